Source: an optimization exercise on an open RTL-to-GDS flow (aim: small area, a short achievable clock period and few clock cycles per item). Production flows keep margins and buffers that such runs may drop.
At most, simulation tests tie the RTL to the original design; equivalence was not proved.
Runs are listed by start time; runs that overlapped did not see each other's results, and the first one shown may already differ from the original design.
Some runs may be left out. An edit can pass the tests and still lose a function that they never use.
Function not checked in runs 1 to 7, 12 to 15, 21, 23, 26 and 27: the RTL went through the layout flow alone.

[design/flow/run.sh]
#!/bin/bash
# synth_recipe.tcl (not shown) runs the flow's synth.tcl, then flattens the netlist and writes it again
# the make line also repeats each setting of config.mk as NAME=value (left out here)
make -C /OpenROAD-flow-scripts/flow DESIGN_CONFIG=/design/flow/config.mk WORK_HOME=/design/flow/orfs CLKGATE_MAP_FILE= SYNTH_SCRIPT=/design/flow/synth_recipe.tcl finish
[design/flow/constraint.sdc]
create_clock -name core_clock -period 6.0 [get_ports {clk}]
set_input_delay 1.2000 -clock core_clock [delete_from_list [all_inputs] [get_ports {clk}]]
set_output_delay 1.2000 -clock core_clock [all_outputs]
set_load 0.01 [all_outputs]
[design/flow/config.mk]
export PLATFORM = sky130hd
export DESIGN_NAME = lzss_enc_top
export DESIGN_NICKNAME = lzss_enc_top
export VERILOG_FILES = /design/flow/design.v
export SDC_FILE = /design/flow/constraint.sdc
export NUM_CORES = 4
export LEC_CHECK = 0
export CAP_MARGIN = 20
export CORE_MARGIN = 2
export CORE_UTILIZATION = 40
export SLEW_MARGIN = 20
[design/flow/design.v]
module lzss_buffer #(
    parameter   pWidth                  = 8,                             
    parameter   pDepth                  = 64,                            
    parameter   pTotalWidth             = pWidth * pDepth                
)(
    input                               clk,                             
    input                               rst_x,                           
    input                               i_clear,                         
    input                               i_shift,                         
    input       [pWidth-1:0]            i_d,                             
    output      [pTotalWidth-1:0]       o_d                              
);
    reg         [pWidth-1:0]            r_d[0:pDepth-2];
    wire        [pWidth-1:0]            w_d[0:pDepth-1];
    genvar                              i;
    generate
        for (i = 0;i < pDepth;i = i + 1) begin : buffer_loop
            assign  o_d[i*pWidth+:pWidth]   = w_d[i];
            if (i == (pDepth - 1)) begin : last
                assign  w_d[i]  = i_d;
            end
            else begin : other
                assign  w_d[i]  = r_d[i];
                always @(posedge clk or negedge rst_x) begin
                    if (!rst_x) begin
                        r_d[i]  <= {pWidth{1'b0}};
                    end
                    else if (i_clear) begin
                        r_d[i]  <= {pWidth{1'b0}};
                    end
                    else if (i_shift) begin
                        r_d[i]  <= w_d[i+1];
                    end
                end
            end
        end
    endgenerate
endmodule
module lzss_enc_match #(
    parameter   pOffset                 = 0,                             
    parameter   pDataWidth              = 8,                             
    parameter   pCodingSize             = 5,                             
    parameter   pOffsetWidth            = 6,                             
    parameter   pLengthWidth            = 3,                             
    parameter   pTotalData              = pDataWidth * pCodingSize       
)(
    input                               clk,                             
    input                               rst_x,                           
    input                               i_update,                        
    input                               i_clear,                         
    input       [pCodingSize-1:0]       i_valid,                         
    input       [pTotalData-1:0]        i_data,                          
    input       [pCodingSize-1:0]       i_last,                          
    input       [pCodingSize-1:0]       i_ref_valid,                     
    input       [pTotalData-1:0]        i_ref_data,                      
    output      [pOffsetWidth-1:0]      o_offset,                        
    output      [pLengthWidth-1:0]      o_length,                        
    output                              o_last                           
);
    wire        [pCodingSize-1:0]       w_each_match;
    wire        [pCodingSize-1:0]       w_match;
    reg         [pCodingSize-1:0]       r_match;
    wire        [pCodingSize-1:0]       w_sel;
    wire        [pLengthWidth-1:0]      w_length;
    wire                                w_last;
    reg         [pLengthWidth-1:0]      r_length;
    reg         [1:0]                   r_last;
    genvar                              i;
    genvar                              j;
    generate
        for (i = 0;i < pCodingSize;i = i + 1) begin : each_matching_loop
            assign  w_each_match[i] = (
                i_valid[i] &&
                i_ref_valid[i] &&
                (i_data[i*pDataWidth+:pDataWidth] == i_ref_data[i*pDataWidth+:pDataWidth])
            ) ? 1'b1 : 1'b0;
        end
        for (i = 0;i < pCodingSize;i = i + 1) begin : matching_loop
            if (i == 0) begin : first
                assign  w_match[i]  = w_each_match[i];
            end
            else begin : other
                assign  w_match[i]  = &w_each_match[i:0];
            end
        end
    endgenerate
    always @(posedge clk or negedge rst_x) begin
        if (!rst_x) begin
            r_match <= {pCodingSize{1'b0}};
        end
        else if (i_clear) begin
            r_match <= {pCodingSize{1'b0}};
        end
        else if (i_update) begin
            r_match <= w_match;
        end
    end
    assign  o_offset    = pOffset[pOffsetWidth-1:0];
    assign  o_length    = r_length;
    assign  o_last      = r_last[1];
    generate
        for (i = 0;i < pCodingSize;i = i + 1) begin : sel_loop
            if (i == (pCodingSize - 1)) begin : last
                assign  w_sel[i]    = r_match[i];
            end
            else begin : other
                assign  w_sel[i]    = r_match[i] & (~r_match[i+1]);
            end
        end
        for (i = 0;i < pLengthWidth;i = i + 1) begin : length_loop1
            wire    [pCodingSize-1:0]   w_length_temp;
            assign  w_length[i] = |(w_sel & w_length_temp);
            for (j = 0;j < pCodingSize;j = j + 1) begin : length_loop2
                assign  w_length_temp[j]    = j[i];
            end
        end
    endgenerate
    assign  w_last  = (|(i_last & w_match)) | i_last[0];
    always @(posedge clk or negedge rst_x) begin
        if (!rst_x) begin
            r_length    <= {pLengthWidth{1'b0}};
            r_last      <= 2'b00;
        end
        else if (i_clear) begin
            r_length    <= {pLengthWidth{1'b0}};
            r_last      <= 2'b00;
        end
        else if (i_update) begin
            r_length    <= w_length;
            r_last      <= {r_last[0], w_last};
        end
    end
endmodule
module lzss_enc_search #(
    parameter   pReferenceSize          = 64,                            
    parameter   pOffsetWidth            = 6,                             
    parameter   pLengthWidth            = 3,                             
    parameter   pTotalOffset            = pOffsetWidth                   
                                        * pReferenceSize,
    parameter   pTotalLength            = pLengthWidth                   
                                        * pReferenceSize
)(
    input                               clk,                             
    input                               rst_x,                           
    input                               i_update,                        
    input                               i_clear,                         
    input       [pTotalOffset-1:0]      i_offset,                        
    input       [pTotalLength-1:0]      i_length,                        
    input       [pReferenceSize-1:0]    i_last,                          
    output      [pOffsetWidth-1:0]      o_offset,                        
    output      [pLengthWidth-1:0]      o_length,                        
    output                              o_last                           
);
    localparam  lpSelNum1               = (1 << (pOffsetWidth + 1)) - 1;
    localparam  lpSelNum2               = (1 << (pOffsetWidth + 0)) - 1;
    wire        [pOffsetWidth-1:0]      w_offset[0:lpSelNum1-1];
    wire        [pLengthWidth-1:0]      w_length[0:lpSelNum1-1];
    wire                                w_last[0:lpSelNum1-1];
    reg         [pOffsetWidth-1:0]      r_offset[0:lpSelNum2-1];
    reg         [pLengthWidth-1:0]      r_length[0:lpSelNum2-1];
    reg                                 r_last[0:lpSelNum2-1];
    genvar                              i;
    genvar                              j;
    assign  o_offset    = w_offset[0];
    assign  o_length    = w_length[0];
    assign  o_last      = w_last[0];
    generate
        for (i = 0;i < pReferenceSize;i = i + 1) begin : input_loop
            assign  w_offset[lpSelNum2+i]  = i_offset[i*pOffsetWidth+:pOffsetWidth];
            assign  w_length[lpSelNum2+i]  = i_length[i*pLengthWidth+:pLengthWidth];
            assign    w_last[lpSelNum2+i]  = i_last[i];
        end
        for (i = 0;i < pOffsetWidth;i = i + 1) begin : search_loop1
            for (j = 0;j < (1 << i);j = j + 1) begin : search_loop2
                assign  w_offset[((1<<i)-1)+j]  = r_offset[((1<<i)-1)+j];
                assign  w_length[((1<<i)-1)+j]  = r_length[((1<<i)-1)+j];
                assign    w_last[((1<<i)-1)+j]  =   r_last[((1<<i)-1)+j];
                always @(posedge clk or negedge rst_x) begin
                    if (!rst_x) begin
                        r_offset[((1<<i)-1)+j]  <= {pOffsetWidth{1'b0}};
                        r_length[((1<<i)-1)+j]  <= {pLengthWidth{1'b0}};
                          r_last[((1<<i)-1)+j]  <= 1'b0;
                    end
                    else if (i_clear) begin
                        r_offset[((1<<i)-1)+j]  <= {pOffsetWidth{1'b0}};
                        r_length[((1<<i)-1)+j]  <= {pLengthWidth{1'b0}};
                          r_last[((1<<i)-1)+j]  <= 1'b0;
                    end
                    else if (i_update) begin
                        if (w_length[((1<<(i+1))-1)+(2*j+1)] >= w_length[((1<<(i+1))-1)+(2*j+0)]) begin
                            r_offset[((1<<i)-1)+j]  <= w_offset[((1<<(i+1))-1)+(2*j+1)];
                            r_length[((1<<i)-1)+j]  <= w_length[((1<<(i+1))-1)+(2*j+1)];
                              r_last[((1<<i)-1)+j]  <=   w_last[((1<<(i+1))-1)+(2*j+1)];
                        end
                        else begin
                            r_offset[((1<<i)-1)+j]  <= w_offset[((1<<(i+1))-1)+(2*j+0)];
                            r_length[((1<<i)-1)+j]  <= w_length[((1<<(i+1))-1)+(2*j+0)];
                              r_last[((1<<i)-1)+j]  <=   w_last[((1<<(i+1))-1)+(2*j+0)];
                        end
                    end
                end
            end
        end
    endgenerate
endmodule
module lzss_enc_top #(
    parameter   pDataWidth              = 8,                             
    parameter   pReferenceSize          = 64,                            
    parameter   pCodingSize             = 5,                             
    parameter   pCodeWidth              = get_code_width(                
                                            pDataWidth,
                                            pReferenceSize,
                                            pCodingSize
                                          )
)(
    input                               clk,                             
    input                               rst_x,                           
    input                               i_valid,                         
    output                              ow_ready,                        
    input       [pDataWidth-1:0]        i_data,                          
    input                               i_last,                          
    output                              o_valid,                         
    input                               i_ready,                         
    output      [pCodeWidth-1:0]        o_code,                          
    output                              o_last                           
);
function integer log2 (
    input   integer n
);
    integer val;
    for (val = 0;n > 0;val = val + 1) begin
        n       = n / 2;
        log2    = val;
    end
endfunction
function integer get_code_width (
    input   integer data_width,
    input   integer reference_size,
    input   integer coding_size
);
    if (data_width <= (log2(reference_size) + log2(coding_size - 1))) begin
        get_code_width  = 1
                        + log2(reference_size )
                        + log2(coding_size - 1);
    end
    else begin
        get_code_width  = 0;
    end
endfunction
    localparam  lpWindowSize            = pReferenceSize + pCodingSize;
    localparam  lpOffsetWidth           = log2(pReferenceSize);
    localparam  lpLengthWidth           = log2(pCodingSize) + 1;
    localparam  lpMatchingData          = pCodingSize    * pDataWidth;
    localparam  lpTotalData             = lpWindowSize   * pDataWidth;
    localparam  lpTotalOffset           = pReferenceSize * lpOffsetWidth;
    localparam  lpTotalLength           = pReferenceSize * lpLengthWidth;
    localparam  lpOutputIndex           = pReferenceSize
                                        - lpOffsetWidth
                                        - 2;
    wire                                w_ready;
    reg                                 r_valid;
    wire                                w_in_ack;
    wire                                w_out_ack;
    wire                                w_new_code;
    wire                                w_shift_enable;
    wire                                w_shift;
    reg         [lpLengthWidth-1:0]     r_shift_count;
    wire                                w_shift_count_ne_0;
    wire                                w_shift_count_eq_0;
    reg                                 r_last_data_done;
    wire                                w_last_code_done;
    wire                                w_in_valid;
    wire        [lpWindowSize-1:0]      w_valid_buffer;
    wire        [lpTotalData-1:0]       w_data_buffer;
    wire        [pCodingSize-1:0]       w_last_buffer;
    wire        [lpTotalOffset-1:0]     w_each_offset;
    wire        [lpTotalLength-1:0]     w_each_length;
    wire        [pReferenceSize-1:0]    w_each_last;
    wire        [lpOffsetWidth-1:0]     w_offset;
    wire        [lpLengthWidth-1:0]     w_length;
    wire                                w_last;
    wire                                w_match;
    wire        [lpLengthWidth-2:0]     w_out_length;
    wire        [pDataWidth-1:0]        w_out_data;
    wire        [pCodeWidth-1:0]        w_match_code;
    wire        [pCodeWidth-1:0]        w_unmatch_code;
    wire        [pCodeWidth-1:0]        w_code;
    reg         [pCodeWidth-1:0]        r_code;
    reg                                 r_last;
    genvar                              i;
    assign  ow_ready    = w_ready;
    assign  o_valid     = r_valid;
    assign  w_ready     = w_shift_enable & (~r_last_data_done);
    assign  w_in_ack    = i_valid & w_ready;
    assign  w_out_ack   = r_valid & i_ready;
    always @(posedge clk or negedge rst_x) begin
        if (!rst_x) begin
            r_valid <= 1'b0;
        end
        else if (w_new_code) begin
            r_valid <= 1'b1;
        end
        else if (w_out_ack) begin
            r_valid <= 1'b0;
        end
    end
    assign  w_shift_enable      = w_shift_count_ne_0 | (w_shift_count_eq_0 & (w_out_ack | (~r_valid)));
    assign  w_shift             = w_shift_enable & (w_in_ack | r_last_data_done);
    assign  w_new_code          = w_shift_count_eq_0 & w_shift & w_valid_buffer[lpOutputIndex];
    assign  w_last_code_done    = w_out_ack & r_last;
    assign  w_shift_count_ne_0  = |r_shift_count;
    assign  w_shift_count_eq_0  = ~w_shift_count_ne_0;
    always @(posedge clk or negedge rst_x) begin
        if (!rst_x) begin
            r_shift_count   <= {lpLengthWidth{1'b0}};
        end
        else if (w_last_code_done) begin
            r_shift_count   <= {lpLengthWidth{1'b0}};
        end
        else if (w_new_code) begin
            r_shift_count   <= w_length;
        end
        else if (w_shift && w_shift_count_ne_0) begin
            r_shift_count   <= r_shift_count + {lpLengthWidth{1'b1}};
        end
    end
    always @(posedge clk or negedge rst_x) begin
        if (!rst_x) begin
            r_last_data_done    <= 1'b0;
        end
        else if (w_last_code_done) begin
            r_last_data_done    <= 1'b0;
        end
        else if (w_in_ack && i_last) begin
            r_last_data_done    <= 1'b1;
        end
    end
    assign  w_in_valid  = i_valid & (~r_last_data_done);
    lzss_buffer #(
        .pWidth (1              ),
        .pDepth (lpWindowSize   )
    ) u_valid_buffer (
        .clk        (clk                ),
        .rst_x      (rst_x              ),
        .i_clear    (w_last_code_done   ),
        .i_shift    (w_shift            ),
        .i_d        (w_in_valid         ),
        .o_d        (w_valid_buffer     )
    );
    lzss_buffer #(
        .pWidth (pDataWidth     ),
        .pDepth (lpWindowSize   )
    ) u_data_buffer (
        .clk        (clk                ),
        .rst_x      (rst_x              ),
        .i_clear    (w_last_code_done   ),
        .i_shift    (w_shift            ),
        .i_d        (i_data             ),
        .o_d        (w_data_buffer      )
    );
    lzss_buffer #(
        .pWidth (1              ),
        .pDepth (pCodingSize    )
    ) u_last_buffer (
        .clk        (clk                ),
        .rst_x      (rst_x              ),
        .i_clear    (w_last_code_done   ),
        .i_shift    (w_shift            ),
        .i_d        (i_last             ),
        .o_d        (w_last_buffer      )
    );
    generate
        for (i = 0;i < pReferenceSize;i = i + 1) begin : matching_loop
            lzss_enc_match #(
                .pOffset        (i              ),
                .pDataWidth     (pDataWidth     ),
                .pCodingSize    (pCodingSize    ),
                .pOffsetWidth   (lpOffsetWidth  ),
                .pLengthWidth   (lpLengthWidth  )
            ) u_match (
                .clk            (clk                                            ),
                .rst_x          (rst_x                                          ),
                .i_update       (w_shift                                        ),
                .i_clear        (w_last_code_done                               ),
                .i_valid        (w_valid_buffer[lpWindowSize-1-:pCodingSize]    ),
                .i_data         (w_data_buffer[lpTotalData-1-:lpMatchingData]   ),
                .i_last         (w_last_buffer[pCodingSize-1:0]                 ),
                .i_ref_valid    (w_valid_buffer[i+:pCodingSize]                 ),
                .i_ref_data     (w_data_buffer[i*pDataWidth+:lpMatchingData]    ),
                .o_offset       (w_each_offset[i*lpOffsetWidth+:lpOffsetWidth]  ),
                .o_length       (w_each_length[i*lpLengthWidth+:lpLengthWidth]  ),
                .o_last         (w_each_last[i]                                 )
            );
        end
    endgenerate
    lzss_enc_search #(
        .pReferenceSize (pReferenceSize ),
        .pOffsetWidth   (lpOffsetWidth  ),
        .pLengthWidth   (lpLengthWidth  )
    ) u_search (
        .clk        (clk                ),
        .rst_x      (rst_x              ),
        .i_update   (w_shift            ),
        .i_clear    (w_last_code_done   ),
        .i_offset   (w_each_offset      ),
        .i_length   (w_each_length      ),
        .i_last     (w_each_last        ),
        .o_offset   (w_offset           ),
        .o_length   (w_length           ),
        .o_last     (w_last             )
    );
    assign  o_code  = r_code;
    assign  o_last  = r_last;
    assign  w_match         = |w_length;
    assign  w_out_length    = w_length[lpLengthWidth-2:0] + {(lpLengthWidth-1){1'b1}};
    assign  w_out_data      = w_data_buffer[lpOutputIndex*pDataWidth+:pDataWidth];
    assign  w_match_code    = {1'b1, w_offset, w_out_length};
    assign  w_unmatch_code  = {{(pCodeWidth-pDataWidth){1'b0}}, w_out_data};
    assign  w_code          = (w_match) ? w_match_code : w_unmatch_code;
    always @(posedge clk or negedge rst_x) begin
        if (!rst_x) begin
            r_code  <= {pCodeWidth{1'b0}};
            r_last  <= 1'b0;
        end
        else if (w_last_code_done) begin
            r_code  <= {pCodeWidth{1'b0}};
            r_last  <= 1'b0;
        end
        else if (w_new_code) begin
            r_code  <= w_code;
            r_last  <= w_last;
        end
    end
endmodule
==> metrics.cfg, run 1 <==
[global_routing]
grt_pass1_wl_um=536000
grt_pass1_vias=78317
antenna_found_initial=15
grt_max_degree=169
overflow=0
grt_usage=0.282

[route]
vias=80129
viasPerCell=6.12
routed_wl_um=360000
drtIter0Drc=9825
drc=0
dr.pass1.iters=9
detail_route.wl_per_cell_um=27.5
detail-route-antenna-nets=0

[layout]
drive_gt1_frac=0.0569
area_delta_synth_final_pct=8.28
fin_nets=9922
seq_area_um2=39800
utilization=0.435
multiInputGateArea_um2=53200
fillers=23216

[cts]
clockRootBuffer=clkbuf_16
postCtsHoldBufs=0
clk_pin_slew_ns=0.07
numClockSinks=1584
cts_max_path_buffers=3
numCtsBuffers=175
htree_levels=4
post-cts-setup-buffers=0
tritoncts=built
cts_resized=0
clkLatencyLatePin_ns=0.85

[floorplan]
rows=182
die_area_um2=251000
die_y_um=501
initial_utilization=0.402
ioPinCount=25
die_x_um=501
design.core.area_um2=245000

[timing]
grt_setup_unrepaired=no
max_freq_mhz=210
finalSetupViolCount=0
final_hold_viol_count=0
tightestPinTransition_ns=1.24
report.final.slew_viol_count=0
finalSetupTns_ns=0
period_needed_ns=4.77
finalCritPeriodShare=0.795
fin_worst_skew_ns=0.0377
maxSlewHeadroom=0.168

[yosys]
ys_async_sr_fraction=1.00
synth.area.top_cells=dfrtp_1 40%, xnor2_1 12%, xor2_1 11%
synthCells=10521
yosysSeqAreaShare=0.402
synthDistinctLibCells=57
ys_ff_latch=1584
syn_avg_cell_area_um2=9.37
synth_edf_count=0
post-synth-top-area-cell=dfrtp_1
ys.flop_type=dfrtp_1
synth_area_um2=98600
syn_nets=10726
synth_top_area_frac=0.402
synth.yosys.warnings=75

[critical_path]
arrival_ns=3.57
worstSetupPathType=input port to output port
required_ns=4.80
worstPathMaxFanout=7
end_kind=output port
cp-start-kind=input port

[status]
status=finished clean

[hold_path]
hp-class=input port to async pin

[placed_design]
place_hpwl_um=222000
port_buffers=24
place_congestion=0.942

[flow_run]
max_cap_viol_count=0

[registers in the layout, summed over array words and instances (netlist names)]
signal	cells
matching_loop.u_match.r_length	192
u_search.r_last	63
r_shift_count	3
r_valid	1
matching_loop.u_match.r_last	128
r_code	9
u_data_buffer.r_d	544
u_search.r_length	189
matching_loop.u_match.r_match	256
u_valid_buffer.r_d	68
r_last	1
u_search.r_offset	125
r_last_data_done	1
u_last_buffer.r_d	4
[metal layers]
metal | vias to the layer above | wire length (um) | GRT usage
met5 | - | 47 | 0
met4 | 8 | 22800 | 0.156
met3 | 1277 | 39400 | 0.0690
met2 | 4788 | 154000 | 0.417
met1 | 39773 | 143000 | 0.377
li1 | 34283 | - | -
[final timing paths]
check	cells after the start	slack (ns)	end	startpoint
worst max-delay path	4	1.23	ow_ready	i_ready
worst min-delay path	1	0.38	u_data_buffer.r_d[35][5]$_DFFE_PN0P_	rst_x
worst max register to register	9	1.98	matching_loop[24].u_match.r_match[4]$_DFFE_PN0P_	r_shift_count[0]$_DFFE_PN0P_
worst min register to register	2	0.47	u_search.r_offset[12][1]$_DFFE_PN0P_	u_search.r_offset[12][1]$_DFFE_PN0P_
max in group asynchronous	2	4.10	u_search.r_offset[59][0]$_DFFE_PN0P_	rst_x
min in group core_clock	2	0.47	u_search.r_offset[12][1]$_DFFE_PN0P_	u_search.r_offset[12][1]$_DFFE_PN0P_
[layout make-up]
cell class              instances  share of cell area
well taps                    3220              0.0377
repair buffers                212              0.0224
clock inverters                81             0.00984
multi-input cells            7410               0.498
diodes                          5            0.000117
clock buffers                 241              0.0475
inverters                     334              0.0118
flip-flops and latches       1584               0.372
[cells in the mapped netlist (25+ instances only)]
master and instances:
and3_1 64, nand2b_1 80, o21a_1 86, nor3_1 159, a22o_1 819, nor2_1 106
nand3_1 278, ha_1 192, nand2_1 1014, buf_1 369, o22ai_1 67, nand4_1 327
mux2i_1 253, clkbuf_1 673, xnor2_1 1337, nor4_1 308, o211ai_1 66, buf_2 150
inv_1 332, a21oi_1 302, a21o_1 91, o31ai_1 25, dfrtp_1 1584, xor2_1 1201
o21ai_0 519
[cells in the final DEF, fill, tap and decap left out, types with 36 or more instances in the layout]
master,count
clkbuf_8,36
and3_1,63
inv_1,330
nand2_1,1013
o211ai_1,66
o22ai_1,67
buf_4,137
nand3_1,278
dfrtp_1,1548
buf_12,58
clkbuf_16,179
o21ai_0,518
nor2_1,104
nor3_1,157
a22o_1,819
xor2_1,1201
mux2i_1,253
xnor2_1,1337
nand2b_1,80
nand4_1,327
o21a_1,86
a21o_1,91
nor4_1,307
a21oi_1,294
ha_1,192
[worst max-delay path, stage by stage]
cell and delay, ns:
clkdlybuf4s50_1 0.81, and3b_1 0.28, nor2_1 0.59, clkdlybuf4s50_1 0.67
[metrics by stage]
stage / setup WS [ns] / hold WS, ns / cells / cell area (um2)
finish: 1.23 / 0.381 / 13087 / 107000
global route: 1.27 / 0.410 / 13083 / 107000
CTS: 1.30 / 0.367 / 13081 / 107000
detailed placement: 1.04 / 0.463 / 12759 / 101000
global placement: 1.16 / 0.458 / 12758 / 101000
floorplan: 2.85 / 0.446 / 10521 / 98600
[kinds of logic (layout without fill, tap and decap cells)]
logic type	Yosys count	count (layout)	share of synthesized area
and+or+nand+nor	2398	2398	0.119
AOI/OAI and AO/OA	2028	2028	0.143
adders and majority gates	192	192	0.0244
buffers and inverters	1527	868	0.0601
muxes	254	254	0.0258
other	0	5	0
DFF	1584	1584	0.402
xor gates and xnor gates	2538	2538	0.225
Power of run 1 is not shown: the default activity estimate is doubtful for this run.
==> inputs of run 2 (changes only) <==
==> design/flow/design.v (replaced) <==
module lzss_enc_top (
    input               clk,
    input               rst_x,
    input               i_valid,
    output              ow_ready,
    input       [7:0]   i_data,
    input               i_last,
    output              o_valid,
    input               i_ready,
    output      [8:0]   o_code,
    output              o_last
);
    integer             k;
    reg                 r_iv;
    reg     [7:0]       r_ib;
    reg                 r_il;
    reg     [7:0]       r_win [1:64];    
    reg     [63:0]      r_row [0:4];     
    reg     [4:0]       r_rv;            
    reg     [4:0]       r_lb;            
    reg     [6:0]       r_cnt;           
    reg     [2:0]       r_skip;          
    reg                 r_hv;
    reg     [9:0]       r_hd;
    reg                 r_sv;
    reg     [9:0]       r_sd;
    wire                w_room  = ~r_sv;
    wire                w_ended = ~r_rv[0] | r_lb[0];
    wire                w_adv   = w_room & (r_iv | (w_ended & (|r_rv)));
    wire                w_take  = w_room;                
    assign  ow_ready    = w_take;
    assign  o_valid     = r_hv;
    assign  o_code      = r_hd[8:0];
    assign  o_last      = r_hd[9];
    always @(posedge clk or negedge rst_x) begin
        if (!rst_x) begin
            r_iv    <= 1'b0;
        end
        else if (w_take) begin
            r_iv    <= i_valid;
        end
    end
    always @(posedge clk) begin
        if (w_take) begin
            r_ib    <= i_data;
            r_il    <= i_last;
        end
    end
    reg     [63:0]      w_eq;
    always @(*) begin
        for (k = 0; k < 64; k = k + 1)
            w_eq[k] = (r_ib == r_win[k+1]) && (r_cnt > k);
    end
    always @(posedge clk) begin
        if (w_adv) begin
            r_win[1]    <= r_ib;
            for (k = 2; k <= 64; k = k + 1)
                r_win[k]    <= r_win[k-1];
            r_row[0]    <= w_eq;
            for (k = 1; k <= 4; k = k + 1)
                r_row[k]    <= r_row[k-1];
            r_lb        <= {r_lb[3:0], r_iv & r_il};
        end
    end
    always @(posedge clk or negedge rst_x) begin
        if (!rst_x) begin
            r_rv    <= 5'd0;
            r_cnt   <= 7'd0;
        end
        else if (w_adv) begin
            r_rv    <= {r_rv[3:0], r_iv};
            if (r_iv) begin
                if (r_il)
                    r_cnt   <= 7'd0;
                else if (!r_cnt[6])
                    r_cnt   <= r_cnt + 7'd1;
            end
        end
    end
    wire    [63:0]      e0 = r_row[4];
    wire    [63:0]      e1 = r_row[3];
    wire    [63:0]      e2 = r_row[2];
    wire    [63:0]      e3 = r_row[1];
    wire    [63:0]      e4 = r_row[0];
    wire    [63:0]      m2 = e0 & e1;
    wire    [63:0]      m3 = m2 & e2;
    wire    [63:0]      m4 = m3 & e3;
    wire    [63:0]      m5 = m4 & e4;
    wire                a2 = |m2;
    wire                a3 = |m3;
    wire                a4 = |m4;
    wire                a5 = |m5;
    wire    [63:0]      sel = m2 & (e2 | {64{~a3}}) & (e3 | {64{~a4}}) & (e4 | {64{~a5}});
    wire    [5:0]       w_idx;
    lzss_lowest #(.W(64), .N(6)) u_lowest (.i_v(sel), .o_idx(w_idx));
    wire    [1:0]       w_len = a5 ? 2'd3 : a4 ? 2'd2 : a3 ? 2'd1 : 2'd0;    
    wire                w_lst = r_lb[4] | (a2 & r_lb[3]) | (a3 & r_lb[2]) | (a4 & r_lb[1]) | (a5 & r_lb[0]);
    wire    [9:0]       w_code = a2 ? {w_lst, 1'b1, ~w_idx, w_len} : {w_lst, 1'b0, r_win[5]};
    wire                w_push = w_adv & r_rv[4] & (r_skip == 3'd0);
    wire                w_pop  = r_hv & i_ready;
    always @(posedge clk or negedge rst_x) begin
        if (!rst_x) begin
            r_skip  <= 3'd0;
        end
        else if (w_adv && r_rv[4]) begin
            if (r_skip != 3'd0)
                r_skip  <= r_skip - 3'd1;
            else
                r_skip  <= a5 ? 3'd4 : a4 ? 3'd3 : a3 ? 3'd2 : a2 ? 3'd1 : 3'd0;
        end
    end
    always @(posedge clk or negedge rst_x) begin
        if (!rst_x) begin
            r_hv    <= 1'b0;
            r_sv    <= 1'b0;
        end
        else begin
            if (r_sv) begin
                if (w_pop)
                    r_sv    <= 1'b0;
            end
            else if (w_push) begin
                r_hv    <= 1'b1;
                if (r_hv && !w_pop)
                    r_sv    <= 1'b1;
            end
            else if (w_pop) begin
                r_hv    <= 1'b0;
            end
        end
    end
    always @(posedge clk) begin
        if (r_sv) begin
            if (w_pop)
                r_hd    <= r_sd;
        end
        else if (w_push) begin
            if (!r_hv || w_pop)
                r_hd    <= w_code;
            else
                r_sd    <= w_code;
        end
    end
endmodule
module lzss_lowest #(
    parameter   W   = 64,
    parameter   N   = 6
)(
    input       [W-1:0]     i_v,
    output      [N-1:0]     o_idx
);
    generate
        if (W == 2) begin : leaf
            assign  o_idx   = ~i_v[0];
        end
        else begin : node
            wire    [N-2:0]     w_lo;
            wire    [N-2:0]     w_hi;
            lzss_lowest #(.W(W/2), .N(N-1)) u_lo (.i_v(i_v[W/2-1:0]), .o_idx(w_lo));
            lzss_lowest #(.W(W/2), .N(N-1)) u_hi (.i_v(i_v[W-1:W/2]), .o_idx(w_hi));
            wire                w_any_lo = |i_v[W/2-1:0];
            assign  o_idx   = w_any_lo ? {1'b0, w_lo} : {1'b1, w_hi};
        end
    endgenerate
endmodule
==> run 2 against run 1 <==
Effect of this change:
- register-to-register slack got worse by 0.97 ns
- critical path depth increased by 9
- flip-flop and latch count decreased by 700
- critical endpoint is now r_hd[2]$_DFFE_PP_
- still clean on timing, DRC and antenna
- first-iteration DRC count decreased by 68%
- count of clock-buffer cells in the layout decreased by 127
- sequential share of layout area increased by 24 points
- setup slack got worse by 0.21 ns
- synthesized cell count decreased by 75%
- critical path type is now register to register
- maximum frequency decreased by 4.3%
- non-clock buffer count decreased by 156
- design area decreased by 60%
==> metrics.cfg, run 2 <==
[cts]
clkLatencyLatePin_ns=0.66  ; -0.19 ns
numCtsBuffers=94  ; -46%
postCtsHoldBufs=0  ; unchanged
htree_levels=3  ; -1
cts_max_path_buffers=3  ; unchanged
clk_pin_slew_ns=0.06  ; about the same
clockRootBuffer=clkbuf_16
tritoncts=built
numClockSinks=884  ; -44%
post-cts-setup-buffers=0  ; unchanged
cts_resized=0  ; unchanged

[timing]
finalSetupViolCount=0  ; unchanged
max_freq_mhz=201  ; -4.3%
finalCritPeriodShare=0.831  ; +0.0356
final_hold_viol_count=0  ; unchanged
fin_worst_skew_ns=0.0371  ; -0.000628 ns
grt_setup_unrepaired=no
tightestPinTransition_ns=1.03  ; -0.205 ns
report.final.slew_viol_count=0  ; unchanged
setup_slack_ns=1.01  ; -0.214 ns
period_needed_ns=4.99  ; +0.214 ns
maxSlewHeadroom=0.309  ; +0.141

[global_routing]
grt_pass1_vias=22275  ; -72%
antenna_found_initial=4  ; -11
grt_pass1_wl_um=156000  ; -71%
grt_usage=0.216  ; -0.0664
overflow=0  ; unchanged
grt_max_degree=183  ; +8.3%

[yosys]
synth_top_area_frac=0.683  ; +0.281
syn_avg_cell_area_um2=14.4  ; +53%
synthCells=2648  ; -75%
yosysSeqAreaShare=0.695  ; +0.293
synthDistinctLibCells=85  ; +49%
synth.area.top_cells=edfxtp_1 68%, xnor2_1 8.9%, nand4_1 3.2%
post-synth-top-area-cell=edfxtp_1
syn_nets=2667  ; -75%
yosysMostFrequentCell=edfxtp_1
ys_ff_latch=884  ; -44%
synth.yosys.warnings=3  ; -96%
synthTopCellsByCount=866 x edfxtp_1, 389 x xnor2_1, 192 x nand4_1
synth_area_um2=38100  ; -61%
ys_async_sr_fraction=0.0204  ; -0.980
ys.flop_type=edfxtp_1
synth_edf_count=866  ; +866

[floorplan]
ioPinCount=25  ; unchanged
die_y_um=313  ; -38%
die_x_um=313  ; -38%
initial_utilization=0.402  ; about the same
rows=113  ; -38%
design.core.area_um2=94700  ; -61%
die_area_um2=97700  ; -61%

[layout]
drive_gt1_frac=0.0853  ; +0.0285
final_cell_mix=866 x edfxtp_1, 389 x xnor2_1, 192 x nand4_1, 133 x inv_1, 123 x xor2_1
utilization=0.454  ; +0.0195
regMostFlops=r_win
fin_nets=2715  ; -73%
stdcell_area_um2=43100  ; -60%
area_delta_synth_final_pct=13.0
top_regs=r_win: 512 flops, r_row: 320 flops
largest_reg_flops=512  ; -5.9%
final_common_cell=edfxtp_1

[critical_path]
path_buf_inv=1  ; -1
cp-start-kind=register
slowest_stage=nor4_1
required_ns=6.38  ; +1.58 ns
worstPathMaxFanout=31  ; +24
crit_family=simple AND/OR/NAND/NOR gates
worstSetupPathType=register to register
end_kind=register
max_stage_delay_ns=0.73  ; -0.08 ns
cp_cell_sequence=nand4_1 > nand4_1 > nor4_1 > nand3_1 > buf_4 > nor2_4 > o21ai_0 > a41oi_1 > nor3_1 > a21o_1 > a221o_1 > a311oi_2 > o31ai_1
crit_top_cell=nand4_1
arrival_ns=5.36  ; +1.79 ns

[placed_design]
place_area_um2=39900  ; -60%
place_congestion=0.998  ; +5.9%
pre_cts_slack_ns=1.06  ; +0.0214 ns
port_buffers=24  ; unchanged
place_hpwl_um=74100  ; -67%

[route]
routed_wl_um=107000  ; -70%
drc=0  ; unchanged
vias=23062  ; -71%
viasPerCell=5.70  ; -6.8%
dr.pass1.iters=6  ; -3
drtIter0Drc=3100  ; -68%
detail-route-antenna-nets=0  ; unchanged
detail_route.wl_per_cell_um=26.4  ; -4.1%

[status]
status=finished clean

[hold_path]
hp-class=register to register

[flow_run]
max_cap_viol_count=0  ; unchanged

-- run 2: routing by layer --
layer,global-route usage,vias up,part of all wire,wire length (um)
met5,0,-,0,0
met4,0.0582,0,0.027,2930
met3,0.0317,164,0.064,6790
met2,0.333,913,0.45,48400
met1,0.319,11817,0.45,48500
li1,-,10168,-,-
-- run 2: layout make-up --
class | instances | area (um2)
Fill cell | 8332 | 51700
Sequential cell | 884 | 26500
Multi-Input combinational cell | 1526 | 10700
Clock buffer | 114 | 2490
Tap cell | 1265 | 1580
Clock inverter | 63 | 703
Timing Repair Buffer | 56 | 631
Inverter | 134 | 503
Antenna cell | 1 | 2.50
-- run 2: worst register-to-register path, cell delays in order, from the launching register on --
cell and delay (ns):
edfxtp_1 0.52, nand4_1 0.24, nand4_1 0.13, nor4_1 0.73, nand3_1 0.14, buf_4 0.24, nor2_4 0.69, o21ai_0 0.39
a41oi_1 0.35, nor3_1 0.16, a21o_1 0.19, a221o_1 0.42, a311oi_2 0.39, o31ai_1 0.13
-- run 2: cell families after synthesis --
group,synth area share
flip-flops,0.695
multiplexers,0.00355
AO/OA/AOI/OAI,0.0681
adder cells (fa/ha/maj),0.00197
buffers and inverters,0.0261
XOR/XNOR,0.118
AND/OR/NAND/NOR,0.0879
-- run 2: stage by stage --
stage	hold WS, ns	TNS (ns)	std cells
after floorplan	0.424	-6497.65	2648
after detailed placement	0.434	0	3865
after global placement	0.433	0	3865
after global routing	0.472	0	4042
after CTS	0.448	0	4042
final	0.457	0	4043
-- run 2: final timing paths --
path | startpoint | to | slack [ns] | depth (start not counted)
setup / recovery | r_row[1][43]$_DFFE_PP_ | r_hd[2]$_DFFE_PP_ | 1.01 | 13
hold / removal | r_row[1][63]$_DFFE_PP_ | r_row[2][63]$_DFFE_PP_ | 0.46 | 0
setup reg to reg | r_row[1][43]$_DFFE_PP_ | r_hd[2]$_DFFE_PP_ | 1.01 | 13
hold reg to reg | r_row[1][63]$_DFFE_PP_ | r_row[2][63]$_DFFE_PP_ | 0.46 | 0
max in group asynchronous | rst_x | r_rv[0]$_DFFE_PN0P_ | 4.26 | 1
min in group asynchronous | rst_x | r_cnt[6]$_DFFE_PN0P_ | 1.11 | 1
Power of run 2 is not shown: the default activity estimate is doubtful for this run.
==> inputs of run 3 (changes only) <==
==> design/flow/design.v (replaced) <==
module lzss_enc_top (
    input               clk,
    input               rst_x,
    input               i_valid,
    output              ow_ready,
    input       [7:0]   i_data,
    input               i_last,
    output              o_valid,
    input               i_ready,
    output      [8:0]   o_code,
    output              o_last
);
    integer             k;
    reg     [7:0]       r_win [1:64];    
    reg     [63:0]      r_row [0:4];     
    reg     [5:0]       r_rv;            
    reg     [5:0]       r_lb;            
    reg     [6:0]       r_cnt;           
    reg     [2:0]       r_skip;          
    reg     [3:0]       r_any;
    reg     [5:0]       r_idx [2:5];
    reg                 r_hv;
    reg     [9:0]       r_hd;
    reg                 r_sv;
    reg     [9:0]       r_sd;
    wire                w_room  = ~r_sv;
    wire                w_ended = ~r_rv[0] | r_lb[0];
    wire                w_adv   = w_room & (i_valid | (w_ended & (|r_rv)));
    assign  ow_ready    = w_room;
    assign  o_valid     = r_hv;
    assign  o_code      = r_hd[8:0];
    assign  o_last      = r_hd[9];
    reg     [63:0]      w_eq;
    always @(*) begin
        for (k = 0; k < 64; k = k + 1)
            w_eq[k] = (i_data == r_win[k+1]) && (r_cnt > k);
    end
    wire    [63:0]      m2 = r_row[4] & r_row[3];
    wire    [63:0]      m3 = m2 & r_row[2];
    wire    [63:0]      m4 = m3 & r_row[1];
    wire    [63:0]      m5 = m4 & r_row[0];
    wire    [5:0]       w_idx2, w_idx3, w_idx4, w_idx5;
    wire    [3:0]       w_any;
    lzss_lowest #(.W(64), .N(6)) u_low2 (.i_v(m2), .o_any(w_any[0]), .o_idx(w_idx2));
    lzss_lowest #(.W(64), .N(6)) u_low3 (.i_v(m3), .o_any(w_any[1]), .o_idx(w_idx3));
    lzss_lowest #(.W(64), .N(6)) u_low4 (.i_v(m4), .o_any(w_any[2]), .o_idx(w_idx4));
    lzss_lowest #(.W(64), .N(6)) u_low5 (.i_v(m5), .o_any(w_any[3]), .o_idx(w_idx5));
    always @(posedge clk) begin
        if (w_adv) begin
            r_win[1]    <= i_data;
            for (k = 2; k <= 64; k = k + 1)
                r_win[k]    <= r_win[k-1];
            r_row[0]    <= w_eq;
            for (k = 1; k <= 4; k = k + 1)
                r_row[k]    <= r_row[k-1];
            r_lb        <= {r_lb[4:0], i_valid & i_last};
            r_any       <= w_any;
            r_idx[2]    <= w_idx2;
            r_idx[3]    <= w_idx3;
            r_idx[4]    <= w_idx4;
            r_idx[5]    <= w_idx5;
        end
    end
    always @(posedge clk or negedge rst_x) begin
        if (!rst_x) begin
            r_rv    <= 6'd0;
            r_cnt   <= 7'd0;
        end
        else if (w_adv) begin
            r_rv    <= {r_rv[4:0], i_valid};
            if (i_valid) begin
                if (i_last)
                    r_cnt   <= 7'd0;
                else if (!r_cnt[6])
                    r_cnt   <= r_cnt + 7'd1;
            end
        end
    end
    wire                a2 = r_any[0];
    wire                a3 = r_any[1];
    wire                a4 = r_any[2];
    wire                a5 = r_any[3];
    wire    [5:0]       w_idx = a5 ? r_idx[5] : a4 ? r_idx[4] : a3 ? r_idx[3] : r_idx[2];
    wire    [1:0]       w_len = a5 ? 2'd3 : a4 ? 2'd2 : a3 ? 2'd1 : 2'd0;    
    wire                w_lst = r_lb[5] | (a2 & r_lb[4]) | (a3 & r_lb[3]) | (a4 & r_lb[2]) | (a5 & r_lb[1]);
    wire    [9:0]       w_code = a2 ? {w_lst, 1'b1, ~w_idx, w_len} : {w_lst, 1'b0, r_win[6]};
    wire                w_push = w_adv & r_rv[5] & (r_skip == 3'd0);
    wire                w_pop  = r_hv & i_ready;
    always @(posedge clk or negedge rst_x) begin
        if (!rst_x) begin
            r_skip  <= 3'd0;
        end
        else if (w_adv && r_rv[5]) begin
            if (r_skip != 3'd0)
                r_skip  <= r_skip - 3'd1;
            else
                r_skip  <= a5 ? 3'd4 : a4 ? 3'd3 : a3 ? 3'd2 : a2 ? 3'd1 : 3'd0;
        end
    end
    always @(posedge clk or negedge rst_x) begin
        if (!rst_x) begin
            r_hv    <= 1'b0;
            r_sv    <= 1'b0;
        end
        else begin
            if (r_sv) begin
                if (w_pop)
                    r_sv    <= 1'b0;
            end
            else if (w_push) begin
                r_hv    <= 1'b1;
                if (r_hv && !w_pop)
                    r_sv    <= 1'b1;
            end
            else if (w_pop) begin
                r_hv    <= 1'b0;
            end
        end
    end
    always @(posedge clk) begin
        if (r_sv) begin
            if (w_pop)
                r_hd    <= r_sd;
        end
        else if (w_push) begin
            if (!r_hv || w_pop)
                r_hd    <= w_code;
            else
                r_sd    <= w_code;
        end
    end
endmodule
module lzss_lowest #(
    parameter   W   = 64,
    parameter   N   = 6
)(
    input       [W-1:0]     i_v,
    output                  o_any,
    output      [N-1:0]     o_idx
);
    generate
        if (W == 2) begin : leaf
            assign  o_any   = i_v[0] | i_v[1];
            assign  o_idx   = ~i_v[0];
        end
        else begin : node
            wire                w_any_lo;
            wire                w_any_hi;
            wire    [N-2:0]     w_lo;
            wire    [N-2:0]     w_hi;
            lzss_lowest #(.W(W/2), .N(N-1)) u_lo (.i_v(i_v[W/2-1:0]), .o_any(w_any_lo), .o_idx(w_lo));
            lzss_lowest #(.W(W/2), .N(N-1)) u_hi (.i_v(i_v[W-1:W/2]), .o_any(w_any_hi), .o_idx(w_hi));
            assign  o_any   = w_any_lo | w_any_hi;
            assign  o_idx   = w_any_lo ? {1'b0, w_lo} : {1'b1, w_hi};
        end
    endgenerate
endmodule
==> run 3 against run 2 <==
Effect of this change:
- global-route usage down 3.2 points
- flip-flop and latch count increased by 20
- area after synthesis grew 1.3%
- non-clock buffer count is 5 lower
- worst hold slack got worse by 0.030 ns
- count of clock-buffer cells in the layout fell by 1
- critical path depth down 9
- maximum frequency is 41% higher
- register-to-register slack improved by 1.6 ns
- die area rose by 1.3%
- critical path type is now input port to register
- critical endpoint is now r_win[37][5]$_DFFE_PN_
==> metrics.cfg, run 3 <==
[status]
status=finished clean

[floorplan]
design.core.area_um2=95300  ; +0.60%
ioPinCount=25  ; unchanged
initial_utilization=0.405  ; +0.00300
die_x_um=315  ; +0.66%
die_y_um=315  ; +0.66%
rows=113  ; unchanged
die_area_um2=99000  ; +1.3%

[cts]
numCtsBuffers=93  ; -1.1%
clkLatencyLatePin_ns=0.66  ; about the same
htree_levels=3  ; unchanged
tritoncts=built
cts_max_path_buffers=3  ; unchanged
clk_pin_slew_ns=0.06  ; about the same
post-cts-setup-buffers=0  ; unchanged
postCtsHoldBufs=0  ; unchanged
cts_resized=0  ; unchanged
clockRootBuffer=clkbuf_16
numClockSinks=904  ; +2.3%

[layout]
final_cell_mix=886 x edfxtp_1, 431 x xnor2_1, 161 x nand2_1, 149 x nand4_1, 95 x clkbuf_16
layout.cells.non_filler=4035  ; -0.20%
final_common_cell=edfxtp_1
area_delta_synth_final_pct=12.5
largest_reg_flops=512  ; unchanged
top_regs=r_win: 512 flops, r_row: 320 flops, r_idx: 24 flops
utilization=0.456  ; +0.00131
drive_gt1_frac=0.0813  ; -0.00409
fin_nets=2713  ; -0.074%
regMostFlops=r_win

[timing]
max_freq_mhz=283  ; +41%
finalSetupViolCount=0  ; unchanged
maxSlewHeadroom=0.244  ; -0.0647
final_hold_viol_count=0  ; unchanged
period_needed_ns=3.54  ; -1.45 ns
fin_worst_skew_ns=0.0264  ; -0.0107 ns
grt_setup_unrepaired=no
tightestPinTransition_ns=1.13  ; +0.0960 ns
finalSetupTns_ns=0  ; unchanged
report.final.slew_viol_count=0  ; unchanged
finalCritPeriodShare=0.589  ; -0.242
hold_ws_ns=0.427  ; -0.0302 ns

[placed_design]
place_hpwl_um=63100  ; -15%
place_congestion=0.908  ; -9.0%
port_buffers=24  ; unchanged
dp_cells=3864  ; -0.026%

[critical_path]
required_ns=6.26  ; -0.12 ns
arrival_ns=3.80  ; -1.56 ns
startpoint=i_valid
end_kind=register
cp-start-kind=input port
worstSetupPathType=input port to register
reg2reg_from=r_sv$_DFF_PN0_
worstPathMaxFanout=116  ; +270%

[yosys]
synth_area_um2=38600  ; +1.3%
synth_edf_count=886  ; +2.3%
ys.flop_type=edfxtp_1
yosysSeqAreaShare=0.701  ; +0.00633
synth_top_area_frac=0.689  ; +0.00648
syn_nets=2655  ; -0.45%
synthCells=2636  ; -0.45%
yosysMostFrequentCell=edfxtp_1
synth.area.top_cells=edfxtp_1 69%, xnor2_1 9.8%, nand4_1 2.4%
synth.yosys.warnings=4  ; +1
post-synth-top-area-cell=edfxtp_1
syn_avg_cell_area_um2=14.6  ; +1.8%
synthTopCellsByCount=886 x edfxtp_1, 431 x xnor2_1, 161 x nand2_1
ys_ff_latch=904  ; +2.3%
ys_async_sr_fraction=0.0199  ; -0.000450
synthDistinctLibCells=78  ; -8.2%

[route]
dr.pass1.iters=5  ; -1
drtIter0Drc=2601  ; -16%
drc=0  ; unchanged
detail_route.wl_per_cell_um=22.9  ; -13%
detail-route-antenna-nets=0  ; unchanged
routed_wl_um=92300  ; -13%
vias=22673  ; -1.7%
viasPerCell=5.62  ; -1.5%

[global_routing]
overflow=0  ; unchanged
grt_pass1_wl_um=139000  ; -11%
grt_usage=0.184  ; -0.0317
antenna_found_initial=2  ; -2
grt_pass1_vias=22180  ; -0.43%
grt_max_degree=192  ; +4.9%

[flow_run]
max_cap_viol_count=0  ; unchanged

[hold_path]
hp-class=register to register
min_from=r_row[1][9]$_DFFE_PN_

[run 3: logic make-up (layout without fill, tap and decap cells)]
logic type / after synthesis / after routing / synth area share
DFF: 904 / 904 / 0.701
other: 0 / 1 / 0
buffers and inverters: 121 / 254 / 0.0120
AOI/OAI and AO/OA: 352 / 352 / 0.0625
muxes: 22 / 22 / 0.00622
and+or+nand+nor: 719 / 719 / 0.100
adders and majority gates: 6 / 6 / 0.00194
xor gates and xnor gates: 512 / 512 / 0.116
[run 3: layout make-up]
class	instances	area, um2
Clock buffer	113	2480
Timing Repair Buffer	51	455
Clock inverter	57	628
Sequential cell	904	27100
Antenna cell	1	2.50
Fill cell	8417	51900
Tap cell	1265	1580
Inverter	33	124
Multi-Input combinational cell	1611	11100
[run 3: final timing paths]
check / slack (ns) / to / cells past startpoint
worst min-delay path: 0.43 / r_row[2][9]$_DFFE_PN_ / 0
worst min register to register: 0.43 / r_row[2][9]$_DFFE_PN_ / 0
min in group asynchronous: 0.52 / r_rv[0]$_DFFE_PN0N_ / 1
max in group asynchronous: 5.10 / r_cnt[6]$_DFFE_PN0P_ / 1
worst max-delay path: 2.46 / r_win[37][5]$_DFFE_PN_ / 4
worst max register to register: 2.58 / r_win[37][5]$_DFFE_PN_ / 4
[run 3: through the flow]
step                      setup WS, ns  instance area, um2
after floorplan                  0.707               38600
after global placement            1.83               40300
after detailed placement          1.75               40300
after CTS                         2.44               43400
after global routing              2.29               43400
final                             2.46               43400
[run 3: metal layers]
metal / wire, um / up-vias / GRT usage
met4: 2190 / 0 / 0.0545
met5: 0 / - / 0
li1: - / 10245 / -
met2: 43000 / 842 / 0.290
met3: 5420 / 135 / 0.0242
met1: 41800 / 11451 / 0.266
[run 3: worst max-delay path: stages]
cell and delay (ns):
clkdlybuf4s50_1 0.53, o21a_4 0.52, buf_12 0.53, buf_4 0.92
Power of run 3 is not shown: the default activity estimate is doubtful for this run.
==> inputs of run 4 (changes only) <==
--- a/design/flow/config.mk
+++ b/design/flow/config.mk
@@ -8,4 +8,5 @@
 export CAP_MARGIN = 20
 export CORE_MARGIN = 2
 export CORE_UTILIZATION = 40
+export SETUP_SLACK_MARGIN = 3.5
 export SLEW_MARGIN = 20
==> run 4 against run 3 <==
Effect of this change:
- still clean on timing, DRC and antenna
- count of clock-buffer cells in the layout decreased by 2
- final cell count increased by 1.5%
- setup slack improved by 0.95 ns
- sequential share of layout area decreased by 1.5 points
- critical endpoint is now r_idx[5][1]$_DFFE_PN_
==> metrics.cfg, run 4 <==
[status]
status=finished clean

[yosys]
ys.flop_type=edfxtp_1
synthDistinctLibCells=78  ; unchanged
synth_area_um2=38600  ; unchanged
syn_nets=2655  ; unchanged
ys_async_sr_fraction=0.0199  ; unchanged
syn_avg_cell_area_um2=14.6  ; unchanged
synth_edf_count=886  ; unchanged
yosysSeqAreaShare=0.701  ; unchanged
synthTopCellsByCount=886 x edfxtp_1, 431 x xnor2_1, 161 x nand2_1
post-synth-top-area-cell=edfxtp_1
synth_top_area_frac=0.689  ; unchanged
ys_ff_latch=904  ; unchanged
synth.area.top_cells=edfxtp_1 69%, xnor2_1 9.8%, nand4_1 2.4%
synthCells=2636  ; unchanged
synth.yosys.warnings=4  ; unchanged
yosysMostFrequentCell=edfxtp_1

[timing]
maxSlewHeadroom=0.359  ; +0.115
grt_setup_unrepaired=yes
finalCritPeriodShare=0.432  ; -0.158
final_hold_viol_count=0  ; unchanged
finalSetupTns_ns=0  ; unchanged
fin_worst_skew_ns=0.0363  ; +0.00986 ns
finalSetupViolCount=0  ; unchanged
tightestPinTransition_ns=0.958  ; -0.171 ns
report.final.slew_viol_count=0  ; unchanged
max_freq_mhz=386  ; +36%
period_needed_ns=2.59  ; -0.946 ns

[global_routing]
grt_pass1_vias=22754  ; +2.6%
antenna_found_initial=1  ; -1
grt_pass1_wl_um=143000  ; +3.1%
overflow=0  ; unchanged
grt_usage=0.190  ; +0.00579
grt_max_degree=164  ; -15%

[placed_design]
port_buffers=24  ; unchanged
place_congestion=0.903  ; -0.64%
place_area_um2=40300  ; about the same
place_hpwl_um=62800  ; -0.51%
dp_cells=3857  ; -0.18%

[flow_run]
max_cap_viol_count=0  ; unchanged

[layout]
largest_reg_flops=512  ; unchanged
insertedDiodeCount=0  ; -1
fillers=8289  ; -1.5%
drive_gt1_frac=0.119  ; +0.0382
utilization=0.467  ; +0.0114
regMostFlops=r_win
top_regs=r_win: 512 flops, r_row: 320 flops, r_idx: 24 flops
final_cell_mix=886 x edfxtp_1, 431 x xnor2_1, 160 x nand2_1, 149 x nand4_1, 99 x clkbuf_16
stdcell_area_um2=44500  ; +2.5%
seq_area_um2=27100  ; about the same
final_common_cell=edfxtp_1
multiInputGateArea_um2=11400  ; +2.7%
fin_nets=2774  ; +2.2%
area_delta_synth_final_pct=15.3
layout.cells.non_filler=4094  ; +1.5%

[critical_path]
worstSetupPathType=register to register
startpoint=r_row[3][4]$_DFFE_PN_
reg2reg_from=r_row[3][4]$_DFFE_PN_
required_ns=6.39  ; +0.13 ns
cp-start-kind=register
r2r_slack_ns=3.41  ; +0.83 ns
end_kind=register
arrival_ns=2.98  ; -0.82 ns
worstPathMaxFanout=6  ; -95%

[route]
drc=0  ; unchanged
routed_wl_um=95100  ; +3.0%
vias=23076  ; +1.8%
detail-route-antenna-nets=0  ; unchanged
drtIter0Drc=2751  ; +5.8%
dr.pass1.iters=7  ; +2
viasPerCell=5.64  ; +0.31%
detail_route.wl_per_cell_um=23.2  ; +1.5%

[floorplan]
die_area_um2=99000  ; unchanged
initial_utilization=0.405  ; unchanged
die_y_um=315  ; unchanged
die_x_um=315  ; unchanged
ioPinCount=25  ; unchanged
rows=113  ; unchanged
design.core.area_um2=95300  ; unchanged

[cts]
htree_levels=3  ; unchanged
cts_max_path_buffers=3  ; unchanged
postCtsHoldBufs=0  ; unchanged
clk_pin_slew_ns=0.06  ; about the same
clockRootBuffer=clkbuf_16
tritoncts=built
clkLatencyLatePin_ns=0.67  ; about the same
numClockSinks=904  ; unchanged
numCtsBuffers=95  ; +2.2%

[hold_path]
hp-class=register to register
min_from=r_row[1][29]$_DFFE_PN_

run 4: path summary, 6_finish.rpt:
path                                     endpoint  cells after the start
setup / recovery            r_idx[5][1]$_DFFE_PN_                      7
hold / removal             r_row[2][29]$_DFFE_PN_                      0
setup reg to reg            r_idx[5][1]$_DFFE_PN_                      7
hold reg to reg            r_row[2][29]$_DFFE_PN_                      0
max in group asynchronous    r_cnt[4]$_DFFE_PN0P_                      1
min in group asynchronous     r_rv[2]$_DFFE_PN0N_                      1
run 4: logic make-up after synthesis:
| group | share of synthesized area |
|---|---|
| and+or+nand+nor | 0.100 |
| DFF | 0.701 |
| xor gates and xnor gates | 0.116 |
| buffers and inverters | 0.0120 |
| muxes | 0.00622 |
| adders and majority gates | 0.00194 |
| AOI/OAI and AO/OA | 0.0625 |
run 4: cell type report:
class / instances / share of cell area
sequential: 904 / 0.608
multi-input combinational: 1613 / 0.256
clock buffer: 111 / 0.0552
tap: 1265 / 0.0356
timing repair buffer: 108 / 0.0260
clock inverter: 60 / 0.0163
inverter: 33 / 0.00287
run 4: timing repair:
action | CTS | global route
setup buffers | 41 | 18
pin swaps | 13 | 15
endpoints found under the setup margin | 917 | 403
gates cloned | 4 | 3
gates resized for setup | 96 | 40
run 4: critical path, stage by stage (launching register included):
cell,delay [ns]
edfxtp_1,0.46
and3_1,0.22
a32oi_1,0.34
nand4_1,0.30
nor2_1,0.39
o21ai_0,0.27
nand3b_1,0.20
o31ai_1,0.13
run 4: routing by layer:
layer  track usage  routed length (um)  vias to the layer above
met1         0.273               42000                    11700
met2         0.294               44100                      845
met4        0.0640                2900                        0
met3        0.0296                6120                      168
met5             0                   0                        -
li1              -                   -                    10363
run 4: metrics by stage:
| step | hold WS (ns) | worst slack (ns) |
|---|---|---|
| after CTS | 0.442 | 3.45 |
| final | 0.442 | 3.41 |
| after floorplan | 0.417 | 1.23 |
| after global routing | 0.449 | 3.37 |
| after detailed placement | 0.426 | 2.05 |
| after global placement | 0.425 | 2.16 |
Power of run 4 is not shown: the default activity estimate is doubtful for this run.
==> inputs of run 5 (changes only) <==
--- a/design/flow/config.mk
+++ b/design/flow/config.mk
@@ -5,8 +5,9 @@
 export SDC_FILE = /design/flow/constraint.sdc
 export NUM_CORES = 4
 export LEC_CHECK = 0
+export ABC_CLOCK_PERIOD_IN_PS = 2500
 export CAP_MARGIN = 20
 export CORE_MARGIN = 2
-export CORE_UTILIZATION = 40
+export CORE_UTILIZATION = 55
 export SETUP_SLACK_MARGIN = 3.5
 export SLEW_MARGIN = 20
==> run 5 against run 4 <==
Effect of this change:
- die area is 27% lower
- first-iteration DRC count fell by 8.0%
- flip-flop and latch count stayed put
- maximum frequency fell by 2.2%
- critical endpoint is now r_any[1]$_DFFE_PN_
- final cell count shrank 7.5%
- sequential share of layout area grew 0.31 points
- critical path depth fell by 1
- setup slack got worse by 0.058 ns
==> metrics.cfg, run 5 <==
[status]
status=finished clean

[yosys]
synth_area_um2=38600  ; unchanged
synth.area.top_cells=edfxtp_1 69%, xnor2_1 9.8%, nand4_1 2.4%
syn_avg_cell_area_um2=14.6  ; unchanged
synthTopCellsByCount=886 x edfxtp_1, 431 x xnor2_1, 161 x nand2_1
syn_nets=2655  ; unchanged
yosysMostFrequentCell=edfxtp_1
ys_ff_latch=904  ; unchanged
synthDistinctLibCells=78  ; unchanged
yosysSeqAreaShare=0.701  ; unchanged
ys_async_sr_fraction=0.0199  ; unchanged
ys.flop_type=edfxtp_1
synthCells=2636  ; unchanged
post-synth-top-area-cell=edfxtp_1
synth.yosys.warnings=4  ; unchanged
synth_edf_count=886  ; unchanged
synth_top_area_frac=0.689  ; unchanged

[floorplan]
die_x_um=269  ; -15%
rows=97  ; -14%
design.core.area_um2=69800  ; -27%
ioPinCount=25  ; unchanged
initial_utilization=0.553  ; +0.148
die_area_um2=72300  ; -27%
die_y_um=269  ; -15%

[timing]
maxSlewHeadroom=0.379  ; +0.0202
finalSetupViolCount=0  ; unchanged
finalSetupTns_ns=0  ; unchanged
tightestPinTransition_ns=0.928  ; -0.0296 ns
report.final.slew_viol_count=0  ; unchanged
fin_worst_skew_ns=0.0276  ; -0.00868 ns
max_freq_mhz=377  ; -2.2%
final_hold_viol_count=0  ; unchanged
grt_setup_unrepaired=yes
period_needed_ns=2.65  ; +0.0582 ns
finalCritPeriodShare=0.442  ; +0.00971

[layout]
fin_nets=2786  ; +0.43%
regMostFlops=r_win
insertedDiodeCount=0  ; unchanged
final_common_cell=edfxtp_1
area_delta_synth_final_pct=14.7
largest_reg_flops=512  ; unchanged
drive_gt1_frac=0.129  ; +0.00948
final_cell_mix=886 x edfxtp_1, 431 x xnor2_1, 161 x nand2_1, 149 x nand4_1, 98 x clkbuf_16
top_regs=r_win: 512 flops, r_row: 320 flops, r_idx: 24 flops

[flow_run]
max_cap_viol_count=0  ; unchanged

[global_routing]
grt_usage=0.272  ; +0.0826
overflow=0  ; unchanged
antenna_found_initial=0  ; -1
grt_max_degree=114  ; -30%
grt_pass1_wl_um=144000  ; +0.79%
grt_pass1_vias=22411  ; -1.5%

[route]
dr.pass1.iters=5  ; -2
detail-route-antenna-nets=0  ; unchanged
met1_length_um=43900  ; +4.5%
viasPerCell=6.18  ; +9.6%
drc=0  ; unchanged
dr_wl_met3_um=6530  ; +6.7%
vias=23399  ; +1.4%
drtIter0Drc=2532  ; -8.0%
dr_wl_met2_um=45300  ; +2.7%
routed_wl_um=98600  ; +3.6%
detail_route.wl_per_cell_um=26.0  ; +12%
top_layer_used=met4

[cts]
clockRootBuffer=clkbuf_16
clkLatencyLatePin_ns=0.65  ; -0.02 ns
tritoncts=built
numClockSinks=904  ; unchanged
numCtsBuffers=94  ; -1.1%
clk_pin_slew_ns=0.06  ; about the same
htree_levels=3  ; unchanged
cts_max_path_buffers=3  ; unchanged
postCtsHoldBufs=0  ; unchanged

[hold_path]
hp-class=register to register

[placed_design]
place_hpwl_um=65800  ; +4.8%
place_congestion=0.984  ; +9.0%
port_buffers=24  ; unchanged

[critical_path]
arrival_ns=2.96  ; -0.02 ns
cp_cell_sequence=nand3_2 > nand4_1 > or4_4 > or4_4 > nor2_4 > nand4_1
worstSetupPathType=register to register
r2r_slack_ns=3.35  ; -0.06 ns
worstPathMaxFanout=5  ; -1
required_ns=6.32  ; -0.07 ns
cp-start-kind=register
max_stage_delay_ns=0.59  ; +0.13 ns
slowest_stage=or4_4
end_kind=register

## run 5: cell types whose count changed in the layout (fill, tap and decap cells not counted), moves of 3 or more
cell / before / now
buf_8: 5 / 0
clkbuf_8: 0 / 4
buf_6: 13 / 16
buf_2: 3 / 0
a22oi_1: 26 / 22
buf_4: 61 / 74
a22oi_2: 1 / 5
## run 5: path summary, 6_finish.rpt
| kind | from | to | cells after the start |
|---|---|---|---|
| max | r_row[2][17]$_DFFE_PN_ | r_any[1]$_DFFE_PN_ | 6 |
| min | r_row[1][29]$_DFFE_PN_ | r_row[2][29]$_DFFE_PN_ | 0 |
| max reg2reg | r_row[2][17]$_DFFE_PN_ | r_any[1]$_DFFE_PN_ | 6 |
| min reg2reg | r_row[1][29]$_DFFE_PN_ | r_row[2][29]$_DFFE_PN_ | 0 |
| max in group asynchronous | rst_x | r_cnt[1]$_DFFE_PN0P_ | 1 |
| min in group asynchronous | rst_x | r_sv$_DFF_PN0_ | 1 |
## run 5: metal layers
layer | track usage | vias up
li1 | - | 10408
met1 | 0.402 | 11886
met2 | 0.420 | 931
met3 | 0.0442 | 174
met4 | 0.0805 | 0
met5 | 0 | -
## run 5: final cells by class
type	count	area (um2)
clock inverters	59	671
clock buffers	116	2510
flip-flops and latches	904	27100
multi-input cells	1613	11500
repair buffers	121	1260
well taps	940	1180
fillers	5221	25500
inverters	33	128
## run 5: stage by stage
step,util,instances,worst slack (ns),area (um2),hold slack (ns)
floorplan,-,2636,1.23,38700,0.417
global placement,0.572,3536,2.29,39900,0.421
detailed placement,0.572,3537,2.21,39900,0.427
CTS,0.630,3769,3.30,44000,0.435
global route,0.635,3786,3.33,44300,0.456
finish,0.635,3786,3.35,44300,0.444
## run 5: worst max-delay path, delay by kind of cell, from the launching register on
kind,cells,cell delay [ns]
simple gates,6,1.90
flops,1,0.42
## run 5: repair_timing
action,4_1_cts,5_1_grt
endpoints found under the setup margin,932,430
pin swaps,21,12
buffers inserted,52,15
gates resized for setup,96,44
gates cloned,5,2
hold endpoints to repair,0,0
## run 5: kinds of logic after synthesis
group / after synthesis / share of synthesized area
adder cells (fa/ha/maj): 6 / 0.00194
AND/OR/NAND/NOR: 719 / 0.100
XOR/XNOR: 512 / 0.116
AO/OA/AOI/OAI: 352 / 0.0625
flip-flops: 904 / 0.701
multiplexers: 22 / 0.00622
buffers and inverters: 121 / 0.0120
Power of run 5 is not shown: the default activity estimate is doubtful for this run.
==> inputs of run 6 (changes only) <==
==> design/flow/config.mk (replaced) <==
export PLATFORM = sky130hd
export DESIGN_NAME = lzss_enc_top
export DESIGN_NICKNAME = lzss_enc_top
export VERILOG_FILES = /design/flow/design.v
export SDC_FILE = /design/flow/constraint.sdc
export NUM_CORES = 4
export LEC_CHECK = 0
export CAP_MARGIN = 20
export CORE_MARGIN = 2
export CORE_UTILIZATION = 40
export CTS_BUF_LIST = sky130_fd_sc_hd__clkbuf_8
export CTS_CLUSTER_SIZE = 30
export SETUP_SLACK_MARGIN = 3.5
export SLEW_MARGIN = 20
==> run 6 against run 5 <==
Effect of this change:
- wire length fell by 3.5%
- synthesized cell count did not move
- still clean
- critical path depth fell by 4
- worst hold slack got worse by 0.069 ns
- final cell count rose by 10%
- critical endpoint is now ow_ready
- setup slack got worse by 0.028 ns
- die area rose by 37%
- flip-flop and latch count did not move
- maximum frequency fell by 1.0%
==> metrics.cfg, run 6 <==
[critical_path]
worstSetupPathType=register to output port
cp_cell_sequence=clkinvlp_4 > buf_6
worstPathMaxFanout=2  ; -3
cp-start-kind=register
r2r_slack_ns=3.37  ; +0.02 ns
max_stage_delay_ns=0.39  ; -0.20 ns
reg2reg_from=r_cnt[3]$_DFFE_PN0P_
r2r_cells=6  ; unchanged
slowest_stage=dfrtp_2
r2r-end=r_row[0][2]$_DFFE_PN_
end_kind=output port
required_ns=4.80  ; -1.52 ns
arrival_ns=1.48  ; -1.48 ns

[yosys]
ys.flop_type=edfxtp_1
yosysMostFrequentCell=edfxtp_1
synth_edf_count=886  ; unchanged
synthDistinctLibCells=78  ; unchanged
synth.area.top_cells=edfxtp_1 69%, xnor2_1 9.8%, nand4_1 2.4%
syn_avg_cell_area_um2=14.6  ; unchanged
synth_area_um2=38600  ; unchanged
post-synth-top-area-cell=edfxtp_1
ys_async_sr_fraction=0.0199  ; unchanged
yosysSeqAreaShare=0.701  ; unchanged
synth.yosys.warnings=4  ; unchanged
ys_ff_latch=904  ; unchanged
synthTopCellsByCount=886 x edfxtp_1, 431 x xnor2_1, 161 x nand2_1
syn_nets=2655  ; unchanged
synthCells=2636  ; unchanged
synth_top_area_frac=0.689  ; unchanged

[layout]
area_delta_synth_final_pct=13.7
fin_nets=2825  ; +1.4%
top_regs=r_win: 512 flops, r_row: 320 flops, r_idx: 24 flops
largest_reg_flops=512  ; unchanged
drive_gt1_frac=0.131  ; +0.00248
regMostFlops=r_win
final_common_cell=edfxtp_1
final_cell_mix=886 x edfxtp_1, 431 x xnor2_1, 161 x clkbuf_8, 160 x nand2_1, 149 x nand4_1

[hold_path]
hp-class=input port to async pin

[route]
drc=0  ; unchanged
viasPerCell=5.56  ; -10%
detail_route.wl_per_cell_um=22.8  ; -13%
vias=23220  ; -0.76%
routed_wl_um=95100  ; -3.5%
detail-route-antenna-nets=0  ; unchanged
dr.pass1.iters=6  ; +1
drtIter0Drc=2421  ; -4.4%

[timing]
final_hold_viol_count=0  ; unchanged
finalCritPeriodShare=0.446  ; +0.00465
grt_setup_unrepaired=yes
report.final.slew_viol_count=0  ; unchanged
fin_worst_skew_ns=0.0389  ; +0.0113 ns
finalSetupTns_ns=0  ; unchanged
max_freq_mhz=374  ; -1.0%
maxSlewHeadroom=0.360  ; -0.0190
finalSetupViolCount=0  ; unchanged
tightestPinTransition_ns=0.956  ; +0.0278 ns
period_needed_ns=2.68  ; +0.0279 ns

[floorplan]
initial_utilization=0.405  ; -0.148
die_x_um=315  ; +17%
die_area_um2=99000  ; +37%
die_y_um=315  ; +17%
ioPinCount=25  ; unchanged
rows=113  ; +16%
design.core.area_um2=95300  ; +37%

[placed_design]
place_congestion=0.903  ; -8.3%
place_hpwl_um=62800  ; -4.6%
port_buffers=24  ; unchanged

[cts]
clockRootBuffer=clkbuf_8
clkLatencyLatePin_ns=0.83  ; +0.18 ns
htree_levels=4  ; +1
numCtsBuffers=152  ; +62%
cts_max_path_buffers=3  ; unchanged
tritoncts=built
clk_pin_slew_ns=0.06  ; about the same
numClockSinks=904  ; unchanged

[global_routing]
grt_pass1_wl_um=144000  ; -0.47%
overflow=0  ; unchanged
grt_usage=0.191  ; -0.0810
antenna_found_initial=3  ; +3
grt_pass1_vias=23173  ; +3.4%
grt_max_degree=164  ; +44%

[status]
status=finished clean

[flow_run]
max_cap_viol_count=0  ; unchanged

## run 6: cell families after synthesis
family / after synthesis / synth area share
xor gates and xnor gates: 512 / 0.116
muxes: 22 / 0.00622
and+or+nand+nor: 719 / 0.100
AOI/OAI and AO/OA: 352 / 0.0625
buffers and inverters: 121 / 0.0120
DFF: 904 / 0.701
adders and majority gates: 6 / 0.00194
## run 6: worst max path at each step
stage / start / end / cells past startpoint
CTS: r_sv$_DFF_PN0_ / ow_ready / 2
global route: r_sv$_DFF_PN0_ / ow_ready / 2
finish: r_sv$_DFF_PN0_ / ow_ready / 2
detailed placement: i_valid / r_sd[2]$_DFFE_PP_ / 5
global placement: i_valid / r_sd[2]$_DFFE_PP_ / 5
floorplan: i_valid / r_sd[0]$_DFFE_PP_ / 6
## run 6: layer usage
layer | GRT usage | wire (um) | share of wire
met1 | 0.267 | 42000 | 0.44
met2 | 0.300 | 44600 | 0.47
met3 | 0.0373 | 6020 | 0.063
met4 | 0.0665 | 2470 | 0.026
met5 | 0 | 0 | 0
## run 6: timing repair
action | CTS | global route
endpoints found under the hold margin | 0 | 0
buffers inserted | 37 | 19
setup endpoints to repair | 892 | 428
hold buffers | 0 | 0
gates cloned | 2 | 2
pin swaps | 13 | 14
resized for setup | 96 | 32
## run 6: worst max-delay path, delay by kind of cell (launching register included)
kind | cells | cell delay [ns]
buffers and inverters | 2 | 0.27
flip-flops | 1 | 0.39
## run 6: layout make-up
class,instances,area [um2]
Clock buffer,159,2190
Antenna cell,1,2.50
Sequential cell,904,27100
Tap cell,1265,1580
Timing Repair Buffer,102,957
Clock inverter,103,582
Multi-Input combinational cell,1613,11400
Fill cell,8417,51400
Inverter,33,128
## run 6: metrics by stage
stage               worst slack, ns  hold WS (ns)  instances   util  instance area, um2
finish                         3.32         0.375       4180  0.460               43900
global route                   3.27         0.362       4180  0.460               43900
CTS                            3.25         0.425       4158  0.457               43500
detailed placement             2.05         0.426       3857  0.423               40300
global placement               2.16         0.425       3857  0.423               40300
floorplan                      1.23         0.417       2636      -               38700
Power of run 6 is not shown: the default activity estimate is doubtful for this run.
==> inputs of run 7 (changes only) <==
==> design/flow/design.v (replaced) <==
module lzss_enc_top (
    input               clk,
    input               rst_x,
    input               i_valid,
    output              ow_ready,
    input       [7:0]   i_data,
    input               i_last,
    output              o_valid,
    input               i_ready,
    output      [8:0]   o_code,
    output              o_last
);
    integer             k;
    reg                 r_room;          
    reg                 r_iv;
    reg     [7:0]       r_ib;
    reg                 r_il;
    reg     [7:0]       r_win [1:64];    
    reg     [63:0]      r_s0, r_s1, r_s2;    
    reg     [5:0]       r_rv;            
    reg     [5:0]       r_lb;            
    reg     [6:0]       r_cnt;           
    reg     [2:0]       r_skip;          
    reg                 r_m1, r_m2, r_m3, r_m4;
    reg                 r_l2;
    reg     [1:0]       r_l3, r_l4;      
    reg     [5:0]       r_x1, r_x2, r_x3, r_x4;  
    reg                 r_hv;
    reg     [9:0]       r_hd;
    reg     [9:0]       r_sd;
    wire                w_ended = ~r_rv[0] | r_lb[0];
    wire                w_adv   = r_room & (r_iv | (w_ended & (|r_rv)));
    assign  ow_ready    = r_room;
    assign  o_valid     = r_hv;
    assign  o_code      = r_hd[8:0];
    assign  o_last      = r_hd[9];
    always @(posedge clk or negedge rst_x) begin
        if (!rst_x) begin
            r_iv    <= 1'b0;
        end
        else if (r_room) begin
            r_iv    <= i_valid;
        end
    end
    always @(posedge clk) begin
        if (r_room) begin
            r_ib    <= i_data;
            r_il    <= i_last;
        end
    end
    reg     [63:0]      w_eq;
    always @(*) begin
        for (k = 0; k < 64; k = k + 1)
            w_eq[k] = (r_ib == r_win[k+1]) && (r_cnt > k);
    end
    wire    [63:0]      t2 = r_s1 | r_s2;
    wire    [63:0]      t3 = r_s2;
    wire    [63:0]      t4 = r_s2 & ~r_s0;
    wire    [63:0]      t5 = r_s2 & ~r_s1;
    wire    [5:0]       w_x2, w_x3, w_x4, w_x5;
    wire                a2, a3, a4, a5;
    lzss_lowest #(.W(64), .N(6)) u_low2 (.i_v(t2), .o_any(a2), .o_idx(w_x2));
    lzss_lowest #(.W(64), .N(6)) u_low3 (.i_v(t3), .o_any(a3), .o_idx(w_x3));
    lzss_lowest #(.W(64), .N(6)) u_low4 (.i_v(t4), .o_any(a4), .o_idx(w_x4));
    lzss_lowest #(.W(64), .N(6)) u_low5 (.i_v(t5), .o_any(a5), .o_idx(w_x5));
    always @(posedge clk) begin
        if (w_adv) begin
            r_win[1]    <= r_ib;
            for (k = 2; k <= 64; k = k + 1)
                r_win[k]    <= r_win[k-1];
            r_s0        <= w_eq & ~r_s2;
            r_s1        <= w_eq & r_s0;
            r_s2        <= w_eq & (r_s1 | (r_s2 & ~r_s0));
            r_lb        <= {r_lb[4:0], r_iv & r_il};
            r_m1        <= a2;
            r_x1        <= w_x2;
            r_m2        <= a3 | r_m1;
            r_l2        <= a3;
            r_x2        <= a3 ? w_x3 : r_x1;
            r_m3        <= a4 | r_m2;
            r_l3        <= a4 ? 2'd2 : {1'b0, r_l2};
            r_x3        <= a4 ? w_x4 : r_x2;
            r_m4        <= a5 | r_m3;
            r_l4        <= a5 ? 2'd3 : r_l3;
            r_x4        <= a5 ? w_x5 : r_x3;
        end
    end
    always @(posedge clk or negedge rst_x) begin
        if (!rst_x) begin
            r_rv    <= 6'd0;
            r_cnt   <= 7'd0;
        end
        else if (w_adv) begin
            r_rv    <= {r_rv[4:0], r_iv};
            if (r_iv) begin
                if (r_il)
                    r_cnt   <= 7'd0;
                else if (!r_cnt[6])
                    r_cnt   <= r_cnt + 7'd1;
            end
        end
    end
    wire                w_lst = r_lb[5] | (r_m4 & (r_lb[4] | ((r_l4 != 2'd0) & r_lb[3]) |
                                ((r_l4[1]) & r_lb[2]) | ((r_l4 == 2'd3) & r_lb[1])));
    wire    [9:0]       w_code = r_m4 ? {w_lst, 1'b1, ~r_x4, r_l4} : {w_lst, 1'b0, r_win[6]};
    wire                w_push = w_adv & r_rv[5] & (r_skip == 3'd0);
    wire                w_pop  = r_hv & i_ready;
    always @(posedge clk or negedge rst_x) begin
        if (!rst_x) begin
            r_skip  <= 3'd0;
        end
        else if (w_adv && r_rv[5]) begin
            if (r_skip != 3'd0)
                r_skip  <= r_skip - 3'd1;
            else if (r_m4)
                r_skip  <= {1'b0, r_l4} + 3'd1;
        end
    end
    always @(posedge clk or negedge rst_x) begin
        if (!rst_x) begin
            r_hv    <= 1'b0;
            r_room  <= 1'b1;
        end
        else begin
            if (!r_room) begin
                if (w_pop)
                    r_room  <= 1'b1;
            end
            else if (w_push) begin
                r_hv    <= 1'b1;
                if (r_hv && !w_pop)
                    r_room  <= 1'b0;
            end
            else if (w_pop) begin
                r_hv    <= 1'b0;
            end
        end
    end
    always @(posedge clk) begin
        if (!r_room) begin
            if (w_pop)
                r_hd    <= r_sd;
        end
        else if (w_push) begin
            if (!r_hv || w_pop)
                r_hd    <= w_code;
            else
                r_sd    <= w_code;
        end
    end
endmodule
module lzss_lowest #(
    parameter   W   = 64,
    parameter   N   = 6
)(
    input       [W-1:0]     i_v,
    output                  o_any,
    output      [N-1:0]     o_idx
);
    generate
        if (W == 2) begin : leaf
            assign  o_any   = i_v[0] | i_v[1];
            assign  o_idx   = ~i_v[0];
        end
        else begin : node
            wire                w_any_lo;
            wire                w_any_hi;
            wire    [N-2:0]     w_lo;
            wire    [N-2:0]     w_hi;
            lzss_lowest #(.W(W/2), .N(N-1)) u_lo (.i_v(i_v[W/2-1:0]), .o_any(w_any_lo), .o_idx(w_lo));
            lzss_lowest #(.W(W/2), .N(N-1)) u_hi (.i_v(i_v[W-1:W/2]), .o_any(w_any_hi), .o_idx(w_hi));
            assign  o_any   = w_any_lo | w_any_hi;
            assign  o_idx   = w_any_lo ? {1'b0, w_lo} : {1'b1, w_hi};
        end
    endgenerate
endmodule
--- a/design/flow/config.mk
+++ b/design/flow/config.mk
@@ -8,7 +8,8 @@
 export CAP_MARGIN = 20
 export CORE_MARGIN = 2
 export CORE_UTILIZATION = 40
-export CTS_BUF_LIST = sky130_fd_sc_hd__clkbuf_8
-export CTS_CLUSTER_SIZE = 30
+export CTS_BUF_LIST = sky130_fd_sc_hd__clkbuf_4 sky130_fd_sc_hd__clkbuf_8
+export CTS_CLUSTER_DIAMETER = 60
+export CTS_CLUSTER_SIZE = 12
 export SETUP_SLACK_MARGIN = 3.5
 export SLEW_MARGIN = 20
==> run 7 against run 6 <==
Effect of this change:
- setup slack got worse by 0.073 ns
- area after synthesis fell by 6.5%
- synthesized cell count rose by 3.8%
- critical path depth rose by 5
- register-to-register slack got worse by 0.12 ns
- sequential share of layout area fell by 4.3 points
- wire length fell by 3.1%
- design area fell by 5.9%
- via count fell by 1.4%
- worst hold slack improved by 0.048 ns
- critical path type is now register to register
- critical endpoint is now r_x4[0]$_DFFE_PP_
- highest routed layer unchanged
==> metrics.cfg, run 7 <==
[cts]
numCtsBuffers=80  ; -47%
htree_levels=3  ; -1
postCtsHoldBufs=0  ; unchanged
clkLatencyLatePin_ns=0.74  ; -0.09 ns
tritoncts=built
clk_pin_slew_ns=0.09  ; +0.03 ns
numClockSinks=791  ; -13%
cts_max_path_buffers=3  ; unchanged
clockRootBuffer=clkbuf_8

[layout]
final_common_cell=edfxtp_1
fin_nets=2923  ; +3.5%
utilization=0.460  ; about the same
fillers=7976  ; -5.2%
largest_reg_flops=512  ; unchanged
final_cell_mix=772 x edfxtp_1, 322 x xnor2_1, 233 x nor2_1, 190 x xor2_1, 111 x buf_4
regMostFlops=r_win
area_delta_synth_final_pct=14.3
drive_gt1_frac=0.145  ; +0.0134

[floorplan]
rows=110  ; -2.7%
design.core.area_um2=89700  ; -5.8%
die_y_um=304  ; -3.2%
die_area_um2=92700  ; -6.4%
die_x_um=304  ; -3.2%
ioPinCount=25  ; unchanged
initial_utilization=0.402  ; -0.00273

[yosys]
synthTopCellsByCount=772 x edfxtp_1, 322 x xnor2_1, 250 x nor2_1
yosysSeqAreaShare=0.655  ; -0.0456
ys_ff_latch=791  ; -13%
synth_area_um2=36100  ; -6.5%
syn_nets=2757  ; +3.8%
post-synth-top-area-cell=edfxtp_1
ys_async_sr_fraction=0.0240  ; +0.00411
ys.flop_type=edfxtp_1
synth.yosys.warnings=2  ; -2
synthDistinctLibCells=74  ; -5.1%
synthCells=2736  ; +3.8%
yosysMostFrequentCell=edfxtp_1
synth.area.top_cells=edfxtp_1 64%, xnor2_1 7.8%, xor2_1 4.6%
syn_avg_cell_area_um2=13.2  ; -9.9%
synth_top_area_frac=0.642  ; -0.0472
synth_edf_count=772  ; -13%

[global_routing]
grt_usage=0.192  ; +0.00111
antenna_found_initial=2  ; -1
grt_pass1_vias=22548  ; -2.7%
grt_max_degree=106  ; -35%
overflow=0  ; unchanged
grt_pass1_wl_um=138000  ; -4.1%

[critical_path]
cp-start-kind=register
worstSetupPathType=register to register
slowest_stage=a2111oi_2
arrival_ns=3.23  ; +1.75 ns
worstPathMaxFanout=5  ; +3
end_kind=register
required_ns=6.47  ; +1.67 ns
crit_family=compound AO/OA/AOI/OAI gates
path_buf_inv=0  ; -2
max_stage_delay_ns=0.61  ; +0.22 ns
cp_cell_sequence=nor2b_1 > a2111oi_2 > and4b_1 > o21ai_0 > a21oi_1 > nor4_2 > o22a_1

[flow_run]
max_cap_viol_count=0  ; unchanged

[timing]
final_hold_viol_count=0  ; unchanged
report.final.slew_viol_count=0  ; unchanged
finalSetupTns_ns=0  ; unchanged
finalSetupViolCount=0  ; unchanged
max_freq_mhz=364  ; -2.7%
tightestPinTransition_ns=0.945  ; -0.0116 ns
period_needed_ns=2.75  ; +0.0732 ns
fin_worst_skew_ns=0.0527  ; +0.0138 ns
finalCritPeriodShare=0.458  ; +0.0122
grt_setup_unrepaired=yes
maxSlewHeadroom=0.368  ; +0.00809

[route]
detail_route.wl_per_cell_um=22.4  ; -1.4%
drc=0  ; unchanged
routed_wl_um=92100  ; -3.1%
dr_wl_met3_um=4770  ; -21%
met1_length_um=41800  ; -0.35%
vias=22889  ; -1.4%
dr_wl_met2_um=42100  ; -5.6%
dr.pass1.iters=6  ; unchanged
detail-route-antenna-nets=0  ; unchanged
top_layer_used=met4
drtIter0Drc=2179  ; -10%
viasPerCell=5.58  ; +0.38%

[status]
status=finished clean

[hold_path]
hp-class=register to register

[placed_design]
place_hpwl_um=58500  ; -6.8%
place_congestion=0.979  ; +8.5%
port_buffers=24  ; unchanged

run 7: changes by cell type after synthesis, moves of 26 or more:
cell,before,now
inv_1,32,68
nor2b_1,8,124
nor2_1,84,250
and2_1,12,47
nand4_1,149,89
a22oi_1,27,1
o21a_1,5,40
edfxtp_1,886,772
and4_1,40,2
xor2_1,81,190
nand3_1,88,31
nand2_1,161,71
xnor2_1,431,322
nor4_1,32,128
run 7: per-layer routing:
layer	vias up	GRT usage
met5	-	0
met2	738	0.300
met3	200	0.0280
li1	10413	-
met4	0	0.0722
met1	11538	0.273
run 7: path summary, 6_finish.rpt:
path	endpoint	slack, ns	cells after the start	start
worst max-delay path	r_x4[0]$_DFFE_PP_	3.25	7	r_s2[45]$_DFFE_PP_
worst max register to register	r_x4[0]$_DFFE_PP_	3.25	7	r_s2[45]$_DFFE_PP_
max in group asynchronous	r_cnt[3]$_DFFE_PN0P_	4.32	1	rst_x
worst min register to register	r_win[29][5]$_DFFE_PP_	0.42	0	r_win[28][5]$_DFFE_PP_
worst min-delay path	r_win[29][5]$_DFFE_PP_	0.42	0	r_win[28][5]$_DFFE_PP_
min in group asynchronous	r_rv[1]$_DFFE_PN0P_	0.99	1	rst_x
run 7: cells by family (layout without fill, tap and decap cells):
family / Yosys count / in the layout / synth area share
mux: 16 / 16 / 0.00496
flops: 791 / 791 / 0.655
simple gates: 914 / 914 / 0.135
other cells: 0 / 2 / 0
fa+ha+maj: 8 / 8 / 0.00277
xor+xnor: 512 / 512 / 0.124
compound gates: 338 / 338 / 0.0612
buf+inv: 157 / 348 / 0.0167
run 7: stage by stage:
step / std cells / area (um2) / setup WS [ns] / hold WS, ns
after detailed placement: 3867 / 37800 / 2.45 / 0.439
after global placement: 3867 / 37800 / 2.43 / 0.433
after CTS: 4052 / 40400 / 3.25 / 0.429
final: 4105 / 41300 / 3.25 / 0.423
after floorplan: 2736 / 36100 / -7.09 / 0.421
after global routing: 4104 / 41300 / 3.24 / 0.447
run 7: final cells by class:
| class | instances | area, um2 | area share |
|---|---|---|---|
| Sequential cell | 791 | 23700 | 0.573 |
| Multi-Input combinational cell | 1788 | 12700 | 0.308 |
| Timing Repair Buffer | 172 | 1820 | 0.0440 |
| Tap cell | 1176 | 1470 | 0.0356 |
| Clock buffer | 94 | 1230 | 0.0298 |
| Inverter | 68 | 263 | 0.00636 |
| Clock inverter | 13 | 119 | 0.00288 |
| Timing Repair inverter | 1 | 7.51 | 0.000182 |
| Antenna cell | 2 | 5.00 | 0.000121 |
run 7: timing repair:
action | CTS | global route
pin swaps | 18 | 28
buffers inserted | 70 | 39
gates resized for setup | 180 | 74
gates cloned | 8 | 12
setup endpoints to repair | 941 | 751
Power of run 7 is not shown: the default activity estimate is doubtful for this run.
==> inputs of run 8 (changes only) <==
--- a/design/flow/design.v
+++ b/design/flow/design.v
@@ -11,10 +11,6 @@
     output              o_last
 );
     integer             k;
-    reg                 r_room;          
-    reg                 r_iv;
-    reg     [7:0]       r_ib;
-    reg                 r_il;
     reg     [7:0]       r_win [1:64];    
     reg     [63:0]      r_s0, r_s1, r_s2;    
     reg     [5:0]       r_rv;            
@@ -25,33 +21,21 @@
     reg                 r_l2;
     reg     [1:0]       r_l3, r_l4;      
     reg     [5:0]       r_x1, r_x2, r_x3, r_x4;  
+    reg                 r_rdy;           
+    reg                 r_sv;
     reg                 r_hv;
     reg     [9:0]       r_hd;
     reg     [9:0]       r_sd;
     wire                w_ended = ~r_rv[0] | r_lb[0];
-    wire                w_adv   = r_room & (r_iv | (w_ended & (|r_rv)));
-    assign  ow_ready    = r_room;
+    wire                w_adv   = r_rdy & (i_valid | (w_ended & (|r_rv)));
+    assign  ow_ready    = r_rdy;
     assign  o_valid     = r_hv;
     assign  o_code      = r_hd[8:0];
     assign  o_last      = r_hd[9];
-    always @(posedge clk or negedge rst_x) begin
-        if (!rst_x) begin
-            r_iv    <= 1'b0;
-        end
-        else if (r_room) begin
-            r_iv    <= i_valid;
-        end
-    end
-    always @(posedge clk) begin
-        if (r_room) begin
-            r_ib    <= i_data;
-            r_il    <= i_last;
-        end
-    end
     reg     [63:0]      w_eq;
     always @(*) begin
         for (k = 0; k < 64; k = k + 1)
-            w_eq[k] = (r_ib == r_win[k+1]) && (r_cnt > k);
+            w_eq[k] = (i_data == r_win[k+1]) && (r_cnt > k);
     end
     wire    [63:0]      t2 = r_s1 | r_s2;
     wire    [63:0]      t3 = r_s2;
@@ -65,13 +49,13 @@
     lzss_lowest #(.W(64), .N(6)) u_low5 (.i_v(t5), .o_any(a5), .o_idx(w_x5));
     always @(posedge clk) begin
         if (w_adv) begin
-            r_win[1]    <= r_ib;
+            r_win[1]    <= i_data;
             for (k = 2; k <= 64; k = k + 1)
                 r_win[k]    <= r_win[k-1];
             r_s0        <= w_eq & ~r_s2;
             r_s1        <= w_eq & r_s0;
             r_s2        <= w_eq & (r_s1 | (r_s2 & ~r_s0));
-            r_lb        <= {r_lb[4:0], r_iv & r_il};
+            r_lb        <= {r_lb[4:0], i_valid & i_last};
             r_m1        <= a2;
             r_x1        <= w_x2;
             r_m2        <= a3 | r_m1;
@@ -91,9 +75,9 @@
             r_cnt   <= 7'd0;
         end
         else if (w_adv) begin
-            r_rv    <= {r_rv[4:0], r_iv};
-            if (r_iv) begin
-                if (r_il)
+            r_rv    <= {r_rv[4:0], i_valid};
+            if (i_valid) begin
+                if (i_last)
                     r_cnt   <= 7'd0;
                 else if (!r_cnt[6])
                     r_cnt   <= r_cnt + 7'd1;
@@ -116,28 +100,24 @@
                 r_skip  <= {1'b0, r_l4} + 3'd1;
         end
     end
+    wire                w_sv_next = r_sv ? ~w_pop : (w_push & r_hv & ~w_pop);
     always @(posedge clk or negedge rst_x) begin
         if (!rst_x) begin
             r_hv    <= 1'b0;
-            r_room  <= 1'b1;
+            r_sv    <= 1'b0;
+            r_rdy   <= 1'b0;
         end
         else begin
-            if (!r_room) begin
-                if (w_pop)
-                    r_room  <= 1'b1;
-            end
-            else if (w_push) begin
+            r_sv    <= w_sv_next;
+            r_rdy   <= ~w_sv_next;
+            if (w_push)
                 r_hv    <= 1'b1;
-                if (r_hv && !w_pop)
-                    r_room  <= 1'b0;
-            end
-            else if (w_pop) begin
+            else if (w_pop && !r_sv)
                 r_hv    <= 1'b0;
-            end
         end
     end
     always @(posedge clk) begin
-        if (!r_room) begin
+        if (r_sv) begin
             if (w_pop)
                 r_hd    <= r_sd;
         end
==> design/flow/config.mk (replaced) <==
export PLATFORM = sky130hd
export DESIGN_NAME = lzss_enc_top
export DESIGN_NICKNAME = lzss_enc_top
export VERILOG_FILES = /design/flow/design.v
export SDC_FILE = /design/flow/constraint.sdc
export NUM_CORES = 4
export LEC_CHECK = 0
export CAP_MARGIN = 20
export CORE_MARGIN = 2
export CORE_UTILIZATION = 40
export SETUP_SLACK_MARGIN = 3.7
export SLEW_MARGIN = 20
==> run 8 against run 7 <==
Effect of this change:
- count of clock-buffer cells in the layout is 6 higher
- non-clock buffer count grew 151
- critical path depth is the same
- critical path type unchanged
- critical endpoint is now r_x1[0]$_DFFE_PP_
- largest cell class unchanged
- highest routed layer unchanged
==> metrics.cfg, run 8 <==
[placed_design]
place_hpwl_um=64900  ; +11%
port_buffers=24  ; unchanged
pre_cts_slack_ns=2.23  ; -0.223 ns
place_area_um2=37700  ; about the same
place_congestion=0.937  ; -4.3%

[layout]
final_cell_mix=763 x edfxtp_1, 328 x xnor2_1, 208 x nor2_1, 197 x buf_4, 170 x xor2_1
regMostFlops=r_win
area_delta_synth_final_pct=26.2
fillers=7346  ; -7.9%
final_common_cell=edfxtp_1
fin_nets=3071  ; +5.1%
drive_gt1_frac=0.226  ; +0.0808
largest_reg_flops=512  ; unchanged
stdcell_area_um2=45400  ; +9.9%

[yosys]
syn_avg_cell_area_um2=13.2  ; about the same
synth_edf_count=763  ; -1.2%
synth.area.top_cells=edfxtp_1 64%, xnor2_1 8.3%, xor2_1 4.1%
synthDistinctLibCells=73  ; -1.4%
synthSimpleGateAreaFrac=0.140  ; +0.00502
yosysSeqAreaShare=0.650  ; -0.00497
synth-xor-area-share=0.125  ; +0.000488
ys.flop_type=edfxtp_1
synthTopCellsByCount=763 x edfxtp_1, 342 x xnor2_1, 221 x nor2_1
synth_top_area_frac=0.637  ; -0.00499
post-synth-top-area-cell=edfxtp_1
synth_fa_ha_area_frac=0.00278  ; +0.0000109
ys_ff_latch=782  ; -1.1%
ys_async_sr_fraction=0.0243  ; +0.000276
synth_area_um2=36000  ; -0.39%
synthMuxAreaShare=0.00616  ; +0.00120
synthCells=2727  ; -0.33%
synth.yosys.warnings=2  ; unchanged
synth_compound_area_frac=0.0591  ; -0.00213
yosysMostFrequentCell=edfxtp_1
syn_nets=2748  ; -0.33%
synth_top_family_by_area=simple AND/OR/NAND/NOR gates

[global_routing]
antenna_found_initial=2  ; unchanged
grt_max_degree=92  ; -13%
grt_pass1_wl_um=149000  ; +8.2%
overflow=0  ; unchanged
grt_pass1_vias=22948  ; +1.8%
grt_usage=0.213  ; +0.0210

[critical_path]
slowest_stage=or4_4
path_buf_inv=0  ; unchanged
max_stage_delay_ns=0.42  ; -0.19 ns
worstSetupPathType=register to register
crit_family=simple AND/OR/NAND/NOR gates
end_kind=register
cp-start-kind=register
worstPathMaxFanout=4  ; -1
required_ns=6.40  ; -0.07 ns
cp_cell_sequence=or3_4 > or4_4 > or3_4 > nor3_4 > or4_4 > o22ai_2 > a21o_1
crit_cells=7  ; unchanged
r2r_cells=7  ; unchanged
arrival_ns=3.01  ; -0.22 ns

[floorplan]
design.core.area_um2=88800  ; -1.1%
ioPinCount=25  ; unchanged
rows=109  ; -0.91%
die_x_um=304  ; -0.19%
die_y_um=304  ; -0.19%
initial_utilization=0.405  ; +0.00272
die_area_um2=92300  ; -0.39%

[timing]
tightestPinTransition_ns=0.761  ; -0.183 ns
fin_worst_skew_ns=0.0243  ; -0.0284 ns
hold_ws_ns=0.466  ; +0.0431 ns
setup_slack_ns=3.39  ; +0.140 ns
finalCritPeriodShare=0.435  ; -0.0233
grt_setup_unrepaired=yes
max_freq_mhz=383  ; +5.3%
finalSetupTns_ns=0  ; unchanged
maxSlewHeadroom=0.493  ; +0.124
finalSetupViolCount=0  ; unchanged
final_hold_viol_count=0  ; unchanged
period_needed_ns=2.61  ; -0.140 ns
report.final.slew_viol_count=0  ; unchanged

[cts]
clkLatencyLatePin_ns=0.65  ; -0.09 ns
numCtsBuffers=84  ; +5.0%
htree_levels=3  ; unchanged
tritoncts=built
clockRootBuffer=clkbuf_16
cts_max_path_buffers=3  ; unchanged
clk_pin_slew_ns=0.06  ; -0.03 ns
numClockSinks=782  ; -1.1%

[route]
vias=24650  ; +7.7%
detail-route-antenna-nets=0  ; unchanged
drc=0  ; unchanged
detail_route.wl_per_cell_um=25.5  ; +14%
dr.pass1.iters=6  ; unchanged
drtIter0Drc=3008  ; +38%
viasPerCell=5.76  ; +3.2%
routed_wl_um=109000  ; +19%

[hold_path]
hold_depth=0  ; unchanged
hp-class=register to register

[status]
status=finished clean

[flow_run]
max_cap_viol_count=0  ; unchanged

==> run 8: through the flow <==
| stage | instances | utilization |
|---|---|---|
| floorplan | 2727 | - |
| global placement | 3847 | 0.425 |
| detailed placement | 3847 | 0.425 |
| CTS | 4155 | 0.485 |
| global route | 4281 | 0.511 |
| finish | 4282 | 0.511 |
==> run 8: final cells by class <==
cell class / instances / area [um2] / area share
timing repair inverter: 6 / 105 / 0.00232
inverter: 65 / 270 / 0.00596
multi-input combinational: 1788 / 13400 / 0.296
sequential: 782 / 23400 / 0.516
antenna: 1 / 2.50 / 0.0000551
clock buffer: 100 / 2210 / 0.0488
clock inverter: 52 / 573 / 0.0126
tap: 1165 / 1460 / 0.0321
timing repair buffer: 323 / 3910 / 0.0861
==> run 8: worst register-to-register path, stage by stage, from the launching register on <==
cell,delay (ns)
edfxtp_1,0.41
or3_4,0.41
or4_4,0.42
or3_4,0.38
nor3_4,0.30
or4_4,0.21
o22ai_2,0.08
a21o_1,0.16
==> run 8: final timing paths <==
kind,start,end,slack (ns)
worst max-delay path,r_s2[46]$_DFFE_PP_,r_x1[0]$_DFFE_PP_,3.39
worst min-delay path,r_lb[3]$_DFFE_PP_,r_lb[4]$_DFFE_PP_,0.47
worst max register to register,r_s2[46]$_DFFE_PP_,r_x1[0]$_DFFE_PP_,3.39
worst min register to register,r_lb[3]$_DFFE_PP_,r_lb[4]$_DFFE_PP_,0.47
max in group asynchronous,rst_x,r_cnt[2]$_DFFE_PN0P_,5.06
min in group asynchronous,rst_x,r_sv$_DFF_PN0_,0.52
==> run 8: what timing repair did <==
action,in CTS,in global routing
resized for setup,276,144
hold buffers,0,0
gates cloned,16,53
pin swaps,46,57
buffers inserted,140,73
endpoints found under the setup margin,992,755
==> run 8: kinds of logic (layout without fill, tap and decap cells) <==
| logic type | after synthesis | after routing |
|---|---|---|
| adders and majority gates | 8 | 8 |
| buffers and inverters | 157 | 546 |
| DFF | 782 | 782 |
| xor gates and xnor gates | 512 | 512 |
| other | 0 | 1 |
| and+or+nand+nor | 925 | 925 |
| AOI/OAI and AO/OA | 323 | 323 |
| muxes | 20 | 20 |
==> run 8: routing by layer <==
layer,global-route usage,up-vias,routed length (um)
met5,0,-,0
li1,-,10792,-
met3,0.0272,163,8180
met2,0.325,1149,49000
met4,0.0665,0,2910
met1,0.318,12546,49300
Testbench counts for the RTL of run 8, summed over its fixed seeds: cycles 85,802, items 84,290.
Power of run 8 is not shown: the default activity estimate is doubtful for this run.
==> inputs of run 9 (changes only) <==
--- a/design/flow/config.mk
+++ b/design/flow/config.mk
@@ -5,6 +5,7 @@
 export SDC_FILE = /design/flow/constraint.sdc
 export NUM_CORES = 4
 export LEC_CHECK = 0
+export ABC_CLOCK_PERIOD_IN_PS = 2000
 export CAP_MARGIN = 20
 export CORE_MARGIN = 2
 export CORE_UTILIZATION = 40
==> run 9 against run 8 <==
Effect of this change:
- clock skew is the same
- synthesized cell count is the same
- worst hold slack is the same
- design area is the same
- flip-flop and latch count is the same
- first-iteration DRC count is the same
- setup slack is the same
==> metrics.cfg, run 9 <==
[global_routing]
grt_usage=0.213  ; unchanged
overflow=0  ; unchanged
grt_pass1_vias=22948  ; unchanged
grt_max_degree=92  ; unchanged
grt_pass1_wl_um=149000  ; unchanged
antenna_found_initial=2  ; unchanged

[yosys]
syn_nets=2748  ; unchanged
yosysSeqAreaShare=0.650  ; unchanged
synthCells=2727  ; unchanged
post-synth-top-area-cell=edfxtp_1
ys.flop_type=edfxtp_1
ys_async_sr_fraction=0.0243  ; unchanged
syn_avg_cell_area_um2=13.2  ; unchanged
synth.yosys.warnings=2  ; unchanged
synthDistinctLibCells=73  ; unchanged
synthTopCellsByCount=763 x edfxtp_1, 342 x xnor2_1, 221 x nor2_1
synth_top_area_frac=0.637  ; unchanged
synth_area_um2=36000  ; unchanged
synth.area.top_cells=edfxtp_1 64%, xnor2_1 8.3%, xor2_1 4.1%
ys_ff_latch=782  ; unchanged
yosysMostFrequentCell=edfxtp_1
synth_edf_count=763  ; unchanged

[route]
drtIter0Drc=3008  ; unchanged
detail-route-antenna-nets=0  ; unchanged
routed_wl_um=109000  ; unchanged
drc=0  ; unchanged
dr.pass1.iters=6  ; unchanged
vias=24650  ; unchanged
viasPerCell=5.76  ; unchanged
detail_route.wl_per_cell_um=25.5  ; unchanged

[placed_design]
place_congestion=0.937  ; unchanged
port_buffers=24  ; unchanged
place_hpwl_um=64900  ; unchanged

[critical_path]
end_kind=register
required_ns=6.40  ; about the same
worstPathMaxFanout=4  ; unchanged
arrival_ns=3.01  ; about the same
worstSetupPathType=register to register
cp-start-kind=register

[cts]
htree_levels=3  ; unchanged
cts_max_path_buffers=3  ; unchanged
clockRootBuffer=clkbuf_16
numClockSinks=782  ; unchanged
clk_pin_slew_ns=0.06  ; about the same
clkLatencyLatePin_ns=0.65  ; about the same
numCtsBuffers=84  ; unchanged
tritoncts=built

[layout]
largest_reg_flops=512  ; unchanged
final_cell_mix=763 x edfxtp_1, 328 x xnor2_1, 208 x nor2_1, 197 x buf_4, 170 x xor2_1
drive_gt1_frac=0.226  ; unchanged
fin_nets=3071  ; unchanged
regMostFlops=r_win
area_delta_synth_final_pct=26.2  ; unchanged
final_common_cell=edfxtp_1

[timing]
grt_setup_unrepaired=yes
max_freq_mhz=383  ; unchanged
finalCritPeriodShare=0.435  ; unchanged
period_needed_ns=2.61  ; unchanged
fin_worst_skew_ns=0.0243  ; unchanged
finalSetupViolCount=0  ; unchanged
final_hold_viol_count=0  ; unchanged
report.final.slew_viol_count=0  ; unchanged
maxSlewHeadroom=0.493  ; unchanged
finalSetupTns_ns=0  ; unchanged
tightestPinTransition_ns=0.761  ; unchanged

[status]
status=finished clean

[hold_path]
hp-class=register to register

[floorplan]
rows=109  ; unchanged
die_x_um=304  ; unchanged
design.core.area_um2=88800  ; unchanged
ioPinCount=25  ; unchanged
die_y_um=304  ; unchanged
die_area_um2=92300  ; unchanged
initial_utilization=0.405  ; unchanged

[flow_run]
max_cap_viol_count=0  ; unchanged

run 9: cell counts in the layout (fill, tap and decap cells not counted):
Identical to the previous run, type by type.
run 9: worst max-delay path, stage by stage (launching register included):
cell and delay, ns:
edfxtp_1 0.41, or3_4 0.41, or4_4 0.42, or3_4 0.38
nor3_4 0.30, or4_4 0.20, o22ai_2 0.08, a21o_1 0.16
run 9: layout make-up:
class / count / area (um2)
Antenna cell: 1 / 2.50
Sequential cell: 782 / 23400
Tap cell: 1165 / 1460
Clock inverter: 52 / 573
Fill cell: 7346 / 43400
Timing Repair Buffer: 323 / 3910
Clock buffer: 100 / 2210
Timing Repair inverter: 6 / 105
Multi-Input combinational cell: 1788 / 13400
Inverter: 65 / 270
run 9: path summary, 6_finish.rpt:
path	start	to	slack (ns)	cells after the start
hold reg to reg	r_lb[3]$_DFFE_PP_	r_lb[4]$_DFFE_PP_	0.47	0
setup / recovery	r_s2[46]$_DFFE_PP_	r_x1[0]$_DFFE_PP_	3.39	7
hold / removal	r_lb[3]$_DFFE_PP_	r_lb[4]$_DFFE_PP_	0.47	0
setup reg to reg	r_s2[46]$_DFFE_PP_	r_x1[0]$_DFFE_PP_	3.39	7
max in group asynchronous	rst_x	r_cnt[2]$_DFFE_PN0P_	5.06	1
min in group asynchronous	rst_x	r_sv$_DFF_PN0_	0.52	1
run 9: through the flow:
| stage | setup slack (ns) | instances | hold WS [ns] | cell area (um2) | utilization |
|---|---|---|---|---|---|
| after CTS | 3.45 | 4155 | 0.462 | 43000 | 0.485 |
| after global placement | 2.31 | 3847 | 0.443 | 37700 | 0.425 |
| after global routing | 3.30 | 4281 | 0.471 | 45400 | 0.511 |
| after floorplan | 2.54 | 2727 | 0.427 | 36700 | - |
| final | 3.39 | 4282 | 0.466 | 45400 | 0.511 |
| after detailed placement | 2.23 | 3847 | 0.447 | 37700 | 0.425 |
run 9: timing repair:
action / in CTS / in global routing
resized for setup: 276 / 144
setup endpoints to repair: 992 / 755
setup buffers: 140 / 73
hold buffers: 0 / 0
pin swaps: 46 / 57
gates cloned: 16 / 53
run 9: kinds of logic after synthesis:
| logic type | count (synthesis) | share of synthesized area |
|---|---|---|
| compound gates | 323 | 0.0591 |
| xor+xnor | 512 | 0.125 |
| fa+ha+maj | 8 | 0.00278 |
| buf+inv | 157 | 0.0171 |
| flops | 782 | 0.650 |
| mux | 20 | 0.00616 |
| simple gates | 925 | 0.140 |
run 9: metal layers:
layer	up-vias	wire, um	global-route usage
li1	10792	-	-
met1	12546	49300	0.318
met2	1149	49000	0.325
met3	163	8180	0.0272
met4	0	2910	0.0665
met5	-	0	0
Power of run 9 is not shown: the default activity estimate is doubtful for this run.
==> inputs of run 10 (changes only) <==
==> design/flow/config.mk (replaced) <==
export PLATFORM = sky130hd
export DESIGN_NAME = lzss_enc_top
export DESIGN_NICKNAME = lzss_enc_top
export VERILOG_FILES = /design/flow/design.v
export SDC_FILE = /design/flow/constraint.sdc
export NUM_CORES = 4
export LEC_CHECK = 0
export CAP_MARGIN = 20
export CORE_MARGIN = 2
export CORE_UTILIZATION = 40
export CTS_BUF_LIST = sky130_fd_sc_hd__clkbuf_4 sky130_fd_sc_hd__clkbuf_8
export CTS_CLUSTER_DIAMETER = 60
export CTS_CLUSTER_SIZE = 12
export SETUP_SLACK_MARGIN = 3.8
export SLEW_MARGIN = 20
export TNS_END_PERCENT = 0
==> run 10 against run 9 <==
Effect of this change:
- die area unchanged
- worst hold slack worse by 0.022 ns
- count of clock-buffer cells in the layout down 9
- clock skew up 0.024 ns
- global-route usage down 0.68 points
- setup slack worse by 0.038 ns
- critical path depth unchanged
- utilization down 5.6 points
- sequential share of layout area up 6.4 points
- register-to-register slack worse by 0.04 ns
- critical endpoint is now r_x3[2]$_DFFE_PP_
- largest cell class unchanged
==> metrics.cfg, run 10 <==
[floorplan]
die_y_um=304  ; unchanged
initial_utilization=0.405  ; unchanged
design.core.area_um2=88800  ; unchanged
rows=109  ; unchanged
die_x_um=304  ; unchanged
ioPinCount=25  ; unchanged
die_area_um2=92300  ; unchanged

[critical_path]
r2r_cells=7  ; unchanged
required_ns=6.55  ; +0.15 ns
end_kind=register
worstSetupPathType=register to register
worstPathMaxFanout=8  ; +4
arrival_ns=3.19  ; +0.18 ns
cp-start-kind=register

[timing]
finalSetupViolCount=0  ; unchanged
fin_worst_skew_ns=0.0486  ; +0.0243 ns
period_needed_ns=2.65  ; +0.0379 ns
max_freq_mhz=378  ; -1.4%
finalCritPeriodShare=0.441  ; +0.00632
grt_setup_unrepaired=yes
final_hold_viol_count=0  ; unchanged
finalSetupTns_ns=0  ; unchanged
hold_ws_ns=0.443  ; -0.0223 ns
maxSlewHeadroom=0.296  ; -0.196
tightestPinTransition_ns=1.06  ; +0.294 ns
report.final.slew_viol_count=0  ; unchanged

[global_routing]
grt_max_degree=103  ; +12%
grt_pass1_vias=22460  ; -2.1%
antenna_found_initial=4  ; +2
grt_pass1_wl_um=145000  ; -3.0%
overflow=0  ; unchanged
grt_usage=0.207  ; -0.00680

[cts]
clkLatencyLatePin_ns=0.71  ; +0.06 ns
clockRootBuffer=clkbuf_8
numClockSinks=782  ; unchanged
htree_levels=3  ; unchanged
numCtsBuffers=79  ; -6.0%
cts_max_path_buffers=3  ; unchanged
tritoncts=built
clk_pin_slew_ns=0.08  ; +0.02 ns
postCtsHoldBufs=0  ; unchanged

[yosys]
synth_edf_count=763  ; unchanged
synth_top_area_frac=0.637  ; unchanged
syn_avg_cell_area_um2=13.2  ; unchanged
post-synth-top-area-cell=edfxtp_1
ys.flop_type=edfxtp_1
ys_ff_latch=782  ; unchanged
synthDistinctLibCells=73  ; unchanged
synth.yosys.warnings=2  ; unchanged
yosysMostFrequentCell=edfxtp_1
synth_area_um2=36000  ; unchanged
yosysSeqAreaShare=0.650  ; unchanged
ys_async_sr_fraction=0.0243  ; unchanged
synthCells=2727  ; unchanged
syn_nets=2748  ; unchanged
synthTopCellsByCount=763 x edfxtp_1, 342 x xnor2_1, 221 x nor2_1
synth.area.top_cells=edfxtp_1 64%, xnor2_1 8.3%, xor2_1 4.1%

[route]
drtIter0Drc=2744  ; -8.8%
dr.pass1.iters=6  ; unchanged
detail-route-antenna-nets=0  ; unchanged
vias=23101  ; -6.3%
drc=0  ; unchanged
viasPerCell=5.71  ; -0.74%
routed_wl_um=97900  ; -11%
detail_route.wl_per_cell_um=24.2  ; -5.2%

[placed_design]
place_hpwl_um=65000  ; about the same
port_buffers=24  ; unchanged
place_congestion=0.967  ; +3.2%

[hold_path]
hold_depth=0  ; unchanged
hp-class=register to register

[layout]
fin_nets=2870  ; -6.5%
regMostFlops=r_win
area_delta_synth_final_pct=12.3
drive_gt1_frac=0.127  ; -0.0984
final_cell_mix=763 x edfxtp_1, 342 x xnor2_1, 215 x nor2_1, 170 x xor2_1, 108 x nor2b_1
final_common_cell=edfxtp_1
largest_reg_flops=512  ; unchanged

[flow_run]
max_cap_viol_count=0  ; unchanged

[status]
status=finished clean

==> run 10: cell families (layout without fill, tap and decap cells) <==
family | after synthesis | after routing | share of synthesized area
simple gates | 925 | 925 | 0.140
mux | 20 | 20 | 0.00616
fa+ha+maj | 8 | 8 | 0.00278
buf+inv | 157 | 307 | 0.0171
xor+xnor | 512 | 512 | 0.125
flops | 782 | 782 | 0.650
other cells | 0 | 1 | 0
compound gates | 323 | 323 | 0.0591
==> run 10: worst paths after layout <==
| check | startpoint | slack (ns) | end |
|---|---|---|---|
| worst max-delay path | r_s2[56]$_DFFE_PP_ | 3.35 | r_x3[2]$_DFFE_PP_ |
| worst min-delay path | r_win[25][3]$_DFFE_PP_ | 0.44 | r_win[26][3]$_DFFE_PP_ |
| worst max register to register | r_s2[56]$_DFFE_PP_ | 3.35 | r_x3[2]$_DFFE_PP_ |
| worst min register to register | r_win[25][3]$_DFFE_PP_ | 0.44 | r_win[26][3]$_DFFE_PP_ |
| max in group asynchronous | rst_x | 5.13 | r_cnt[1]$_DFFE_PN0P_ |
| min in group asynchronous | rst_x | 0.47 | r_hv$_DFFE_PN0P_ |
==> run 10: worst max-delay path, stage by stage (launching register included) <==
cell      delay [ns]
edfxtp_1        0.59
inv_1           0.19
nor2_1          0.11
nor4_4          0.50
o21ai_0         0.32
a41oi_1         0.44
o21ai_1         0.16
a21oi_1         0.18
==> run 10: stage by stage <==
step	util	cells	setup WS, ns	area (um2)
floorplan	-	2727	2.54	36000
global placement	0.422	3841	2.20	37500
detailed placement	0.422	3841	2.15	37500
CTS	0.452	4029	3.46	40100
global route	0.455	4043	3.36	40400
finish	0.455	4043	3.35	40400
==> run 10: timing repair <==
item	in CTS	in global routing
gates cloned	5	1
endpoints found under the setup margin	999	954
resized for setup	185	36
pin swaps	22	5
buffers inserted	74	12
==> run 10: layer usage <==
layer,global-route usage,part of all wire,vias to the layer above
met2,0.307,0.44,918
met1,0.311,0.47,11729
met4,0.0540,0.025,4
li1,-,-,10294
met3,0.0375,0.074,156
met5,0,0.00027,-
==> run 10: area by class of cell <==
cell class	count	area, um2
flip-flops and latches	782	23400
clock inverters	18	155
well taps	1165	1460
clock buffers	91	1190
multi-input cells	1788	12600
repair inverters	3	57.6
fillers	7889	48400
diodes	1	2.50
repair buffers	130	1240
inverters	65	270
Power of run 10 is not shown: the default activity estimate is doubtful for this run.
==> inputs of run 11 (changes only) <==
--- a/design/flow/config.mk
+++ b/design/flow/config.mk
@@ -11,6 +11,6 @@
 export CTS_BUF_LIST = sky130_fd_sc_hd__clkbuf_4 sky130_fd_sc_hd__clkbuf_8
 export CTS_CLUSTER_DIAMETER = 60
 export CTS_CLUSTER_SIZE = 12
-export SETUP_SLACK_MARGIN = 3.8
+export SETUP_SLACK_MARGIN = 3.6
 export SLEW_MARGIN = 20
-export TNS_END_PERCENT = 0
+export TNS_END_PERCENT = 5
==> run 11 against run 10 <==
Effect of this change:
- still clean on timing, DRC and antenna
- die area unchanged
- count of clock-buffer cells in the layout unchanged
- final cell count grew 0.12%
- synthesized cell count stayed put
- setup slack gained 0.069 ns
- maximum frequency up 2.7%
- register-to-register slack improved by 0.07 ns
- utilization up 0.10 points
- first-iteration DRC count decreased by 4.9%
- area after synthesis unchanged
- flip-flop and latch count unchanged
- largest cell class unchanged
- highest routed layer unchanged
==> metrics.cfg, run 11 <==
[floorplan]
die_x_um=304  ; unchanged
ioPinCount=25  ; unchanged
die_y_um=304  ; unchanged
initial_utilization=0.405  ; unchanged
rows=109  ; unchanged
die_area_um2=92300  ; unchanged
design.core.area_um2=88800  ; unchanged

[timing]
finalCritPeriodShare=0.430  ; -0.0115
report.final.slew_viol_count=0  ; unchanged
grt_setup_unrepaired=yes
period_needed_ns=2.58  ; -0.0691 ns
finalSetupTns_ns=0  ; unchanged
max_freq_mhz=388  ; +2.7%
fin_worst_skew_ns=0.0503  ; +0.00172 ns
tightestPinTransition_ns=0.985  ; -0.0701 ns
finalSetupViolCount=0  ; unchanged
final_hold_viol_count=0  ; unchanged
maxSlewHeadroom=0.343  ; +0.0468

[cts]
numClockSinks=782  ; unchanged
clkLatencyLatePin_ns=0.71  ; about the same
postCtsHoldBufs=0  ; unchanged
clockRootBuffer=clkbuf_8
tritoncts=built
cts_max_path_buffers=3  ; unchanged
clk_pin_slew_ns=0.09  ; about the same
htree_levels=3  ; unchanged
numCtsBuffers=79  ; unchanged

[yosys]
synth.yosys.warnings=2  ; unchanged
syn_avg_cell_area_um2=13.2  ; unchanged
synthCells=2727  ; unchanged
post-synth-top-area-cell=edfxtp_1
synth_edf_count=763  ; unchanged
synth.area.top_cells=edfxtp_1 64%, xnor2_1 8.3%, xor2_1 4.1%
syn_nets=2748  ; unchanged
ys_async_sr_fraction=0.0243  ; unchanged
synthDistinctLibCells=73  ; unchanged
yosysMostFrequentCell=edfxtp_1
ys_ff_latch=782  ; unchanged
synth_top_area_frac=0.637  ; unchanged
yosysSeqAreaShare=0.650  ; unchanged
synth_area_um2=36000  ; unchanged
ys.flop_type=edfxtp_1
synthTopCellsByCount=763 x edfxtp_1, 342 x xnor2_1, 221 x nor2_1

[global_routing]
overflow=0  ; unchanged
antenna_found_initial=3  ; -1
grt_pass1_wl_um=145000  ; +0.16%
grt_pass1_vias=22495  ; +0.16%
grt_max_degree=103  ; unchanged
grt_usage=0.207  ; +0.000306

[critical_path]
r2r_slack_ns=3.42  ; +0.07 ns
arrival_ns=3.05  ; -0.14 ns
worstSetupPathType=register to register
cp-start-kind=register
required_ns=6.47  ; -0.08 ns
worstPathMaxFanout=4  ; -4
end_kind=register

[route]
drtIter0Drc=2610  ; -4.9%
vias=23162  ; +0.26%
viasPerCell=5.72  ; +0.14%
routed_wl_um=97800  ; about the same
detail_route.wl_per_cell_um=24.2  ; -0.15%
drc=0  ; unchanged
dr.pass1.iters=6  ; unchanged
detail-route-antenna-nets=0  ; unchanged

[status]
status=finished clean

[flow_run]
max_cap_viol_count=0  ; unchanged

[placed_design]
dp_cells=3841  ; unchanged
place_congestion=0.967  ; unchanged
place_hpwl_um=65000  ; unchanged
port_buffers=24  ; unchanged

[layout]
area_delta_synth_final_pct=12.5
drive_gt1_frac=0.129  ; +0.00151
regMostFlops=r_win
final_common_cell=edfxtp_1
layout.cells.non_filler=4048  ; +0.12%
fillers=7887  ; -0.025%
fin_nets=2875  ; +0.17%
final_cell_mix=763 x edfxtp_1, 342 x xnor2_1, 214 x nor2_1, 170 x xor2_1, 108 x nor2b_1
largest_reg_flops=512  ; unchanged

[hold_path]
hp-class=register to register

[run 11: cell types whose count changed in the layout (fill, tap and decap cells not counted), moves of 2 or more]
cell,delta
nand2b_1,-2
buf_4,+3
nand2b_2,+2
clkdlybuf4s15_1,+2
buf_2,-3
[run 11: logic make-up (layout without fill, tap and decap cells)]
kind of cell    Yosys count  count (layout)  share of synthesized area
compound gates          323             323                     0.0591
xor+xnor                512             512                      0.125
fa+ha+maj                 8               8                    0.00278
buf+inv                 157             312                     0.0171
flops                   782             782                      0.650
mux                      20              20                    0.00616
other cells               0               1                          0
simple gates            925             925                      0.140
[run 11: path summary, 6_finish.rpt]
kind,from,cells after the start,end
worst max-delay path,r_s2[44]$_DFFE_PP_,7,r_x1[3]$_DFFE_PP_
worst min-delay path,r_win[25][3]$_DFFE_PP_,0,r_win[26][3]$_DFFE_PP_
worst max register to register,r_s2[44]$_DFFE_PP_,7,r_x1[3]$_DFFE_PP_
worst min register to register,r_win[25][3]$_DFFE_PP_,0,r_win[26][3]$_DFFE_PP_
max in group asynchronous,rst_x,1,r_cnt[1]$_DFFE_PN0P_
min in group asynchronous,rst_x,1,r_hv$_DFFE_PN0P_
[run 11: layout make-up]
class	instances	area, um2	share of cell area
flip-flops and latches	782	23400	0.578
multi-input cells	1788	12600	0.312
well taps	1165	1460	0.0360
repair buffers	135	1310	0.0324
clock buffers	91	1190	0.0294
inverters	65	270	0.00668
clock inverters	18	155	0.00383
repair inverters	3	57.6	0.00142
diodes	1	2.50	0.0000618
[run 11: critical path, stage by stage, from the launching register on]
cell,delay (ns)
edfxtp_1,0.46
or3_4,0.43
or4_1,0.43
or3_4,0.37
nor3_4,0.22
a21oi_1,0.18
o21bai_1,0.16
a21boi_1,0.09
[run 11: per-layer routing]
metal / up-vias / track usage / share of wire
li1: 10311 / - / -
met1: 11761 / 0.312 / 0.46
met2: 930 / 0.308 / 0.44
met3: 158 / 0.0352 / 0.073
met4: 2 / 0.0554 / 0.026
met5: - / 0 / 0.00013
[run 11: timing repair]
action,4_1_cts,5_1_grt
resized for setup,176,50
pin swaps,25,4
buffers inserted,81,10
setup endpoints to repair,974,845
cloned,5,1
[run 11: per-stage QoR]
stage	setup slack (ns)	area [um2]	utilization	hold slack, ns
after floorplan	2.54	36000	-	0.427
after global placement	2.20	37500	0.422	0.440
after detailed placement	2.15	37500	0.422	0.439
after CTS	3.43	40200	0.452	0.441
after global routing	3.36	40500	0.456	0.456
final	3.42	40500	0.456	0.447
Power of run 11 is not shown: the default activity estimate is doubtful for this run.
==> inputs of run 12 (changes only) <==
--- a/design/flow/design.v
+++ b/design/flow/design.v
@@ -11,6 +11,10 @@
     output              o_last
 );
     integer             k;
+    reg                 r_rdy;           
+    reg                 r_iv;
+    reg     [7:0]       r_ib;
+    reg                 r_il;
     reg     [7:0]       r_win [1:64];    
     reg     [63:0]      r_s0, r_s1, r_s2;    
     reg     [5:0]       r_rv;            
@@ -21,21 +25,34 @@
     reg                 r_l2;
     reg     [1:0]       r_l3, r_l4;      
     reg     [5:0]       r_x1, r_x2, r_x3, r_x4;  
-    reg                 r_rdy;           
     reg                 r_sv;
     reg                 r_hv;
     reg     [9:0]       r_hd;
     reg     [9:0]       r_sd;
     wire                w_ended = ~r_rv[0] | r_lb[0];
-    wire                w_adv   = r_rdy & (i_valid | (w_ended & (|r_rv)));
+    wire                w_adv   = ~r_sv & (r_iv | (w_ended & (|r_rv)));
     assign  ow_ready    = r_rdy;
     assign  o_valid     = r_hv;
     assign  o_code      = r_hd[8:0];
     assign  o_last      = r_hd[9];
+    always @(posedge clk or negedge rst_x) begin
+        if (!rst_x) begin
+            r_iv    <= 1'b0;
+        end
+        else if (r_rdy) begin
+            r_iv    <= i_valid;
+        end
+    end
+    always @(posedge clk) begin
+        if (r_rdy) begin
+            r_ib    <= i_data;
+            r_il    <= i_last;
+        end
+    end
     reg     [63:0]      w_eq;
     always @(*) begin
         for (k = 0; k < 64; k = k + 1)
-            w_eq[k] = (i_data == r_win[k+1]) && (r_cnt > k);
+            w_eq[k] = (r_ib == r_win[k+1]) && (r_cnt > k);
     end
     wire    [63:0]      t2 = r_s1 | r_s2;
     wire    [63:0]      t3 = r_s2;
@@ -49,13 +66,13 @@
     lzss_lowest #(.W(64), .N(6)) u_low5 (.i_v(t5), .o_any(a5), .o_idx(w_x5));
     always @(posedge clk) begin
         if (w_adv) begin
-            r_win[1]    <= i_data;
+            r_win[1]    <= r_ib;
             for (k = 2; k <= 64; k = k + 1)
                 r_win[k]    <= r_win[k-1];
             r_s0        <= w_eq & ~r_s2;
             r_s1        <= w_eq & r_s0;
             r_s2        <= w_eq & (r_s1 | (r_s2 & ~r_s0));
-            r_lb        <= {r_lb[4:0], i_valid & i_last};
+            r_lb        <= {r_lb[4:0], r_iv & r_il};
             r_m1        <= a2;
             r_x1        <= w_x2;
             r_m2        <= a3 | r_m1;
@@ -75,9 +92,9 @@
             r_cnt   <= 7'd0;
         end
         else if (w_adv) begin
-            r_rv    <= {r_rv[4:0], i_valid};
-            if (i_valid) begin
-                if (i_last)
+            r_rv    <= {r_rv[4:0], r_iv};
+            if (r_iv) begin
+                if (r_il)
                     r_cnt   <= 7'd0;
                 else if (!r_cnt[6])
                     r_cnt   <= r_cnt + 7'd1;
==> run 12 against run 11 <==
Effect of this change:
- still clean
- setup slack improved by 0.051 ns
- first-iteration DRC count decreased by 20%
- maximum frequency increased by 2.0%
- global-route usage decreased by 1.1 points
- worst hold slack got worse by 0.010 ns
- design area increased by 3.4%
- via count increased by 0.40%
- non-clock buffer count increased by 73
- area after synthesis increased by 0.63%
- die area increased by 0.62%
- utilization increased by 0.96 points
- largest cell class unchanged
==> metrics.cfg, run 12 <==
[layout]
utilization=0.465  ; +0.00965
multiInputGateArea_um2=12900  ; +1.9%
area_delta_synth_final_pct=15.6
regMostFlops=r_win
final_common_cell=edfxtp_1
seq_area_um2=23700  ; +1.3%
fillers=7906  ; +0.24%
largest_reg_flops=512  ; unchanged
final_cell_mix=772 x edfxtp_1, 261 x xnor2_1, 251 x xor2_1, 244 x nor2_1, 151 x buf_4
drive_gt1_frac=0.166  ; +0.0370
fin_nets=2961  ; +3.0%
stdcell_area_um2=41800  ; +3.4%

[timing]
finalCritPeriodShare=0.421  ; -0.00857
period_needed_ns=2.53  ; -0.0514 ns
finalSetupTns_ns=0  ; unchanged
final_hold_viol_count=0  ; unchanged
max_freq_mhz=396  ; +2.0%
tightestPinTransition_ns=0.984  ; -0.00107 ns
fin_worst_skew_ns=0.0396  ; -0.0108 ns
report.final.slew_viol_count=0  ; unchanged
hold_ws_ns=0.437  ; -0.0100 ns
maxSlewHeadroom=0.339  ; -0.00433
finalSetupViolCount=0  ; unchanged
grt_setup_unrepaired=yes

[critical_path]
worstSetupPathType=register to register
crit_cells=7  ; unchanged
path_buf_inv=1  ; +1
crit_family=simple AND/OR/NAND/NOR gates
cp-start-kind=register
slowest_stage=edfxtp_1
r2r_cells=7  ; unchanged
r2r_slack_ns=3.47  ; +0.05 ns
arrival_ns=3.06  ; about the same
worstPathMaxFanout=8  ; +4
end_kind=register
cp-endpoint=r_x1[0]$_DFFE_PP_
r2r-end=r_x1[0]$_DFFE_PP_
cp_cell_sequence=or4_4 > buf_4 > nor2_4 > nand3_2 > nand2b_4 > or3_1 > o31ai_1
required_ns=6.53  ; +0.06 ns
reg2reg_from=r_s2[0]$_DFFE_PP_
startpoint=r_s2[0]$_DFFE_PP_
max_stage_delay_ns=0.54  ; +0.08 ns

[yosys]
synth.area.top_cells=edfxtp_1 64%, xnor2_1 6.3%, xor2_1 6.1%
ys_ff_latch=792  ; +1.3%
ys.flop_type=edfxtp_1
syn_nets=2761  ; +0.47%
synth_top_area_frac=0.641  ; +0.00348
yosysSeqAreaShare=0.654  ; +0.00409
synth_edf_count=772  ; +1.2%
synthCells=2740  ; +0.48%
ys_async_sr_fraction=0.0253  ; +0.000956
synthTopCellsByCount=772 x edfxtp_1, 261 x xnor2_1, 258 x nor2_1
synth_area_um2=36200  ; +0.63%
yosysMostFrequentCell=edfxtp_1
synth.yosys.warnings=2  ; unchanged
syn_avg_cell_area_um2=13.2  ; +0.15%
synthDistinctLibCells=77  ; +5.5%
post-synth-top-area-cell=edfxtp_1

[floorplan]
ioPinCount=25  ; unchanged
die_y_um=305  ; +0.31%
rows=110  ; +0.92%
initial_utilization=0.403  ; -0.00239
die_x_um=305  ; +0.31%
design.core.area_um2=89900  ; +1.2%
die_area_um2=92900  ; +0.62%

[cts]
clkLatencyLatePin_ns=0.72  ; about the same
clk_pin_slew_ns=0.08  ; about the same
numCtsBuffers=82  ; +3.8%
clockRootBuffer=clkbuf_8
cts_max_path_buffers=3  ; unchanged
htree_levels=3  ; unchanged
postCtsHoldBufs=0  ; unchanged
numClockSinks=792  ; +1.3%
tritoncts=built

[global_routing]
grt_max_degree=109  ; +5.8%
antenna_found_initial=3  ; unchanged
grt_pass1_wl_um=140000  ; -3.3%
overflow=0  ; unchanged
grt_pass1_vias=22828  ; +1.5%
grt_usage=0.196  ; -0.0111

[route]
routed_wl_um=93900  ; -4.1%
detail_route.wl_per_cell_um=22.6  ; -6.5%
drc=0  ; unchanged
dr.pass1.iters=6  ; unchanged
viasPerCell=5.60  ; -2.1%
drtIter0Drc=2081  ; -20%
vias=23254  ; +0.40%
detail-route-antenna-nets=0  ; unchanged

[placed_design]
place_congestion=0.950  ; -1.8%
place_hpwl_um=61900  ; -4.7%
port_buffers=24  ; unchanged
place_area_um2=37800  ; +0.94%

[hold_path]
hp-class=register to register

[flow_run]
max_cap_viol_count=0  ; unchanged

[status]
status=finished clean

[run 12: changes by cell type after synthesis, moves of 15 or more]
cell,delta
inv_1,+18
xnor2_1,-81
and2_1,-15
nand4_1,-23
nor2_1,+37
nor3_1,-25
xor2_1,+81
[run 12: worst min-delay path by stage]
stage | slack [ns] | startpoint | to | depth (start not counted)
after floorplan | 0.42 | r_ib[1]$_DFFE_PP_ | r_win[1][1]$_DFFE_PP_ | 0
after global placement | 0.44 | r_lb[2]$_DFFE_PP_ | r_lb[3]$_DFFE_PP_ | 0
after detailed placement | 0.43 | r_lb[0]$_DFFE_PP_ | r_lb[1]$_DFFE_PP_ | 0
after CTS | 0.45 | r_win[40][1]$_DFFE_PP_ | r_win[41][1]$_DFFE_PP_ | 0
after global routing | 0.45 | r_win[40][1]$_DFFE_PP_ | r_win[41][1]$_DFFE_PP_ | 0
final | 0.44 | r_win[40][1]$_DFFE_PP_ | r_win[41][1]$_DFFE_PP_ | 0
[run 12: layer usage]
metal	share of wire	up-vias	global-route usage
met3	0.052	159	0.0296
met4	0.026	0	0.0591
met1	0.45	11842	0.275
li1	-	10510	-
met5	0	-	0
met2	0.47	743	0.315
[run 12: stage by stage]
| step | setup WS (ns) | std cells |
|---|---|---|
| after floorplan | -7.46 | 2740 |
| final | 3.47 | 4153 |
| after global placement | 2.70 | 3873 |
| after global routing | 3.39 | 4152 |
| after CTS | 3.41 | 4047 |
| after detailed placement | 2.86 | 3873 |
[run 12: final cells by class]
type	instances	share of cell area
clock inverters	21	0.00476
multi-input cells	1775	0.308
flip-flops and latches	792	0.566
well taps	1176	0.0352
repair buffers	208	0.0488
diodes	3	0.000179
inverters	81	0.00727
clock buffers	97	0.0300
[run 12: cell families (layout without fill, tap and decap cells)]
group | after synthesis | in the layout | share of synthesized area
other | 0 | 3 | 0
multiplexers | 19 | 19 | 0.00591
XOR/XNOR | 512 | 512 | 0.124
adder cells (fa/ha/maj) | 8 | 8 | 0.00277
buffers and inverters | 175 | 407 | 0.0187
flip-flops | 792 | 792 | 0.654
AND/OR/NAND/NOR | 892 | 893 | 0.132
AO/OA/AOI/OAI | 342 | 343 | 0.0624
[run 12: what timing repair did]
action | 4_1_cts | 5_1_grt
pin swaps | 9 | 47
gates resized for setup | 118 | 157
cloned | 7 | 4
setup buffers | 49 | 99
hold endpoints to repair | 0 | 0
setup endpoints to repair | 645 | 736
Power of run 12 is not shown: the default activity estimate is doubtful for this run.
==> inputs of run 13 (changes only) <==
--- a/design/flow/config.mk
+++ b/design/flow/config.mk
@@ -8,9 +8,6 @@
 export CAP_MARGIN = 20
 export CORE_MARGIN = 2
 export CORE_UTILIZATION = 40
-export CTS_BUF_LIST = sky130_fd_sc_hd__clkbuf_4 sky130_fd_sc_hd__clkbuf_8
-export CTS_CLUSTER_DIAMETER = 60
-export CTS_CLUSTER_SIZE = 12
 export SETUP_SLACK_MARGIN = 3.6
 export SLEW_MARGIN = 20
 export TNS_END_PERCENT = 5
==> run 13 against run 12 <==
Effect of this change:
- via count up 0.26%
- utilization is 1.1 points higher
- count of clock-buffer cells in the layout increased by 7
- wire length up 1.0%
- worst hold slack gained 0.011 ns
- clock skew down 0.016 ns
- sequential share of layout area shrank 1.3 points
- non-clock buffer count shrank 16
- critical endpoint is now r_x1[2]$_DFFE_PP_
- register-to-register slack lost 0.08 ns
- final cell count up 0.43%
- maximum frequency is 2.9% lower
- die area unchanged
==> metrics.cfg, run 13 <==
[route]
dr_wl_met3_um=5370  ; +9.3%
top_layer_used=met5
routed_wl_um=94800  ; +1.0%
vias=23315  ; +0.26%
met1_length_um=42400  ; about the same
dr.pass1.iters=6  ; unchanged
dr_wl_met2_um=44200  ; +0.24%
viasPerCell=5.59  ; -0.17%
drtIter0Drc=2251  ; +8.2%
drc=0  ; unchanged
detail-route-antenna-nets=0  ; unchanged
detail_route.wl_per_cell_um=22.7  ; +0.58%

[layout]
layout.cells.non_filler=4171  ; +0.43%
final_cell_mix=772 x edfxtp_1, 261 x xnor2_1, 251 x xor2_1, 245 x nor2_1, 138 x buf_4
final_common_cell=edfxtp_1
area_delta_synth_final_pct=18.2
stdcell_area_um2=42800  ; +2.3%
drive_gt1_frac=0.153  ; -0.0128
regMostFlops=r_win
largest_reg_flops=512  ; unchanged
insertedDiodeCount=0  ; -3
fin_nets=2948  ; -0.44%

[yosys]
syn_avg_cell_area_um2=13.2  ; unchanged
ys_ff_latch=792  ; unchanged
synth_top_area_frac=0.641  ; unchanged
synthTopCellsByCount=772 x edfxtp_1, 261 x xnor2_1, 258 x nor2_1
synth.area.top_cells=edfxtp_1 64%, xnor2_1 6.3%, xor2_1 6.1%
post-synth-top-area-cell=edfxtp_1
synthDistinctLibCells=77  ; unchanged
synth.yosys.warnings=2  ; unchanged
synth_edf_count=772  ; unchanged
yosysMostFrequentCell=edfxtp_1
ys.flop_type=edfxtp_1
yosysSeqAreaShare=0.654  ; unchanged
ys_async_sr_fraction=0.0253  ; unchanged
synth_area_um2=36200  ; unchanged
synthCells=2740  ; unchanged
syn_nets=2761  ; unchanged

[cts]
htree_levels=3  ; unchanged
tritoncts=built
clkLatencyLatePin_ns=0.66  ; -0.06 ns
numCtsBuffers=85  ; +3.7%
cts_max_path_buffers=3  ; unchanged
clockRootBuffer=clkbuf_16
clk_pin_slew_ns=0.06  ; -0.02 ns
numClockSinks=792  ; unchanged

[critical_path]
worstSetupPathType=register to register
required_ns=6.51  ; -0.02 ns
end_kind=register
worstPathMaxFanout=5  ; -3
r2r_slack_ns=3.40  ; -0.08 ns
cp-start-kind=register
arrival_ns=3.11  ; +0.05 ns

[timing]
tightestPinTransition_ns=0.953  ; -0.0316 ns
maxSlewHeadroom=0.360  ; +0.0212
finalSetupTns_ns=0  ; unchanged
fin_worst_skew_ns=0.0237  ; -0.0158 ns
final_hold_viol_count=0  ; unchanged
finalSetupViolCount=0  ; unchanged
grt_setup_unrepaired=yes
max_freq_mhz=384  ; -2.9%
finalCritPeriodShare=0.434  ; +0.0127
report.final.slew_viol_count=0  ; unchanged
hold_ws_ns=0.448  ; +0.0107 ns
period_needed_ns=2.60  ; +0.0761 ns

[global_routing]
antenna_found_initial=3  ; unchanged
grt_usage=0.198  ; +0.00197
grt_pass1_wl_um=141000  ; +0.82%
grt_pass1_vias=22944  ; +0.51%
grt_max_degree=109  ; unchanged
overflow=0  ; unchanged

[placed_design]
port_buffers=24  ; unchanged
place_congestion=0.950  ; unchanged
dp_cells=3873  ; unchanged
place_hpwl_um=61900  ; unchanged
place_area_um2=37800  ; unchanged

[floorplan]
rows=110  ; unchanged
design.core.area_um2=89900  ; unchanged
die_x_um=305  ; unchanged
die_y_um=305  ; unchanged
ioPinCount=25  ; unchanged
die_area_um2=92900  ; unchanged
initial_utilization=0.403  ; unchanged

[hold_path]
hp-class=register to register

[status]
status=finished clean

[flow_run]
max_cap_viol_count=0  ; unchanged

[run 13: through the flow]
stage	setup WS, ns	util
CTS	3.43	0.462
finish	3.40	0.476
floorplan	-7.46	-
global route	3.34	0.476
global placement	2.70	0.421
detailed placement	2.86	0.421
[run 13: cells by family after synthesis]
logic type      Yosys count  synth area share
xor+xnor                512             0.124
compound gates          342            0.0624
mux                      19           0.00591
buf+inv                 175            0.0187
flops                   792             0.654
fa+ha+maj                 8           0.00277
simple gates            892             0.132
[run 13: critical path: stages (launching register included)]
cell	delay [ns]
edfxtp_1	0.46
or4_1	0.64
nor4_1	0.32
buf_4	0.22
nand4_1	0.10
buf_4	0.20
nor2_4	0.20
o211ai_1	0.20
o21ai_1	0.11
[run 13: per-layer routing]
metal,GRT usage,up-vias
li1,-,10507
met1,0.274,11876
met2,0.318,748
met3,0.0293,180
met4,0.0692,4
met5,0,-
[run 13: worst paths after layout]
path	startpoint	endpoint	cells after the start
min	r_lb[0]$_DFFE_PP_	r_lb[1]$_DFFE_PP_	0
max reg2reg	r_s2[19]$_DFFE_PP_	r_x1[2]$_DFFE_PP_	8
max in group asynchronous	rst_x	r_rdy$_DFF_PN0_	1
min in group asynchronous	rst_x	r_rdy$_DFF_PN0_	1
min reg2reg	r_lb[0]$_DFFE_PP_	r_lb[1]$_DFFE_PP_	0
max	r_s2[19]$_DFFE_PP_	r_x1[2]$_DFFE_PP_	8
[run 13: cell type report]
type,instances,area [um2]
clock buffer,104,2200
clock inverter,51,507
fill,7817,47100
inverter,81,304
multi-input combinational,1775,12700
sequential,792,23700
tap,1176,1470
timing repair buffer,192,1870
[run 13: timing repair]
action,4_1_cts,5_1_grt
gates resized for setup,100,134
hold buffers,0,0
pin swaps,12,43
cloned,7,3
endpoints found under the setup margin,640,736
setup buffers,52,81
Power of run 13 is not shown: the default activity estimate is doubtful for this run.
==> inputs of run 14 (changes only) <==
--- a/design/flow/config.mk
+++ b/design/flow/config.mk
@@ -8,6 +8,8 @@
 export CAP_MARGIN = 20
 export CORE_MARGIN = 2
 export CORE_UTILIZATION = 40
-export SETUP_SLACK_MARGIN = 3.6
+export CTS_BUF_LIST = sky130_fd_sc_hd__clkbuf_4 sky130_fd_sc_hd__clkbuf_8
+export CTS_CLUSTER_DIAMETER = 60
+export CTS_CLUSTER_SIZE = 12
+export SETUP_SLACK_MARGIN = 3.5
 export SLEW_MARGIN = 20
-export TNS_END_PERCENT = 5
==> run 14 against run 13 <==
Effect of this change:
- utilization shrank 1.1 points
- die area is the same
- critical path depth shrank 1
- critical path type unchanged
- highest routed layer is now met4
- global-route usage is essentially flat
- final cell count shrank 0.46%
==> metrics.cfg, run 14 <==
[timing]
grt_setup_unrepaired=yes
finalCritPeriodShare=0.433  ; -0.000570
finalSetupViolCount=0  ; unchanged
hold_ws_ns=0.436  ; -0.0113 ns
fin_worst_skew_ns=0.0548  ; +0.0311 ns
report.final.slew_viol_count=0  ; unchanged
max_freq_mhz=385  ; +0.13%
tightestPinTransition_ns=1.18  ; +0.225 ns
maxSlewHeadroom=0.215  ; -0.145
period_needed_ns=2.60  ; -0.00342 ns
final_hold_viol_count=0  ; unchanged

[route]
routed_wl_um=96100  ; +1.3%
detail_route.wl_per_cell_um=23.1  ; +1.8%
vias=23054  ; -1.1%
drtIter0Drc=2498  ; +11%
viasPerCell=5.55  ; -0.67%
detail-route-antenna-nets=0  ; unchanged
dr.pass1.iters=6  ; unchanged
drc=0  ; unchanged

[floorplan]
initial_utilization=0.403  ; unchanged
ioPinCount=25  ; unchanged
rows=110  ; unchanged
design.core.area_um2=89900  ; unchanged
die_area_um2=92900  ; unchanged
die_y_um=305  ; unchanged
die_x_um=305  ; unchanged

[critical_path]
slowest_stage=or4_4
worstSetupPathType=register to register
max_stage_delay_ns=0.53  ; -0.11 ns
worstPathMaxFanout=24  ; +19
end_kind=register
r2r_cells=7  ; -1
arrival_ns=3.04  ; -0.07 ns
cp_cell_sequence=or4_4 > or3_4 > a21oi_4 > nor2_4 > buf_12 > buf_4 > buf_16
cp-start-kind=register
required_ns=6.44  ; -0.07 ns

[yosys]
synth.area.top_cells=edfxtp_1 64%, xnor2_1 6.3%, xor2_1 6.1%
synth_area_um2=36200  ; unchanged
ys_ff_latch=792  ; unchanged
ys.flop_type=edfxtp_1
yosysSeqAreaShare=0.654  ; unchanged
synth.yosys.warnings=2  ; unchanged
synth_top_area_frac=0.641  ; unchanged
synthTopCellsByCount=772 x edfxtp_1, 261 x xnor2_1, 258 x nor2_1
synthDistinctLibCells=77  ; unchanged
synthCells=2740  ; unchanged
syn_avg_cell_area_um2=13.2  ; unchanged
post-synth-top-area-cell=edfxtp_1
syn_nets=2761  ; unchanged
yosysMostFrequentCell=edfxtp_1
ys_async_sr_fraction=0.0253  ; unchanged
synth_edf_count=772  ; unchanged

[layout]
final_cell_mix=772 x edfxtp_1, 261 x xnor2_1, 251 x xor2_1, 242 x nor2_1, 130 x buf_4
area_delta_synth_final_pct=15.5
drive_gt1_frac=0.157  ; +0.00416
final_common_cell=edfxtp_1
largest_reg_flops=512  ; unchanged
regMostFlops=r_win
fin_nets=2954  ; +0.20%

[placed_design]
port_buffers=24  ; unchanged
place_hpwl_um=62400  ; +0.80%
place_congestion=0.965  ; +1.6%

[cts]
postCtsHoldBufs=0  ; unchanged
htree_levels=3  ; unchanged
clk_pin_slew_ns=0.09  ; +0.03 ns
clockRootBuffer=clkbuf_8
numCtsBuffers=83  ; -2.4%
clkLatencyLatePin_ns=0.74  ; +0.08 ns
cts_max_path_buffers=3  ; unchanged
tritoncts=built
numClockSinks=792  ; unchanged

[flow_run]
max_cap_viol_count=0  ; unchanged

[global_routing]
grt_pass1_wl_um=140000  ; -0.49%
overflow=0  ; unchanged
grt_usage=0.198  ; +0.000267
grt_pass1_vias=22613  ; -1.4%
antenna_found_initial=4  ; +1
grt_max_degree=99  ; -9.2%

[hold_path]
hp-class=register to register
hold_depth=0  ; unchanged

[status]
status=finished clean

[run 14: cell counts after synthesis]
No cell type changed its count.
[run 14: path summary, 6_finish.rpt]
kind                                        start                endpoint  slack (ns)
max                           r_rv[3]$_DFFE_PN0P_  r_win[40][6]$_DFFE_PP_        3.40
min                        r_win[56][2]$_DFFE_PP_  r_win[57][2]$_DFFE_PP_        0.44
max reg2reg                   r_rv[3]$_DFFE_PN0P_  r_win[40][6]$_DFFE_PP_        3.40
min reg2reg                r_win[56][2]$_DFFE_PP_  r_win[57][2]$_DFFE_PP_        0.44
max in group asynchronous                   rst_x         r_rdy$_DFF_PN0_        4.36
min in group asynchronous                   rst_x         r_rdy$_DFF_PN0_        0.97
[run 14: layout make-up]
cell class,instances,area (um2)
Clock inverter,25,235
Inverter,81,304
Antenna cell,3,7.51
Clock buffer,100,1310
Fill cell,7897,48100
Tap cell,1176,1470
Sequential cell,792,23700
Multi-Input combinational cell,1778,12800
Timing Repair Buffer,197,2020
[run 14: per-stage QoR]
stage | utilization | std cells | area, um2 | TNS (ns) | worst slack, ns
after floorplan | - | 2740 | 36200 | -4724.04 | -7.46
after global placement | 0.421 | 3871 | 37800 | 0 | 2.77
after detailed placement | 0.421 | 3871 | 37800 | 0 | 2.75
after CTS | 0.452 | 4066 | 40600 | 0 | 3.28
after global routing | 0.465 | 4151 | 41800 | 0 | 3.36
final | 0.465 | 4152 | 41800 | 0 | 3.40
[run 14: repair_timing]
| action | CTS | global route |
|---|---|---|
| hold endpoints to repair | 0 | 0 |
| pin swaps | 27 | 24 |
| setup endpoints to repair | 838 | 646 |
| cloned | 7 | 15 |
| buffers inserted | 63 | 68 |
| resized for setup | 187 | 77 |
[run 14: critical path: cells and delay by family, from the launching register on]
kind	cells	cell delay, ns
simple gates	3	1.03
buf+inv	3	0.56
flops	1	0.39
compound gates	1	0.26
[run 14: layer usage]
layer	wire length, um	vias to the layer above	track usage
met5	0	-	0
met4	3060	0	0.0723
met3	5420	151	0.0275
met2	44000	735	0.312
met1	43600	11688	0.280
li1	-	10480	-
[run 14: logic make-up (layout without fill, tap and decap cells)]
family | Yosys count | count (layout) | synth area share
AOI/OAI and AO/OA | 342 | 343 | 0.0624
muxes | 19 | 19 | 0.00591
and+or+nand+nor | 892 | 896 | 0.132
adders and majority gates | 8 | 8 | 0.00277
buffers and inverters | 175 | 403 | 0.0187
DFF | 792 | 792 | 0.654
other | 0 | 3 | 0
xor gates and xnor gates | 512 | 512 | 0.124
Power of run 14 is not shown: the default activity estimate is doubtful for this run.
==> inputs of run 15 (changes only) <==
--- a/design/flow/design.v
+++ b/design/flow/design.v
@@ -17,10 +17,12 @@
     reg                 r_il;
     reg     [7:0]       r_win [1:64];    
     reg     [63:0]      r_s0, r_s1, r_s2;    
-    reg     [5:0]       r_rv;            
-    reg     [5:0]       r_lb;            
+    reg     [6:0]       r_rv;            
+    reg     [6:0]       r_lb;            
     reg     [6:0]       r_cnt;           
     reg     [2:0]       r_skip;          
+    reg     [3:0]       r_ea;
+    reg     [5:0]       r_ex2, r_ex3, r_ex4, r_ex5;
     reg                 r_m1, r_m2, r_m3, r_m4;
     reg                 r_l2;
     reg     [1:0]       r_l3, r_l4;      
@@ -72,27 +74,32 @@
             r_s0        <= w_eq & ~r_s2;
             r_s1        <= w_eq & r_s0;
             r_s2        <= w_eq & (r_s1 | (r_s2 & ~r_s0));
-            r_lb        <= {r_lb[4:0], r_iv & r_il};
-            r_m1        <= a2;
-            r_x1        <= w_x2;
-            r_m2        <= a3 | r_m1;
-            r_l2        <= a3;
-            r_x2        <= a3 ? w_x3 : r_x1;
-            r_m3        <= a4 | r_m2;
-            r_l3        <= a4 ? 2'd2 : {1'b0, r_l2};
-            r_x3        <= a4 ? w_x4 : r_x2;
-            r_m4        <= a5 | r_m3;
-            r_l4        <= a5 ? 2'd3 : r_l3;
-            r_x4        <= a5 ? w_x5 : r_x3;
+            r_lb        <= {r_lb[5:0], r_iv & r_il};
+            r_ea        <= {a5, a4, a3, a2};
+            r_ex2       <= w_x2;
+            r_ex3       <= w_x3;
+            r_ex4       <= w_x4;
+            r_ex5       <= w_x5;
+            r_m1        <= r_ea[0];
+            r_x1        <= r_ex2;
+            r_m2        <= r_ea[1] | r_m1;
+            r_l2        <= r_ea[1];
+            r_x2        <= r_ea[1] ? r_ex3 : r_x1;
+            r_m3        <= r_ea[2] | r_m2;
+            r_l3        <= r_ea[2] ? 2'd2 : {1'b0, r_l2};
+            r_x3        <= r_ea[2] ? r_ex4 : r_x2;
+            r_m4        <= r_ea[3] | r_m3;
+            r_l4        <= r_ea[3] ? 2'd3 : r_l3;
+            r_x4        <= r_ea[3] ? r_ex5 : r_x3;
         end
     end
     always @(posedge clk or negedge rst_x) begin
         if (!rst_x) begin
-            r_rv    <= 6'd0;
+            r_rv    <= 7'd0;
             r_cnt   <= 7'd0;
         end
         else if (w_adv) begin
-            r_rv    <= {r_rv[4:0], r_iv};
+            r_rv    <= {r_rv[5:0], r_iv};
             if (r_iv) begin
                 if (r_il)
                     r_cnt   <= 7'd0;
@@ -101,16 +108,16 @@
             end
         end
     end
-    wire                w_lst = r_lb[5] | (r_m4 & (r_lb[4] | ((r_l4 != 2'd0) & r_lb[3]) |
-                                ((r_l4[1]) & r_lb[2]) | ((r_l4 == 2'd3) & r_lb[1])));
-    wire    [9:0]       w_code = r_m4 ? {w_lst, 1'b1, ~r_x4, r_l4} : {w_lst, 1'b0, r_win[6]};
-    wire                w_push = w_adv & r_rv[5] & (r_skip == 3'd0);
+    wire                w_lst = r_lb[6] | (r_m4 & (r_lb[5] | ((r_l4 != 2'd0) & r_lb[4]) |
+                                ((r_l4[1]) & r_lb[3]) | ((r_l4 == 2'd3) & r_lb[2])));
+    wire    [9:0]       w_code = r_m4 ? {w_lst, 1'b1, ~r_x4, r_l4} : {w_lst, 1'b0, r_win[7]};
+    wire                w_push = w_adv & r_rv[6] & (r_skip == 3'd0);
     wire                w_pop  = r_hv & i_ready;
     always @(posedge clk or negedge rst_x) begin
         if (!rst_x) begin
             r_skip  <= 3'd0;
         end
-        else if (w_adv && r_rv[5]) begin
+        else if (w_adv && r_rv[6]) begin
             if (r_skip != 3'd0)
                 r_skip  <= r_skip - 3'd1;
             else if (r_m4)
==> run 15 against run 14 <==
Effect of this change:
- highest routed layer is now met5
- register-to-register slack better by 0.05 ns
- utilization is 1.8 points lower
- setup slack better by 0.051 ns
- synthesized cell count is 1.3% higher
- clock skew decreased by 0.019 ns
- flip-flop and latch count increased by 30
- wire length is 2.0% higher
- worst hold slack got worse by 0.0084 ns
==> metrics.cfg, run 15 <==
[status]
status=finished clean

[yosys]
synthDistinctLibCells=87  ; +13%
syn_nets=2797  ; +1.3%
ys_ff_latch=822  ; +3.8%
yosysMostFrequentCell=edfxtp_1
yosysSeqAreaShare=0.655  ; about the same
syn_avg_cell_area_um2=13.5  ; +2.4%
synth.yosys.warnings=2  ; unchanged
ys_async_sr_fraction=0.0255  ; +0.000295
synth_top_area_frac=0.641  ; about the same
synth_area_um2=37600  ; +3.8%
ys.flop_type=edfxtp_1
synthTopCellsByCount=801 x edfxtp_1, 262 x xor2_1, 250 x xnor2_1
synth_edf_count=801  ; +3.8%
post-synth-top-area-cell=edfxtp_1
synth.area.top_cells=edfxtp_1 64%, xor2_1 6.1%, xnor2_1 5.8%
synthCells=2776  ; +1.3%

[timing]
finalSetupViolCount=0  ; unchanged
grt_setup_unrepaired=yes
maxSlewHeadroom=0.436  ; +0.221
max_freq_mhz=392  ; +2.0%
fin_worst_skew_ns=0.0359  ; -0.0189 ns
finalCritPeriodShare=0.425  ; -0.00857
report.final.slew_viol_count=0  ; unchanged
finalSetupTns_ns=0  ; unchanged
period_needed_ns=2.55  ; -0.0514 ns
final_hold_viol_count=0  ; unchanged
tightestPinTransition_ns=0.839  ; -0.338 ns

[critical_path]
path_buf_inv=0  ; -3
arrival_ns=2.98  ; -0.06 ns
crit_family=simple AND/OR/NAND/NOR gates
max_stage_delay_ns=0.52  ; about the same
worstPathMaxFanout=6  ; -75%
cp-start-kind=register
worstSetupPathType=register to register
slowest_stage=edfxtp_1
cp_cell_sequence=nor4_2 > nand4_1 > nor2_1 > nand2_1 > o21ai_0 > a221oi_1
end_kind=register
required_ns=6.43  ; about the same

[hold_path]
hp-class=register to register

[placed_design]
place_congestion=0.960  ; -0.55%
port_buffers=24  ; unchanged
place_hpwl_um=63300  ; +1.5%

[floorplan]
die_y_um=310  ; +1.8%
initial_utilization=0.403  ; about the same
die_area_um2=96300  ; +3.7%
design.core.area_um2=93200  ; +3.7%
rows=112  ; +1.8%
ioPinCount=25  ; unchanged
die_x_um=310  ; +1.8%

[layout]
largest_reg_flops=512  ; unchanged
drive_gt1_frac=0.114  ; -0.0427
regMostFlops=r_win
fin_nets=2863  ; -3.1%
final_cell_mix=801 x edfxtp_1, 262 x xor2_1, 250 x xnor2_1, 229 x nor2_1, 109 x nor4_1
final_common_cell=edfxtp_1
area_delta_synth_final_pct=10.8

[cts]
tritoncts=built
cts_max_path_buffers=3  ; unchanged
clk_pin_slew_ns=0.08  ; about the same
postCtsHoldBufs=0  ; unchanged
numCtsBuffers=85  ; +2.4%
htree_levels=3  ; unchanged
clockRootBuffer=clkbuf_8
clkLatencyLatePin_ns=0.71  ; -0.03 ns
numClockSinks=822  ; +3.8%

[route]
dr.pass1.iters=5  ; -1
routed_wl_um=98000  ; +2.0%
drtIter0Drc=2293  ; -8.2%
drc=0  ; unchanged
detail-route-antenna-nets=0  ; unchanged
viasPerCell=5.56  ; +0.14%
vias=22976  ; -0.34%
detail_route.wl_per_cell_um=23.7  ; +2.5%

[global_routing]
overflow=0  ; unchanged
antenna_found_initial=4  ; unchanged
grt_pass1_vias=22985  ; +1.6%
grt_usage=0.203  ; +0.00543
grt_pass1_wl_um=146000  ; +3.7%
grt_max_degree=79  ; -20%

[flow_run]
max_cap_viol_count=0  ; unchanged

[run 15: what timing repair did]
action	in CTS	in global routing
buffers inserted	12	6
cloned	10	2
resized for setup	106	44
endpoints found under the setup margin	592	356
pin swaps	6	4
[run 15: cell type report]
class | instances | area [um2]
Sequential cell | 822 | 24600
Inverter | 82 | 308
Tap cell | 1254 | 1570
Clock buffer | 100 | 1290
Clock inverter | 22 | 254
Fill cell | 8290 | 51600
Multi-Input combinational cell | 1769 | 12500
Timing Repair Buffer | 82 | 1110
Antenna cell | 1 | 2.50
[run 15: cell families (layout without fill, tap and decap cells)]
family                   count (synthesis)  in the layout  share of synthesized area
AO/OA/AOI/OAI                          340            340                     0.0614
AND/OR/NAND/NOR                        869            869                      0.128
buffers and inverters                  185            286                     0.0218
flip-flops                             822            822                      0.655
adder cells (fa/ha/maj)                  8              8                    0.00267
other                                    0              1                          0
XOR/XNOR                               512            512                      0.119
multiplexers                            40             40                     0.0119
[run 15: worst paths after layout]
| check | start | end | cells after the start | slack, ns |
|---|---|---|---|---|
| setup / recovery | r_s2[39]$_DFFE_PP_ | r_ex2[3]$_DFFE_PP_ | 6 | 3.45 |
| hold / removal | r_ex2[1]$_DFFE_PP_ | r_x1[1]$_DFFE_PP_ | 0 | 0.43 |
| setup reg to reg | r_s2[39]$_DFFE_PP_ | r_ex2[3]$_DFFE_PP_ | 6 | 3.45 |
| hold reg to reg | r_ex2[1]$_DFFE_PP_ | r_x1[1]$_DFFE_PP_ | 0 | 0.43 |
| max in group asynchronous | rst_x | r_cnt[5]$_DFFE_PN0P_ | 1 | 5.12 |
| min in group asynchronous | rst_x | r_hv$_DFFE_PN0P_ | 1 | 0.46 |
[run 15: per-layer routing]
| metal | part of all wire | vias up | global-route usage |
|---|---|---|---|
| li1 | - | 10353 | - |
| met2 | 0.46 | 795 | 0.320 |
| met5 | 0.00026 | - | 0 |
| met1 | 0.43 | 11644 | 0.278 |
| met4 | 0.036 | 4 | 0.0773 |
| met3 | 0.073 | 180 | 0.0429 |
[run 15: stage by stage]
step / worst slack [ns] / cell area, um2 / instances / hold slack (ns) / utilization
after floorplan: -9.40 / 37600 / 2776 / 0.400 / -
after global placement: 2.87 / 39200 / 3979 / 0.402 / 0.420
after detailed placement: 2.83 / 39200 / 3979 / 0.408 / 0.421
after CTS: 3.30 / 41400 / 4123 / 0.428 / 0.444
after global routing: 3.38 / 41600 / 4132 / 0.432 / 0.447
final: 3.45 / 41600 / 4132 / 0.428 / 0.447
Power of run 15 is not shown: the default activity estimate is doubtful for this run.
==> inputs of run 16 (changes only) <==
--- a/design/flow/design.v
+++ b/design/flow/design.v
@@ -125,15 +125,16 @@
         end
     end
     wire                w_sv_next = r_sv ? ~w_pop : (w_push & r_hv & ~w_pop);
+    always @(posedge clk) begin
+        r_rdy   <= ~w_sv_next;
+    end
     always @(posedge clk or negedge rst_x) begin
         if (!rst_x) begin
             r_hv    <= 1'b0;
             r_sv    <= 1'b0;
-            r_rdy   <= 1'b0;
         end
         else begin
             r_sv    <= w_sv_next;
-            r_rdy   <= ~w_sv_next;
             if (w_push)
                 r_hv    <= 1'b1;
             else if (w_pop && !r_sv)
==> run 16 against run 15 <==
Effect of this change:
- flip-flop and latch count unchanged
- via count increased by 0.89%
- still clean
- first-iteration DRC count up 6.5%
- area after synthesis down 1.0%
- design area is 1.3% higher
- die area is 1.0% lower
- wire length decreased by 0.20%
- synthesized cell count is essentially flat
- highest routed layer is now met4
==> metrics.cfg, run 16 <==
[cts]
htree_levels=3  ; unchanged
numCtsBuffers=85  ; unchanged
cts_max_path_buffers=3  ; unchanged
clockRootBuffer=clkbuf_8
postCtsHoldBufs=0  ; unchanged
tritoncts=built
clkLatencyLatePin_ns=0.73  ; +0.02 ns
numClockSinks=822  ; unchanged
clk_pin_slew_ns=0.09  ; about the same

[yosys]
synthDistinctLibCells=73  ; -16%
ys_ff_latch=822  ; unchanged
post-synth-top-area-cell=edfxtp_1
yosysSeqAreaShare=0.661  ; +0.00659
syn_nets=2799  ; +0.072%
syn_avg_cell_area_um2=13.4  ; -1.1%
synthTopCellsByCount=801 x edfxtp_1, 343 x xnor2_1, 230 x nor2_1
ys.flop_type=edfxtp_1
ys_async_sr_fraction=0.0243  ; -0.00122
synth.yosys.warnings=2  ; unchanged
synthCells=2778  ; +0.072%
synth.area.top_cells=edfxtp_1 65%, xnor2_1 8.1%, xor2_1 4.0%
yosysMostFrequentCell=edfxtp_1
synth_top_area_frac=0.647  ; +0.00658
synth_edf_count=801  ; unchanged
synth_area_um2=37200  ; -1.0%

[timing]
fin_worst_skew_ns=0.0507  ; +0.0148 ns
report.final.slew_viol_count=0  ; unchanged
finalCritPeriodShare=0.425  ; about the same
setup_slack_ns=3.45  ; -0.000240 ns
tightestPinTransition_ns=0.895  ; +0.0562 ns
max_freq_mhz=392  ; about the same
grt_setup_unrepaired=yes
period_needed_ns=2.55  ; +0.000240 ns
maxSlewHeadroom=0.398  ; -0.0387
final_hold_viol_count=0  ; unchanged
finalSetupViolCount=0  ; unchanged

[route]
viasPerCell=5.52  ; -0.79%
drtIter0Drc=2441  ; +6.5%
drc=0  ; unchanged
detail_route.wl_per_cell_um=23.3  ; -1.9%
dr.pass1.iters=6  ; +1
detail-route-antenna-nets=0  ; unchanged
routed_wl_um=97800  ; -0.20%
vias=23180  ; +0.89%

[global_routing]
antenna_found_initial=2  ; -2
overflow=0  ; unchanged
grt_usage=0.198  ; -0.00579
grt_max_degree=95  ; +20%
grt_pass1_vias=22802  ; -0.80%
grt_pass1_wl_um=144000  ; -1.3%

[critical_path]
end_kind=register
worstSetupPathType=register to register
cp-start-kind=register
worstPathMaxFanout=6  ; unchanged
startpoint=r_s2[27]$_DFFE_PP_
arrival_ns=3.03  ; +0.05 ns
reg2reg_from=r_s2[27]$_DFFE_PP_
required_ns=6.48  ; +0.05 ns

[placed_design]
port_buffers=24  ; unchanged
place_hpwl_um=64500  ; +1.8%
pre_cts_slack_ns=2.75  ; -0.0735 ns
place_congestion=0.953  ; -0.72%

[hold_path]
hp-class=register to register
min_from=r_ex2[2]$_DFFE_PP_

[floorplan]
die_area_um2=95400  ; -1.0%
die_y_um=309  ; -0.50%
die_x_um=309  ; -0.50%
ioPinCount=25  ; unchanged
rows=111  ; -0.89%
design.core.area_um2=91900  ; -1.3%
initial_utilization=0.404  ; +0.00132

[layout]
drive_gt1_frac=0.136  ; +0.0219
regMostFlops=r_win
fillers=8191  ; -1.2%
fin_nets=2944  ; +2.8%
final_cell_mix=801 x edfxtp_1, 343 x xnor2_1, 223 x nor2_1, 169 x xor2_1, 99 x nand4_1
area_delta_synth_final_pct=13.4
seq_area_um2=24600  ; about the same
largest_reg_flops=512  ; unchanged
multiInputGateArea_um2=12500  ; -0.30%
final_common_cell=edfxtp_1

[flow_run]
max_cap_viol_count=0  ; unchanged

[status]
status=finished clean

## run 16: cell types whose count changed in the layout (fill, tap and decap cells not counted), moves of 9 or more
cell / before / now
nor2b_1: 103 / 84
nand4_1: 77 / 99
and2_1: 44 / 53
xor2_1: 262 / 169
clkbuf_16: 2 / 12
nor4_1: 109 / 93
xnor2_1: 250 / 343
a21oi_1: 85 / 95
buf_4: 25 / 89
nand2b_1: 60 / 72
## run 16: what timing repair did
item	in CTS	in global routing
endpoints found under the setup margin	732	624
buffers inserted	46	24
resized for setup	122	67
gates cloned	4	17
pin swaps	13	12
## run 16: worst max-delay path, cell delays in order (launching register included)
cell      delay, ns
edfxtp_1       0.40
nor2b_4        0.16
or4_4          0.54
or4_4          0.55
or2_4          0.33
a22oi_2        0.23
o21ai_1        0.11
## run 16: area by class of cell
type / instances / share of cell area
Tap cell: 1243 / 0.0369
Sequential cell: 822 / 0.583
Clock inverter: 24 / 0.00665
Timing Repair Buffer: 155 / 0.0401
Inverter: 84 / 0.00754
Antenna cell: 2 / 0.000119
Multi-Input combinational cell: 1775 / 0.296
Clock buffer: 97 / 0.0300
## run 16: cells by family after synthesis
kind of cell,count (synthesis),synth area share
buf+inv,181,0.0186
compound gates,343,0.0594
fa+ha+maj,8,0.00269
mux,38,0.0114
simple gates,874,0.126
xor+xnor,512,0.121
flops,822,0.661
## run 16: path summary, 6_finish.rpt
check                                   endpoint  slack (ns)  depth (start not counted)
min in group asynchronous  r_skip[1]$_DFFE_PN0P_        0.47                          1
setup / recovery              r_ex4[0]$_DFFE_PP_        3.45                          6
hold / removal                 r_x1[2]$_DFFE_PP_        0.40                          0
max in group asynchronous   r_cnt[5]$_DFFE_PN0P_        5.08                          1
hold reg to reg                r_x1[2]$_DFFE_PP_        0.40                          0
setup reg to reg              r_ex4[0]$_DFFE_PP_        3.45                          6
## run 16: metrics by stage
step | cell area [um2] | TNS, ns | instances | utilization | hold WS (ns)
3_5_place_dp | 39000 | 0 | 3988 | 0.425 | 0.405
4_1_cts | 41400 | 0 | 4159 | 0.450 | 0.397
5_1_grt | 42200 | 0 | 4201 | 0.459 | 0.424
3_3_place_gp | 39000 | 0 | 3988 | 0.424 | 0.405
2_1_floorplan | 37200 | -6545.15 | 2778 | - | 0.400
6_report | 42200 | 0 | 4202 | 0.459 | 0.399
## run 16: layer usage
layer / vias up / global-route usage / wire length, um
met3: 161 / 0.0312 / 5970
met4: 0 / 0.0555 / 2580
met2: 753 / 0.306 / 43900
met5: - / 0 / 0
met1: 11757 / 0.289 / 45300
li1: 10509 / - / -
Testbench counts for the RTL of run 16, summed over its fixed seeds: cycles 85,802, items 84,290.
Power of run 16 is not shown: the default activity estimate is doubtful for this run.
==> inputs of run 17 (changes only) <==
--- a/design/flow/config.mk
+++ b/design/flow/config.mk
@@ -8,8 +8,8 @@
 export CAP_MARGIN = 20
 export CORE_MARGIN = 2
 export CORE_UTILIZATION = 40
-export CTS_BUF_LIST = sky130_fd_sc_hd__clkbuf_4 sky130_fd_sc_hd__clkbuf_8
-export CTS_CLUSTER_DIAMETER = 60
-export CTS_CLUSTER_SIZE = 12
+export CTS_BUF_LIST = sky130_fd_sc_hd__clkbuf_8 sky130_fd_sc_hd__clkbuf_16
+export CTS_CLUSTER_DIAMETER = 70
+export CTS_CLUSTER_SIZE = 24
 export SETUP_SLACK_MARGIN = 3.5
 export SLEW_MARGIN = 20
==> run 17 against run 16 <==
Effect of this change:
- still clean
- flip-flop and latch count unchanged
- non-clock buffer count decreased by 5
- maximum frequency decreased by 1.3%
- critical path depth unchanged
- worst hold slack improved by 0.0088 ns
- highest routed layer unchanged
==> metrics.cfg, run 17 <==
[yosys]
synth_area_um2=37200  ; unchanged
ys_async_sr_fraction=0.0243  ; unchanged
ys_ff_latch=822  ; unchanged
synthCells=2778  ; unchanged
synth.yosys.warnings=2  ; unchanged
yosysMostFrequentCell=edfxtp_1
synth.area.top_cells=edfxtp_1 65%, xnor2_1 8.1%, xor2_1 4.0%
syn_nets=2799  ; unchanged
syn_avg_cell_area_um2=13.4  ; unchanged
synthTopCellsByCount=801 x edfxtp_1, 343 x xnor2_1, 230 x nor2_1
synthDistinctLibCells=73  ; unchanged
post-synth-top-area-cell=edfxtp_1
ys.flop_type=edfxtp_1
synth_top_area_frac=0.647  ; unchanged
yosysSeqAreaShare=0.661  ; unchanged
synth_edf_count=801  ; unchanged

[critical_path]
worstSetupPathType=register to register
end_kind=register
cp-start-kind=register
worstPathMaxFanout=6  ; unchanged
slowest_stage=or4_4
arrival_ns=2.96  ; -0.07 ns
startpoint=r_s2[19]$_DFFE_PP_
crit_top_cell=or4_4
required_ns=6.38  ; -0.10 ns
reg2reg_from=r_s2[19]$_DFFE_PP_
r2r_cells=6  ; unchanged
r2r_slack_ns=3.42  ; -0.03 ns
r2r-end=r_ex4[0]$_DFFE_PP_
max_stage_delay_ns=0.55  ; about the same
cp-endpoint=r_ex4[0]$_DFFE_PP_
cp_cell_sequence=nor2b_2 > or4_4 > or4_4 > or2_4 > a22oi_2 > o21ai_1

[timing]
fin_worst_skew_ns=0.0293  ; -0.0214 ns
maxSlewHeadroom=0.433  ; +0.0355
max_freq_mhz=387  ; -1.3%
finalSetupTns_ns=0  ; unchanged
finalSetupViolCount=0  ; unchanged
final_hold_viol_count=0  ; unchanged
setup_slack_ns=3.42  ; -0.0329 ns
period_needed_ns=2.58  ; +0.0329 ns
hold_ws_ns=0.408  ; +0.00876 ns
tightestPinTransition_ns=0.843  ; -0.0527 ns
grt_setup_unrepaired=yes
report.final.slew_viol_count=0  ; unchanged
finalCritPeriodShare=0.430  ; +0.00548

[layout]
fillers=8188  ; -0.037%
insertedDiodeCount=0  ; -2
fin_nets=2902  ; -1.4%
final_cell_mix=801 x edfxtp_1, 343 x xnor2_1, 223 x nor2_1, 169 x xor2_1, 99 x nand4_1
layout.cells.non_filler=4160  ; -1.0%
area_delta_synth_final_pct=13.7
drive_gt1_frac=0.119  ; -0.0173
regMostFlops=r_win
largest_reg_flops=512  ; unchanged
final_common_cell=edfxtp_1

[route]
viasPerCell=5.52  ; about the same
routed_wl_um=97100  ; -0.74%
drc=0  ; unchanged
drtIter0Drc=2502  ; +2.5%
dr.pass1.iters=6  ; unchanged
detail-route-antenna-nets=0  ; unchanged
vias=22964  ; -0.93%
detail_route.wl_per_cell_um=23.3  ; +0.27%

[flow_run]
max_cap_viol_count=0  ; unchanged

[global_routing]
grt_pass1_vias=22399  ; -1.8%
antenna_found_initial=0  ; -2
grt_pass1_wl_um=143000  ; -0.59%
overflow=0  ; unchanged
grt_max_degree=95  ; unchanged
met3_usage=0.0273  ; -0.00391
grt-busiest-layer=met2
grt_usage=0.196  ; -0.00181
global_route.usage.met2=0.306  ; +0.000523
grtUsageMet1=0.290  ; +0.000890

[cts]
clkLatencyLatePin_ns=0.64  ; -0.09 ns
numCtsBuffers=48  ; -44%
htree_levels=2  ; -1
postCtsHoldBufs=0  ; unchanged
tritoncts=built
clk_pin_slew_ns=0.10  ; about the same
cts_max_path_buffers=3  ; unchanged
numClockSinks=822  ; unchanged
clockRootBuffer=clkbuf_16

[placed_design]
port_buffers=24  ; unchanged
pre_cts_slack_ns=2.75  ; unchanged
place_hpwl_um=64500  ; unchanged
dp_cells=3988  ; unchanged
place_congestion=0.953  ; unchanged

[status]
status=finished clean

[floorplan]
die_y_um=309  ; unchanged
die_x_um=309  ; unchanged
design.core.area_um2=91900  ; unchanged
ioPinCount=25  ; unchanged
die_area_um2=95400  ; unchanged
rows=111  ; unchanged
initial_utilization=0.404  ; unchanged

[hold_path]
hp-class=register to register

## run 17: layout make-up
cell class                      instances  area, um2  share of cell area
Inverter                               84        318             0.00752
Clock inverter                         36        423              0.0100
Timing Repair Buffer                  150       1650              0.0390
Sequential cell                       822      24600               0.582
Multi-Input combinational cell       1775      12500               0.296
Tap cell                             1243       1560              0.0368
Clock buffer                           50       1240              0.0293
## run 17: worst min path at each step
stage / start / to / cells after the start / slack [ns]
5_1_grt: r_ex2[2]$_DFFE_PP_ / r_x1[2]$_DFFE_PP_ / 0 / 0.42
6_report: r_ex2[2]$_DFFE_PP_ / r_x1[2]$_DFFE_PP_ / 0 / 0.41
2_1_floorplan: r_lb[1]$_DFFE_PP_ / r_lb[2]$_DFFE_PP_ / 0 / 0.40
4_1_cts: r_ex2[2]$_DFFE_PP_ / r_x1[2]$_DFFE_PP_ / 0 / 0.41
3_3_place_gp: r_ex2[3]$_DFFE_PP_ / r_x1[3]$_DFFE_PP_ / 0 / 0.41
3_5_place_dp: r_ex2[2]$_DFFE_PP_ / r_x1[2]$_DFFE_PP_ / 0 / 0.40
## run 17: layer usage
layer | vias to the layer above | share of wire
met5 | - | 0
met4 | 0 | 0.022
met3 | 114 | 0.056
met2 | 716 | 0.45
met1 | 11686 | 0.47
li1 | 10448 | -
## run 17: repair_timing
| action | 4_1_cts | 5_1_grt |
|---|---|---|
| endpoints found under the setup margin | 713 | 547 |
| gates cloned | 4 | 12 |
| pin swaps | 12 | 11 |
| setup buffers | 49 | 21 |
| gates resized for setup | 103 | 67 |
## run 17: worst max-delay path, delay by kind of cell, from the launching register on
kind,cells,cell delay [ns]
flip-flops,1,0.39
AND/OR/NAND/NOR,4,1.60
AO/OA/AOI/OAI,2,0.34
## run 17: cell families (layout without fill, tap and decap cells)
kind of cell             after synthesis  after routing  share of synthesized area
AO/OA/AOI/OAI                        343            343                     0.0594
buffers and inverters                181            320                     0.0186
AND/OR/NAND/NOR                      874            874                      0.126
adder cells (fa/ha/maj)                8              8                    0.00269
XOR/XNOR                             512            512                      0.121
flip-flops                           822            822                      0.661
multiplexers                          38             38                     0.0114
## run 17: metrics by stage
step,cell area [um2],util
5_1_grt,42300,0.460
4_1_cts,41500,0.452
3_5_place_dp,39000,0.425
3_3_place_gp,39000,0.424
2_1_floorplan,37200,-
6_report,42300,0.460
Power of run 17 is not shown: the default activity estimate is doubtful for this run.
==> inputs of run 18 (changes only) <==
==> design/flow/config.mk (replaced) <==
export PLATFORM = sky130hd
export DESIGN_NAME = lzss_enc_top
export DESIGN_NICKNAME = lzss_enc_top
export VERILOG_FILES = /design/flow/design.v
export SDC_FILE = /design/flow/constraint.sdc
export NUM_CORES = 4
export LEC_CHECK = 0
export CAP_MARGIN = 20
export CORE_MARGIN = 2
export CORE_UTILIZATION = 60
export CTS_BUF_LIST = sky130_fd_sc_hd__clkbuf_4 sky130_fd_sc_hd__clkbuf_8
export CTS_CLUSTER_DIAMETER = 60
export CTS_CLUSTER_SIZE = 12
export SETUP_SLACK_MARGIN = 3.5
export SLEW_MARGIN = 20
==> run 18 against run 17 <==
Effect of this change:
- still clean
- critical path depth is the same
- non-clock buffer count down 3
- clock skew increased by 0.0046 ns
- area after synthesis unchanged
- worst hold slack improved by 0.010 ns
- final cell count down 10%
- wire length is 3.9% lower
- synthesized cell count stayed put
- global-route usage rose by 9.5 points
- via count did not move
- count of clock-buffer cells in the layout is 47 higher
==> metrics.cfg, run 18 <==
[timing]
tightestPinTransition_ns=1.05  ; +0.212 ns
finalCritPeriodShare=0.426  ; -0.00425
max_freq_mhz=391  ; +1.0%
fin_worst_skew_ns=0.0338  ; +0.00456 ns
final_hold_viol_count=0  ; unchanged
grt_setup_unrepaired=yes
period_needed_ns=2.56  ; -0.0255 ns
finalSetupViolCount=0  ; unchanged
report.final.slew_viol_count=0  ; unchanged
maxSlewHeadroom=0.295  ; -0.139

[global_routing]
grt_pass1_vias=22382  ; -0.076%
overflow=0  ; unchanged
grt_pass1_wl_um=138000  ; -3.7%
grt_usage=0.291  ; +0.0951
grt_max_degree=125  ; +32%
antenna_found_initial=4  ; +4

[layout]
area_delta_synth_final_pct=11.0
final_common_cell=edfxtp_1
utilization=0.671  ; +0.211
fin_nets=2931  ; +1.0%
fillers=4456  ; -46%
layout.cells.non_filler=3731  ; -10%
largest_reg_flops=512  ; unchanged
stdcell_area_um2=41300  ; -2.4%
regMostFlops=r_win
drive_gt1_frac=0.133  ; +0.0141
final_cell_mix=801 x edfxtp_1, 343 x xnor2_1, 224 x nor2_1, 169 x xor2_1, 99 x nand4_1

[critical_path]
r2r_cells=6  ; unchanged
worstSetupPathType=register to register
required_ns=6.45  ; +0.07 ns
arrival_ns=3.01  ; +0.05 ns
reg2reg_from=r_s2[19]$_DFFE_PP_
r2r-end=r_ex4[0]$_DFFE_PP_
end_kind=register
cp-start-kind=register
r2r_slack_ns=3.44  ; +0.03 ns
worstPathMaxFanout=6  ; unchanged

[floorplan]
initial_utilization=0.605  ; +0.200
rows=91  ; -18%
die_x_um=253  ; -18%
die_y_um=253  ; -18%
ioPinCount=25  ; unchanged
die_area_um2=64000  ; -33%
design.core.area_um2=61500  ; -33%

[hold_path]
hold_depth=0  ; unchanged
min_from=r_ex2[2]$_DFFE_PP_
hp-class=register to register
holdPathEnd=r_x1[2]$_DFFE_PP_

[cts]
tritoncts=built
clkLatencyLatePin_ns=0.71  ; +0.07 ns
numClockSinks=822  ; unchanged
cts_max_path_buffers=3  ; unchanged
clk_pin_slew_ns=0.09  ; about the same
htree_levels=3  ; +1
clockRootBuffer=clkbuf_8
postCtsHoldBufs=0  ; unchanged
numCtsBuffers=80  ; +67%

[placed_design]
place_area_um2=38400  ; -1.7%
place_congestion=0.985  ; +3.3%
dp_cells=3528  ; -12%
place_hpwl_um=63800  ; -1.0%
port_buffers=24  ; unchanged

[yosys]
synth_top_area_frac=0.647  ; unchanged
yosysSeqAreaShare=0.661  ; unchanged
post-synth-top-area-cell=edfxtp_1
synth.area.top_cells=edfxtp_1 65%, xnor2_1 8.1%, xor2_1 4.0%
synth_area_um2=37200  ; unchanged
yosysMostFrequentCell=edfxtp_1
synthTopCellsByCount=801 x edfxtp_1, 343 x xnor2_1, 230 x nor2_1
syn_avg_cell_area_um2=13.4  ; unchanged
syn_nets=2799  ; unchanged
ys.flop_type=edfxtp_1
ys_ff_latch=822  ; unchanged
synthDistinctLibCells=73  ; unchanged
ys_async_sr_fraction=0.0243  ; unchanged
synth.yosys.warnings=2  ; unchanged
synthCells=2778  ; unchanged
synth_edf_count=801  ; unchanged

[route]
viasPerCell=6.15  ; +11%
dr.pass1.iters=6  ; unchanged
routed_wl_um=93300  ; -3.9%
vias=22964  ; unchanged
drc=0  ; unchanged
detail_route.wl_per_cell_um=25.0  ; +7.2%
drtIter0Drc=2161  ; -14%
detail-route-antenna-nets=0  ; unchanged

[status]
status=finished clean

[flow_run]
max_cap_viol_count=0  ; unchanged

run 18: changes by cell type in the layout (fill, tap and decap cells not counted), sizes merged:
cell	previous run	this run
clkbuf	60	102
inv	102	87
buf	119	129
clkdlybuf4s15	8	0
clkinv	10	4
bufinv	5	0
clkinvlp	3	6
diode	0	3
bufbuf	1	2
dlygate4sd2	1	0
run 18: logic make-up after synthesis:
kind of cell,after synthesis,synth area share
AOI/OAI and AO/OA,343,0.0594
xor gates and xnor gates,512,0.121
adders and majority gates,8,0.00269
buffers and inverters,181,0.0186
DFF,822,0.661
muxes,38,0.0114
and+or+nand+nor,874,0.126
run 18: area by class of cell:
class	instances	area, um2	area share
flip-flops and latches	822	24600	0.596
multi-input cells	1775	12500	0.303
repair buffers	147	1520	0.0367
clock buffers	97	1230	0.0298
well taps	790	988	0.0240
inverters	84	315	0.00764
clock inverters	13	100	0.00243
diodes	3	7.51	0.000182
run 18: critical path, cell delays in order (launching register included):
cell and delay, ns:
edfxtp_1 0.41, nor2b_1 0.18, or4_4 0.54, or4_4 0.54, or2_4 0.32, a22oi_2 0.21
o21ai_1 0.12
run 18: through the flow:
step / setup TNS (ns) / setup slack, ns / hold slack [ns]
global route: 0 / 3.40 / 0.444
detailed placement: 0 / 2.65 / 0.405
global placement: 0 / 2.78 / 0.402
CTS: 0 / 3.40 / 0.419
floorplan: -6545.15 / -9.65 / 0.400
finish: 0 / 3.44 / 0.418
run 18: worst max-delay path by stage:
stage | from | endpoint | slack (ns)
floorplan | r_rv[0]$_DFFE_PN0P_ | r_hd[0]$_DFFE_PP_ | -9.65
global placement | r_sv$_DFF_PN0_ | r_win[51][3]$_DFFE_PP_ | 2.78
detailed placement | r_ib[2]$_DFFE_PP_ | r_s2[43]$_DFFE_PP_ | 2.65
finish | r_s2[19]$_DFFE_PP_ | r_ex4[0]$_DFFE_PP_ | 3.44
global route | r_s2[24]$_DFFE_PP_ | r_ex4[0]$_DFFE_PP_ | 3.40
CTS | r_cnt[2]$_DFFE_PN0P_ | r_s2[23]$_DFFE_PP_ | 3.40
run 18: per-layer routing:
metal / track usage / up-vias / wire length [um]
met2: 0.455 / 855 / 43000
met1: 0.417 / 11464 / 40900
li1: - / 10474 / -
met3: 0.0574 / 169 / 6650
met5: 0 / - / 13
met4: 0.0857 / 2 / 2750
run 18: timing repair:
| action | 4_1_cts | 5_1_grt |
|---|---|---|
| cloned | 7 | 4 |
| gates resized for setup | 142 | 62 |
| setup endpoints to repair | 664 | 340 |
| pin swaps | 9 | 10 |
| setup buffers | 37 | 42 |
Power of run 18 is not shown: the default activity estimate is doubtful for this run.
==> inputs of run 19 (changes only) <==
--- a/design/flow/config.mk
+++ b/design/flow/config.mk
@@ -7,9 +7,10 @@
 export LEC_CHECK = 0
 export CAP_MARGIN = 20
 export CORE_MARGIN = 2
-export CORE_UTILIZATION = 60
+export CORE_UTILIZATION = 70
 export CTS_BUF_LIST = sky130_fd_sc_hd__clkbuf_4 sky130_fd_sc_hd__clkbuf_8
 export CTS_CLUSTER_DIAMETER = 60
 export CTS_CLUSTER_SIZE = 12
+export PLACE_DENSITY = 0.8
 export SETUP_SLACK_MARGIN = 3.5
 export SLEW_MARGIN = 20
==> run 19 against run 18 <==
Effect of this change:
- still clean
- global-route usage increased by 3.6 points
- wire length decreased by 3.4%
- area after synthesis unchanged
- worst hold slack improved by 0.012 ns
- utilization increased by 11 points
- maximum frequency increased by 1.4%
- register-to-register slack improved by 0.04 ns
- critical path type unchanged
- critical endpoint is now r_ea[2]$_DFFE_PP_
==> metrics.cfg, run 19 <==
[yosys]
post-synth-top-area-cell=edfxtp_1
synth.area.top_cells=edfxtp_1 65%, xnor2_1 8.1%, xor2_1 4.0%
synth_top_area_frac=0.647  ; unchanged
synth_edf_count=801  ; unchanged
ys.flop_type=edfxtp_1
synth-xor-area-share=0.121  ; unchanged
synthTopCellsByCount=801 x edfxtp_1, 343 x xnor2_1, 230 x nor2_1
ys_async_sr_fraction=0.0243  ; unchanged
synthCells=2778  ; unchanged
ys_ff_latch=822  ; unchanged
yosysMostFrequentCell=edfxtp_1
syn_nets=2799  ; unchanged
synthDistinctLibCells=73  ; unchanged
yosysSeqAreaShare=0.661  ; unchanged
syn_avg_cell_area_um2=13.4  ; unchanged
synth_top_family_by_area=simple AND/OR/NAND/NOR gates
synth_area_um2=37200  ; unchanged
synth.yosys.warnings=2  ; unchanged
synth_compound_area_frac=0.0594  ; unchanged
synthSimpleGateAreaFrac=0.126  ; unchanged
synthMuxAreaShare=0.0114  ; unchanged
synth_fa_ha_area_frac=0.00269  ; unchanged

[critical_path]
reg2reg_from=r_s2[16]$_DFFE_PP_
path_buf_inv=0  ; unchanged
worstPathMaxFanout=6  ; unchanged
cp_cell_sequence=nor2b_4 > or4_4 > or4_4 > or2_4 > nor4_2 > nand3_1
worstSetupPathType=register to register
startpoint=r_s2[16]$_DFFE_PP_
crit_top_cell=or4_4
arrival_ns=2.94  ; -0.07 ns
max_stage_delay_ns=0.56  ; +0.02 ns
slowest_stage=or4_4
required_ns=6.42  ; -0.03 ns
end_kind=register
crit_family=simple AND/OR/NAND/NOR gates
cp-start-kind=register

[route]
dr_wl_met3_um=8160  ; +23%
met1_length_um=38200  ; -6.6%
vias=23585  ; +2.7%
dr.pass1.iters=6  ; unchanged
viasPerCell=6.54  ; +6.2%
routed_wl_um=90100  ; -3.4%
drtIter0Drc=3002  ; +39%
dr_wl_met2_um=41100  ; -4.5%
drc=0  ; unchanged
detail-route-antenna-nets=0  ; unchanged
top_layer_used=met5
detail_route.wl_per_cell_um=25.0  ; -0.13%

[hold_path]
min_from=r_ex2[3]$_DFFE_PP_
hp-class=register to register

[timing]
grt_setup_unrepaired=yes
fin_worst_skew_ns=0.0413  ; +0.00743 ns
finalSetupViolCount=0  ; unchanged
maxSlewHeadroom=0.335  ; +0.0405
period_needed_ns=2.52  ; -0.0365 ns
final_hold_viol_count=0  ; unchanged
max_freq_mhz=397  ; +1.4%
tightestPinTransition_ns=0.992  ; -0.0623 ns
finalSetupTns_ns=0  ; unchanged
hold_ws_ns=0.431  ; +0.0123 ns
finalCritPeriodShare=0.420  ; -0.00609
report.final.slew_viol_count=0  ; unchanged

[cts]
clkLatencyLatePin_ns=0.71  ; about the same
numCtsBuffers=80  ; unchanged
htree_levels=3  ; unchanged
postCtsHoldBufs=0  ; unchanged
clk_pin_slew_ns=0.09  ; about the same
numClockSinks=822  ; unchanged
cts_max_path_buffers=3  ; unchanged
clockRootBuffer=clkbuf_8
tritoncts=built

[global_routing]
grt_usage=0.327  ; +0.0358
antenna_found_initial=1  ; -3
grt_pass1_wl_um=134000  ; -2.7%
grt_max_degree=159  ; +27%
overflow=0  ; unchanged
grt_pass1_vias=22588  ; +0.92%

[floorplan]
ioPinCount=25  ; unchanged
die_y_um=234  ; -7.3%
die_area_um2=55000  ; -14%
initial_utilization=0.707  ; +0.103
design.core.area_um2=52600  ; -15%
die_x_um=234  ; -7.3%
rows=84  ; -7.7%

[layout]
fillers=3108  ; -30%
drive_gt1_frac=0.124  ; -0.00915
final_common_cell=edfxtp_1
largest_reg_flops=512  ; unchanged
regMostFlops=r_win
area_delta_synth_final_pct=10.1
fin_nets=2895  ; -1.2%
utilization=0.779  ; +0.108
insertedDiodeCount=0  ; -3
final_cell_mix=801 x edfxtp_1, 343 x xnor2_1, 224 x nor2_1, 169 x xor2_1, 99 x nand4_1

[placed_design]
place_hpwl_um=60000  ; -5.9%
port_buffers=24  ; unchanged
place_congestion=0.974  ; -1.1%

[status]
status=finished clean

[flow_run]
max_cap_viol_count=0  ; unchanged

==> run 19: cell counts after synthesis <==
No cell type changed its count.
==> run 19: final cells by class <==
class / count / area [um2] / share of cell area
inverter: 84 / 315 / 0.00771
clock buffer: 123 / 1460 / 0.0357
clock inverter: 6 / 46.3 / 0.00113
sequential: 822 / 24600 / 0.601
multi-input combinational: 1776 / 12500 / 0.304
timing repair buffer: 110 / 1200 / 0.0292
tap: 688 / 861 / 0.0210
==> run 19: cells by family after synthesis <==
logic type / after synthesis
XOR/XNOR: 512
buffers and inverters: 181
AO/OA/AOI/OAI: 343
AND/OR/NAND/NOR: 874
adder cells (fa/ha/maj): 8
flip-flops: 822
multiplexers: 38
==> run 19: final timing paths <==
check | end | cells after the start | slack (ns)
max | r_ea[2]$_DFFE_PP_ | 6 | 3.48
min | r_x1[3]$_DFFE_PP_ | 0 | 0.43
max reg2reg | r_ea[2]$_DFFE_PP_ | 6 | 3.48
min reg2reg | r_x1[3]$_DFFE_PP_ | 0 | 0.43
max in group asynchronous | r_cnt[1]$_DFFE_PN0P_ | 1 | 5.10
min in group asynchronous | r_cnt[5]$_DFFE_PN0P_ | 1 | 0.49
==> run 19: metrics by stage <==
stage	worst slack (ns)	instances	cell area [um2]
final	3.48	3609	40900
after global routing	3.38	3609	40900
after CTS	3.39	3576	40200
after detailed placement	2.52	3421	38200
after global placement	2.66	3421	38200
after floorplan	-9.65	2778	37200
==> run 19: timing repair <==
item | in CTS | in global routing
setup endpoints to repair | 838 | 458
buffers inserted | 24 | 28
gates resized for setup | 121 | 73
hold endpoints to repair | 0 | 0
cloned | 2 | 5
pin swaps | 4 | 6
==> run 19: metal layers <==
metal  vias up  GRT usage
li1      10433          -
met5         -          0
met2      1194      0.498
met4         2      0.100
met1     11756      0.481
met3       200     0.0687
==> run 19: worst register-to-register path, cell delays in order (launching register included) <==
cell      delay [ns]
edfxtp_1        0.40
nor2b_4         0.16
or4_4           0.55
or4_4           0.56
or2_4           0.32
nor4_2          0.17
nand3_1         0.11
Power of run 19 is not shown: the default activity estimate is doubtful for this run.
==> inputs of run 20 (changes only) <==
--- a/design/flow/config.mk
+++ b/design/flow/config.mk
@@ -7,10 +7,10 @@
 export LEC_CHECK = 0
 export CAP_MARGIN = 20
 export CORE_MARGIN = 2
-export CORE_UTILIZATION = 70
+export CORE_UTILIZATION = 80
 export CTS_BUF_LIST = sky130_fd_sc_hd__clkbuf_4 sky130_fd_sc_hd__clkbuf_8
 export CTS_CLUSTER_DIAMETER = 60
 export CTS_CLUSTER_SIZE = 12
-export PLACE_DENSITY = 0.8
+export PLACE_DENSITY = 0.9
 export SETUP_SLACK_MARGIN = 3.5
 export SLEW_MARGIN = 20
==> run 20 against run 19 <==
Effect of this change:
- first-iteration DRC count rose by 69%
- area after synthesis did not move
- synthesized cell count did not move
- highest routed layer unchanged
==> metrics.cfg, run 20 <==
[cts]
tritoncts=built
htree_levels=3  ; unchanged
numClockSinks=822  ; unchanged
clkLatencyLatePin_ns=0.72  ; about the same
postCtsHoldBufs=0  ; unchanged
clk_pin_slew_ns=0.11  ; +0.02 ns
clockRootBuffer=clkbuf_8
cts_max_path_buffers=3  ; unchanged
numCtsBuffers=78  ; -2.5%

[yosys]
ys_ff_latch=822  ; unchanged
synthDistinctLibCells=73  ; unchanged
synthCells=2778  ; unchanged
synthTopCellsByCount=801 x edfxtp_1, 343 x xnor2_1, 230 x nor2_1
synth.area.top_cells=edfxtp_1 65%, xnor2_1 8.1%, xor2_1 4.0%
syn_nets=2799  ; unchanged
syn_avg_cell_area_um2=13.4  ; unchanged
synth.yosys.warnings=2  ; unchanged
synth_edf_count=801  ; unchanged
yosysMostFrequentCell=edfxtp_1
ys.flop_type=edfxtp_1
ys_async_sr_fraction=0.0243  ; unchanged
yosysSeqAreaShare=0.661  ; unchanged
synth_top_area_frac=0.647  ; unchanged
post-synth-top-area-cell=edfxtp_1
synth_area_um2=37200  ; unchanged

[layout]
utilization=0.896  ; +0.118
final_cell_mix=801 x edfxtp_1, 343 x xnor2_1, 225 x nor2_1, 169 x xor2_1, 99 x nand4_1
insertedDiodeCount=0  ; unchanged
seq_area_um2=24600  ; about the same
largest_reg_flops=512  ; unchanged
drive_gt1_frac=0.131  ; +0.00725
final_common_cell=edfxtp_1
regMostFlops=r_win
fin_nets=2919  ; +0.83%
fillers=1669  ; -46%
area_delta_synth_final_pct=9.91
multiInputGateArea_um2=12400  ; about the same

[critical_path]
end_kind=register
worstPathMaxFanout=65  ; +59
cp-start-kind=register
arrival_ns=3.19  ; +0.25 ns
worstSetupPathType=register to register
required_ns=6.56  ; +0.14 ns

[global_routing]
overflow=0  ; unchanged
grt_max_degree=171  ; +7.5%
grt_pass1_vias=24941  ; +10%
antenna_found_initial=3  ; +2
grt_pass1_wl_um=154000  ; +15%
grt_usage=0.441  ; +0.114

[route]
met1_length_um=35900  ; -5.9%
drc=0  ; unchanged
detail_route.wl_per_cell_um=31.3  ; +25%
dr_wl_met3_um=15900  ; +94%
dr_wl_met2_um=50500  ; +23%
detail-route-antenna-nets=0  ; unchanged
vias=26540  ; +13%
drtIter0Drc=5061  ; +69%
viasPerCell=7.51  ; +15%
routed_wl_um=111000  ; +23%
dr.pass1.iters=7  ; +1
top_layer_used=met5

[placed_design]
place_hpwl_um=65500  ; +9.1%
place_congestion=1.02  ; +4.5%
pre_cts_slack_ns=2.66  ; +0.143 ns
port_buffers=24  ; unchanged

[hold_path]
hp-class=register to register

[timing]
hold_ws_ns=0.423  ; -0.00790 ns
report.final.slew_viol_count=0  ; unchanged
grt_setup_unrepaired=yes
finalCritPeriodShare=0.439  ; +0.0186
final_hold_viol_count=0  ; unchanged
fin_worst_skew_ns=0.0370  ; -0.00430 ns
period_needed_ns=2.63  ; +0.112 ns
setup_slack_ns=3.37  ; -0.112 ns
tightestPinTransition_ns=1.02  ; +0.0238 ns
finalSetupViolCount=0  ; unchanged
maxSlewHeadroom=0.320  ; -0.0148
max_freq_mhz=380  ; -4.2%

[floorplan]
design.core.area_um2=45600  ; -13%
initial_utilization=0.816  ; +0.108
die_x_um=220  ; -6.3%
rows=78  ; -7.1%
ioPinCount=25  ; unchanged
die_y_um=220  ; -6.3%
die_area_um2=48200  ; -12%

[flow_run]
max_cap_viol_count=0  ; unchanged

[status]
status=finished clean

## run 20: metal layers
metal	global-route usage	vias to the layer above
met5	0	-
met4	0.221	2
met3	0.122	712
met2	0.698	2834
met1	0.567	12537
li1	-	10455
## run 20: worst paths after layout
path / start / cells past startpoint / to / slack (ns)
setup / recovery: r_ib[2]$_DFFE_PP_ / 6 / r_s1[6]$_DFFE_PP_ / 3.37
hold / removal: r_ex2[4]$_DFFE_PP_ / 0 / r_x1[4]$_DFFE_PP_ / 0.42
setup reg to reg: r_ib[2]$_DFFE_PP_ / 6 / r_s1[6]$_DFFE_PP_ / 3.37
hold reg to reg: r_ex2[4]$_DFFE_PP_ / 0 / r_x1[4]$_DFFE_PP_ / 0.42
max in group asynchronous: rst_x / 1 / r_cnt[2]$_DFFE_PN0P_ / 5.03
min in group asynchronous: rst_x / 1 / r_rv[0]$_DFFE_PN0P_ / 0.48
## run 20: worst max-delay path, stage by stage, from the launching register on
cell,delay (ns)
edfxtp_1,0.41
buf_12,0.46
xnor2_1,0.19
nand4_1,0.23
a2111oi_1,0.63
nand3_1,0.30
nor2_1,0.19
## run 20: area by class of cell
cell class,instances,share of cell area
Tap cell,600,0.0184
Clock buffer,112,0.0330
Clock inverter,5,0.00147
Multi-Input combinational cell,1775,0.305
Inverter,84,0.00778
Sequential cell,822,0.602
Timing Repair Buffer,137,0.0330
## run 20: stage by stage
step                area [um2]  setup TNS [ns]  instances
global route             40900               0       3535
finish                   40900               0       3535
CTS                      40200               0       3493
floorplan                37200        -6545.15       2778
detailed placement       38100               0       3334
global placement         38100               0       3334
## run 20: what timing repair did
action | 4_1_cts | 5_1_grt
cloned | 2 | 8
endpoints found under the setup margin | 904 | 546
resized for setup | 130 | 68
setup buffers | 40 | 34
pin swaps | 9 | 13
## run 20: cell families after synthesis
kind of cell	share of synthesized area
compound gates	0.0594
xor+xnor	0.121
fa+ha+maj	0.00269
buf+inv	0.0186
flops	0.661
mux	0.0114
simple gates	0.126
Power of run 20 is not shown: the default activity estimate is doubtful for this run.
==> inputs of run 21 (changes only) <==
--- a/design/flow/design.v
+++ b/design/flow/design.v
@@ -11,10 +11,6 @@
     output              o_last
 );
     integer             k;
-    reg                 r_rdy;           
-    reg                 r_iv;
-    reg     [7:0]       r_ib;
-    reg                 r_il;
     reg     [7:0]       r_win [1:64];    
     reg     [63:0]      r_s0, r_s1, r_s2;    
     reg     [6:0]       r_rv;            
@@ -27,34 +23,21 @@
     reg                 r_l2;
     reg     [1:0]       r_l3, r_l4;      
     reg     [5:0]       r_x1, r_x2, r_x3, r_x4;  
+    reg                 r_rdy;           
     reg                 r_sv;
     reg                 r_hv;
     reg     [9:0]       r_hd;
     reg     [9:0]       r_sd;
     wire                w_ended = ~r_rv[0] | r_lb[0];
-    wire                w_adv   = ~r_sv & (r_iv | (w_ended & (|r_rv)));
+    wire                w_adv   = r_rdy & (i_valid | (w_ended & (|r_rv)));
     assign  ow_ready    = r_rdy;
     assign  o_valid     = r_hv;
     assign  o_code      = r_hd[8:0];
     assign  o_last      = r_hd[9];
-    always @(posedge clk or negedge rst_x) begin
-        if (!rst_x) begin
-            r_iv    <= 1'b0;
-        end
-        else if (r_rdy) begin
-            r_iv    <= i_valid;
-        end
-    end
-    always @(posedge clk) begin
-        if (r_rdy) begin
-            r_ib    <= i_data;
-            r_il    <= i_last;
-        end
-    end
     reg     [63:0]      w_eq;
     always @(*) begin
         for (k = 0; k < 64; k = k + 1)
-            w_eq[k] = (r_ib == r_win[k+1]) && (r_cnt > k);
+            w_eq[k] = (i_data == r_win[k+1]) && (r_cnt > k);
     end
     wire    [63:0]      t2 = r_s1 | r_s2;
     wire    [63:0]      t3 = r_s2;
@@ -68,13 +51,13 @@
     lzss_lowest #(.W(64), .N(6)) u_low5 (.i_v(t5), .o_any(a5), .o_idx(w_x5));
     always @(posedge clk) begin
         if (w_adv) begin
-            r_win[1]    <= r_ib;
+            r_win[1]    <= i_data;
             for (k = 2; k <= 64; k = k + 1)
                 r_win[k]    <= r_win[k-1];
             r_s0        <= w_eq & ~r_s2;
             r_s1        <= w_eq & r_s0;
             r_s2        <= w_eq & (r_s1 | (r_s2 & ~r_s0));
-            r_lb        <= {r_lb[5:0], r_iv & r_il};
+            r_lb        <= {r_lb[5:0], i_valid & i_last};
             r_ea        <= {a5, a4, a3, a2};
             r_ex2       <= w_x2;
             r_ex3       <= w_x3;
@@ -99,9 +82,9 @@
             r_cnt   <= 7'd0;
         end
         else if (w_adv) begin
-            r_rv    <= {r_rv[5:0], r_iv};
-            if (r_iv) begin
-                if (r_il)
+            r_rv    <= {r_rv[5:0], i_valid};
+            if (i_valid) begin
+                if (i_last)
                     r_cnt   <= 7'd0;
                 else if (!r_cnt[6])
                     r_cnt   <= r_cnt + 7'd1;
--- a/design/flow/config.mk
+++ b/design/flow/config.mk
@@ -7,10 +7,10 @@
 export LEC_CHECK = 0
 export CAP_MARGIN = 20
 export CORE_MARGIN = 2
-export CORE_UTILIZATION = 80
+export CORE_UTILIZATION = 70
 export CTS_BUF_LIST = sky130_fd_sc_hd__clkbuf_4 sky130_fd_sc_hd__clkbuf_8
 export CTS_CLUSTER_DIAMETER = 60
 export CTS_CLUSTER_SIZE = 12
-export PLACE_DENSITY = 0.9
+export PLACE_DENSITY = 0.8
 export SETUP_SLACK_MARGIN = 3.5
 export SLEW_MARGIN = 20
==> run 21 against run 20 <==
Effect of this change:
- global-route usage shrank 9.1 points
- count of clock-buffer cells in the layout shrank 10
- area after synthesis shrank 0.70%
- first-iteration DRC count shrank 29%
- critical path depth grew 2
- die area grew 13%
==> metrics.cfg, run 21 <==
[hold_path]
min_from=r_ex2[5]$_DFFE_PP_
holdPathEnd=r_x1[5]$_DFFE_PP_
hp-class=register to register
hold_depth=0  ; unchanged

[yosys]
post-synth-top-area-cell=edfxtp_1
synth_area_um2=36900  ; -0.70%
synth_compound_area_frac=0.0618  ; +0.00239
yosysMostFrequentCell=edfxtp_1
ys.flop_type=edfxtp_1
synthCells=2745  ; -1.2%
synthTopCellsByCount=792 x edfxtp_1, 285 x xnor2_1, 227 x xor2_1
synth_edf_count=792  ; -1.1%
synth_top_area_frac=0.644  ; -0.00274
synth_fa_ha_area_frac=0.00271  ; +0.0000191
ys_ff_latch=812  ; -1.2%
syn_avg_cell_area_um2=13.4  ; +0.49%
synthDistinctLibCells=79  ; +8.2%
synth.area.top_cells=edfxtp_1 64%, xnor2_1 6.8%, xor2_1 5.4%
synthMuxAreaShare=0.0115  ; +0.0000811
synth-xor-area-share=0.121  ; +0.000855
synth.yosys.warnings=2  ; unchanged
ys_async_sr_fraction=0.0234  ; -0.000932
synthSimpleGateAreaFrac=0.126  ; -0.000191
synth_top_family_by_area=simple AND/OR/NAND/NOR gates
yosysSeqAreaShare=0.658  ; -0.00332
syn_nets=2766  ; -1.2%

[critical_path]
worstSetupPathType=register to register
required_ns=6.41  ; -0.15 ns
cp-start-kind=register
r2r_slack_ns=3.34  ; -0.02 ns
reg2reg_from=r_s2[38]$_DFFE_PP_
r2r_cells=8  ; +2
cp_cell_sequence=buf_4 > buf_4 > nor4_4 > nor2b_4 > nand2_2 > or3_4 > o2111ai_4 > o311ai_2
worstPathMaxFanout=5  ; -92%
max_stage_delay_ns=0.52  ; -0.11 ns
crit_family=simple AND/OR/NAND/NOR gates
r2r-end=r_ex2[1]$_DFFE_PP_
crit_top_cell=buf_4
path_buf_inv=2  ; +1
arrival_ns=3.07  ; -0.12 ns
slowest_stage=edfxtp_1
end_kind=register

[global_routing]
overflow=0  ; unchanged
grt_usage=0.350  ; -0.0906
grt_max_degree=82  ; -52%
antenna_found_initial=1  ; -2
grt_pass1_wl_um=141000  ; -8.9%
grt_pass1_vias=23430  ; -6.1%

[floorplan]
initial_utilization=0.705  ; -0.110
die_x_um=234  ; +6.4%
die_area_um2=54600  ; +13%
rows=84  ; +7.7%
design.core.area_um2=52300  ; +15%
ioPinCount=25  ; unchanged
die_y_um=234  ; +6.4%

[route]
viasPerCell=6.69  ; -11%
routed_wl_um=97700  ; -12%
drc=0  ; unchanged
detail-route-antenna-nets=0  ; unchanged
vias=24527  ; -7.6%
drtIter0Drc=3576  ; -29%
detail_route.wl_per_cell_um=26.7  ; -15%
dr.pass1.iters=6  ; -1

[cts]
tritoncts=built
numCtsBuffers=78  ; unchanged
numClockSinks=812  ; -1.2%
htree_levels=3  ; unchanged
clkLatencyLatePin_ns=0.70  ; -0.02 ns
clk_pin_slew_ns=0.08  ; -0.03 ns
cts_max_path_buffers=3  ; unchanged
clockRootBuffer=clkbuf_8

[timing]
finalSetupTns_ns=0  ; unchanged
finalCritPeriodShare=0.443  ; +0.00392
maxSlewHeadroom=0.373  ; +0.0531
report.final.slew_viol_count=0  ; unchanged
max_freq_mhz=377  ; -0.89%
fin_worst_skew_ns=0.0325  ; -0.00444 ns
grt_setup_unrepaired=yes
period_needed_ns=2.66  ; +0.0235 ns
finalSetupViolCount=0  ; unchanged
tightestPinTransition_ns=0.928  ; -0.0876 ns
final_hold_viol_count=0  ; unchanged

[placed_design]
port_buffers=24  ; unchanged
place_hpwl_um=62400  ; -4.7%
place_congestion=0.987  ; -3.0%

[layout]
fillers=2920  ; +75%
final_cell_mix=792 x edfxtp_1, 285 x xnor2_1, 227 x xor2_1, 220 x nor2_1, 138 x buf_4
seq_area_um2=24300  ; -1.2%
multiInputGateArea_um2=12700  ; +2.0%
utilization=0.798  ; -0.0984
area_delta_synth_final_pct=13.2
drive_gt1_frac=0.164  ; +0.0329
largest_reg_flops=512  ; unchanged
final_common_cell=edfxtp_1
fin_nets=2968  ; +1.7%
regMostFlops=r_win

[flow_run]
max_cap_viol_count=0  ; unchanged

[status]
status=finished clean

run 21: cell types whose count changed after synthesis, sizes merged, moves of 8 or more:
| cell | previous run | this run |
|---|---|---|
| xnor2 | 343 | 285 |
| nand2b | 72 | 53 |
| nand4 | 99 | 85 |
| buf | 15 | 47 |
| xor2 | 169 | 227 |
| nand3 | 31 | 22 |
| nor2b | 89 | 106 |
| clkbuf | 82 | 46 |
| or4 | 15 | 23 |
| edfxtp | 801 | 792 |
run 21: how the worst max path moves through the flow:
stage / start / endpoint / slack (ns) / cells after the start
floorplan: i_valid / r_sd[0]$_DFFE_PP_ / 1.78 / 5
global placement: i_data[7] / r_s2[14]$_DFFE_PP_ / 2.42 / 6
detailed placement: i_valid / r_sd[5]$_DFFE_PP_ / 2.34 / 6
CTS: r_s2[39]$_DFFE_PP_ / r_ex5[2]$_DFFE_PP_ / 3.43 / 7
global route: r_s2[38]$_DFFE_PP_ / r_ex2[1]$_DFFE_PP_ / 3.33 / 8
finish: r_s2[38]$_DFFE_PP_ / r_ex2[1]$_DFFE_PP_ / 3.34 / 8
run 21: what timing repair did:
item                                     CTS  global route
hold buffers                               0             0
setup buffers                             79            58
endpoints found under the setup margin  1021           774
cloned                                    10            15
gates resized for setup                  191            91
pin swaps                                 20            28
run 21: metal layers:
layer	GRT usage	part of all wire	vias up
met4	0.157	0.046	0
li1	-	-	10533
met5	0	0	-
met2	0.535	0.46	1571
met3	0.0669	0.11	268
met1	0.494	0.39	12155
run 21: area by class of cell:
class                   count  share of cell area
multi-input cells        1757               0.304
clock inverters             6             0.00117
diodes                      1           0.0000599
flip-flops and latches    812               0.582
clock buffers             102              0.0305
well taps                 688              0.0206
repair buffers            212              0.0527
repair inverters            3             0.00117
inverters                  83             0.00818
run 21: cells by family (layout without fill, tap and decap cells):
logic type	after synthesis	count (layout)
AO/OA/AOI/OAI	347	347
XOR/XNOR	512	512
adder cells (fa/ha/maj)	8	8
buffers and inverters	176	406
flip-flops	812	812
multiplexers	38	38
other	0	1
AND/OR/NAND/NOR	852	852
run 21: metrics by stage:
| step | hold slack, ns | instance area (um2) | cells | setup slack [ns] |
|---|---|---|---|---|
| 3_5_place_dp | 0.407 | 37900 | 3393 | 2.34 |
| 3_3_place_gp | 0.403 | 37900 | 3393 | 2.42 |
| 5_1_grt | 0.432 | 41800 | 3664 | 3.33 |
| 2_1_floorplan | 0.400 | 37100 | 2745 | 1.78 |
| 4_1_cts | 0.425 | 40600 | 3590 | 3.43 |
| 6_report | 0.422 | 41800 | 3664 | 3.34 |
Power of run 21 is not shown: the default activity estimate is doubtful for this run.
==> inputs of run 22 (changes only) <==
==> design/flow/design.v: back to that of run 16 <==
--- a/design/flow/config.mk
+++ b/design/flow/config.mk
@@ -5,6 +5,7 @@
 export SDC_FILE = /design/flow/constraint.sdc
 export NUM_CORES = 4
 export LEC_CHECK = 0
+export ABC_AREA = 1
 export CAP_MARGIN = 20
 export CORE_MARGIN = 2
 export CORE_UTILIZATION = 70
==> run 22 against run 21 <==
Effect of this change:
- setup slack better by 0.21 ns
- die area is 3.3% higher
- area after synthesis is 3.4% higher
- design area is 2.1% lower
- non-clock buffer count is 144 lower
- count of clock-buffer cells in the layout is 6 higher
- synthesized cell count is 27% higher
- register-to-register slack better by 0.22 ns
- sequential share of layout area is 1.9 points higher
- flip-flop and latch count is 10 higher
- critical path type is now register to output port
- largest cell class unchanged
==> metrics.cfg, run 22 <==
[layout]
drive_gt1_frac=0.0805  ; -0.0836
multiInputGateArea_um2=12000  ; -5.2%
fillers=3543  ; +21%
final_cell_mix=801 x edfxtp_1, 761 x nand2_1, 398 x nor2_1, 290 x inv_1, 210 x xor2_1
fin_nets=3575  ; +20%
largest_reg_flops=512  ; unchanged
stdcell_area_um2=40900  ; -2.1%
final_common_cell=edfxtp_1
area_delta_synth_final_pct=7.21
seq_area_um2=24600  ; +1.2%
regMostFlops=r_win

[timing]
finalSetupViolCount=0  ; unchanged
max_freq_mhz=408  ; +8.4%
tightestPinTransition_ns=0.768  ; -0.160 ns
report.final.slew_viol_count=0  ; unchanged
period_needed_ns=2.45  ; -0.206 ns
maxSlewHeadroom=0.483  ; +0.109
fin_worst_skew_ns=0.0387  ; +0.00616 ns
finalCritPeriodShare=0.408  ; -0.0343
finalSetupTns_ns=0  ; unchanged
final_hold_viol_count=0  ; unchanged
grt_setup_unrepaired=yes

[global_routing]
met3_usage=0.0578  ; -0.00906
overflow=0  ; unchanged
antenna_found_initial=2  ; +1
grt_usage=0.339  ; -0.0114
grt_pass1_vias=25001  ; +6.7%
global_route.usage.met2=0.515  ; -0.0205
grtUsageMet1=0.493  ; -0.00176
grt-busiest-layer=met2
grt_max_degree=106  ; +29%
grt_pass1_wl_um=143000  ; +1.6%

[placed_design]
place_area_um2=39100  ; +3.1%
port_buffers=24  ; unchanged
place_hpwl_um=65100  ; +4.3%
place_congestion=1.02  ; +3.1%

[cts]
cts_max_path_buffers=3  ; unchanged
htree_levels=3  ; unchanged
tritoncts=built
clkLatencyLatePin_ns=0.72  ; +0.02 ns
clk_pin_slew_ns=0.08  ; about the same
numCtsBuffers=79  ; +1.3%
numClockSinks=822  ; +1.2%
postCtsHoldBufs=0  ; unchanged
clockRootBuffer=clkbuf_8

[route]
detail_route.wl_per_cell_um=22.1  ; -17%
vias=26043  ; +6.2%
drtIter0Drc=3493  ; -2.3%
drc=0  ; unchanged
viasPerCell=6.07  ; -9.3%
routed_wl_um=94600  ; -3.1%
dr.pass1.iters=7  ; +1
detail-route-antenna-nets=0  ; unchanged

[critical_path]
cp_cell_sequence=buf_2
r2r_slack_ns=3.56  ; +0.22 ns
required_ns=4.80  ; -1.61 ns
crit_family=flip-flops
slowest_stage=edfxtp_1
path_buf_inv=1  ; -1
worstSetupPathType=register to output port
worstPathMaxFanout=1  ; -4
arrival_ns=1.25  ; -1.82 ns
end_kind=output port
max_stage_delay_ns=0.40  ; -0.12 ns
cp-start-kind=register

[yosys]
synthCells=3484  ; +27%
synth_area_um2=38200  ; +3.4%
synth.yosys.warnings=2  ; unchanged
syn_avg_cell_area_um2=11.0  ; -19%
synthTopCellsByCount=801 x edfxtp_1, 761 x nand2_1, 401 x nor2_1
yosysSeqAreaShare=0.644  ; -0.0137
post-synth-top-area-cell=edfxtp_1
yosysMostFrequentCell=edfxtp_1
synthDistinctLibCells=50  ; -37%
synth.area.top_cells=edfxtp_1 63%, nand2_1 7.5%, xor2_1 4.8%
ys.flop_type=edfxtp_1
ys_async_sr_fraction=0.0243  ; +0.000932
syn_nets=3505  ; +27%
synth_top_area_frac=0.630  ; -0.0139
ys_ff_latch=822  ; +1.2%
synth_edf_count=801  ; +1.1%

[floorplan]
die_y_um=237  ; +1.6%
die_x_um=237  ; +1.6%
die_area_um2=56400  ; +3.3%
design.core.area_um2=53800  ; +2.8%
ioPinCount=25  ; unchanged
rows=85  ; +1.2%
initial_utilization=0.709  ; +0.00377

[flow_run]
max_cap_viol_count=0  ; unchanged

[hold_path]
hp-class=register to register

[status]
status=finished clean

-- run 22: timing repair --
action,CTS,global route
pin swaps,1,0
setup endpoints to repair,945,511
setup buffers,15,1
gates resized for setup,73,24
cloned,5,1
-- run 22: per-layer routing --
| metal | up-vias | share of wire |
|---|---|---|
| met2 | 1478 | 0.45 |
| met5 | - | 0 |
| met3 | 206 | 0.11 |
| met1 | 12474 | 0.40 |
| li1 | 11885 | - |
| met4 | 0 | 0.042 |
-- run 22: path summary, 6_finish.rpt --
path,to,depth (start not counted),start
hold reg to reg,r_x1[2]$_DFFE_PP_,0,r_ex2[2]$_DFFE_PP_
hold / removal,r_x1[2]$_DFFE_PP_,0,r_ex2[2]$_DFFE_PP_
max in group asynchronous,r_sv$_DFF_PN0_,1,rst_x
setup reg to reg,r_s2[34]$_DFFE_PP_,6,r_ib[2]$_DFFE_PP_
setup / recovery,o_code[5],1,r_hd[5]$_DFFE_PP_
min in group asynchronous,r_cnt[3]$_DFFE_PN0P_,1,rst_x
-- run 22: cell families after synthesis --
group / count (synthesis) / share of synthesized area
xor+xnor: 408 / 0.0937
compound gates: 321 / 0.0469
flops: 822 / 0.644
simple gates: 1539 / 0.171
buf+inv: 386 / 0.0413
fa+ha+maj: 8 / 0.00262
-- run 22: final cells by class --
class | count | area share
multi-input cells | 2276 | 0.294
flip-flops and latches | 822 | 0.601
diodes | 2 | 0.000122
inverters | 305 | 0.0286
clock buffers | 108 | 0.0319
repair buffers | 68 | 0.0194
well taps | 696 | 0.0213
repair inverters | 2 | 0.000367
clock inverters | 10 | 0.00303
-- run 22: through the flow --
stage	std cells	worst slack [ns]	util	hold slack (ns)
floorplan	3484	2.79	-	0.400
global placement	4147	2.96	0.727	0.403
detailed placement	4147	2.88	0.727	0.405
CTS	4285	3.40	0.758	0.423
global route	4289	3.47	0.760	0.430
finish	4289	3.55	0.760	0.420
Testbench counts for the RTL of run 22, summed over its fixed seeds: cycles 85,802, items 84,290.
Power of run 22 is not shown: the default activity estimate is doubtful for this run.
==> inputs of run 23 (changes only) <==
--- a/design/flow/design.v
+++ b/design/flow/design.v
@@ -19,7 +19,8 @@
     reg     [63:0]      r_s0, r_s1, r_s2;    
     reg     [6:0]       r_rv;            
     reg     [6:0]       r_lb;            
-    reg     [6:0]       r_cnt;           
+    reg     [7:0]       r_chi;
+    reg     [6:0]       r_clo;
     reg     [2:0]       r_skip;          
     reg     [3:0]       r_ea;
     reg     [5:0]       r_ex2, r_ex3, r_ex4, r_ex5;
@@ -51,10 +52,17 @@
             r_il    <= i_last;
         end
     end
+    wire    [7:0]       w_ceq = r_chi ^ {r_chi[6:0], 1'b1};      
+    reg     [63:0]      w_in;
     reg     [63:0]      w_eq;
     always @(*) begin
-        for (k = 0; k < 64; k = k + 1)
-            w_eq[k] = (r_ib == r_win[k+1]) && (r_cnt > k);
+        for (k = 0; k < 64; k = k + 1) begin
+            if ((k % 8) == 7)
+                w_in[k] = r_chi[k/8];
+            else
+                w_in[k] = r_chi[k/8] | (w_ceq[k/8] & r_clo[k%8]);
+            w_eq[k] = (r_ib == r_win[k+1]) && w_in[k];
+        end
     end
     wire    [63:0]      t2 = r_s1 | r_s2;
     wire    [63:0]      t3 = r_s2;
@@ -96,15 +104,25 @@
     always @(posedge clk or negedge rst_x) begin
         if (!rst_x) begin
             r_rv    <= 7'd0;
-            r_cnt   <= 7'd0;
+            r_chi   <= 8'd0;
+            r_clo   <= 7'd0;
         end
         else if (w_adv) begin
             r_rv    <= {r_rv[5:0], r_iv};
             if (r_iv) begin
-                if (r_il)
-                    r_cnt   <= 7'd0;
-                else if (!r_cnt[6])
-                    r_cnt   <= r_cnt + 7'd1;
+                if (r_il) begin
+                    r_chi   <= 8'd0;
+                    r_clo   <= 7'd0;
+                end
+                else if (!r_chi[7]) begin
+                    if (r_clo[6]) begin
+                        r_chi   <= {r_chi[6:0], 1'b1};
+                        r_clo   <= 7'd0;
+                    end
+                    else begin
+                        r_clo   <= {r_clo[5:0], 1'b1};
+                    end
+                end
             end
         end
     end
==> run 23 against run 22 <==
Effect of this change:
- still clean on timing, DRC and antenna
- die area about the same
- flip-flop and latch count increased by 8
- final cell count decreased by 1.7%
- first-iteration DRC count increased by 4.2%
- count of clock-buffer cells in the layout decreased by 10
- utilization decreased by 0.65 points
- global-route usage increased by 0.54 points
- synthesized cell count decreased by 0.92%
- wire length increased by 2.7%
- clock skew increased by 0.0086 ns
- largest cell class unchanged
- highest routed layer unchanged
==> metrics.cfg, run 23 <==
[status]
status=finished clean

[layout]
layout.cells.non_filler=4216  ; -1.7%
final_cell_mix=801 x edfxtp_1, 648 x nand2_1, 369 x nor2_1, 324 x inv_1, 166 x xor2_1
largest_reg_flops=512  ; unchanged
fin_nets=3510  ; -1.8%
final_common_cell=edfxtp_1
regMostFlops=r_win
area_delta_synth_final_pct=6.32
stdcell_area_um2=40600  ; -0.85%
drive_gt1_frac=0.0730  ; -0.00745

[route]
drc=0  ; unchanged
detail_route.wl_per_cell_um=23.1  ; +4.5%
detail-route-antenna-nets=0  ; unchanged
routed_wl_um=97200  ; +2.7%
drtIter0Drc=3641  ; +4.2%
vias=26737  ; +2.7%
dr.pass1.iters=6  ; -1
viasPerCell=6.34  ; +4.4%

[placed_design]
place_congestion=0.962  ; -5.4%
place_area_um2=38900  ; -0.41%
place_hpwl_um=64700  ; -0.53%
port_buffers=24  ; unchanged
pre_cts_slack_ns=3.00  ; +0.122 ns
dp_cells=4099  ; -1.2%

[yosys]
yosysSeqAreaShare=0.649  ; +0.00538
synth_edf_count=801  ; unchanged
synth_top_family_by_area=simple AND/OR/NAND/NOR gates
synth.area.top_cells=edfxtp_1 63%, nand2_1 6.4%, xor2_1 3.8%
yosysMostFrequentCell=edfxtp_1
ys_async_sr_fraction=0.0337  ; +0.00940
ys.flop_type=edfxtp_1
synth.yosys.warnings=2  ; unchanged
syn_nets=3469  ; -1.0%
syn_avg_cell_area_um2=11.0  ; +0.91%
synth_area_um2=38100  ; about the same
synthDistinctLibCells=52  ; +4.0%
synthTopCellsByCount=801 x edfxtp_1, 648 x nand2_1, 372 x nor2_1
synthMuxAreaShare=0  ; unchanged
synthSimpleGateAreaFrac=0.168  ; -0.00367
synthCells=3452  ; -0.92%
synth_fa_ha_area_frac=0.00131  ; -0.00131
synth_top_area_frac=0.631  ; about the same
synth-xor-area-share=0.0638  ; -0.0298
ys_ff_latch=830  ; +0.97%
post-synth-top-area-cell=edfxtp_1
synth_compound_area_frac=0.0697  ; +0.0227

[cts]
cts_max_path_buffers=3  ; unchanged
clk_pin_slew_ns=0.08  ; about the same
htree_levels=3  ; unchanged
numCtsBuffers=80  ; +1.3%
clkLatencyLatePin_ns=0.75  ; +0.03 ns
tritoncts=built
numClockSinks=830  ; +0.97%
clockRootBuffer=clkbuf_8
postCtsHoldBufs=0  ; unchanged

[critical_path]
reg2reg_from=r_ib[7]$_DFFE_PP_
end_kind=output port
r2r_slack_ns=3.57  ; about the same
worstPathMaxFanout=1  ; unchanged
cp-start-kind=register
crit_family=flip-flops
arrival_ns=1.24  ; about the same
r2r_cells=8  ; +2
required_ns=4.80  ; about the same
slowest_stage=edfxtp_1
path_buf_inv=1  ; unchanged
max_stage_delay_ns=0.38  ; -0.02 ns
r2r-end=r_s2[0]$_DFFE_PP_
worstSetupPathType=register to output port
cp_cell_sequence=buf_2

[timing]
max_freq_mhz=410  ; +0.56%
final_hold_viol_count=0  ; unchanged
finalSetupViolCount=0  ; unchanged
finalSetupTns_ns=0  ; unchanged
fin_worst_skew_ns=0.0473  ; +0.00859 ns
setup_slack_ns=3.56  ; +0.0135 ns
maxSlewHeadroom=0.306  ; -0.177
finalCritPeriodShare=0.406  ; -0.00226
period_needed_ns=2.44  ; -0.0135 ns
tightestPinTransition_ns=1.04  ; +0.274 ns
report.final.slew_viol_count=0  ; unchanged
grt_setup_unrepaired=yes

[global_routing]
antenna_found_initial=2  ; unchanged
overflow=0  ; unchanged
grt_pass1_vias=25303  ; +1.2%
grt_pass1_wl_um=145000  ; +1.5%
grt_usage=0.344  ; +0.00541
grt_max_degree=206  ; +94%

[floorplan]
initial_utilization=0.709  ; about the same
die_x_um=237  ; about the same
die_area_um2=56400  ; about the same
design.core.area_um2=53800  ; unchanged
ioPinCount=25  ; unchanged
die_y_um=237  ; about the same
rows=85  ; unchanged

[hold_path]
hp-class=register to register
holdPathEnd=r_x1[4]$_DFFE_PP_
hold_depth=0  ; unchanged
min_from=r_ex2[4]$_DFFE_PP_

[flow_run]
max_cap_viol_count=0  ; unchanged

## run 23: cell types whose count changed in the layout (fill, tap and decap cells not counted), sizes merged, moves of 42 or more
cell	previous run	this run
nand2	771	659
xnor2	198	112
o22ai	11	76
nor3	74	130
xor2	210	166
inv	305	347
## run 23: layer usage
metal / up-vias / global-route usage / wire, um
met4: 0 / 0.114 / 3480
met5: - / 0 / 0
met2: 1642 / 0.527 / 43800
met3: 265 / 0.0782 / 11800
met1: 12848 / 0.496 / 38200
li1: 11982 / - / -
## run 23: metrics by stage
step                      hold WS (ns)   util
final                            0.407  0.754
after global routing             0.422  0.754
after CTS                        0.411  0.750
after detailed placement         0.405  0.724
after global placement           0.402  0.724
after floorplan                  0.400      -
## run 23: worst max-delay path by stage
stage,start,to,slack (ns),cells past startpoint
final,r_hd[9]$_DFFE_PP_,o_last,3.56,1
after floorplan,r_sv$_DFF_PN0_,r_ea[0]$_DFFE_PP_,2.79,4
after detailed placement,r_sv$_DFF_PN0_,r_win[41][5]$_DFFE_PP_,3.00,5
after global routing,r_ib[7]$_DFFE_PP_,r_s2[0]$_DFFE_PP_,3.49,8
after CTS,r_sv$_DFF_PN0_,r_skip[2]$_DFFE_PN0P_,3.33,8
after global placement,r_sv$_DFF_PN0_,r_win[42][2]$_DFFE_PP_,3.09,5
## run 23: final cells by class
cell class,count,area (um2)
Clock inverter,10,97.6
Sequential cell,830,24800
Tap cell,696,871
Inverter,342,1300
Timing Repair Buffer,56,689
Antenna cell,1,2.50
Fill cell,3570,13300
Multi-Input combinational cell,2183,11600
Clock buffer,98,1250
## run 23: logic make-up (layout without fill, tap and decap cells)
kind of cell             after synthesis  in the layout
AO/OA/AOI/OAI                        450            450
XOR/XNOR                             278            278
adder cells (fa/ha/maj)                4              4
buffers and inverters                439            506
flip-flops                           830            830
other                                  0              1
AND/OR/NAND/NOR                     1451           1451
## run 23: worst reg2reg max path: cells and delay by family (launching register included)
family	cells	cell delay (ns)
buffers and inverters	3	0.95
and+or+nand+nor	3	0.60
AOI/OAI and AO/OA	2	0.37
DFF	1	0.34
## run 23: what timing repair did
item,4_1_cts,5_1_grt
pin swaps,0,1
gates cloned,0,4
gates resized for setup,71,31
setup buffers,2,2
endpoints found under the hold margin,0,0
setup endpoints to repair,889,797
Power of run 23 is not shown: the default activity estimate is doubtful for this run.
==> inputs of run 24 (changes only) <==
--- a/design/flow/design.v
+++ b/design/flow/design.v
@@ -17,17 +17,17 @@
     reg                 r_il;
     reg     [7:0]       r_win [1:64];    
     reg     [63:0]      r_s0, r_s1, r_s2;    
-    reg     [6:0]       r_rv;            
-    reg     [6:0]       r_lb;            
+    reg     [5:0]       r_rv;            
+    reg     [5:0]       r_lb;            
     reg     [7:0]       r_chi;
     reg     [6:0]       r_clo;
     reg     [2:0]       r_skip;          
     reg     [3:0]       r_ea;
     reg     [5:0]       r_ex2, r_ex3, r_ex4, r_ex5;
-    reg                 r_m1, r_m2, r_m3, r_m4;
+    reg                 r_m1, r_m2, r_m3;
     reg                 r_l2;
-    reg     [1:0]       r_l3, r_l4;      
-    reg     [5:0]       r_x1, r_x2, r_x3, r_x4;  
+    reg     [1:0]       r_l3;            
+    reg     [5:0]       r_x1, r_x2, r_x3;    
     reg                 r_sv;
     reg                 r_hv;
     reg     [9:0]       r_hd;
@@ -82,7 +82,7 @@
             r_s0        <= w_eq & ~r_s2;
             r_s1        <= w_eq & r_s0;
             r_s2        <= w_eq & (r_s1 | (r_s2 & ~r_s0));
-            r_lb        <= {r_lb[5:0], r_iv & r_il};
+            r_lb        <= {r_lb[4:0], r_iv & r_il};
             r_ea        <= {a5, a4, a3, a2};
             r_ex2       <= w_x2;
             r_ex3       <= w_x3;
@@ -96,19 +96,16 @@
             r_m3        <= r_ea[2] | r_m2;
             r_l3        <= r_ea[2] ? 2'd2 : {1'b0, r_l2};
             r_x3        <= r_ea[2] ? r_ex4 : r_x2;
-            r_m4        <= r_ea[3] | r_m3;
-            r_l4        <= r_ea[3] ? 2'd3 : r_l3;
-            r_x4        <= r_ea[3] ? r_ex5 : r_x3;
         end
     end
     always @(posedge clk or negedge rst_x) begin
         if (!rst_x) begin
-            r_rv    <= 7'd0;
+            r_rv    <= 6'd0;
             r_chi   <= 8'd0;
             r_clo   <= 7'd0;
         end
         else if (w_adv) begin
-            r_rv    <= {r_rv[5:0], r_iv};
+            r_rv    <= {r_rv[4:0], r_iv};
             if (r_iv) begin
                 if (r_il) begin
                     r_chi   <= 8'd0;
@@ -126,20 +123,23 @@
             end
         end
     end
-    wire                w_lst = r_lb[6] | (r_m4 & (r_lb[5] | ((r_l4 != 2'd0) & r_lb[4]) |
-                                ((r_l4[1]) & r_lb[3]) | ((r_l4 == 2'd3) & r_lb[2])));
-    wire    [9:0]       w_code = r_m4 ? {w_lst, 1'b1, ~r_x4, r_l4} : {w_lst, 1'b0, r_win[7]};
-    wire                w_push = w_adv & r_rv[6] & (r_skip == 3'd0);
+    wire                w_cm = r_ea[3] | r_m3;
+    wire    [1:0]       w_cl = r_ea[3] ? 2'd3 : r_l3;
+    wire    [5:0]       w_cx = r_ea[3] ? r_ex5 : r_x3;
+    wire                w_lst = r_lb[5] | (w_cm & (r_lb[4] | ((w_cl != 2'd0) & r_lb[3]) |
+                                ((w_cl[1]) & r_lb[2]) | ((w_cl == 2'd3) & r_lb[1])));
+    wire    [9:0]       w_code = w_cm ? {w_lst, 1'b1, ~w_cx, w_cl} : {w_lst, 1'b0, r_win[6]};
+    wire                w_push = w_adv & r_rv[5] & (r_skip == 3'd0);
     wire                w_pop  = r_hv & i_ready;
     always @(posedge clk or negedge rst_x) begin
         if (!rst_x) begin
             r_skip  <= 3'd0;
         end
-        else if (w_adv && r_rv[6]) begin
+        else if (w_adv && r_rv[5]) begin
             if (r_skip != 3'd0)
                 r_skip  <= r_skip - 3'd1;
-            else if (r_m4)
-                r_skip  <= {1'b0, r_l4} + 3'd1;
+            else if (w_cm)
+                r_skip  <= {1'b0, w_cl} + 3'd1;
         end
     end
     wire                w_sv_next = r_sv ? ~w_pop : (w_push & r_hv & ~w_pop);
--- a/design/flow/config.mk
+++ b/design/flow/config.mk
@@ -10,8 +10,8 @@
 export CORE_MARGIN = 2
 export CORE_UTILIZATION = 70
 export CTS_BUF_LIST = sky130_fd_sc_hd__clkbuf_4 sky130_fd_sc_hd__clkbuf_8
-export CTS_CLUSTER_DIAMETER = 60
-export CTS_CLUSTER_SIZE = 12
+export CTS_CLUSTER_DIAMETER = 45
+export CTS_CLUSTER_SIZE = 18
 export PLACE_DENSITY = 0.8
 export SETUP_SLACK_MARGIN = 3.5
 export SLEW_MARGIN = 20
==> run 24 against run 23 <==
Effect of this change:
- design area rose by 0.37%
- area after synthesis is 0.75% lower
- utilization up 0.58 points
- still clean
- first-iteration DRC count is 6.3% higher
- worst hold slack got worse by 0.0017 ns
- count of clock-buffer cells in the layout decreased by 10
- critical path depth increased by 5
- sequential share of layout area decreased by 1.0 points
- final cell count up 0.78%
- register-to-register slack got worse by 0.05 ns
- clock skew fell by 0.010 ns
==> metrics.cfg, run 24 <==
[critical_path]
required_ns=6.49  ; +1.69 ns
cp_cell_sequence=buf_4 > buf_4 > o22ai_1 > nor2_1 > nand3_1 > nor3_1
crit_family=buffers and inverters
arrival_ns=2.98  ; +1.74 ns
path_buf_inv=2  ; +1
slowest_stage=buf_4
worstSetupPathType=register to register
max_stage_delay_ns=0.54  ; +0.16 ns
end_kind=register
crit_top_cell=buf_4
cp-start-kind=register
worstPathMaxFanout=27  ; +26

[yosys]
synth.area.top_cells=edfxtp_1 63%, nand2_1 6.4%, nor2_1 3.5%
synth_edf_count=791  ; -1.2%
synthDistinctLibCells=52  ; unchanged
syn_nets=3451  ; -0.52%
synthTopCellsByCount=791 x edfxtp_1, 647 x nand2_1, 350 x nor2_1
synth.yosys.warnings=2  ; unchanged
syn_avg_cell_area_um2=11.0  ; -0.23%
synthCells=3434  ; -0.52%
ys_async_sr_fraction=0.0330  ; -0.000768
ys_ff_latch=819  ; -1.3%
yosysMostFrequentCell=edfxtp_1
synth_area_um2=37900  ; -0.75%
ys.flop_type=edfxtp_1
synth_top_area_frac=0.627  ; -0.00316
post-synth-top-area-cell=edfxtp_1
yosysSeqAreaShare=0.646  ; -0.00368

[floorplan]
ioPinCount=25  ; unchanged
design.core.area_um2=53600  ; -0.40%
die_y_um=237  ; -0.37%
initial_utilization=0.706  ; -0.00253
rows=85  ; unchanged
die_area_um2=56000  ; -0.74%
die_x_um=237  ; -0.37%

[layout]
fillers=3441  ; -3.6%
fin_nets=3500  ; -0.28%
area_delta_synth_final_pct=7.52
final_common_cell=edfxtp_1
regMostFlops=r_win
utilization=0.759  ; +0.00577
largest_reg_flops=512  ; unchanged
final_cell_mix=791 x edfxtp_1, 646 x nand2_1, 349 x nor2_1, 331 x inv_1, 150 x nor3_1
drive_gt1_frac=0.0848  ; +0.0117

[timing]
grt_setup_unrepaired=yes
report.final.slew_viol_count=0  ; unchanged
final_hold_viol_count=0  ; unchanged
tightestPinTransition_ns=1.12  ; +0.0739 ns
finalSetupTns_ns=0  ; unchanged
period_needed_ns=2.48  ; +0.0456 ns
maxSlewHeadroom=0.256  ; -0.0493
max_freq_mhz=403  ; -1.8%
finalSetupViolCount=0  ; unchanged
hold_ws_ns=0.405  ; -0.00173 ns
fin_worst_skew_ns=0.0369  ; -0.0104 ns
finalCritPeriodShare=0.414  ; +0.00760

[flow_run]
max_cap_viol_count=0  ; unchanged

[cts]
numClockSinks=819  ; -1.3%
clockRootBuffer=clkbuf_8
clk_pin_slew_ns=0.10  ; +0.02 ns
htree_levels=3  ; unchanged
tritoncts=built
clkLatencyLatePin_ns=0.73  ; -0.02 ns
cts_max_path_buffers=3  ; unchanged
numCtsBuffers=83  ; +3.8%

[route]
detail-route-antenna-nets=0  ; unchanged
routed_wl_um=99000  ; +1.9%
viasPerCell=6.33  ; -0.22%
vias=26888  ; +0.56%
drc=0  ; unchanged
detail_route.wl_per_cell_um=23.3  ; +1.1%
dr.pass1.iters=8  ; +2
drtIter0Drc=3871  ; +6.3%

[global_routing]
grt_pass1_vias=25518  ; +0.85%
grt_pass1_wl_um=147000  ; +1.0%
antenna_found_initial=4  ; +2
grt_max_degree=186  ; -9.7%
overflow=0  ; unchanged
grt_usage=0.351  ; +0.00656

[status]
status=finished clean

[placed_design]
place_hpwl_um=64400  ; -0.48%
port_buffers=24  ; unchanged
place_congestion=0.940  ; -2.3%

[hold_path]
hp-class=register to register

-- run 24: cell count changes after synthesis, sizes merged, moves of 6 or more --
cell and change:
buf +6, o22ai +11, or2 -9, xor2 -24
a21boi -6, nor2 -25, nand3 +10, nor3 +20
edfxtp -10, xnor2 +12, o21ai -14
-- run 24: cell families (layout without fill, tap and decap cells) --
kind of cell    count (synthesis)  in the layout  synth area share
compound gates                446            446            0.0708
xor+xnor                      266            266            0.0615
fa+ha+maj                       4              4           0.00132
buf+inv                       447            562            0.0504
flops                         819            819             0.646
other cells                     0              2                 0
simple gates                 1452           1454             0.170
-- run 24: layout make-up --
type / count / area (um2) / area share
Antenna cell: 2 / 5.00 / 0.000123
Clock buffer: 88 / 1190 / 0.0293
Clock inverter: 65 / 672 / 0.0165
Inverter: 349 / 1330 / 0.0328
Multi-Input combinational cell: 2170 / 11600 / 0.284
Sequential cell: 819 / 24500 / 0.601
Tap cell: 696 / 871 / 0.0214
Timing Repair Buffer: 60 / 628 / 0.0154
-- run 24: what timing repair did --
| item | CTS | global route |
|---|---|---|
| setup buffers | 2 | 8 |
| hold buffers | 0 | 0 |
| resized for setup | 61 | 13 |
| pin swaps | 1 | 1 |
| endpoints found under the setup margin | 866 | 730 |
| gates cloned | 1 | 4 |
-- run 24: path summary, 6_finish.rpt --
check	slack (ns)	cells after the start	endpoint	start
min	0.41	0	r_x1[3]$_DFFE_PP_	r_ex2[3]$_DFFE_PP_
max reg2reg	3.52	6	r_s0[11]$_DFFE_PP_	r_ib[0]$_DFFE_PP_
min reg2reg	0.41	0	r_x1[3]$_DFFE_PP_	r_ex2[3]$_DFFE_PP_
max in group asynchronous	4.77	2	r_chi[2]$_DFFE_PN0P_	rst_x
min in group asynchronous	0.91	2	r_skip[0]$_DFFE_PN0P_	rst_x
max	3.52	6	r_s0[11]$_DFFE_PP_	r_ib[0]$_DFFE_PP_
-- run 24: metal layers --
layer,up-vias,track usage,share of wire
li1,12044,-,-
met1,13004,0.489,0.39
met2,1595,0.541,0.46
met3,241,0.0804,0.12
met4,4,0.147,0.039
met5,-,0,0.00027
-- run 24: through the flow --
| stage | worst slack [ns] | instances | area [um2] |
|---|---|---|---|
| 4_1_cts | 3.42 | 4235 | 40500 |
| 3_5_place_dp | 2.91 | 4079 | 38600 |
| 3_3_place_gp | 3.04 | 4079 | 38600 |
| 2_1_floorplan | 2.86 | 3434 | 37900 |
| 5_1_grt | 3.49 | 4248 | 40700 |
| 6_report | 3.52 | 4249 | 40700 |
Testbench counts for the RTL of run 24, summed over its fixed seeds: cycles 85,802, items 84,290.
Power of run 24 is not shown: the default activity estimate is doubtful for this run.
==> inputs of run 25 (changes only) <==
--- a/design/flow/config.mk
+++ b/design/flow/config.mk
@@ -10,8 +10,8 @@
 export CORE_MARGIN = 2
 export CORE_UTILIZATION = 70
 export CTS_BUF_LIST = sky130_fd_sc_hd__clkbuf_4 sky130_fd_sc_hd__clkbuf_8
-export CTS_CLUSTER_DIAMETER = 45
-export CTS_CLUSTER_SIZE = 18
+export CTS_CLUSTER_DIAMETER = 60
+export CTS_CLUSTER_SIZE = 12
 export PLACE_DENSITY = 0.8
 export SETUP_SLACK_MARGIN = 3.5
 export SLEW_MARGIN = 20
==> run 25 against run 24 <==
Effect of this change:
- clock skew grew 0.0045 ns
- count of clock-buffer cells in the layout grew 27
- critical path type is now register to output port
- global-route usage shrank 0.33 points
==> metrics.cfg, run 25 <==
[cts]
tritoncts=built
postCtsHoldBufs=0  ; unchanged
numClockSinks=819  ; unchanged
clk_pin_slew_ns=0.08  ; -0.02 ns
clockRootBuffer=clkbuf_8
numCtsBuffers=79  ; -4.8%
cts_max_path_buffers=3  ; unchanged
clkLatencyLatePin_ns=0.70  ; -0.03 ns
htree_levels=3  ; unchanged

[yosys]
synth.yosys.warnings=2  ; unchanged
synth-xor-area-share=0.0615  ; unchanged
synthMuxAreaShare=0  ; unchanged
ys_ff_latch=819  ; unchanged
syn_avg_cell_area_um2=11.0  ; unchanged
synth_compound_area_frac=0.0708  ; unchanged
synth_area_um2=37900  ; unchanged
synthDistinctLibCells=52  ; unchanged
yosysMostFrequentCell=edfxtp_1
synth.area.top_cells=edfxtp_1 63%, nand2_1 6.4%, nor2_1 3.5%
yosysSeqAreaShare=0.646  ; unchanged
synthCells=3434  ; unchanged
post-synth-top-area-cell=edfxtp_1
ys_async_sr_fraction=0.0330  ; unchanged
syn_nets=3451  ; unchanged
synth_top_family_by_area=simple AND/OR/NAND/NOR gates
synthSimpleGateAreaFrac=0.170  ; unchanged
synth_fa_ha_area_frac=0.00132  ; unchanged
synth_top_area_frac=0.627  ; unchanged
ys.flop_type=edfxtp_1
synth_edf_count=791  ; unchanged
synthTopCellsByCount=791 x edfxtp_1, 647 x nand2_1, 350 x nor2_1

[critical_path]
cp_cell_sequence=clkdlybuf4s15_1
r2r_slack_ns=3.57  ; +0.05 ns
path_buf_inv=1  ; -1
max_stage_delay_ns=0.35  ; -0.19 ns
worstPathMaxFanout=2  ; -93%
r2r_cells=5  ; -1
reg2reg_from=r_clo[6]$_DFFE_PN0P_
startpoint=r_rdy$_DFF_P_
crit_family=flip-flops
required_ns=4.80  ; -1.69 ns
cp-endpoint=ow_ready
r2r-end=r_chi[4]$_DFFE_PN0P_
arrival_ns=1.25  ; -1.73 ns
slowest_stage=dfxtp_4
cp-start-kind=register
end_kind=output port
crit_cells=1  ; -5
worstSetupPathType=register to output port

[floorplan]
ioPinCount=25  ; unchanged
die_area_um2=56000  ; unchanged
rows=85  ; unchanged
die_x_um=237  ; unchanged
die_y_um=237  ; unchanged
design.core.area_um2=53600  ; unchanged
initial_utilization=0.706  ; unchanged

[timing]
tightestPinTransition_ns=1.12  ; +0.00661 ns
finalSetupTns_ns=0  ; unchanged
maxSlewHeadroom=0.252  ; -0.00440
final_hold_viol_count=0  ; unchanged
report.final.slew_viol_count=0  ; unchanged
finalCritPeriodShare=0.409  ; -0.00503
grt_setup_unrepaired=no
period_needed_ns=2.45  ; -0.0302 ns
finalSetupViolCount=0  ; unchanged
max_freq_mhz=408  ; +1.2%
fin_worst_skew_ns=0.0414  ; +0.00452 ns

[route]
drtIter0Drc=3893  ; +0.57%
viasPerCell=6.35  ; +0.38%
routed_wl_um=98400  ; -0.62%
detail-route-antenna-nets=0  ; unchanged
dr.pass1.iters=6  ; -2
vias=26754  ; -0.50%
detail_route.wl_per_cell_um=23.4  ; +0.26%
drc=0  ; unchanged

[global_routing]
grt_pass1_vias=25283  ; -0.92%
grt_pass1_wl_um=146000  ; -0.74%
grt_usage=0.348  ; -0.00326
antenna_found_initial=2  ; -2
overflow=0  ; unchanged
grt_max_degree=186  ; unchanged

[status]
status=finished clean

[placed_design]
place_area_um2=38600  ; unchanged
place_congestion=0.940  ; unchanged
dp_cells=4079  ; unchanged
place_hpwl_um=64400  ; unchanged
port_buffers=24  ; unchanged

[layout]
layout.cells.non_filler=4212  ; -0.87%
area_delta_synth_final_pct=6.34
largest_reg_flops=512  ; unchanged
final_common_cell=edfxtp_1
final_cell_mix=791 x edfxtp_1, 646 x nand2_1, 349 x nor2_1, 331 x inv_1, 150 x nor3_1
drive_gt1_frac=0.0768  ; -0.00795
regMostFlops=r_win
utilization=0.751  ; -0.00838
stdcell_area_um2=40300  ; -1.1%
fin_nets=3491  ; -0.26%

[flow_run]
max_cap_viol_count=0  ; unchanged

[hold_path]
hp-class=register to register

==> run 25: cell types whose count changed in the layout (fill, tap and decap cells not counted), moves of 2 or more <==
cell / change
inv_6: -12
clkinv_8: -10
clkinv_2: -2
bufinv_16: -2
clkinv_4: -9
clkbuf_4: +28
buf_6: +3
buf_4: -8
clkinvlp_4: -5
inv_8: -13
clkinv_1: -5
==> run 25: kinds of logic after synthesis <==
family,after synthesis
fa+ha+maj,4
flops,819
compound gates,446
xor+xnor,266
simple gates,1452
buf+inv,447
==> run 25: timing repair <==
action                                  CTS  global route
endpoints found under the hold margin     0             0
gates resized for setup                  57            14
pin swaps                                 1             1
buffers inserted                          2             2
endpoints found under the setup margin  875           743
gates cloned                              1             5
==> run 25: layout make-up <==
class | instances | area (um2)
Sequential cell | 819 | 24500
Fill cell | 3534 | 13300
Multi-Input combinational cell | 2171 | 11600
Clock buffer | 115 | 1390
Inverter | 349 | 1340
Tap cell | 696 | 871
Timing Repair Buffer | 54 | 587
Clock inverter | 7 | 50.0
Antenna cell | 1 | 2.50
==> run 25: worst min path at each step <==
stage | from | end | depth (start not counted)
floorplan | r_ea[0]$_DFFE_PP_ | r_m1$_DFFE_PP_ | 0
global placement | r_ex2[0]$_DFFE_PP_ | r_x1[0]$_DFFE_PP_ | 0
detailed placement | r_ex2[1]$_DFFE_PP_ | r_x1[1]$_DFFE_PP_ | 0
CTS | r_ex2[4]$_DFFE_PP_ | r_x1[4]$_DFFE_PP_ | 0
global route | r_ex2[1]$_DFFE_PP_ | r_x1[1]$_DFFE_PP_ | 0
finish | r_ex2[4]$_DFFE_PP_ | r_x1[4]$_DFFE_PP_ | 0
==> run 25: per-stage QoR <==
stage                     setup WS, ns  hold slack, ns
after global placement            3.04           0.402
after global routing              3.51           0.430
after detailed placement          2.91           0.406
after floorplan                   2.86           0.400
after CTS                         3.46           0.422
final                             3.55           0.427
==> run 25: layer usage <==
metal / up-vias / wire length [um] / GRT usage
met4: 0 / 3780 / 0.136
met3: 244 / 11900 / 0.0703
met5: - / 0 / 0
met2: 1676 / 44900 / 0.539
met1: 12858 / 37900 / 0.492
li1: 11976 / - / -
Power of run 25 is not shown: the default activity estimate is doubtful for this run.
==> inputs of run 26 (changes only) <==
--- a/design/flow/design.v
+++ b/design/flow/design.v
@@ -101,24 +101,28 @@
     always @(posedge clk or negedge rst_x) begin
         if (!rst_x) begin
             r_rv    <= 6'd0;
+        end
+        else if (w_adv) begin
+            r_rv    <= {r_rv[4:0], r_iv};
+        end
+    end
+    always @(posedge clk or negedge rst_x) begin
+        if (!rst_x) begin
             r_chi   <= 8'd0;
             r_clo   <= 7'd0;
         end
-        else if (w_adv) begin
-            r_rv    <= {r_rv[4:0], r_iv};
-            if (r_iv) begin
-                if (r_il) begin
-                    r_chi   <= 8'd0;
+        else if (!r_sv && r_iv) begin
+            if (r_il) begin
+                r_chi   <= 8'd0;
+                r_clo   <= 7'd0;
+            end
+            else if (!r_chi[7]) begin
+                if (r_clo[6]) begin
+                    r_chi   <= {r_chi[6:0], 1'b1};
                     r_clo   <= 7'd0;
                 end
-                else if (!r_chi[7]) begin
-                    if (r_clo[6]) begin
-                        r_chi   <= {r_chi[6:0], 1'b1};
-                        r_clo   <= 7'd0;
-                    end
-                    else begin
-                        r_clo   <= {r_clo[5:0], 1'b1};
-                    end
+                else begin
+                    r_clo   <= {r_clo[5:0], 1'b1};
                 end
             end
         end
--- a/design/flow/config.mk
+++ b/design/flow/config.mk
@@ -13,5 +13,5 @@
 export CTS_CLUSTER_DIAMETER = 60
 export CTS_CLUSTER_SIZE = 12
 export PLACE_DENSITY = 0.8
-export SETUP_SLACK_MARGIN = 3.5
+export SETUP_SLACK_MARGIN = 3.75
 export SLEW_MARGIN = 20
==> run 26 against run 25 <==
Effect of this change:
- design area is 0.83% higher
- non-clock buffer count is 20 higher
- first-iteration DRC count is 3.3% lower
- sequential share of layout area is 0.50 points lower
- worst hold slack worse by 0.0039 ns
- wire length is 1.4% higher
- utilization is 0.62 points higher
- clock skew is 0.014 ns lower
- final cell count is 1.4% higher
==> metrics.cfg, run 26 <==
[yosys]
ys.flop_type=edfxtp_1
yosysSeqAreaShare=0.647  ; +0.000769
synthDistinctLibCells=52  ; unchanged
ys_async_sr_fraction=0.0330  ; unchanged
synthCells=3471  ; +1.1%
yosysMostFrequentCell=edfxtp_1
syn_avg_cell_area_um2=10.9  ; -1.2%
synth_edf_count=791  ; unchanged
post-synth-top-area-cell=edfxtp_1
synth.yosys.warnings=2  ; unchanged
synth_top_area_frac=0.628  ; +0.000747
ys_ff_latch=819  ; unchanged
synth_area_um2=37800  ; -0.12%
syn_nets=3488  ; +1.1%
synthTopCellsByCount=791 x edfxtp_1, 700 x nand2_1, 411 x nor2_1
synth.area.top_cells=edfxtp_1 63%, nand2_1 6.9%, nor2_1 4.1%

[route]
detail-route-antenna-nets=0  ; unchanged
drtIter0Drc=3763  ; -3.3%
detail_route.wl_per_cell_um=23.4  ; about the same
viasPerCell=6.33  ; -0.32%
dr.pass1.iters=7  ; +1
vias=27028  ; +1.0%
routed_wl_um=99800  ; +1.4%
drc=0  ; unchanged

[critical_path]
crit_family=flip-flops
worstPathMaxFanout=1  ; -1
path_buf_inv=1  ; unchanged
max_stage_delay_ns=0.42  ; +0.07 ns
end_kind=output port
cp_cell_sequence=buf_2
arrival_ns=1.25  ; about the same
worstSetupPathType=register to output port
required_ns=4.80  ; about the same
slowest_stage=edfxtp_1
cp-start-kind=register

[timing]
period_needed_ns=2.45  ; -0.00503 ns
final_hold_viol_count=0  ; unchanged
grt_setup_unrepaired=yes
max_freq_mhz=409  ; +0.21%
finalCritPeriodShare=0.408  ; -0.000838
finalSetupViolCount=0  ; unchanged
setup_slack_ns=3.55  ; +0.00503 ns
hold_ws_ns=0.423  ; -0.00394 ns
maxSlewHeadroom=0.441  ; +0.189
finalSetupTns_ns=0  ; unchanged
tightestPinTransition_ns=0.831  ; -0.291 ns
fin_worst_skew_ns=0.0274  ; -0.0141 ns
report.final.slew_viol_count=0  ; unchanged

[flow_run]
max_cap_viol_count=0  ; unchanged

[layout]
drive_gt1_frac=0.0880  ; +0.0111
area_delta_synth_final_pct=7.35
final_cell_mix=791 x edfxtp_1, 698 x nand2_1, 400 x nor2_1, 292 x inv_1, 166 x o21ai_0
largest_reg_flops=512  ; unchanged
final_common_cell=edfxtp_1
regMostFlops=r_win
fin_nets=3551  ; +1.7%

[placed_design]
place_hpwl_um=66100  ; +2.6%
pre_cts_slack_ns=2.81  ; -0.103 ns
port_buffers=24  ; unchanged
place_congestion=0.990  ; +5.4%

[global_routing]
overflow=0  ; unchanged
grt_pass1_wl_um=148000  ; +1.8%
antenna_found_initial=1  ; -1
grt_max_degree=133  ; -28%
grt_usage=0.355  ; +0.00769
grt_pass1_vias=25548  ; +1.0%

[floorplan]
initial_utilization=0.705  ; -0.000840
ioPinCount=25  ; unchanged
design.core.area_um2=53600  ; unchanged
rows=85  ; unchanged
die_y_um=236  ; about the same
die_area_um2=55900  ; -0.12%
die_x_um=236  ; about the same

[hold_path]
hp-class=register to register

[cts]
numCtsBuffers=79  ; unchanged
tritoncts=built
cts_max_path_buffers=3  ; unchanged
clockRootBuffer=clkbuf_8
postCtsHoldBufs=0  ; unchanged
clkLatencyLatePin_ns=0.69  ; about the same
htree_levels=3  ; unchanged
numClockSinks=819  ; unchanged
clk_pin_slew_ns=0.08  ; about the same

[status]
status=finished clean

## run 26: worst paths after layout
path / from / end / slack [ns] / cells past startpoint
setup / recovery: r_hd[3]$_DFFE_PP_ / o_code[3] / 3.55 / 1
hold / removal: r_ex2[5]$_DFFE_PN_ / r_x1[5]$_DFFE_PN_ / 0.42 / 0
setup reg to reg: r_ib[6]$_DFFE_PP_ / r_s2[34]$_DFFE_PN_ / 3.80 / 7
hold reg to reg: r_ex2[5]$_DFFE_PN_ / r_x1[5]$_DFFE_PN_ / 0.42 / 0
max in group asynchronous: rst_x / r_sv$_DFF_PN0_ / 4.74 / 2
min in group asynchronous: rst_x / r_skip[0]$_DFFE_PN0P_ / 0.92 / 2
## run 26: area by class of cell
type / count / area [um2]
clock buffers: 110 / 1330
well taps: 696 / 871
repair buffers: 74 / 891
multi-input cells: 2250 / 11800
clock inverters: 7 / 53.8
inverters: 310 / 1220
diodes: 3 / 7.51
flip-flops and latches: 819 / 24500
fillers: 3472 / 13000
## run 26: cell families (layout without fill, tap and decap cells)
group           after synthesis  after routing  share of synthesized area
fa+ha+maj                     4              4                    0.00132
buf+inv                     406            501                     0.0470
simple gates               1517           1521                      0.174
other cells                   0              3                          0
flops                       819            819                      0.647
xor+xnor                    264            264                     0.0611
compound gates              461            461                     0.0696
## run 26: per-stage QoR
stage                     cell area, um2  utilization  cells
after floorplan                    37800            -   3471
after global placement             38500        0.719   4117
after detailed placement           38500        0.719   4117
after CTS                          40300        0.751   4251
after global routing               40600        0.757   4268
final                              40600        0.757   4269
## run 26: layer usage
layer  global-route usage  part of all wire  up-vias
met5                    0                 0        -
met2                0.550              0.46     1686
li1                     -                 -    12055
met1                0.513              0.39    13067
met3               0.0703              0.12      220
met4                0.119             0.031        0
## run 26: what timing repair did
action / in CTS / in global routing
setup buffers: 12 / 12
cloned: 5 / 3
gates resized for setup: 96 / 55
setup endpoints to repair: 973 / 768
pin swaps: 3 / 4
Power of run 26 is not shown: the default activity estimate is doubtful for this run.
==> inputs of run 27 (changes only) <==
--- a/design/flow/config.mk
+++ b/design/flow/config.mk
@@ -13,5 +13,5 @@
 export CTS_CLUSTER_DIAMETER = 60
 export CTS_CLUSTER_SIZE = 12
 export PLACE_DENSITY = 0.8
-export SETUP_SLACK_MARGIN = 3.75
+export SETUP_SLACK_MARGIN = 3.62
 export SLEW_MARGIN = 20
==> run 27 against run 26 <==
Effect of this change:
- register-to-register slack worse by 0.21 ns
- global-route usage hardly changed
- setup slack worse by 0.00053 ns
- critical path depth stayed put
- design area is 0.61% lower
- wire length is 0.37% lower
- still clean on timing, DRC and antenna
- utilization is 0.46 points lower
- maximum frequency hardly changed
==> metrics.cfg, run 27 <==
[yosys]
syn_avg_cell_area_um2=10.9  ; unchanged
synthTopCellsByCount=791 x edfxtp_1, 700 x nand2_1, 411 x nor2_1
synthDistinctLibCells=52  ; unchanged
ys_async_sr_fraction=0.0330  ; unchanged
post-synth-top-area-cell=edfxtp_1
synth_edf_count=791  ; unchanged
synth.yosys.warnings=2  ; unchanged
yosysSeqAreaShare=0.647  ; unchanged
synthCells=3471  ; unchanged
synth_top_area_frac=0.628  ; unchanged
syn_nets=3488  ; unchanged
ys.flop_type=edfxtp_1
synth_area_um2=37800  ; unchanged
synth.area.top_cells=edfxtp_1 63%, nand2_1 6.9%, nor2_1 4.1%
ys_ff_latch=819  ; unchanged
yosysMostFrequentCell=edfxtp_1

[critical_path]
required_ns=4.80  ; about the same
r2r_slack_ns=3.59  ; -0.21 ns
worstSetupPathType=register to output port
worstPathMaxFanout=1  ; unchanged
path_buf_inv=1  ; unchanged
max_stage_delay_ns=0.41  ; about the same
arrival_ns=1.25  ; about the same
r2r-end=r_ex3[0]$_DFFE_PN_
crit_family=flip-flops
reg2reg_from=r_s2[12]$_DFFE_PN_
r2r_cells=8  ; +1
slowest_stage=edfxtp_1
end_kind=output port
cp-start-kind=register
cp_cell_sequence=buf_2

[hold_path]
hp-class=register to register
min_from=r_ex2[5]$_DFFE_PN_
hold_depth=0  ; unchanged
holdPathEnd=r_x1[5]$_DFFE_PN_

[timing]
grt_setup_unrepaired=yes
setup_slack_ns=3.55  ; -0.000530 ns
max_freq_mhz=409  ; about the same
maxSlewHeadroom=0.441  ; about the same
fin_worst_skew_ns=0.0346  ; +0.00727 ns
finalSetupTns_ns=0  ; unchanged
tightestPinTransition_ns=0.831  ; +0.000289 ns
finalCritPeriodShare=0.408  ; about the same
period_needed_ns=2.45  ; +0.000530 ns
final_hold_viol_count=0  ; unchanged
report.final.slew_viol_count=0  ; unchanged
finalSetupViolCount=0  ; unchanged

[placed_design]
port_buffers=24  ; unchanged
dp_cells=4117  ; unchanged
pre_cts_slack_ns=2.81  ; unchanged
place_congestion=0.990  ; unchanged
place_hpwl_um=66100  ; unchanged

[cts]
tritoncts=built
postCtsHoldBufs=0  ; unchanged
clkLatencyLatePin_ns=0.70  ; about the same
cts_max_path_buffers=3  ; unchanged
htree_levels=3  ; unchanged
clockRootBuffer=clkbuf_8
numCtsBuffers=79  ; unchanged
clk_pin_slew_ns=0.08  ; about the same
numClockSinks=819  ; unchanged

[global_routing]
grt_pass1_vias=25436  ; -0.44%
grt_pass1_wl_um=148000  ; about the same
antenna_found_initial=1  ; unchanged
grt_usage=0.355  ; about the same
grt_max_degree=133  ; unchanged
overflow=0  ; unchanged

[route]
viasPerCell=6.33  ; about the same
vias=26959  ; -0.26%
dr.pass1.iters=6  ; -1
detail-route-antenna-nets=0  ; unchanged
drc=0  ; unchanged
routed_wl_um=99400  ; -0.37%
detail_route.wl_per_cell_um=23.4  ; about the same
drtIter0Drc=3905  ; +3.8%

[layout]
regMostFlops=r_win
drive_gt1_frac=0.0812  ; -0.00675
seq_area_um2=24500  ; unchanged
multiInputGateArea_um2=11700  ; -0.69%
final_cell_mix=791 x edfxtp_1, 699 x nand2_1, 407 x nor2_1, 294 x inv_1, 169 x o21ai_0
area_delta_synth_final_pct=6.69
final_common_cell=edfxtp_1
fillers=3515  ; +1.2%
largest_reg_flops=512  ; unchanged
layout.cells.non_filler=4257  ; -0.28%
fin_nets=3540  ; -0.31%

[floorplan]
design.core.area_um2=53600  ; unchanged
rows=85  ; unchanged
initial_utilization=0.705  ; unchanged
die_y_um=236  ; unchanged
die_x_um=236  ; unchanged
ioPinCount=25  ; unchanged
die_area_um2=55900  ; unchanged

[status]
status=finished clean

[flow_run]
max_cap_viol_count=0  ; unchanged

run 27: changes by cell type in the layout (fill, tap and decap cells not counted), sizes merged:
cell and delta:
clkbuf -3, inv +2, nor2 -1, diode -1
clkinvlp -1, clkinv -1, bufbuf +1, buf -8
run 27: how the worst max path moves through the flow:
| stage | startpoint | endpoint | slack [ns] | cells after the start |
|---|---|---|---|---|
| after floorplan | r_sv$_DFF_PN0_ | r_ea[0]$_DFFE_PN_ | 2.91 | 4 |
| after global placement | r_sv$_DFF_PN0_ | r_hd[2]$_DFFE_PP_ | 2.99 | 7 |
| after detailed placement | r_sv$_DFF_PN0_ | r_hd[6]$_DFFE_PP_ | 2.81 | 7 |
| after CTS | r_rdy$_DFF_P_ | ow_ready | 3.45 | 1 |
| after global routing | r_hd[3]$_DFFE_PP_ | o_code[3] | 3.52 | 1 |
| final | r_hd[3]$_DFFE_PP_ | o_code[3] | 3.55 | 1 |
run 27: layout make-up:
| cell class | instances | area share |
|---|---|---|
| clock inverters | 7 | 0.00133 |
| flip-flops and latches | 819 | 0.606 |
| repair buffers | 64 | 0.0185 |
| clock buffers | 110 | 0.0330 |
| well taps | 696 | 0.0216 |
| inverters | 310 | 0.0296 |
| multi-input cells | 2249 | 0.290 |
| diodes | 2 | 0.000124 |
run 27: timing repair:
action | in CTS | in global routing
pin swaps | 2 | 2
gates resized for setup | 78 | 30
cloned | 5 | 1
setup buffers | 4 | 11
endpoints found under the setup margin | 839 | 597
run 27: per-layer routing:
metal	up-vias	routed length, um	global-route usage
met1	12966	38000	0.514
li1	12027	-	-
met5	-	0	0
met3	223	12600	0.0668
met4	0	3310	0.120
met2	1743	45500	0.550
run 27: stage by stage:
| stage | utilization | hold WS (ns) | cell area [um2] |
|---|---|---|---|
| final | 0.753 | 0.423 | 40300 |
| after global routing | 0.753 | 0.430 | 40300 |
| after CTS | 0.749 | 0.419 | 40100 |
| after detailed placement | 0.719 | 0.405 | 38500 |
| after global placement | 0.719 | 0.403 | 38500 |
| after floorplan | - | 0.400 | 37800 |
run 27: cell families (layout without fill, tap and decap cells):
family	Yosys count	in the layout	share of synthesized area
adder cells (fa/ha/maj)	4	4	0.00132
buffers and inverters	406	491	0.0470
AO/OA/AOI/OAI	461	461	0.0696
XOR/XNOR	264	264	0.0611
AND/OR/NAND/NOR	1517	1520	0.174
flip-flops	819	819	0.647
other	0	2	0
Power of run 27 is not shown: the default activity estimate is doubtful for this run.
==> inputs of run 28 (changes only) <==
--- a/design/flow/design.v
+++ b/design/flow/design.v
@@ -101,28 +101,24 @@
     always @(posedge clk or negedge rst_x) begin
         if (!rst_x) begin
             r_rv    <= 6'd0;
+            r_chi   <= 8'd0;
+            r_clo   <= 7'd0;
         end
         else if (w_adv) begin
             r_rv    <= {r_rv[4:0], r_iv};
-        end
-    end
-    always @(posedge clk or negedge rst_x) begin
-        if (!rst_x) begin
-            r_chi   <= 8'd0;
-            r_clo   <= 7'd0;
-        end
-        else if (!r_sv && r_iv) begin
-            if (r_il) begin
-                r_chi   <= 8'd0;
-                r_clo   <= 7'd0;
-            end
-            else if (!r_chi[7]) begin
-                if (r_clo[6]) begin
-                    r_chi   <= {r_chi[6:0], 1'b1};
+            if (r_iv) begin
+                if (r_il) begin
+                    r_chi   <= 8'd0;
                     r_clo   <= 7'd0;
                 end
-                else begin
-                    r_clo   <= {r_clo[5:0], 1'b1};
+                else if (!r_chi[7]) begin
+                    if (r_clo[6]) begin
+                        r_chi   <= {r_chi[6:0], 1'b1};
+                        r_clo   <= 7'd0;
+                    end
+                    else begin
+                        r_clo   <= {r_clo[5:0], 1'b1};
+                    end
                 end
             end
         end
==> run 28 against run 27 <==
Effect of this change:
- wire length is 2.4% lower
- first-iteration DRC count is 4.8% lower
- count of clock-buffer cells in the layout is 7 lower
- area after synthesis is 0.12% higher
- critical path type unchanged
- utilization is 0.10 points lower
- critical endpoint is now o_code[2]
- maximum frequency is 1.3% higher
- non-clock buffer count is 6 lower
- design area is 0.13% lower
- flip-flop and latch count stayed put
- clock skew is 0.0081 ns higher
- synthesized cell count is 1.1% lower
- sequential share of layout area is 0.081 points higher
==> metrics.cfg, run 28 <==
[status]
status=finished clean

[critical_path]
slowest_stage=edfxtp_1
worstPathMaxFanout=1  ; unchanged
cp-endpoint=o_code[2]
r2r_slack_ns=3.64  ; +0.05 ns
crit_family=flip-flops
r2r_cells=4  ; -4
path_buf_inv=1  ; unchanged
r2r-end=r_win[35][3]$_DFFE_PP_
arrival_ns=1.22  ; -0.03 ns
cp_cell_sequence=buf_2
end_kind=output port
reg2reg_from=r_sv$_DFF_PN0_
startpoint=r_hd[2]$_DFFE_PP_
required_ns=4.80  ; about the same
max_stage_delay_ns=0.37  ; -0.04 ns
cp-start-kind=register
crit_cells=1  ; unchanged
worstSetupPathType=register to output port

[global_routing]
grt_pass1_wl_um=146000  ; -1.7%
grt_pass1_vias=25806  ; +1.5%
grt_usage=0.346  ; -0.00918
antenna_found_initial=5  ; +4
grt_max_degree=157  ; +18%
overflow=0  ; unchanged

[yosys]
syn_nets=3451  ; -1.1%
ys.flop_type=edfxtp_1
ys_async_sr_fraction=0.0330  ; unchanged
synthTopCellsByCount=791 x edfxtp_1, 647 x nand2_1, 350 x nor2_1
synthDistinctLibCells=52  ; unchanged
post-synth-top-area-cell=edfxtp_1
synth_top_area_frac=0.627  ; -0.000747
synth_edf_count=791  ; unchanged
synthCells=3434  ; -1.1%
yosysMostFrequentCell=edfxtp_1
synth_area_um2=37900  ; +0.12%
synth.area.top_cells=edfxtp_1 63%, nand2_1 6.4%, nor2_1 3.5%
synth.yosys.warnings=2  ; unchanged
syn_avg_cell_area_um2=11.0  ; +1.2%
ys_ff_latch=819  ; unchanged
yosysSeqAreaShare=0.646  ; -0.000769

[timing]
fin_worst_skew_ns=0.0427  ; +0.00808 ns
tightestPinTransition_ns=1.00  ; +0.172 ns
finalCritPeriodShare=0.403  ; -0.00512
max_freq_mhz=414  ; +1.3%
finalSetupViolCount=0  ; unchanged
maxSlewHeadroom=0.332  ; -0.109
period_needed_ns=2.42  ; -0.0307 ns
finalSetupTns_ns=0  ; unchanged
grt_setup_unrepaired=yes
report.final.slew_viol_count=0  ; unchanged
final_hold_viol_count=0  ; unchanged

[cts]
clkLatencyLatePin_ns=0.71  ; about the same
postCtsHoldBufs=0  ; unchanged
cts_max_path_buffers=3  ; unchanged
clk_pin_slew_ns=0.09  ; about the same
numCtsBuffers=79  ; unchanged
tritoncts=built
htree_levels=3  ; unchanged
numClockSinks=819  ; unchanged
clockRootBuffer=clkbuf_8

[floorplan]
die_x_um=237  ; about the same
die_y_um=237  ; about the same
die_area_um2=56000  ; +0.12%
ioPinCount=25  ; unchanged
rows=85  ; unchanged
design.core.area_um2=53600  ; unchanged
initial_utilization=0.706  ; +0.000840

[route]
detail-route-antenna-nets=0  ; unchanged
detail_route.wl_per_cell_um=23.1  ; -1.3%
drc=0  ; unchanged
vias=26834  ; -0.46%
routed_wl_um=97000  ; -2.4%
drtIter0Drc=3719  ; -4.8%
dr.pass1.iters=6  ; unchanged
viasPerCell=6.38  ; +0.70%

[layout]
area_delta_synth_final_pct=6.42
largest_reg_flops=512  ; unchanged
final_common_cell=edfxtp_1
final_cell_mix=791 x edfxtp_1, 646 x nand2_1, 347 x nor2_1, 329 x inv_1, 150 x nor3_1
regMostFlops=r_win
drive_gt1_frac=0.0764  ; -0.00481
fin_nets=3495  ; -1.3%

[hold_path]
hp-class=register to register

[flow_run]
max_cap_viol_count=0  ; unchanged

[placed_design]
port_buffers=24  ; unchanged
place_congestion=0.990  ; about the same
place_hpwl_um=63600  ; -3.7%

## run 28: cell type report
class                   instances  area [um2]
diodes                          4        10.0
clock buffers                 103        1270
clock inverters                 8        82.6
fillers                      3484       13300
inverters                     349        1350
multi-input cells            2171       11600
flip-flops and latches        819       24500
well taps                     696         871
repair buffers                 58         662
## run 28: logic make-up (layout without fill, tap and decap cells)
group / after synthesis / in the layout / share of synthesized area
AOI/OAI and AO/OA: 446 / 446 / 0.0708
other: 0 / 4 / 0
xor gates and xnor gates: 266 / 266 / 0.0615
adders and majority gates: 4 / 4 / 0.00132
and+or+nand+nor: 1452 / 1455 / 0.170
buffers and inverters: 447 / 518 / 0.0504
DFF: 819 / 819 / 0.646
## run 28: routing by layer
metal  vias to the layer above  share of wire  global-route usage
met5                         -              0                   0
met4                         0          0.039               0.134
met3                       248           0.11              0.0656
met2                      1588           0.46               0.535
met1                     13013           0.39               0.495
li1                      11985              -                   -
## run 28: how the worst min path moves through the flow
| stage | startpoint | endpoint | slack (ns) | depth (start not counted) |
|---|---|---|---|---|
| after global placement | r_ex2[4]$_DFFE_PP_ | r_x1[4]$_DFFE_PP_ | 0.40 | 0 |
| after detailed placement | r_ex2[3]$_DFFE_PP_ | r_x1[3]$_DFFE_PP_ | 0.40 | 0 |
| after CTS | r_ex2[2]$_DFFE_PP_ | r_x1[2]$_DFFE_PP_ | 0.43 | 0 |
| after floorplan | r_ea[0]$_DFFE_PP_ | r_m1$_DFFE_PP_ | 0.40 | 0 |
| after global routing | r_ex2[4]$_DFFE_PP_ | r_x1[4]$_DFFE_PP_ | 0.44 | 0 |
| final | r_ex2[3]$_DFFE_PP_ | r_x1[3]$_DFFE_PP_ | 0.42 | 0 |
## run 28: timing repair
action / 4_1_cts / 5_1_grt
cloned: 4 / 2
resized for setup: 83 / 13
setup buffers: 4 / 2
setup endpoints to repair: 877 / 428
pin swaps: 2 / 1
## run 28: metrics by stage
step,instance area (um2),std cells,setup slack [ns],util,hold slack [ns]
after global placement,38600,4081,2.64,0.720,0.401
after global routing,40300,4206,3.53,0.752,0.439
final,40300,4208,3.58,0.752,0.416
after floorplan,37900,3434,2.86,-,0.400
after CTS,40200,4200,3.43,0.750,0.426
after detailed placement,38600,4081,2.41,0.720,0.405
Testbench counts for the RTL of run 28, summed over its fixed seeds: cycles 85,802, items 84,290.
Power of run 28 is not shown: the default activity estimate is doubtful for this run.
==> inputs of run 29 (changes only) <==
--- a/design/flow/config.mk
+++ b/design/flow/config.mk
@@ -9,9 +9,9 @@
 export CAP_MARGIN = 20
 export CORE_MARGIN = 2
 export CORE_UTILIZATION = 70
-export CTS_BUF_LIST = sky130_fd_sc_hd__clkbuf_4 sky130_fd_sc_hd__clkbuf_8
-export CTS_CLUSTER_DIAMETER = 60
-export CTS_CLUSTER_SIZE = 12
+export CTS_BUF_LIST = sky130_fd_sc_hd__clkbuf_16
+export CTS_CLUSTER_DIAMETER = 50
+export CTS_CLUSTER_SIZE = 20
 export PLACE_DENSITY = 0.8
 export SETUP_SLACK_MARGIN = 3.62
 export SLEW_MARGIN = 20
==> run 29 against run 28 <==
Effect of this change:
- first-iteration DRC count down 6.1%
- register-to-register slack worse by 0.06 ns
- design area up 2.7%
- via count up 1.1%
- worst hold slack worse by 0.025 ns
- area after synthesis unchanged
- clock skew down 0.0093 ns
- critical endpoint is now r_win[28][1]$_DFFE_PP_
- setup slack worse by 0.0063 ns
- still clean
- wire length up 1.7%
==> metrics.cfg, run 29 <==
[timing]
max_freq_mhz=413  ; -0.26%
fin_worst_skew_ns=0.0334  ; -0.00932 ns
tightestPinTransition_ns=1.02  ; +0.0179 ns
report.final.slew_viol_count=0  ; unchanged
grt_setup_unrepaired=yes
finalCritPeriodShare=0.404  ; +0.00104
finalSetupViolCount=0  ; unchanged
final_hold_viol_count=0  ; unchanged
period_needed_ns=2.42  ; +0.00627 ns
maxSlewHeadroom=0.320  ; -0.0119
hold_ws_ns=0.391  ; -0.0247 ns
finalSetupTns_ns=0  ; unchanged

[cts]
tritoncts=built
htree_levels=3  ; unchanged
cts_max_path_buffers=3  ; unchanged
clockRootBuffer=clkbuf_16
clkLatencyLatePin_ns=0.64  ; -0.07 ns
clk_pin_slew_ns=0.08  ; about the same
numClockSinks=819  ; unchanged
numCtsBuffers=73  ; -7.6%
postCtsHoldBufs=0  ; unchanged

[flow_run]
max_cap_viol_count=0  ; unchanged

[global_routing]
grt_pass1_vias=26291  ; +1.9%
grt_usage=0.351  ; +0.00525
overflow=0  ; unchanged
antenna_found_initial=0  ; -5
grt_max_degree=185  ; +18%
grt_pass1_wl_um=148000  ; +1.7%

[yosys]
yosysSeqAreaShare=0.646  ; unchanged
syn_avg_cell_area_um2=11.0  ; unchanged
synth_area_um2=37900  ; unchanged
syn_nets=3451  ; unchanged
synth_edf_count=791  ; unchanged
synthTopCellsByCount=791 x edfxtp_1, 647 x nand2_1, 350 x nor2_1
ys_async_sr_fraction=0.0330  ; unchanged
synth.yosys.warnings=2  ; unchanged
synthDistinctLibCells=52  ; unchanged
ys_ff_latch=819  ; unchanged
yosysMostFrequentCell=edfxtp_1
post-synth-top-area-cell=edfxtp_1
synth_top_area_frac=0.627  ; unchanged
synthCells=3434  ; unchanged
synth.area.top_cells=edfxtp_1 63%, nand2_1 6.4%, nor2_1 3.5%
ys.flop_type=edfxtp_1

[route]
routed_wl_um=98700  ; +1.7%
drc=0  ; unchanged
viasPerCell=6.43  ; +0.80%
detail_route.wl_per_cell_um=23.4  ; +1.3%
vias=27139  ; +1.1%
drtIter0Drc=3493  ; -6.1%
dr.pass1.iters=9  ; +3
detail-route-antenna-nets=0  ; unchanged

[placed_design]
place_congestion=0.990  ; unchanged
port_buffers=24  ; unchanged
place_hpwl_um=63600  ; unchanged
dp_cells=4081  ; unchanged

[layout]
final_cell_mix=791 x edfxtp_1, 646 x nand2_1, 348 x nor2_1, 331 x inv_1, 150 x nor3_1
seq_area_um2=24500  ; unchanged
insertedDiodeCount=0  ; -4
fin_nets=3487  ; -0.23%
regMostFlops=r_win
largest_reg_flops=512  ; unchanged
utilization=0.772  ; +0.0202
fillers=3275  ; -6.0%
area_delta_synth_final_pct=9.28
drive_gt1_frac=0.0797  ; +0.00330
multiInputGateArea_um2=11600  ; -0.12%
final_common_cell=edfxtp_1
layout.cells.non_filler=4222  ; +0.33%

[floorplan]
die_y_um=237  ; unchanged
rows=85  ; unchanged
design.core.area_um2=53600  ; unchanged
die_x_um=237  ; unchanged
ioPinCount=25  ; unchanged
die_area_um2=56000  ; unchanged
initial_utilization=0.706  ; unchanged

[critical_path]
r2r_slack_ns=3.58  ; -0.06 ns
end_kind=register
worstSetupPathType=register to register
worstPathMaxFanout=184  ; +183
cp-start-kind=register
arrival_ns=2.66  ; +1.44 ns
required_ns=6.24  ; +1.44 ns

[status]
status=finished clean

[hold_path]
hp-class=register to register

==> run 29: cell counts after synthesis <==
No cell type changed its count.
==> run 29: cells by family after synthesis <==
| kind of cell | after synthesis | synth area share |
|---|---|---|
| adders and majority gates | 4 | 0.00132 |
| xor gates and xnor gates | 266 | 0.0615 |
| AOI/OAI and AO/OA | 446 | 0.0708 |
| and+or+nand+nor | 1452 | 0.170 |
| DFF | 819 | 0.646 |
| buffers and inverters | 447 | 0.0504 |
==> run 29: worst paths after layout <==
check / start / end / cells past startpoint
setup / recovery: r_sv$_DFF_PN0_ / r_win[28][1]$_DFFE_PP_ / 4
hold / removal: r_ex2[3]$_DFFE_PP_ / r_x1[3]$_DFFE_PP_ / 0
setup reg to reg: r_sv$_DFF_PN0_ / r_win[28][1]$_DFFE_PP_ / 4
hold reg to reg: r_ex2[3]$_DFFE_PP_ / r_x1[3]$_DFFE_PP_ / 0
max in group asynchronous: rst_x / r_sv$_DFF_PN0_ / 2
min in group asynchronous: rst_x / r_hv$_DFFE_PN0P_ / 2
==> run 29: area by class of cell <==
cell class,instances,area share
clock inverters,54,0.0139
multi-input cells,2170,0.280
inverters,349,0.0325
repair buffers,57,0.0152
clock buffers,77,0.0466
well taps,696,0.0210
flip-flops and latches,819,0.591
==> run 29: metal layers <==
metal	vias up	GRT usage	routed length, um
met2	1636	0.552	45400
met1	13210	0.494	38500
met3	280	0.0604	10700
met5	-	0	0
met4	0	0.144	4020
li1	12013	-	-
==> run 29: per-stage QoR <==
step / instance area [um2] / setup WS, ns
finish: 41400 / 3.58
global route: 41400 / 3.54
global placement: 38600 / 2.64
detailed placement: 38600 / 2.41
CTS: 41300 / 3.61
floorplan: 37900 / 2.86
==> run 29: timing repair <==
action	4_1_cts	5_1_grt
cloned	3	1
endpoints found under the setup margin	889	574
pin swaps	1	1
buffers inserted	5	1
endpoints found under the hold margin	0	0
gates resized for setup	84	10
==> run 29: worst max-delay path: stages (launching register included) <==
cell and delay (ns):
dfrtp_2 0.51, nor2_1 0.26, inv_2 0.19, nand2_8 0.23, buf_16 0.52
Power of run 29 is not shown: the default activity estimate is doubtful for this run.
==> inputs of run 30 (changes only) <==
==> design/flow/config.mk (replaced) <==
export PLATFORM = sky130hd
export DESIGN_NAME = lzss_enc_top
export DESIGN_NICKNAME = lzss_enc_top
export VERILOG_FILES = /design/flow/design.v
export SDC_FILE = /design/flow/constraint.sdc
export NUM_CORES = 4
export LEC_CHECK = 0
export ABC_AREA = 1
export CAP_MARGIN = 5
export CORE_MARGIN = 2
export CORE_UTILIZATION = 70
export CTS_BUF_LIST = sky130_fd_sc_hd__clkbuf_4 sky130_fd_sc_hd__clkbuf_8
export CTS_CLUSTER_DIAMETER = 60
export CTS_CLUSTER_SIZE = 12
export PLACE_DENSITY = 0.8
export SETUP_SLACK_MARGIN = 3.62
export SLEW_MARGIN = 5
==> run 30 against run 29 <==
Effect of this change:
- design area fell by 2.6%
- critical path depth fell by 3
- setup slack improved by 0.0063 ns
- clock skew up 0.0093 ns
- non-clock buffer count is 1 higher
- flip-flop and latch count unchanged
- utilization shrank 2.0 points
- first-iteration DRC count increased by 6.5%
- via count down 1.1%
- count of clock-buffer cells in the layout up 26
- wire length down 1.6%
- critical path type is now register to output port
- highest routed layer unchanged
==> metrics.cfg, run 30 <==
[status]
status=finished clean

[yosys]
ys_async_sr_fraction=0.0330  ; unchanged
ys.flop_type=edfxtp_1
yosysSeqAreaShare=0.646  ; unchanged
synth_top_area_frac=0.627  ; unchanged
synthDistinctLibCells=52  ; unchanged
syn_avg_cell_area_um2=11.0  ; unchanged
synth_edf_count=791  ; unchanged
synthTopCellsByCount=791 x edfxtp_1, 647 x nand2_1, 350 x nor2_1
synthCells=3434  ; unchanged
post-synth-top-area-cell=edfxtp_1
synth.area.top_cells=edfxtp_1 63%, nand2_1 6.4%, nor2_1 3.5%
synth.yosys.warnings=2  ; unchanged
syn_nets=3451  ; unchanged
yosysMostFrequentCell=edfxtp_1
ys_ff_latch=819  ; unchanged
synth_area_um2=37900  ; unchanged

[floorplan]
die_x_um=237  ; unchanged
die_y_um=237  ; unchanged
rows=85  ; unchanged
die_area_um2=56000  ; unchanged
design.core.area_um2=53600  ; unchanged
initial_utilization=0.706  ; unchanged
ioPinCount=25  ; unchanged

[route]
detail-route-antenna-nets=0  ; unchanged
drc=0  ; unchanged
vias=26834  ; -1.1%
drtIter0Drc=3719  ; +6.5%
routed_wl_um=97000  ; -1.6%
viasPerCell=6.38  ; -0.79%
detail_route.wl_per_cell_um=23.1  ; -1.3%
dr.pass1.iters=6  ; -3

[cts]
numCtsBuffers=79  ; +8.2%
numClockSinks=819  ; unchanged
clk_pin_slew_ns=0.09  ; about the same
cts_max_path_buffers=3  ; unchanged
clockRootBuffer=clkbuf_8
clkLatencyLatePin_ns=0.71  ; +0.07 ns
tritoncts=built
htree_levels=3  ; unchanged

[critical_path]
r2r_slack_ns=3.64  ; +0.06 ns
slowest_stage=edfxtp_1
r2r-end=r_win[35][3]$_DFFE_PP_
path_buf_inv=1  ; -1
r2r_cells=4  ; unchanged
worstPathMaxFanout=1  ; -99%
worstSetupPathType=register to output port
startpoint=r_hd[2]$_DFFE_PP_
cp_cell_sequence=buf_2
cp-start-kind=register
end_kind=output port
crit_cells=1  ; -3
reg2reg_from=r_sv$_DFF_PN0_
required_ns=4.80  ; -1.44 ns
max_stage_delay_ns=0.37  ; -0.15 ns
crit_family=flip-flops
cp-endpoint=o_code[2]
arrival_ns=1.22  ; -1.44 ns

[timing]
final_hold_viol_count=0  ; unchanged
hold_ws_ns=0.416  ; +0.0247 ns
report.final.slew_viol_count=0  ; unchanged
grt_setup_unrepaired=yes
max_freq_mhz=414  ; +0.26%
tightestPinTransition_ns=1.00  ; -0.0179 ns
fin_worst_skew_ns=0.0427  ; +0.00932 ns
maxSlewHeadroom=0.332  ; +0.0119
period_needed_ns=2.42  ; -0.00627 ns
finalSetupTns_ns=0  ; unchanged
finalCritPeriodShare=0.403  ; -0.00104
finalSetupViolCount=0  ; unchanged

[global_routing]
grt_max_degree=157  ; -15%
grt_pass1_wl_um=146000  ; -1.7%
overflow=0  ; unchanged
antenna_found_initial=5  ; +5
grt_pass1_vias=25806  ; -1.8%
grt_usage=0.346  ; -0.00525

[layout]
final_common_cell=edfxtp_1
drive_gt1_frac=0.0764  ; -0.00330
regMostFlops=r_win
utilization=0.752  ; -0.0202
fillers=3484  ; +6.4%
layout.cells.non_filler=4208  ; -0.33%
largest_reg_flops=512  ; unchanged
final_cell_mix=791 x edfxtp_1, 646 x nand2_1, 347 x nor2_1, 329 x inv_1, 150 x nor3_1
area_delta_synth_final_pct=6.42
fin_nets=3495  ; +0.23%

[placed_design]
port_buffers=24  ; unchanged
place_congestion=0.990  ; unchanged
place_hpwl_um=63600  ; unchanged
dp_cells=4081  ; unchanged

[flow_run]
max_cap_viol_count=0  ; unchanged

[hold_path]
hp-class=register to register

## run 30: kinds of logic (layout without fill, tap and decap cells)
kind of cell,after synthesis,after routing,share of synthesized area
fa+ha+maj,4,4,0.00132
simple gates,1452,1455,0.170
flops,819,819,0.646
xor+xnor,266,266,0.0615
other cells,0,4,0
compound gates,446,446,0.0708
buf+inv,447,518,0.0504
## run 30: area by class of cell
| type | count | area, um2 | area share |
|---|---|---|---|
| Sequential cell | 819 | 24500 | 0.607 |
| Multi-Input combinational cell | 2171 | 11600 | 0.288 |
| Tap cell | 696 | 871 | 0.0216 |
| Antenna cell | 4 | 10.0 | 0.000248 |
| Inverter | 349 | 1350 | 0.0335 |
| Clock inverter | 8 | 82.6 | 0.00205 |
| Timing Repair Buffer | 58 | 662 | 0.0164 |
| Clock buffer | 103 | 1270 | 0.0316 |
## run 30: how the worst min path moves through the flow
stage,startpoint,end,slack [ns],cells past startpoint
2_1_floorplan,r_ea[0]$_DFFE_PP_,r_m1$_DFFE_PP_,0.40,0
3_3_place_gp,r_ex2[4]$_DFFE_PP_,r_x1[4]$_DFFE_PP_,0.40,0
3_5_place_dp,r_ex2[3]$_DFFE_PP_,r_x1[3]$_DFFE_PP_,0.40,0
4_1_cts,r_ex2[2]$_DFFE_PP_,r_x1[2]$_DFFE_PP_,0.43,0
5_1_grt,r_ex2[4]$_DFFE_PP_,r_x1[4]$_DFFE_PP_,0.44,0
6_report,r_ex2[3]$_DFFE_PP_,r_x1[3]$_DFFE_PP_,0.42,0
## run 30: per-stage QoR
step,area (um2),setup slack (ns)
2_1_floorplan,37900,2.86
3_3_place_gp,38600,2.64
3_5_place_dp,38600,2.41
4_1_cts,40200,3.43
5_1_grt,40300,3.53
6_report,40300,3.58
## run 30: layer usage
layer | vias to the layer above | global-route usage | share of wire
met1 | 13013 | 0.495 | 0.39
met4 | 0 | 0.134 | 0.039
met2 | 1588 | 0.535 | 0.46
met5 | - | 0 | 0
met3 | 248 | 0.0656 | 0.11
li1 | 11985 | - | -
## run 30: timing repair
item                                    CTS  global route
buffers inserted                          4             2
resized for setup                        83            13
pin swaps                                 2             1
endpoints found under the setup margin  877           428
hold buffers                              0             0
gates cloned                              4             2
Power of run 30 is not shown: the default activity estimate is doubtful for this run.
==> inputs of run 31 (changes only) <==
==> design/flow/config.mk (replaced) <==
export PLATFORM = sky130hd
export DESIGN_NAME = lzss_enc_top
export DESIGN_NICKNAME = lzss_enc_top
export VERILOG_FILES = /design/flow/design.v
export SDC_FILE = /design/flow/constraint.sdc
export NUM_CORES = 4
export LEC_CHECK = 0
export ABC_AREA = 1
export CAP_MARGIN = 20
export CORE_MARGIN = 2
export CORE_UTILIZATION = 70
export CTS_BUF_LIST = sky130_fd_sc_hd__clkbuf_8 sky130_fd_sc_hd__clkbuf_16
export CTS_CLUSTER_DIAMETER = 60
export CTS_CLUSTER_SIZE = 16
export PLACE_DENSITY = 0.8
export SETUP_SLACK_MARGIN = 3.62
export SLEW_MARGIN = 20
==> run 31 against run 30 <==
Effect of this change:
- die area did not move
- via count barely moved
- area after synthesis did not move
- synthesized cell count did not move
- count of clock-buffer cells in the layout fell by 40
- wire length rose by 0.56%
- final cell count fell by 0.38%
- critical path depth did not move
- maximum frequency rose by 1.8%
- design area rose by 1.1%
- sequential share of layout area fell by 0.64 points
- highest routed layer unchanged
==> metrics.cfg, run 31 <==
[timing]
final_hold_viol_count=0  ; unchanged
finalSetupTns_ns=0  ; unchanged
report.final.slew_viol_count=0  ; unchanged
fin_worst_skew_ns=0.0281  ; -0.0146 ns
period_needed_ns=2.38  ; -0.0418 ns
setup_slack_ns=3.62  ; +0.0418 ns
tightestPinTransition_ns=0.967  ; -0.0360 ns
max_freq_mhz=421  ; +1.8%
maxSlewHeadroom=0.356  ; +0.0240
grt_setup_unrepaired=yes
finalCritPeriodShare=0.396  ; -0.00697
finalSetupViolCount=0  ; unchanged

[critical_path]
path_buf_inv=1  ; unchanged
r2r_slack_ns=3.71  ; +0.07 ns
cp_cell_sequence=buf_2
r2r_cells=8  ; +4
end_kind=output port
max_stage_delay_ns=0.39  ; +0.02 ns
r2r-end=r_s2[0]$_DFFE_PP_
crit_family=flip-flops
cp-start-kind=register
worstPathMaxFanout=1  ; unchanged
crit_cells=1  ; unchanged
reg2reg_from=r_ib[3]$_DFFE_PP_
required_ns=4.80  ; about the same
startpoint=r_hd[8]$_DFFE_PP_
arrival_ns=1.18  ; -0.04 ns
worstSetupPathType=register to output port
slowest_stage=edfxtp_1
cp-endpoint=o_code[8]

[global_routing]
grt_usage=0.347  ; +0.000915
grt_pass1_vias=25849  ; +0.17%
grt_max_degree=93  ; -41%
antenna_found_initial=3  ; -2
overflow=0  ; unchanged
grt_pass1_wl_um=147000  ; +0.66%

[floorplan]
initial_utilization=0.706  ; unchanged
rows=85  ; unchanged
die_area_um2=56000  ; unchanged
die_y_um=237  ; unchanged
design.core.area_um2=53600  ; unchanged
ioPinCount=25  ; unchanged
die_x_um=237  ; unchanged

[yosys]
synth_area_um2=37900  ; unchanged
syn_nets=3451  ; unchanged
synth.yosys.warnings=2  ; unchanged
synth.area.top_cells=edfxtp_1 63%, nand2_1 6.4%, nor2_1 3.5%
ys_ff_latch=819  ; unchanged
synth_top_area_frac=0.627  ; unchanged
synthDistinctLibCells=52  ; unchanged
synthTopCellsByCount=791 x edfxtp_1, 647 x nand2_1, 350 x nor2_1
ys.flop_type=edfxtp_1
synth_edf_count=791  ; unchanged
synthCells=3434  ; unchanged
yosysSeqAreaShare=0.646  ; unchanged
yosysMostFrequentCell=edfxtp_1
syn_avg_cell_area_um2=11.0  ; unchanged
ys_async_sr_fraction=0.0330  ; unchanged
post-synth-top-area-cell=edfxtp_1

[layout]
regMostFlops=r_win
final_common_cell=edfxtp_1
largest_reg_flops=512  ; unchanged
drive_gt1_frac=0.0664  ; -0.0100
area_delta_synth_final_pct=7.55
stdcell_area_um2=40700  ; +1.1%
fillers=3379  ; -3.0%
utilization=0.760  ; +0.00801
fin_nets=3481  ; -0.40%
insertedDiodeCount=0  ; -4
final_cell_mix=791 x edfxtp_1, 646 x nand2_1, 351 x inv_1, 349 x nor2_1, 150 x nor3_1

[cts]
clk_pin_slew_ns=0.07  ; -0.02 ns
numClockSinks=819  ; unchanged
postCtsHoldBufs=0  ; unchanged
htree_levels=2  ; -1
numCtsBuffers=59  ; -25%
clockRootBuffer=clkbuf_16
cts_max_path_buffers=3  ; unchanged
tritoncts=built
clkLatencyLatePin_ns=0.65  ; -0.06 ns

[placed_design]
place_area_um2=38600  ; unchanged
place_hpwl_um=63600  ; unchanged
place_congestion=0.990  ; unchanged
port_buffers=24  ; unchanged
pre_cts_slack_ns=2.41  ; unchanged

[route]
dr.pass1.iters=6  ; unchanged
drtIter0Drc=3756  ; +0.99%
vias=26843  ; +0.034%
detail_route.wl_per_cell_um=23.3  ; +0.95%
viasPerCell=6.40  ; +0.42%
routed_wl_um=97600  ; +0.56%
detail-route-antenna-nets=0  ; unchanged
drc=0  ; unchanged

[status]
status=finished clean

[hold_path]
hp-class=register to register

[flow_run]
max_cap_viol_count=0  ; unchanged

[run 31: what timing repair did]
action                     in CTS  in global routing
cloned                          5                  2
setup endpoints to repair     890                469
setup buffers                   4                  7
pin swaps                       2                  1
resized for setup              83                 14
[run 31: stage by stage]
| stage | std cells | hold slack [ns] |
|---|---|---|
| 6_report | 4192 | 0.412 |
| 5_1_grt | 4192 | 0.435 |
| 4_1_cts | 4183 | 0.416 |
| 3_5_place_dp | 4081 | 0.405 |
| 3_3_place_gp | 4081 | 0.401 |
| 2_1_floorplan | 3434 | 0.400 |
[run 31: logic make-up (layout without fill, tap and decap cells)]
group,after synthesis,after routing,synth area share
and+or+nand+nor,1452,1455,0.170
DFF,819,819,0.646
buffers and inverters,447,506,0.0504
AOI/OAI and AO/OA,446,446,0.0708
xor gates and xnor gates,266,266,0.0615
adders and majority gates,4,4,0.00132
[run 31: routing by layer]
| layer | wire length, um | global-route usage |
|---|---|---|
| met1 | 38200 | 0.497 |
| met2 | 44600 | 0.539 |
| met3 | 10700 | 0.0572 |
| met4 | 4090 | 0.141 |
| met5 | 0 | 0 |
[run 31: area by class of cell]
type | count | area [um2] | share of cell area
clock buffers | 63 | 1550 | 0.0382
clock inverters | 30 | 164 | 0.00403
inverters | 349 | 1350 | 0.0331
multi-input cells | 2171 | 11600 | 0.285
flip-flops and latches | 819 | 24500 | 0.601
well taps | 696 | 871 | 0.0214
repair buffers | 64 | 738 | 0.0181
[run 31: worst min path at each step]
stage	to	cells after the start	slack, ns	from
detailed placement	r_x1[3]$_DFFE_PP_	0	0.40	r_ex2[3]$_DFFE_PP_
floorplan	r_m1$_DFFE_PP_	0	0.40	r_ea[0]$_DFFE_PP_
CTS	r_x1[3]$_DFFE_PP_	0	0.42	r_ex2[3]$_DFFE_PP_
global placement	r_x1[4]$_DFFE_PP_	0	0.40	r_ex2[4]$_DFFE_PP_
global route	r_x1[3]$_DFFE_PP_	0	0.43	r_ex2[3]$_DFFE_PP_
finish	r_x1[3]$_DFFE_PP_	0	0.41	r_ex2[3]$_DFFE_PP_
Power of run 31 is not shown: the default activity estimate is doubtful for this run.
==> inputs of run 32 (changes only) <==
--- a/design/flow/config.mk
+++ b/design/flow/config.mk
@@ -9,8 +9,8 @@
 export CAP_MARGIN = 20
 export CORE_MARGIN = 2
 export CORE_UTILIZATION = 70
-export CTS_BUF_LIST = sky130_fd_sc_hd__clkbuf_8 sky130_fd_sc_hd__clkbuf_16
-export CTS_CLUSTER_DIAMETER = 60
+export CTS_BUF_LIST = sky130_fd_sc_hd__clkbuf_4 sky130_fd_sc_hd__clkbuf_8
+export CTS_CLUSTER_DIAMETER = 70
 export CTS_CLUSTER_SIZE = 16
 export PLACE_DENSITY = 0.8
 export SETUP_SLACK_MARGIN = 3.62
==> run 32 against run 31 <==
Effect of this change:
- critical path type unchanged
- global-route usage is 0.24 points lower
- design area is 1.7% lower
- via count hardly changed
- highest routed layer is now met5
- first-iteration DRC count is 1.3% lower
- sequential share of layout area is 1.0 points higher
- setup slack worse by 0.080 ns
==> metrics.cfg, run 32 <==
[cts]
clockRootBuffer=clkbuf_8
numClockSinks=819  ; unchanged
htree_levels=2  ; unchanged
postCtsHoldBufs=0  ; unchanged
cts_max_path_buffers=3  ; unchanged
clkLatencyLatePin_ns=0.72  ; +0.07 ns
numCtsBuffers=58  ; -1.7%
tritoncts=built
clk_pin_slew_ns=0.11  ; +0.04 ns

[timing]
maxSlewHeadroom=0.332  ; -0.0238
finalCritPeriodShare=0.409  ; +0.0134
grt_setup_unrepaired=yes
finalSetupViolCount=0  ; unchanged
report.final.slew_viol_count=0  ; unchanged
final_hold_viol_count=0  ; unchanged
fin_worst_skew_ns=0.0260  ; -0.00210 ns
period_needed_ns=2.46  ; +0.0803 ns
finalSetupTns_ns=0  ; unchanged
max_freq_mhz=407  ; -3.3%
tightestPinTransition_ns=1.00  ; +0.0357 ns

[yosys]
synth_edf_count=791  ; unchanged
synth_area_um2=37900  ; unchanged
ys_async_sr_fraction=0.0330  ; unchanged
synth-xor-area-share=0.0615  ; unchanged
synth.area.top_cells=edfxtp_1 63%, nand2_1 6.4%, nor2_1 3.5%
synth_compound_area_frac=0.0708  ; unchanged
ys_ff_latch=819  ; unchanged
synth.yosys.warnings=2  ; unchanged
yosysSeqAreaShare=0.646  ; unchanged
syn_nets=3451  ; unchanged
synthCells=3434  ; unchanged
synthSimpleGateAreaFrac=0.170  ; unchanged
yosysMostFrequentCell=edfxtp_1
synth_fa_ha_area_frac=0.00132  ; unchanged
synth_top_area_frac=0.627  ; unchanged
synthDistinctLibCells=52  ; unchanged
synthTopCellsByCount=791 x edfxtp_1, 647 x nand2_1, 350 x nor2_1
post-synth-top-area-cell=edfxtp_1
synthMuxAreaShare=0  ; unchanged
ys.flop_type=edfxtp_1
syn_avg_cell_area_um2=11.0  ; unchanged
synth_top_family_by_area=simple AND/OR/NAND/NOR gates

[route]
drtIter0Drc=3707  ; -1.3%
detail_route.wl_per_cell_um=23.2  ; -0.53%
drc=0  ; unchanged
dr.pass1.iters=8  ; +2
viasPerCell=6.41  ; +0.16%
routed_wl_um=97000  ; -0.60%
vias=26868  ; +0.093%
detail-route-antenna-nets=0  ; unchanged

[status]
status=finished clean

[global_routing]
overflow=0  ; unchanged
antenna_found_initial=6  ; +3
grt_pass1_vias=25603  ; -0.95%
grt_max_degree=93  ; unchanged
grt_pass1_wl_um=145000  ; -0.77%
grt_usage=0.344  ; -0.00243

[floorplan]
ioPinCount=25  ; unchanged
initial_utilization=0.706  ; unchanged
die_y_um=237  ; unchanged
die_area_um2=56000  ; unchanged
die_x_um=237  ; unchanged
rows=85  ; unchanged
design.core.area_um2=53600  ; unchanged

[layout]
largest_reg_flops=512  ; unchanged
stdcell_area_um2=40000  ; -1.7%
regMostFlops=r_win
area_delta_synth_final_pct=5.74
layout.cells.non_filler=4189  ; -0.072%
final_common_cell=edfxtp_1
drive_gt1_frac=0.0713  ; +0.00494
final_cell_mix=791 x edfxtp_1, 646 x nand2_1, 348 x nor2_1, 329 x inv_1, 150 x nor3_1
fin_nets=3479  ; -0.057%
utilization=0.747  ; -0.0128

[critical_path]
cp-start-kind=register
r2r_slack_ns=3.63  ; -0.08 ns
slowest_stage=dfrtp_1
worstSetupPathType=register to output port
end_kind=output port
cp_cell_sequence=buf_2
worstPathMaxFanout=2  ; +1
required_ns=4.80  ; about the same
arrival_ns=1.26  ; +0.08 ns
path_buf_inv=1  ; unchanged
max_stage_delay_ns=0.40  ; about the same
crit_family=flip-flops

[placed_design]
place_congestion=0.990  ; unchanged
port_buffers=24  ; unchanged
place_area_um2=38600  ; unchanged
place_hpwl_um=63600  ; unchanged
dp_cells=4081  ; unchanged

[flow_run]
max_cap_viol_count=0  ; unchanged

[hold_path]
hp-class=register to register

run 32: what timing repair did:
item | 4_1_cts | 5_1_grt
endpoints found under the setup margin | 884 | 395
resized for setup | 84 | 7
buffers inserted | 5 | 4
pin swaps | 2 | 1
gates cloned | 7 | 1
run 32: metal layers:
layer | share of wire | GRT usage | vias up
met5 | 0.000093 | 0 | -
met4 | 0.040 | 0.120 | 2
met3 | 0.11 | 0.0590 | 247
met2 | 0.45 | 0.538 | 1648
met1 | 0.40 | 0.498 | 13020
li1 | - | - | 11951
run 32: final timing paths:
path	startpoint	to	cells past startpoint
setup / recovery	r_hv$_DFFE_PN0P_	o_valid	1
hold reg to reg	r_ex2[3]$_DFFE_PP_	r_x1[3]$_DFFE_PP_	0
min in group asynchronous	rst_x	r_skip[0]$_DFFE_PN0P_	2
hold / removal	r_ex2[3]$_DFFE_PP_	r_x1[3]$_DFFE_PP_	0
max in group asynchronous	rst_x	r_sv$_DFF_PN0_	2
setup reg to reg	r_rv[1]$_DFFE_PN0P_	r_win[29][1]$_DFFE_PP_	6
run 32: layout make-up:
class	instances	area, um2
Antenna cell	1	2.50
Clock buffer	82	985
Clock inverter	8	48.8
Fill cell	3520	13600
Inverter	349	1350
Multi-Input combinational cell	2171	11600
Sequential cell	819	24500
Tap cell	696	871
Timing Repair Buffer	63	747
run 32: cells by family after synthesis:
| family | after synthesis |
|---|---|
| AOI/OAI and AO/OA | 446 |
| xor gates and xnor gates | 266 |
| adders and majority gates | 4 |
| buffers and inverters | 447 |
| DFF | 819 |
| and+or+nand+nor | 1452 |
run 32: per-stage QoR:
stage,hold WS (ns),setup WS (ns)
after floorplan,0.400,2.86
after global placement,0.401,2.64
after detailed placement,0.405,2.41
after CTS,0.405,3.49
after global routing,0.437,3.50
final,0.411,3.54
Power of run 32 is not shown: the default activity estimate is doubtful for this run.
==> inputs of run 33 (changes only) <==
==> design/flow/config.mk (replaced) <==
export PLATFORM = sky130hd
export DESIGN_NAME = lzss_enc_top
export DESIGN_NICKNAME = lzss_enc_top
export VERILOG_FILES = /design/flow/design.v
export SDC_FILE = /design/flow/constraint.sdc
export NUM_CORES = 4
export LEC_CHECK = 0
export CAP_MARGIN = 20
export CORE_MARGIN = 2
export CORE_UTILIZATION = 70
export CTS_BUF_LIST = sky130_fd_sc_hd__clkbuf_8 sky130_fd_sc_hd__clkbuf_16
export CTS_CLUSTER_DIAMETER = 60
export CTS_CLUSTER_SIZE = 16
export PLACE_DENSITY = 0.8
export SETUP_SLACK_MARGIN = 3.62
export SLEW_MARGIN = 20
==> run 33 against run 32 <==
Effect of this change:
- still clean on timing, DRC and antenna
- design area grew 2.2%
- via count fell by 14%
- global-route usage is 1.9 points lower
- wire length is 8.3% lower
- final cell count down 15%
- setup slack better by 0.0061 ns
==> metrics.cfg, run 33 <==
[cts]
clk_pin_slew_ns=0.07  ; -0.04 ns
cts_max_path_buffers=3  ; unchanged
postCtsHoldBufs=0  ; unchanged
clkLatencyLatePin_ns=0.64  ; -0.08 ns
numClockSinks=819  ; unchanged
tritoncts=built
numCtsBuffers=58  ; unchanged
htree_levels=2  ; unchanged
clockRootBuffer=clkbuf_16

[status]
status=finished clean

[global_routing]
overflow=0  ; unchanged
grt_usage=0.325  ; -0.0192
antenna_found_initial=2  ; -4
grt_max_degree=103  ; +11%
grt_pass1_vias=22302  ; -13%
grt_pass1_wl_um=132000  ; -9.1%

[placed_design]
port_buffers=24  ; unchanged
pre_cts_slack_ns=2.76  ; +0.355 ns
place_hpwl_um=57300  ; -9.9%
place_area_um2=37800  ; -2.2%
place_congestion=0.950  ; -4.1%

[flow_run]
max_cap_viol_count=0  ; unchanged

[hold_path]
hold_depth=0  ; unchanged
hp-class=register to register

[timing]
finalSetupTns_ns=0  ; unchanged
max_freq_mhz=408  ; +0.25%
report.final.slew_viol_count=0  ; unchanged
finalSetupViolCount=0  ; unchanged
setup_slack_ns=3.55  ; +0.00610 ns
finalCritPeriodShare=0.408  ; -0.00102
maxSlewHeadroom=0.186  ; -0.146
final_hold_viol_count=0  ; unchanged
grt_setup_unrepaired=yes
fin_worst_skew_ns=0.0204  ; -0.00556 ns
tightestPinTransition_ns=1.22  ; +0.219 ns
period_needed_ns=2.45  ; -0.00610 ns

[critical_path]
worstSetupPathType=register to register
end_kind=register
worstPathMaxFanout=8  ; +6
cp-start-kind=register
arrival_ns=2.89  ; +1.63 ns
r2r_cells=9  ; +3
required_ns=6.44  ; +1.64 ns

[yosys]
syn_avg_cell_area_um2=13.4  ; +22%
synthTopCellsByCount=791 x edfxtp_1, 386 x xor2_1, 305 x nor2_1
synthMuxAreaShare=0.0116  ; +0.0116
synth_fa_ha_area_frac=0.00136  ; +0.0000396
yosysSeqAreaShare=0.665  ; +0.0193
synth_top_area_frac=0.646  ; +0.0188
post-synth-top-area-cell=edfxtp_1
synth.area.top_cells=edfxtp_1 65%, xor2_1 9.2%, nor2_1 3.1%
synth-xor-area-share=0.122  ; +0.0602
synthSimpleGateAreaFrac=0.124  ; -0.0460
synthCells=2743  ; -20%
ys_async_sr_fraction=0.0330  ; unchanged
synth_area_um2=36800  ; -2.9%
ys.flop_type=edfxtp_1
ys_ff_latch=819  ; unchanged
synthDistinctLibCells=78  ; +50%
synth_compound_area_frac=0.0539  ; -0.0169
syn_nets=2760  ; -20%
synth_top_family_by_area=simple AND/OR/NAND/NOR gates
synth.yosys.warnings=2  ; unchanged
yosysMostFrequentCell=edfxtp_1
synth_edf_count=791  ; unchanged

[floorplan]
die_x_um=233  ; -1.4%
ioPinCount=25  ; unchanged
rows=83  ; -2.4%
die_area_um2=54400  ; -2.9%
design.core.area_um2=51600  ; -3.7%
initial_utilization=0.712  ; +0.00590
die_y_um=233  ; -1.4%

[layout]
drive_gt1_frac=0.114  ; +0.0426
area_delta_synth_final_pct=11.3
final_cell_mix=791 x edfxtp_1, 386 x xor2_1, 295 x nor2_1, 136 x inv_1, 125 x xnor2_1
fin_nets=2866  ; -18%
insertedDiodeCount=0  ; -1
stdcell_area_um2=40900  ; +2.2%
largest_reg_flops=512  ; unchanged
regMostFlops=r_win
final_common_cell=edfxtp_1

[route]
drtIter0Drc=2918  ; -21%
dr.pass1.iters=6  ; -2
drc=0  ; unchanged
vias=23205  ; -14%
detail_route.wl_per_cell_um=24.9  ; +7.7%
viasPerCell=6.50  ; +1.4%
routed_wl_um=89000  ; -8.3%
detail-route-antenna-nets=0  ; unchanged

## run 33: cell types whose count changed after synthesis, sizes merged, moves of 98 or more
| cell | before | now |
|---|---|---|
| inv | 345 | 104 |
| nor4 | 4 | 125 |
| nor2b | 0 | 98 |
| nand2 | 658 | 43 |
| xor2 | 142 | 386 |
| nand3 | 141 | 19 |
## run 33: what timing repair did
| item | in CTS | in global routing |
|---|---|---|
| pin swaps | 10 | 16 |
| cloned | 6 | 7 |
| setup buffers | 52 | 26 |
| endpoints found under the hold margin | 0 | 0 |
| setup endpoints to repair | 727 | 384 |
| gates resized for setup | 101 | 66 |
## run 33: worst max-delay path, cell delays in order (launching register included)
cell	delay, ns
edfxtp_1	0.48
buf_6	0.18
nor4_4	0.37
nand4_2	0.19
or3_4	0.41
nor4_4	0.16
buf_6	0.18
buf_6	0.11
o21ai_1	0.08
o31ai_1	0.10
## run 33: stage by stage
step	instances	utilization	hold WS (ns)
6_report	3568	0.793	0.431
5_1_grt	3568	0.793	0.434
4_1_cts	3535	0.781	0.420
3_5_place_dp	3378	0.732	0.407
3_3_place_gp	3378	0.732	0.412
2_1_floorplan	2743	-	0.400
## run 33: cells by family after synthesis
group | count (synthesis)
AOI/OAI and AO/OA | 307
xor gates and xnor gates | 511
adders and majority gates | 4
buffers and inverters | 205
DFF | 819
muxes | 39
and+or+nand+nor | 858
## run 33: final timing paths
path	from	end	slack (ns)
max in group asynchronous	rst_x	r_clo[0]$_DFFE_PN0P_	4.66
hold reg to reg	r_ex2[2]$_DFFE_PP_	r_x1[2]$_DFFE_PP_	0.43
setup / recovery	r_s2[11]$_DFFE_PP_	r_ex2[2]$_DFFE_PP_	3.55
setup reg to reg	r_s2[11]$_DFFE_PP_	r_ex2[2]$_DFFE_PP_	3.55
min in group asynchronous	rst_x	r_skip[2]$_DFFE_PN0P_	0.99
hold / removal	r_ex2[2]$_DFFE_PP_	r_x1[2]$_DFFE_PP_	0.43
## run 33: cell type report
| cell class | instances | area (um2) |
|---|---|---|
| Sequential cell | 819 | 24500 |
| Multi-Input combinational cell | 1719 | 12000 |
| Fill cell | 2868 | 10700 |
| Clock buffer | 63 | 1570 |
| Timing Repair Buffer | 147 | 1430 |
| Tap cell | 680 | 851 |
| Inverter | 104 | 390 |
| Clock inverter | 36 | 219 |
## run 33: layer usage
metal | wire [um] | share of wire | GRT usage
met2 | 41300 | 0.46 | 0.498
met1 | 36800 | 0.41 | 0.483
met4 | 2450 | 0.028 | 0.0989
met3 | 8420 | 0.095 | 0.0577
met5 | 27 | 0.00030 | 0
Power of run 33 is not shown: the default activity estimate is doubtful for this run.
==> inputs of run 34 (changes only) <==
--- a/design/flow/config.mk
+++ b/design/flow/config.mk
@@ -5,6 +5,7 @@
 export SDC_FILE = /design/flow/constraint.sdc
 export NUM_CORES = 4
 export LEC_CHECK = 0
+export ABC_AREA = 1
 export CAP_MARGIN = 20
 export CORE_MARGIN = 2
 export CORE_UTILIZATION = 70
@@ -12,5 +13,5 @@
 export CTS_CLUSTER_DIAMETER = 60
 export CTS_CLUSTER_SIZE = 16
 export PLACE_DENSITY = 0.8
-export SETUP_SLACK_MARGIN = 3.62
+export SETUP_SLACK_MARGIN = 3.72
 export SLEW_MARGIN = 20
==> run 34 against run 33 <==
Effect of this change:
- maximum frequency up 2.9%
- count of clock-buffer cells in the layout unchanged
- flip-flop and latch count unchanged
- global-route usage up 2.3 points
- final cell count up 18%
- via count up 16%
- critical path type is now register to output port
- largest cell class unchanged
==> metrics.cfg, run 34 <==
[status]
status=finished clean

[critical_path]
worstPathMaxFanout=1  ; -7
cp_cell_sequence=buf_2
reg2reg_from=r_s2[1]$_DFFE_PP_
required_ns=4.80  ; -1.64 ns
cp-endpoint=o_code[8]
path_buf_inv=1  ; -2
startpoint=r_hd[8]$_DFFE_PP_
slowest_stage=edfxtp_1
r2r-end=r_ex4[1]$_DFFE_PP_
worstSetupPathType=register to output port
r2r_slack_ns=3.75  ; +0.20 ns
crit_cells=1  ; -8
r2r_cells=10  ; +1
max_stage_delay_ns=0.39  ; -0.09 ns
end_kind=output port
cp-start-kind=register
crit_family=flip-flops
arrival_ns=1.18  ; -1.71 ns

[yosys]
syn_nets=3451  ; +25%
synth.area.top_cells=edfxtp_1 63%, nand2_1 6.4%, nor2_1 3.5%
syn_avg_cell_area_um2=11.0  ; -18%
synthDistinctLibCells=52  ; -33%
synthCells=3434  ; +25%
synth_top_area_frac=0.627  ; -0.0188
ys_async_sr_fraction=0.0330  ; unchanged
ys.flop_type=edfxtp_1
synthTopCellsByCount=791 x edfxtp_1, 647 x nand2_1, 350 x nor2_1
ys_ff_latch=819  ; unchanged
synth_area_um2=37900  ; +3.0%
yosysSeqAreaShare=0.646  ; -0.0193
post-synth-top-area-cell=edfxtp_1
synth.yosys.warnings=2  ; unchanged
synth_edf_count=791  ; unchanged
yosysMostFrequentCell=edfxtp_1

[placed_design]
place_congestion=0.990  ; +4.3%
port_buffers=24  ; unchanged
dp_cells=4081  ; +21%
place_area_um2=38600  ; +2.3%
place_hpwl_um=63600  ; +11%

[timing]
finalSetupTns_ns=0  ; unchanged
finalCritPeriodShare=0.397  ; -0.0116
tightestPinTransition_ns=1.00  ; -0.222 ns
grt_setup_unrepaired=yes
report.final.slew_viol_count=0  ; unchanged
maxSlewHeadroom=0.334  ; +0.148
max_freq_mhz=420  ; +2.9%
finalSetupViolCount=0  ; unchanged
period_needed_ns=2.38  ; -0.0696 ns
fin_worst_skew_ns=0.0216  ; +0.00123 ns
final_hold_viol_count=0  ; unchanged

[global_routing]
overflow=0  ; unchanged
grt_pass1_wl_um=147000  ; +11%
grt_max_degree=93  ; -9.7%
grt_usage=0.349  ; +0.0235
grt_pass1_vias=25932  ; +16%
antenna_found_initial=3  ; +1

[route]
vias=26955  ; +16%
detail_route.wl_per_cell_um=23.4  ; -6.3%
drtIter0Drc=3778  ; +29%
dr.pass1.iters=7  ; +1
viasPerCell=6.43  ; -1.2%
drc=0  ; unchanged
routed_wl_um=97900  ; +10%
detail-route-antenna-nets=0  ; unchanged

[hold_path]
min_from=r_ex2[3]$_DFFE_PP_
hp-class=register to register

[layout]
stdcell_area_um2=40900  ; -0.16%
multiInputGateArea_um2=11600  ; -3.2%
seq_area_um2=24500  ; unchanged
regMostFlops=r_win
fillers=3364  ; +17%
insertedDiodeCount=0  ; unchanged
final_cell_mix=791 x edfxtp_1, 646 x nand2_1, 351 x inv_1, 345 x nor2_1, 149 x nor3_1
largest_reg_flops=512  ; unchanged
fin_nets=3482  ; +21%
final_common_cell=edfxtp_1
drive_gt1_frac=0.0686  ; -0.0453
layout.cells.non_filler=4193  ; +18%
area_delta_synth_final_pct=7.92

[cts]
numClockSinks=819  ; unchanged
numCtsBuffers=59  ; +1.7%
cts_max_path_buffers=3  ; unchanged
tritoncts=built
htree_levels=2  ; unchanged
clkLatencyLatePin_ns=0.64  ; about the same
clockRootBuffer=clkbuf_16
clk_pin_slew_ns=0.07  ; about the same

[floorplan]
die_y_um=237  ; +1.5%
die_x_um=237  ; +1.5%
rows=85  ; +2.4%
die_area_um2=56000  ; +2.9%
design.core.area_um2=53600  ; +3.9%
initial_utilization=0.706  ; -0.00590
ioPinCount=25  ; unchanged

[flow_run]
max_cap_viol_count=0  ; unchanged

run 34: per-layer routing:
metal | track usage | part of all wire
met5 | 0 | 0
met3 | 0.0584 | 0.11
met2 | 0.544 | 0.46
met4 | 0.136 | 0.040
met1 | 0.499 | 0.39
run 34: how the worst min path moves through the flow:
| stage | to | cells after the start |
|---|---|---|
| floorplan | r_m1$_DFFE_PP_ | 0 |
| global placement | r_x1[4]$_DFFE_PP_ | 0 |
| detailed placement | r_x1[3]$_DFFE_PP_ | 0 |
| CTS | r_x1[3]$_DFFE_PP_ | 0 |
| global route | r_x1[3]$_DFFE_PP_ | 0 |
| finish | r_x1[3]$_DFFE_PP_ | 0 |
run 34: through the flow:
stage               worst slack (ns)  utilization  hold slack, ns
finish                          3.62        0.762           0.419
global route                    3.58        0.762           0.435
CTS                             3.60        0.759           0.416
detailed placement              2.41        0.720           0.405
global placement                2.64        0.720           0.401
floorplan                       2.86            -           0.400
run 34: final cells by class:
| type | instances | area share |
|---|---|---|
| flip-flops and latches | 819 | 0.599 |
| multi-input cells | 2172 | 0.285 |
| clock buffers | 63 | 0.0380 |
| inverters | 349 | 0.0335 |
| well taps | 696 | 0.0213 |
| repair buffers | 64 | 0.0201 |
| clock inverters | 30 | 0.00401 |
run 34: repair_timing:
action | CTS | global route
buffers inserted | 5 | 5
hold buffers | 0 | 0
cloned | 8 | 1
resized for setup | 91 | 32
endpoints found under the setup margin | 909 | 712
pin swaps | 2 | 2
run 34: cell families after synthesis:
group	Yosys count	share of synthesized area
compound gates	446	0.0708
simple gates	1452	0.170
flops	819	0.646
fa+ha+maj	4	0.00132
xor+xnor	266	0.0615
buf+inv	447	0.0504
Power of run 34 is not shown: the default activity estimate is doubtful for this run.

## what the ideal ports hide
How much do the figures lean on ideal ports? The routed layouts below were timed once more, with nothing changed but the port constraints.
Step 1 sets driving cells, clkbuf_16 on the clock port and buf_2 on the other inputs (assumed; they add their load-dependent delay and slew).
Step 2 times the ports against the registers' clock, not the clock port: input delays grow and output delays shrink by t, the midpoint of the rising clock arrivals with the driver on.
a / b / c = ideal / step 1 / step 2; a / b = the first two.
run	t, ns	setup slack, ns	worst setup path after step 2
run 1	0.938	1.228 / 1.106 / 0.840	input to register
run 2	0.713	1.014 / 1.014 / 1.014	register to register
run 3	0.712	2.464 / 2.504 / 1.792	input to register
run 4	0.718	3.409 / 3.409 / 2.953	input to register
run 5	0.708	3.351 / 3.351 / 2.852	input to register
run 6	0.865	3.323 / 3.265 / 2.744	input to register
run 7	0.774	3.250 / 3.250 / 3.250	register to register
run 8	0.712	3.389 / 3.389 / 2.769	input to register
run 9	0.712	3.389 / 3.389 / 2.769	input to register
run 10	0.750	3.351 / 3.351 / 2.681	input to register
run 11	0.748	3.421 / 3.421 / 2.695	input to register
run 12	0.764	3.472 / 3.414 / 3.266	input to register
run 13	0.714	3.396 / 3.396 / 3.208	input to register
run 14	0.774	3.399 / 3.393 / 3.155	input to register
run 15	0.756	3.451 / 3.413 / 3.451	register to register
run 16	0.763	3.450 / 3.448 / 3.450	input to register
run 17	0.693	3.418 / 3.418 / 3.385	input to register
run 18	0.752	3.443 / 3.443 / 3.345	input to register
run 19	0.746	3.480 / 3.468 / 3.364	input to register
run 20	0.766	3.368 / 3.368 / 3.236	input to register
run 21	0.748	3.344 / 3.344 / 2.811	input to register
run 22	0.772	3.550 / 3.484 / 3.271	input to register
run 23	0.783	3.563 / 3.503 / 3.291	input to register
run 24	0.780	3.518 / 3.472 / 3.303	input to register
run 25	0.746	3.548 / 3.485 / 3.307	input to register
run 26	0.744	3.553 / 3.490 / 3.314	input to register
run 27	0.748	3.552 / 3.488 / 3.240	input to register
run 28	0.747	3.583 / 3.525 / 3.301	input to register
run 29	0.683	3.577 / 3.577 / 3.324	input to register
run 30	0.747	3.583 / 3.525 / 3.301	input to register
run 31	0.698	3.625 / 3.561 / 3.296	input to register
run 32	0.766	3.545 / 3.487 / 3.336	input to register
run 33	0.691	3.551 / 3.551 / 3.347	input to register
run 34	0.695	3.620 / 3.560 / 3.374	input to register
After both steps every run listed still meets setup and hold. For run 11, which loses most, drivers alone change the setup slack by 0.000 ns; drivers and shift together by -0.726 ns.
